What follows belongs to an exercise in optimizing a design on an open flow for small area; a production flow would make more cautious choices.
At most, simulation tests tie the RTL to the original design; equivalence was not proved.
The runs stand in the order in which they began. Some may have run side by side, so a run need not build on the results above it, and the first need not be the original design.
Not every run is shown, and edits may drop behaviour that the tests do not exercise.
Only the layout flow was run in runs 2, 3, 7, 8, 18 and 21; the RTL was not checked for function there.
No activity file was given, so power comes from the tool's default toggle rates.

## flow/design.v

```verilog
module alu #(
	parameter INT_W =3,
	parameter FRAC_W = 5,
	parameter INST_W = 3,
	parameter DATA_W = INT_W + FRAC_W
)(
	input 				i_clk,
	input 				i_rst_n,
	input				i_valid,
	input signed	[DATA_W-1:0]	i_data_a,
	input signed	[DATA_W-1:0]	i_data_b,
	input		[INST_W-1:0]	i_inst,
	output				o_valid,
	output		[DATA_W-1:0] 	o_data
);
localparam ADD = 3'b000;
localparam SUB = 3'b001;
localparam MULTI = 3'b010;
localparam NAND = 3'b011;
localparam XNOR = 3'b100;
localparam SIGMOID = 3'b101;
localparam R_CIRCULAR_SHIFT = 3'b110;
localparam MIN = 3'b111;
localparam ROUND_DOWN = 1'b0;
localparam ROUND = 1'b1;
reg [DATA_W:0]	o_data_w, o_data_r;
reg	   	o_valid_w, o_valid_r;
assign o_valid = o_valid_r;
assign o_data = o_data_r;
always@(*) begin
	o_data_w = o_data_r;
	if(i_valid) begin
		case(i_inst)
			ADD: 
				o_data_w = arithmetic(i_data_a, i_data_b, ADD);
			SUB: 
				o_data_w = arithmetic(i_data_a, i_data_b, SUB);
			MULTI: 
				o_data_w = multi(i_data_a, i_data_b, ROUND);
			NAND: 
				o_data_w = ~(i_data_a & i_data_b);
			XNOR:
				o_data_w = ~(i_data_a ^ i_data_b);
			SIGMOID: 
				o_data_w = sigmoid(i_data_a);
			R_CIRCULAR_SHIFT: 
				o_data_w = rotate_R(i_data_a, i_data_b);
			MIN: 
				o_data_w = (i_data_a < i_data_b) ? i_data_a : i_data_b;
		endcase
		o_valid_w = 1'b1;
	end
	else
		o_valid_w = 1'b0;
end
always@(posedge i_clk or negedge i_rst_n) begin
	if(!i_rst_n) begin
		o_data_r <= 0;
		o_valid_r <= 0;
	end else begin
		o_data_r <= o_data_w;
		o_valid_r <= o_valid_w;
	end
end
function [DATA_W-1:0] arithmetic;
	input signed [DATA_W-1:0] 	i_data_a, i_data_b;
	input 				minus;
	reg   	     [DATA_W:0]		temp;
	begin
		if (minus)
			temp = i_data_a - i_data_b;
		else
			temp = i_data_a + i_data_b;
		arithmetic = (temp[DATA_W:DATA_W-1] == 2'b00 || temp[DATA_W:DATA_W-1] == 2'b11) ? temp[DATA_W-1:0] : {temp[DATA_W],{(DATA_W-1){!temp[DATA_W]}}};
	end
endfunction
function [DATA_W-1:0] multi;
	input signed [DATA_W-1:0] 	i_data_a, i_data_b;
	input 				round;
	reg				carry;
	reg				ovf;
	reg   	     [DATA_W-1:0]	temp;
	reg   signed [2*DATA_W-1:0] 	result; 
	begin
		result = i_data_a * i_data_b;
		ovf = (|result[2*DATA_W-1:DATA_W+FRAC_W-1]) && !(&result[2*DATA_W-1:DATA_W+FRAC_W-1]);
		if (round) begin
			carry = result[DATA_W*2-1] ? (result[FRAC_W-1] & (|result[FRAC_W-2:0])) : result[FRAC_W-1];
			temp = result[DATA_W+FRAC_W-1:FRAC_W] + carry;
			multi = (!ovf && !(!result[DATA_W*2-1] && temp[DATA_W-1])) ? 
				temp : {result[DATA_W*2-1],{(DATA_W-1){!result[DATA_W*2-1]}}};
		end
		else
			multi = !ovf ? 
				result[DATA_W+FRAC_W-1:FRAC_W]  : {result[DATA_W*2-1],{(DATA_W-1){!result[DATA_W*2-1]}}};
	end
endfunction
function [DATA_W-1:0] sigmoid;
	input signed [DATA_W-1:0]  	i_data_a;
	begin
		if (!i_data_a[DATA_W-1] && i_data_a >= 8'b01000000)
			sigmoid = 8'b00100000;
		else if (i_data_a[DATA_W-1] && (i_data_a[DATA_W-2:0] <= 7'b1000000))
			sigmoid = 8'b00000000;
		else
			sigmoid = multi(8'b00001000 , (i_data_a-8'b11000000), ROUND_DOWN);
	end
endfunction
function [DATA_W-1:0] rotate_R;
	input 	[DATA_W-1:0] 	i_data_a, i_data_b;
	reg 	[2:0] 		shift;
	begin
		shift = i_data_b[2:0];
		rotate_R = ({i_data_a, i_data_a} >> shift);
	end
endfunction
endmodule
```

## flow/config.mk

```make
export PLATFORM = sky130hd
export DESIGN_NAME = alu
export DESIGN_NICKNAME = alu
export VERILOG_FILES = /design/flow/design.v
export SDC_FILE = /design/flow/constraint.sdc
export NUM_CORES = 8
export LEC_CHECK = 0
export CAP_MARGIN = 20
export CORE_MARGIN = 2
export CORE_UTILIZATION = 40
export SLEW_MARGIN = 20
```

## flow/constraint.sdc

```tcl
create_clock -name core_clock -period 7.0 [get_ports {i_clk}]
set_input_delay 1.4000 -clock core_clock [delete_from_list [all_inputs] [get_ports {i_clk}]]
set_output_delay 1.4000 -clock core_clock [all_outputs]
set_load 0.01 [all_outputs]
```

## flow/run.sh

```bash
#!/bin/bash
# synth_recipe.tcl (not shown) runs the flow's synth.tcl, then flattens the netlist and writes it again
# the make line also repeats each setting of config.mk as NAME=value (left out here)
make -C /OpenROAD-flow-scripts/flow DESIGN_CONFIG=/design/flow/config.mk WORK_HOME=/design/flow/orfs CLKGATE_MAP_FILE= SYNTH_SCRIPT=/design/flow/synth_recipe.tcl finish
```

==> results by group, run 1 <==
Die
  – Core ar.: 0.01211 sq mm
  – Top Ports: 31
  – Total die area: 0.01346 sq mm
  – Initial cell density of the core: 0.4145
  – Chip width: between 100 and 150 microns
  – Die Y: 116.0 microns
  – Row count: 40

GRT
  – GRT overflow: 0
  – Vias in the first global route: 5078
  – Global-route wire length before repair: 25450 microns
  – Antenna violations before repair: 0
  – Largest net degree at the start of global routing: 24
  – Global Route Usage Sum: 0.2417

Detailed routing
  – # DRC: 0
  – Antenna Nets Post-Route: 0
  – Number of vias per cell: around 5.5
  – WL final: around 15000 microns
  – Wire per inst: roughly 18 microns
  – Vias: 4808
  – DR pass1 iterations: 5
  – Iter 0 DRT Violations: 333

Yosys
  – Post-Synth Simple-Gate Area: 0.1780
  – Cell taking the most area after synthesis: fa_1
  – Post-synthesis mux area share: 0.08375
  – Mapped Area: around 0.0050 sq mm
  – Mapped Cells: around 620
  – XOR/XNOR share of the synthesized area: 0.04885
  – Syn_area_per_cell: slightly above 8 sq um
  – Main combinational cell family by area after synthesis: adder cells
  – Syn nets: approximately 740
  – Yosys warns: 1
  – Most frequent cell after synthesis: inv_1
  – Number of synthesized flops with an enable pin: 0
  – Post-synthesis async set-or-reset flop share: 1.000
  – Synthesized flop and latch total: 9
  – Netlist cell types: between 70 and 80
  – Area share of the largest cell type after synthesis: 0.2273
  – Top post-synthesis cells by area: fa_1 23%, ha_1 12%, inv_1 8.1%, nor2_1 4.6%, dfrtp_1 4.5%
  – Seq/Total Area, Yosys: 0.04487
  – Post-Synth Adder-Cell Area: 0.3470
  – Post-synthesis compound-gate area fraction: 0.1919
  – Post-synth top cells: 108 x inv_1, 61 x nor2_1, 57 x fa_1
  – Primary FF master, synth: dfrtp_1

Placed design
  – Final GP Congestion: 0.9302
  – Placed cell count: about 870
  – Port-buffer cells: 30
  – DP HPWL: 12880 microns
  – Pre-CTS setup slack: -0.4304 ns
  – Cell Area, Placed: roughly 0.0060 sq mm

Timing
  – Pins over their slew limit: 0
  – Setup ws final: between 0.3 and 0.4 ns
  – WHS: approximately 0.49 ns
  – Post-route clock period utilization: 0.9567
  – Crit path time final: 6.697 ns
  – Final setup fails: 0
  – Max frequency: about 150 MHz
  – RSZ-0062 raised after global routing: no
  – Final Hold Vio Count: 0
  – Clock skew: 0 ns
  – Max_slew headroom: 0.4775
  – Setup TNS: 0 ns
  – Worst-Margin Slew: 0.7813 ns

Setup path
  – WP depth: 27
  – CP max stage cell: fa_1
  – WP buf/inv: 8
  – Critical path destination: o_data_r[6]
  – Crit-path max FO: 5
  – Most frequent cell on the critical path: inv_1
  – Crit-path leading delay family: adder cells
  – Crit end category: register
  – R2R setup slack: ~6.3 ns
  – Worst flop-to-flop path endpoint: o_data_r[6]
  – Worst Reg-to-Reg Cells: 3
  – Critical Path RT: 7.10 ns
  – Crit path launch type: input port
  – R2R Path Start: o_data_r[6]
  – Crit path DAT: roughly 7 ns
  – WS Path Type: in -> reg
  – CP peak stage delay: between 0.5 and 0.6 ns
  – Crit path launch: i_data_b[3]

Power and ir drop
  – Worst vdd ir: roughly 0.00024 V
  – PwrDens: about 340 mW/mm^2
  – Lkg Pwr: between 0.003 and 0.004 uW

Clock tree
  – Root Driver: clkbuf_16
  – Clock Path Buffers: 2
  – CTS tree: yes
  – Sink Count: 9
  – Inserted Clock Buffers: 3
  – Clock latency (worst-skew pair): 0.24 ns
  – Htree depth: 1
  – Clock transition at path regs: 0.04 ns

Job
  – MaxCap Viol Count: 0

Layout
  – Proportion of layout cells with a drive suffix above 1: 0.2000
  – Filler cells: 1206
  – Ant. Diodes: 0
  – Multi-input logic area: 0.004373 sq mm
  – Finished Layout Cells: about 870
  – Sequential cell area: roughly 230 sq um
  – Nets@finish: 833
  – Area delta synth->final: 24.63%
  – Layout Cell Area excl Fill: 0.006256 sq mm

Outcome
  – Outcome: timing/DRC/antenna clean

Min path
  – Worst min path class: reg -> reg
==> final cells by class <==
class / instances / share of cell area
clock buffer: 4 / 0.01260
timing repair buffer: 113 / 0.1528
tap: 168 / 0.03360
multi-input combinational: 469 / 0.6990
inverter: 110 / 0.06600
sequential: 9 / 0.03600
==> power by group <==
part | switching [uW] | internal (uW) | leakage, uW
Combinational | 1040 | 908 | 0.00286
Clock | 24.4 | 76.1 | 0.0000382
Sequential | 10.9 | 72.5 | 0.000108
==> logic make-up after synthesis <==
kind of cell | Yosys count
AND/OR/NAND/NOR | 178
buffers and inverters | 138
AO/OA/AOI/OAI | 129
adder cells (fa/ha/maj) | 105
multiplexers | 29
XOR/XNOR | 28
flip-flops | 9
==> state kept, by name, indices dropped and copies added (netlist names) <==
| signal | cells |
|---|---|
| o_data_r | 8 |
| o_valid_r | 1 |
==> how the worst min path moves through the flow <==
stage	start	end	slack, ns	cells after the start
2_1_floorplan	o_data_r[2]	o_data_r[2]	0.52	2
3_3_place_gp	o_data_r[2]	o_data_r[2]	0.48	2
3_5_place_dp	o_data_r[2]	o_data_r[2]	0.49	2
4_1_cts	o_data_r[2]	o_data_r[2]	0.50	2
5_1_grt	o_data_r[5]	o_data_r[5]	0.53	2
6_report	o_data_r[2]	o_data_r[2]	0.49	2
==> per-stage QoR <==
stage / utilization / power (uW)
CTS: 0.5043 / 2071
global route: 0.5165 / 2353
finish: 0.5165 / 2133
floorplan: - / 1335
detailed placement: 0.4965 / 1930
global placement: 0.4965 / 1894
==> cell usage in the layout (no fill, tap or decap), types with 4 or more instances in the layout <==
| cell type | n |
|---|---|
| inv_1 | 102 |
| buf_4 | 80 |
| fa_1 | 57 |
| nor2_1 | 56 |
| ha_1 | 43 |
| nand2_1 | 29 |
| and2_1 | 26 |
| a21oi_1 | 25 |
| xnor2_1 | 19 |
| o21ai_0 | 18 |
| o211ai_1 | 17 |
| mux2i_1 | 17 |
| nand3_1 | 16 |
| clkdlybuf4s50_1 | 14 |
| dlymetal6s2s_1 | 12 |
| mux4_2 | 10 |
| nand2b_1 | 9 |
| dfrtp_1 | 9 |
| inv_2 | 7 |
| xor2_1 | 7 |
| nor3_1 | 7 |
| o221ai_1 | 7 |
| a21o_1 | 6 |
| nor2_2 | 6 |
| a31oi_1 | 6 |
| a211oi_1 | 5 |
| and3_1 | 4 |
==> layer usage <==
metal / track usage / wire (microns)
met4: 0.06667 / 378
met3: 0.03556 / 795
met5: 0 / 0
met1: 0.3054 / 6619
met2: 0.4308 / 7499
==> worst reg2reg max path, delay by kind of cell (launching register included) <==
kind	cells	cell delay [ns]
AND/OR/NAND/NOR	1	0.09
flip-flops	1	0.37
AO/OA/AOI/OAI	2	0.15
==> what timing repair did <==
| item | in CTS | in global routing |
|---|---|---|
| setup endpoints to repair | 6 | 8 |
| hold buffers | 0 | 0 |
| gates cloned | 0 | 0 |
| pin swaps | 3 | 12 |
| setup buffers | 0 | 4 |
| resized for setup | 9 | 38 |
==> run 2: changes to the inputs <==
==> flow/design.v (replaced) <==
module alu (
	input			i_clk,
	input			i_rst_n,
	input			i_valid,
	input	signed	[7:0]	i_data_a,
	input	signed	[7:0]	i_data_b,
	input		[2:0]	i_inst,
	output			o_valid,
	output		[7:0]	o_data
);
reg		o_valid_r;
reg	[7:0]	o_data_r;
reg	[7:0]	res;
assign o_valid = o_valid_r;
assign o_data  = o_data_r;
wire [7:0] a = i_data_a;
wire [7:0] b = i_data_b;
wire       sub = i_inst[0];
wire [7:0] bx  = b ^ {8{sub}};
wire [8:0] cy;
wire [8:0] s;
assign cy[0] = sub;
genvar gi;
generate for (gi = 0; gi < 8; gi = gi + 1) begin : g_add
	assign s[gi] = a[gi] ^ bx[gi] ^ cy[gi];
	assign cy[gi+1] = (a[gi] & bx[gi]) | (a[gi] & cy[gi]) | (bx[gi] & cy[gi]);
end endgenerate
assign s[8] = a[7] ^ bx[7] ^ cy[8];
wire [7:0] as_res = (s[8] ^ s[7]) ? {s[8], {7{~s[8]}}} : s[7:0];
wire [7:0] min_res = s[8] ? a : b;
	wire pp1 = a[0] & b[0];
	wire pp2 = a[0] & b[1];
	wire pp3 = a[0] & b[2];
	wire pp4 = a[0] & b[3];
	wire pp5 = a[0] & b[4];
	wire pp6 = a[0] & b[5];
	wire pp7 = a[0] & b[6];
	wire pp8 = ~(a[0] & b[7]);
	wire pp9 = a[1] & b[0];
	wire pp10 = a[1] & b[1];
	wire pp11 = a[1] & b[2];
	wire pp12 = a[1] & b[3];
	wire pp13 = a[1] & b[4];
	wire pp14 = a[1] & b[5];
	wire pp15 = a[1] & b[6];
	wire pp16 = ~(a[1] & b[7]);
	wire pp17 = a[2] & b[0];
	wire pp18 = a[2] & b[1];
	wire pp19 = a[2] & b[2];
	wire pp20 = a[2] & b[3];
	wire pp21 = a[2] & b[4];
	wire pp22 = a[2] & b[5];
	wire pp23 = a[2] & b[6];
	wire pp24 = ~(a[2] & b[7]);
	wire pp25 = a[3] & b[0];
	wire pp26 = a[3] & b[1];
	wire pp27 = a[3] & b[2];
	wire pp28 = a[3] & b[3];
	wire pp29 = a[3] & b[4];
	wire pp30 = a[3] & b[5];
	wire pp31 = a[3] & b[6];
	wire pp32 = ~(a[3] & b[7]);
	wire pp33 = a[4] & b[0];
	wire pp34 = a[4] & b[1];
	wire pp35 = a[4] & b[2];
	wire pp36 = a[4] & b[3];
	wire pp37 = a[4] & b[4];
	wire pp38 = a[4] & b[5];
	wire pp39 = a[4] & b[6];
	wire pp40 = ~(a[4] & b[7]);
	wire pp41 = a[5] & b[0];
	wire pp42 = a[5] & b[1];
	wire pp43 = a[5] & b[2];
	wire pp44 = a[5] & b[3];
	wire pp45 = a[5] & b[4];
	wire pp46 = a[5] & b[5];
	wire pp47 = a[5] & b[6];
	wire pp48 = ~(a[5] & b[7]);
	wire pp49 = a[6] & b[0];
	wire pp50 = a[6] & b[1];
	wire pp51 = a[6] & b[2];
	wire pp52 = a[6] & b[3];
	wire pp53 = a[6] & b[4];
	wire pp54 = a[6] & b[5];
	wire pp55 = a[6] & b[6];
	wire pp56 = ~(a[6] & b[7]);
	wire pp57 = ~(a[7] & b[0]);
	wire pp58 = ~(a[7] & b[1]);
	wire pp59 = ~(a[7] & b[2]);
	wire pp60 = ~(a[7] & b[3]);
	wire pp61 = ~(a[7] & b[4]);
	wire pp62 = ~(a[7] & b[5]);
	wire pp63 = ~(a[7] & b[6]);
	wire pp64 = a[7] & b[7];
	wire nx = ~(a[7] ^ b[7]);
	wire ci65 = ~pp1;
	wire hc66 = nx & ci65;
	wire ci67 = ~pp1;
	wire s68 = pp2 ^ pp9 ^ ci67;
	wire c69 = (pp2 & pp9) | (pp2 & ci67) | (pp9 & ci67);
	wire hc70 = hc66 & s68;
	wire ci71 = ~pp1;
	wire s72 = pp10 ^ pp17 ^ pp3;
	wire c73 = (pp10 & pp17) | (pp10 & pp3) | (pp17 & pp3);
	wire s74 = ci71 ^ c69 ^ s72;
	wire c75 = (ci71 & c69) | (ci71 & s72) | (c69 & s72);
	wire hc76 = hc70 & s74;
	wire ci77 = ~pp1;
	wire s78 = pp11 ^ pp18 ^ pp25;
	wire c79 = (pp11 & pp18) | (pp11 & pp25) | (pp18 & pp25);
	wire s80 = pp4 ^ ci77 ^ c73;
	wire c81 = (pp4 & ci77) | (pp4 & c73) | (ci77 & c73);
	wire s82 = s78 ^ c75 ^ s80;
	wire c83 = (s78 & c75) | (s78 & s80) | (c75 & s80);
	wire hc84 = hc76 & s82;
	wire s85 = pp1 ^ pp12 ^ pp19;
	wire c86 = (pp1 & pp12) | (pp1 & pp19) | (pp12 & pp19);
	wire s87 = pp26 ^ pp33 ^ pp5;
	wire c88 = (pp26 & pp33) | (pp26 & pp5) | (pp33 & pp5);
	wire s89 = c79 ^ s85 ^ s87;
	wire c90 = (c79 & s85) | (c79 & s87) | (s85 & s87);
	wire s91 = c81 ^ s89 ^ c83;
	wire c92 = (c81 & s89) | (c81 & c83) | (s89 & c83);
	wire hc93 = hc84 & s91;
	wire s94 = pp13 ^ pp20 ^ pp27;
	wire c95 = (pp13 & pp20) | (pp13 & pp27) | (pp20 & pp27);
	wire s96 = pp34 ^ pp41 ^ pp6;
	wire c97 = (pp34 & pp41) | (pp34 & pp6) | (pp41 & pp6);
	wire s98 = c86 ^ c88 ^ s94;
	wire c99 = (c86 & c88) | (c86 & s94) | (c88 & s94);
	wire s100 = s96 ^ c90 ^ s98;
	wire c101 = (s96 & c90) | (s96 & s98) | (c90 & s98);
	wire s102 = s100 ^ c92 ^ hc93;
	wire c103 = (s100 & c92) | (s100 & hc93) | (c92 & hc93);
	wire s104 = pp14 ^ pp21 ^ pp28;
	wire c105 = (pp14 & pp21) | (pp14 & pp28) | (pp21 & pp28);
	wire s106 = pp35 ^ pp42 ^ pp49;
	wire c107 = (pp35 & pp42) | (pp35 & pp49) | (pp42 & pp49);
	wire s108 = pp7 ^ c95 ^ c97;
	wire c109 = (pp7 & c95) | (pp7 & c97) | (c95 & c97);
	wire s110 = s104 ^ s106 ^ c99;
	wire c111 = (s104 & s106) | (s104 & c99) | (s106 & c99);
	wire s112 = s108 ^ c101 ^ s110;
	wire c113 = (s108 & c101) | (s108 & s110) | (c101 & s110);
	wire s114 = s112 ^ c103;
	wire c115 = s112 & c103;
	wire s116 = pp15 ^ pp22 ^ pp29;
	wire c117 = (pp15 & pp22) | (pp15 & pp29) | (pp22 & pp29);
	wire s118 = pp36 ^ pp43 ^ pp50;
	wire c119 = (pp36 & pp43) | (pp36 & pp50) | (pp43 & pp50);
	wire s120 = pp57 ^ pp8 ^ c105;
	wire c121 = (pp57 & pp8) | (pp57 & c105) | (pp8 & c105);
	wire s122 = c107 ^ s116 ^ s118;
	wire c123 = (c107 & s116) | (c107 & s118) | (s116 & s118);
	wire s124 = c109 ^ s120 ^ s122;
	wire c125 = (c109 & s120) | (c109 & s122) | (s120 & s122);
	wire s126 = c111 ^ s124 ^ c113;
	wire c127 = (c111 & s124) | (c111 & c113) | (s124 & c113);
	wire s128 = s126 ^ c115;
	wire c129 = s126 & c115;
	wire ci130 = ~pp16;
	wire s131 = pp23 ^ pp30 ^ pp37;
	wire c132 = (pp23 & pp30) | (pp23 & pp37) | (pp30 & pp37);
	wire s133 = pp44 ^ pp51 ^ pp58;
	wire c134 = (pp44 & pp51) | (pp44 & pp58) | (pp51 & pp58);
	wire s135 = ci130 ^ c117 ^ c119;
	wire c136 = (ci130 & c117) | (ci130 & c119) | (c117 & c119);
	wire s137 = s131 ^ s133 ^ c121;
	wire c138 = (s131 & s133) | (s131 & c121) | (s133 & c121);
	wire s139 = c123 ^ s135 ^ s137;
	wire c140 = (c123 & s135) | (c123 & s137) | (s135 & s137);
	wire s141 = c125 ^ s139 ^ c127;
	wire c142 = (c125 & s139) | (c125 & c127) | (s139 & c127);
	wire s143 = s141 ^ c129;
	wire c144 = s141 & c129;
	wire s145 = pp16 ^ pp24 ^ pp31;
	wire c146 = (pp16 & pp24) | (pp16 & pp31) | (pp24 & pp31);
	wire s147 = pp38 ^ pp45 ^ pp52;
	wire c148 = (pp38 & pp45) | (pp38 & pp52) | (pp45 & pp52);
	wire s149 = pp59 ^ c132 ^ c134;
	wire c150 = (pp59 & c132) | (pp59 & c134) | (c132 & c134);
	wire s151 = s145 ^ s147 ^ c136;
	wire c152 = (s145 & s147) | (s145 & c136) | (s147 & c136);
	wire s153 = s149 ^ c138 ^ s151;
	wire c154 = (s149 & c138) | (s149 & s151) | (c138 & s151);
	wire s155 = c140 ^ s153 ^ c142;
	wire c156 = (c140 & s153) | (c140 & c142) | (s153 & c142);
	wire s157 = s155 ^ c144;
	wire c158 = s155 & c144;
	wire s159 = pp32 ^ pp39 ^ pp46;
	wire c160 = (pp32 & pp39) | (pp32 & pp46) | (pp39 & pp46);
	wire s161 = pp53 ^ pp60 ^ c146;
	wire c162 = (pp53 & pp60) | (pp53 & c146) | (pp60 & c146);
	wire s163 = c148 ^ s159 ^ c150;
	wire c164 = (c148 & s159) | (c148 & c150) | (s159 & c150);
	wire s165 = s161 ^ c152 ^ s163;
	wire c166 = (s161 & c152) | (s161 & s163) | (c152 & s163);
	wire s167 = c154 ^ s165 ^ c156;
	wire c168 = (c154 & s165) | (c154 & c156) | (s165 & c156);
	wire s169 = c158 ^ s167;
	wire c170 = c158 & s167;
	wire s171 = pp40 ^ pp47 ^ pp54;
	wire c172 = (pp40 & pp47) | (pp40 & pp54) | (pp47 & pp54);
	wire s173 = pp61 ^ c160 ^ s171;
	wire c174 = (pp61 & c160) | (pp61 & s171) | (c160 & s171);
	wire s175 = c162 ^ s173 ^ c164;
	wire c176 = (c162 & s173) | (c162 & c164) | (s173 & c164);
	wire s177 = c166 ^ s175 ^ c168;
	wire c178 = (c166 & s175) | (c166 & c168) | (s175 & c168);
	wire s179 = c170 ^ s177;
	wire c180 = c170 & s177;
	wire s181 = pp48 ^ pp55 ^ pp62;
	wire c182 = (pp48 & pp55) | (pp48 & pp62) | (pp55 & pp62);
	wire s183 = c172 ^ s181 ^ c174;
	wire c184 = (c172 & s181) | (c172 & c174) | (s181 & c174);
	wire s185 = s183 ^ c176 ^ c178;
	wire c186 = (s183 & c176) | (s183 & c178) | (c176 & c178);
	wire s187 = c180 ^ s185;
	wire c188 = c180 & s185;
	wire s189 = pp56 ^ pp63 ^ c182;
	wire c190 = (pp56 & pp63) | (pp56 & c182) | (pp63 & c182);
	wire s191 = s189 ^ c184 ^ c186;
	wire c192 = (s189 & c184) | (s189 & c186) | (c184 & c186);
	wire s193 = c188 ^ s191;
	wire c194 = c188 & s191;
	wire s195 = pp64 ^ c190 ^ c192;
	wire c196 = (pp64 & c190) | (pp64 & c192) | (c190 & c192);
	wire s197 = c194 ^ s195;
	wire c198 = c194 & s195;
	wire ci199 = ~c196;
	wire s200 = ci199 ^ c198;
wire [15:5] pr = {s200, s197, s193, s187, s179, s169, s157, s143, s128, s114, s102};
wire       movf = !((pr[15:12] == 4'b0000) || (pr[15:12] == 4'b1111));
wire [7:0] mul_res = movf ? {pr[15], {7{~pr[15]}}} : pr[12:5];
wire       sg_hi  = ~a[7] & a[6];
wire       sg_mid = ~(a[7] ^ a[6]);
wire [7:0] sig_res = {2'b00, sg_hi, sg_mid & ~a[6], a[5:2] & {4{sg_mid}}};
wire [15:0] rr = {a, a} >> b[2:0];
wire [7:0] ror_res = rr[7:0];
always @(*) begin
	case (i_inst)
		3'd0, 3'd1: res = as_res;
		3'd2: res = mul_res;
		3'd3: res = ~(a & b);
		3'd4: res = ~(a ^ b);
		3'd5: res = sig_res;
		3'd6: res = ror_res;
		default: res = min_res;
	endcase
end
always @(posedge i_clk or negedge i_rst_n) begin
	if (!i_rst_n)
		o_valid_r <= 1'b0;
	else
		o_valid_r <= i_valid;
end
always @(posedge i_clk)
	o_data_r <= res;
endmodule
--- a/flow/config.mk
+++ b/flow/config.mk
@@ -5,6 +5,7 @@
 export SDC_FILE = /design/flow/constraint.sdc
 export NUM_CORES = 8
 export LEC_CHECK = 0
+export ABC_AREA = 1
 export CAP_MARGIN = 20
 export CORE_MARGIN = 2
 export CORE_UTILIZATION = 40
==> results by group, run 2 <==
Timing
  – Pins over their slew limit: 0 (unchanged)
  – RSZ-0062 raised after global routing: yes
  – Max_slew headroom: 0.6244 (+0.1468)
  – WHS: 1.304 ns (+0.8105 ns)
  – Post-route clock period utilization: 1.015 (+0.05813)
  – Setup ws final: -0.1036 ns (-0.4069 ns)
  – Final Hold Vio Count: 0 (unchanged)
  – Max frequency: 140.8 MHz (-5.7%)
  – Final setup fails: 8 (+8)
  – Crit path time final: 7.104 ns (+0.4069 ns)
  – Worst-Margin Slew: 0.5617 ns (-0.2196 ns)

Clock tree
  – Inserted Clock Buffers: 3 (unchanged)
  – Root Driver: clkbuf_8
  – Clock transition at path regs: 0.05 ns (about the same)
  – Sink Count: 9 (unchanged)
  – Hold_buf cts: 0 (unchanged)
  – Clock Path Buffers: 2 (unchanged)
  – CTS tree: yes
  – Htree depth: 1 (unchanged)

Yosys
  – Cell taking the most area after synthesis: fa_1
  – Post-synthesis async set-or-reset flop share: 0.1111 (-0.8889)
  – Seq/Total Area, Yosys: 0.05617 (+0.01130)
  – Mapped Area: 0.003297 sq mm (-34%)
  – Area share of the largest cell type after synthesis: 0.3461 (+0.1188)
  – Most frequent cell after synthesis: nand2_1
  – Top post-synthesis cells by area: fa_1 35%, nand2_1 16%, inv_1 12%, ha_1 8.7%, nand3_1 6.1%
  – Primary FF master, synth: dfxtp_1
  – Yosys warns: 1 (unchanged)
  – Netlist cell types: 25 (-66%)
  – Syn_area_per_cell: 6.812 sq um (-16%)
  – Number of synthesized flops with an enable pin: 0 (unchanged)
  – Mapped Cells: 484 (-21%)
  – Synthesized flop and latch total: 9 (unchanged)
  – Post-synth top cells: 142 x nand2_1, 104 x inv_1, 57 x fa_1
  – Syn nets: 586 (-21%)

GRT
  – Global-route wire length before repair: 16070 microns (-37%)
  – Global Route Usage Sum: 0.2364 (-0.005305)
  – Antenna violations before repair: 0 (unchanged)
  – Vias in the first global route: 3284 (-35%)
  – Largest net degree at the start of global routing: 16 (-33%)
  – GRT overflow: 0 (unchanged)

Die
  – Core ar.: 0.008093 sq mm (-33%)
  – Row count: 33 (-18%)
  – Initial cell density of the core: 0.4074 (-0.007073)
  – Top Ports: 31 (unchanged)
  – Chip width: 94.79 microns (-18%)
  – Die Y: 94.79 microns (-18%)
  – Total die area: 0.008984 sq mm (-33%)

Power and ir drop
  – PwrDens: 196.9 mW/mm^2 (-42%)
  – Worst vdd ir: 0.0001116 V (-54%)
  – Lkg Pwr: 0.002350 uW (-22%)

Layout
  – Most frequent cells in the layout: 123 x nand2_1, 98 x inv_1, 48 x buf_4, 44 x fa_1, 39 x nand3_1
  – Ant. Diodes: 0 (unchanged)
  – Number of flip-flops in the largest register: 8 (unchanged)
  – Finished Layout Cells: 654 (-25%)
  – Most common library cell in the layout ignoring fill and taps: nand2_1
  – Proportion of layout cells with a drive suffix above 1: 0.2332 (+0.03315)
  – Area delta synth->final: 28.31%
  – Nets@finish: 652 (-22%)
  – Top Registers: o_data_r x8, o_valid_r x1
  – Biggest register: o_data_r

Setup path
  – Most frequent cell on the critical path: fa_2
  – WS Path Type: in -> reg
  – Crit path DAT: 7.21 ns (+0.41 ns)
  – Cell Chain, Critical Path: buf_8, buf_8, nand2_4, inv_2, fa_1, fa_2, fa_2, fa_2, fa_2, fa_2, fa_2, fa_2, fa_2, fa_2, fa_2, fa_1, ha_4, inv_4, nand2_2, nand2_2, buf_4, buf_6, a22oi_2, nand4_1
  – CP peak stage delay: 0.57 ns (+0.02 ns)
  – Crit path launch: i_data_a[3]
  – Crit end category: register
  – Critical Path RT: 7.10 ns (about the same)
  – Crit path launch type: input port
  – Crit-path max FO: 5 (unchanged)
  – CP max stage cell: fa_1

Outcome
  – Outcome: failed layout checks
  – Fail Reasons: setup timing

Detailed routing
  – Vias: 3246 (-32%)
  – Antenna Nets Post-Route: 0 (unchanged)
  – Number of vias per cell: 4.963 (-9.9%)
  – Iter 0 DRT Violations: 180 (-46%)
  – WL final: 9936 microns (-35%)
  – DR pass1 iterations: 5 (unchanged)
  – # DRC: 0 (unchanged)
  – Wire per inst: 15.19 microns (-13%)

Job
  – MaxCap Viol Count: 0 (unchanged)

Placed design
  – Final GP Congestion: 0.9354 (+0.56%)
  – DP HPWL: 8440 microns (-34%)
  – Placed cell count: 648 (-25%)
  – Port-buffer cells: 30 (unchanged)

Min path
  – Worst min path class: in -> async
run 2: power breakdown:
part | internal [uW] | switching [uW]
clock network | 39.8 | 22.3
registers | 65.1 | 3.91
logic | 308 | 394
run 2: final timing paths:
| path | end | slack, ns |
|---|---|---|
| min in group core_clock | o_valid_r | 1.60 |
| max | o_data_r[7] | -0.10 |
| max in group asynchronous | o_valid_r | 5.60 |
| min | o_valid_r | 1.30 |
run 2: worst max-delay path: cells and delay by family:
family | cells | cell delay [ns]
AOI/OAI and AO/OA | 1 | 0.13
adders and majority gates | 13 | 4.86
buffers and inverters | 6 | 0.54
and+or+nand+nor | 4 | 0.28
run 2: metrics by stage:
step | util | setup TNS, ns | cell area, sq um | setup slack (ns) | total power [uW]
5_1_grt | 0.5227 | -2.110 | 4230 | -0.3104 | 922.9
6_report | 0.5227 | -0.4555 | 4230 | -0.1036 | 832.9
3_3_place_gp | 0.5026 | -5.671 | 4068 | -0.7171 | 710.1
2_1_floorplan | - | -0.7644 | 3391 | -0.1402 | 524.1
4_1_cts | 0.5159 | -0.7929 | 4175 | -0.1245 | 812.3
3_5_place_dp | 0.5026 | -7.013 | 4068 | -0.9003 | 727.3
run 2: area by class of cell:
cell class | count | area [sq um]
fill | 854 | 3862
multi-input combinational | 341 | 2741
timing repair buffer | 82 | 698.2
inverter | 113 | 429.2
sequential | 9 | 185.2
tap | 105 | 131.4
clock buffer | 4 | 45.04
run 2: cells by family (layout without fill, tap and decap cells):
kind of cell | count (synthesis) | after routing | synth area share
and+or+nand+nor | 221 | 221 | 0.2767
buffers and inverters | 134 | 199 | 0.1598
adders and majority gates | 80 | 80 | 0.4334
AOI/OAI and AO/OA | 31 | 31 | 0.05009
xor gates and xnor gates | 9 | 9 | 0.02391
DFF | 9 | 9 | 0.05616
run 2: timing repair:
action                                  CTS  global route
pin swaps                                10            12
setup buffers                             1             1
gates resized for setup                  71            21
endpoints found under the setup margin    8             8
run 2: routing by layer:
metal  part of all wire  track usage  up-vias
li1                   -            -     1570
met1               0.45       0.3355     1570
met2               0.48       0.3995       94
met3              0.047      0.01516       12
met4              0.016      0.04710        0
met5                  0            0        -
==> run 3: changes to the inputs <==
==> flow/design.v (replaced) <==
module alu (
	input			i_clk,
	input			i_rst_n,
	input			i_valid,
	input	signed	[7:0]	i_data_a,
	input	signed	[7:0]	i_data_b,
	input		[2:0]	i_inst,
	output			o_valid,
	output		[7:0]	o_data
);
reg		o_valid_r;
reg	[7:0]	o_data_r;
reg	[7:0]	res;
assign o_valid = o_valid_r;
assign o_data  = o_data_r;
wire [7:0] a = i_data_a;
wire [7:0] b = i_data_b;
wire       sub = i_inst[0];
wire [8:0] s   = {a[7], a} + ({b[7], b} ^ {9{sub}}) + sub;
wire [7:0] as_res = (s[8] ^ s[7]) ? {s[8], {7{~s[8]}}} : s[7:0];
wire [7:0] min_res = s[8] ? a : b;
wire signed [15:0] prod = $signed(a) * $signed(b);
wire [15:0] pr = prod + 16'd15 + {15'd0, ~(a[7] ^ b[7])};
wire       movf = !((pr[15:12] == 4'b0000) || (pr[15:12] == 4'b1111));
wire [7:0] mul_res = movf ? {pr[15], {7{~pr[15]}}} : pr[12:5];
wire       sg_hi  = ~a[7] & a[6];
wire       sg_mid = ~(a[7] ^ a[6]);
wire [7:0] sig_res = {2'b00, sg_hi, sg_mid & ~a[6], a[5:2] & {4{sg_mid}}};
wire [15:0] rr = {a, a} >> b[2:0];
wire [7:0] ror_res = rr[7:0];
always @(*) begin
	case (i_inst)
		3'd0, 3'd1: res = as_res;
		3'd2: res = mul_res;
		3'd3: res = ~(a & b);
		3'd4: res = ~(a ^ b);
		3'd5: res = sig_res;
		3'd6: res = ror_res;
		default: res = min_res;
	endcase
end
always @(posedge i_clk or negedge i_rst_n) begin
	if (!i_rst_n)
		o_valid_r <= 1'b0;
	else
		o_valid_r <= i_valid;
end
always @(posedge i_clk)
	o_data_r <= res;
endmodule
--- a/flow/config.mk
+++ b/flow/config.mk
@@ -8,5 +8,5 @@
 export ABC_AREA = 1
 export CAP_MARGIN = 20
 export CORE_MARGIN = 2
-export CORE_UTILIZATION = 40
+export CORE_UTILIZATION = 55
 export SLEW_MARGIN = 20
==> results by group, run 3 <==
Die
  – Top Ports: 31 (unchanged)
  – Total die area: 0.009046 sq mm (+0.69%)
  – Row count: 33 (unchanged)
  – Core ar.: 0.008134 sq mm (+0.51%)
  – Die Y: 95.11 microns (+0.34%)
  – Initial cell density of the core: 0.5613 (+0.1539)
  – Chip width: 95.11 microns (+0.34%)

Job
  – MaxCap Viol Count: 0 (unchanged)

Layout
  – Proportion of layout cells with a drive suffix above 1: 0.06483 (-0.1683)
  – Top Registers: o_data_r x8, o_valid_r x1
  – Nets@finish: 852 (+31%)
  – Ant. Diodes: 0 (unchanged)
  – Biggest register: o_data_r
  – Most common library cell in the layout ignoring fill and taps: nand2_1
  – Number of flip-flops in the largest register: 8 (unchanged)
  – Area delta synth->final: 10.47%
  – Layout Cell Area excl Fill: 0.005044 sq mm (+19%)
  – Most frequent cells in the layout: 194 x nand2_1, 174 x inv_1, 58 x fa_1, 46 x ha_1, 42 x nand3_1
  – Filler cells: 809 (-5.3%)

Yosys
  – Mapped Area: 0.004566 sq mm (+38%)
  – Top post-synthesis cells by area: fa_1 25%, nand2_1 16%, inv_1 14%, ha_1 13%, nand3_1 4.6%
  – Seq/Total Area, Yosys: 0.04056 (-0.01561)
  – Area share of the largest cell type after synthesis: 0.2543 (-0.09179)
  – Cell taking the most area after synthesis: fa_1
  – Most frequent cell after synthesis: nand2_1
  – Yosys warns: 1 (unchanged)
  – Post-synth top cells: 194 x nand2_1, 174 x inv_1, 58 x fa_1
  – Syn nets: 824 (+41%)
  – Primary FF master, synth: dfxtp_1
  – Netlist cell types: 40 (+60%)
  – Synthesized flop and latch total: 9 (unchanged)
  – Mapped Cells: 698 (+44%)
  – Number of synthesized flops with an enable pin: 0 (unchanged)
  – Syn_area_per_cell: 6.541 sq um (-4.0%)
  – Post-synthesis async set-or-reset flop share: 0.1111 (unchanged)

Setup path
  – Most frequent cell on the critical path: nand2_1
  – Crit end category: register
  – Crit path launch type: input port
  – WS Path Type: in -> reg
  – Crit-path max FO: 13 (+8)
  – CP peak stage delay: 0.80 ns (+0.23 ns)
  – Crit path DAT: 6.46 ns (-0.75 ns)
  – CP max stage cell: clkdlybuf4s50_1
  – Cell Chain, Critical Path: clkdlybuf4s50_1, nand2_1, fa_1, inv_1, fa_1, inv_1, fa_1, inv_1, fa_1, ha_1, inv_1, nor3_2, nand3_1, nand2_1, inv_1, nand2_1, nand2_1, nand2_1, nand3_1, nand2_1, nand3_1
  – Critical Path RT: 7.10 ns (about the same)

GRT
  – Antenna violations before repair: 0 (unchanged)
  – Global-route wire length before repair: 21050 microns (+31%)
  – Global Route Usage Sum: 0.3002 (+0.06381)
  – GRT overflow: 0 (unchanged)
  – Largest net degree at the start of global routing: 17 (+1)
  – Vias in the first global route: 4379 (+33%)

Detailed routing
  – Number of vias per cell: 5.153 (+3.8%)
  – Antenna Nets Post-Route: 0 (unchanged)
  – Wire per inst: 14.71 microns (-3.1%)
  – Iter 0 DRT Violations: 193 (+7.2%)
  – WL final: 12210 microns (+23%)
  – # DRC: 0 (unchanged)
  – Vias: 4277 (+32%)
  – DR pass1 iterations: 5 (unchanged)

Timing
  – Final setup fails: 0 (-8)
  – Post-route clock period utilization: 0.9087 (-0.1061)
  – RSZ-0062 raised after global routing: no
  – Worst-Margin Slew: 0.7753 ns (+0.2136 ns)
  – Max frequency: 157.2 MHz (+12%)
  – Crit path time final: 6.361 ns (-0.7430 ns)
  – Pins over their slew limit: 0 (unchanged)
  – Final Hold Vio Count: 0 (unchanged)
  – Setup TNS: 0 ns (+0.4555 ns)
  – Max_slew headroom: 0.4784 (-0.1460)
  – Setup ws final: 0.6394 ns (+0.7430 ns)

Clock tree
  – PostCTS Resize Cnt: 0 (-100%)
  – Root Driver: clkbuf_8
  – Hold_buf cts: 0 (unchanged)
  – Clock transition at path regs: 0.04 ns (about the same)
  – Sink Count: 9 (unchanged)
  – Inserted Clock Buffers: 3 (unchanged)
  – CTS tree: yes
  – Clock Path Buffers: 2 (unchanged)
  – Postcts setup bufs: 0 (-1)
  – Htree depth: 1 (unchanged)

Placed design
  – Pre-CTS setup slack: 0.4342 ns (+1.334 ns)
  – Final GP Congestion: 0.9514 (+1.7%)
  – Cell Area, Placed: 0.004999 sq mm (+23%)
  – Port-buffer cells: 30 (unchanged)
  – DP HPWL: 10530 microns (+25%)

Outcome
  – Outcome: timing/DRC/antenna clean

Power and ir drop
  – Lkg Pwr: 0.002903 uW (+24%)
  – PwrDens: 332.3 mW/mm^2 (+69%)
  – Worst vdd ir: 0.0004543 V (+310%)

Min path
  – Worst min path class: in -> async
## run 3: changes by cell type in the layout (fill, tap and decap cells not counted), moves of 6 or more
cell             previous run  this run
a21oi_1                     7        27
buf_4                      48        11
clkdlybuf4s50_1            16        30
fa_1                       44        58
fa_2                       13         0
ha_1                       20        46
inv_1                      98       174
nand2_1                   123       194
o211ai_1                    0         6
xnor2_1                     1        12
## run 3: final timing paths
kind / slack (ns) / startpoint / end
max in group asynchronous: 5.58 / i_rst_n / o_valid_r
setup / recovery: 0.64 / i_data_a[7] / o_data_r[1]
hold / removal: 1.32 / i_rst_n / o_valid_r
min in group core_clock: 1.65 / i_valid / o_valid_r
## run 3: area by class of cell
class                      instances  area, sq um  area share
inverter                         186        698.2      0.1384
timing repair buffer              41        382.9     0.07591
clock buffer                       4        45.04    0.008931
multi-input combinational        485         3601      0.7140
sequential                         9        185.2     0.03672
tap                              105        131.4     0.02605
## run 3: critical path, delay by kind of cell
kind / cells / cell delay, ns
fa+ha+maj: 5 / 2.61
simple gates: 10 / 1.24
buf+inv: 6 / 1.19
## run 3: kinds of logic (layout without fill, tap and decap cells)
logic type,count (synthesis),count (layout),share of synthesized area
mux,1,1,0.002192
compound gates,70,70,0.09427
simple gates,286,286,0.2658
xor+xnor,24,24,0.04604
buf+inv,204,231,0.1707
fa+ha+maj,104,104,0.3804
flops,9,9,0.04056
## run 3: report_power, final
part | total [uW] | leakage [uW] | switching, uW | internal [uW]
registers | 82.4 | 0.0000790 | 9.31 | 73.1
logic | 1530 | 0.00280 | 966 | 567
clock network | 61.4 | 0.0000228 | 21.6 | 39.8
total | 1680 | 0.00290 | 997 | 679
## run 3: layer usage
layer / track usage / vias up / part of all wire
met5: 0 / - / 0
met4: 0.09541 / 0 / 0.026
met3: 0.01581 / 19 / 0.046
met2: 0.5012 / 122 / 0.46
met1: 0.4188 / 1974 / 0.46
li1: - / 2162 / -
## run 3: through the flow
step | hold slack (ns) | power, uW | std cells | utilization
finish | 1.318 | 1676 | 830 | 0.6201
global route | 1.319 | 1917 | 830 | 0.6201
CTS | 1.320 | 1683 | 830 | 0.6201
detailed placement | 1.560 | 1609 | 826 | 0.6145
global placement | 1.549 | 1577 | 826 | 0.6145
floorplan | 1.104 | 1234 | 698 | -
==> run 4: changes to the inputs <==
--- a/flow/design.v
+++ b/flow/design.v
@@ -19,7 +19,7 @@
 wire [8:0] s   = {a[7], a} + ({b[7], b} ^ {9{sub}}) + sub;
 wire [7:0] as_res = (s[8] ^ s[7]) ? {s[8], {7{~s[8]}}} : s[7:0];
 wire [7:0] min_res = s[8] ? a : b;
-wire signed [15:0] prod = $signed(a) * $signed(b);
+wire signed [15:0] prod = i_data_a * i_data_b;
 wire [15:0] pr = prod + 16'd15 + {15'd0, ~(a[7] ^ b[7])};
 wire       movf = !((pr[15:12] == 4'b0000) || (pr[15:12] == 4'b1111));
 wire [7:0] mul_res = movf ? {pr[15], {7{~pr[15]}}} : pr[12:5];
==> results by group, run 4 <==
Job
  – MaxCap Viol Count: 0 (unchanged)

Die
  – Row count: 33 (unchanged)
  – Total die area: 0.009046 sq mm (unchanged)
  – Chip width: 95.11 microns (unchanged)
  – Initial cell density of the core: 0.5613 (unchanged)
  – Top Ports: 31 (unchanged)
  – Core ar.: 0.008134 sq mm (unchanged)
  – Die Y: 95.11 microns (unchanged)

Setup path
  – Crit-path max FO: 13 (unchanged)
  – CP max stage cell: clkdlybuf4s50_1
  – Cell Chain, Critical Path: clkdlybuf4s50_1, nand2_1, fa_1, inv_1, fa_1, inv_1, fa_1, inv_1, fa_1, ha_1, inv_1, nor3_2, nand3_1, nand2_1, inv_1, nand2_1, nand2_1, nand2_1, nand3_1, nand2_1, nand3_1
  – Crit-path leading delay family: adder cells
  – Critical Path RT: 7.10 ns (about the same)
  – Crit path DAT: 6.46 ns (about the same)
  – Crit end category: register
  – Crit path launch: i_data_a[7]
  – WS Path Type: in -> reg
  – WP buf/inv: 6 (unchanged)
  – Most frequent cell on the critical path: nand2_1
  – CP peak stage delay: 0.80 ns (about the same)
  – Crit path launch type: input port

Layout
  – Proportion of layout cells with a drive suffix above 1: 0.06483 (unchanged)
  – Area delta synth->final: 10.47% (unchanged)
  – Biggest register: o_data_r
  – Ant. Diodes: 0 (unchanged)
  – Most common library cell in the layout ignoring fill and taps: nand2_1
  – Number of flip-flops in the largest register: 8 (unchanged)
  – Finished Layout Cells: 830 (unchanged)
  – Top Registers: o_data_r x8, o_valid_r x1
  – Most frequent cells in the layout: 194 x nand2_1, 174 x inv_1, 58 x fa_1, 46 x ha_1, 42 x nand3_1
  – Nets@finish: 852 (unchanged)

Placed design
  – DP HPWL: 10530 microns (unchanged)
  – Final GP Congestion: 0.9514 (unchanged)
  – Placed cell count: 826 (unchanged)
  – Port-buffer cells: 30 (unchanged)

Detailed routing
  – Wire per inst: 14.71 microns (unchanged)
  – # DRC: 0 (unchanged)
  – WL final: 12210 microns (unchanged)
  – Met3 Routed Length: 563 microns (unchanged)
  – Metal2 WL: 5661 microns (unchanged)
  – DR pass1 iterations: 5 (unchanged)
  – Max Used Layer: met4
  – Iter 0 DRT Violations: 193 (unchanged)
  – Antenna Nets Post-Route: 0 (unchanged)
  – Vias: 4277 (unchanged)
  – M1 wire length: 5668 microns (unchanged)
  – Number of vias per cell: 5.153 (unchanged)

Yosys
  – Primary FF master, synth: dfxtp_1
  – Area share of the largest cell type after synthesis: 0.2543 (unchanged)
  – Mapped Area: 0.004566 sq mm (unchanged)
  – Post-synth top cells: 194 x nand2_1, 174 x inv_1, 58 x fa_1
  – Most frequent cell after synthesis: nand2_1
  – Post-synthesis async set-or-reset flop share: 0.1111 (unchanged)
  – Yosys warns: 1 (unchanged)
  – Synthesized flop and latch total: 9 (unchanged)
  – Syn_area_per_cell: 6.541 sq um (unchanged)
  – Netlist cell types: 40 (unchanged)
  – Cell taking the most area after synthesis: fa_1
  – Seq/Total Area, Yosys: 0.04056 (unchanged)
  – Syn nets: 824 (unchanged)
  – Top post-synthesis cells by area: fa_1 25%, nand2_1 16%, inv_1 14%, ha_1 13%, nand3_1 4.6%
  – Number of synthesized flops with an enable pin: 0 (unchanged)
  – Mapped Cells: 698 (unchanged)

Timing
  – Crit path time final: 6.361 ns (unchanged)
  – Max frequency: 157.2 MHz (unchanged)
  – Pins over their slew limit: 0 (unchanged)
  – Worst-Margin Slew: 0.7753 ns (unchanged)
  – RSZ-0062 raised after global routing: no
  – Post-route clock period utilization: 0.9087 (unchanged)
  – Setup TNS: 0 ns (unchanged)
  – Final setup fails: 0 (unchanged)
  – WHS: 1.318 ns (unchanged)
  – Max_slew headroom: 0.4784 (unchanged)
  – Final Hold Vio Count: 0 (unchanged)

Power and ir drop
  – Net Sw Frac: 0.5947 (unchanged)
  – NetSw: 996.7 uW (unchanged)
  – Power share of the sequential group: 0.049 (about the same)
  – Clock power share: 0.037 (about the same)
  – Lkg Pwr: 0.002903 uW (unchanged)
  – Worst vdd ir: 0.0004543 V (unchanged)
  – Combinational Power Share: 0.914 (about the same)
  – Internal: 679.4 uW (unchanged)
  – PwrDens: 332.3 mW/mm^2 (unchanged)

Outcome
  – Outcome: timing/DRC/antenna clean

GRT
  – Largest net degree at the start of global routing: 17 (unchanged)
  – Antenna violations before repair: 0 (unchanged)
  – Global Route Usage Sum: 0.3002 (unchanged)
  – GRT overflow: 0 (unchanged)
  – Global-route wire length before repair: 21050 microns (unchanged)
  – Vias in the first global route: 4379 (unchanged)

Min path
  – Worst min path class: in -> async

Clock tree
  – PostCTS Resize Cnt: 0 (unchanged)
  – Postcts setup bufs: 0 (unchanged)
  – Root Driver: clkbuf_8
  – Inserted Clock Buffers: 3 (unchanged)
  – Clock Path Buffers: 2 (unchanged)
  – Sink Count: 9 (unchanged)
  – Clock transition at path regs: 0.04 ns (about the same)
  – Htree depth: 1 (unchanged)
  – Hold_buf cts: 0 (unchanged)
  – CTS tree: yes
[run 4: final timing paths]
check	to	cells past startpoint
setup / recovery	o_data_r[1]	21
hold / removal	o_valid_r	1
max in group asynchronous	o_valid_r	1
min in group core_clock	o_valid_r	1
[run 4: cell type report]
class | count | area (sq um)
Fill cell | 809 | 3090
Multi-Input combinational cell | 485 | 3601
Timing Repair Buffer | 41 | 382.9
Inverter | 186 | 698.2
Clock buffer | 4 | 45.04
Sequential cell | 9 | 185.2
Tap cell | 105 | 131.4
[run 4: metal layers]
| metal | up-vias | global-route usage |
|---|---|---|
| met5 | - | 0 |
| met4 | 0 | 0.09541 |
| met3 | 19 | 0.01581 |
| met2 | 122 | 0.5012 |
| met1 | 1974 | 0.4188 |
| li1 | 2162 | - |
[run 4: logic make-up after synthesis]
| logic type | after synthesis | synth area share |
|---|---|---|
| AOI/OAI and AO/OA | 70 | 0.09427 |
| xor gates and xnor gates | 24 | 0.04604 |
| adders and majority gates | 104 | 0.3804 |
| buffers and inverters | 204 | 0.1707 |
| DFF | 9 | 0.04056 |
| muxes | 1 | 0.002192 |
| and+or+nand+nor | 286 | 0.2658 |
[run 4: per-stage QoR]
stage	total power, uW	worst slack [ns]	area (sq um)	util
after floorplan	1234	1.484	4566	-
after global placement	1577	0.6022	4999	0.6145
after detailed placement	1609	0.4342	4999	0.6145
after CTS	1683	0.6586	5044	0.6201
after global routing	1917	0.2255	5044	0.6201
final	1676	0.6394	5044	0.6201
[run 4: power groups by stage]
stage          clock network [uW]  registers, uW  logic (uW)
2_1_floorplan                   0           90.3        1140
3_3_place_gp                    0           82.8        1490
3_5_place_dp                    0           83.4        1530
4_1_cts                      62.7           82.4        1540
5_1_grt                      65.6           83.7        1770
6_report                     61.4           82.4        1530
==> run 5: changes to the inputs <==
==> flow/design.v (replaced) <==
module alu (
	input			i_clk,
	input			i_rst_n,
	input			i_valid,
	input	signed	[7:0]	i_data_a,
	input	signed	[7:0]	i_data_b,
	input		[2:0]	i_inst,
	output			o_valid,
	output		[7:0]	o_data
);
reg		o_valid_r;
reg	[7:0]	o_data_r;
reg	[7:0]	res;
reg	[7:0]	oth;
assign o_valid = o_valid_r;
assign o_data  = o_data_r;
wire [7:0] a = i_data_a;
wire [7:0] b = i_data_b;
wire       sub = i_inst[0];
wire [7:0] bx  = b ^ {8{sub}};
wire [8:0] cy;
wire [7:0] s;
assign cy[0] = sub;
genvar gi;
generate for (gi = 0; gi < 8; gi = gi + 1) begin : g_add
	assign s[gi] = a[gi] ^ bx[gi] ^ cy[gi];
	assign cy[gi+1] = (a[gi] & bx[gi]) | (a[gi] & cy[gi]) | (bx[gi] & cy[gi]);
end endgenerate
wire       aovf = cy[8] ^ cy[7];
wire       s8   = s[7] ^ aovf;
wire [7:0] as_res = aovf ? {s8, {7{~s8}}} : s;
wire [7:0] min_res = s8 ? a : b;
	wire pp1 = a[0] & b[0];
	wire pp2 = a[0] & b[1];
	wire pp3 = a[0] & b[2];
	wire pp4 = a[0] & b[3];
	wire pp5 = a[0] & b[4];
	wire pp6 = a[0] & b[5];
	wire pp7 = a[0] & b[6];
	wire pp8 = ~(a[0] & b[7]);
	wire pp9 = a[1] & b[0];
	wire pp10 = a[1] & b[1];
	wire pp11 = a[1] & b[2];
	wire pp12 = a[1] & b[3];
	wire pp13 = a[1] & b[4];
	wire pp14 = a[1] & b[5];
	wire pp15 = a[1] & b[6];
	wire pp16 = ~(a[1] & b[7]);
	wire pp17 = a[2] & b[0];
	wire pp18 = a[2] & b[1];
	wire pp19 = a[2] & b[2];
	wire pp20 = a[2] & b[3];
	wire pp21 = a[2] & b[4];
	wire pp22 = a[2] & b[5];
	wire pp23 = a[2] & b[6];
	wire pp24 = ~(a[2] & b[7]);
	wire pp25 = a[3] & b[0];
	wire pp26 = a[3] & b[1];
	wire pp27 = a[3] & b[2];
	wire pp28 = a[3] & b[3];
	wire pp29 = a[3] & b[4];
	wire pp30 = a[3] & b[5];
	wire pp31 = a[3] & b[6];
	wire pp32 = ~(a[3] & b[7]);
	wire pp33 = a[4] & b[0];
	wire pp34 = a[4] & b[1];
	wire pp35 = a[4] & b[2];
	wire pp36 = a[4] & b[3];
	wire pp37 = a[4] & b[4];
	wire pp38 = a[4] & b[5];
	wire pp39 = a[4] & b[6];
	wire pp40 = ~(a[4] & b[7]);
	wire pp41 = a[5] & b[0];
	wire pp42 = a[5] & b[1];
	wire pp43 = a[5] & b[2];
	wire pp44 = a[5] & b[3];
	wire pp45 = a[5] & b[4];
	wire pp46 = a[5] & b[5];
	wire pp47 = a[5] & b[6];
	wire pp48 = ~(a[5] & b[7]);
	wire pp49 = a[6] & b[0];
	wire pp50 = a[6] & b[1];
	wire pp51 = a[6] & b[2];
	wire pp52 = a[6] & b[3];
	wire pp53 = a[6] & b[4];
	wire pp54 = a[6] & b[5];
	wire pp55 = a[6] & b[6];
	wire pp56 = ~(a[6] & b[7]);
	wire pp57 = ~(a[7] & b[0]);
	wire pp58 = ~(a[7] & b[1]);
	wire pp59 = ~(a[7] & b[2]);
	wire pp60 = ~(a[7] & b[3]);
	wire pp61 = ~(a[7] & b[4]);
	wire pp62 = ~(a[7] & b[5]);
	wire pp63 = ~(a[7] & b[6]);
	wire pp64 = a[7] & b[7];
	wire nx65 = ~(a[7] ^ b[7]);
	wire kc66 = nx65 | pp1;
	wire kc67 = pp2 | pp9;
	wire ks68 = ~(pp2 ^ pp9);
	wire ac69 = kc66 & ks68;
	wire kc70 = pp10 | pp17;
	wire ks71 = ~(pp10 ^ pp17);
	wire fs72 = pp3 ^ kc67 ^ ks71;
	wire fc73 = (pp3 & kc67) | (pp3 & ks71) | (kc67 & ks71);
	wire ac74 = ac69 & fs72;
	wire kc75 = pp11 | pp18;
	wire ks76 = ~(pp11 ^ pp18);
	wire fs77 = pp25 ^ pp4 ^ kc70;
	wire fc78 = (pp25 & pp4) | (pp25 & kc70) | (pp4 & kc70);
	wire fs79 = ks76 ^ fs77 ^ fc73;
	wire fc80 = (ks76 & fs77) | (ks76 & fc73) | (fs77 & fc73);
	wire ac81 = ac74 & fs79;
	wire fs82 = pp12 ^ pp19 ^ pp26;
	wire fc83 = (pp12 & pp19) | (pp12 & pp26) | (pp19 & pp26);
	wire fs84 = pp33 ^ pp5 ^ kc75;
	wire fc85 = (pp33 & pp5) | (pp33 & kc75) | (pp5 & kc75);
	wire fs86 = fs82 ^ fc78 ^ fs84;
	wire fc87 = (fs82 & fc78) | (fs82 & fs84) | (fc78 & fs84);
	wire mc88 = (fc80 & fs86) | (fc80 & ac81) | (fs86 & ac81);
	wire fs89 = pp13 ^ pp20 ^ pp27;
	wire fc90 = (pp13 & pp20) | (pp13 & pp27) | (pp20 & pp27);
	wire fs91 = pp34 ^ pp41 ^ pp6;
	wire fc92 = (pp34 & pp41) | (pp34 & pp6) | (pp41 & pp6);
	wire fs93 = fc83 ^ fs89 ^ fs91;
	wire fc94 = (fc83 & fs89) | (fc83 & fs91) | (fs89 & fs91);
	wire fs95 = fc85 ^ fs93 ^ fc87;
	wire fc96 = (fc85 & fs93) | (fc85 & fc87) | (fs93 & fc87);
	wire fs97 = pp14 ^ pp21 ^ pp28;
	wire fc98 = (pp14 & pp21) | (pp14 & pp28) | (pp21 & pp28);
	wire fs99 = pp35 ^ pp42 ^ pp49;
	wire fc100 = (pp35 & pp42) | (pp35 & pp49) | (pp42 & pp49);
	wire fs101 = pp7 ^ fc90 ^ fc92;
	wire fc102 = (pp7 & fc90) | (pp7 & fc92) | (fc90 & fc92);
	wire fs103 = fs97 ^ fs99 ^ fc94;
	wire fc104 = (fs97 & fs99) | (fs97 & fc94) | (fs99 & fc94);
	wire fs105 = fs101 ^ fs103 ^ fc96;
	wire fc106 = (fs101 & fs103) | (fs101 & fc96) | (fs103 & fc96);
	wire fs107 = pp15 ^ pp22 ^ pp29;
	wire fc108 = (pp15 & pp22) | (pp15 & pp29) | (pp22 & pp29);
	wire fs109 = pp36 ^ pp43 ^ pp50;
	wire fc110 = (pp36 & pp43) | (pp36 & pp50) | (pp43 & pp50);
	wire fs111 = pp57 ^ pp8 ^ fc100;
	wire fc112 = (pp57 & pp8) | (pp57 & fc100) | (pp8 & fc100);
	wire fs113 = fc98 ^ fs107 ^ fs109;
	wire fc114 = (fc98 & fs107) | (fc98 & fs109) | (fs107 & fs109);
	wire fs115 = fc102 ^ fs111 ^ fs113;
	wire fc116 = (fc102 & fs111) | (fc102 & fs113) | (fs111 & fs113);
	wire fs117 = fc104 ^ fs115 ^ fc106;
	wire fc118 = (fc104 & fs115) | (fc104 & fc106) | (fs115 & fc106);
	wire kc119 = pp16 | pp23;
	wire ks120 = ~(pp16 ^ pp23);
	wire fs121 = pp30 ^ pp37 ^ pp44;
	wire fc122 = (pp30 & pp37) | (pp30 & pp44) | (pp37 & pp44);
	wire fs123 = pp51 ^ pp58 ^ ks120;
	wire fc124 = (pp51 & pp58) | (pp51 & ks120) | (pp58 & ks120);
	wire fs125 = fc108 ^ fc110 ^ fs121;
	wire fc126 = (fc108 & fc110) | (fc108 & fs121) | (fc110 & fs121);
	wire fs127 = fs123 ^ fc112 ^ fc114;
	wire fc128 = (fs123 & fc112) | (fs123 & fc114) | (fc112 & fc114);
	wire fs129 = fs125 ^ fs127 ^ fc116;
	wire fc130 = (fs125 & fs127) | (fs125 & fc116) | (fs127 & fc116);
	wire fs131 = pp24 ^ pp31 ^ pp38;
	wire fc132 = (pp24 & pp31) | (pp24 & pp38) | (pp31 & pp38);
	wire fs133 = pp45 ^ pp52 ^ pp59;
	wire fc134 = (pp45 & pp52) | (pp45 & pp59) | (pp52 & pp59);
	wire fs135 = kc119 ^ fc122 ^ fs131;
	wire fc136 = (kc119 & fc122) | (kc119 & fs131) | (fc122 & fs131);
	wire fs137 = fs133 ^ fc124 ^ fc126;
	wire fc138 = (fs133 & fc124) | (fs133 & fc126) | (fc124 & fc126);
	wire fs139 = fs135 ^ fc128 ^ fs137;
	wire fc140 = (fs135 & fc128) | (fs135 & fs137) | (fc128 & fs137);
	wire fs141 = pp32 ^ pp39 ^ pp46;
	wire fc142 = (pp32 & pp39) | (pp32 & pp46) | (pp39 & pp46);
	wire fs143 = pp53 ^ pp60 ^ fc132;
	wire fc144 = (pp53 & pp60) | (pp53 & fc132) | (pp60 & fc132);
	wire fs145 = fc134 ^ fs141 ^ fs143;
	wire fc146 = (fc134 & fs141) | (fc134 & fs143) | (fs141 & fs143);
	wire fs147 = fc136 ^ fs145 ^ fc138;
	wire fc148 = (fc136 & fs145) | (fc136 & fc138) | (fs145 & fc138);
	wire fs149 = pp40 ^ pp47 ^ pp54;
	wire fc150 = (pp40 & pp47) | (pp40 & pp54) | (pp47 & pp54);
	wire fs151 = pp61 ^ fc142 ^ fs149;
	wire fc152 = (pp61 & fc142) | (pp61 & fs149) | (fc142 & fs149);
	wire fs153 = fc144 ^ fs151 ^ fc146;
	wire fc154 = (fc144 & fs151) | (fc144 & fc146) | (fs151 & fc146);
	wire fs155 = pp48 ^ pp55 ^ pp62;
	wire fc156 = (pp48 & pp55) | (pp48 & pp62) | (pp55 & pp62);
	wire fs157 = fc150 ^ fs155 ^ fc152;
	wire fc158 = (fc150 & fs155) | (fc150 & fc152) | (fs155 & fc152);
	wire fs159 = pp56 ^ pp63 ^ fc156;
	wire fc160 = (pp56 & pp63) | (pp56 & fc156) | (pp63 & fc156);
	wire cp161 = fs95 ^ mc88;
	wire cg162 = fs95 & mc88;
	wire cp163 = fs105 ^ 1'b0;
	wire cg164 = fs105 & 1'b0;
	wire cp165 = fs117 ^ 1'b0;
	wire cg166 = fs117 & 1'b0;
	wire cp167 = fs129 ^ fc118;
	wire cg168 = fs129 & fc118;
	wire cp169 = fc130 ^ fs139;
	wire cg170 = fc130 & fs139;
	wire cp171 = fc140 ^ fs147;
	wire cg172 = fc140 & fs147;
	wire cp173 = fs153 ^ fc148;
	wire cg174 = fs153 & fc148;
	wire cp175 = fs157 ^ fc154;
	wire cg176 = fs157 & fc154;
	wire cp177 = fs159 ^ fc158;
	wire cg178 = fs159 & fc158;
	wire cp179 = pp64 ^ fc160;
	wire cg180 = pp64 & fc160;
	wire cp181 = 1'b0 ^ 1'b0;
	wire cg182 = 1'b0 & 1'b0;
	wire ps183 = cp161 ^ 1'b0;
	wire pc184 = cg162 | (cp161 & 1'b0);
	wire ps185 = cp163 ^ pc184;
	wire pc186 = cg164 | (cp163 & pc184);
	wire ps187 = cp165 ^ pc186;
	wire pc188 = cg166 | (cp165 & pc186);
	wire ps189 = cp167 ^ pc188;
	wire pc190 = cg168 | (cp167 & pc188);
	wire ps191 = cp169 ^ pc190;
	wire pc192 = cg170 | (cp169 & pc190);
	wire ps193 = cp171 ^ pc192;
	wire pc194 = cg172 | (cp171 & pc192);
	wire ps195 = cp173 ^ pc194;
	wire pc196 = cg174 | (cp173 & pc194);
	wire ps197 = cp175 ^ pc196;
	wire pc198 = cg176 | (cp175 & pc196);
	wire ps199 = cp177 ^ pc198;
	wire pc200 = cg178 | (cp177 & pc198);
	wire ps201 = cp179 ^ pc200;
	wire pc202 = cg180 | (cp179 & pc200);
	wire ps203 = cp181 ^ pc202;
	wire pc204 = cg182 | (cp181 & pc202);
	wire p15205 = ~ps203;
	wire o1206 = (cp175 ^ 1'b0) | (cp177 ^ (cg176 | (cp175 & 1'b0))) | (cp179 ^ (cg178 | (cp177 & (cg176 | (cp175 & 1'b0))))) | ~(cp181 ^ (cg180 | (cp179 & (cg178 | (cp177 & (cg176 | (cp175 & 1'b0)))))));
	wire o2207 = (cp175 ^ 1'b0) & (cp177 ^ (cg176 | (cp175 & 1'b0))) & (cp179 ^ (cg178 | (cp177 & (cg176 | (cp175 & 1'b0))))) & ~(cp181 ^ (cg180 | (cp179 & (cg178 | (cp177 & (cg176 | (cp175 & 1'b0)))))));
	wire o1208 = (cp175 ^ 1'b1) | (cp177 ^ (cg176 | (cp175 & 1'b1))) | (cp179 ^ (cg178 | (cp177 & (cg176 | (cp175 & 1'b1))))) | ~(cp181 ^ (cg180 | (cp179 & (cg178 | (cp177 & (cg176 | (cp175 & 1'b1)))))));
	wire o2209 = (cp175 ^ 1'b1) & (cp177 ^ (cg176 | (cp175 & 1'b1))) & (cp179 ^ (cg178 | (cp177 & (cg176 | (cp175 & 1'b1))))) & ~(cp181 ^ (cg180 | (cp179 & (cg178 | (cp177 & (cg176 | (cp175 & 1'b1)))))));
	wire movf210 = pc196 ? (o1208 & ~o2209) : (o1206 & ~o2207);
wire [15:5] pr = {p15205, ps201, ps199, ps197, ps195, ps193, ps191, ps189, ps187, ps185, ps183};
wire       msgn = a[7] ^ b[7];
wire       movf = movf210;
wire [7:0] mul_res = movf ? {msgn, {7{~msgn}}} : pr[12:5];
wire       sg_hi  = ~a[7] & a[6];
wire       sg_mid = ~(a[7] ^ a[6]);
wire [7:0] sig_res = {2'b00, sg_hi, sg_mid & ~a[6], a[5:2] & {4{sg_mid}}};
wire [15:0] rr = {a, a} >> b[2:0];
wire [7:0] ror_res = rr[7:0];
always @(*) begin
	case (i_inst)
		3'd0, 3'd1: oth = as_res;
		3'd3: oth = ~(a & b);
		3'd4: oth = ~(a ^ b);
		3'd5: oth = sig_res;
		3'd6: oth = ror_res;
		default: oth = min_res;
	endcase
	res = (i_inst == 3'd2) ? mul_res : oth;
end
always @(posedge i_clk or negedge i_rst_n) begin
	if (!i_rst_n)
		o_valid_r <= 1'b0;
	else
		o_valid_r <= i_valid;
end
always @(posedge i_clk)
	o_data_r <= res;
endmodule
==> flow/flow/run.sh (new file) <==
#!/bin/bash
set -euo pipefail
W=$PWD
export FLOW_WORK=$W
export FLOW_ABC_SCRIPT=$W/flow/area.abc
LIB=$FLOW_HOME/platforms/sky130hd/lib/sky130_fd_sc_hd__tt_025C_1v80.lib

# impl.v must do what design.v does: prove it before laying it out
cat > equiv.ys <<EOY
read_liberty -ignore_miss_func $LIB
read_verilog -sv $W/design.v
rename alu gold
read_verilog -sv $W/flow/impl.v
proc; flatten; opt_clean
rename alu gate
miter -equiv -flatten -make_assert gold gate miter
hierarchy -top miter
flatten; async2sync; opt -fast
sat -verify -prove-asserts -set-init-zero -seq 2 -show-inputs miter
EOY
yosys -l equiv.log -q -s equiv.ys > /dev/null

MK=(make -C "$FLOW_HOME" DESIGN_CONFIG="$W/config.mk" WORK_HOME="$W/orfs"
    CLKGATE_MAP_FILE= SYNTH_SCRIPT="$W/flow/synth.tcl"
    VERILOG_FILES="$W/flow/impl.v" ADDER_MAP_FILE=
    "BUFFER_PORTS_ARGS=-buffer_cell sky130_fd_sc_hd__buf_1")
"${MK[@]}" synth > make_synth.log 2>&1
"${MK[@]}" finish > make_finish.log 2>&1
R=$W/orfs/results/sky130hd/alu/base
: # left out here: write the final layout as DEF
==> flow/flow/area.abc (new file) <==
strash
dch
amap
==> flow/flow/impl.v (new file) <==
// generated by gen/gen.py (impl )
module alu (
	input			i_clk,
	input			i_rst_n,
	input			i_valid,
	input	signed	[7:0]	i_data_a,
	input	signed	[7:0]	i_data_b,
	input		[2:0]	i_inst,
	output			o_valid,
	output		[7:0]	o_data
);
reg		o_valid_r;
reg	[7:0]	o_data_r;
reg	[7:0]	res;
reg	[7:0]	oth;

assign o_valid = o_valid_r;
assign o_data  = o_data_r;

wire [7:0] a = i_data_a;
wire [7:0] b = i_data_b;

// add / sub / compare share one ripple adder; s8 is the true sign
wire       sub = i_inst[0];
wire [7:0] bx  = b ^ {8{sub}};
wire [8:0] cy;
wire [7:0] s;
assign cy[0] = sub;
genvar gi;
generate for (gi = 0; gi < 8; gi = gi + 1) begin : g_add
	assign s[gi] = a[gi] ^ bx[gi] ^ cy[gi];
	assign cy[gi+1] = (a[gi] & bx[gi]) | (a[gi] & cy[gi]) | (bx[gi] & cy[gi]);
end endgenerate
wire       aovf = cy[8] ^ cy[7];
wire       s8   = s[7] ^ aovf;
wire [7:0] as_res = aovf ? {s8, {7{~s8}}} : s;
wire [7:0] min_res = s8 ? a : b;

// multiply: pr = (a*b + 15 + (a*b >= 0)) >> 5, saturated
	wire pp1 = a[0] & b[0];
	wire pp2 = a[0] & b[1];
	wire pp3 = a[0] & b[2];
	wire pp4 = a[0] & b[3];
	wire pp5 = a[0] & b[4];
	wire pp6 = a[0] & b[5];
	wire pp7 = a[0] & b[6];
	wire pp8 = ~(a[0] & b[7]);
	wire pp9 = a[1] & b[0];
	wire pp10 = a[1] & b[1];
	wire pp11 = a[1] & b[2];
	wire pp12 = a[1] & b[3];
	wire pp13 = a[1] & b[4];
	wire pp14 = a[1] & b[5];
	wire pp15 = a[1] & b[6];
	wire pp16 = ~(a[1] & b[7]);
	wire pp17 = a[2] & b[0];
	wire pp18 = a[2] & b[1];
	wire pp19 = a[2] & b[2];
	wire pp20 = a[2] & b[3];
	wire pp21 = a[2] & b[4];
	wire pp22 = a[2] & b[5];
	wire pp23 = a[2] & b[6];
	wire pp24 = ~(a[2] & b[7]);
	wire pp25 = a[3] & b[0];
	wire pp26 = a[3] & b[1];
	wire pp27 = a[3] & b[2];
	wire pp28 = a[3] & b[3];
	wire pp29 = a[3] & b[4];
	wire pp30 = a[3] & b[5];
	wire pp31 = a[3] & b[6];
	wire pp32 = ~(a[3] & b[7]);
	wire pp33 = a[4] & b[0];
	wire pp34 = a[4] & b[1];
	wire pp35 = a[4] & b[2];
	wire pp36 = a[4] & b[3];
	wire pp37 = a[4] & b[4];
	wire pp38 = a[4] & b[5];
	wire pp39 = a[4] & b[6];
	wire pp40 = ~(a[4] & b[7]);
	wire pp41 = a[5] & b[0];
	wire pp42 = a[5] & b[1];
	wire pp43 = a[5] & b[2];
	wire pp44 = a[5] & b[3];
	wire pp45 = a[5] & b[4];
	wire pp46 = a[5] & b[5];
	wire pp47 = a[5] & b[6];
	wire pp48 = ~(a[5] & b[7]);
	wire pp49 = a[6] & b[0];
	wire pp50 = a[6] & b[1];
	wire pp51 = a[6] & b[2];
	wire pp52 = a[6] & b[3];
	wire pp53 = a[6] & b[4];
	wire pp54 = a[6] & b[5];
	wire pp55 = a[6] & b[6];
	wire pp56 = ~(a[6] & b[7]);
	wire pp57 = ~(a[7] & b[0]);
	wire pp58 = ~(a[7] & b[1]);
	wire pp59 = ~(a[7] & b[2]);
	wire pp60 = ~(a[7] & b[3]);
	wire pp61 = ~(a[7] & b[4]);
	wire pp62 = ~(a[7] & b[5]);
	wire pp63 = ~(a[7] & b[6]);
	wire pp64 = a[7] & b[7];
	wire nx65 = ~(a[7] ^ b[7]);
	wire kc66 = nx65 | pp1;
	wire kc67 = pp2 | pp9;
	wire ks68 = ~(pp2 ^ pp9);
	wire ac69 = kc66 & ks68;
	wire kc70 = pp10 | pp17;
	wire ks71 = ~(pp10 ^ pp17);
	wire fs72, fc73;
	sky130_fd_sc_hd__fa_1 u_fs72 (.A(pp3), .B(kc67), .CIN(ks71), .SUM(fs72), .COUT(fc73));
	wire ac74 = ac69 & fs72;
	wire kc75 = pp11 | pp18;
	wire ks76 = ~(pp11 ^ pp18);
	wire fs77, fc78;
	sky130_fd_sc_hd__fa_1 u_fs77 (.A(pp25), .B(pp4), .CIN(kc70), .SUM(fs77), .COUT(fc78));
	wire fs79, fc80;
	sky130_fd_sc_hd__fa_1 u_fs79 (.A(ks76), .B(fs77), .CIN(fc73), .SUM(fs79), .COUT(fc80));
	wire ac81 = ac74 & fs79;
	wire fs82, fc83;
	sky130_fd_sc_hd__fa_1 u_fs82 (.A(pp12), .B(pp19), .CIN(pp26), .SUM(fs82), .COUT(fc83));
	wire fs84, fc85;
	sky130_fd_sc_hd__fa_1 u_fs84 (.A(pp33), .B(pp5), .CIN(kc75), .SUM(fs84), .COUT(fc85));
	wire fs86, fc87;
	sky130_fd_sc_hd__fa_1 u_fs86 (.A(fs82), .B(fc78), .CIN(fs84), .SUM(fs86), .COUT(fc87));
	wire mc88 = (fc80 & fs86) | (fc80 & ac81) | (fs86 & ac81);
	wire fs89, fc90;
	sky130_fd_sc_hd__fa_1 u_fs89 (.A(pp13), .B(pp20), .CIN(pp27), .SUM(fs89), .COUT(fc90));
	wire fs91, fc92;
	sky130_fd_sc_hd__fa_1 u_fs91 (.A(pp34), .B(pp41), .CIN(pp6), .SUM(fs91), .COUT(fc92));
	wire fs93, fc94;
	sky130_fd_sc_hd__fa_1 u_fs93 (.A(fc83), .B(fs89), .CIN(fs91), .SUM(fs93), .COUT(fc94));
	wire fs95, fc96;
	sky130_fd_sc_hd__fa_1 u_fs95 (.A(fc85), .B(fs93), .CIN(fc87), .SUM(fs95), .COUT(fc96));
	wire fs97, fc98;
	sky130_fd_sc_hd__fa_1 u_fs97 (.A(pp14), .B(pp21), .CIN(pp28), .SUM(fs97), .COUT(fc98));
	wire fs99, fc100;
	sky130_fd_sc_hd__fa_1 u_fs99 (.A(pp35), .B(pp42), .CIN(pp49), .SUM(fs99), .COUT(fc100));
	wire fs101, fc102;
	sky130_fd_sc_hd__fa_1 u_fs101 (.A(pp7), .B(fc90), .CIN(fc92), .SUM(fs101), .COUT(fc102));
	wire fs103, fc104;
	sky130_fd_sc_hd__fa_1 u_fs103 (.A(fs97), .B(fs99), .CIN(fc94), .SUM(fs103), .COUT(fc104));
	wire fs105, fc106;
	sky130_fd_sc_hd__fa_1 u_fs105 (.A(fs101), .B(fs103), .CIN(fc96), .SUM(fs105), .COUT(fc106));
	wire fs107, fc108;
	sky130_fd_sc_hd__fa_1 u_fs107 (.A(pp15), .B(pp22), .CIN(pp29), .SUM(fs107), .COUT(fc108));
	wire fs109, fc110;
	sky130_fd_sc_hd__fa_1 u_fs109 (.A(pp36), .B(pp43), .CIN(pp50), .SUM(fs109), .COUT(fc110));
	wire fs111, fc112;
	sky130_fd_sc_hd__fa_1 u_fs111 (.A(pp57), .B(pp8), .CIN(fc100), .SUM(fs111), .COUT(fc112));
	wire fs113, fc114;
	sky130_fd_sc_hd__fa_1 u_fs113 (.A(fc98), .B(fs107), .CIN(fs109), .SUM(fs113), .COUT(fc114));
	wire fs115, fc116;
	sky130_fd_sc_hd__fa_1 u_fs115 (.A(fc102), .B(fs111), .CIN(fs113), .SUM(fs115), .COUT(fc116));
	wire fs117, fc118;
	sky130_fd_sc_hd__fa_1 u_fs117 (.A(fc104), .B(fs115), .CIN(fc106), .SUM(fs117), .COUT(fc118));
	wire kc119 = pp16 | pp23;
	wire ks120 = ~(pp16 ^ pp23);
	wire fs121, fc122;
	sky130_fd_sc_hd__fa_1 u_fs121 (.A(pp30), .B(pp37), .CIN(pp44), .SUM(fs121), .COUT(fc122));
	wire fs123, fc124;
	sky130_fd_sc_hd__fa_1 u_fs123 (.A(pp51), .B(pp58), .CIN(ks120), .SUM(fs123), .COUT(fc124));
	wire fs125, fc126;
	sky130_fd_sc_hd__fa_1 u_fs125 (.A(fc108), .B(fc110), .CIN(fs121), .SUM(fs125), .COUT(fc126));
	wire fs127, fc128;
	sky130_fd_sc_hd__fa_1 u_fs127 (.A(fs123), .B(fc112), .CIN(fc114), .SUM(fs127), .COUT(fc128));
	wire fs129, fc130;
	sky130_fd_sc_hd__fa_1 u_fs129 (.A(fs125), .B(fs127), .CIN(fc116), .SUM(fs129), .COUT(fc130));
	wire fs131, fc132;
	sky130_fd_sc_hd__fa_1 u_fs131 (.A(pp24), .B(pp31), .CIN(pp38), .SUM(fs131), .COUT(fc132));
	wire fs133, fc134;
	sky130_fd_sc_hd__fa_1 u_fs133 (.A(pp45), .B(pp52), .CIN(pp59), .SUM(fs133), .COUT(fc134));
	wire fs135, fc136;
	sky130_fd_sc_hd__fa_1 u_fs135 (.A(kc119), .B(fc122), .CIN(fs131), .SUM(fs135), .COUT(fc136));
	wire fs137, fc138;
	sky130_fd_sc_hd__fa_1 u_fs137 (.A(fs133), .B(fc124), .CIN(fc126), .SUM(fs137), .COUT(fc138));
	wire fs139, fc140;
	sky130_fd_sc_hd__fa_1 u_fs139 (.A(fs135), .B(fc128), .CIN(fs137), .SUM(fs139), .COUT(fc140));
	wire fs141, fc142;
	sky130_fd_sc_hd__fa_1 u_fs141 (.A(pp32), .B(pp39), .CIN(pp46), .SUM(fs141), .COUT(fc142));
	wire fs143, fc144;
	sky130_fd_sc_hd__fa_1 u_fs143 (.A(pp53), .B(pp60), .CIN(fc132), .SUM(fs143), .COUT(fc144));
	wire fs145, fc146;
	sky130_fd_sc_hd__fa_1 u_fs145 (.A(fc134), .B(fs141), .CIN(fs143), .SUM(fs145), .COUT(fc146));
	wire fs147, fc148;
	sky130_fd_sc_hd__fa_1 u_fs147 (.A(fc136), .B(fs145), .CIN(fc138), .SUM(fs147), .COUT(fc148));
	wire fs149, fc150;
	sky130_fd_sc_hd__fa_1 u_fs149 (.A(pp40), .B(pp47), .CIN(pp54), .SUM(fs149), .COUT(fc150));
	wire fs151, fc152;
	sky130_fd_sc_hd__fa_1 u_fs151 (.A(pp61), .B(fc142), .CIN(fs149), .SUM(fs151), .COUT(fc152));
	wire fs153, fc154;
	sky130_fd_sc_hd__fa_1 u_fs153 (.A(fc144), .B(fs151), .CIN(fc146), .SUM(fs153), .COUT(fc154));
	wire fs155, fc156;
	sky130_fd_sc_hd__fa_1 u_fs155 (.A(pp48), .B(pp55), .CIN(pp62), .SUM(fs155), .COUT(fc156));
	wire fs157, fc158;
	sky130_fd_sc_hd__fa_1 u_fs157 (.A(fc150), .B(fs155), .CIN(fc152), .SUM(fs157), .COUT(fc158));
	wire fs159, fc160;
	sky130_fd_sc_hd__fa_1 u_fs159 (.A(pp56), .B(pp63), .CIN(fc156), .SUM(fs159), .COUT(fc160));
	wire cp161 = fs95 ^ mc88;
	wire cg162 = fs95 & mc88;
	wire cp163 = fs105 ^ 1'b0;
	wire cg164 = fs105 & 1'b0;
	wire cp165 = fs117 ^ 1'b0;
	wire cg166 = fs117 & 1'b0;
	wire cp167 = fs129 ^ fc118;
	wire cg168 = fs129 & fc118;
	wire cp169 = fc130 ^ fs139;
	wire cg170 = fc130 & fs139;
	wire cp171 = fc140 ^ fs147;
	wire cg172 = fc140 & fs147;
	wire cp173 = fs153 ^ fc148;
	wire cg174 = fs153 & fc148;
	wire cp175 = fs157 ^ fc154;
	wire cg176 = fs157 & fc154;
	wire cp177 = fs159 ^ fc158;
	wire cg178 = fs159 & fc158;
	wire cp179 = pp64 ^ fc160;
	wire cg180 = pp64 & fc160;
	wire cp181 = 1'b0 ^ 1'b0;
	wire cg182 = 1'b0 & 1'b0;
	wire ps183 = cp161 ^ 1'b0;
	wire pc184 = cg162 | (cp161 & 1'b0);
	wire ps185 = cp163 ^ pc184;
	wire pc186 = cg164 | (cp163 & pc184);
	wire ps187 = cp165 ^ pc186;
	wire pc188 = cg166 | (cp165 & pc186);
	wire ps189 = cp167 ^ pc188;
	wire pc190 = cg168 | (cp167 & pc188);
	wire ps191 = cp169 ^ pc190;
	wire pc192 = cg170 | (cp169 & pc190);
	wire ps193 = cp171 ^ pc192;
	wire pc194 = cg172 | (cp171 & pc192);
	wire ps195 = cp173 ^ pc194;
	wire pc196 = cg174 | (cp173 & pc194);
	wire ps197 = cp175 ^ pc196;
	wire pc198 = cg176 | (cp175 & pc196);
	wire ps199 = cp177 ^ pc198;
	wire pc200 = cg178 | (cp177 & pc198);
	wire ps201 = cp179 ^ pc200;
	wire pc202 = cg180 | (cp179 & pc200);
	wire ps203 = cp181 ^ pc202;
	wire pc204 = cg182 | (cp181 & pc202);
	wire p15205 = ~ps203;
	wire o1206 = (cp175 ^ 1'b0) | (cp177 ^ (cg176 | (cp175 & 1'b0))) | (cp179 ^ (cg178 | (cp177 & (cg176 | (cp175 & 1'b0))))) | ~(cp181 ^ (cg180 | (cp179 & (cg178 | (cp177 & (cg176 | (cp175 & 1'b0)))))));
	wire o2207 = (cp175 ^ 1'b0) & (cp177 ^ (cg176 | (cp175 & 1'b0))) & (cp179 ^ (cg178 | (cp177 & (cg176 | (cp175 & 1'b0))))) & ~(cp181 ^ (cg180 | (cp179 & (cg178 | (cp177 & (cg176 | (cp175 & 1'b0)))))));
	wire o1208 = (cp175 ^ 1'b1) | (cp177 ^ (cg176 | (cp175 & 1'b1))) | (cp179 ^ (cg178 | (cp177 & (cg176 | (cp175 & 1'b1))))) | ~(cp181 ^ (cg180 | (cp179 & (cg178 | (cp177 & (cg176 | (cp175 & 1'b1)))))));
	wire o2209 = (cp175 ^ 1'b1) & (cp177 ^ (cg176 | (cp175 & 1'b1))) & (cp179 ^ (cg178 | (cp177 & (cg176 | (cp175 & 1'b1))))) & ~(cp181 ^ (cg180 | (cp179 & (cg178 | (cp177 & (cg176 | (cp175 & 1'b1)))))));
	wire movf210 = pc196 ? (o1208 & ~o2209) : (o1206 & ~o2207);
wire [15:5] pr = {p15205, ps201, ps199, ps197, ps195, ps193, ps191, ps189, ps187, ps185, ps183};
wire       msgn = a[7] ^ b[7];
wire       movf = movf210;
wire [7:0] mul_res = movf ? {msgn, {7{~msgn}}} : pr[12:5];

// sigmoid
wire       sg_hi  = ~a[7] & a[6];
wire       sg_mid = ~(a[7] ^ a[6]);
wire [7:0] sig_res = {2'b00, sg_hi, sg_mid & ~a[6], a[5:2] & {4{sg_mid}}};

wire [15:0] rr = {a, a} >> b[2:0];
wire [7:0] ror_res = rr[7:0];

always @(*) begin
	case (i_inst)
		3'd0, 3'd1: oth = as_res;
		3'd3: oth = ~(a & b);
		3'd4: oth = ~(a ^ b);
		3'd5: oth = sig_res;
		3'd6: oth = ror_res;
		default: oth = min_res;
	endcase
	res = (i_inst == 3'd2) ? mul_res : oth;
end

always @(posedge i_clk or negedge i_rst_n) begin
	if (!i_rst_n)
		o_valid_r <= 1'b0;
	else
		o_valid_r <= i_valid;
end

always @(posedge i_clk)
	o_data_r <= res;

endmodule
==> flow/flow/synth.tcl (new file) <==
proc abc {args} {
  set i [lsearch -exact $args -script]
  if {$i >= 0 && ![string match "*-fast*" $args]} {
    lset args [expr {$i + 1}] $::env(FLOW_ABC_SCRIPT)
    set j [lsearch -exact $args -D]
    if {$j >= 0} { set args [lreplace $args $j [expr {$j + 1}]] }
  }
  puts "abc (flow wrapper): $args"
  yosys abc {*}$args
}
source $::env(FLOW_WORK)/synth_recipe.tcl
==> flow/standard.sh (new file) <==
#!/bin/bash
# synth_recipe.tcl (not shown) runs the flow's synth.tcl, then flattens the netlist and writes it again
# the make line also repeats each setting of config.mk as NAME=value (left out here)
make -C /OpenROAD-flow-scripts/flow DESIGN_CONFIG=/design/flow/config.mk WORK_HOME=/design/flow/orfs CLKGATE_MAP_FILE= SYNTH_SCRIPT=/design/flow/synth_recipe.tcl "${@:-finish}"
--- a/flow/config.mk
+++ b/flow/config.mk
@@ -5,8 +5,7 @@
 export SDC_FILE = /design/flow/constraint.sdc
 export NUM_CORES = 8
 export LEC_CHECK = 0
-export ABC_AREA = 1
 export CAP_MARGIN = 20
 export CORE_MARGIN = 2
-export CORE_UTILIZATION = 55
+export CORE_UTILIZATION = 40
 export SLEW_MARGIN = 20
removed: flow/run.sh
==> results by group, run 5 <==
Yosys
  – Most frequent cell after synthesis: nor2_1
  – Syn_area_per_cell: 6.919 sq um (+5.8%)
  – Mapped Area: 0.002546 sq mm (-44%)
  – Cell taking the most area after synthesis: fa_1
  – Syn nets: 431 (-48%)
  – Post-synth top cells: 96 x nor2_1, 41 x fa_1, 40 x nand2_1
  – Number of synthesized flops with an enable pin: 0 (unchanged)
  – Seq/Total Area, Yosys: 0.07273 (+0.03217)
  – Primary FF master, synth: dfxtp_1
  – Top post-synthesis cells by area: fa_1 32%, nor2_1 14%, a21oi_1 7.7%, o22ai_1 7.6%, dfxtp_1 6.3%
  – Area share of the largest cell type after synthesis: 0.3224 (+0.06804)
  – Yosys warns: 1 (unchanged)
  – Netlist cell types: 26 (-35%)
  – Synthesized flop and latch total: 9 (unchanged)
  – Post-synthesis async set-or-reset flop share: 0.1111 (unchanged)
  – Mapped Cells: 368 (-47%)

Setup path
  – Critical Path RT: 7.07 ns (-0.03 ns)
  – CP peak stage delay: 0.47 ns (-0.33 ns)
  – Crit end category: register
  – Cell Chain, Critical Path: buf_1, clkinv_1, nor2_1, fa_1, fa_1, fa_1, fa_1, fa_1, o21ai_0, nor2_1, a21oi_1, nor2_1, a21oi_1, nor2_1, a21oi_1, nor2_1, a21oi_1, nand2_1, o22ai_1, clkinv_1, nor2_1, nor2_1, o21ai_0, o21ai_0
  – WS Path Type: in -> reg
  – WP buf/inv: 3 (-3)
  – Most frequent cell on the critical path: nor2_1
  – Crit path launch type: input port
  – CP max stage cell: fa_1
  – Crit-path max FO: 8 (-5)
  – Crit path DAT: 6.54 ns (+0.08 ns)
  – Crit-path leading delay family: adder cells

Detailed routing
  – Wire per inst: 18.73 microns (+27%)
  – Number of vias per cell: 6.239 (+21%)
  – # DRC: 0 (unchanged)
  – Antenna Nets Post-Route: 0 (unchanged)
  – WL final: 9476 microns (-22%)
  – Iter 0 DRT Violations: 343 (+78%)
  – DR pass1 iterations: 6 (+1)
  – Vias: 3157 (-26%)

Timing
  – Setup TNS: 0 ns (unchanged)
  – Final setup fails: 0 (unchanged)
  – Max frequency: 154.4 MHz (-1.8%)
  – Final Hold Vio Count: 0 (unchanged)
  – Worst-Margin Slew: 1.080 ns (+0.3048 ns)
  – Post-route clock period utilization: 0.9252 (+0.01656)
  – Pins over their slew limit: 0 (unchanged)
  – RSZ-0062 raised after global routing: no
  – Max_slew headroom: 0.2744 (-0.2040)
  – WHS: 0.9172 ns (-0.4010 ns)
  – Crit path time final: 6.477 ns (+0.1160 ns)

Layout
  – Area delta synth->final: 17.94%
  – Filler cells: 670 (-17%)
  – Number of flip-flops in the largest register: 8 (unchanged)
  – Nets@finish: 493 (-42%)
  – Proportion of layout cells with a drive suffix above 1: 0.07226 (+0.007433)
  – Most frequent cells in the layout: 96 x nor2_1, 41 x fa_1, 40 x nand2_1, 39 x a21oi_1, 34 x clkinv_1
  – Most common library cell in the layout ignoring fill and taps: nor2_1
  – Ant. Diodes: 0 (unchanged)
  – Top Registers: o_data_r x8, o_valid_r x1
  – Layout Cell Area excl Fill: 0.003003 sq mm (-40%)
  – Finished Layout Cells: 506 (-39%)
  – Biggest register: o_data_r

Outcome
  – Outcome: timing/DRC/antenna clean

GRT
  – Largest net degree at the start of global routing: 16 (-1)
  – Global-route wire length before repair: 15320 microns (-27%)
  – Vias in the first global route: 3039 (-31%)
  – Antenna violations before repair: 0 (unchanged)
  – GRT overflow: 0 (unchanged)
  – Global Route Usage Sum: 0.2762 (-0.02404)

Clock tree
  – Sink Count: 9 (unchanged)
  – Inserted Clock Buffers: 3 (unchanged)
  – Clock Path Buffers: 2 (unchanged)
  – Htree depth: 1 (unchanged)
  – CTS tree: yes
  – Postcts setup bufs: 0 (unchanged)
  – Root Driver: clkbuf_8
  – Clock transition at path regs: 0.05 ns (about the same)

Placed design
  – Port-buffer cells: 30 (unchanged)
  – Cell Area, Placed: 0.002958 sq mm (-41%)
  – Placed cell count: 502 (-39%)
  – DP HPWL: 7806 microns (-26%)
  – Final GP Congestion: 1.029 (+8.1%)

Die
  – Initial cell density of the core: 0.4080 (-0.1533)
  – Core ar.: 0.006241 sq mm (-23%)
  – Chip width: 83.79 microns (-12%)
  – Top Ports: 31 (unchanged)
  – Die Y: 83.79 microns (-12%)
  – Total die area: 0.007020 sq mm (-22%)
  – Row count: 29 (-12%)

Power and ir drop
  – Lkg Pwr: 0.001151 uW (-60%)
  – PwrDens: 223.3 mW/mm^2 (-33%)
  – Worst vdd ir: 0.0001084 V (-76%)

Job
  – MaxCap Viol Count: 0 (unchanged)

Min path
  – Worst min path class: in -> async
[run 5: stage by stage]
step / util / total power, uW / setup slack (ns)
finish: 0.4812 / 670.7 / 0.5234
CTS: 0.4812 / 660.7 / 0.6152
detailed placement: 0.4739 / 596.7 / 0.3592
global route: 0.4812 / 743.2 / 0.08047
floorplan: - / 433.4 / 0.7057
global placement: 0.4739 / 590.3 / 0.4444
[run 5: layout make-up]
type,instances,area [sq um],share of cell area
inverters,35,131.4,0.04375
clock buffers,4,45.04,0.01500
multi-input cells,324,2230,0.7425
flip-flops and latches,9,185.2,0.06167
repair buffers,57,315.3,0.1050
well taps,77,96.34,0.03208
[run 5: final timing paths]
kind / depth (start not counted) / endpoint / from / slack (ns)
worst max-delay path: 24 / o_data_r[7] / i_data_a[0] / 0.52
worst min-delay path: 1 / o_valid_r / i_rst_n / 0.92
max in group asynchronous: 1 / o_valid_r / i_rst_n / 5.99
min in group core_clock: 1 / o_valid_r / i_valid / 1.26
[run 5: logic make-up (layout without fill, tap and decap cells)]
| kind of cell | after synthesis | in the layout | share of synthesized area |
|---|---|---|---|
| compound gates | 129 | 129 | 0.3155 |
| fa+ha+maj | 41 | 41 | 0.3224 |
| buf+inv | 35 | 96 | 0.05160 |
| flops | 9 | 9 | 0.07272 |
| simple gates | 154 | 154 | 0.2378 |
[run 5: power by group]
group	total, uW	internal, uW	switching, uW
logic	538	206	332
clock network	62.4	39.9	22.5
registers	70.7	65.4	5.28
[run 5: timing repair]
| action | CTS | global route |
|---|---|---|
| hold buffers | 0 | 0 |
| resized for setup | 0 | 1 |
| endpoints found under the setup margin | 0 | 4 |
[run 5: per-layer routing]
layer  vias to the layer above  GRT usage  share of wire
met5                         -          0              0
met4                         0    0.09238          0.032
met3                        34    0.05440          0.096
met2                       179     0.4480           0.46
met1                      1490     0.3698           0.41
li1                       1454          -              -
==> run 6: changes to the inputs <==
--- a/flow/config.mk
+++ b/flow/config.mk
@@ -8,4 +8,6 @@
 export CAP_MARGIN = 20
 export CORE_MARGIN = 2
 export CORE_UTILIZATION = 40
+export CTS_BUF_LIST = sky130_fd_sc_hd__clkbuf_2
+export GPL_TIMING_DRIVEN = 0
 export SLEW_MARGIN = 20
==> results by group, run 6 <==
Yosys
  – Yosys warns: 1 (unchanged)
  – Mapped Cells: 368 (unchanged)
  – Syn nets: 431 (unchanged)
  – Post-synthesis async set-or-reset flop share: 0.1111 (unchanged)
  – Synthesized flop and latch total: 9 (unchanged)
  – Netlist cell types: 26 (unchanged)
  – Top post-synthesis cells by area: fa_1 32%, nor2_1 14%, a21oi_1 7.7%, o22ai_1 7.6%, dfxtp_1 6.3%
  – Syn_area_per_cell: 6.919 sq um (unchanged)
  – Cell taking the most area after synthesis: fa_1
  – Post-synth top cells: 96 x nor2_1, 41 x fa_1, 40 x nand2_1
  – Most frequent cell after synthesis: nor2_1
  – Mapped Area: 0.002546 sq mm (unchanged)
  – Area share of the largest cell type after synthesis: 0.3224 (unchanged)
  – Number of synthesized flops with an enable pin: 0 (unchanged)
  – Seq/Total Area, Yosys: 0.07273 (unchanged)
  – Primary FF master, synth: dfxtp_1

GRT
  – Antenna violations before repair: 0 (unchanged)
  – Vias in the first global route: 2796 (-8.0%)
  – GRT overflow: 0 (unchanged)
  – Largest net degree at the start of global routing: 17 (+1)
  – Global-route wire length before repair: 14190 microns (-7.4%)
  – Global Route Usage Sum: 0.2529 (-0.02329)

Timing
  – Final setup fails: 0 (unchanged)
  – Max frequency: 151.3 MHz (-2.0%)
  – Final Hold Vio Count: 0 (unchanged)
  – Max_slew headroom: 0.4692 (+0.1948)
  – Post-route clock period utilization: 0.9445 (+0.01926)
  – WHS: 0.8999 ns (-0.01724 ns)
  – Worst-Margin Slew: 0.7962 ns (-0.2839 ns)
  – Pins over their slew limit: 0 (unchanged)
  – Setup TNS: 0 ns (unchanged)
  – Crit path time final: 6.611 ns (+0.1348 ns)

Detailed routing
  – # DRC: 0 (unchanged)
  – Wire per inst: 17.76 microns (-5.2%)
  – WL final: 8526 microns (-10%)
  – Iter 0 DRT Violations: 261 (-24%)
  – Number of vias per cell: 6.085 (-2.5%)
  – Vias: 2921 (-7.5%)
  – DR pass1 iterations: 5 (-1)
  – Antenna Nets Post-Route: 0 (unchanged)

Power and ir drop
  – PwrDens: 224.3 mW/mm^2 (+0.45%)
  – Lkg Pwr: 0.001059 uW (-8.0%)
  – Clock power share: 0.050 (-0.043)
  – Worst vdd ir: 0.0001900 V (+75%)
  – Power share of the sequential group: 0.106 (about the same)
  – Net Sw Frac: 0.5786 (+0.04237)
  – Combinational Power Share: 0.844 (+0.042)
  – Internal: 270.3 uW (-13%)
  – NetSw: 371.1 uW (+3.2%)

Die
  – Top Ports: 31 (unchanged)
  – Total die area: 0.007020 sq mm (unchanged)
  – Die Y: 83.79 microns (unchanged)
  – Initial cell density of the core: 0.4080 (unchanged)
  – Core ar.: 0.006241 sq mm (unchanged)
  – Chip width: 83.79 microns (unchanged)
  – Row count: 29 (unchanged)

Job
  – MaxCap Viol Count: 0 (unchanged)

Setup path
  – Most frequent cell on the critical path: nor2_1
  – Crit path launch type: input port
  – Crit-path max FO: 16 (+8)
  – WP buf/inv: 3 (unchanged)
  – Crit-path leading delay family: adder cells
  – CP peak stage delay: 0.47 ns (about the same)
  – Crit end category: register
  – WS Path Type: in -> reg
  – CP max stage cell: fa_1
  – Cell Chain, Critical Path: buf_1, inv_4, nor2_1, fa_1, fa_1, fa_1, fa_1, fa_1, o21ai_0, nor2_1, a21oi_1, nor2_1, a21oi_1, nor2_1, a21oi_1, nor2_1, a21oi_2, nand2_1, o22ai_4, clkinv_1, nor2_2, nor2_1, o21ai_0, o21ai_0
  – Crit path DAT: 6.71 ns (+0.17 ns)
  – Critical Path RT: 7.10 ns (+0.03 ns)

Clock tree
  – CTS tree: yes
  – Root Driver: clkbuf_2
  – Clock transition at path regs: 0.09 ns (+0.04 ns)
  – Htree depth: 1 (unchanged)
  – Postcts setup bufs: 0 (unchanged)
  – Clock Path Buffers: 2 (unchanged)
  – Hold_buf cts: 0 (unchanged)
  – Inserted Clock Buffers: 3 (unchanged)
  – Sink Count: 9 (unchanged)
  – PostCTS Resize Cnt: 12 (+12)

Layout
  – Number of flip-flops in the largest register: 8 (unchanged)
  – Nets@finish: 467 (-5.3%)
  – Filler cells: 678 (+1.2%)
  – Proportion of layout cells with a drive suffix above 1: 0.07692 (+0.004662)
  – Biggest register: o_data_r
  – Ant. Diodes: 0 (unchanged)
  – Area delta synth->final: 12.28%
  – Most frequent cells in the layout: 93 x nor2_1, 41 x fa_1, 40 x nand2_1, 36 x a21oi_1, 30 x o22ai_1
  – Top Registers: o_data_r x8, o_valid_r x1
  – Utilization after layout: 0.4581 (-0.02306)
  – Most common library cell in the layout ignoring fill and taps: nor2_1

Placed design
  – DP HPWL: 6732 microns (-14%)
  – Final GP Congestion: 0.9451 (-8.1%)
  – Port-buffer cells: 30 (unchanged)

Outcome
  – Outcome: timing/DRC/antenna clean

Min path
  – Worst min path class: in -> async
[run 6: cell type report]
type,count,area (sq um),area share
Clock buffer,4,20.02,0.007002
Inverter,35,162.7,0.05689
Multi-Input combinational cell,324,2270,0.7939
Sequential cell,9,185.2,0.06477
Tap cell,77,96.34,0.03370
Timing Repair Buffer,31,125.1,0.04376
[run 6: metal layers]
| metal | vias up | GRT usage | wire [microns] |
|---|---|---|---|
| met5 | - | 0 | 0 |
| met4 | 0 | 0.03666 | 63 |
| met3 | 8 | 0.03462 | 647 |
| met2 | 131 | 0.4131 | 4039 |
| met1 | 1381 | 0.3666 | 3774 |
| li1 | 1401 | - | - |
[run 6: worst max path at each step]
stage,cells after the start,endpoint,from
floorplan,23,o_data_r[7],i_data_b[0]
global placement,24,o_data_r[7],i_data_b[2]
finish,24,o_data_r[7],i_data_b[0]
CTS,24,o_data_r[7],i_data_b[0]
global route,24,o_data_r[7],i_data_b[0]
detailed placement,24,o_data_r[7],i_data_b[2]
[run 6: kinds of logic after synthesis]
| kind of cell | synth area share |
|---|---|
| simple gates | 0.2378 |
| flops | 0.07272 |
| compound gates | 0.3155 |
| fa+ha+maj | 0.3224 |
| buf+inv | 0.05160 |
[run 6: power by group through the flow]
stage                     clock (uW)  combinational, uW  sequential, uW
after CTS                       35.0                523            68.0
final                           32.3                541            67.9
after floorplan                    0                356            76.9
after detailed placement           0                514            69.2
after global placement             0                502            68.7
after global routing            38.7                614            68.6
[run 6: through the flow]
step | instance area, sq um | total power [uW] | cells | setup slack, ns
5_1_grt | 2859 | 721.5 | 480 | -0.02989
3_5_place_dp | 2755 | 583.1 | 475 | -1.042
4_1_cts | 2798 | 626.1 | 479 | 0.02552
3_3_place_gp | 2755 | 570.9 | 475 | -0.9525
2_1_floorplan | 2546 | 433.4 | 368 | 0.7057
6_report | 2859 | 641.4 | 480 | 0.3886
==> run 7: changes to the inputs <==
--- a/flow/design.v
+++ b/flow/design.v
@@ -11,7 +11,6 @@
 reg		o_valid_r;
 reg	[7:0]	o_data_r;
 reg	[7:0]	res;
-reg	[7:0]	oth;
 assign o_valid = o_valid_r;
 assign o_data  = o_data_r;
 wire [7:0] a = i_data_a;
@@ -28,8 +27,6 @@
 end endgenerate
 wire       aovf = cy[8] ^ cy[7];
 wire       s8   = s[7] ^ aovf;
-wire [7:0] as_res = aovf ? {s8, {7{~s8}}} : s;
-wire [7:0] min_res = s8 ? a : b;
 	wire pp1 = a[0] & b[0];
 	wire pp2 = a[0] & b[1];
 	wire pp3 = a[0] & b[2];
@@ -243,12 +240,15 @@
 wire [15:5] pr = {p15205, ps201, ps199, ps197, ps195, ps193, ps191, ps189, ps187, ps185, ps183};
 wire       msgn = a[7] ^ b[7];
 wire       movf = movf210;
-wire [7:0] mul_res = movf ? {msgn, {7{~msgn}}} : pr[12:5];
 wire       sg_hi  = ~a[7] & a[6];
 wire       sg_mid = ~(a[7] ^ a[6]);
 wire [7:0] sig_res = {2'b00, sg_hi, sg_mid & ~a[6], a[5:2] & {4{sg_mid}}};
 wire [15:0] rr = {a, a} >> b[2:0];
 wire [7:0] ror_res = rr[7:0];
+wire [7:0] as_res = aovf ? {s8, {7{~s8}}} : s;
+wire [7:0] min_res = s8 ? a : b;
+wire [7:0] mul_res = movf ? {msgn, {7{~msgn}}} : pr[12:5];
+reg  [7:0] oth;
 always @(*) begin
 	case (i_inst)
 		3'd0, 3'd1: oth = as_res;
==> flow/flow/area.abc (replaced) <==
strash
balance; rewrite; refactor; balance; rewrite; rewrite -z; balance; refactor -z; rewrite -z; balance
balance; rewrite; refactor; balance; rewrite; rewrite -z; balance; refactor -z; rewrite -z; balance
dch -f
amap
--- a/flow/flow/impl.v
+++ b/flow/flow/impl.v
@@ -12,7 +12,6 @@
 reg		o_valid_r;
 reg	[7:0]	o_data_r;
 reg	[7:0]	res;
-reg	[7:0]	oth;
 
 assign o_valid = o_valid_r;
 assign o_data  = o_data_r;
@@ -33,9 +32,6 @@
 end endgenerate
 wire       aovf = cy[8] ^ cy[7];
 wire       s8   = s[7] ^ aovf;
-wire [7:0] as_res = aovf ? {s8, {7{~s8}}} : s;
-wire [7:0] min_res = s8 ? a : b;
-
 // multiply: pr = (a*b + 15 + (a*b >= 0)) >> 5, saturated
 	wire pp1 = a[0] & b[0];
 	wire pp2 = a[0] & b[1];
@@ -250,7 +246,6 @@
 wire [15:5] pr = {p15205, ps201, ps199, ps197, ps195, ps193, ps191, ps189, ps187, ps185, ps183};
 wire       msgn = a[7] ^ b[7];
 wire       movf = movf210;
-wire [7:0] mul_res = movf ? {msgn, {7{~msgn}}} : pr[12:5];
 
 // sigmoid
 wire       sg_hi  = ~a[7] & a[6];
@@ -260,6 +255,10 @@
 wire [15:0] rr = {a, a} >> b[2:0];
 wire [7:0] ror_res = rr[7:0];
 
+wire [7:0] as_res = aovf ? {s8, {7{~s8}}} : s;
+wire [7:0] min_res = s8 ? a : b;
+wire [7:0] mul_res = movf ? {msgn, {7{~msgn}}} : pr[12:5];
+reg  [7:0] oth;
 always @(*) begin
 	case (i_inst)
 		3'd0, 3'd1: oth = as_res;
@@ -271,7 +270,6 @@
 	endcase
 	res = (i_inst == 3'd2) ? mul_res : oth;
 end
-
 always @(posedge i_clk or negedge i_rst_n) begin
 	if (!i_rst_n)
 		o_valid_r <= 1'b0;
--- a/flow/config.mk
+++ b/flow/config.mk
@@ -8,6 +8,8 @@
 export CAP_MARGIN = 20
 export CORE_MARGIN = 2
 export CORE_UTILIZATION = 40
-export CTS_BUF_LIST = sky130_fd_sc_hd__clkbuf_2
+export CTS_BUF_LIST = sky130_fd_sc_hd__clkbuf_4
+export CTS_CLUSTER_DIAMETER = 200
+export CTS_CLUSTER_SIZE = 20
 export GPL_TIMING_DRIVEN = 0
 export SLEW_MARGIN = 20
==> results by group, run 7 <==
Die
  – Die Y: 83.81 microns (about the same)
  – Row count: 29 (unchanged)
  – Total die area: 0.007023 sq mm (about the same)
  – Chip width: 83.81 microns (about the same)
  – Initial cell density of the core: 0.4082 (about the same)
  – Top Ports: 31 (unchanged)
  – Core ar.: 0.006241 sq mm (unchanged)

Setup path
  – Critical Path RT: 7.15 ns (+0.05 ns)
  – Crit-path max FO: 10 (-6)
  – WP buf/inv: 2 (-1)
  – CP max stage cell: fa_1
  – Crit path launch: i_data_a[2]
  – Critical path destination: o_data_r[2]
  – Most frequent cell on the critical path: fa_1
  – Crit path DAT: 6.79 ns (+0.08 ns)
  – Cell Chain, Critical Path: buf_1, clkinv_2, nor2_2, fa_1, fa_1, fa_1, fa_1, fa_1, o22ai_1, or2_0, o21ai_0, nand2_1, o21ai_0, nand2_1, o21ai_0, nand2_1, o21ai_0, or3_1, nand2_2, o21ai_4, a31oi_1, a31oi_1
  – Crit-path leading delay family: adder cells
  – Crit end category: register
  – CP peak stage delay: 0.48 ns (about the same)
  – Crit path launch type: input port
  – WS Path Type: in -> reg
  – WP depth: 22 (-8.3%)

Layout
  – Ant. Diodes: 0 (unchanged)
  – Nets@finish: 444 (-4.9%)
  – Most frequent cells in the layout: 69 x nor2_1, 41 x fa_1, 38 x nand2_1, 30 x clkinv_1, 27 x buf_1
  – Sequential cell area: 185.2 sq um (unchanged)
  – Most common library cell in the layout ignoring fill and taps: nor2_1
  – Multi-input logic area: 0.002241 sq mm (-1.3%)
  – Top Registers: o_data_r x8, o_valid_r x1
  – Utilization after layout: 0.4537 (-0.004410)
  – Number of flip-flops in the largest register: 8 (unchanged)
  – Filler cells: 663 (-2.2%)
  – Biggest register: o_data_r
  – Area delta synth->final: 11.15%
  – Proportion of layout cells with a drive suffix above 1: 0.05000 (-0.02692)
  – Finished Layout Cells: 457 (-4.8%)

Yosys
  – Mapped Area: 0.002547 sq mm (about the same)
  – Syn nets: 409 (-5.1%)
  – Post-synth top cells: 70 x nor2_1, 41 x fa_1, 39 x nand2_1
  – Number of synthesized flops with an enable pin: 0 (unchanged)
  – Mapped Cells: 346 (-6.0%)
  – Primary FF master, synth: dfxtp_1
  – Area share of the largest cell type after synthesis: 0.3222 (about the same)
  – Synthesized flop and latch total: 9 (unchanged)
  – Most frequent cell after synthesis: nor2_1
  – Cell taking the most area after synthesis: fa_1
  – Seq/Total Area, Yosys: 0.07269 (about the same)
  – Top post-synthesis cells by area: fa_1 32%, nor2_1 10%, dfxtp_1 6.3%, nand2_1 5.7%, clkinv_1 5.6%
  – Netlist cell types: 30 (+15%)
  – Post-synthesis async set-or-reset flop share: 0.1111 (unchanged)
  – Yosys warns: 1 (unchanged)
  – Syn_area_per_cell: 7.363 sq um (+6.4%)

Timing
  – Final Hold Vio Count: 0 (unchanged)
  – Final setup fails: 0 (unchanged)
  – Crit path time final: 6.642 ns (+0.03048 ns)
  – Pins over their slew limit: 0 (unchanged)
  – Max frequency: 150.6 MHz (-0.46%)
  – Max_slew headroom: 0.3131 (-0.1561)
  – Post-route clock period utilization: 0.9488 (+0.004355)
  – Worst-Margin Slew: 1.022 ns (+0.2263 ns)

Detailed routing
  – DR pass1 iterations: 5 (unchanged)
  – Antenna Nets Post-Route: 0 (unchanged)
  – Iter 0 DRT Violations: 278 (+6.5%)
  – Wire per inst: 18.15 microns (+2.2%)
  – Number of vias per cell: 6.219 (+2.2%)
  – # DRC: 0 (unchanged)
  – WL final: 8295 microns (-2.7%)
  – Vias: 2842 (-2.7%)

Clock tree
  – CTS tree: yes
  – Postcts setup bufs: 0 (unchanged)
  – Inserted Clock Buffers: 3 (unchanged)
  – Clock Path Buffers: 2 (unchanged)
  – Htree depth: 1 (unchanged)
  – Sink Count: 9 (unchanged)
  – Root Driver: clkbuf_4
  – Clock transition at path regs: 0.06 ns (-0.03 ns)

Outcome
  – Outcome: timing/DRC/antenna clean

Power and ir drop
  – Total Power: 539.1 uW (-16%)
  – PwrDens: 190.4 mW/mm^2 (-15%)
  – Worst vdd ir: 0.0001633 V (-14%)
  – Lkg Pwr: 0.001015 uW (-4.1%)

Placed design
  – Placed cell count: 453 (-4.6%)
  – DP HPWL: 6456 microns (-4.1%)
  – Port-buffer cells: 30 (unchanged)
  – Final GP Congestion: 0.9133 (-3.4%)

Min path
  – Worst min path class: in -> async

GRT
  – Largest net degree at the start of global routing: 17 (unchanged)
  – GRT overflow: 0 (unchanged)
  – Vias in the first global route: 2706 (-3.2%)
  – Global-route wire length before repair: 13660 microns (-3.7%)
  – Antenna violations before repair: 0 (unchanged)
  – Global Route Usage Sum: 0.2454 (-0.007456)

Job
  – MaxCap Viol Count: 0 (unchanged)
run 7: power breakdown:
| group | leakage [uW] | internal (uW) | switching (uW) |
|---|---|---|---|
| Clock | 0.0000184 | 26.0 | 20.1 |
| Sequential | 0.0000791 | 62.7 | 2.49 |
| Combinational | 0.000917 | 161 | 267 |
| Total | 0.00101 | 250 | 289 |
run 7: layout make-up:
type / count / area share
inverter: 38 / 0.05745
sequential: 9 / 0.06540
timing repair buffer: 30 / 0.04110
clock buffer: 4 / 0.01061
multi-input combinational: 299 / 0.7914
tap: 77 / 0.03403
run 7: worst min path at each step:
stage               startpoint   endpoint  slack [ns]
finish                 i_rst_n  o_valid_r        0.88
global route           i_rst_n  o_valid_r        0.86
CTS                    i_rst_n  o_valid_r        0.87
detailed placement     i_rst_n  o_valid_r        1.16
global placement       i_rst_n  o_valid_r        1.16
floorplan              i_rst_n  o_valid_r        1.10
run 7: cells by family (layout without fill, tap and decap cells):
group,count (synthesis),after routing,share of synthesized area
compound gates,121,121,0.3237
fa+ha+maj,41,41,0.3222
buf+inv,38,72,0.05599
simple gates,137,137,0.2254
flops,9,9,0.07269
run 7: metal layers:
layer  vias up  GRT usage  share of wire
met5         -          0              0
met4         0    0.06745          0.035
met3        26    0.02473          0.071
met2       135     0.4015           0.48
met1      1347     0.3471           0.42
li1       1334          -              -
run 7: repair_timing:
item	in CTS	in global routing
hold buffers	0	0
setup endpoints to repair	8	8
resized for setup	7	10
run 7: metrics by stage:
stage	hold WS [ns]	cell area [sq um]	setup TNS (ns)	worst slack [ns]
2_1_floorplan	1.104	2547	0	0.9077
3_3_place_gp	1.163	2756	-9.284	-1.178
3_5_place_dp	1.164	2756	-9.818	-1.264
4_1_cts	0.8716	2796	0	0.03343
5_1_grt	0.8634	2831	-0.0001434	-0.0001434
6_report	0.8800	2831	0	0.3581
==> run 8: changes to the inputs <==
--- a/flow/config.mk
+++ b/flow/config.mk
@@ -7,9 +7,10 @@
 export LEC_CHECK = 0
 export CAP_MARGIN = 20
 export CORE_MARGIN = 2
-export CORE_UTILIZATION = 40
+export CORE_UTILIZATION = 60
 export CTS_BUF_LIST = sky130_fd_sc_hd__clkbuf_4
 export CTS_CLUSTER_DIAMETER = 200
 export CTS_CLUSTER_SIZE = 20
 export GPL_TIMING_DRIVEN = 0
+export PLACE_DENSITY = 0.8
 export SLEW_MARGIN = 20
==> results by group, run 8 <==
Outcome
  – Outcome: timing/DRC/antenna clean

Layout
  – Top Registers: o_data_r x8, o_valid_r x1
  – Multi-input logic area: 0.002233 sq mm (-0.34%)
  – Area delta synth->final: 13.06%
  – Ant. Diodes: 0 (unchanged)
  – Sequential cell area: 185.2 sq um (unchanged)
  – Proportion of layout cells with a drive suffix above 1: 0.07692 (+0.02692)
  – Number of flip-flops in the largest register: 8 (unchanged)
  – Nets@finish: 454 (+2.3%)
  – Most common library cell in the layout ignoring fill and taps: nor2_1
  – Finished Layout Cells: 440 (-3.7%)
  – Filler cells: 356 (-46%)
  – Most frequent cells in the layout: 70 x nor2_1, 41 x fa_1, 38 x nand2_1, 27 x clkinv_1, 27 x buf_1
  – Biggest register: o_data_r

Placed design
  – Pre-CTS setup slack: -0.9083 ns (+0.3560 ns)
  – Port-buffer cells: 30 (unchanged)
  – Final GP Congestion: 1.013 (+11%)
  – Placed cell count: 426 (-6.0%)
  – DP HPWL: 6120 microns (-5.2%)

Yosys
  – Mapped Area: 0.002547 sq mm (unchanged)
  – Number of synthesized flops with an enable pin: 0 (unchanged)
  – Syn_area_per_cell: 7.363 sq um (unchanged)
  – Syn nets: 409 (unchanged)
  – Mapped Cells: 346 (unchanged)
  – Post-synthesis async set-or-reset flop share: 0.1111 (unchanged)
  – Post-synth top cells: 70 x nor2_1, 41 x fa_1, 39 x nand2_1
  – Area share of the largest cell type after synthesis: 0.3222 (unchanged)
  – Yosys warns: 1 (unchanged)
  – Synthesized flop and latch total: 9 (unchanged)
  – Top post-synthesis cells by area: fa_1 32%, nor2_1 10%, dfxtp_1 6.3%, nand2_1 5.7%, clkinv_1 5.6%
  – Netlist cell types: 30 (unchanged)
  – Most frequent cell after synthesis: nor2_1
  – Cell taking the most area after synthesis: fa_1
  – Primary FF master, synth: dfxtp_1
  – Seq/Total Area, Yosys: 0.07269 (unchanged)

GRT
  – GRT overflow: 0 (unchanged)
  – Vias in the first global route: 2837 (+4.8%)
  – Antenna violations before repair: 0 (unchanged)
  – Met3 Use GR: 0.06140 (+0.03668)
  – GR peak layer: met2
  – Global Route Usage Sum: 0.3435 (+0.09806)
  – Global-route wire length before repair: 13410 microns (-1.9%)
  – GRT met1 Usage: 0.4782 (+0.1311)
  – Global Route met2 Usage: 0.5385 (+0.1370)
  – Largest net degree at the start of global routing: 17 (unchanged)

Die
  – Initial cell density of the core: 0.6278 (+0.2196)
  – Row count: 23 (-21%)
  – Core ar.: 0.004058 sq mm (-35%)
  – Die Y: 69.16 microns (-17%)
  – Top Ports: 31 (unchanged)
  – Chip width: 69.16 microns (-17%)
  – Total die area: 0.004783 sq mm (-32%)

Power and ir drop
  – Total Power: 553.1 uW (+2.6%)
  – Worst vdd ir: 0.0002176 V (+33%)
  – PwrDens: 192.0 mW/mm^2 (+0.86%)
  – Lkg Pwr: 0.001054 uW (+3.9%)

Setup path
  – Crit path DAT: 6.91 ns (+0.12 ns)
  – Crit end category: register
  – Crit path launch type: input port
  – Critical Path RT: 7.13 ns (-0.02 ns)
  – Critical path destination: o_data_r[5]
  – Crit path launch: i_data_a[2]
  – Crit-path max FO: 8 (-2)
  – WS Path Type: in -> reg

Clock tree
  – Root Driver: clkbuf_4
  – Sink Count: 9 (unchanged)
  – Htree depth: 1 (unchanged)
  – Inserted Clock Buffers: 3 (unchanged)
  – Clock transition at path regs: 0.06 ns (about the same)
  – CTS tree: yes
  – Clock Path Buffers: 2 (unchanged)
  – Hold_buf cts: 0 (unchanged)

Min path
  – Worst min path class: in -> async

Detailed routing
  – # DRC: 0 (unchanged)
  – Vias: 2994 (+5.3%)
  – Number of vias per cell: 6.805 (+9.4%)
  – Wire per inst: 18.47 microns (+1.7%)
  – DR pass1 iterations: 6 (+1)
  – Iter 0 DRT Violations: 547 (+97%)
  – WL final: 8126 microns (-2.0%)
  – Antenna Nets Post-Route: 0 (unchanged)

Timing
  – WHS: 0.8910 ns (+0.01092 ns)
  – Pins over their slew limit: 0 (unchanged)
  – Worst-Margin Slew: 1.067 ns (+0.04414 ns)
  – Post-route clock period utilization: 0.9683 (+0.01945)
  – Crit path time final: 6.778 ns (+0.1361 ns)
  – Max frequency: 147.5 MHz (-2.0%)
  – Final setup fails: 0 (unchanged)
  – Setup ws final: 0.2220 ns (-0.1361 ns)
  – Max_slew headroom: 0.2814 (-0.03170)
  – Final Hold Vio Count: 0 (unchanged)
  – Setup TNS: 0 ns (unchanged)

Job
  – MaxCap Viol Count: 0 (unchanged)
## run 8: critical path, cell delays in order
cell        delay, ns
buf_1            0.36
clkinvlp_4       0.24
nor2_1           0.29
fa_1             0.50
fa_1             0.44
fa_1             0.40
fa_1             0.42
fa_1             0.43
o22ai_1          0.19
or2_0            0.17
o21ai_0          0.14
nand2_1          0.11
o21ai_0          0.11
nand2_1          0.09
o21ai_0          0.12
nand2_1          0.09
o21ai_0          0.13
or3_1            0.44
nand2_2          0.25
o21ai_4          0.15
a31oi_1          0.32
a31oi_1          0.10
## run 8: power by group
part	internal [uW]	total (uW)	switching [uW]	leakage (uW)
Clock	25.8	43.6	17.7	0.0000184
Sequential	62.7	64.9	2.19	0.0000791
Combinational	168	445	277	0.000957
## run 8: kinds of logic after synthesis
logic type                 after synthesis  synth area share
and+or+nand+nor                        137            0.2254
adders and majority gates               41            0.3222
AOI/OAI and AO/OA                      121            0.3237
DFF                                      9           0.07269
buffers and inverters                   38           0.05599
## run 8: what timing repair did
item	in CTS	in global routing
setup endpoints to repair	8	8
buffers inserted	0	10
resized for setup	6	12
gates cloned	0	0
## run 8: worst min-delay path by stage
| stage | from | end | slack [ns] |
|---|---|---|---|
| 6_report | i_rst_n | o_valid_r | 0.89 |
| 5_1_grt | i_rst_n | o_valid_r | 0.89 |
| 4_1_cts | i_rst_n | o_valid_r | 0.88 |
| 3_5_place_dp | i_rst_n | o_valid_r | 1.16 |
| 3_3_place_gp | i_rst_n | o_valid_r | 1.16 |
| 2_1_floorplan | i_rst_n | o_valid_r | 1.10 |
## run 8: cell type report
type	count	area share
Sequential cell	9	0.06429
Clock buffer	4	0.01043
Timing Repair Buffer	40	0.06646
Multi-Input combinational cell	299	0.7754
Inverter	38	0.06169
Tap cell	50	0.02172
## run 8: metal layers
metal	vias up	part of all wire	wire length, microns
met3	33	0.11	876
met2	216	0.47	3782
met1	1405	0.39	3189
li1	1340	-	-
met5	-	0	0
met4	0	0.034	278
## run 8: through the flow
step,utilization,instance area [sq um]
3_5_place_dp,0.6710,2723
4_1_cts,0.6824,2769
6_report,0.7098,2880
3_3_place_gp,0.6710,2723
2_1_floorplan,-,2547
5_1_grt,0.7098,2880
==> run 9: changes to the inputs <==
--- a/flow/design.v
+++ b/flow/design.v
@@ -27,87 +27,87 @@
 end endgenerate
 wire       aovf = cy[8] ^ cy[7];
 wire       s8   = s[7] ^ aovf;
-	wire pp1 = a[0] & b[0];
-	wire pp2 = a[0] & b[1];
-	wire pp3 = a[0] & b[2];
-	wire pp4 = a[0] & b[3];
-	wire pp5 = a[0] & b[4];
-	wire pp6 = a[0] & b[5];
-	wire pp7 = a[0] & b[6];
-	wire pp8 = ~(a[0] & b[7]);
-	wire pp9 = a[1] & b[0];
-	wire pp10 = a[1] & b[1];
-	wire pp11 = a[1] & b[2];
-	wire pp12 = a[1] & b[3];
-	wire pp13 = a[1] & b[4];
-	wire pp14 = a[1] & b[5];
-	wire pp15 = a[1] & b[6];
-	wire pp16 = ~(a[1] & b[7]);
-	wire pp17 = a[2] & b[0];
-	wire pp18 = a[2] & b[1];
-	wire pp19 = a[2] & b[2];
-	wire pp20 = a[2] & b[3];
-	wire pp21 = a[2] & b[4];
-	wire pp22 = a[2] & b[5];
-	wire pp23 = a[2] & b[6];
-	wire pp24 = ~(a[2] & b[7]);
-	wire pp25 = a[3] & b[0];
-	wire pp26 = a[3] & b[1];
-	wire pp27 = a[3] & b[2];
-	wire pp28 = a[3] & b[3];
-	wire pp29 = a[3] & b[4];
-	wire pp30 = a[3] & b[5];
-	wire pp31 = a[3] & b[6];
-	wire pp32 = ~(a[3] & b[7]);
-	wire pp33 = a[4] & b[0];
-	wire pp34 = a[4] & b[1];
-	wire pp35 = a[4] & b[2];
-	wire pp36 = a[4] & b[3];
-	wire pp37 = a[4] & b[4];
-	wire pp38 = a[4] & b[5];
-	wire pp39 = a[4] & b[6];
-	wire pp40 = ~(a[4] & b[7]);
-	wire pp41 = a[5] & b[0];
-	wire pp42 = a[5] & b[1];
-	wire pp43 = a[5] & b[2];
-	wire pp44 = a[5] & b[3];
-	wire pp45 = a[5] & b[4];
-	wire pp46 = a[5] & b[5];
-	wire pp47 = a[5] & b[6];
-	wire pp48 = ~(a[5] & b[7]);
-	wire pp49 = a[6] & b[0];
-	wire pp50 = a[6] & b[1];
-	wire pp51 = a[6] & b[2];
-	wire pp52 = a[6] & b[3];
-	wire pp53 = a[6] & b[4];
-	wire pp54 = a[6] & b[5];
-	wire pp55 = a[6] & b[6];
-	wire pp56 = ~(a[6] & b[7]);
-	wire pp57 = ~(a[7] & b[0]);
-	wire pp58 = ~(a[7] & b[1]);
-	wire pp59 = ~(a[7] & b[2]);
-	wire pp60 = ~(a[7] & b[3]);
-	wire pp61 = ~(a[7] & b[4]);
-	wire pp62 = ~(a[7] & b[5]);
-	wire pp63 = ~(a[7] & b[6]);
-	wire pp64 = a[7] & b[7];
-	wire nx65 = ~(a[7] ^ b[7]);
-	wire kc66 = nx65 | pp1;
-	wire kc67 = pp2 | pp9;
-	wire ks68 = ~(pp2 ^ pp9);
-	wire ac69 = kc66 & ks68;
-	wire kc70 = pp10 | pp17;
-	wire ks71 = ~(pp10 ^ pp17);
+	wire pp1 = ~(a[0] & b[0]);
+	wire pp2 = ~(a[0] & b[1]);
+	wire pp3 = ~(a[0] & b[2]);
+	wire pp4 = ~(a[0] & b[3]);
+	wire pp5 = ~(a[0] & b[4]);
+	wire pp6 = ~(a[0] & b[5]);
+	wire pp7 = ~(a[0] & b[6]);
+	wire pp8 = a[0] & b[7];
+	wire pp9 = ~(a[1] & b[0]);
+	wire pp10 = ~(a[1] & b[1]);
+	wire pp11 = ~(a[1] & b[2]);
+	wire pp12 = ~(a[1] & b[3]);
+	wire pp13 = ~(a[1] & b[4]);
+	wire pp14 = ~(a[1] & b[5]);
+	wire pp15 = ~(a[1] & b[6]);
+	wire pp16 = a[1] & b[7];
+	wire pp17 = ~(a[2] & b[0]);
+	wire pp18 = ~(a[2] & b[1]);
+	wire pp19 = ~(a[2] & b[2]);
+	wire pp20 = ~(a[2] & b[3]);
+	wire pp21 = ~(a[2] & b[4]);
+	wire pp22 = ~(a[2] & b[5]);
+	wire pp23 = ~(a[2] & b[6]);
+	wire pp24 = a[2] & b[7];
+	wire pp25 = ~(a[3] & b[0]);
+	wire pp26 = ~(a[3] & b[1]);
+	wire pp27 = ~(a[3] & b[2]);
+	wire pp28 = ~(a[3] & b[3]);
+	wire pp29 = ~(a[3] & b[4]);
+	wire pp30 = ~(a[3] & b[5]);
+	wire pp31 = ~(a[3] & b[6]);
+	wire pp32 = a[3] & b[7];
+	wire pp33 = ~(a[4] & b[0]);
+	wire pp34 = ~(a[4] & b[1]);
+	wire pp35 = ~(a[4] & b[2]);
+	wire pp36 = ~(a[4] & b[3]);
+	wire pp37 = ~(a[4] & b[4]);
+	wire pp38 = ~(a[4] & b[5]);
+	wire pp39 = ~(a[4] & b[6]);
+	wire pp40 = a[4] & b[7];
+	wire pp41 = ~(a[5] & b[0]);
+	wire pp42 = ~(a[5] & b[1]);
+	wire pp43 = ~(a[5] & b[2]);
+	wire pp44 = ~(a[5] & b[3]);
+	wire pp45 = ~(a[5] & b[4]);
+	wire pp46 = ~(a[5] & b[5]);
+	wire pp47 = ~(a[5] & b[6]);
+	wire pp48 = a[5] & b[7];
+	wire pp49 = ~(a[6] & b[0]);
+	wire pp50 = ~(a[6] & b[1]);
+	wire pp51 = ~(a[6] & b[2]);
+	wire pp52 = ~(a[6] & b[3]);
+	wire pp53 = ~(a[6] & b[4]);
+	wire pp54 = ~(a[6] & b[5]);
+	wire pp55 = ~(a[6] & b[6]);
+	wire pp56 = a[6] & b[7];
+	wire pp57 = a[7] & b[0];
+	wire pp58 = a[7] & b[1];
+	wire pp59 = a[7] & b[2];
+	wire pp60 = a[7] & b[3];
+	wire pp61 = a[7] & b[4];
+	wire pp62 = a[7] & b[5];
+	wire pp63 = a[7] & b[6];
+	wire pp64 = ~(a[7] & b[7]);
+	wire nx65 = a[7] ^ b[7];
+	wire kc66 = nx65 & pp1;
+	wire kc67 = pp2 & pp9;
+	wire ks68 = pp2 ^ pp9;
+	wire ac69 = kc66 | ks68;
+	wire kc70 = pp10 & pp17;
+	wire ks71 = pp10 ^ pp17;
 	wire fs72 = pp3 ^ kc67 ^ ks71;
 	wire fc73 = (pp3 & kc67) | (pp3 & ks71) | (kc67 & ks71);
-	wire ac74 = ac69 & fs72;
-	wire kc75 = pp11 | pp18;
-	wire ks76 = ~(pp11 ^ pp18);
+	wire ac74 = ac69 | fs72;
+	wire kc75 = pp11 & pp18;
+	wire ks76 = pp11 ^ pp18;
 	wire fs77 = pp25 ^ pp4 ^ kc70;
 	wire fc78 = (pp25 & pp4) | (pp25 & kc70) | (pp4 & kc70);
 	wire fs79 = ks76 ^ fs77 ^ fc73;
 	wire fc80 = (ks76 & fs77) | (ks76 & fc73) | (fs77 & fc73);
-	wire ac81 = ac74 & fs79;
+	wire ac81 = ac74 | fs79;
 	wire fs82 = pp12 ^ pp19 ^ pp26;
 	wire fc83 = (pp12 & pp19) | (pp12 & pp26) | (pp19 & pp26);
 	wire fs84 = pp33 ^ pp5 ^ kc75;
@@ -145,8 +145,8 @@
 	wire fc116 = (fc102 & fs111) | (fc102 & fs113) | (fs111 & fs113);
 	wire fs117 = fc104 ^ fs115 ^ fc106;
 	wire fc118 = (fc104 & fs115) | (fc104 & fc106) | (fs115 & fc106);
-	wire kc119 = pp16 | pp23;
-	wire ks120 = ~(pp16 ^ pp23);
+	wire kc119 = pp16 & pp23;
+	wire ks120 = pp16 ^ pp23;
 	wire fs121 = pp30 ^ pp37 ^ pp44;
 	wire fc122 = (pp30 & pp37) | (pp30 & pp44) | (pp37 & pp44);
 	wire fs123 = pp51 ^ pp58 ^ ks120;
@@ -187,26 +187,26 @@
 	wire fc158 = (fc150 & fs155) | (fc150 & fc152) | (fs155 & fc152);
 	wire fs159 = pp56 ^ pp63 ^ fc156;
 	wire fc160 = (pp56 & pp63) | (pp56 & fc156) | (pp63 & fc156);
-	wire cp161 = fs95 ^ mc88;
-	wire cg162 = fs95 & mc88;
-	wire cp163 = fs105 ^ 1'b0;
-	wire cg164 = fs105 & 1'b0;
-	wire cp165 = fs117 ^ 1'b0;
-	wire cg166 = fs117 & 1'b0;
-	wire cp167 = fs129 ^ fc118;
-	wire cg168 = fs129 & fc118;
-	wire cp169 = fc130 ^ fs139;
-	wire cg170 = fc130 & fs139;
-	wire cp171 = fc140 ^ fs147;
-	wire cg172 = fc140 & fs147;
-	wire cp173 = fs153 ^ fc148;
-	wire cg174 = fs153 & fc148;
-	wire cp175 = fs157 ^ fc154;
-	wire cg176 = fs157 & fc154;
-	wire cp177 = fs159 ^ fc158;
-	wire cg178 = fs159 & fc158;
-	wire cp179 = pp64 ^ fc160;
-	wire cg180 = pp64 & fc160;
+	wire cp161 = ~fs95 ^ ~mc88;
+	wire cg162 = ~fs95 & ~mc88;
+	wire cp163 = ~fs105 ^ 1'b0;
+	wire cg164 = ~fs105 & 1'b0;
+	wire cp165 = ~fs117 ^ 1'b0;
+	wire cg166 = ~fs117 & 1'b0;
+	wire cp167 = ~fs129 ^ ~fc118;
+	wire cg168 = ~fs129 & ~fc118;
+	wire cp169 = ~fc130 ^ ~fs139;
+	wire cg170 = ~fc130 & ~fs139;
+	wire cp171 = ~fc140 ^ ~fs147;
+	wire cg172 = ~fc140 & ~fs147;
+	wire cp173 = ~fs153 ^ ~fc148;
+	wire cg174 = ~fs153 & ~fc148;
+	wire cp175 = ~fs157 ^ ~fc154;
+	wire cg176 = ~fs157 & ~fc154;
+	wire cp177 = ~fs159 ^ ~fc158;
+	wire cg178 = ~fs159 & ~fc158;
+	wire cp179 = ~pp64 ^ ~fc160;
+	wire cg180 = ~pp64 & ~fc160;
 	wire cp181 = 1'b0 ^ 1'b0;
 	wire cg182 = 1'b0 & 1'b0;
 	wire ps183 = cp161 ^ 1'b0;
@@ -245,21 +245,27 @@
 wire [7:0] sig_res = {2'b00, sg_hi, sg_mid & ~a[6], a[5:2] & {4{sg_mid}}};
 wire [15:0] rr = {a, a} >> b[2:0];
 wire [7:0] ror_res = rr[7:0];
-wire [7:0] as_res = aovf ? {s8, {7{~s8}}} : s;
-wire [7:0] min_res = s8 ? a : b;
-wire [7:0] mul_res = movf ? {msgn, {7{~msgn}}} : pr[12:5];
-reg  [7:0] oth;
-always @(*) begin
-	case (i_inst)
-		3'd0, 3'd1: oth = as_res;
-		3'd3: oth = ~(a & b);
-		3'd4: oth = ~(a ^ b);
-		3'd5: oth = sig_res;
-		3'd6: oth = ror_res;
-		default: oth = min_res;
-	endcase
-	res = (i_inst == 3'd2) ? mul_res : oth;
-end
+wire       is_as  = (i_inst[2:1] == 2'b00);
+wire       is_mul = (i_inst == 3'd2);
+wire       sat    = (is_as & aovf) | (is_mul & movf);
+wire       sgn    = is_mul ? msgn : s8;
+wire       ok_as  = is_as & ~aovf;
+wire       ok_mul = is_mul & ~movf;
+wire       e_nand = (i_inst == 3'd3);
+wire       e_xnor = (i_inst == 3'd4);
+wire       e_sig  = (i_inst == 3'd5);
+wire       e_rlo  = (i_inst == 3'd6) & ~b[2];
+wire       e_rhi  = (i_inst == 3'd6) & b[2];
+wire       e_mina = (i_inst == 3'd7) & s8;
+wire       e_minb = (i_inst == 3'd7) & ~s8;
+wire [15:0] r2 = {a, a} >> b[1:0];
+wire [7:0] rq = r2[7:0];
+wire [7:0] rqh = {rq[3:0], rq[7:4]};
+wire [7:0] satv = {sgn, {7{~sgn}}};
+always @(*)
+	res = ({8{sat}} & satv) | ({8{ok_as}} & s) | ({8{ok_mul}} & pr[12:5])
+	    | ({8{e_nand}} & ~(a & b)) | ({8{e_xnor}} & ~(a ^ b)) | ({8{e_sig}} & sig_res)
+	    | ({8{e_rlo}} & rq) | ({8{e_rhi}} & rqh) | ({8{e_mina}} & a) | ({8{e_minb}} & b);
 always @(posedge i_clk or negedge i_rst_n) begin
 	if (!i_rst_n)
 		o_valid_r <= 1'b0;
==> flow/flow/area.abc (replaced) <==
strash
balance; rewrite; refactor; balance; rewrite; rewrite -z; balance; refactor -z; rewrite -z; balance
&get -n
&deepsyn -T 60
&put
balance; rewrite; refactor; balance; rewrite; rewrite -z; balance; refactor -z; rewrite -z; balance
dch -f
amap
topo
mfs3 -ae -H 6 -R 4
mfs3 -ae -H 6 -R 4 -r
--- a/flow/flow/impl.v
+++ b/flow/flow/impl.v
@@ -1,4 +1,4 @@
-// generated by gen/gen.py (impl )
+// generated by gen/gen.py (impl ops=aoi2 pol=1)
 module alu (
 	input			i_clk,
 	input			i_rst_n,
@@ -33,87 +33,87 @@
 wire       aovf = cy[8] ^ cy[7];
 wire       s8   = s[7] ^ aovf;
 // multiply: pr = (a*b + 15 + (a*b >= 0)) >> 5, saturated
-	wire pp1 = a[0] & b[0];
-	wire pp2 = a[0] & b[1];
-	wire pp3 = a[0] & b[2];
-	wire pp4 = a[0] & b[3];
-	wire pp5 = a[0] & b[4];
-	wire pp6 = a[0] & b[5];
-	wire pp7 = a[0] & b[6];
-	wire pp8 = ~(a[0] & b[7]);
-	wire pp9 = a[1] & b[0];
-	wire pp10 = a[1] & b[1];
-	wire pp11 = a[1] & b[2];
-	wire pp12 = a[1] & b[3];
-	wire pp13 = a[1] & b[4];
-	wire pp14 = a[1] & b[5];
-	wire pp15 = a[1] & b[6];
-	wire pp16 = ~(a[1] & b[7]);
-	wire pp17 = a[2] & b[0];
-	wire pp18 = a[2] & b[1];
-	wire pp19 = a[2] & b[2];
-	wire pp20 = a[2] & b[3];
-	wire pp21 = a[2] & b[4];
-	wire pp22 = a[2] & b[5];
-	wire pp23 = a[2] & b[6];
-	wire pp24 = ~(a[2] & b[7]);
-	wire pp25 = a[3] & b[0];
-	wire pp26 = a[3] & b[1];
-	wire pp27 = a[3] & b[2];
-	wire pp28 = a[3] & b[3];
-	wire pp29 = a[3] & b[4];
-	wire pp30 = a[3] & b[5];
-	wire pp31 = a[3] & b[6];
-	wire pp32 = ~(a[3] & b[7]);
-	wire pp33 = a[4] & b[0];
-	wire pp34 = a[4] & b[1];
-	wire pp35 = a[4] & b[2];
-	wire pp36 = a[4] & b[3];
-	wire pp37 = a[4] & b[4];
-	wire pp38 = a[4] & b[5];
-	wire pp39 = a[4] & b[6];
-	wire pp40 = ~(a[4] & b[7]);
-	wire pp41 = a[5] & b[0];
-	wire pp42 = a[5] & b[1];
-	wire pp43 = a[5] & b[2];
-	wire pp44 = a[5] & b[3];
-	wire pp45 = a[5] & b[4];
-	wire pp46 = a[5] & b[5];
-	wire pp47 = a[5] & b[6];
-	wire pp48 = ~(a[5] & b[7]);
-	wire pp49 = a[6] & b[0];
-	wire pp50 = a[6] & b[1];
-	wire pp51 = a[6] & b[2];
-	wire pp52 = a[6] & b[3];
-	wire pp53 = a[6] & b[4];
-	wire pp54 = a[6] & b[5];
-	wire pp55 = a[6] & b[6];
-	wire pp56 = ~(a[6] & b[7]);
-	wire pp57 = ~(a[7] & b[0]);
-	wire pp58 = ~(a[7] & b[1]);
-	wire pp59 = ~(a[7] & b[2]);
-	wire pp60 = ~(a[7] & b[3]);
-	wire pp61 = ~(a[7] & b[4]);
-	wire pp62 = ~(a[7] & b[5]);
-	wire pp63 = ~(a[7] & b[6]);
-	wire pp64 = a[7] & b[7];
-	wire nx65 = ~(a[7] ^ b[7]);
-	wire kc66 = nx65 | pp1;
-	wire kc67 = pp2 | pp9;
-	wire ks68 = ~(pp2 ^ pp9);
-	wire ac69 = kc66 & ks68;
-	wire kc70 = pp10 | pp17;
-	wire ks71 = ~(pp10 ^ pp17);
+	wire pp1 = ~(a[0] & b[0]);
+	wire pp2 = ~(a[0] & b[1]);
+	wire pp3 = ~(a[0] & b[2]);
+	wire pp4 = ~(a[0] & b[3]);
+	wire pp5 = ~(a[0] & b[4]);
+	wire pp6 = ~(a[0] & b[5]);
+	wire pp7 = ~(a[0] & b[6]);
+	wire pp8 = a[0] & b[7];
+	wire pp9 = ~(a[1] & b[0]);
+	wire pp10 = ~(a[1] & b[1]);
+	wire pp11 = ~(a[1] & b[2]);
+	wire pp12 = ~(a[1] & b[3]);
+	wire pp13 = ~(a[1] & b[4]);
+	wire pp14 = ~(a[1] & b[5]);
+	wire pp15 = ~(a[1] & b[6]);
+	wire pp16 = a[1] & b[7];
+	wire pp17 = ~(a[2] & b[0]);
+	wire pp18 = ~(a[2] & b[1]);
+	wire pp19 = ~(a[2] & b[2]);
+	wire pp20 = ~(a[2] & b[3]);
+	wire pp21 = ~(a[2] & b[4]);
+	wire pp22 = ~(a[2] & b[5]);
+	wire pp23 = ~(a[2] & b[6]);
+	wire pp24 = a[2] & b[7];
+	wire pp25 = ~(a[3] & b[0]);
+	wire pp26 = ~(a[3] & b[1]);
+	wire pp27 = ~(a[3] & b[2]);
+	wire pp28 = ~(a[3] & b[3]);
+	wire pp29 = ~(a[3] & b[4]);
+	wire pp30 = ~(a[3] & b[5]);
+	wire pp31 = ~(a[3] & b[6]);
+	wire pp32 = a[3] & b[7];
+	wire pp33 = ~(a[4] & b[0]);
+	wire pp34 = ~(a[4] & b[1]);
+	wire pp35 = ~(a[4] & b[2]);
+	wire pp36 = ~(a[4] & b[3]);
+	wire pp37 = ~(a[4] & b[4]);
+	wire pp38 = ~(a[4] & b[5]);
+	wire pp39 = ~(a[4] & b[6]);
+	wire pp40 = a[4] & b[7];
+	wire pp41 = ~(a[5] & b[0]);
+	wire pp42 = ~(a[5] & b[1]);
+	wire pp43 = ~(a[5] & b[2]);
+	wire pp44 = ~(a[5] & b[3]);
+	wire pp45 = ~(a[5] & b[4]);
+	wire pp46 = ~(a[5] & b[5]);
+	wire pp47 = ~(a[5] & b[6]);
+	wire pp48 = a[5] & b[7];
+	wire pp49 = ~(a[6] & b[0]);
+	wire pp50 = ~(a[6] & b[1]);
+	wire pp51 = ~(a[6] & b[2]);
+	wire pp52 = ~(a[6] & b[3]);
+	wire pp53 = ~(a[6] & b[4]);
+	wire pp54 = ~(a[6] & b[5]);
+	wire pp55 = ~(a[6] & b[6]);
+	wire pp56 = a[6] & b[7];
+	wire pp57 = a[7] & b[0];
+	wire pp58 = a[7] & b[1];
+	wire pp59 = a[7] & b[2];
+	wire pp60 = a[7] & b[3];
+	wire pp61 = a[7] & b[4];
+	wire pp62 = a[7] & b[5];
+	wire pp63 = a[7] & b[6];
+	wire pp64 = ~(a[7] & b[7]);
+	wire nx65 = a[7] ^ b[7];
+	wire kc66 = nx65 & pp1;
+	wire kc67 = pp2 & pp9;
+	wire ks68 = pp2 ^ pp9;
+	wire ac69 = kc66 | ks68;
+	wire kc70 = pp10 & pp17;
+	wire ks71 = pp10 ^ pp17;
 	wire fs72, fc73;
 	sky130_fd_sc_hd__fa_1 u_fs72 (.A(pp3), .B(kc67), .CIN(ks71), .SUM(fs72), .COUT(fc73));
-	wire ac74 = ac69 & fs72;
-	wire kc75 = pp11 | pp18;
-	wire ks76 = ~(pp11 ^ pp18);
+	wire ac74 = ac69 | fs72;
+	wire kc75 = pp11 & pp18;
+	wire ks76 = pp11 ^ pp18;
 	wire fs77, fc78;
 	sky130_fd_sc_hd__fa_1 u_fs77 (.A(pp25), .B(pp4), .CIN(kc70), .SUM(fs77), .COUT(fc78));
 	wire fs79, fc80;
 	sky130_fd_sc_hd__fa_1 u_fs79 (.A(ks76), .B(fs77), .CIN(fc73), .SUM(fs79), .COUT(fc80));
-	wire ac81 = ac74 & fs79;
+	wire ac81 = ac74 | fs79;
 	wire fs82, fc83;
 	sky130_fd_sc_hd__fa_1 u_fs82 (.A(pp12), .B(pp19), .CIN(pp26), .SUM(fs82), .COUT(fc83));
 	wire fs84, fc85;
@@ -151,8 +151,8 @@
 	sky130_fd_sc_hd__fa_1 u_fs115 (.A(fc102), .B(fs111), .CIN(fs113), .SUM(fs115), .COUT(fc116));
 	wire fs117, fc118;
 	sky130_fd_sc_hd__fa_1 u_fs117 (.A(fc104), .B(fs115), .CIN(fc106), .SUM(fs117), .COUT(fc118));
-	wire kc119 = pp16 | pp23;
-	wire ks120 = ~(pp16 ^ pp23);
+	wire kc119 = pp16 & pp23;
+	wire ks120 = pp16 ^ pp23;
 	wire fs121, fc122;
 	sky130_fd_sc_hd__fa_1 u_fs121 (.A(pp30), .B(pp37), .CIN(pp44), .SUM(fs121), .COUT(fc122));
 	wire fs123, fc124;
@@ -193,26 +193,26 @@
 	sky130_fd_sc_hd__fa_1 u_fs157 (.A(fc150), .B(fs155), .CIN(fc152), .SUM(fs157), .COUT(fc158));
 	wire fs159, fc160;
 	sky130_fd_sc_hd__fa_1 u_fs159 (.A(pp56), .B(pp63), .CIN(fc156), .SUM(fs159), .COUT(fc160));
-	wire cp161 = fs95 ^ mc88;
-	wire cg162 = fs95 & mc88;
-	wire cp163 = fs105 ^ 1'b0;
-	wire cg164 = fs105 & 1'b0;
-	wire cp165 = fs117 ^ 1'b0;
-	wire cg166 = fs117 & 1'b0;
-	wire cp167 = fs129 ^ fc118;
-	wire cg168 = fs129 & fc118;
-	wire cp169 = fc130 ^ fs139;
-	wire cg170 = fc130 & fs139;
-	wire cp171 = fc140 ^ fs147;
-	wire cg172 = fc140 & fs147;
-	wire cp173 = fs153 ^ fc148;
-	wire cg174 = fs153 & fc148;
-	wire cp175 = fs157 ^ fc154;
-	wire cg176 = fs157 & fc154;
-	wire cp177 = fs159 ^ fc158;
-	wire cg178 = fs159 & fc158;
-	wire cp179 = pp64 ^ fc160;
-	wire cg180 = pp64 & fc160;
+	wire cp161 = ~fs95 ^ ~mc88;
+	wire cg162 = ~fs95 & ~mc88;
+	wire cp163 = ~fs105 ^ 1'b0;
+	wire cg164 = ~fs105 & 1'b0;
+	wire cp165 = ~fs117 ^ 1'b0;
+	wire cg166 = ~fs117 & 1'b0;
+	wire cp167 = ~fs129 ^ ~fc118;
+	wire cg168 = ~fs129 & ~fc118;
+	wire cp169 = ~fc130 ^ ~fs139;
+	wire cg170 = ~fc130 & ~fs139;
+	wire cp171 = ~fc140 ^ ~fs147;
+	wire cg172 = ~fc140 & ~fs147;
+	wire cp173 = ~fs153 ^ ~fc148;
+	wire cg174 = ~fs153 & ~fc148;
+	wire cp175 = ~fs157 ^ ~fc154;
+	wire cg176 = ~fs157 & ~fc154;
+	wire cp177 = ~fs159 ^ ~fc158;
+	wire cg178 = ~fs159 & ~fc158;
+	wire cp179 = ~pp64 ^ ~fc160;
+	wire cg180 = ~pp64 & ~fc160;
 	wire cp181 = 1'b0 ^ 1'b0;
 	wire cg182 = 1'b0 & 1'b0;
 	wire ps183 = cp161 ^ 1'b0;
@@ -255,21 +255,28 @@
 wire [15:0] rr = {a, a} >> b[2:0];
 wire [7:0] ror_res = rr[7:0];
 
-wire [7:0] as_res = aovf ? {s8, {7{~s8}}} : s;
-wire [7:0] min_res = s8 ? a : b;
-wire [7:0] mul_res = movf ? {msgn, {7{~msgn}}} : pr[12:5];
-reg  [7:0] oth;
-always @(*) begin
-	case (i_inst)
-		3'd0, 3'd1: oth = as_res;
-		3'd3: oth = ~(a & b);
-		3'd4: oth = ~(a ^ b);
-		3'd5: oth = sig_res;
-		3'd6: oth = ror_res;
-		default: oth = min_res;
-	endcase
-	res = (i_inst == 3'd2) ? mul_res : oth;
-end
+// one AND-OR plane: each result bit is an OR of gated terms
+wire       is_as  = (i_inst[2:1] == 2'b00);
+wire       is_mul = (i_inst == 3'd2);
+wire       sat    = (is_as & aovf) | (is_mul & movf);
+wire       sgn    = is_mul ? msgn : s8;
+wire       ok_as  = is_as & ~aovf;
+wire       ok_mul = is_mul & ~movf;
+wire       e_nand = (i_inst == 3'd3);
+wire       e_xnor = (i_inst == 3'd4);
+wire       e_sig  = (i_inst == 3'd5);
+wire       e_rlo  = (i_inst == 3'd6) & ~b[2];
+wire       e_rhi  = (i_inst == 3'd6) & b[2];
+wire       e_mina = (i_inst == 3'd7) & s8;
+wire       e_minb = (i_inst == 3'd7) & ~s8;
+wire [15:0] r2 = {a, a} >> b[1:0];
+wire [7:0] rq = r2[7:0];
+wire [7:0] rqh = {rq[3:0], rq[7:4]};
+wire [7:0] satv = {sgn, {7{~sgn}}};
+always @(*)
+	res = ({8{sat}} & satv) | ({8{ok_as}} & s) | ({8{ok_mul}} & pr[12:5])
+	    | ({8{e_nand}} & ~(a & b)) | ({8{e_xnor}} & ~(a ^ b)) | ({8{e_sig}} & sig_res)
+	    | ({8{e_rlo}} & rq) | ({8{e_rhi}} & rqh) | ({8{e_mina}} & a) | ({8{e_minb}} & b);
 always @(posedge i_clk or negedge i_rst_n) begin
 	if (!i_rst_n)
 		o_valid_r <= 1'b0;
==> flow/config.mk (replaced) <==
export PLATFORM = sky130hd
export DESIGN_NAME = alu
export DESIGN_NICKNAME = alu
export VERILOG_FILES = /design/flow/design.v
export SDC_FILE = /design/flow/constraint.sdc
export NUM_CORES = 8
export LEC_CHECK = 0
export CAP_MARGIN = 20
export CORE_MARGIN = 2
export CORE_UTILIZATION = 40
export CTS_BUF_LIST = sky130_fd_sc_hd__clkbuf_2
export GPL_TIMING_DRIVEN = 0
export SLEW_MARGIN = 20
==> results by group, run 9 <==
Setup path
  – Critical Path RT: 7.15 ns (+0.02 ns)
  – Crit path DAT: 6.74 ns (-0.17 ns)
  – Crit end category: register
  – WS Path Type: in -> reg
  – Crit-path max FO: 9 (+1)
  – Crit path launch type: input port

Timing
  – Final setup fails: 0 (unchanged)
  – Pins over their slew limit: 0 (unchanged)
  – Setup TNS: 0 ns (unchanged)
  – RSZ-0062 raised after global routing: no
  – Max frequency: 151.6 MHz (+2.7%)
  – WHS: 0.8596 ns (-0.03132 ns)
  – Worst-Margin Slew: 1.042 ns (-0.02486 ns)
  – Max_slew headroom: 0.3002 (+0.01874)
  – Setup ws final: 0.4023 ns (+0.1804 ns)
  – Final Hold Vio Count: 0 (unchanged)
  – Post-route clock period utilization: 0.9425 (-0.02577)
  – Crit path time final: 6.598 ns (-0.1804 ns)

Layout
  – Number of flip-flops in the largest register: 8 (unchanged)
  – Nets@finish: 427 (-5.9%)
  – Biggest register: o_data_r
  – Most common library cell in the layout ignoring fill and taps: nand2_1
  – Layout Cell Area excl Fill: 0.002626 sq mm (-8.8%)
  – Most frequent cells in the layout: 64 x nand2_1, 47 x nor2_1, 42 x o21ai_0, 41 x fa_1, 33 x o22ai_1
  – Top Registers: o_data_r x8, o_valid_r x1
  – Ant. Diodes: 0 (unchanged)
  – Area delta synth->final: 11.71%
  – Filler cells: 594 (+67%)
  – Proportion of layout cells with a drive suffix above 1: 0.05785 (-0.01907)

Power and ir drop
  – Lkg Pwr: 0.0008991 uW (-15%)
  – PwrDens: 182.6 mW/mm^2 (-4.9%)
  – Worst vdd ir: 0.0001024 V (-53%)

GRT
  – Largest net degree at the start of global routing: 18 (+1)
  – Antenna violations before repair: 0 (unchanged)
  – Global Route Usage Sum: 0.2518 (-0.09163)
  – Vias in the first global route: 2544 (-10%)
  – Global-route wire length before repair: 12570 microns (-6.2%)
  – GRT overflow: 0 (unchanged)

Yosys
  – Mapped Area: 0.002351 sq mm (-7.7%)
  – Area share of the largest cell type after synthesis: 0.3491 (+0.02692)
  – Post-synth top cells: 64 x nand2_1, 49 x nor2_1, 42 x o21ai_0
  – Syn_area_per_cell: 7.190 sq um (-2.3%)
  – Post-synthesis async set-or-reset flop share: 0.1111 (unchanged)
  – Top post-synthesis cells by area: fa_1 35%, nand2_1 10%, o21ai_0 8.9%, o22ai_1 8.8%, nor2_1 7.8%
  – Syn nets: 390 (-4.6%)
  – Netlist cell types: 26 (-13%)
  – Number of synthesized flops with an enable pin: 0 (unchanged)
  – Cell taking the most area after synthesis: fa_1
  – Most frequent cell after synthesis: nand2_1
  – Primary FF master, synth: dfxtp_1
  – Seq/Total Area, Yosys: 0.07877 (+0.006074)
  – Synthesized flop and latch total: 9 (unchanged)
  – Yosys warns: 1 (unchanged)
  – Mapped Cells: 327 (-5.5%)

Clock tree
  – Sink Count: 9 (unchanged)
  – Root Driver: clkbuf_2
  – Clock Path Buffers: 2 (unchanged)
  – Hold_buf cts: 0 (unchanged)
  – CTS tree: yes
  – Htree depth: 1 (unchanged)
  – Clock transition at path regs: 0.12 ns (+0.06 ns)
  – Inserted Clock Buffers: 3 (unchanged)

Placed design
  – Final GP Congestion: 0.9479 (-6.4%)
  – Port-buffer cells: 30 (unchanged)
  – Pre-CTS setup slack: -1.022 ns (-0.1139 ns)
  – Cell Area, Placed: 0.002554 sq mm (-6.2%)
  – DP HPWL: 5959 microns (-2.6%)

Detailed routing
  – Vias: 2574 (-14%)
  – Wire per inst: 17.21 microns (-6.8%)
  – DR pass1 iterations: 4 (-2)
  – Iter 0 DRT Violations: 330 (-40%)
  – # DRC: 0 (unchanged)
  – Antenna Nets Post-Route: 0 (unchanged)
  – Number of vias per cell: 5.917 (-13%)
  – WL final: 7487 microns (-7.9%)

Die
  – Core ar.: 0.005608 sq mm (+38%)
  – Initial cell density of the core: 0.4192 (-0.2086)
  – Chip width: 80.67 microns (+17%)
  – Top Ports: 31 (unchanged)
  – Total die area: 0.006507 sq mm (+36%)
  – Row count: 27 (+17%)
  – Die Y: 80.67 microns (+17%)

Min path
  – Worst min path class: in -> async

Job
  – MaxCap Viol Count: 0 (unchanged)

Outcome
  – Outcome: timing/DRC/antenna clean
[run 9: final cells by class]
| cell class | count | area [sq um] | share of cell area |
|---|---|---|---|
| flip-flops and latches | 9 | 185.2 | 0.07051 |
| inverters | 29 | 123.9 | 0.04717 |
| repair buffers | 32 | 141.4 | 0.05384 |
| multi-input cells | 289 | 2066 | 0.7866 |
| clock buffers | 4 | 20.02 | 0.007623 |
| well taps | 72 | 90.09 | 0.03430 |
[run 9: worst max-delay path, cell delays in order]
cell,delay [ns]
buf_2,0.23
clkinvlp_4,0.21
nor2_1,0.17
nor2_1,0.09
fa_1,0.46
fa_1,0.39
fa_1,0.38
fa_1,0.38
fa_1,0.47
nor2_1,0.17
clkinv_1,0.11
nor2_1,0.15
o21bai_1,0.17
nand2_1,0.09
o21ai_0,0.11
nand2_1,0.10
o21ai_0,0.13
nand2_1,0.10
o21ai_0,0.11
nand2_1,0.11
clkinv_1,0.07
a32oi_1,0.06
or2_4,0.31
nand2_1,0.14
nor2_2,0.10
or4_1,0.52
[run 9: power by group]
| group | switching (uW) | internal, uW | total (uW) |
|---|---|---|---|
| Sequential | 2.75 | 63.4 | 66.1 |
| Clock | 24.1 | 15.2 | 39.2 |
| Combinational | 230 | 144 | 374 |
[run 9: repair_timing]
item                                    in CTS  in global routing
setup buffers                                0                  2
endpoints found under the setup margin       8                  8
resized for setup                            7                 13
[run 9: per-layer routing]
metal  vias to the layer above  track usage  share of wire
met3                        15      0.05955          0.076
li1                       1254            -              -
met5                         -            0              0
met1                      1204       0.3477           0.44
met4                         0      0.06441          0.022
met2                       101       0.3967           0.46
[run 9: path summary, 6_finish.rpt]
kind,slack (ns),from,end,cells after the start
max in group asynchronous,6.05,i_rst_n,o_valid_r,1
min in group core_clock,1.22,i_valid,o_valid_r,1
worst min-delay path,0.86,i_rst_n,o_valid_r,1
worst max-delay path,0.40,i_data_b[2],o_data_r[3],26
[run 9: stage by stage]
step	power, uW	utilization	instances
2_1_floorplan	341.7	-	327
3_3_place_gp	429.8	0.4554	429
3_5_place_dp	438.5	0.4554	429
4_1_cts	481.7	0.4603	433
5_1_grt	545.9	0.4683	435
6_report	479.6	0.4683	435
[run 9: cells by family (layout without fill, tap and decap cells)]
group	count (synthesis)	after routing	share of synthesized area
AND/OR/NAND/NOR	133	133	0.2315
AO/OA/AOI/OAI	115	115	0.2943
adder cells (fa/ha/maj)	41	41	0.3491
buffers and inverters	29	65	0.04630
flip-flops	9	9	0.07876
==> run 10: changes to the inputs <==
--- a/flow/flow/run.sh
+++ b/flow/flow/run.sh
@@ -2,7 +2,7 @@
 set -euo pipefail
 W=$PWD
 export FLOW_WORK=$W
-export FLOW_ABC_SCRIPT=$W/flow/area.abc
+export FLOW_ABC_SCRIPTS="$W/flow/abc/a1.abc $W/flow/abc/a2.abc $W/flow/abc/a3.abc $W/flow/abc/a4.abc"
 LIB=$FLOW_HOME/platforms/sky130hd/lib/sky130_fd_sc_hd__tt_025C_1v80.lib
 
 # impl.v must do what design.v does: prove it before laying it out
@@ -23,7 +23,8 @@
 MK=(make -C "$FLOW_HOME" DESIGN_CONFIG="$W/config.mk" WORK_HOME="$W/orfs"
     CLKGATE_MAP_FILE= SYNTH_SCRIPT="$W/flow/synth.tcl"
     VERILOG_FILES="$W/flow/impl.v" ADDER_MAP_FILE=
-    "BUFFER_PORTS_ARGS=-buffer_cell sky130_fd_sc_hd__buf_1")
+    "BUFFER_PORTS_ARGS=-buffer_cell sky130_fd_sc_hd__buf_1"
+    "CTS_ARGS=-sink_clustering_enable -repair_clock_nets -dont_use_dummy_load -buf_list sky130_fd_sc_hd__clkbuf_2 -root_buf sky130_fd_sc_hd__clkbuf_4")
 "${MK[@]}" synth > make_synth.log 2>&1
 "${MK[@]}" finish > make_finish.log 2>&1
 R=$W/orfs/results/sky130hd/alu/base
==> flow/flow/abc/a1.abc (new file) <==
strash
balance; rewrite; refactor; balance; rewrite; rewrite -z; balance; refactor -z; rewrite -z; balance
&get -n
&deepsyn -T 60
&put
balance; rewrite; refactor; balance; rewrite; rewrite -z; balance; refactor -z; rewrite -z; balance
dch -f
amap
topo
mfs3 -ae -H 6 -R 4
mfs3 -ae -H 6 -R 4 -r
==> flow/flow/abc/a2.abc (new file) <==
strash
balance -l; resub -K 6 -l; rewrite -l; resub -K 6 -N 2 -l; refactor -l; resub -K 8 -l; balance -l; resub -K 8 -N 2 -l; rewrite -l; resub -K 10 -l; rewrite -z -l; resub -K 10 -N 2 -l; balance -l; resub -K 12 -l; refactor -z -l; resub -K 12 -N 2 -l; rewrite -z -l; balance -l
balance -l; resub -K 6 -l; rewrite -l; resub -K 6 -N 2 -l; refactor -l; resub -K 8 -l; balance -l; resub -K 8 -N 2 -l; rewrite -l; resub -K 10 -l; rewrite -z -l; resub -K 10 -N 2 -l; balance -l; resub -K 12 -l; refactor -z -l; resub -K 12 -N 2 -l; rewrite -z -l; balance -l
dch -f
amap
topo
mfs3 -ae -H 6 -R 4
mfs3 -ae -H 6 -R 4 -r
==> flow/flow/abc/a3.abc (new file) <==
strash
balance; rewrite; refactor; balance; rewrite; rewrite -z; balance; refactor -z; rewrite -z; balance
balance; rewrite; refactor; balance; rewrite; rewrite -z; balance; refactor -z; rewrite -z; balance
dch -f
amap
topo
mfs3 -ae -H 6 -R 4
mfs3 -ae -H 6 -R 4 -r
==> flow/flow/abc/a4.abc (new file) <==
strash
balance; rewrite; refactor; balance; rewrite; rewrite -z; balance; refactor -z; rewrite -z; balance
&get -n
&deepsyn -T 60
&put
balance; rewrite; refactor; balance; rewrite; rewrite -z; balance; refactor -z; rewrite -z; balance
dch -f
amap
==> flow/flow/synth.tcl (replaced) <==
proc abc {args} {
  set i [lsearch -exact $args -script]
  if {$i < 0 || [string match "*-fast*" $args]} {
    yosys abc {*}$args
    return
  }
  set j [lsearch -exact $args -D]
  if {$j >= 0} { set args [lreplace $args $j [expr {$j + 1}]] }
  set lib [lindex $::env(LIB_FILES) 0]
  yosys design -save flow_pre_abc
  set best ""
  foreach script $::env(FLOW_ABC_SCRIPTS) {
    yosys design -load flow_pre_abc
    lset args [expr {$i + 1}] $script
    puts "abc (flow wrapper): $script"
    yosys abc {*}$args
    set st [tee -q -s result.string stat -liberty $lib]
    if {![regexp {Chip area for module [^:]*: ([0-9.]+)} $st -> area]} { error "no area after abc" }
    puts "abc (flow wrapper): $script gives cell area $area"
    if {$best eq "" || $area < $best} {
      set best $area
      yosys design -save flow_best_abc
    }
  }
  yosys design -load flow_best_abc
  puts "abc (flow wrapper): kept cell area $best"
}
source $::env(FLOW_WORK)/synth_recipe.tcl
removed: flow/flow/area.abc
==> results by group, run 10 <==
Outcome
  – Outcome: timing/DRC/antenna clean

Yosys
  – Post-Synth Adder-Cell Area: 0.3491 (unchanged)
  – Syn nets: 390 (unchanged)
  – Post-synthesis compound-gate area fraction: 0.2943 (unchanged)
  – Mapped Cells: 327 (unchanged)
  – Post-synthesis async set-or-reset flop share: 0.1111 (unchanged)
  – Post-Synth Simple-Gate Area: 0.2315 (unchanged)
  – Most frequent cell after synthesis: nand2_1
  – Post-synthesis mux area share: 0 (unchanged)
  – Seq/Total Area, Yosys: 0.07877 (unchanged)
  – Yosys warns: 1 (unchanged)
  – XOR/XNOR share of the synthesized area: 0 (unchanged)
  – Main combinational cell family by area after synthesis: adder cells
  – Number of synthesized flops with an enable pin: 0 (unchanged)
  – Primary FF master, synth: dfxtp_1
  – Syn_area_per_cell: 7.190 sq um (unchanged)
  – Area share of the largest cell type after synthesis: 0.3491 (unchanged)
  – Synthesized flop and latch total: 9 (unchanged)
  – Top post-synthesis cells by area: fa_1 35%, nand2_1 10%, o21ai_0 8.9%, o22ai_1 8.8%, nor2_1 7.8%
  – Mapped Area: 0.002351 sq mm (unchanged)
  – Cell taking the most area after synthesis: fa_1
  – Post-synth top cells: 64 x nand2_1, 49 x nor2_1, 42 x o21ai_0
  – Netlist cell types: 26 (unchanged)

Layout
  – Number of flip-flops in the largest register: 8 (unchanged)
  – Most common library cell in the layout ignoring fill and taps: nand2_1
  – Finished Layout Cells: 434 (-0.23%)
  – Proportion of layout cells with a drive suffix above 1: 0.05525 (-0.002603)
  – Area delta synth->final: 11.81% (about the same)
  – Top Registers: o_data_r x8, o_valid_r x1
  – Nets@finish: 427 (unchanged)
  – Biggest register: o_data_r
  – Most frequent cells in the layout: 64 x nand2_1, 47 x nor2_1, 42 x o21ai_0, 41 x fa_1, 33 x o22ai_1
  – Ant. Diodes: 0 (unchanged)

Placed design
  – Final GP Congestion: 0.9479 (unchanged)
  – DP HPWL: 5959 microns (unchanged)
  – Placed cell count: 429 (unchanged)
  – Port-buffer cells: 30 (unchanged)

Die
  – Top Ports: 31 (unchanged)
  – Row count: 27 (unchanged)
  – Initial cell density of the core: 0.4192 (unchanged)
  – Core ar.: 0.005608 sq mm (unchanged)
  – Chip width: 80.67 microns (unchanged)
  – Total die area: 0.006507 sq mm (unchanged)
  – Die Y: 80.67 microns (unchanged)

Detailed routing
  – Wire per inst: 17.36 microns (+0.85%)
  – Iter 0 DRT Violations: 321 (-2.7%)
  – Antenna Nets Post-Route: 0 (unchanged)
  – Number of vias per cell: 5.968 (+0.85%)
  – # DRC: 0 (unchanged)
  – DR pass1 iterations: 5 (+1)
  – WL final: 7533 microns (+0.61%)
  – Vias: 2590 (+0.62%)

Clock tree
  – Sink Count: 9 (unchanged)
  – Inserted Clock Buffers: 3 (unchanged)
  – Hold_buf cts: 0 (unchanged)
  – Clock Path Buffers: 2 (unchanged)
  – Htree depth: 1 (unchanged)
  – Clock transition at path regs: 0.08 ns (-0.04 ns)
  – CTS tree: yes
  – Root Driver: clkbuf_4

Power and ir drop
  – Combinational Power Share: 0.775 (-0.005)
  – Internal: 227.8 uW (+2.2%)
  – PwrDens: 184.0 mW/mm^2 (+0.77%)
  – Lkg Pwr: 0.0008963 uW (-0.31%)
  – Total Power: 483.8 uW (+0.87%)
  – Clock power share: 0.088 (+0.006)
  – NetSw: 256.0 uW (-0.28%)
  – Power share of the sequential group: 0.137 (about the same)
  – Worst vdd ir: 0.0001024 V (about the same)
  – Net Sw Frac: 0.5291 (-0.006086)

GRT
  – Vias in the first global route: 2538 (-0.24%)
  – Global Route Usage Sum: 0.2516 (about the same)
  – Global-route wire length before repair: 12540 microns (-0.21%)
  – Antenna violations before repair: 0 (unchanged)
  – GRT overflow: 0 (unchanged)
  – Largest net degree at the start of global routing: 18 (unchanged)

Timing
  – Pins over their slew limit: 0 (unchanged)
  – Crit path time final: 6.617 ns (+0.01898 ns)
  – RSZ-0062 raised after global routing: no
  – Worst-Margin Slew: 1.008 ns (-0.03325 ns)
  – Post-route clock period utilization: 0.9452 (+0.002711)
  – Final Hold Vio Count: 0 (unchanged)
  – Max frequency: 151.1 MHz (-0.29%)
  – Final setup fails: 0 (unchanged)
  – WHS: 0.8682 ns (+0.008575 ns)
  – Max_slew headroom: 0.3225 (+0.02234)

Setup path
  – Crit-path max FO: 9 (unchanged)
  – Crit path launch type: input port
  – Critical Path RT: 7.13 ns (-0.02 ns)
  – Crit path DAT: 6.75 ns (about the same)
  – Crit end category: register
  – WS Path Type: in -> reg

Min path
  – Worst min path class: in -> async

Job
  – MaxCap Viol Count: 0 (unchanged)
-- run 10: logic make-up after synthesis --
logic type / Yosys count
flops: 9
buf+inv: 29
fa+ha+maj: 41
compound gates: 115
simple gates: 133
-- run 10: cell type report --
class | count | area, sq um
Tap cell | 72 | 90.09
Multi-Input combinational cell | 289 | 2066
Sequential cell | 9 | 185.2
Clock buffer | 3 | 22.52
Timing Repair Buffer | 32 | 141.4
Inverter | 29 | 123.9
Fill cell | 591 | 2979
-- run 10: timing repair --
item,in CTS,in global routing
endpoints found under the setup margin,8,8
pin swaps,0,0
buffers inserted,0,2
resized for setup,7,13
-- run 10: power groups by stage --
| stage | clock (uW) | sequential, uW | combinational [uW] |
|---|---|---|---|
| 2_1_floorplan | 0 | 74.2 | 267 |
| 3_3_place_gp | 0 | 67.1 | 363 |
| 3_5_place_dp | 0 | 67.2 | 371 |
| 4_1_cts | 44.3 | 66.1 | 375 |
| 5_1_grt | 48.3 | 67.3 | 434 |
| 6_report | 42.8 | 66.2 | 375 |
-- run 10: per-stage QoR --
stage / area (sq um) / worst slack (ns) / TNS [ns] / util
after floorplan: 2351 / 0.7767 / 0 / -
after global placement: 2554 / -0.9452 / -7.220 / 0.4554
after detailed placement: 2554 / -1.022 / -7.775 / 0.4554
after CTS: 2584 / 0.02245 / 0 / 0.4607
after global routing: 2629 / 0.001625 / 0 / 0.4688
final: 2629 / 0.3833 / 0 / 0.4688
-- run 10: layer usage --
metal,part of all wire,global-route usage,vias up
li1,-,-,1254
met1,0.45,0.3477,1218
met2,0.46,0.3950,102
met3,0.070,0.05955,16
met4,0.023,0.06610,0
met5,0,0,-
-- run 10: how the worst max path moves through the flow --
stage | endpoint | startpoint | depth (start not counted) | slack (ns)
after floorplan | o_data_r[2] | i_data_b[1] | 25 | 0.78
after global placement | o_data_r[0] | i_data_b[1] | 26 | -0.95
after detailed placement | o_data_r[5] | i_data_b[1] | 26 | -1.02
after CTS | o_data_r[3] | i_data_b[1] | 26 | 0.02
after global routing | o_data_r[3] | i_data_b[2] | 26 | 0.002
final | o_data_r[3] | i_data_b[2] | 26 | 0.38
-- run 10: worst max-delay path: stages --
cell        delay [ns]
buf_2             0.23
clkinvlp_4        0.22
nor2_1            0.17
nor2_1            0.09
fa_1              0.46
fa_1              0.39
fa_1              0.38
fa_1              0.38
fa_1              0.47
nor2_1            0.17
clkinv_1          0.11
nor2_1            0.15
o21bai_1          0.17
nand2_1           0.09
o21ai_0           0.11
nand2_1           0.10
o21ai_0           0.13
nand2_1           0.10
o21ai_0           0.11
nand2_1           0.11
clkinv_1          0.07
a32oi_1           0.05
or2_4             0.31
nand2_1           0.14
nor2_2            0.10
or4_1             0.52
==> run 11: changes to the inputs <==
--- a/flow/flow/run.sh
+++ b/flow/flow/run.sh
@@ -23,7 +23,7 @@
 MK=(make -C "$FLOW_HOME" DESIGN_CONFIG="$W/config.mk" WORK_HOME="$W/orfs"
     CLKGATE_MAP_FILE= SYNTH_SCRIPT="$W/flow/synth.tcl"
     VERILOG_FILES="$W/flow/impl.v" ADDER_MAP_FILE=
-    "BUFFER_PORTS_ARGS=-buffer_cell sky130_fd_sc_hd__buf_1"
+    "BUFFER_PORTS_ARGS=-buffer_cell sky130_fd_sc_hd__buf_1" SKIP_CTS_REPAIR_TIMING=1
     "CTS_ARGS=-sink_clustering_enable -repair_clock_nets -dont_use_dummy_load -buf_list sky130_fd_sc_hd__clkbuf_2 -root_buf sky130_fd_sc_hd__clkbuf_4")
 "${MK[@]}" synth > make_synth.log 2>&1
 "${MK[@]}" finish > make_finish.log 2>&1
==> results by group, run 11 <==
GRT
  – Vias in the first global route: 2534 (-0.16%)
  – Largest net degree at the start of global routing: 18 (unchanged)
  – Global Route Usage Sum: 0.2516 (unchanged)
  – Global-route wire length before repair: 12540 microns (about the same)
  – Antenna violations before repair: 0 (unchanged)
  – GRT overflow: 0 (unchanged)

Detailed routing
  – Number of vias per cell: 6.009 (+0.69%)
  – Iter 0 DRT Violations: 312 (-2.8%)
  – WL final: 7588 microns (+0.73%)
  – DR pass1 iterations: 5 (unchanged)
  – Antenna Nets Post-Route: 0 (unchanged)
  – Wire per inst: 17.36 microns (about the same)
  – Vias: 2626 (+1.4%)
  – # DRC: 0 (unchanged)

Die
  – Top Ports: 31 (unchanged)
  – Initial cell density of the core: 0.4192 (unchanged)
  – Core ar.: 0.005608 sq mm (unchanged)
  – Row count: 27 (unchanged)
  – Total die area: 0.006507 sq mm (unchanged)
  – Die Y: 80.67 microns (unchanged)
  – Chip width: 80.67 microns (unchanged)

Yosys
  – Syn nets: 390 (unchanged)
  – Mapped Area: 0.002351 sq mm (unchanged)
  – Seq/Total Area, Yosys: 0.07877 (unchanged)
  – Syn_area_per_cell: 7.190 sq um (unchanged)
  – Synthesized flop and latch total: 9 (unchanged)
  – Primary FF master, synth: dfxtp_1
  – Post-synth top cells: 64 x nand2_1, 49 x nor2_1, 42 x o21ai_0
  – Cell taking the most area after synthesis: fa_1
  – Yosys warns: 1 (unchanged)
  – Post-synthesis async set-or-reset flop share: 0.1111 (unchanged)
  – Mapped Cells: 327 (unchanged)
  – Number of synthesized flops with an enable pin: 0 (unchanged)
  – Most frequent cell after synthesis: nand2_1
  – Netlist cell types: 26 (unchanged)
  – Area share of the largest cell type after synthesis: 0.3491 (unchanged)
  – Top post-synthesis cells by area: fa_1 35%, nand2_1 10%, o21ai_0 8.9%, o22ai_1 8.8%, nor2_1 7.8%

Clock tree
  – Htree depth: 1 (unchanged)
  – Sink Count: 9 (unchanged)
  – Clock Path Buffers: 2 (unchanged)
  – CTS tree: yes
  – Clock transition at path regs: 0.08 ns (about the same)
  – Root Driver: clkbuf_4
  – Inserted Clock Buffers: 3 (unchanged)

Timing
  – Max frequency: 150.8 MHz (-0.25%)
  – Pins over their slew limit: 0 (unchanged)
  – Max_slew headroom: 0.2906 (-0.03197)
  – Crit path time final: 6.633 ns (+0.01670 ns)
  – Final setup fails: 0 (unchanged)
  – Post-route clock period utilization: 0.9476 (+0.002386)
  – Worst-Margin Slew: 1.056 ns (+0.04759 ns)
  – Setup TNS: 0 ns (unchanged)
  – RSZ-0062 raised after global routing: no
  – Final Hold Vio Count: 0 (unchanged)

Setup path
  – CP peak stage delay: 0.53 ns (about the same)
  – Crit-path max FO: 9 (unchanged)
  – Crit-path leading delay family: adder cells
  – CP max stage cell: or4_1
  – Critical Path RT: 7.13 ns (about the same)
  – WP buf/inv: 4 (unchanged)
  – Crit path launch: i_data_b[2]
  – WS Path Type: in -> reg
  – Crit path DAT: 6.77 ns (+0.02 ns)
  – Crit path launch type: input port
  – Crit end category: register

Layout
  – Most common library cell in the layout ignoring fill and taps: nand2_1
  – Multi-input logic area: 0.002066 sq mm (unchanged)
  – Biggest register: o_data_r
  – Layout Cell Area excl Fill: 0.002651 sq mm (+0.86%)
  – Top Registers: o_data_r x8, o_valid_r x1
  – Filler cells: 589 (-0.34%)
  – Proportion of layout cells with a drive suffix above 1: 0.06301 (+0.007765)
  – Sequential cell area: 185.2 sq um (unchanged)
  – Most frequent cells in the layout: 64 x nand2_1, 47 x nor2_1, 42 x o21ai_0, 41 x fa_1, 33 x o22ai_1
  – Ant. Diodes: 0 (unchanged)
  – Nets@finish: 430 (+0.70%)
  – Area delta synth->final: 12.77%
  – Number of flip-flops in the largest register: 8 (unchanged)

Power and ir drop
  – PwrDens: 183.2 mW/mm^2 (-0.42%)
  – Lkg Pwr: 0.0009072 uW (+1.2%)
  – Worst vdd ir: 0.0001024 V (about the same)

Outcome
  – Outcome: timing/DRC/antenna clean

Min path
  – Worst min path class: in -> async

Job
  – MaxCap Viol Count: 0 (unchanged)

Placed design
  – DP HPWL: 5959 microns (unchanged)
  – Cell Area, Placed: 0.002554 sq mm (unchanged)
  – Port-buffer cells: 30 (unchanged)
  – Final GP Congestion: 0.9479 (unchanged)
## run 11: cell counts after synthesis
Identical to the previous run, type by type.
## run 11: final cells by class
cell class / instances / share of cell area
multi-input cells: 289 / 0.7791
flip-flops and latches: 9 / 0.06984
repair buffers: 35 / 0.06182
inverters: 29 / 0.04672
well taps: 72 / 0.03398
clock buffers: 3 / 0.008495
## run 11: worst max-delay path by stage
| stage | endpoint | depth (start not counted) | slack, ns |
|---|---|---|---|
| after global routing | o_data_r[3] | 24 | 0.008 |
| after global placement | o_data_r[0] | 26 | -0.95 |
| after floorplan | o_data_r[2] | 25 | 0.78 |
| after CTS | o_data_r[5] | 26 | -0.77 |
| after detailed placement | o_data_r[5] | 26 | -1.02 |
| final | o_data_r[3] | 26 | 0.37 |
## run 11: report_power, final
part / switching (uW) / total, uW / internal, uW
Clock: 23.3 / 43.3 / 19.9
Sequential: 2.78 / 66.2 / 63.4
Combinational: 231 / 376 / 145
## run 11: routing by layer
layer	part of all wire	wire, microns	up-vias	global-route usage
met5	0	0	-	0
met4	0.019	143	0	0.06780
met3	0.077	584	18	0.05955
met2	0.47	3542	118	0.3942
met1	0.44	3317	1235	0.3477
li1	-	-	1255	-
## run 11: logic make-up after synthesis
| kind of cell | after synthesis | synth area share |
|---|---|---|
| compound gates | 115 | 0.2943 |
| fa+ha+maj | 41 | 0.3491 |
| flops | 9 | 0.07876 |
| buf+inv | 29 | 0.04630 |
| simple gates | 133 | 0.2315 |
## run 11: per-stage QoR
stage	utilization	setup WS [ns]	hold WS [ns]	std cells	power, uW
3_3_place_gp	0.4554	-0.9452	1.162	429	429.8
5_1_grt	0.4728	0.008276	0.8603	437	550.5
2_1_floorplan	-	0.7767	1.104	327	341.7
6_report	0.4728	0.3666	0.8674	437	485.8
3_5_place_dp	0.4554	-1.022	1.165	429	438.5
4_1_cts	0.4594	-0.7715	0.8688	432	484.7
==> run 12: changes to the inputs <==
--- a/flow/design.v
+++ b/flow/design.v
@@ -232,10 +232,10 @@
 	wire ps203 = cp181 ^ pc202;
 	wire pc204 = cg182 | (cp181 & pc202);
 	wire p15205 = ~ps203;
-	wire o1206 = (cp175 ^ 1'b0) | (cp177 ^ (cg176 | (cp175 & 1'b0))) | (cp179 ^ (cg178 | (cp177 & (cg176 | (cp175 & 1'b0))))) | ~(cp181 ^ (cg180 | (cp179 & (cg178 | (cp177 & (cg176 | (cp175 & 1'b0)))))));
-	wire o2207 = (cp175 ^ 1'b0) & (cp177 ^ (cg176 | (cp175 & 1'b0))) & (cp179 ^ (cg178 | (cp177 & (cg176 | (cp175 & 1'b0))))) & ~(cp181 ^ (cg180 | (cp179 & (cg178 | (cp177 & (cg176 | (cp175 & 1'b0)))))));
-	wire o1208 = (cp175 ^ 1'b1) | (cp177 ^ (cg176 | (cp175 & 1'b1))) | (cp179 ^ (cg178 | (cp177 & (cg176 | (cp175 & 1'b1))))) | ~(cp181 ^ (cg180 | (cp179 & (cg178 | (cp177 & (cg176 | (cp175 & 1'b1)))))));
-	wire o2209 = (cp175 ^ 1'b1) & (cp177 ^ (cg176 | (cp175 & 1'b1))) & (cp179 ^ (cg178 | (cp177 & (cg176 | (cp175 & 1'b1))))) & ~(cp181 ^ (cg180 | (cp179 & (cg178 | (cp177 & (cg176 | (cp175 & 1'b1)))))));
+	wire o1206 = (cp175 ^ 1'b0) | (cp177 ^ (cg176 | (cp175 & 1'b0))) | (cp179 ^ (cg178 | (cp177 & (cg176 | (cp175 & 1'b0)))));
+	wire o2207 = (cp175 ^ 1'b0) & (cp177 ^ (cg176 | (cp175 & 1'b0))) & (cp179 ^ (cg178 | (cp177 & (cg176 | (cp175 & 1'b0)))));
+	wire o1208 = (cp175 ^ 1'b1) | (cp177 ^ (cg176 | (cp175 & 1'b1))) | (cp179 ^ (cg178 | (cp177 & (cg176 | (cp175 & 1'b1)))));
+	wire o2209 = (cp175 ^ 1'b1) & (cp177 ^ (cg176 | (cp175 & 1'b1))) & (cp179 ^ (cg178 | (cp177 & (cg176 | (cp175 & 1'b1)))));
 	wire movf210 = pc196 ? (o1208 & ~o2209) : (o1206 & ~o2207);
 wire [15:5] pr = {p15205, ps201, ps199, ps197, ps195, ps193, ps191, ps189, ps187, ps185, ps183};
 wire       msgn = a[7] ^ b[7];
--- a/flow/flow/run.sh
+++ b/flow/flow/run.sh
@@ -2,7 +2,7 @@
 set -euo pipefail
 W=$PWD
 export FLOW_WORK=$W
-export FLOW_ABC_SCRIPTS="$W/flow/abc/a1.abc $W/flow/abc/a2.abc $W/flow/abc/a3.abc $W/flow/abc/a4.abc"
+export FLOW_ABC_SCRIPTS="$W/flow/abc/a1.abc $W/flow/abc/a2.abc $W/flow/abc/a3.abc $W/flow/abc/a4.abc $W/flow/abc/a5.abc"
 LIB=$FLOW_HOME/platforms/sky130hd/lib/sky130_fd_sc_hd__tt_025C_1v80.lib
 
 # impl.v must do what design.v does: prove it before laying it out
@@ -23,9 +23,14 @@
 MK=(make -C "$FLOW_HOME" DESIGN_CONFIG="$W/config.mk" WORK_HOME="$W/orfs"
     CLKGATE_MAP_FILE= SYNTH_SCRIPT="$W/flow/synth.tcl"
     VERILOG_FILES="$W/flow/impl.v" ADDER_MAP_FILE=
-    "BUFFER_PORTS_ARGS=-buffer_cell sky130_fd_sc_hd__buf_1" SKIP_CTS_REPAIR_TIMING=1
+    "BUFFER_PORTS_ARGS=-buffer_cell sky130_fd_sc_hd__buf_1"
     "CTS_ARGS=-sink_clustering_enable -repair_clock_nets -dont_use_dummy_load -buf_list sky130_fd_sc_hd__clkbuf_2 -root_buf sky130_fd_sc_hd__clkbuf_4")
-"${MK[@]}" synth > make_synth.log 2>&1
+if ! "${MK[@]}" synth > make_synth.log 2>&1; then
+  # an ABC script can abort on some inputs: retry with the scripts that do not use &deepsyn
+  rm -rf "$W/orfs/results" "$W/orfs/logs" "$W/orfs/reports" "$W/orfs/objects"
+  export FLOW_ABC_SCRIPTS="$W/flow/abc/a2.abc $W/flow/abc/a3.abc"
+  "${MK[@]}" synth > make_synth_retry.log 2>&1
+fi
 "${MK[@]}" finish > make_finish.log 2>&1
 R=$W/orfs/results/sky130hd/alu/base
 : # left out here: write the final layout as DEF
==> flow/flow/abc/a5.abc (new file) <==
strash
balance; rewrite; refactor; balance; rewrite; rewrite -z; balance; refactor -z; rewrite -z; balance
&get -n
&deepsyn -T 60
&put
balance; rewrite; refactor; balance; rewrite; rewrite -z; balance; refactor -z; rewrite -z; balance
dch -f
amap -F 4 -A 10
topo
mfs3 -ae -H 6 -R 4
mfs3 -ae -H 6 -R 4 -r
--- a/flow/flow/impl.v
+++ b/flow/flow/impl.v
@@ -1,4 +1,4 @@
-// generated by gen/gen.py (impl ops=aoi2 pol=1)
+// generated by gen/gen.py (impl ops=aoi2 pol=1 top3=1)
 module alu (
 	input			i_clk,
 	input			i_rst_n,
@@ -238,10 +238,10 @@
 	wire ps203 = cp181 ^ pc202;
 	wire pc204 = cg182 | (cp181 & pc202);
 	wire p15205 = ~ps203;
-	wire o1206 = (cp175 ^ 1'b0) | (cp177 ^ (cg176 | (cp175 & 1'b0))) | (cp179 ^ (cg178 | (cp177 & (cg176 | (cp175 & 1'b0))))) | ~(cp181 ^ (cg180 | (cp179 & (cg178 | (cp177 & (cg176 | (cp175 & 1'b0)))))));
-	wire o2207 = (cp175 ^ 1'b0) & (cp177 ^ (cg176 | (cp175 & 1'b0))) & (cp179 ^ (cg178 | (cp177 & (cg176 | (cp175 & 1'b0))))) & ~(cp181 ^ (cg180 | (cp179 & (cg178 | (cp177 & (cg176 | (cp175 & 1'b0)))))));
-	wire o1208 = (cp175 ^ 1'b1) | (cp177 ^ (cg176 | (cp175 & 1'b1))) | (cp179 ^ (cg178 | (cp177 & (cg176 | (cp175 & 1'b1))))) | ~(cp181 ^ (cg180 | (cp179 & (cg178 | (cp177 & (cg176 | (cp175 & 1'b1)))))));
-	wire o2209 = (cp175 ^ 1'b1) & (cp177 ^ (cg176 | (cp175 & 1'b1))) & (cp179 ^ (cg178 | (cp177 & (cg176 | (cp175 & 1'b1))))) & ~(cp181 ^ (cg180 | (cp179 & (cg178 | (cp177 & (cg176 | (cp175 & 1'b1)))))));
+	wire o1206 = (cp175 ^ 1'b0) | (cp177 ^ (cg176 | (cp175 & 1'b0))) | (cp179 ^ (cg178 | (cp177 & (cg176 | (cp175 & 1'b0)))));
+	wire o2207 = (cp175 ^ 1'b0) & (cp177 ^ (cg176 | (cp175 & 1'b0))) & (cp179 ^ (cg178 | (cp177 & (cg176 | (cp175 & 1'b0)))));
+	wire o1208 = (cp175 ^ 1'b1) | (cp177 ^ (cg176 | (cp175 & 1'b1))) | (cp179 ^ (cg178 | (cp177 & (cg176 | (cp175 & 1'b1)))));
+	wire o2209 = (cp175 ^ 1'b1) & (cp177 ^ (cg176 | (cp175 & 1'b1))) & (cp179 ^ (cg178 | (cp177 & (cg176 | (cp175 & 1'b1)))));
 	wire movf210 = pc196 ? (o1208 & ~o2209) : (o1206 & ~o2207);
 wire [15:5] pr = {p15205, ps201, ps199, ps197, ps195, ps193, ps191, ps189, ps187, ps185, ps183};
 wire       msgn = a[7] ^ b[7];
--- a/flow/flow/synth.tcl
+++ b/flow/flow/synth.tcl
@@ -13,7 +13,10 @@
     yosys design -load flow_pre_abc
     lset args [expr {$i + 1}] $script
     puts "abc (flow wrapper): $script"
-    yosys abc {*}$args
+    if {[catch {yosys abc {*}$args} err]} {
+      puts "abc (flow wrapper): $script failed: $err"
+      continue
+    }
     set st [tee -q -s result.string stat -liberty $lib]
     if {![regexp {Chip area for module [^:]*: ([0-9.]+)} $st -> area]} { error "no area after abc" }
     puts "abc (flow wrapper): $script gives cell area $area"
@@ -22,6 +25,7 @@
       yosys design -save flow_best_abc
     }
   }
+  if {$best eq ""} { error "every ABC script failed" }
   yosys design -load flow_best_abc
   puts "abc (flow wrapper): kept cell area $best"
 }
==> results by group, run 12 <==
Detailed routing
  – WL final: 7818 microns (+3.0%)
  – Antenna Nets Post-Route: 0 (unchanged)
  – # DRC: 0 (unchanged)
  – DR pass1 iterations: 5 (unchanged)
  – Number of vias per cell: 6.275 (+4.4%)
  – Wire per inst: 18.35 microns (+5.7%)
  – Iter 0 DRT Violations: 292 (-6.4%)
  – Vias: 2673 (+1.8%)

Timing
  – Final Hold Vio Count: 0 (unchanged)
  – Max frequency: 149.4 MHz (-0.90%)
  – Crit path time final: 6.694 ns (+0.06033 ns)
  – Worst-Margin Slew: 0.8505 ns (-0.2055 ns)
  – Post-route clock period utilization: 0.9562 (+0.008618)
  – Pins over their slew limit: 0 (unchanged)
  – Setup ws final: 0.3063 ns (-0.06033 ns)
  – Max_slew headroom: 0.4286 (+0.1381)
  – WHS: 0.8841 ns (+0.01670 ns)
  – Final setup fails: 0 (unchanged)

Clock tree
  – Inserted Clock Buffers: 3 (unchanged)
  – Root Driver: clkbuf_4
  – Postcts setup bufs: 0
  – Htree depth: 1 (unchanged)
  – CTS tree: yes
  – Clock transition at path regs: 0.06 ns (-0.02 ns)
  – Clock Path Buffers: 2 (unchanged)
  – Sink Count: 9 (unchanged)

Layout
  – Nets@finish: 419 (-2.6%)
  – Most common library cell in the layout ignoring fill and taps: nand2_1
  – Top Registers: o_data_r x8, o_valid_r x1
  – Biggest register: o_data_r
  – Most frequent cells in the layout: 56 x nand2_1, 46 x nor2_1, 41 x fa_1, 34 x o22ai_1, 30 x o21ai_0
  – Finished Layout Cells: 426 (-2.5%)
  – Multi-input logic area: 0.002072 sq mm (+0.30%)
  – Area delta synth->final: 10.92%
  – Layout Cell Area excl Fill: 0.002619 sq mm (-1.2%)
  – Sequential cell area: 185.2 sq um (unchanged)
  – Ant. Diodes: 0 (unchanged)
  – Proportion of layout cells with a drive suffix above 1: 0.04237 (-0.02064)
  – Number of flip-flops in the largest register: 8 (unchanged)
  – Filler cells: 603 (+2.4%)

Setup path
  – Most frequent cell on the critical path: fa_1
  – Crit end category: register
  – WS Path Type: in -> reg
  – Crit path DAT: 6.82 ns (+0.05 ns)
  – Critical Path RT: 7.13 ns (about the same)
  – Crit-path leading delay family: adder cells
  – WP buf/inv: 1 (-3)
  – CP max stage cell: fa_1
  – Crit path launch type: input port
  – CP peak stage delay: 0.57 ns (+0.04 ns)
  – Crit-path max FO: 9 (unchanged)
  – Cell Chain, Critical Path: buf_1, nand2_1, fa_1, fa_1, fa_1, fa_1, fa_1, nor2_1, a21o_1, nand2_1, o21ai_0, nand2_1, o21ai_0, nand2_1, o21ai_0, nor2_1, nor3_2, a31oi_2, a32oi_1, nor2b_2, a2111oi_0, o31ai_1

Die
  – Top Ports: 31 (unchanged)
  – Initial cell density of the core: 0.4210 (+0.001785)
  – Core ar.: 0.005608 sq mm (unchanged)
  – Row count: 27 (unchanged)
  – Chip width: 80.83 microns (+0.20%)
  – Total die area: 0.006533 sq mm (+0.40%)
  – Die Y: 80.83 microns (+0.20%)

Yosys
  – Primary FF master, synth: dfxtp_1
  – Syn_area_per_cell: 7.355 sq um (+2.3%)
  – Synthesized flop and latch total: 9 (unchanged)
  – Top post-synthesis cells by area: fa_1 35%, o22ai_1 9.0%, nand2_1 8.9%, nor2_1 7.5%, dfxtp_1 6.8%
  – Most frequent cell after synthesis: nand2_1
  – Yosys warns: 1 (unchanged)
  – Post-synth top cells: 56 x nand2_1, 47 x nor2_1, 41 x fa_1
  – Cell taking the most area after synthesis: fa_1
  – Number of synthesized flops with an enable pin: 0 (unchanged)
  – Seq/Total Area, Yosys: 0.07843 (-0.0003339)
  – Syn nets: 384 (-1.5%)
  – Area share of the largest cell type after synthesis: 0.3476 (-0.001480)
  – Mapped Area: 0.002361 sq mm (+0.43%)
  – Mapped Cells: 321 (-1.8%)
  – Netlist cell types: 31 (+19%)
  – Post-synthesis async set-or-reset flop share: 0.1111 (unchanged)

Power and ir drop
  – Lkg Pwr: 0.0008740 uW (-3.7%)
  – PwrDens: 193.3 mW/mm^2 (+5.5%)
  – Worst vdd ir: 0.0001362 V (+33%)

Placed design
  – DP HPWL: 6229 microns (+4.5%)
  – Cell Area, Placed: 0.002564 sq mm (+0.39%)
  – Port-buffer cells: 30 (unchanged)
  – Placed cell count: 423 (-1.4%)
  – Pre-CTS setup slack: -0.8406 ns (+0.1816 ns)
  – Final GP Congestion: 1.021 (+7.7%)

Outcome
  – Outcome: timing/DRC/antenna clean

GRT
  – Global-route wire length before repair: 12740 microns (+1.6%)
  – Largest net degree at the start of global routing: 16 (-2)
  – Antenna violations before repair: 0 (unchanged)
  – Global Route Usage Sum: 0.2562 (+0.004642)
  – Vias in the first global route: 2498 (-1.4%)
  – GRT overflow: 0 (unchanged)

Min path
  – Worst min path class: in -> async

Job
  – MaxCap Viol Count: 0 (unchanged)
==> run 12: timing repair <==
item	4_1_cts	5_1_grt
endpoints found under the setup margin	8	7
hold buffers	0	0
gates cloned	0	0
gates resized for setup	6	7
==> run 12: final cells by class <==
type                    count  share of cell area
clock buffers               3            0.008600
inverters                  32             0.04969
multi-input cells         280              0.7912
flip-flops and latches      9             0.07071
well taps                  72             0.03440
repair buffers             30             0.04539
==> run 12: final timing paths <==
check | slack, ns | start | cells after the start | end
worst max-delay path | 0.31 | i_data_a[5] | 22 | o_data_r[0]
worst min-delay path | 0.88 | i_rst_n | 1 | o_valid_r
max in group asynchronous | 6.02 | i_rst_n | 1 | o_valid_r
min in group core_clock | 1.23 | i_valid | 1 | o_valid_r
==> run 12: kinds of logic (layout without fill, tap and decap cells) <==
| family | count (synthesis) | in the layout | synth area share |
|---|---|---|---|
| AO/OA/AOI/OAI | 115 | 115 | 0.3068 |
| buffers and inverters | 32 | 65 | 0.05088 |
| AND/OR/NAND/NOR | 124 | 124 | 0.2162 |
| flip-flops | 9 | 9 | 0.07843 |
| adder cells (fa/ha/maj) | 41 | 41 | 0.3476 |
==> run 12: power by group <==
group | internal (uW) | switching [uW] | total (uW)
registers | 64.5 | 2.91 | 67.4
clock network | 19.7 | 17.4 | 37.1
logic | 147 | 254 | 402
==> run 12: stage by stage <==
| step | total power, uW | util | setup TNS, ns |
|---|---|---|---|
| 2_1_floorplan | 349.1 | - | 0 |
| 3_3_place_gp | 453.4 | 0.4572 | -6.281 |
| 3_5_place_dp | 462.5 | 0.4572 | -5.962 |
| 4_1_cts | 504.8 | 0.4634 | 0 |
| 5_1_grt | 568.4 | 0.4670 | -0.01091 |
| 6_report | 506.1 | 0.4670 | 0 |
==> run 12: routing by layer <==
metal  wire [microns]  GRT usage  vias up
met3              743    0.03667       15
met2             3714     0.4149      170
li1                 -          -     1252
met4              151    0.04915        0
met5                0          0        -
met1             3208     0.3678     1236
==> run 13: changes to the inputs <==
--- a/flow/config.mk
+++ b/flow/config.mk
@@ -8,6 +8,6 @@
 export CAP_MARGIN = 20
 export CORE_MARGIN = 2
 export CORE_UTILIZATION = 40
-export CTS_BUF_LIST = sky130_fd_sc_hd__clkbuf_2
 export GPL_TIMING_DRIVEN = 0
+export PLACE_DENSITY = 0.75
 export SLEW_MARGIN = 20
==> results by group, run 13 <==
Layout
  – Proportion of layout cells with a drive suffix above 1: 0.06723 (+0.02485)
  – Utilization after layout: 0.4768 (+0.009817)
  – Sequential cell area: 185.2 sq um (unchanged)
  – Filler cells: 580 (-3.8%)
  – Multi-input logic area: 0.002103 sq mm (+1.5%)
  – Most common library cell in the layout ignoring fill and taps: nand2_1
  – Top Registers: o_data_r x8, o_valid_r x1
  – Biggest register: o_data_r
  – Nets@finish: 422 (+0.72%)
  – Most frequent cells in the layout: 56 x nand2_1, 45 x nor2_1, 41 x fa_1, 34 x o22ai_1, 30 x o21ai_0
  – Ant. Diodes: 0 (unchanged)
  – Area delta synth->final: 13.25%
  – Number of flip-flops in the largest register: 8 (unchanged)

Setup path
  – Crit-path leading delay family: adder cells
  – WP depth: 23 (+4.5%)
  – WS Path Type: in -> reg
  – Most frequent cell on the critical path: fa_1
  – Crit path DAT: 6.98 ns (+0.16 ns)
  – Crit end category: register
  – CP max stage cell: fa_1
  – Cell Chain, Critical Path: buf_2, clkinvlp_4, nor2_2, nor2_1, fa_1, fa_1, fa_1, fa_1, fa_1, nor2_4, a21o_1, nand2_1, o21ai_0, nand2_1, o21ai_0, nand2_1, o21ai_0, nor2_1, nor3_2, a31oi_2, a32oi_2, nor2b_2, or4_1
  – Critical Path RT: 7.13 ns (about the same)
  – CP peak stage delay: 0.54 ns (-0.03 ns)
  – Crit path launch type: input port
  – Critical path destination: o_data_r[3]
  – Crit-path max FO: 9 (unchanged)
  – Crit path launch: i_data_a[1]
  – WP buf/inv: 2 (+1)

Clock tree
  – Clock transition at path regs: 0.06 ns (about the same)
  – Clock Path Buffers: 2 (unchanged)
  – Inserted Clock Buffers: 3 (unchanged)
  – Sink Count: 9 (unchanged)
  – Root Driver: clkbuf_4
  – CTS tree: yes
  – Htree depth: 1 (unchanged)

Placed design
  – Final GP Congestion: 1.049 (+2.8%)
  – Port-buffer cells: 30 (unchanged)
  – DP HPWL: 6109 microns (-1.9%)

Power and ir drop
  – Worst vdd ir: 0.0001114 V (-18%)
  – Total Power: 541.6 uW (+7.0%)
  – Lkg Pwr: 0.0008964 uW (+2.6%)
  – PwrDens: 202.6 mW/mm^2 (+4.8%)

Die
  – Chip width: 80.83 microns (unchanged)
  – Core ar.: 0.005608 sq mm (unchanged)
  – Die Y: 80.83 microns (unchanged)
  – Top Ports: 31 (unchanged)
  – Total die area: 0.006533 sq mm (unchanged)
  – Initial cell density of the core: 0.4210 (unchanged)
  – Row count: 27 (unchanged)

GRT
  – Antenna violations before repair: 0 (unchanged)
  – Largest net degree at the start of global routing: 16 (unchanged)
  – Vias in the first global route: 2567 (+2.8%)
  – Global Route Usage Sum: 0.2526 (-0.003601)
  – Global-route wire length before repair: 12810 microns (+0.54%)
  – GRT overflow: 0 (unchanged)

Yosys
  – XOR/XNOR share of the synthesized area: 0 (unchanged)
  – Post-synthesis mux area share: 0 (unchanged)
  – Post-synthesis async set-or-reset flop share: 0.1111 (unchanged)
  – Netlist cell types: 31 (unchanged)
  – Top post-synthesis cells by area: fa_1 35%, o22ai_1 9.0%, nand2_1 8.9%, nor2_1 7.5%, dfxtp_1 6.8%
  – Mapped Cells: 321 (unchanged)
  – Post-synth top cells: 56 x nand2_1, 47 x nor2_1, 41 x fa_1
  – Syn_area_per_cell: 7.355 sq um (unchanged)
  – Primary FF master, synth: dfxtp_1
  – Area share of the largest cell type after synthesis: 0.3476 (unchanged)
  – Seq/Total Area, Yosys: 0.07843 (unchanged)
  – Post-synthesis compound-gate area fraction: 0.3068 (unchanged)
  – Post-Synth Adder-Cell Area: 0.3476 (unchanged)
  – Synthesized flop and latch total: 9 (unchanged)
  – Yosys warns: 1 (unchanged)
  – Main combinational cell family by area after synthesis: adder cells
  – Cell taking the most area after synthesis: fa_1
  – Syn nets: 384 (unchanged)
  – Most frequent cell after synthesis: nand2_1
  – Number of synthesized flops with an enable pin: 0 (unchanged)
  – Mapped Area: 0.002361 sq mm (unchanged)
  – Post-Synth Simple-Gate Area: 0.2162 (unchanged)

Detailed routing
  – Wire per inst: 18.31 microns (-0.22%)
  – Iter 0 DRT Violations: 392 (+34%)
  – Vias: 2797 (+4.6%)
  – DR pass1 iterations: 5 (unchanged)
  – Antenna Nets Post-Route: 0 (unchanged)
  – # DRC: 0 (unchanged)
  – Number of vias per cell: 6.520 (+3.9%)
  – WL final: 7856 microns (+0.49%)

Timing
  – Final setup fails: 0 (unchanged)
  – RSZ-0062 raised after global routing: yes
  – Post-route clock period utilization: 0.9783 (+0.02205)
  – Pins over their slew limit: 0 (unchanged)
  – Max frequency: 146.0 MHz (-2.3%)
  – Final Hold Vio Count: 0 (unchanged)
  – Worst-Margin Slew: 0.9061 ns (+0.05553 ns)
  – Max_slew headroom: 0.3913 (-0.03730)
  – Crit path time final: 6.848 ns (+0.1543 ns)
  – Setup TNS: 0 ns (unchanged)

Outcome
  – Outcome: timing/DRC/antenna clean

Min path
  – Worst min path class: in -> async

Job
  – MaxCap Viol Count: 0 (unchanged)
## run 13: cell counts after synthesis
Identical to the previous run, type by type.
## run 13: cell families (layout without fill, tap and decap cells)
logic type,after synthesis,after routing
buffers and inverters,32,68
AO/OA/AOI/OAI,115,115
adder cells (fa/ha/maj),41,41
flip-flops,9,9
AND/OR/NAND/NOR,124,124
## run 13: how the worst min path moves through the flow
| stage | end | start | cells after the start | slack (ns) |
|---|---|---|---|---|
| after floorplan | o_valid_r | i_rst_n | 0 | 1.10 |
| after global placement | o_valid_r | i_rst_n | 1 | 1.16 |
| after detailed placement | o_valid_r | i_rst_n | 1 | 1.16 |
| after CTS | o_valid_r | i_rst_n | 1 | 0.89 |
| after global routing | o_valid_r | i_rst_n | 1 | 0.87 |
| final | o_valid_r | i_rst_n | 1 | 0.89 |
## run 13: metal layers
metal	track usage	share of wire	routed length (microns)	vias to the layer above
met5	0	0	0	-
met4	0.09492	0.052	412	0
met3	0.03444	0.10	814	40
met2	0.3992	0.46	3584	221
met1	0.3522	0.39	3045	1290
li1	-	-	-	1246
## run 13: where the power goes
group	leakage, uW	total [uW]	internal [uW]	switching (uW)
Sequential	0.0000790	67.3	64.5	2.78
Combinational	0.000804	438	157	282
Clock	0.0000138	36.0	19.7	16.4
## run 13: stage by stage
stage	instance area, sq um	setup slack (ns)	hold slack, ns	std cells
6_report	2674	0.1520	0.8890	429
5_1_grt	2674	-0.04687	0.8658	429
4_1_cts	2606	0.01222	0.8879	426
3_5_place_dp	2564	-1.042	1.165	423
3_3_place_gp	2564	-0.8444	1.164	423
2_1_floorplan	2361	0.9086	1.104	321
## run 13: timing repair
action / CTS / global route
gates resized for setup: 10 / 11
hold buffers: 0 / 0
setup endpoints to repair: 8 / 7
pin swaps: 0 / 0
setup buffers: 0 / 3
## run 13: cell type report
class | count | area share
Tap cell | 72 | 0.03369
Sequential cell | 9 | 0.06926
Clock buffer | 3 | 0.008423
Multi-Input combinational cell | 280 | 0.7866
Timing Repair Buffer | 33 | 0.05288
Inverter | 32 | 0.04913
==> run 14: changes to the inputs <==
--- a/flow/config.mk
+++ b/flow/config.mk
@@ -9,5 +9,5 @@
 export CORE_MARGIN = 2
 export CORE_UTILIZATION = 40
 export GPL_TIMING_DRIVEN = 0
-export PLACE_DENSITY = 0.75
+export PLACE_DENSITY = 0.9
 export SLEW_MARGIN = 20
==> results by group, run 14 <==
Outcome
  – Outcome: timing/DRC/antenna clean

Detailed routing
  – Vias: 2776 (-0.75%)
  – DR pass1 iterations: 6 (+1)
  – Wire per inst: 19.02 microns (+3.8%)
  – Antenna Nets Post-Route: 0 (unchanged)
  – # DRC: 0 (unchanged)
  – Number of vias per cell: 6.471 (-0.75%)
  – Iter 0 DRT Violations: 380 (-3.1%)
  – WL final: 8158 microns (+3.8%)

Die
  – Core ar.: 0.005608 sq mm (unchanged)
  – Chip width: 80.83 microns (unchanged)
  – Top Ports: 31 (unchanged)
  – Die Y: 80.83 microns (unchanged)
  – Initial cell density of the core: 0.4210 (unchanged)
  – Total die area: 0.006533 sq mm (unchanged)
  – Row count: 27 (unchanged)

Setup path
  – Crit-path max FO: 9 (unchanged)
  – Critical Path RT: 7.15 ns (+0.02 ns)
  – Crit end category: register
  – Crit path launch type: input port
  – WS Path Type: in -> reg
  – Crit path DAT: 6.83 ns (-0.15 ns)

GRT
  – Global Route Usage Sum: 0.2613 (+0.008653)
  – Antenna violations before repair: 0 (unchanged)
  – GRT overflow: 0 (unchanged)
  – Vias in the first global route: 2731 (+6.4%)
  – Largest net degree at the start of global routing: 16 (unchanged)
  – Global-route wire length before repair: 13040 microns (+1.8%)

Placed design
  – Final GP Congestion: 0.9899 (-5.7%)
  – Port-buffer cells: 30 (unchanged)
  – Placed cell count: 423 (unchanged)
  – DP HPWL: 6275 microns (+2.7%)
  – Cell Area, Placed: 0.002564 sq mm (unchanged)
  – Pre-CTS setup slack: -1.018 ns (+0.02351 ns)

Power and ir drop
  – Lkg Pwr: 0.0008911 uW (-0.60%)
  – Power share of the sequential group: 0.129 (+0.005)
  – Worst vdd ir: 0.0001457 V (+31%)
  – Internal: 237.0 uW (-1.6%)
  – Combinational Power Share: 0.794 (-0.015)
  – Net Sw Frac: 0.5532 (-0.002110)
  – Clock power share: 0.078 (+0.011)
  – NetSw: 293.5 uW (-2.4%)
  – PwrDens: 199.5 mW/mm^2 (-1.5%)

Min path
  – Worst min path class: in -> async

Clock tree
  – Hold_buf cts: 0 (unchanged)
  – Htree depth: 1 (unchanged)
  – Root Driver: clkbuf_4
  – CTS tree: yes
  – Clock transition at path regs: 0.07 ns (about the same)
  – Inserted Clock Buffers: 3 (unchanged)
  – Sink Count: 9 (unchanged)
  – Clock Path Buffers: 2 (unchanged)

Timing
  – Worst-Margin Slew: 0.9507 ns (+0.04465 ns)
  – Max frequency: 149.9 MHz (+2.7%)
  – Setup ws final: 0.3289 ns (+0.1769 ns)
  – Final setup fails: 0 (unchanged)
  – Post-route clock period utilization: 0.9530 (-0.02527)
  – Setup TNS: 0 ns (unchanged)
  – Crit path time final: 6.671 ns (-0.1769 ns)
  – Max_slew headroom: 0.3613 (-0.03000)
  – Final Hold Vio Count: 0 (unchanged)
  – Pins over their slew limit: 0 (unchanged)

Layout
  – Number of flip-flops in the largest register: 8 (unchanged)
  – Most common library cell in the layout ignoring fill and taps: nand2_1
  – Layout Cell Area excl Fill: 0.002659 sq mm (-0.56%)
  – Top Registers: o_data_r x8, o_valid_r x1
  – Proportion of layout cells with a drive suffix above 1: 0.05602 (-0.01120)
  – Sequential cell area: 185.2 sq um (unchanged)
  – Most frequent cells in the layout: 56 x nand2_1, 45 x nor2_1, 41 x fa_1, 34 x o22ai_1, 30 x o21ai_0
  – Ant. Diodes: 0 (unchanged)
  – Biggest register: o_data_r
  – Area delta synth->final: 12.61%
  – Multi-input logic area: 0.002091 sq mm (-0.59%)
  – Filler cells: 604 (+4.1%)
  – Nets@finish: 422 (unchanged)
  – Finished Layout Cells: 429 (unchanged)

Yosys
  – Seq/Total Area, Yosys: 0.07843 (unchanged)
  – Post-synth top cells: 56 x nand2_1, 47 x nor2_1, 41 x fa_1
  – Syn_area_per_cell: 7.355 sq um (unchanged)
  – Cell taking the most area after synthesis: fa_1
  – Netlist cell types: 31 (unchanged)
  – Most frequent cell after synthesis: nand2_1
  – Synthesized flop and latch total: 9 (unchanged)
  – Number of synthesized flops with an enable pin: 0 (unchanged)
  – Yosys warns: 1 (unchanged)
  – Area share of the largest cell type after synthesis: 0.3476 (unchanged)
  – Primary FF master, synth: dfxtp_1
  – Post-synthesis async set-or-reset flop share: 0.1111 (unchanged)
  – Syn nets: 384 (unchanged)
  – Mapped Area: 0.002361 sq mm (unchanged)
  – Mapped Cells: 321 (unchanged)
  – Top post-synthesis cells by area: fa_1 35%, o22ai_1 9.0%, nand2_1 8.9%, nor2_1 7.5%, dfxtp_1 6.8%

Job
  – MaxCap Viol Count: 0 (unchanged)
==> run 14: critical path, cell delays in order <==
cell and delay [ns]:
buf_2 0.22, clkinvlp_4 0.21, nor2_2 0.24, nor2_1 0.11
fa_1 0.39, fa_1 0.42, fa_1 0.39, fa_1 0.39
fa_1 0.49, nor2_2 0.19, a21o_1 0.15, nand2_1 0.06
o21ai_0 0.10, nand2_1 0.09, o21ai_0 0.12, nand2_1 0.09
o21ai_0 0.13, nor2_1 0.15, nor3_2 0.39, a31oi_4 0.15
a32oi_2 0.31, nor2b_2 0.15, or4_1 0.49
==> run 14: area by class of cell <==
class                      instances  area share
timing repair buffer              33     0.05271
clock buffer                       3    0.008471
multi-input combinational        280      0.7864
sequential                         9     0.06965
tap                               72     0.03388
inverter                          32     0.04894
==> run 14: kinds of logic after synthesis <==
logic type	Yosys count	share of synthesized area
simple gates	124	0.2162
compound gates	115	0.3068
flops	9	0.07843
buf+inv	32	0.05088
fa+ha+maj	41	0.3476
==> run 14: power by group through the flow <==
stage / combinational, uW / clock [uW] / sequential [uW]
3_3_place_gp: 379 / 0 / 67.9
4_1_cts: 400 / 39.9 / 68.3
5_1_grt: 473 / 43.6 / 69.4
3_5_place_dp: 394 / 0 / 69.4
2_1_floorplan: 273 / 0 / 75.9
6_report: 421 / 41.2 / 68.4
==> run 14: layer usage <==
metal	wire, microns	GRT usage	vias to the layer above
met4	266	0.09661	0
met1	3232	0.3396	1319
met5	0	0	-
li1	-	-	1247
met3	866	0.05556	30
met2	3792	0.4281	180
==> run 14: metrics by stage <==
step | hold slack (ns) | util | total power (uW)
after floorplan | 1.104 | - | 349.1
after global placement | 1.166 | 0.4572 | 446.7
after detailed placement | 1.165 | 0.4572 | 463.5
after CTS | 0.8845 | 0.4634 | 507.8
after global routing | 0.8754 | 0.4741 | 585.9
final | 0.8784 | 0.4741 | 530.5
==> run 14: worst paths after layout <==
check	start	end	cells after the start
max	i_data_a[1]	o_data_r[3]	23
min	i_rst_n	o_valid_r	1
max in group asynchronous	i_rst_n	o_valid_r	1
min in group core_clock	i_valid	o_valid_r	1
==> run 14: repair_timing <==
action | 4_1_cts | 5_1_grt
gates resized for setup | 6 | 10
buffers inserted | 0 | 3
endpoints found under the setup margin | 8 | 7
pin swaps | 0 | 0
cloned | 0 | 0
==> run 15: changes to the inputs <==
--- a/flow/config.mk
+++ b/flow/config.mk
@@ -7,7 +7,6 @@
 export LEC_CHECK = 0
 export CAP_MARGIN = 20
 export CORE_MARGIN = 2
-export CORE_UTILIZATION = 40
+export CORE_UTILIZATION = 30
 export GPL_TIMING_DRIVEN = 0
-export PLACE_DENSITY = 0.9
 export SLEW_MARGIN = 20
==> results by group, run 15 <==
Outcome
  – Outcome: timing/DRC/antenna clean

Layout
  – Sequential cell area: 185.2 sq um (unchanged)
  – Number of flip-flops in the largest register: 8 (unchanged)
  – Proportion of layout cells with a drive suffix above 1: 0.08540 (+0.02938)
  – Biggest register: o_data_r
  – Most frequent cells in the layout: 56 x nand2_1, 45 x nor2_1, 41 x fa_1, 34 x o22ai_1, 30 x o21ai_0
  – Ant. Diodes: 0 (unchanged)
  – Filler cells: 851 (+41%)
  – Area delta synth->final: 16.43%
  – Multi-input logic area: 0.002088 sq mm (-0.12%)
  – Top Registers: o_data_r x8, o_valid_r x1
  – Nets@finish: 428 (+1.4%)
  – Utilization after layout: 0.3576 (-0.1165)
  – Most common library cell in the layout ignoring fill and taps: nand2_1
  – Finished Layout Cells: 465 (+8.4%)

Timing
  – Worst-Margin Slew: 0.9447 ns (-0.005984 ns)
  – Setup TNS: 0 ns (unchanged)
  – Final setup fails: 0 (unchanged)
  – Post-route clock period utilization: 0.9477 (-0.005332)
  – Setup ws final: 0.3662 ns (+0.03733 ns)
  – WHS: 0.8939 ns (+0.01549 ns)
  – Max_slew headroom: 0.3653 (+0.004020)
  – Final Hold Vio Count: 0 (unchanged)
  – Pins over their slew limit: 0 (unchanged)
  – Crit path time final: 6.634 ns (-0.03733 ns)
  – RSZ-0062 raised after global routing: no
  – Max frequency: 150.7 MHz (+0.56%)

GRT
  – Antenna violations before repair: 0 (unchanged)
  – GR peak layer: met2
  – Met3 Use GR: 0.02441 (-0.03115)
  – Largest net degree at the start of global routing: 16 (unchanged)
  – Global-route wire length before repair: 13460 microns (+3.2%)
  – Vias in the first global route: 2639 (-3.4%)
  – Global Route met2 Usage: 0.3096 (-0.1185)
  – GRT met1 Usage: 0.2921 (-0.04752)
  – Global Route Usage Sum: 0.1974 (-0.06388)
  – GRT overflow: 0 (unchanged)

Setup path
  – Cell Chain, Critical Path: buf_1, nand2_1, fa_1, fa_1, fa_1, fa_1, fa_1, nor2_1, a21oi_1, a21o_1, nand2_1, o21ai_0, nand2_1, o21ai_0, nand2_1, o21ai_0, nor2_1, nor3_2, a31oi_2, a32oi_2, nor2b_2, nor4_1, o31ai_1
  – Critical Path RT: 7.15 ns (about the same)
  – WP buf/inv: 1 (-1)
  – WS Path Type: in -> reg
  – Crit end category: register
  – Crit path launch type: input port
  – Most frequent cell on the critical path: fa_1
  – Crit-path max FO: 9 (unchanged)
  – Crit-path leading delay family: adder cells
  – CP max stage cell: fa_1
  – Crit path DAT: 6.78 ns (-0.05 ns)
  – CP peak stage delay: 0.57 ns (+0.08 ns)

Clock tree
  – Inserted Clock Buffers: 3 (unchanged)
  – Clock transition at path regs: 0.06 ns (about the same)
  – Root Driver: clkbuf_4
  – Htree depth: 1 (unchanged)
  – Clock Path Buffers: 2 (unchanged)
  – Sink Count: 9 (unchanged)
  – CTS tree: yes
  – Hold_buf cts: 0 (unchanged)

Power and ir drop
  – Lkg Pwr: 0.0009286 uW (+4.2%)
  – NetSw: 274.5 uW (-6.5%)
  – Combinational Power Share: 0.798 (+0.004)
  – Internal: 235.1 uW (-0.82%)
  – Worst vdd ir: 0.00008184 V (-44%)
  – Net Sw Frac: 0.5387 (-0.01454)
  – Clock power share: 0.071 (-0.007)
  – Power share of the sequential group: 0.132 (+0.003)
  – PwrDens: 185.4 mW/mm^2 (-7.1%)

Die
  – Initial cell density of the core: 0.3071 (-0.1139)
  – Die Y: 92.72 microns (+15%)
  – Chip width: 92.72 microns (+15%)
  – Top Ports: 31 (unchanged)
  – Total die area: 0.008596 sq mm (+32%)
  – Core ar.: 0.007687 sq mm (+37%)
  – Row count: 32 (+19%)

Detailed routing
  – DR pass1 iterations: 5 (-1)
  – Number of vias per cell: 5.796 (-10%)
  – Iter 0 DRT Violations: 340 (-11%)
  – # DRC: 0 (unchanged)
  – WL final: 8177 microns (+0.23%)
  – Vias: 2695 (-2.9%)
  – Wire per inst: 17.58 microns (-7.5%)
  – Antenna Nets Post-Route: 0 (unchanged)

Yosys
  – Mapped Cells: 321 (unchanged)
  – Post-synthesis async set-or-reset flop share: 0.1111 (unchanged)
  – Top post-synthesis cells by area: fa_1 35%, o22ai_1 9.0%, nand2_1 8.9%, nor2_1 7.5%, dfxtp_1 6.8%
  – Syn nets: 384 (unchanged)
  – Most frequent cell after synthesis: nand2_1
  – Synthesized flop and latch total: 9 (unchanged)
  – Syn_area_per_cell: 7.355 sq um (unchanged)
  – Netlist cell types: 31 (unchanged)
  – Number of synthesized flops with an enable pin: 0 (unchanged)
  – Yosys warns: 1 (unchanged)
  – Area share of the largest cell type after synthesis: 0.3476 (unchanged)
  – Seq/Total Area, Yosys: 0.07843 (unchanged)
  – Primary FF master, synth: dfxtp_1
  – Post-synth top cells: 56 x nand2_1, 47 x nor2_1, 41 x fa_1
  – Cell taking the most area after synthesis: fa_1
  – Mapped Area: 0.002361 sq mm (unchanged)

Placed design
  – Placed cell count: 453 (+7.1%)
  – Pre-CTS setup slack: -1.093 ns (-0.07470 ns)
  – Final GP Congestion: 0.9322 (-5.8%)
  – DP HPWL: 6353 microns (+1.2%)
  – Port-buffer cells: 30 (unchanged)

Job
  – MaxCap Viol Count: 0 (unchanged)

Min path
  – Worst min path class: in -> async
## run 15: what timing repair did
action / in CTS / in global routing
setup buffers: 0 / 9
pin swaps: 0 / 1
gates resized for setup: 7 / 15
setup endpoints to repair: 8 / 7
## run 15: metrics by stage
stage	cell area, sq um	total power (uW)
3_5_place_dp	2601	457.8
3_3_place_gp	2601	453.0
6_report	2749	509.6
4_1_cts	2639	501.0
5_1_grt	2749	578.6
2_1_floorplan	2361	349.1
## run 15: worst max-delay path by stage
stage	start	end	slack (ns)	cells past startpoint
after CTS	i_data_b[1]	o_data_r[3]	0.05	23
after detailed placement	i_data_b[1]	o_data_r[0]	-1.09	25
final	i_data_a[5]	o_data_r[4]	0.37	23
after global placement	i_data_b[1]	o_data_r[0]	-1.11	25
after floorplan	i_data_b[1]	o_data_r[2]	0.91	22
after global routing	i_data_a[1]	o_data_r[4]	0.04	25
## run 15: layout make-up
| type | count | share of cell area |
|---|---|---|
| Multi-Input combinational cell | 280 | 0.7597 |
| Sequential cell | 9 | 0.06736 |
| Clock buffer | 3 | 0.008193 |
| Timing Repair Buffer | 39 | 0.06964 |
| Tap cell | 102 | 0.04643 |
| Inverter | 32 | 0.04870 |
## run 15: cells by family after synthesis
logic type                 Yosys count  synth area share
buffers and inverters               32           0.05088
adders and majority gates           41            0.3476
and+or+nand+nor                    124            0.2162
AOI/OAI and AO/OA                  115            0.3068
DFF                                  9           0.07843
## run 15: routing by layer
layer	vias to the layer above	wire length, microns
li1	1262	-
met1	1271	3783
met2	144	3656
met3	18	561
met4	0	176
met5	-	0
## run 15: power by group through the flow
stage	Clock [uW]	Sequential [uW]	Combinational [uW]
4_1_cts	37.9	67.3	396
6_report	36.0	67.1	406
3_5_place_dp	0	68.4	389
5_1_grt	41.2	68.5	469
3_3_place_gp	0	68.2	385
2_1_floorplan	0	75.9	273
==> run 16: changes to the inputs <==
--- a/flow/config.mk
+++ b/flow/config.mk
@@ -7,6 +7,6 @@
 export LEC_CHECK = 0
 export CAP_MARGIN = 20
 export CORE_MARGIN = 2
-export CORE_UTILIZATION = 30
+export CORE_UTILIZATION = 55
 export GPL_TIMING_DRIVEN = 0
 export SLEW_MARGIN = 20
==> results by group, run 16 <==
Outcome
  – Outcome: timing/DRC/antenna clean

Die
  – Total die area: 0.004833 sq mm (-44%)
  – Core ar.: 0.004058 sq mm (-47%)
  – Top Ports: 31 (unchanged)
  – Row count: 23 (-28%)
  – Initial cell density of the core: 0.5819 (+0.2747)
  – Die Y: 69.52 microns (-25%)
  – Chip width: 69.52 microns (-25%)

Setup path
  – Critical Path RT: 7.17 ns (+0.02 ns)
  – Crit path DAT: 6.85 ns (+0.07 ns)
  – Crit-path max FO: 9 (unchanged)
  – WS Path Type: in -> reg
  – Crit end category: register
  – Crit path launch type: input port

Clock tree
  – Inserted Clock Buffers: 3 (unchanged)
  – CTS tree: yes
  – Clock transition at path regs: 0.06 ns (about the same)
  – Postcts setup bufs: 0 (unchanged)
  – Root Driver: clkbuf_4
  – Htree depth: 1 (unchanged)
  – Sink Count: 9 (unchanged)
  – Clock Path Buffers: 2 (unchanged)
  – Hold_buf cts: 0 (unchanged)

Timing
  – Final setup fails: 0 (unchanged)
  – Worst-Margin Slew: 0.8715 ns (-0.07327 ns)
  – Post-route clock period utilization: 0.9533 (+0.005635)
  – Max_slew headroom: 0.4146 (+0.04922)
  – RSZ-0062 raised after global routing: no
  – Setup TNS: 0 ns (unchanged)
  – Crit path time final: 6.673 ns (+0.03944 ns)
  – Setup ws final: 0.3268 ns (-0.03945 ns)
  – Final Hold Vio Count: 0 (unchanged)
  – Pins over their slew limit: 0 (unchanged)
  – Max frequency: 149.9 MHz (-0.59%)
  – WHS: 0.8893 ns (-0.004533 ns)

GRT
  – Vias in the first global route: 2649 (+0.38%)
  – Global Route Usage Sum: 0.3412 (+0.1438)
  – Largest net degree at the start of global routing: 16 (unchanged)
  – Antenna violations before repair: 0 (unchanged)
  – Global-route wire length before repair: 12940 microns (-3.9%)
  – GRT overflow: 0 (unchanged)

Power and ir drop
  – Worst vdd ir: 0.0001531 V (+87%)
  – Lkg Pwr: 0.0008884 uW (-4.3%)
  – PwrDens: 197.1 mW/mm^2 (+6.3%)
  – Total Power: 512.1 uW (+0.49%)

Layout
  – Proportion of layout cells with a drive suffix above 1: 0.05367 (-0.03173)
  – Number of flip-flops in the largest register: 8 (unchanged)
  – Most common library cell in the layout ignoring fill and taps: nand2_1
  – Sequential cell area: 185.2 sq um (unchanged)
  – Nets@finish: 419 (-2.1%)
  – Area delta synth->final: 10.07%
  – Multi-input logic area: 0.002077 sq mm (-0.54%)
  – Biggest register: o_data_r
  – Ant. Diodes: 0 (unchanged)
  – Most frequent cells in the layout: 56 x nand2_1, 45 x nor2_1, 41 x fa_1, 34 x o22ai_1, 30 x o21ai_0
  – Utilization after layout: 0.6405 (+0.2829)
  – Top Registers: o_data_r x8, o_valid_r x1
  – Filler cells: 379 (-55%)

Yosys
  – Primary FF master, synth: dfxtp_1
  – Netlist cell types: 31 (unchanged)
  – Mapped Cells: 321 (unchanged)
  – Mapped Area: 0.002361 sq mm (unchanged)
  – Cell taking the most area after synthesis: fa_1
  – Seq/Total Area, Yosys: 0.07843 (unchanged)
  – Syn nets: 384 (unchanged)
  – Post-synth top cells: 56 x nand2_1, 47 x nor2_1, 41 x fa_1
  – Top post-synthesis cells by area: fa_1 35%, o22ai_1 9.0%, nand2_1 8.9%, nor2_1 7.5%, dfxtp_1 6.8%
  – Post-synthesis async set-or-reset flop share: 0.1111 (unchanged)
  – Synthesized flop and latch total: 9 (unchanged)
  – Number of synthesized flops with an enable pin: 0 (unchanged)
  – Most frequent cell after synthesis: nand2_1
  – Yosys warns: 1 (unchanged)
  – Syn_area_per_cell: 7.355 sq um (unchanged)
  – Area share of the largest cell type after synthesis: 0.3476 (unchanged)

Detailed routing
  – Iter 0 DRT Violations: 436 (+28%)
  – WL final: 7890 microns (-3.5%)
  – DR pass1 iterations: 5 (unchanged)
  – Wire per inst: 19.53 microns (+11%)
  – Vias: 2729 (+1.3%)
  – Number of vias per cell: 6.755 (+17%)
  – # DRC: 0 (unchanged)
  – Antenna Nets Post-Route: 0 (unchanged)

Job
  – MaxCap Viol Count: 0 (unchanged)

Placed design
  – Final GP Congestion: 0.9964 (+6.9%)
  – Pre-CTS setup slack: -0.8863 ns (+0.2066 ns)
  – DP HPWL: 6117 microns (-3.7%)
  – Port-buffer cells: 30 (unchanged)

Min path
  – Worst min path class: in -> async
==> run 16: cell counts after synthesis <==
No cell type changed its count.
==> run 16: final cells by class <==
type	instances	area share
multi-input combinational	280	0.7992
sequential	9	0.07126
inverter	32	0.05007
timing repair buffer	30	0.04670
tap	50	0.02407
clock buffer	3	0.008666
==> run 16: kinds of logic (layout without fill, tap and decap cells) <==
family / count (synthesis) / after routing / synth area share
AND/OR/NAND/NOR: 124 / 124 / 0.2162
AO/OA/AOI/OAI: 115 / 115 / 0.3068
adder cells (fa/ha/maj): 41 / 41 / 0.3476
buffers and inverters: 32 / 65 / 0.05088
flip-flops: 9 / 9 / 0.07843
==> run 16: stage by stage <==
step                cells  instance area [sq um]
finish                404                   2599
global route          404                   2599
CTS                   404                   2575
detailed placement    401                   2536
global placement      401                   2536
floorplan             321                   2361
==> run 16: what timing repair did <==
action                     4_1_cts  5_1_grt
setup endpoints to repair        8        7
gates cloned                     0        0
gates resized for setup          8       10
==> run 16: how the worst max path moves through the flow <==
stage / startpoint / to / slack, ns / cells past startpoint
2_1_floorplan: i_data_b[1] / o_data_r[2] / 0.91 / 22
3_3_place_gp: i_data_b[1] / o_data_r[0] / -0.85 / 25
3_5_place_dp: i_data_b[1] / o_data_r[0] / -0.89 / 25
4_1_cts: i_data_a[2] / o_data_r[3] / 0.004 / 23
5_1_grt: i_data_a[2] / o_data_r[0] / 0.009 / 25
6_report: i_data_a[5] / o_data_r[0] / 0.33 / 23
==> run 16: worst max-delay path, cell delays in order <==
cell and delay, ns:
buf_1 0.37, nand2_1 0.20, fa_1 0.58, fa_1 0.44, fa_1 0.43, fa_1 0.40, fa_1 0.40, nor2_1 0.16
a21oi_1 0.09, a21o_1 0.19, nand2_1 0.06, o21ai_0 0.11, nand2_1 0.09, o21ai_0 0.11, nand2_1 0.09, o21ai_0 0.11
nor2_1 0.21, nor3_2 0.10, a31oi_2 0.43, a32oi_1 0.14, nor2b_1 0.51, a2111oi_0 0.13, o31ai_1 0.10
==> run 16: per-layer routing <==
layer  part of all wire  wire [microns]  global-route usage  vias up
li1                   -               -                   -     1253
met1               0.38            3013              0.4547     1257
met2               0.47            3725              0.5545      185
met3               0.11             866             0.07267       34
met4              0.036             285              0.1133        0
met5                  0               0                   0        -
==> run 16: report_power, final <==
part | internal, uW | switching (uW)
combinational | 149 | 256
sequential | 64.4 | 2.80
clock | 19.9 | 19.8
total | 234 | 278
==> run 17: changes to the inputs <==
==> flow/design.v (replaced) <==
module alu (
	input			i_clk,
	input			i_rst_n,
	input			i_valid,
	input	signed	[7:0]	i_data_a,
	input	signed	[7:0]	i_data_b,
	input		[2:0]	i_inst,
	output			o_valid,
	output		[7:0]	o_data
);
reg		o_valid_r;
reg	[7:0]	o_data_r;
reg	[7:0]	res;
assign o_valid = o_valid_r;
assign o_data  = o_data_r;
wire [7:0] a = i_data_a;
wire [7:0] b = i_data_b;
wire       sub = i_inst[0];
wire [7:0] bx  = b ^ {8{sub}};
wire [8:0] cy;
wire [7:0] s;
assign cy[0] = sub;
genvar gi;
generate for (gi = 0; gi < 8; gi = gi + 1) begin : g_add
	assign s[gi] = a[gi] ^ bx[gi] ^ cy[gi];
	assign cy[gi+1] = (a[gi] & bx[gi]) | (a[gi] & cy[gi]) | (bx[gi] & cy[gi]);
end endgenerate
wire       aovf = cy[8] ^ cy[7];
wire       s8   = s[7] ^ aovf;
	wire bo1 = b[0] ^ 1'b0;
	wire bt2 = (b[1] & ~b[0] & ~1'b0) | (~b[1] & b[0] & 1'b0);
	wire bz3 = bo1 | bt2;
	wire bp4 = (((bo1 & a[0]) | (bt2 & 1'b0)) ^ b[1]);
	wire bp5 = (((bo1 & a[1]) | (bt2 & a[0])) ^ b[1]);
	wire bp6 = (((bo1 & a[2]) | (bt2 & a[1])) ^ b[1]);
	wire bp7 = (((bo1 & a[3]) | (bt2 & a[2])) ^ b[1]);
	wire bp8 = (((bo1 & a[4]) | (bt2 & a[3])) ^ b[1]);
	wire bp9 = (((bo1 & a[5]) | (bt2 & a[4])) ^ b[1]);
	wire bp10 = (((bo1 & a[6]) | (bt2 & a[5])) ^ b[1]);
	wire bp11 = (((bo1 & a[7]) | (bt2 & a[6])) ^ b[1]);
	wire bp12 = ~(((bo1 & a[7]) | (bt2 & a[7])) ^ b[1]);
	wire bn13 = b[1];
	wire bo14 = b[2] ^ b[1];
	wire bt15 = (b[3] & ~b[2] & ~b[1]) | (~b[3] & b[2] & b[1]);
	wire bz16 = bo14 | bt15;
	wire bp17 = (((bo14 & a[0]) | (bt15 & 1'b0)) ^ b[3]);
	wire bp18 = (((bo14 & a[1]) | (bt15 & a[0])) ^ b[3]);
	wire bp19 = (((bo14 & a[2]) | (bt15 & a[1])) ^ b[3]);
	wire bp20 = (((bo14 & a[3]) | (bt15 & a[2])) ^ b[3]);
	wire bp21 = (((bo14 & a[4]) | (bt15 & a[3])) ^ b[3]);
	wire bp22 = (((bo14 & a[5]) | (bt15 & a[4])) ^ b[3]);
	wire bp23 = (((bo14 & a[6]) | (bt15 & a[5])) ^ b[3]);
	wire bp24 = (((bo14 & a[7]) | (bt15 & a[6])) ^ b[3]);
	wire bp25 = ~(((bo14 & a[7]) | (bt15 & a[7])) ^ b[3]);
	wire bn26 = b[3];
	wire bo27 = b[4] ^ b[3];
	wire bt28 = (b[5] & ~b[4] & ~b[3]) | (~b[5] & b[4] & b[3]);
	wire bz29 = bo27 | bt28;
	wire bp30 = (((bo27 & a[0]) | (bt28 & 1'b0)) ^ b[5]);
	wire bp31 = (((bo27 & a[1]) | (bt28 & a[0])) ^ b[5]);
	wire bp32 = (((bo27 & a[2]) | (bt28 & a[1])) ^ b[5]);
	wire bp33 = (((bo27 & a[3]) | (bt28 & a[2])) ^ b[5]);
	wire bp34 = (((bo27 & a[4]) | (bt28 & a[3])) ^ b[5]);
	wire bp35 = (((bo27 & a[5]) | (bt28 & a[4])) ^ b[5]);
	wire bp36 = (((bo27 & a[6]) | (bt28 & a[5])) ^ b[5]);
	wire bp37 = (((bo27 & a[7]) | (bt28 & a[6])) ^ b[5]);
	wire bp38 = ~(((bo27 & a[7]) | (bt28 & a[7])) ^ b[5]);
	wire bn39 = b[5];
	wire bo40 = b[6] ^ b[5];
	wire bt41 = (b[7] & ~b[6] & ~b[5]) | (~b[7] & b[6] & b[5]);
	wire bz42 = bo40 | bt41;
	wire bp43 = (((bo40 & a[0]) | (bt41 & 1'b0)) ^ b[7]);
	wire bp44 = (((bo40 & a[1]) | (bt41 & a[0])) ^ b[7]);
	wire bp45 = (((bo40 & a[2]) | (bt41 & a[1])) ^ b[7]);
	wire bp46 = (((bo40 & a[3]) | (bt41 & a[2])) ^ b[7]);
	wire bp47 = (((bo40 & a[4]) | (bt41 & a[3])) ^ b[7]);
	wire bp48 = (((bo40 & a[5]) | (bt41 & a[4])) ^ b[7]);
	wire bp49 = (((bo40 & a[6]) | (bt41 & a[5])) ^ b[7]);
	wire bp50 = (((bo40 & a[7]) | (bt41 & a[6])) ^ b[7]);
	wire bp51 = ~(((bo40 & a[7]) | (bt41 & a[7])) ^ b[7]);
	wire bn52 = b[7];
	wire nx53 = ~(a[7] ^ b[7]);
	wire kc54 = bn13 | nx53;
	wire ks55 = ~(bn13 ^ nx53);
	wire ac56 = ks55 & bp4;
	wire kc57 = kc54 | bp5;
	wire ks58 = ~(kc54 ^ bp5);
	wire ac59 = ac56 & ks58;
	wire kc60 = bn26 | bp17;
	wire ks61 = ~(bn26 ^ bp17);
	wire fs62 = bp6 ^ kc57 ^ ks61;
	wire fc63 = (bp6 & kc57) | (bp6 & ks61) | (kc57 & ks61);
	wire ac64 = ac59 & fs62;
	wire kc65 = bp18 | bp7;
	wire ks66 = ~(bp18 ^ bp7);
	wire fs67 = kc60 ^ ks66 ^ fc63;
	wire fc68 = (kc60 & ks66) | (kc60 & fc63) | (ks66 & fc63);
	wire ac69 = ac64 & fs67;
	wire fs70 = bn39 ^ bp19 ^ bp30;
	wire fc71 = (bn39 & bp19) | (bn39 & bp30) | (bp19 & bp30);
	wire fs72 = bp8 ^ kc65 ^ fs70;
	wire fc73 = (bp8 & kc65) | (bp8 & fs70) | (kc65 & fs70);
	wire mc74 = (fs72 & fc68) | (fs72 & ac69) | (fc68 & ac69);
	wire fs75 = bp20 ^ bp31 ^ bp9;
	wire fc76 = (bp20 & bp31) | (bp20 & bp9) | (bp31 & bp9);
	wire fs77 = fc71 ^ fs75 ^ fc73;
	wire fc78 = (fc71 & fs75) | (fc71 & fc73) | (fs75 & fc73);
	wire fs79 = bn52 ^ bp10 ^ bp21;
	wire fc80 = (bn52 & bp10) | (bn52 & bp21) | (bp10 & bp21);
	wire fs81 = bp32 ^ bp43 ^ fc76;
	wire fc82 = (bp32 & bp43) | (bp32 & fc76) | (bp43 & fc76);
	wire fs83 = fs79 ^ fs81 ^ fc78;
	wire fc84 = (fs79 & fs81) | (fs79 & fc78) | (fs81 & fc78);
	wire fs85 = bp11 ^ bp22 ^ bp33;
	wire fc86 = (bp11 & bp22) | (bp11 & bp33) | (bp22 & bp33);
	wire fs87 = bp44 ^ fc80 ^ fs85;
	wire fc88 = (bp44 & fc80) | (bp44 & fs85) | (fc80 & fs85);
	wire fs89 = fc82 ^ fs87 ^ fc84;
	wire fc90 = (fc82 & fs87) | (fc82 & fc84) | (fs87 & fc84);
	wire kc91 = bp12 | bp23;
	wire ks92 = ~(bp12 ^ bp23);
	wire fs93 = bp34 ^ bp45 ^ ks92;
	wire fc94 = (bp34 & bp45) | (bp34 & ks92) | (bp45 & ks92);
	wire fs95 = fc86 ^ fs93 ^ fc88;
	wire fc96 = (fc86 & fs93) | (fc86 & fc88) | (fs93 & fc88);
	wire kc97 = bp24 | bp35;
	wire ks98 = ~(bp24 ^ bp35);
	wire fs99 = bp46 ^ kc91 ^ ks98;
	wire fc100 = (bp46 & kc91) | (bp46 & ks98) | (kc91 & ks98);
	wire fs101 = fc94 ^ fs99 ^ fc96;
	wire fc102 = (fc94 & fs99) | (fc94 & fc96) | (fs99 & fc96);
	wire fs103 = bp25 ^ bp36 ^ bp47;
	wire fc104 = (bp25 & bp36) | (bp25 & bp47) | (bp36 & bp47);
	wire fs105 = kc97 ^ fs103 ^ fc100;
	wire fc106 = (kc97 & fs103) | (kc97 & fc100) | (fs103 & fc100);
	wire kc107 = bp37 | bp48;
	wire ks108 = ~(bp37 ^ bp48);
	wire fs109 = ks108 ^ fc104 ^ fc106;
	wire fc110 = (ks108 & fc104) | (ks108 & fc106) | (fc104 & fc106);
	wire fs111 = bp38 ^ bp49 ^ kc107;
	wire fc112 = (bp38 & bp49) | (bp38 & kc107) | (bp49 & kc107);
	wire hs113 = bp50 ^ fc112;
	wire hc114 = bp50 & fc112;
	wire cp115 = fs77 ^ mc74;
	wire cg116 = fs77 & mc74;
	wire cp117 = fs83 ^ 1'b0;
	wire cg118 = fs83 & 1'b0;
	wire cp119 = fs89 ^ 1'b0;
	wire cg120 = fs89 & 1'b0;
	wire cp121 = fs95 ^ fc90;
	wire cg122 = fs95 & fc90;
	wire cp123 = fs101 ^ 1'b0;
	wire cg124 = fs101 & 1'b0;
	wire cp125 = fs105 ^ fc102;
	wire cg126 = fs105 & fc102;
	wire cp127 = fs109 ^ 1'b0;
	wire cg128 = fs109 & 1'b0;
	wire cp129 = fs111 ^ fc110;
	wire cg130 = fs111 & fc110;
	wire cp131 = hs113 ^ 1'b1;
	wire cg132 = hs113 & 1'b1;
	wire cp133 = bp51 ^ hc114;
	wire cg134 = bp51 & hc114;
	wire cp135 = 1'b1 ^ 1'b0;
	wire cg136 = 1'b1 & 1'b0;
	wire ps137 = cp115 ^ 1'b0;
	wire pc138 = cg116 | (cp115 & 1'b0);
	wire ps139 = cp117 ^ pc138;
	wire pc140 = cg118 | (cp117 & pc138);
	wire ps141 = cp119 ^ pc140;
	wire pc142 = cg120 | (cp119 & pc140);
	wire ps143 = cp121 ^ pc142;
	wire pc144 = cg122 | (cp121 & pc142);
	wire ps145 = cp123 ^ pc144;
	wire pc146 = cg124 | (cp123 & pc144);
	wire ps147 = cp125 ^ pc146;
	wire pc148 = cg126 | (cp125 & pc146);
	wire ps149 = cp127 ^ pc148;
	wire pc150 = cg128 | (cp127 & pc148);
	wire ps151 = cp129 ^ pc150;
	wire pc152 = cg130 | (cp129 & pc150);
	wire ps153 = cp131 ^ pc152;
	wire pc154 = cg132 | (cp131 & pc152);
	wire ps155 = cp133 ^ pc154;
	wire pc156 = cg134 | (cp133 & pc154);
	wire ps157 = cp135 ^ pc156;
	wire pc158 = cg136 | (cp135 & pc156);
	wire o1159 = (cp129 ^ 1'b0) | (cp131 ^ (cg130 | (cp129 & 1'b0))) | (cp133 ^ (cg132 | (cp131 & (cg130 | (cp129 & 1'b0)))));
	wire o2160 = (cp129 ^ 1'b0) & (cp131 ^ (cg130 | (cp129 & 1'b0))) & (cp133 ^ (cg132 | (cp131 & (cg130 | (cp129 & 1'b0)))));
	wire o1161 = (cp129 ^ 1'b1) | (cp131 ^ (cg130 | (cp129 & 1'b1))) | (cp133 ^ (cg132 | (cp131 & (cg130 | (cp129 & 1'b1)))));
	wire o2162 = (cp129 ^ 1'b1) & (cp131 ^ (cg130 | (cp129 & 1'b1))) & (cp133 ^ (cg132 | (cp131 & (cg130 | (cp129 & 1'b1)))));
	wire movf163 = pc150 ? (o1161 & ~o2162) : (o1159 & ~o2160);
wire [15:5] pr = {ps157, ps155, ps153, ps151, ps149, ps147, ps145, ps143, ps141, ps139, ps137};
wire       msgn = a[7] ^ b[7];
wire       movf = movf163;
wire       sg_hi  = ~a[7] & a[6];
wire       sg_mid = ~(a[7] ^ a[6]);
wire [7:0] sig_res = {2'b00, sg_hi, sg_mid & ~a[6], a[5:2] & {4{sg_mid}}};
wire [15:0] rr = {a, a} >> b[2:0];
wire [7:0] ror_res = rr[7:0];
wire       is_as  = (i_inst[2:1] == 2'b00);
wire       is_mul = (i_inst == 3'd2);
wire       sat    = (is_as & aovf) | (is_mul & movf);
wire       sgn    = is_mul ? msgn : s8;
wire       ok_as  = is_as & ~aovf;
wire       ok_mul = is_mul & ~movf;
wire       e_nand = (i_inst == 3'd3);
wire       e_xnor = (i_inst == 3'd4);
wire       e_sig  = (i_inst == 3'd5);
wire       e_rlo  = (i_inst == 3'd6) & ~b[2];
wire       e_rhi  = (i_inst == 3'd6) & b[2];
wire       e_mina = (i_inst == 3'd7) & s8;
wire       e_minb = (i_inst == 3'd7) & ~s8;
wire [15:0] r2 = {a, a} >> b[1:0];
wire [7:0] rq = r2[7:0];
wire [7:0] rqh = {rq[3:0], rq[7:4]};
wire [7:0] satv = {sgn, {7{~sgn}}};
always @(*)
	res = ({8{sat}} & satv) | ({8{ok_as}} & s) | ({8{ok_mul}} & pr[12:5])
	    | ({8{e_nand}} & ~(a & b)) | ({8{e_xnor}} & ~(a ^ b)) | ({8{e_sig}} & sig_res)
	    | ({8{e_rlo}} & rq) | ({8{e_rhi}} & rqh) | ({8{e_mina}} & a) | ({8{e_minb}} & b);
always @(posedge i_clk or negedge i_rst_n) begin
	if (!i_rst_n)
		o_valid_r <= 1'b0;
	else
		o_valid_r <= i_valid;
end
always @(posedge i_clk)
	o_data_r <= res;
endmodule
==> flow/flow/impl.v (replaced) <==
// generated by gen/gen.py (impl ops=aoi2 pol=0 top3=1 booth=1)
module alu (
	input			i_clk,
	input			i_rst_n,
	input			i_valid,
	input	signed	[7:0]	i_data_a,
	input	signed	[7:0]	i_data_b,
	input		[2:0]	i_inst,
	output			o_valid,
	output		[7:0]	o_data
);
reg		o_valid_r;
reg	[7:0]	o_data_r;
reg	[7:0]	res;

assign o_valid = o_valid_r;
assign o_data  = o_data_r;

wire [7:0] a = i_data_a;
wire [7:0] b = i_data_b;

// add / sub / compare share one ripple adder; s8 is the true sign
wire       sub = i_inst[0];
wire [7:0] bx  = b ^ {8{sub}};
wire [8:0] cy;
wire [7:0] s;
assign cy[0] = sub;
genvar gi;
generate for (gi = 0; gi < 8; gi = gi + 1) begin : g_add
	assign s[gi] = a[gi] ^ bx[gi] ^ cy[gi];
	assign cy[gi+1] = (a[gi] & bx[gi]) | (a[gi] & cy[gi]) | (bx[gi] & cy[gi]);
end endgenerate
wire       aovf = cy[8] ^ cy[7];
wire       s8   = s[7] ^ aovf;
// multiply: pr = (a*b + 15 + (a*b >= 0)) >> 5, saturated
	wire bo1 = b[0] ^ 1'b0;
	wire bt2 = (b[1] & ~b[0] & ~1'b0) | (~b[1] & b[0] & 1'b0);
	wire bz3 = bo1 | bt2;
	wire bp4 = (((bo1 & a[0]) | (bt2 & 1'b0)) ^ b[1]);
	wire bp5 = (((bo1 & a[1]) | (bt2 & a[0])) ^ b[1]);
	wire bp6 = (((bo1 & a[2]) | (bt2 & a[1])) ^ b[1]);
	wire bp7 = (((bo1 & a[3]) | (bt2 & a[2])) ^ b[1]);
	wire bp8 = (((bo1 & a[4]) | (bt2 & a[3])) ^ b[1]);
	wire bp9 = (((bo1 & a[5]) | (bt2 & a[4])) ^ b[1]);
	wire bp10 = (((bo1 & a[6]) | (bt2 & a[5])) ^ b[1]);
	wire bp11 = (((bo1 & a[7]) | (bt2 & a[6])) ^ b[1]);
	wire bp12 = ~(((bo1 & a[7]) | (bt2 & a[7])) ^ b[1]);
	wire bn13 = b[1];
	wire bo14 = b[2] ^ b[1];
	wire bt15 = (b[3] & ~b[2] & ~b[1]) | (~b[3] & b[2] & b[1]);
	wire bz16 = bo14 | bt15;
	wire bp17 = (((bo14 & a[0]) | (bt15 & 1'b0)) ^ b[3]);
	wire bp18 = (((bo14 & a[1]) | (bt15 & a[0])) ^ b[3]);
	wire bp19 = (((bo14 & a[2]) | (bt15 & a[1])) ^ b[3]);
	wire bp20 = (((bo14 & a[3]) | (bt15 & a[2])) ^ b[3]);
	wire bp21 = (((bo14 & a[4]) | (bt15 & a[3])) ^ b[3]);
	wire bp22 = (((bo14 & a[5]) | (bt15 & a[4])) ^ b[3]);
	wire bp23 = (((bo14 & a[6]) | (bt15 & a[5])) ^ b[3]);
	wire bp24 = (((bo14 & a[7]) | (bt15 & a[6])) ^ b[3]);
	wire bp25 = ~(((bo14 & a[7]) | (bt15 & a[7])) ^ b[3]);
	wire bn26 = b[3];
	wire bo27 = b[4] ^ b[3];
	wire bt28 = (b[5] & ~b[4] & ~b[3]) | (~b[5] & b[4] & b[3]);
	wire bz29 = bo27 | bt28;
	wire bp30 = (((bo27 & a[0]) | (bt28 & 1'b0)) ^ b[5]);
	wire bp31 = (((bo27 & a[1]) | (bt28 & a[0])) ^ b[5]);
	wire bp32 = (((bo27 & a[2]) | (bt28 & a[1])) ^ b[5]);
	wire bp33 = (((bo27 & a[3]) | (bt28 & a[2])) ^ b[5]);
	wire bp34 = (((bo27 & a[4]) | (bt28 & a[3])) ^ b[5]);
	wire bp35 = (((bo27 & a[5]) | (bt28 & a[4])) ^ b[5]);
	wire bp36 = (((bo27 & a[6]) | (bt28 & a[5])) ^ b[5]);
	wire bp37 = (((bo27 & a[7]) | (bt28 & a[6])) ^ b[5]);
	wire bp38 = ~(((bo27 & a[7]) | (bt28 & a[7])) ^ b[5]);
	wire bn39 = b[5];
	wire bo40 = b[6] ^ b[5];
	wire bt41 = (b[7] & ~b[6] & ~b[5]) | (~b[7] & b[6] & b[5]);
	wire bz42 = bo40 | bt41;
	wire bp43 = (((bo40 & a[0]) | (bt41 & 1'b0)) ^ b[7]);
	wire bp44 = (((bo40 & a[1]) | (bt41 & a[0])) ^ b[7]);
	wire bp45 = (((bo40 & a[2]) | (bt41 & a[1])) ^ b[7]);
	wire bp46 = (((bo40 & a[3]) | (bt41 & a[2])) ^ b[7]);
	wire bp47 = (((bo40 & a[4]) | (bt41 & a[3])) ^ b[7]);
	wire bp48 = (((bo40 & a[5]) | (bt41 & a[4])) ^ b[7]);
	wire bp49 = (((bo40 & a[6]) | (bt41 & a[5])) ^ b[7]);
	wire bp50 = (((bo40 & a[7]) | (bt41 & a[6])) ^ b[7]);
	wire bp51 = ~(((bo40 & a[7]) | (bt41 & a[7])) ^ b[7]);
	wire bn52 = b[7];
	wire nx53 = ~(a[7] ^ b[7]);
	wire kc54 = bn13 | nx53;
	wire ks55 = ~(bn13 ^ nx53);
	wire ac56 = ks55 & bp4;
	wire kc57 = kc54 | bp5;
	wire ks58 = ~(kc54 ^ bp5);
	wire ac59 = ac56 & ks58;
	wire kc60 = bn26 | bp17;
	wire ks61 = ~(bn26 ^ bp17);
	wire fs62, fc63;
	sky130_fd_sc_hd__fa_1 u_fs62 (.A(bp6), .B(kc57), .CIN(ks61), .SUM(fs62), .COUT(fc63));
	wire ac64 = ac59 & fs62;
	wire kc65 = bp18 | bp7;
	wire ks66 = ~(bp18 ^ bp7);
	wire fs67, fc68;
	sky130_fd_sc_hd__fa_1 u_fs67 (.A(kc60), .B(ks66), .CIN(fc63), .SUM(fs67), .COUT(fc68));
	wire ac69 = ac64 & fs67;
	wire fs70, fc71;
	sky130_fd_sc_hd__fa_1 u_fs70 (.A(bn39), .B(bp19), .CIN(bp30), .SUM(fs70), .COUT(fc71));
	wire fs72, fc73;
	sky130_fd_sc_hd__fa_1 u_fs72 (.A(bp8), .B(kc65), .CIN(fs70), .SUM(fs72), .COUT(fc73));
	wire mc74 = (fs72 & fc68) | (fs72 & ac69) | (fc68 & ac69);
	wire fs75, fc76;
	sky130_fd_sc_hd__fa_1 u_fs75 (.A(bp20), .B(bp31), .CIN(bp9), .SUM(fs75), .COUT(fc76));
	wire fs77, fc78;
	sky130_fd_sc_hd__fa_1 u_fs77 (.A(fc71), .B(fs75), .CIN(fc73), .SUM(fs77), .COUT(fc78));
	wire fs79, fc80;
	sky130_fd_sc_hd__fa_1 u_fs79 (.A(bn52), .B(bp10), .CIN(bp21), .SUM(fs79), .COUT(fc80));
	wire fs81, fc82;
	sky130_fd_sc_hd__fa_1 u_fs81 (.A(bp32), .B(bp43), .CIN(fc76), .SUM(fs81), .COUT(fc82));
	wire fs83, fc84;
	sky130_fd_sc_hd__fa_1 u_fs83 (.A(fs79), .B(fs81), .CIN(fc78), .SUM(fs83), .COUT(fc84));
	wire fs85, fc86;
	sky130_fd_sc_hd__fa_1 u_fs85 (.A(bp11), .B(bp22), .CIN(bp33), .SUM(fs85), .COUT(fc86));
	wire fs87, fc88;
	sky130_fd_sc_hd__fa_1 u_fs87 (.A(bp44), .B(fc80), .CIN(fs85), .SUM(fs87), .COUT(fc88));
	wire fs89, fc90;
	sky130_fd_sc_hd__fa_1 u_fs89 (.A(fc82), .B(fs87), .CIN(fc84), .SUM(fs89), .COUT(fc90));
	wire kc91 = bp12 | bp23;
	wire ks92 = ~(bp12 ^ bp23);
	wire fs93, fc94;
	sky130_fd_sc_hd__fa_1 u_fs93 (.A(bp34), .B(bp45), .CIN(ks92), .SUM(fs93), .COUT(fc94));
	wire fs95, fc96;
	sky130_fd_sc_hd__fa_1 u_fs95 (.A(fc86), .B(fs93), .CIN(fc88), .SUM(fs95), .COUT(fc96));
	wire kc97 = bp24 | bp35;
	wire ks98 = ~(bp24 ^ bp35);
	wire fs99, fc100;
	sky130_fd_sc_hd__fa_1 u_fs99 (.A(bp46), .B(kc91), .CIN(ks98), .SUM(fs99), .COUT(fc100));
	wire fs101, fc102;
	sky130_fd_sc_hd__fa_1 u_fs101 (.A(fc94), .B(fs99), .CIN(fc96), .SUM(fs101), .COUT(fc102));
	wire fs103, fc104;
	sky130_fd_sc_hd__fa_1 u_fs103 (.A(bp25), .B(bp36), .CIN(bp47), .SUM(fs103), .COUT(fc104));
	wire fs105, fc106;
	sky130_fd_sc_hd__fa_1 u_fs105 (.A(kc97), .B(fs103), .CIN(fc100), .SUM(fs105), .COUT(fc106));
	wire kc107 = bp37 | bp48;
	wire ks108 = ~(bp37 ^ bp48);
	wire fs109, fc110;
	sky130_fd_sc_hd__fa_1 u_fs109 (.A(ks108), .B(fc104), .CIN(fc106), .SUM(fs109), .COUT(fc110));
	wire fs111, fc112;
	sky130_fd_sc_hd__fa_1 u_fs111 (.A(bp38), .B(bp49), .CIN(kc107), .SUM(fs111), .COUT(fc112));
	wire hs113, hc114;
	sky130_fd_sc_hd__ha_1 u_hs113 (.A(bp50), .B(fc112), .SUM(hs113), .COUT(hc114));
	wire cp115 = fs77 ^ mc74;
	wire cg116 = fs77 & mc74;
	wire cp117 = fs83 ^ 1'b0;
	wire cg118 = fs83 & 1'b0;
	wire cp119 = fs89 ^ 1'b0;
	wire cg120 = fs89 & 1'b0;
	wire cp121 = fs95 ^ fc90;
	wire cg122 = fs95 & fc90;
	wire cp123 = fs101 ^ 1'b0;
	wire cg124 = fs101 & 1'b0;
	wire cp125 = fs105 ^ fc102;
	wire cg126 = fs105 & fc102;
	wire cp127 = fs109 ^ 1'b0;
	wire cg128 = fs109 & 1'b0;
	wire cp129 = fs111 ^ fc110;
	wire cg130 = fs111 & fc110;
	wire cp131 = hs113 ^ 1'b1;
	wire cg132 = hs113 & 1'b1;
	wire cp133 = bp51 ^ hc114;
	wire cg134 = bp51 & hc114;
	wire cp135 = 1'b1 ^ 1'b0;
	wire cg136 = 1'b1 & 1'b0;
	wire ps137 = cp115 ^ 1'b0;
	wire pc138 = cg116 | (cp115 & 1'b0);
	wire ps139 = cp117 ^ pc138;
	wire pc140 = cg118 | (cp117 & pc138);
	wire ps141 = cp119 ^ pc140;
	wire pc142 = cg120 | (cp119 & pc140);
	wire ps143 = cp121 ^ pc142;
	wire pc144 = cg122 | (cp121 & pc142);
	wire ps145 = cp123 ^ pc144;
	wire pc146 = cg124 | (cp123 & pc144);
	wire ps147 = cp125 ^ pc146;
	wire pc148 = cg126 | (cp125 & pc146);
	wire ps149 = cp127 ^ pc148;
	wire pc150 = cg128 | (cp127 & pc148);
	wire ps151 = cp129 ^ pc150;
	wire pc152 = cg130 | (cp129 & pc150);
	wire ps153 = cp131 ^ pc152;
	wire pc154 = cg132 | (cp131 & pc152);
	wire ps155 = cp133 ^ pc154;
	wire pc156 = cg134 | (cp133 & pc154);
	wire ps157 = cp135 ^ pc156;
	wire pc158 = cg136 | (cp135 & pc156);
	wire o1159 = (cp129 ^ 1'b0) | (cp131 ^ (cg130 | (cp129 & 1'b0))) | (cp133 ^ (cg132 | (cp131 & (cg130 | (cp129 & 1'b0)))));
	wire o2160 = (cp129 ^ 1'b0) & (cp131 ^ (cg130 | (cp129 & 1'b0))) & (cp133 ^ (cg132 | (cp131 & (cg130 | (cp129 & 1'b0)))));
	wire o1161 = (cp129 ^ 1'b1) | (cp131 ^ (cg130 | (cp129 & 1'b1))) | (cp133 ^ (cg132 | (cp131 & (cg130 | (cp129 & 1'b1)))));
	wire o2162 = (cp129 ^ 1'b1) & (cp131 ^ (cg130 | (cp129 & 1'b1))) & (cp133 ^ (cg132 | (cp131 & (cg130 | (cp129 & 1'b1)))));
	wire movf163 = pc150 ? (o1161 & ~o2162) : (o1159 & ~o2160);
wire [15:5] pr = {ps157, ps155, ps153, ps151, ps149, ps147, ps145, ps143, ps141, ps139, ps137};
wire       msgn = a[7] ^ b[7];
wire       movf = movf163;

// sigmoid
wire       sg_hi  = ~a[7] & a[6];
wire       sg_mid = ~(a[7] ^ a[6]);
wire [7:0] sig_res = {2'b00, sg_hi, sg_mid & ~a[6], a[5:2] & {4{sg_mid}}};

wire [15:0] rr = {a, a} >> b[2:0];
wire [7:0] ror_res = rr[7:0];

// one AND-OR plane: each result bit is an OR of gated terms
wire       is_as  = (i_inst[2:1] == 2'b00);
wire       is_mul = (i_inst == 3'd2);
wire       sat    = (is_as & aovf) | (is_mul & movf);
wire       sgn    = is_mul ? msgn : s8;
wire       ok_as  = is_as & ~aovf;
wire       ok_mul = is_mul & ~movf;
wire       e_nand = (i_inst == 3'd3);
wire       e_xnor = (i_inst == 3'd4);
wire       e_sig  = (i_inst == 3'd5);
wire       e_rlo  = (i_inst == 3'd6) & ~b[2];
wire       e_rhi  = (i_inst == 3'd6) & b[2];
wire       e_mina = (i_inst == 3'd7) & s8;
wire       e_minb = (i_inst == 3'd7) & ~s8;
wire [15:0] r2 = {a, a} >> b[1:0];
wire [7:0] rq = r2[7:0];
wire [7:0] rqh = {rq[3:0], rq[7:4]};
wire [7:0] satv = {sgn, {7{~sgn}}};
always @(*)
	res = ({8{sat}} & satv) | ({8{ok_as}} & s) | ({8{ok_mul}} & pr[12:5])
	    | ({8{e_nand}} & ~(a & b)) | ({8{e_xnor}} & ~(a ^ b)) | ({8{e_sig}} & sig_res)
	    | ({8{e_rlo}} & rq) | ({8{e_rhi}} & rqh) | ({8{e_mina}} & a) | ({8{e_minb}} & b);
always @(posedge i_clk or negedge i_rst_n) begin
	if (!i_rst_n)
		o_valid_r <= 1'b0;
	else
		o_valid_r <= i_valid;
end

always @(posedge i_clk)
	o_data_r <= res;

endmodule
--- a/flow/config.mk
+++ b/flow/config.mk
@@ -7,6 +7,6 @@
 export LEC_CHECK = 0
 export CAP_MARGIN = 20
 export CORE_MARGIN = 2
-export CORE_UTILIZATION = 55
+export CORE_UTILIZATION = 40
 export GPL_TIMING_DRIVEN = 0
 export SLEW_MARGIN = 20
==> results by group, run 17 <==
Placed design
  – Port-buffer cells: 30 (unchanged)
  – DP HPWL: 5694 microns (-6.9%)
  – Final GP Congestion: 0.9501 (-4.6%)
  – Cell Area, Placed: 0.002421 sq mm (-4.5%)

Die
  – Total die area: 0.006158 sq mm (+27%)
  – Row count: 27 (+17%)
  – Die Y: 78.47 microns (+13%)
  – Chip width: 78.47 microns (+13%)
  – Top Ports: 31 (unchanged)
  – Core ar.: 0.005439 sq mm (+34%)
  – Initial cell density of the core: 0.4079 (-0.1740)

Yosys
  – Primary FF master, synth: dfxtp_1
  – Most frequent cell after synthesis: o22ai_1
  – Synthesized flop and latch total: 9 (unchanged)
  – Area share of the largest cell type after synthesis: 0.1805 (-0.1672)
  – Mapped Area: 0.002218 sq mm (-6.0%)
  – Number of synthesized flops with an enable pin: 0 (unchanged)
  – Netlist cell types: 33 (+6.5%)
  – Yosys warns: 1 (unchanged)
  – Post-synthesis async set-or-reset flop share: 0.1111 (unchanged)
  – Post-synth top cells: 61 x o22ai_1, 56 x o21ai_0, 51 x nor2_1
  – Mapped Cells: 342 (+6.5%)
  – Syn_area_per_cell: 6.486 sq um (-12%)
  – Seq/Total Area, Yosys: 0.08347 (+0.005043)
  – Syn nets: 385 (+0.26%)
  – Top post-synthesis cells by area: fa_1 18%, o22ai_1 17%, o21ai_0 13%, nor2_1 8.6%, dfxtp_1 7.2%
  – Cell taking the most area after synthesis: fa_1

Job
  – MaxCap Viol Count: 0 (unchanged)

Layout
  – Biggest register: o_data_r
  – Top Registers: o_data_r x8, o_valid_r x1
  – Nets@finish: 425 (+1.4%)
  – Utilization after layout: 0.4764 (-0.1640)
  – Most common library cell in the layout ignoring fill and taps: o22ai_1
  – Area delta synth->final: 16.81%
  – Filler cells: 585 (+54%)
  – Most frequent cells in the layout: 58 x o22ai_1, 54 x o21ai_0, 50 x nor2_1, 40 x nand2_1, 25 x buf_1
  – Proportion of layout cells with a drive suffix above 1: 0.07105 (+0.01738)
  – Number of flip-flops in the largest register: 8 (unchanged)
  – Ant. Diodes: 0 (unchanged)
  – Layout Cell Area excl Fill: 0.002591 sq mm (-0.29%)

Outcome
  – Outcome: timing/DRC/antenna clean

Clock tree
  – Root Driver: clkbuf_4
  – Clock Path Buffers: 2 (unchanged)
  – CTS tree: yes
  – Sink Count: 9 (unchanged)
  – Hold_buf cts: 0 (unchanged)
  – Clock transition at path regs: 0.07 ns (about the same)
  – Htree depth: 1 (unchanged)
  – Inserted Clock Buffers: 3 (unchanged)

Min path
  – Worst min path class: in -> async

Timing
  – Final Hold Vio Count: 0 (unchanged)
  – Post-route clock period utilization: 0.9259 (-0.02744)
  – Pins over their slew limit: 0 (unchanged)
  – RSZ-0062 raised after global routing: no
  – Setup TNS: 0 ns (unchanged)
  – Max_slew headroom: 0.4933 (+0.07879)
  – Worst-Margin Slew: 0.7565 ns (-0.1150 ns)
  – WHS: 0.8640 ns (-0.02530 ns)
  – Crit path time final: 6.481 ns (-0.1921 ns)
  – Max frequency: 154.3 MHz (+3.0%)
  – Final setup fails: 0 (unchanged)

GRT
  – Largest net degree at the start of global routing: 24 (+8)
  – GRT overflow: 0 (unchanged)
  – Vias in the first global route: 2520 (-4.9%)
  – Global Route Usage Sum: 0.2521 (-0.08911)
  – Antenna violations before repair: 0 (unchanged)
  – Global-route wire length before repair: 12350 microns (-4.5%)

Power and ir drop
  – Lkg Pwr: 0.0008328 uW (-6.3%)
  – Worst vdd ir: 0.00008671 V (-43%)
  – PwrDens: 175.7 mW/mm^2 (-11%)
  – Total Power: 455.2 uW (-11%)

Setup path
  – WS Path Type: in -> reg
  – Crit-path max FO: 20 (+11)
  – Critical Path RT: 7.15 ns (-0.02 ns)
  – Crit path DAT: 6.63 ns (-0.22 ns)
  – Crit path launch type: input port
  – Crit end category: register

Detailed routing
  – # DRC: 0 (unchanged)
  – Antenna Nets Post-Route: 0 (unchanged)
  – DR pass1 iterations: 5 (unchanged)
  – Vias: 2822 (+3.4%)
  – Wire per inst: 16.58 microns (-15%)
  – Number of vias per cell: 6.243 (-7.6%)
  – WL final: 7492 microns (-5.0%)
  – Iter 0 DRT Violations: 287 (-34%)
-- run 17: cell types whose count changed after synthesis, moves of 7 or more --
cell and change:
o21ai_0 +26, a21oi_1 +7, nand2_1 -16, o22ai_1 +27
fa_1 -21, clkinv_1 -8
-- run 17: where the power goes --
group          total [uW]  leakage (uW)  internal (uW)  switching, uW
clock                41.4     0.0000138           20.0           21.5
combinational         347      0.000740            128            219
sequential           66.4     0.0000791           63.7           2.70
total                 455      0.000833            212            244
-- run 17: final cells by class --
| class | count | area, sq um | share of cell area |
|---|---|---|---|
| multi-input cells | 309 | 2022 | 0.7803 |
| well taps | 72 | 90.09 | 0.03477 |
| inverters | 24 | 105.1 | 0.04056 |
| repair buffers | 35 | 166.4 | 0.06422 |
| flip-flops and latches | 9 | 185.2 | 0.07146 |
| clock buffers | 3 | 22.52 | 0.008691 |
-- run 17: final timing paths --
| kind | from | to | slack [ns] | cells past startpoint |
|---|---|---|---|---|
| min in group core_clock | i_valid | o_valid_r | 1.22 | 1 |
| max in group asynchronous | i_rst_n | o_valid_r | 6.04 | 1 |
| worst min-delay path | i_rst_n | o_valid_r | 0.86 | 1 |
| worst max-delay path | i_data_b[3] | o_data_r[2] | 0.52 | 22 |
-- run 17: per-stage QoR --
stage,cells,setup slack [ns]
finish,452,0.5188
global route,452,0.1014
CTS,447,0.09485
detailed placement,444,-1.543
global placement,444,-1.478
floorplan,342,0.4447
-- run 17: kinds of logic after synthesis --
group	synth area share
AO/OA/AOI/OAI	0.4591
AND/OR/NAND/NOR	0.2307
adder cells (fa/ha/maj)	0.1861
flip-flops	0.08347
buffers and inverters	0.04061
-- run 17: repair_timing --
action,in CTS,in global routing
endpoints found under the hold margin,0,0
pin swaps,0,2
buffers inserted,0,5
resized for setup,21,14
endpoints found under the setup margin,8,7
-- run 17: layer usage --
metal | global-route usage | wire length, microns | vias to the layer above
li1 | - | - | 1414
met1 | 0.3402 | 3451 | 1288
met2 | 0.4336 | 3481 | 109
met3 | 0.01264 | 418 | 11
met4 | 0.07895 | 140 | 0
met5 | 0 | 0 | -
-- run 17: critical path, cell delays in order --
cell and delay [ns]:
buf_4 0.24, clkinv_2 0.26, a32oi_4 0.35, o22ai_1 0.14, a21oi_1 0.22, fa_1 0.46, fa_1 0.38, fa_1 0.39
fa_1 0.38, fa_1 0.38, nand2_1 0.08, o21ai_0 0.14, o21ai_1 0.24, nand2_1 0.14, o21ai_1 0.20, nand2_1 0.12
nand2_1 0.09, a32oi_1 0.10, or2_4 0.31, nand2_1 0.12, nor2b_2 0.09, or4_1 0.40
==> run 18: changes to the inputs <==
--- a/flow/design.v
+++ b/flow/design.v
@@ -80,91 +80,91 @@
 	wire bp51 = ~(((bo40 & a[7]) | (bt41 & a[7])) ^ b[7]);
 	wire bn52 = b[7];
 	wire nx53 = ~(a[7] ^ b[7]);
-	wire kc54 = bn13 | nx53;
-	wire ks55 = ~(bn13 ^ nx53);
-	wire ac56 = ks55 & bp4;
-	wire kc57 = kc54 | bp5;
-	wire ks58 = ~(kc54 ^ bp5);
-	wire ac59 = ac56 & ks58;
-	wire kc60 = bn26 | bp17;
-	wire ks61 = ~(bn26 ^ bp17);
-	wire fs62 = bp6 ^ kc57 ^ ks61;
-	wire fc63 = (bp6 & kc57) | (bp6 & ks61) | (kc57 & ks61);
-	wire ac64 = ac59 & fs62;
-	wire kc65 = bp18 | bp7;
-	wire ks66 = ~(bp18 ^ bp7);
-	wire fs67 = kc60 ^ ks66 ^ fc63;
-	wire fc68 = (kc60 & ks66) | (kc60 & fc63) | (ks66 & fc63);
-	wire ac69 = ac64 & fs67;
-	wire fs70 = bn39 ^ bp19 ^ bp30;
-	wire fc71 = (bn39 & bp19) | (bn39 & bp30) | (bp19 & bp30);
-	wire fs72 = bp8 ^ kc65 ^ fs70;
-	wire fc73 = (bp8 & kc65) | (bp8 & fs70) | (kc65 & fs70);
-	wire mc74 = (fs72 & fc68) | (fs72 & ac69) | (fc68 & ac69);
-	wire fs75 = bp20 ^ bp31 ^ bp9;
-	wire fc76 = (bp20 & bp31) | (bp20 & bp9) | (bp31 & bp9);
-	wire fs77 = fc71 ^ fs75 ^ fc73;
-	wire fc78 = (fc71 & fs75) | (fc71 & fc73) | (fs75 & fc73);
-	wire fs79 = bn52 ^ bp10 ^ bp21;
-	wire fc80 = (bn52 & bp10) | (bn52 & bp21) | (bp10 & bp21);
-	wire fs81 = bp32 ^ bp43 ^ fc76;
-	wire fc82 = (bp32 & bp43) | (bp32 & fc76) | (bp43 & fc76);
-	wire fs83 = fs79 ^ fs81 ^ fc78;
-	wire fc84 = (fs79 & fs81) | (fs79 & fc78) | (fs81 & fc78);
-	wire fs85 = bp11 ^ bp22 ^ bp33;
-	wire fc86 = (bp11 & bp22) | (bp11 & bp33) | (bp22 & bp33);
-	wire fs87 = bp44 ^ fc80 ^ fs85;
-	wire fc88 = (bp44 & fc80) | (bp44 & fs85) | (fc80 & fs85);
-	wire fs89 = fc82 ^ fs87 ^ fc84;
-	wire fc90 = (fc82 & fs87) | (fc82 & fc84) | (fs87 & fc84);
-	wire kc91 = bp12 | bp23;
-	wire ks92 = ~(bp12 ^ bp23);
-	wire fs93 = bp34 ^ bp45 ^ ks92;
-	wire fc94 = (bp34 & bp45) | (bp34 & ks92) | (bp45 & ks92);
-	wire fs95 = fc86 ^ fs93 ^ fc88;
-	wire fc96 = (fc86 & fs93) | (fc86 & fc88) | (fs93 & fc88);
-	wire kc97 = bp24 | bp35;
-	wire ks98 = ~(bp24 ^ bp35);
-	wire fs99 = bp46 ^ kc91 ^ ks98;
-	wire fc100 = (bp46 & kc91) | (bp46 & ks98) | (kc91 & ks98);
-	wire fs101 = fc94 ^ fs99 ^ fc96;
-	wire fc102 = (fc94 & fs99) | (fc94 & fc96) | (fs99 & fc96);
-	wire fs103 = bp25 ^ bp36 ^ bp47;
-	wire fc104 = (bp25 & bp36) | (bp25 & bp47) | (bp36 & bp47);
-	wire fs105 = kc97 ^ fs103 ^ fc100;
-	wire fc106 = (kc97 & fs103) | (kc97 & fc100) | (fs103 & fc100);
-	wire kc107 = bp37 | bp48;
-	wire ks108 = ~(bp37 ^ bp48);
-	wire fs109 = ks108 ^ fc104 ^ fc106;
-	wire fc110 = (ks108 & fc104) | (ks108 & fc106) | (fc104 & fc106);
-	wire fs111 = bp38 ^ bp49 ^ kc107;
-	wire fc112 = (bp38 & bp49) | (bp38 & kc107) | (bp49 & kc107);
-	wire hs113 = bp50 ^ fc112;
-	wire hc114 = bp50 & fc112;
-	wire cp115 = fs77 ^ mc74;
-	wire cg116 = fs77 & mc74;
-	wire cp117 = fs83 ^ 1'b0;
-	wire cg118 = fs83 & 1'b0;
-	wire cp119 = fs89 ^ 1'b0;
-	wire cg120 = fs89 & 1'b0;
-	wire cp121 = fs95 ^ fc90;
-	wire cg122 = fs95 & fc90;
-	wire cp123 = fs101 ^ 1'b0;
-	wire cg124 = fs101 & 1'b0;
-	wire cp125 = fs105 ^ fc102;
-	wire cg126 = fs105 & fc102;
-	wire cp127 = fs109 ^ 1'b0;
-	wire cg128 = fs109 & 1'b0;
-	wire cp129 = fs111 ^ fc110;
-	wire cg130 = fs111 & fc110;
-	wire cp131 = hs113 ^ 1'b1;
-	wire cg132 = hs113 & 1'b1;
-	wire cp133 = bp51 ^ hc114;
-	wire cg134 = bp51 & hc114;
-	wire cp135 = 1'b1 ^ 1'b0;
-	wire cg136 = 1'b1 & 1'b0;
-	wire ps137 = cp115 ^ 1'b0;
-	wire pc138 = cg116 | (cp115 & 1'b0);
+	wire hs54 = bn52 ^ bp10;
+	wire hc55 = bn52 & bp10;
+	wire hs56 = bp11 ^ bp22;
+	wire hc57 = bp11 & bp22;
+	wire ks58 = ~(bp12 ^ bp23);
+	wire kc59 = bp12 | bp23;
+	wire ki60 = ~bp24;
+	wire ki61 = ~bn13;
+	wire ki62 = ~bn26;
+	wire ki63 = ~bp18;
+	wire fs64 = bn39 ^ bp19 ^ bp30;
+	wire fc65 = (bn39 & bp19) | (bn39 & bp30) | (bp19 & bp30);
+	wire hs66 = bp20 ^ bp31;
+	wire hc67 = bp20 & bp31;
+	wire fs68 = bp21 ^ bp32 ^ bp43;
+	wire fc69 = (bp21 & bp32) | (bp21 & bp43) | (bp32 & bp43);
+	wire fs70 = bp33 ^ bp44 ^ hc55;
+	wire fc71 = (bp33 & bp44) | (bp33 & hc55) | (bp44 & hc55);
+	wire fs72 = bp34 ^ bp45 ^ hc57;
+	wire fc73 = (bp34 & bp45) | (bp34 & hc57) | (bp45 & hc57);
+	wire fs74 = bp35 ^ bp46 ^ ki60;
+	wire fc75 = (bp35 & bp46) | (bp35 & ki60) | (bp46 & ki60);
+	wire fs76 = bp24 ^ bp25 ^ bp36;
+	wire fc77 = (bp24 & bp25) | (bp24 & bp36) | (bp25 & bp36);
+	wire ki78 = ~bp37;
+	wire hs79 = nx53 ^ ki61;
+	wire hc80 = nx53 & ki61;
+	wire ks81 = ~(bn13 ^ bp5);
+	wire kc82 = bn13 | bp5;
+	wire fs83 = ki62 ^ bp17 ^ bp6;
+	wire fc84 = (ki62 & bp17) | (ki62 & bp6) | (bp17 & bp6);
+	wire fs85 = bn26 ^ bp7 ^ ki63;
+	wire fc86 = (bn26 & bp7) | (bn26 & ki63) | (bp7 & ki63);
+	wire fs87 = bp18 ^ bp8 ^ fs64;
+	wire fc88 = (bp18 & bp8) | (bp18 & fs64) | (bp8 & fs64);
+	wire fs89 = bp9 ^ hs66 ^ fc65;
+	wire fc90 = (bp9 & hs66) | (bp9 & fc65) | (hs66 & fc65);
+	wire fs91 = hc67 ^ hs54 ^ fs68;
+	wire fc92 = (hc67 & hs54) | (hc67 & fs68) | (hs54 & fs68);
+	wire fs93 = hs56 ^ fc69 ^ fs70;
+	wire fc94 = (hs56 & fc69) | (hs56 & fs70) | (fc69 & fs70);
+	wire fs95 = ks58 ^ fc71 ^ fs72;
+	wire fc96 = (ks58 & fc71) | (ks58 & fs72) | (fc71 & fs72);
+	wire fs97 = kc59 ^ fs74 ^ fc73;
+	wire fc98 = (kc59 & fs74) | (kc59 & fc73) | (fs74 & fc73);
+	wire fs99 = bp47 ^ fs76 ^ fc75;
+	wire fc100 = (bp47 & fs76) | (bp47 & fc75) | (fs76 & fc75);
+	wire fs101 = bp48 ^ ki78 ^ fc77;
+	wire fc102 = (bp48 & ki78) | (bp48 & fc77) | (ki78 & fc77);
+	wire fs103 = bp37 ^ bp38 ^ bp49;
+	wire fc104 = (bp37 & bp38) | (bp37 & bp49) | (bp38 & bp49);
+	wire ki105 = ~bp50;
+	wire lcy106 = (hs79 & bp4) | ((hs79 | bp4) & 1'b0);
+	wire lcy107 = (hc80 & ks81) | ((hc80 | ks81) & lcy106);
+	wire lcy108 = (kc82 & fs83) | ((kc82 | fs83) & lcy107);
+	wire lcy109 = (fc84 & fs85) | ((fc84 | fs85) & lcy108);
+	wire lcy110 = (fc86 & fs87) | ((fc86 | fs87) & lcy109);
+	wire cp111 = fs89 ^ fc88;
+	wire cg112 = fs89 & fc88;
+	wire cp113 = fc90 ^ fs91;
+	wire cg114 = fc90 & fs91;
+	wire cp115 = fc92 ^ fs93;
+	wire cg116 = fc92 & fs93;
+	wire cp117 = fc94 ^ fs95;
+	wire cg118 = fc94 & fs95;
+	wire cp119 = fc96 ^ fs97;
+	wire cg120 = fc96 & fs97;
+	wire cp121 = fs99 ^ fc98;
+	wire cg122 = fs99 & fc98;
+	wire cp123 = fs101 ^ fc100;
+	wire cg124 = fs101 & fc100;
+	wire cp125 = fs103 ^ fc102;
+	wire cg126 = fs103 & fc102;
+	wire cp127 = ki105 ^ fc104;
+	wire cg128 = ki105 & fc104;
+	wire cp129 = bp50 ^ bp51;
+	wire cg130 = bp50 & bp51;
+	wire cp131 = 1'b1 ^ 1'b0;
+	wire cg132 = 1'b1 & 1'b0;
+	wire ps133 = cp111 ^ lcy110;
+	wire pc134 = cg112 | (cp111 & lcy110);
+	wire ps135 = cp113 ^ pc134;
+	wire pc136 = cg114 | (cp113 & pc134);
+	wire ps137 = cp115 ^ pc136;
+	wire pc138 = cg116 | (cp115 & pc136);
 	wire ps139 = cp117 ^ pc138;
 	wire pc140 = cg118 | (cp117 & pc138);
 	wire ps141 = cp119 ^ pc140;
@@ -181,18 +181,14 @@
 	wire pc152 = cg130 | (cp129 & pc150);
 	wire ps153 = cp131 ^ pc152;
 	wire pc154 = cg132 | (cp131 & pc152);
-	wire ps155 = cp133 ^ pc154;
-	wire pc156 = cg134 | (cp133 & pc154);
-	wire ps157 = cp135 ^ pc156;
-	wire pc158 = cg136 | (cp135 & pc156);
-	wire o1159 = (cp129 ^ 1'b0) | (cp131 ^ (cg130 | (cp129 & 1'b0))) | (cp133 ^ (cg132 | (cp131 & (cg130 | (cp129 & 1'b0)))));
-	wire o2160 = (cp129 ^ 1'b0) & (cp131 ^ (cg130 | (cp129 & 1'b0))) & (cp133 ^ (cg132 | (cp131 & (cg130 | (cp129 & 1'b0)))));
-	wire o1161 = (cp129 ^ 1'b1) | (cp131 ^ (cg130 | (cp129 & 1'b1))) | (cp133 ^ (cg132 | (cp131 & (cg130 | (cp129 & 1'b1)))));
-	wire o2162 = (cp129 ^ 1'b1) & (cp131 ^ (cg130 | (cp129 & 1'b1))) & (cp133 ^ (cg132 | (cp131 & (cg130 | (cp129 & 1'b1)))));
-	wire movf163 = pc150 ? (o1161 & ~o2162) : (o1159 & ~o2160);
-wire [15:5] pr = {ps157, ps155, ps153, ps151, ps149, ps147, ps145, ps143, ps141, ps139, ps137};
+	wire o1155 = (cp125 ^ 1'b0) | (cp127 ^ (cg126 | (cp125 & 1'b0))) | (cp129 ^ (cg128 | (cp127 & (cg126 | (cp125 & 1'b0)))));
+	wire o2156 = (cp125 ^ 1'b0) & (cp127 ^ (cg126 | (cp125 & 1'b0))) & (cp129 ^ (cg128 | (cp127 & (cg126 | (cp125 & 1'b0)))));
+	wire o1157 = (cp125 ^ 1'b1) | (cp127 ^ (cg126 | (cp125 & 1'b1))) | (cp129 ^ (cg128 | (cp127 & (cg126 | (cp125 & 1'b1)))));
+	wire o2158 = (cp125 ^ 1'b1) & (cp127 ^ (cg126 | (cp125 & 1'b1))) & (cp129 ^ (cg128 | (cp127 & (cg126 | (cp125 & 1'b1)))));
+	wire movf159 = pc146 ? (o1157 & ~o2158) : (o1155 & ~o2156);
+wire [15:5] pr = {ps153, ps151, ps149, ps147, ps145, ps143, ps141, ps139, ps137, ps135, ps133};
 wire       msgn = a[7] ^ b[7];
-wire       movf = movf163;
+wire       movf = movf159;
 wire       sg_hi  = ~a[7] & a[6];
 wire       sg_mid = ~(a[7] ^ a[6]);
 wire [7:0] sig_res = {2'b00, sg_hi, sg_mid & ~a[6], a[5:2] & {4{sg_mid}}};
--- a/flow/flow/impl.v
+++ b/flow/flow/impl.v
@@ -1,4 +1,4 @@
-// generated by gen/gen.py (impl ops=aoi2 pol=0 top3=1 booth=1)
+// generated by gen/gen.py (impl ops=aoi2 pol=0 top3=1 booth=1 sched=dadda)
 module alu (
 	input			i_clk,
 	input			i_rst_n,
@@ -86,91 +86,91 @@
 	wire bp51 = ~(((bo40 & a[7]) | (bt41 & a[7])) ^ b[7]);
 	wire bn52 = b[7];
 	wire nx53 = ~(a[7] ^ b[7]);
-	wire kc54 = bn13 | nx53;
-	wire ks55 = ~(bn13 ^ nx53);
-	wire ac56 = ks55 & bp4;
-	wire kc57 = kc54 | bp5;
-	wire ks58 = ~(kc54 ^ bp5);
-	wire ac59 = ac56 & ks58;
-	wire kc60 = bn26 | bp17;
-	wire ks61 = ~(bn26 ^ bp17);
-	wire fs62, fc63;
-	sky130_fd_sc_hd__fa_1 u_fs62 (.A(bp6), .B(kc57), .CIN(ks61), .SUM(fs62), .COUT(fc63));
-	wire ac64 = ac59 & fs62;
-	wire kc65 = bp18 | bp7;
-	wire ks66 = ~(bp18 ^ bp7);
-	wire fs67, fc68;
-	sky130_fd_sc_hd__fa_1 u_fs67 (.A(kc60), .B(ks66), .CIN(fc63), .SUM(fs67), .COUT(fc68));
-	wire ac69 = ac64 & fs67;
+	wire hs54, hc55;
+	sky130_fd_sc_hd__ha_1 u_hs54 (.A(bn52), .B(bp10), .SUM(hs54), .COUT(hc55));
+	wire hs56, hc57;
+	sky130_fd_sc_hd__ha_1 u_hs56 (.A(bp11), .B(bp22), .SUM(hs56), .COUT(hc57));
+	wire ks58 = ~(bp12 ^ bp23);
+	wire kc59 = bp12 | bp23;
+	wire ki60 = ~bp24;
+	wire ki61 = ~bn13;
+	wire ki62 = ~bn26;
+	wire ki63 = ~bp18;
+	wire fs64, fc65;
+	sky130_fd_sc_hd__fa_1 u_fs64 (.A(bn39), .B(bp19), .CIN(bp30), .SUM(fs64), .COUT(fc65));
+	wire hs66, hc67;
+	sky130_fd_sc_hd__ha_1 u_hs66 (.A(bp20), .B(bp31), .SUM(hs66), .COUT(hc67));
+	wire fs68, fc69;
+	sky130_fd_sc_hd__fa_1 u_fs68 (.A(bp21), .B(bp32), .CIN(bp43), .SUM(fs68), .COUT(fc69));
 	wire fs70, fc71;
-	sky130_fd_sc_hd__fa_1 u_fs70 (.A(bn39), .B(bp19), .CIN(bp30), .SUM(fs70), .COUT(fc71));
+	sky130_fd_sc_hd__fa_1 u_fs70 (.A(bp33), .B(bp44), .CIN(hc55), .SUM(fs70), .COUT(fc71));
 	wire fs72, fc73;
-	sky130_fd_sc_hd__fa_1 u_fs72 (.A(bp8), .B(kc65), .CIN(fs70), .SUM(fs72), .COUT(fc73));
-	wire mc74 = (fs72 & fc68) | (fs72 & ac69) | (fc68 & ac69);
-	wire fs75, fc76;
-	sky130_fd_sc_hd__fa_1 u_fs75 (.A(bp20), .B(bp31), .CIN(bp9), .SUM(fs75), .COUT(fc76));
-	wire fs77, fc78;
-	sky130_fd_sc_hd__fa_1 u_fs77 (.A(fc71), .B(fs75), .CIN(fc73), .SUM(fs77), .COUT(fc78));
-	wire fs79, fc80;
-	sky130_fd_sc_hd__fa_1 u_fs79 (.A(bn52), .B(bp10), .CIN(bp21), .SUM(fs79), .COUT(fc80));
-	wire fs81, fc82;
-	sky130_fd_sc_hd__fa_1 u_fs81 (.A(bp32), .B(bp43), .CIN(fc76), .SUM(fs81), .COUT(fc82));
+	sky130_fd_sc_hd__fa_1 u_fs72 (.A(bp34), .B(bp45), .CIN(hc57), .SUM(fs72), .COUT(fc73));
+	wire fs74, fc75;
+	sky130_fd_sc_hd__fa_1 u_fs74 (.A(bp35), .B(bp46), .CIN(ki60), .SUM(fs74), .COUT(fc75));
+	wire fs76, fc77;
+	sky130_fd_sc_hd__fa_1 u_fs76 (.A(bp24), .B(bp25), .CIN(bp36), .SUM(fs76), .COUT(fc77));
+	wire ki78 = ~bp37;
+	wire hs79, hc80;
+	sky130_fd_sc_hd__ha_1 u_hs79 (.A(nx53), .B(ki61), .SUM(hs79), .COUT(hc80));
+	wire ks81 = ~(bn13 ^ bp5);
+	wire kc82 = bn13 | bp5;
 	wire fs83, fc84;
-	sky130_fd_sc_hd__fa_1 u_fs83 (.A(fs79), .B(fs81), .CIN(fc78), .SUM(fs83), .COUT(fc84));
+	sky130_fd_sc_hd__fa_1 u_fs83 (.A(ki62), .B(bp17), .CIN(bp6), .SUM(fs83), .COUT(fc84));
 	wire fs85, fc86;
-	sky130_fd_sc_hd__fa_1 u_fs85 (.A(bp11), .B(bp22), .CIN(bp33), .SUM(fs85), .COUT(fc86));
+	sky130_fd_sc_hd__fa_1 u_fs85 (.A(bn26), .B(bp7), .CIN(ki63), .SUM(fs85), .COUT(fc86));
 	wire fs87, fc88;
-	sky130_fd_sc_hd__fa_1 u_fs87 (.A(bp44), .B(fc80), .CIN(fs85), .SUM(fs87), .COUT(fc88));
+	sky130_fd_sc_hd__fa_1 u_fs87 (.A(bp18), .B(bp8), .CIN(fs64), .SUM(fs87), .COUT(fc88));
 	wire fs89, fc90;
-	sky130_fd_sc_hd__fa_1 u_fs89 (.A(fc82), .B(fs87), .CIN(fc84), .SUM(fs89), .COUT(fc90));
-	wire kc91 = bp12 | bp23;
-	wire ks92 = ~(bp12 ^ bp23);
+	sky130_fd_sc_hd__fa_1 u_fs89 (.A(bp9), .B(hs66), .CIN(fc65), .SUM(fs89), .COUT(fc90));
+	wire fs91, fc92;
+	sky130_fd_sc_hd__fa_1 u_fs91 (.A(hc67), .B(hs54), .CIN(fs68), .SUM(fs91), .COUT(fc92));
 	wire fs93, fc94;
-	sky130_fd_sc_hd__fa_1 u_fs93 (.A(bp34), .B(bp45), .CIN(ks92), .SUM(fs93), .COUT(fc94));
+	sky130_fd_sc_hd__fa_1 u_fs93 (.A(hs56), .B(fc69), .CIN(fs70), .SUM(fs93), .COUT(fc94));
 	wire fs95, fc96;
-	sky130_fd_sc_hd__fa_1 u_fs95 (.A(fc86), .B(fs93), .CIN(fc88), .SUM(fs95), .COUT(fc96));
-	wire kc97 = bp24 | bp35;
-	wire ks98 = ~(bp24 ^ bp35);
+	sky130_fd_sc_hd__fa_1 u_fs95 (.A(ks58), .B(fc71), .CIN(fs72), .SUM(fs95), .COUT(fc96));
+	wire fs97, fc98;
+	sky130_fd_sc_hd__fa_1 u_fs97 (.A(kc59), .B(fs74), .CIN(fc73), .SUM(fs97), .COUT(fc98));
 	wire fs99, fc100;
-	sky130_fd_sc_hd__fa_1 u_fs99 (.A(bp46), .B(kc91), .CIN(ks98), .SUM(fs99), .COUT(fc100));
+	sky130_fd_sc_hd__fa_1 u_fs99 (.A(bp47), .B(fs76), .CIN(fc75), .SUM(fs99), .COUT(fc100));
 	wire fs101, fc102;
-	sky130_fd_sc_hd__fa_1 u_fs101 (.A(fc94), .B(fs99), .CIN(fc96), .SUM(fs101), .COUT(fc102));
+	sky130_fd_sc_hd__fa_1 u_fs101 (.A(bp48), .B(ki78), .CIN(fc77), .SUM(fs101), .COUT(fc102));
 	wire fs103, fc104;
-	sky130_fd_sc_hd__fa_1 u_fs103 (.A(bp25), .B(bp36), .CIN(bp47), .SUM(fs103), .COUT(fc104));
-	wire fs105, fc106;
-	sky130_fd_sc_hd__fa_1 u_fs105 (.A(kc97), .B(fs103), .CIN(fc100), .SUM(fs105), .COUT(fc106));
-	wire kc107 = bp37 | bp48;
-	wire ks108 = ~(bp37 ^ bp48);
-	wire fs109, fc110;
-	sky130_fd_sc_hd__fa_1 u_fs109 (.A(ks108), .B(fc104), .CIN(fc106), .SUM(fs109), .COUT(fc110));
-	wire fs111, fc112;
-	sky130_fd_sc_hd__fa_1 u_fs111 (.A(bp38), .B(bp49), .CIN(kc107), .SUM(fs111), .COUT(fc112));
-	wire hs113, hc114;
-	sky130_fd_sc_hd__ha_1 u_hs113 (.A(bp50), .B(fc112), .SUM(hs113), .COUT(hc114));
-	wire cp115 = fs77 ^ mc74;
-	wire cg116 = fs77 & mc74;
-	wire cp117 = fs83 ^ 1'b0;
-	wire cg118 = fs83 & 1'b0;
-	wire cp119 = fs89 ^ 1'b0;
-	wire cg120 = fs89 & 1'b0;
-	wire cp121 = fs95 ^ fc90;
-	wire cg122 = fs95 & fc90;
-	wire cp123 = fs101 ^ 1'b0;
-	wire cg124 = fs101 & 1'b0;
-	wire cp125 = fs105 ^ fc102;
-	wire cg126 = fs105 & fc102;
-	wire cp127 = fs109 ^ 1'b0;
-	wire cg128 = fs109 & 1'b0;
-	wire cp129 = fs111 ^ fc110;
-	wire cg130 = fs111 & fc110;
-	wire cp131 = hs113 ^ 1'b1;
-	wire cg132 = hs113 & 1'b1;
-	wire cp133 = bp51 ^ hc114;
-	wire cg134 = bp51 & hc114;
-	wire cp135 = 1'b1 ^ 1'b0;
-	wire cg136 = 1'b1 & 1'b0;
-	wire ps137 = cp115 ^ 1'b0;
-	wire pc138 = cg116 | (cp115 & 1'b0);
+	sky130_fd_sc_hd__fa_1 u_fs103 (.A(bp37), .B(bp38), .CIN(bp49), .SUM(fs103), .COUT(fc104));
+	wire ki105 = ~bp50;
+	wire lcy106 = (hs79 & bp4) | ((hs79 | bp4) & 1'b0);
+	wire lcy107 = (hc80 & ks81) | ((hc80 | ks81) & lcy106);
+	wire lcy108 = (kc82 & fs83) | ((kc82 | fs83) & lcy107);
+	wire lcy109 = (fc84 & fs85) | ((fc84 | fs85) & lcy108);
+	wire lcy110 = (fc86 & fs87) | ((fc86 | fs87) & lcy109);
+	wire cp111 = fs89 ^ fc88;
+	wire cg112 = fs89 & fc88;
+	wire cp113 = fc90 ^ fs91;
+	wire cg114 = fc90 & fs91;
+	wire cp115 = fc92 ^ fs93;
+	wire cg116 = fc92 & fs93;
+	wire cp117 = fc94 ^ fs95;
+	wire cg118 = fc94 & fs95;
+	wire cp119 = fc96 ^ fs97;
+	wire cg120 = fc96 & fs97;
+	wire cp121 = fs99 ^ fc98;
+	wire cg122 = fs99 & fc98;
+	wire cp123 = fs101 ^ fc100;
+	wire cg124 = fs101 & fc100;
+	wire cp125 = fs103 ^ fc102;
+	wire cg126 = fs103 & fc102;
+	wire cp127 = ki105 ^ fc104;
+	wire cg128 = ki105 & fc104;
+	wire cp129 = bp50 ^ bp51;
+	wire cg130 = bp50 & bp51;
+	wire cp131 = 1'b1 ^ 1'b0;
+	wire cg132 = 1'b1 & 1'b0;
+	wire ps133 = cp111 ^ lcy110;
+	wire pc134 = cg112 | (cp111 & lcy110);
+	wire ps135 = cp113 ^ pc134;
+	wire pc136 = cg114 | (cp113 & pc134);
+	wire ps137 = cp115 ^ pc136;
+	wire pc138 = cg116 | (cp115 & pc136);
 	wire ps139 = cp117 ^ pc138;
 	wire pc140 = cg118 | (cp117 & pc138);
 	wire ps141 = cp119 ^ pc140;
@@ -187,18 +187,14 @@
 	wire pc152 = cg130 | (cp129 & pc150);
 	wire ps153 = cp131 ^ pc152;
 	wire pc154 = cg132 | (cp131 & pc152);
-	wire ps155 = cp133 ^ pc154;
-	wire pc156 = cg134 | (cp133 & pc154);
-	wire ps157 = cp135 ^ pc156;
-	wire pc158 = cg136 | (cp135 & pc156);
-	wire o1159 = (cp129 ^ 1'b0) | (cp131 ^ (cg130 | (cp129 & 1'b0))) | (cp133 ^ (cg132 | (cp131 & (cg130 | (cp129 & 1'b0)))));
-	wire o2160 = (cp129 ^ 1'b0) & (cp131 ^ (cg130 | (cp129 & 1'b0))) & (cp133 ^ (cg132 | (cp131 & (cg130 | (cp129 & 1'b0)))));
-	wire o1161 = (cp129 ^ 1'b1) | (cp131 ^ (cg130 | (cp129 & 1'b1))) | (cp133 ^ (cg132 | (cp131 & (cg130 | (cp129 & 1'b1)))));
-	wire o2162 = (cp129 ^ 1'b1) & (cp131 ^ (cg130 | (cp129 & 1'b1))) & (cp133 ^ (cg132 | (cp131 & (cg130 | (cp129 & 1'b1)))));
-	wire movf163 = pc150 ? (o1161 & ~o2162) : (o1159 & ~o2160);
-wire [15:5] pr = {ps157, ps155, ps153, ps151, ps149, ps147, ps145, ps143, ps141, ps139, ps137};
+	wire o1155 = (cp125 ^ 1'b0) | (cp127 ^ (cg126 | (cp125 & 1'b0))) | (cp129 ^ (cg128 | (cp127 & (cg126 | (cp125 & 1'b0)))));
+	wire o2156 = (cp125 ^ 1'b0) & (cp127 ^ (cg126 | (cp125 & 1'b0))) & (cp129 ^ (cg128 | (cp127 & (cg126 | (cp125 & 1'b0)))));
+	wire o1157 = (cp125 ^ 1'b1) | (cp127 ^ (cg126 | (cp125 & 1'b1))) | (cp129 ^ (cg128 | (cp127 & (cg126 | (cp125 & 1'b1)))));
+	wire o2158 = (cp125 ^ 1'b1) & (cp127 ^ (cg126 | (cp125 & 1'b1))) & (cp129 ^ (cg128 | (cp127 & (cg126 | (cp125 & 1'b1)))));
+	wire movf159 = pc146 ? (o1157 & ~o2158) : (o1155 & ~o2156);
+wire [15:5] pr = {ps153, ps151, ps149, ps147, ps145, ps143, ps141, ps139, ps137, ps135, ps133};
 wire       msgn = a[7] ^ b[7];
-wire       movf = movf163;
+wire       movf = movf159;
 
 // sigmoid
 wire       sg_hi  = ~a[7] & a[6];
==> results by group, run 18 <==
Clock tree
  – Postcts setup bufs: 0 (unchanged)
  – Hold_buf cts: 0 (unchanged)
  – Clock transition at path regs: 0.07 ns (about the same)
  – Root Driver: clkbuf_4
  – Htree depth: 1 (unchanged)
  – Sink Count: 9 (unchanged)
  – Inserted Clock Buffers: 3 (unchanged)
  – PostCTS Resize Cnt: 16 (-24%)
  – Clock Path Buffers: 2 (unchanged)
  – CTS tree: yes

Layout
  – Top Registers: o_data_r x8, o_valid_r x1
  – Area delta synth->final: 14.22%
  – Most common library cell in the layout ignoring fill and taps: o22ai_1
  – Proportion of layout cells with a drive suffix above 1: 0.05808 (-0.01297)
  – Sequential cell area: 185.2 sq um (unchanged)
  – Multi-input logic area: 0.002039 sq mm (+0.87%)
  – Most frequent cells in the layout: 57 x o22ai_1, 50 x nor2_1, 49 x o21ai_0, 38 x a21oi_1, 37 x clkinv_1
  – Number of flip-flops in the largest register: 8 (unchanged)
  – Finished Layout Cells: 468 (+3.5%)
  – Layout Cell Area excl Fill: 0.002634 sq mm (+1.6%)
  – Filler cells: 614 (+5.0%)
  – Nets@finish: 441 (+3.8%)
  – Ant. Diodes: 0 (unchanged)
  – Biggest register: o_data_r

GRT
  – Antenna violations before repair: 0 (unchanged)
  – GRT overflow: 0 (unchanged)
  – Vias in the first global route: 2727 (+8.2%)
  – Largest net degree at the start of global routing: 24 (unchanged)
  – Global-route wire length before repair: 13940 microns (+13%)
  – Global Route Usage Sum: 0.2760 (+0.02391)

Timing
  – Pins over their slew limit: 0 (unchanged)
  – Max frequency: 155.1 MHz (+0.52%)
  – Crit path time final: 6.448 ns (-0.03350 ns)
  – Worst-Margin Slew: 0.8076 ns (+0.05118 ns)
  – Post-route clock period utilization: 0.9211 (-0.004785)
  – Max_slew headroom: 0.4477 (-0.04569)
  – RSZ-0062 raised after global routing: no
  – Final Hold Vio Count: 0 (unchanged)
  – Final setup fails: 0 (unchanged)

Power and ir drop
  – Lkg Pwr: 0.0008466 uW (+1.7%)
  – PwrDens: 196.2 mW/mm^2 (+12%)
  – Worst vdd ir: 0.0001992 V (+130%)

Setup path
  – WS Path Type: in -> reg
  – Critical Path RT: 7.14 ns (about the same)
  – CP peak stage delay: 0.47 ns (about the same)
  – Most frequent cell on the critical path: nand2_1
  – Crit-path max FO: 23 (+15%)
  – CP max stage cell: fa_1
  – Crit path launch type: input port
  – Crit end category: register
  – Crit path DAT: 6.58 ns (-0.05 ns)

Yosys
  – Mapped Cells: 363 (+6.1%)
  – Post-Synth Simple-Gate Area: 0.1742 (-0.05651)
  – Seq/Total Area, Yosys: 0.08030 (-0.003170)
  – Syn nets: 406 (+5.5%)
  – Area share of the largest cell type after synthesis: 0.1682 (-0.01228)
  – Mapped Area: 0.002306 sq mm (+3.9%)
  – Post-synthesis mux area share: 0 (unchanged)
  – Number of synthesized flops with an enable pin: 0 (unchanged)
  – Cell taking the most area after synthesis: o22ai_1
  – Post-synth top cells: 62 x o22ai_1, 51 x nor2_1, 50 x o21ai_0
  – Most frequent cell after synthesis: o22ai_1
  – Yosys warns: 1 (unchanged)
  – Post-synthesis async set-or-reset flop share: 0.1111 (unchanged)
  – Netlist cell types: 25 (-24%)
  – Post-Synth Adder-Cell Area: 0.1693 (-0.01684)
  – Post-synthesis compound-gate area fraction: 0.5079 (+0.04876)
  – Syn_area_per_cell: 6.353 sq um (-2.1%)
  – XOR/XNOR share of the synthesized area: 0 (unchanged)
  – Main combinational cell family by area after synthesis: compound AO/OA/AOI/OAI gates
  – Top post-synthesis cells by area: o22ai_1 17%, fa_1 15%, o21ai_0 11%, nor2_1 8.3%, a21oi_1 8.2%
  – Primary FF master, synth: dfxtp_1
  – Synthesized flop and latch total: 9 (unchanged)

Die
  – Initial cell density of the core: 0.4162 (+0.008347)
  – Top Ports: 31 (unchanged)
  – Total die area: 0.006388 sq mm (+3.7%)
  – Chip width: 79.93 microns (+1.9%)
  – Row count: 27 (unchanged)
  – Core ar.: 0.005540 sq mm (+1.9%)
  – Die Y: 79.93 microns (+1.9%)

Detailed routing
  – Wire per inst: 17.38 microns (+4.8%)
  – Antenna Nets Post-Route: 0 (unchanged)
  – DR pass1 iterations: 6 (+1)
  – Number of vias per cell: 6.329 (+1.4%)
  – WL final: 8132 microns (+8.5%)
  – Iter 0 DRT Violations: 286 (-0.35%)
  – Vias: 2962 (+5.0%)
  – # DRC: 0 (unchanged)

Placed design
  – Port-buffer cells: 30 (unchanged)
  – Cell Area, Placed: 0.002509 sq mm (+3.6%)
  – Placed cell count: 465 (+4.7%)
  – Final GP Congestion: 0.9652 (+1.6%)
  – DP HPWL: 6050 microns (+6.2%)

Min path
  – Worst min path class: in -> async

Job
  – MaxCap Viol Count: 0 (unchanged)

Outcome
  – Outcome: timing/DRC/antenna clean
run 18: changes by cell type after synthesis, moves of 8 or more:
cell,before,now
clkinv_1,24,42
a21oi_1,24,38
nand2_1,40,28
nor3_1,7,15
run 18: critical path, delay by kind of cell:
kind	cells	cell delay [ns]
simple gates	11	1.16
compound gates	15	2.62
buf+inv	2	0.45
fa+ha+maj	2	0.93
run 18: area by class of cell:
cell class,count,share of cell area
inverter,42,0.06461
timing repair buffer,30,0.04798
clock buffer,3,0.008551
sequential,9,0.07031
tap,72,0.03420
multi-input combinational,312,0.7743
run 18: per-stage QoR:
step	utilization	total power, uW	worst slack (ns)	hold slack, ns	TNS (ns)
after floorplan	-	352.3	0.8575	1.104	0
after global placement	0.4528	445.0	-1.876	1.162	-14.18
after detailed placement	0.4528	451.2	-1.579	1.165	-11.75
after CTS	0.4675	504.1	0.1062	0.8742	0
after global routing	0.4754	589.7	0.006351	0.8615	0
final	0.4754	516.8	0.5523	0.8785	0
run 18: power by group:
group	switching, uW	internal (uW)	total [uW]
clock	23.2	19.9	43.1
combinational	263	143	406
sequential	2.86	65.2	68.0
total	289	228	517
run 18: cells by family (layout without fill, tap and decap cells):
| group | count (synthesis) | count (layout) |
|---|---|---|
| AOI/OAI and AO/OA | 192 | 192 |
| and+or+nand+nor | 99 | 99 |
| buffers and inverters | 42 | 75 |
| adders and majority gates | 21 | 21 |
| DFF | 9 | 9 |
run 18: worst paths after layout:
check	startpoint	endpoint	cells past startpoint	slack (ns)
max	i_data_b[1]	o_data_r[0]	30	0.55
min	i_rst_n	o_valid_r	1	0.88
max in group asynchronous	i_rst_n	o_valid_r	1	6.03
min in group core_clock	i_valid	o_valid_r	1	1.23
run 18: metal layers:
metal | GRT usage | share of wire | wire, microns | vias up
li1 | - | - | - | 1482
met4 | 0.02712 | 0.012 | 95 | 0
met3 | 0.04977 | 0.076 | 620 | 12
met5 | 0 | 0 | 0 | -
met1 | 0.3956 | 0.45 | 3631 | 1338
met2 | 0.4467 | 0.47 | 3784 | 130
==> run 19: changes to the inputs <==
==> flow/design.v: back to that of run 17 <==
--- a/flow/flow/run.sh
+++ b/flow/flow/run.sh
@@ -23,7 +23,7 @@
 MK=(make -C "$FLOW_HOME" DESIGN_CONFIG="$W/config.mk" WORK_HOME="$W/orfs"
     CLKGATE_MAP_FILE= SYNTH_SCRIPT="$W/flow/synth.tcl"
     VERILOG_FILES="$W/flow/impl.v" ADDER_MAP_FILE=
-    "BUFFER_PORTS_ARGS=-buffer_cell sky130_fd_sc_hd__buf_1"
+    "BUFFER_PORTS_ARGS=-buffer_cell sky130_fd_sc_hd__buf_1" SKIP_INCREMENTAL_REPAIR=1
     "CTS_ARGS=-sink_clustering_enable -repair_clock_nets -dont_use_dummy_load -buf_list sky130_fd_sc_hd__clkbuf_2 -root_buf sky130_fd_sc_hd__clkbuf_4")
 if ! "${MK[@]}" synth > make_synth.log 2>&1; then
   # an ABC script can abort on some inputs: retry with the scripts that do not use &deepsyn
==> flow/flow/impl.v: back to that of run 17 <==
--- a/flow/config.mk
+++ b/flow/config.mk
@@ -9,4 +9,5 @@
 export CORE_MARGIN = 2
 export CORE_UTILIZATION = 40
 export GPL_TIMING_DRIVEN = 0
+export SETUP_SLACK_MARGIN = 0.2
 export SLEW_MARGIN = 20
==> results by group, run 19 <==
Outcome
  – Outcome: timing/DRC/antenna clean

Power and ir drop
  – PwrDens: 176.9 mW/mm^2 (-9.8%)
  – Worst vdd ir: 0.00008430 V (-58%)
  – Lkg Pwr: 0.0008129 uW (-4.0%)

Setup path
  – WS Path Type: in -> reg
  – Crit-path max FO: 20 (-13%)
  – Crit path DAT: 6.87 ns (+0.29 ns)
  – Crit end category: register
  – Critical Path RT: 7.14 ns (about the same)
  – Crit path launch type: input port

Yosys
  – Cell taking the most area after synthesis: fa_1
  – Top post-synthesis cells by area: fa_1 18%, o22ai_1 17%, o21ai_0 13%, nor2_1 8.6%, dfxtp_1 7.2%
  – Mapped Area: 0.002218 sq mm (-3.8%)
  – Post-synthesis async set-or-reset flop share: 0.1111 (unchanged)
  – Primary FF master, synth: dfxtp_1
  – Netlist cell types: 33 (+32%)
  – Synthesized flop and latch total: 9 (unchanged)
  – Seq/Total Area, Yosys: 0.08347 (+0.003170)
  – Mapped Cells: 342 (-5.8%)
  – Post-synth top cells: 61 x o22ai_1, 56 x o21ai_0, 51 x nor2_1
  – Syn nets: 385 (-5.2%)
  – Most frequent cell after synthesis: o22ai_1
  – Yosys warns: 1 (unchanged)
  – Number of synthesized flops with an enable pin: 0 (unchanged)
  – Area share of the largest cell type after synthesis: 0.1805 (+0.01228)
  – Syn_area_per_cell: 6.486 sq um (+2.1%)

Clock tree
  – Clock transition at path regs: 0.07 ns (about the same)
  – Sink Count: 9 (unchanged)
  – Htree depth: 1 (unchanged)
  – Hold_buf cts: 0 (unchanged)
  – PostCTS Resize Cnt: 28 (+12)
  – CTS tree: yes
  – Inserted Clock Buffers: 3 (unchanged)
  – Root Driver: clkbuf_4
  – Clock Path Buffers: 2 (unchanged)
  – Postcts setup bufs: 1 (+1)

Min path
  – Worst min path class: in -> async

Detailed routing
  – Number of vias per cell: 6.290 (-0.61%)
  – DR pass1 iterations: 5 (-1)
  – # DRC: 0 (unchanged)
  – Antenna Nets Post-Route: 0 (unchanged)
  – Vias: 2818 (-4.9%)
  – Iter 0 DRT Violations: 261 (-8.7%)
  – Wire per inst: 16.85 microns (-3.0%)
  – WL final: 7548 microns (-7.2%)

Timing
  – Post-route clock period utilization: 0.9616 (+0.04047)
  – Final Hold Vio Count: 0 (unchanged)
  – Worst-Margin Slew: 0.7635 ns (-0.04413 ns)
  – Setup ws final: 0.2691 ns (-0.2833 ns)
  – Final setup fails: 0 (unchanged)
  – Pins over their slew limit: 0 (unchanged)
  – Crit path time final: 6.731 ns (+0.2833 ns)
  – WHS: 0.8653 ns (-0.01321 ns)
  – Max_slew headroom: 0.4886 (+0.04096)
  – Max frequency: 148.6 MHz (-4.2%)

GRT
  – Global-route wire length before repair: 12500 microns (-10%)
  – Antenna violations before repair: 0 (unchanged)
  – Largest net degree at the start of global routing: 24 (unchanged)
  – GRT overflow: 0 (unchanged)
  – Vias in the first global route: 2566 (-5.9%)
  – Global Route Usage Sum: 0.2547 (-0.02124)

Layout
  – Nets@finish: 421 (-4.5%)
  – Proportion of layout cells with a drive suffix above 1: 0.05053 (-0.007549)
  – Layout Cell Area excl Fill: 0.002546 sq mm (-3.3%)
  – Area delta synth->final: 14.78%
  – Top Registers: o_data_r x8, o_valid_r x1
  – Most common library cell in the layout ignoring fill and taps: o22ai_1
  – Biggest register: o_data_r
  – Number of flip-flops in the largest register: 8 (unchanged)
  – Utilization after layout: 0.4681 (-0.007245)
  – Ant. Diodes: 0 (unchanged)
  – Most frequent cells in the layout: 59 x o22ai_1, 55 x o21ai_0, 50 x nor2_1, 40 x nand2_1, 25 x buf_1

Placed design
  – Pre-CTS setup slack: -1.543 ns (+0.03552 ns)
  – Port-buffer cells: 30 (unchanged)
  – Cell Area, Placed: 0.002421 sq mm (-3.5%)
  – Final GP Congestion: 0.9501 (-1.6%)
  – DP HPWL: 5694 microns (-5.9%)

Die
  – Initial cell density of the core: 0.4079 (-0.008347)
  – Die Y: 78.47 microns (-1.8%)
  – Total die area: 0.006158 sq mm (-3.6%)
  – Chip width: 78.47 microns (-1.8%)
  – Top Ports: 31 (unchanged)
  – Core ar.: 0.005439 sq mm (-1.8%)
  – Row count: 27 (unchanged)

Job
  – MaxCap Viol Count: 0 (unchanged)
[run 19: cell types whose count changed in the layout (fill, tap and decap cells not counted), moves of 4 or more]
cell	change
nand2_1	+12
o221ai_1	-7
a21oi_1	-14
o31ai_1	-7
clkinv_2	+4
nor3_1	-7
a22oi_1	-7
or2_0	+5
clkinv_1	-18
o21ai_0	+6
o22ai_2	-4
[run 19: worst max-delay path, cell delays in order]
cell      delay (ns)
buf_4           0.24
clkinv_2        0.26
a32oi_4         0.35
o22ai_1         0.14
a21oi_1         0.22
fa_1            0.45
fa_1            0.38
fa_1            0.38
fa_1            0.38
fa_1            0.38
nand2_1         0.08
o21ai_0         0.14
o21ai_1         0.24
nand2_1         0.14
o21ai_0         0.26
nand2_1         0.14
nand2_1         0.09
a32oi_1         0.09
or2_1           0.38
nand2_1         0.15
nor2b_1         0.13
or4_1           0.42
[run 19: kinds of logic (layout without fill, tap and decap cells)]
group                    after synthesis  in the layout  share of synthesized area
flip-flops                             9              9                    0.08347
AO/OA/AOI/OAI                        169            169                     0.4591
buffers and inverters                 24             58                    0.04061
AND/OR/NAND/NOR                      119            119                     0.2307
adder cells (fa/ha/maj)               21             21                     0.1861
[run 19: worst paths after layout]
path                        startpoint     endpoint  slack [ns]  depth (start not counted)
worst max-delay path       i_data_b[3]  o_data_r[2]        0.27                         22
worst min-delay path           i_rst_n    o_valid_r        0.87                          1
max in group asynchronous      i_rst_n    o_valid_r        6.04                          1
min in group core_clock        i_valid    o_valid_r        1.23                          1
[run 19: metal layers]
| metal | up-vias | track usage | share of wire |
|---|---|---|---|
| met5 | - | 0 | 0 |
| met4 | 0 | 0.08772 | 0.013 |
| met2 | 121 | 0.4388 | 0.47 |
| met3 | 9 | 0.01494 | 0.055 |
| met1 | 1278 | 0.3388 | 0.46 |
| li1 | 1410 | - | - |
[run 19: final cells by class]
| type | count | area (sq um) |
|---|---|---|
| clock buffers | 3 | 22.52 |
| well taps | 72 | 90.09 |
| fillers | 595 | 2893 |
| repair buffers | 31 | 137.6 |
| inverters | 24 | 100.1 |
| multi-input cells | 309 | 2011 |
| flip-flops and latches | 9 | 185.2 |
[run 19: through the flow]
step / power, uW / cells / setup TNS (ns)
5_1_grt: 505.7 / 448 / -1.407
2_1_floorplan: 306.1 / 342 / 0
3_5_place_dp: 401.3 / 444 / -11.79
3_3_place_gp: 396.1 / 444 / -11.29
4_1_cts: 449.6 / 448 / 0
6_report: 450.5 / 448 / 0
[run 19: power by group]
part / leakage [uW] / total, uW / switching, uW / internal [uW]
registers: 0.0000791 / 66.4 / 2.70 / 63.7
clock network: 0.0000138 / 41.3 / 21.4 / 19.9
logic: 0.000720 / 343 / 218 / 125
==> run 20: changes to the inputs <==
--- a/flow/design.v
+++ b/flow/design.v
@@ -82,95 +82,95 @@
 	wire nx53 = ~(a[7] ^ b[7]);
 	wire kc54 = bn13 | nx53;
 	wire ks55 = ~(bn13 ^ nx53);
-	wire ac56 = ks55 & bp4;
-	wire kc57 = kc54 | bp5;
-	wire ks58 = ~(kc54 ^ bp5);
-	wire ac59 = ac56 & ks58;
-	wire kc60 = bn26 | bp17;
-	wire ks61 = ~(bn26 ^ bp17);
-	wire fs62 = bp6 ^ kc57 ^ ks61;
-	wire fc63 = (bp6 & kc57) | (bp6 & ks61) | (kc57 & ks61);
-	wire ac64 = ac59 & fs62;
-	wire kc65 = bp18 | bp7;
-	wire ks66 = ~(bp18 ^ bp7);
-	wire fs67 = kc60 ^ ks66 ^ fc63;
-	wire fc68 = (kc60 & ks66) | (kc60 & fc63) | (ks66 & fc63);
-	wire ac69 = ac64 & fs67;
-	wire fs70 = bn39 ^ bp19 ^ bp30;
-	wire fc71 = (bn39 & bp19) | (bn39 & bp30) | (bp19 & bp30);
-	wire fs72 = bp8 ^ kc65 ^ fs70;
-	wire fc73 = (bp8 & kc65) | (bp8 & fs70) | (kc65 & fs70);
-	wire mc74 = (fs72 & fc68) | (fs72 & ac69) | (fc68 & ac69);
-	wire fs75 = bp20 ^ bp31 ^ bp9;
-	wire fc76 = (bp20 & bp31) | (bp20 & bp9) | (bp31 & bp9);
-	wire fs77 = fc71 ^ fs75 ^ fc73;
-	wire fc78 = (fc71 & fs75) | (fc71 & fc73) | (fs75 & fc73);
-	wire fs79 = bn52 ^ bp10 ^ bp21;
-	wire fc80 = (bn52 & bp10) | (bn52 & bp21) | (bp10 & bp21);
-	wire fs81 = bp32 ^ bp43 ^ fc76;
-	wire fc82 = (bp32 & bp43) | (bp32 & fc76) | (bp43 & fc76);
-	wire fs83 = fs79 ^ fs81 ^ fc78;
-	wire fc84 = (fs79 & fs81) | (fs79 & fc78) | (fs81 & fc78);
-	wire fs85 = bp11 ^ bp22 ^ bp33;
-	wire fc86 = (bp11 & bp22) | (bp11 & bp33) | (bp22 & bp33);
-	wire fs87 = bp44 ^ fc80 ^ fs85;
-	wire fc88 = (bp44 & fc80) | (bp44 & fs85) | (fc80 & fs85);
-	wire fs89 = fc82 ^ fs87 ^ fc84;
-	wire fc90 = (fc82 & fs87) | (fc82 & fc84) | (fs87 & fc84);
-	wire kc91 = bp12 | bp23;
-	wire ks92 = ~(bp12 ^ bp23);
-	wire fs93 = bp34 ^ bp45 ^ ks92;
-	wire fc94 = (bp34 & bp45) | (bp34 & ks92) | (bp45 & ks92);
-	wire fs95 = fc86 ^ fs93 ^ fc88;
-	wire fc96 = (fc86 & fs93) | (fc86 & fc88) | (fs93 & fc88);
-	wire kc97 = bp24 | bp35;
-	wire ks98 = ~(bp24 ^ bp35);
-	wire fs99 = bp46 ^ kc91 ^ ks98;
-	wire fc100 = (bp46 & kc91) | (bp46 & ks98) | (kc91 & ks98);
-	wire fs101 = fc94 ^ fs99 ^ fc96;
-	wire fc102 = (fc94 & fs99) | (fc94 & fc96) | (fs99 & fc96);
-	wire fs103 = bp25 ^ bp36 ^ bp47;
-	wire fc104 = (bp25 & bp36) | (bp25 & bp47) | (bp36 & bp47);
-	wire fs105 = kc97 ^ fs103 ^ fc100;
-	wire fc106 = (kc97 & fs103) | (kc97 & fc100) | (fs103 & fc100);
-	wire kc107 = bp37 | bp48;
-	wire ks108 = ~(bp37 ^ bp48);
-	wire fs109 = ks108 ^ fc104 ^ fc106;
-	wire fc110 = (ks108 & fc104) | (ks108 & fc106) | (fc104 & fc106);
-	wire fs111 = bp38 ^ bp49 ^ kc107;
-	wire fc112 = (bp38 & bp49) | (bp38 & kc107) | (bp49 & kc107);
-	wire hs113 = bp50 ^ fc112;
-	wire hc114 = bp50 & fc112;
-	wire cp115 = fs77 ^ mc74;
-	wire cg116 = fs77 & mc74;
-	wire cp117 = fs83 ^ 1'b0;
-	wire cg118 = fs83 & 1'b0;
-	wire cp119 = fs89 ^ 1'b0;
-	wire cg120 = fs89 & 1'b0;
-	wire cp121 = fs95 ^ fc90;
-	wire cg122 = fs95 & fc90;
-	wire cp123 = fs101 ^ 1'b0;
-	wire cg124 = fs101 & 1'b0;
-	wire cp125 = fs105 ^ fc102;
-	wire cg126 = fs105 & fc102;
-	wire cp127 = fs109 ^ 1'b0;
-	wire cg128 = fs109 & 1'b0;
-	wire cp129 = fs111 ^ fc110;
-	wire cg130 = fs111 & fc110;
-	wire cp131 = hs113 ^ 1'b1;
-	wire cg132 = hs113 & 1'b1;
-	wire cp133 = bp51 ^ hc114;
-	wire cg134 = bp51 & hc114;
-	wire cp135 = 1'b1 ^ 1'b0;
-	wire cg136 = 1'b1 & 1'b0;
-	wire ps137 = cp115 ^ 1'b0;
-	wire pc138 = cg116 | (cp115 & 1'b0);
-	wire ps139 = cp117 ^ pc138;
-	wire pc140 = cg118 | (cp117 & pc138);
-	wire ps141 = cp119 ^ pc140;
-	wire pc142 = cg120 | (cp119 & pc140);
-	wire ps143 = cp121 ^ pc142;
-	wire pc144 = cg122 | (cp121 & pc142);
+	wire hs56 = kc54 ^ bp5;
+	wire hc57 = kc54 & bp5;
+	wire kc58 = bn26 | bp17;
+	wire ks59 = ~(bn26 ^ bp17);
+	wire fs60 = bp6 ^ hc57 ^ ks59;
+	wire fc61 = (bp6 & hc57) | (bp6 & ks59) | (hc57 & ks59);
+	wire kc62 = bp18 | bp7;
+	wire ks63 = ~(bp18 ^ bp7);
+	wire fs64 = kc58 ^ ks63 ^ fc61;
+	wire fc65 = (kc58 & ks63) | (kc58 & fc61) | (ks63 & fc61);
+	wire fs66 = bn39 ^ bp19 ^ bp30;
+	wire fc67 = (bn39 & bp19) | (bn39 & bp30) | (bp19 & bp30);
+	wire fs68 = bp8 ^ kc62 ^ fs66;
+	wire fc69 = (bp8 & kc62) | (bp8 & fs66) | (kc62 & fs66);
+	wire lg70 = ks55 & bp4;
+	wire lp71 = ks55 | bp4;
+	wire lg72 = hs56 & 1'b1;
+	wire lp73 = hs56 | 1'b1;
+	wire lg74 = fs60 & 1'b0;
+	wire lp75 = fs60 | 1'b0;
+	wire lg76 = fs64 & 1'b0;
+	wire lp77 = fs64 | 1'b0;
+	wire lg78 = fs68 & fc65;
+	wire lp79 = fs68 | fc65;
+	wire lcy80 = (lg70 & lp73 & lp75 & lp77 & lp79) | (lg72 & lp75 & lp77 & lp79) | (lg74 & lp77 & lp79) | (lg76 & lp79) | (lg78);
+	wire fs81 = bp20 ^ bp31 ^ bp9;
+	wire fc82 = (bp20 & bp31) | (bp20 & bp9) | (bp31 & bp9);
+	wire fs83 = fc67 ^ fs81 ^ fc69;
+	wire fc84 = (fc67 & fs81) | (fc67 & fc69) | (fs81 & fc69);
+	wire fs85 = bn52 ^ bp10 ^ bp21;
+	wire fc86 = (bn52 & bp10) | (bn52 & bp21) | (bp10 & bp21);
+	wire fs87 = bp32 ^ bp43 ^ fc82;
+	wire fc88 = (bp32 & bp43) | (bp32 & fc82) | (bp43 & fc82);
+	wire fs89 = fs85 ^ fs87 ^ fc84;
+	wire fc90 = (fs85 & fs87) | (fs85 & fc84) | (fs87 & fc84);
+	wire fs91 = bp11 ^ bp22 ^ bp33;
+	wire fc92 = (bp11 & bp22) | (bp11 & bp33) | (bp22 & bp33);
+	wire fs93 = bp44 ^ fc86 ^ fs91;
+	wire fc94 = (bp44 & fc86) | (bp44 & fs91) | (fc86 & fs91);
+	wire fs95 = fc88 ^ fs93 ^ fc90;
+	wire fc96 = (fc88 & fs93) | (fc88 & fc90) | (fs93 & fc90);
+	wire kc97 = bp12 | bp23;
+	wire ks98 = ~(bp12 ^ bp23);
+	wire fs99 = bp34 ^ bp45 ^ ks98;
+	wire fc100 = (bp34 & bp45) | (bp34 & ks98) | (bp45 & ks98);
+	wire fs101 = fc92 ^ fs99 ^ fc94;
+	wire fc102 = (fc92 & fs99) | (fc92 & fc94) | (fs99 & fc94);
+	wire kc103 = bp24 | bp35;
+	wire ks104 = ~(bp24 ^ bp35);
+	wire fs105 = bp46 ^ kc97 ^ ks104;
+	wire fc106 = (bp46 & kc97) | (bp46 & ks104) | (kc97 & ks104);
+	wire fs107 = fc100 ^ fs105 ^ fc102;
+	wire fc108 = (fc100 & fs105) | (fc100 & fc102) | (fs105 & fc102);
+	wire fs109 = bp25 ^ bp36 ^ bp47;
+	wire fc110 = (bp25 & bp36) | (bp25 & bp47) | (bp36 & bp47);
+	wire fs111 = kc103 ^ fs109 ^ fc106;
+	wire fc112 = (kc103 & fs109) | (kc103 & fc106) | (fs109 & fc106);
+	wire kc113 = bp37 | bp48;
+	wire ks114 = ~(bp37 ^ bp48);
+	wire fs115 = ks114 ^ fc110 ^ fc112;
+	wire fc116 = (ks114 & fc110) | (ks114 & fc112) | (fc110 & fc112);
+	wire fs117 = bp38 ^ bp49 ^ kc113;
+	wire fc118 = (bp38 & bp49) | (bp38 & kc113) | (bp49 & kc113);
+	wire hs119 = bp50 ^ fc118;
+	wire hc120 = bp50 & fc118;
+	wire cp121 = fs83 ^ 1'b0;
+	wire cg122 = fs83 & 1'b0;
+	wire cp123 = fs89 ^ 1'b0;
+	wire cg124 = fs89 & 1'b0;
+	wire cp125 = fs95 ^ 1'b0;
+	wire cg126 = fs95 & 1'b0;
+	wire cp127 = fs101 ^ fc96;
+	wire cg128 = fs101 & fc96;
+	wire cp129 = fs107 ^ 1'b0;
+	wire cg130 = fs107 & 1'b0;
+	wire cp131 = fs111 ^ fc108;
+	wire cg132 = fs111 & fc108;
+	wire cp133 = fs115 ^ 1'b0;
+	wire cg134 = fs115 & 1'b0;
+	wire cp135 = fs117 ^ fc116;
+	wire cg136 = fs117 & fc116;
+	wire cp137 = hs119 ^ 1'b1;
+	wire cg138 = hs119 & 1'b1;
+	wire cp139 = bp51 ^ hc120;
+	wire cg140 = bp51 & hc120;
+	wire cp141 = 1'b1 ^ 1'b0;
+	wire cg142 = 1'b1 & 1'b0;
+	wire ps143 = cp121 ^ lcy80;
+	wire pc144 = cg122 | (cp121 & lcy80);
 	wire ps145 = cp123 ^ pc144;
 	wire pc146 = cg124 | (cp123 & pc144);
 	wire ps147 = cp125 ^ pc146;
@@ -185,14 +185,20 @@
 	wire pc156 = cg134 | (cp133 & pc154);
 	wire ps157 = cp135 ^ pc156;
 	wire pc158 = cg136 | (cp135 & pc156);
-	wire o1159 = (cp129 ^ 1'b0) | (cp131 ^ (cg130 | (cp129 & 1'b0))) | (cp133 ^ (cg132 | (cp131 & (cg130 | (cp129 & 1'b0)))));
-	wire o2160 = (cp129 ^ 1'b0) & (cp131 ^ (cg130 | (cp129 & 1'b0))) & (cp133 ^ (cg132 | (cp131 & (cg130 | (cp129 & 1'b0)))));
-	wire o1161 = (cp129 ^ 1'b1) | (cp131 ^ (cg130 | (cp129 & 1'b1))) | (cp133 ^ (cg132 | (cp131 & (cg130 | (cp129 & 1'b1)))));
-	wire o2162 = (cp129 ^ 1'b1) & (cp131 ^ (cg130 | (cp129 & 1'b1))) & (cp133 ^ (cg132 | (cp131 & (cg130 | (cp129 & 1'b1)))));
-	wire movf163 = pc150 ? (o1161 & ~o2162) : (o1159 & ~o2160);
-wire [15:5] pr = {ps157, ps155, ps153, ps151, ps149, ps147, ps145, ps143, ps141, ps139, ps137};
+	wire ps159 = cp137 ^ pc158;
+	wire pc160 = cg138 | (cp137 & pc158);
+	wire ps161 = cp139 ^ pc160;
+	wire pc162 = cg140 | (cp139 & pc160);
+	wire ps163 = cp141 ^ pc162;
+	wire pc164 = cg142 | (cp141 & pc162);
+	wire o1165 = (cp135 ^ 1'b0) | (cp137 ^ (cg136 | (cp135 & 1'b0))) | (cp139 ^ (cg138 | (cp137 & (cg136 | (cp135 & 1'b0)))));
+	wire o2166 = (cp135 ^ 1'b0) & (cp137 ^ (cg136 | (cp135 & 1'b0))) & (cp139 ^ (cg138 | (cp137 & (cg136 | (cp135 & 1'b0)))));
+	wire o1167 = (cp135 ^ 1'b1) | (cp137 ^ (cg136 | (cp135 & 1'b1))) | (cp139 ^ (cg138 | (cp137 & (cg136 | (cp135 & 1'b1)))));
+	wire o2168 = (cp135 ^ 1'b1) & (cp137 ^ (cg136 | (cp135 & 1'b1))) & (cp139 ^ (cg138 | (cp137 & (cg136 | (cp135 & 1'b1)))));
+	wire movf169 = pc156 ? (o1167 & ~o2168) : (o1165 & ~o2166);
+wire [15:5] pr = {ps163, ps161, ps159, ps157, ps155, ps153, ps151, ps149, ps147, ps145, ps143};
 wire       msgn = a[7] ^ b[7];
-wire       movf = movf163;
+wire       movf = movf169;
 wire       sg_hi  = ~a[7] & a[6];
 wire       sg_mid = ~(a[7] ^ a[6]);
 wire [7:0] sig_res = {2'b00, sg_hi, sg_mid & ~a[6], a[5:2] & {4{sg_mid}}};
--- a/flow/flow/impl.v
+++ b/flow/flow/impl.v
@@ -1,4 +1,4 @@
-// generated by gen/gen.py (impl ops=aoi2 pol=0 top3=1 booth=1)
+// generated by gen/gen.py (impl ops=aoi2 pol=0 top3=1 booth=1 sched=hyb)
 module alu (
 	input			i_clk,
 	input			i_rst_n,
@@ -88,95 +88,95 @@
 	wire nx53 = ~(a[7] ^ b[7]);
 	wire kc54 = bn13 | nx53;
 	wire ks55 = ~(bn13 ^ nx53);
-	wire ac56 = ks55 & bp4;
-	wire kc57 = kc54 | bp5;
-	wire ks58 = ~(kc54 ^ bp5);
-	wire ac59 = ac56 & ks58;
-	wire kc60 = bn26 | bp17;
-	wire ks61 = ~(bn26 ^ bp17);
-	wire fs62, fc63;
-	sky130_fd_sc_hd__fa_1 u_fs62 (.A(bp6), .B(kc57), .CIN(ks61), .SUM(fs62), .COUT(fc63));
-	wire ac64 = ac59 & fs62;
-	wire kc65 = bp18 | bp7;
-	wire ks66 = ~(bp18 ^ bp7);
-	wire fs67, fc68;
-	sky130_fd_sc_hd__fa_1 u_fs67 (.A(kc60), .B(ks66), .CIN(fc63), .SUM(fs67), .COUT(fc68));
-	wire ac69 = ac64 & fs67;
-	wire fs70, fc71;
-	sky130_fd_sc_hd__fa_1 u_fs70 (.A(bn39), .B(bp19), .CIN(bp30), .SUM(fs70), .COUT(fc71));
-	wire fs72, fc73;
-	sky130_fd_sc_hd__fa_1 u_fs72 (.A(bp8), .B(kc65), .CIN(fs70), .SUM(fs72), .COUT(fc73));
-	wire mc74 = (fs72 & fc68) | (fs72 & ac69) | (fc68 & ac69);
-	wire fs75, fc76;
-	sky130_fd_sc_hd__fa_1 u_fs75 (.A(bp20), .B(bp31), .CIN(bp9), .SUM(fs75), .COUT(fc76));
-	wire fs77, fc78;
-	sky130_fd_sc_hd__fa_1 u_fs77 (.A(fc71), .B(fs75), .CIN(fc73), .SUM(fs77), .COUT(fc78));
-	wire fs79, fc80;
-	sky130_fd_sc_hd__fa_1 u_fs79 (.A(bn52), .B(bp10), .CIN(bp21), .SUM(fs79), .COUT(fc80));
+	wire hs56, hc57;
+	sky130_fd_sc_hd__ha_1 u_hs56 (.A(kc54), .B(bp5), .SUM(hs56), .COUT(hc57));
+	wire kc58 = bn26 | bp17;
+	wire ks59 = ~(bn26 ^ bp17);
+	wire fs60, fc61;
+	sky130_fd_sc_hd__fa_1 u_fs60 (.A(bp6), .B(hc57), .CIN(ks59), .SUM(fs60), .COUT(fc61));
+	wire kc62 = bp18 | bp7;
+	wire ks63 = ~(bp18 ^ bp7);
+	wire fs64, fc65;
+	sky130_fd_sc_hd__fa_1 u_fs64 (.A(kc58), .B(ks63), .CIN(fc61), .SUM(fs64), .COUT(fc65));
+	wire fs66, fc67;
+	sky130_fd_sc_hd__fa_1 u_fs66 (.A(bn39), .B(bp19), .CIN(bp30), .SUM(fs66), .COUT(fc67));
+	wire fs68, fc69;
+	sky130_fd_sc_hd__fa_1 u_fs68 (.A(bp8), .B(kc62), .CIN(fs66), .SUM(fs68), .COUT(fc69));
+	wire lg70 = ks55 & bp4;
+	wire lp71 = ks55 | bp4;
+	wire lg72 = hs56 & 1'b1;
+	wire lp73 = hs56 | 1'b1;
+	wire lg74 = fs60 & 1'b0;
+	wire lp75 = fs60 | 1'b0;
+	wire lg76 = fs64 & 1'b0;
+	wire lp77 = fs64 | 1'b0;
+	wire lg78 = fs68 & fc65;
+	wire lp79 = fs68 | fc65;
+	wire lcy80 = (lg70 & lp73 & lp75 & lp77 & lp79) | (lg72 & lp75 & lp77 & lp79) | (lg74 & lp77 & lp79) | (lg76 & lp79) | (lg78);
 	wire fs81, fc82;
-	sky130_fd_sc_hd__fa_1 u_fs81 (.A(bp32), .B(bp43), .CIN(fc76), .SUM(fs81), .COUT(fc82));
+	sky130_fd_sc_hd__fa_1 u_fs81 (.A(bp20), .B(bp31), .CIN(bp9), .SUM(fs81), .COUT(fc82));
 	wire fs83, fc84;
-	sky130_fd_sc_hd__fa_1 u_fs83 (.A(fs79), .B(fs81), .CIN(fc78), .SUM(fs83), .COUT(fc84));
+	sky130_fd_sc_hd__fa_1 u_fs83 (.A(fc67), .B(fs81), .CIN(fc69), .SUM(fs83), .COUT(fc84));
 	wire fs85, fc86;
-	sky130_fd_sc_hd__fa_1 u_fs85 (.A(bp11), .B(bp22), .CIN(bp33), .SUM(fs85), .COUT(fc86));
+	sky130_fd_sc_hd__fa_1 u_fs85 (.A(bn52), .B(bp10), .CIN(bp21), .SUM(fs85), .COUT(fc86));
 	wire fs87, fc88;
-	sky130_fd_sc_hd__fa_1 u_fs87 (.A(bp44), .B(fc80), .CIN(fs85), .SUM(fs87), .COUT(fc88));
+	sky130_fd_sc_hd__fa_1 u_fs87 (.A(bp32), .B(bp43), .CIN(fc82), .SUM(fs87), .COUT(fc88));
 	wire fs89, fc90;
-	sky130_fd_sc_hd__fa_1 u_fs89 (.A(fc82), .B(fs87), .CIN(fc84), .SUM(fs89), .COUT(fc90));
-	wire kc91 = bp12 | bp23;
-	wire ks92 = ~(bp12 ^ bp23);
+	sky130_fd_sc_hd__fa_1 u_fs89 (.A(fs85), .B(fs87), .CIN(fc84), .SUM(fs89), .COUT(fc90));
+	wire fs91, fc92;
+	sky130_fd_sc_hd__fa_1 u_fs91 (.A(bp11), .B(bp22), .CIN(bp33), .SUM(fs91), .COUT(fc92));
 	wire fs93, fc94;
-	sky130_fd_sc_hd__fa_1 u_fs93 (.A(bp34), .B(bp45), .CIN(ks92), .SUM(fs93), .COUT(fc94));
+	sky130_fd_sc_hd__fa_1 u_fs93 (.A(bp44), .B(fc86), .CIN(fs91), .SUM(fs93), .COUT(fc94));
 	wire fs95, fc96;
-	sky130_fd_sc_hd__fa_1 u_fs95 (.A(fc86), .B(fs93), .CIN(fc88), .SUM(fs95), .COUT(fc96));
-	wire kc97 = bp24 | bp35;
-	wire ks98 = ~(bp24 ^ bp35);
+	sky130_fd_sc_hd__fa_1 u_fs95 (.A(fc88), .B(fs93), .CIN(fc90), .SUM(fs95), .COUT(fc96));
+	wire kc97 = bp12 | bp23;
+	wire ks98 = ~(bp12 ^ bp23);
 	wire fs99, fc100;
-	sky130_fd_sc_hd__fa_1 u_fs99 (.A(bp46), .B(kc91), .CIN(ks98), .SUM(fs99), .COUT(fc100));
+	sky130_fd_sc_hd__fa_1 u_fs99 (.A(bp34), .B(bp45), .CIN(ks98), .SUM(fs99), .COUT(fc100));
 	wire fs101, fc102;
-	sky130_fd_sc_hd__fa_1 u_fs101 (.A(fc94), .B(fs99), .CIN(fc96), .SUM(fs101), .COUT(fc102));
-	wire fs103, fc104;
-	sky130_fd_sc_hd__fa_1 u_fs103 (.A(bp25), .B(bp36), .CIN(bp47), .SUM(fs103), .COUT(fc104));
+	sky130_fd_sc_hd__fa_1 u_fs101 (.A(fc92), .B(fs99), .CIN(fc94), .SUM(fs101), .COUT(fc102));
+	wire kc103 = bp24 | bp35;
+	wire ks104 = ~(bp24 ^ bp35);
 	wire fs105, fc106;
-	sky130_fd_sc_hd__fa_1 u_fs105 (.A(kc97), .B(fs103), .CIN(fc100), .SUM(fs105), .COUT(fc106));
-	wire kc107 = bp37 | bp48;
-	wire ks108 = ~(bp37 ^ bp48);
+	sky130_fd_sc_hd__fa_1 u_fs105 (.A(bp46), .B(kc97), .CIN(ks104), .SUM(fs105), .COUT(fc106));
+	wire fs107, fc108;
+	sky130_fd_sc_hd__fa_1 u_fs107 (.A(fc100), .B(fs105), .CIN(fc102), .SUM(fs107), .COUT(fc108));
 	wire fs109, fc110;
-	sky130_fd_sc_hd__fa_1 u_fs109 (.A(ks108), .B(fc104), .CIN(fc106), .SUM(fs109), .COUT(fc110));
+	sky130_fd_sc_hd__fa_1 u_fs109 (.A(bp25), .B(bp36), .CIN(bp47), .SUM(fs109), .COUT(fc110));
 	wire fs111, fc112;
-	sky130_fd_sc_hd__fa_1 u_fs111 (.A(bp38), .B(bp49), .CIN(kc107), .SUM(fs111), .COUT(fc112));
-	wire hs113, hc114;
-	sky130_fd_sc_hd__ha_1 u_hs113 (.A(bp50), .B(fc112), .SUM(hs113), .COUT(hc114));
-	wire cp115 = fs77 ^ mc74;
-	wire cg116 = fs77 & mc74;
-	wire cp117 = fs83 ^ 1'b0;
-	wire cg118 = fs83 & 1'b0;
-	wire cp119 = fs89 ^ 1'b0;
-	wire cg120 = fs89 & 1'b0;
-	wire cp121 = fs95 ^ fc90;
-	wire cg122 = fs95 & fc90;
-	wire cp123 = fs101 ^ 1'b0;
-	wire cg124 = fs101 & 1'b0;
-	wire cp125 = fs105 ^ fc102;
-	wire cg126 = fs105 & fc102;
-	wire cp127 = fs109 ^ 1'b0;
-	wire cg128 = fs109 & 1'b0;
-	wire cp129 = fs111 ^ fc110;
-	wire cg130 = fs111 & fc110;
-	wire cp131 = hs113 ^ 1'b1;
-	wire cg132 = hs113 & 1'b1;
-	wire cp133 = bp51 ^ hc114;
-	wire cg134 = bp51 & hc114;
-	wire cp135 = 1'b1 ^ 1'b0;
-	wire cg136 = 1'b1 & 1'b0;
-	wire ps137 = cp115 ^ 1'b0;
-	wire pc138 = cg116 | (cp115 & 1'b0);
-	wire ps139 = cp117 ^ pc138;
-	wire pc140 = cg118 | (cp117 & pc138);
-	wire ps141 = cp119 ^ pc140;
-	wire pc142 = cg120 | (cp119 & pc140);
-	wire ps143 = cp121 ^ pc142;
-	wire pc144 = cg122 | (cp121 & pc142);
+	sky130_fd_sc_hd__fa_1 u_fs111 (.A(kc103), .B(fs109), .CIN(fc106), .SUM(fs111), .COUT(fc112));
+	wire kc113 = bp37 | bp48;
+	wire ks114 = ~(bp37 ^ bp48);
+	wire fs115, fc116;
+	sky130_fd_sc_hd__fa_1 u_fs115 (.A(ks114), .B(fc110), .CIN(fc112), .SUM(fs115), .COUT(fc116));
+	wire fs117, fc118;
+	sky130_fd_sc_hd__fa_1 u_fs117 (.A(bp38), .B(bp49), .CIN(kc113), .SUM(fs117), .COUT(fc118));
+	wire hs119, hc120;
+	sky130_fd_sc_hd__ha_1 u_hs119 (.A(bp50), .B(fc118), .SUM(hs119), .COUT(hc120));
+	wire cp121 = fs83 ^ 1'b0;
+	wire cg122 = fs83 & 1'b0;
+	wire cp123 = fs89 ^ 1'b0;
+	wire cg124 = fs89 & 1'b0;
+	wire cp125 = fs95 ^ 1'b0;
+	wire cg126 = fs95 & 1'b0;
+	wire cp127 = fs101 ^ fc96;
+	wire cg128 = fs101 & fc96;
+	wire cp129 = fs107 ^ 1'b0;
+	wire cg130 = fs107 & 1'b0;
+	wire cp131 = fs111 ^ fc108;
+	wire cg132 = fs111 & fc108;
+	wire cp133 = fs115 ^ 1'b0;
+	wire cg134 = fs115 & 1'b0;
+	wire cp135 = fs117 ^ fc116;
+	wire cg136 = fs117 & fc116;
+	wire cp137 = hs119 ^ 1'b1;
+	wire cg138 = hs119 & 1'b1;
+	wire cp139 = bp51 ^ hc120;
+	wire cg140 = bp51 & hc120;
+	wire cp141 = 1'b1 ^ 1'b0;
+	wire cg142 = 1'b1 & 1'b0;
+	wire ps143 = cp121 ^ lcy80;
+	wire pc144 = cg122 | (cp121 & lcy80);
 	wire ps145 = cp123 ^ pc144;
 	wire pc146 = cg124 | (cp123 & pc144);
 	wire ps147 = cp125 ^ pc146;
@@ -191,14 +191,20 @@
 	wire pc156 = cg134 | (cp133 & pc154);
 	wire ps157 = cp135 ^ pc156;
 	wire pc158 = cg136 | (cp135 & pc156);
-	wire o1159 = (cp129 ^ 1'b0) | (cp131 ^ (cg130 | (cp129 & 1'b0))) | (cp133 ^ (cg132 | (cp131 & (cg130 | (cp129 & 1'b0)))));
-	wire o2160 = (cp129 ^ 1'b0) & (cp131 ^ (cg130 | (cp129 & 1'b0))) & (cp133 ^ (cg132 | (cp131 & (cg130 | (cp129 & 1'b0)))));
-	wire o1161 = (cp129 ^ 1'b1) | (cp131 ^ (cg130 | (cp129 & 1'b1))) | (cp133 ^ (cg132 | (cp131 & (cg130 | (cp129 & 1'b1)))));
-	wire o2162 = (cp129 ^ 1'b1) & (cp131 ^ (cg130 | (cp129 & 1'b1))) & (cp133 ^ (cg132 | (cp131 & (cg130 | (cp129 & 1'b1)))));
-	wire movf163 = pc150 ? (o1161 & ~o2162) : (o1159 & ~o2160);
-wire [15:5] pr = {ps157, ps155, ps153, ps151, ps149, ps147, ps145, ps143, ps141, ps139, ps137};
+	wire ps159 = cp137 ^ pc158;
+	wire pc160 = cg138 | (cp137 & pc158);
+	wire ps161 = cp139 ^ pc160;
+	wire pc162 = cg140 | (cp139 & pc160);
+	wire ps163 = cp141 ^ pc162;
+	wire pc164 = cg142 | (cp141 & pc162);
+	wire o1165 = (cp135 ^ 1'b0) | (cp137 ^ (cg136 | (cp135 & 1'b0))) | (cp139 ^ (cg138 | (cp137 & (cg136 | (cp135 & 1'b0)))));
+	wire o2166 = (cp135 ^ 1'b0) & (cp137 ^ (cg136 | (cp135 & 1'b0))) & (cp139 ^ (cg138 | (cp137 & (cg136 | (cp135 & 1'b0)))));
+	wire o1167 = (cp135 ^ 1'b1) | (cp137 ^ (cg136 | (cp135 & 1'b1))) | (cp139 ^ (cg138 | (cp137 & (cg136 | (cp135 & 1'b1)))));
+	wire o2168 = (cp135 ^ 1'b1) & (cp137 ^ (cg136 | (cp135 & 1'b1))) & (cp139 ^ (cg138 | (cp137 & (cg136 | (cp135 & 1'b1)))));
+	wire movf169 = pc156 ? (o1167 & ~o2168) : (o1165 & ~o2166);
+wire [15:5] pr = {ps163, ps161, ps159, ps157, ps155, ps153, ps151, ps149, ps147, ps145, ps143};
 wire       msgn = a[7] ^ b[7];
-wire       movf = movf163;
+wire       movf = movf169;
 
 // sigmoid
 wire       sg_hi  = ~a[7] & a[6];
==> results by group, run 20 <==
Outcome
  – Outcome: timing/DRC/antenna clean

Setup path
  – CP max stage cell: fa_1
  – Crit-path max FO: 18 (-10%)
  – WS Path Type: in -> reg
  – WP depth: 22 (unchanged)
  – Crit end category: register
  – CP peak stage delay: 0.52 ns (+0.07 ns)
  – Crit path launch type: input port
  – Crit-path leading delay family: adder cells
  – Most frequent cell on the critical path: fa_1
  – WP buf/inv: 2 (unchanged)
  – Critical Path RT: 7.13 ns (about the same)
  – Crit path DAT: 6.97 ns (+0.10 ns)
  – Cell Chain, Critical Path: buf_2, clkinv_4, nor2_1, a32oi_4, o22ai_1, nor2_1, a21oi_1, fa_1, fa_1, fa_1, fa_1, fa_1, nand2_1, o21ai_0, nand2_1, o21ai_0, nand2_1, o21ai_0, nand2_1, nand3_1, nor2_1, or4_1

Yosys
  – Syn_area_per_cell: 6.504 sq um (+0.27%)
  – Syn nets: 387 (+0.52%)
  – Mapped Cells: 343 (+0.29%)
  – Seq/Total Area, Yosys: 0.08301 (-0.0004682)
  – Cell taking the most area after synthesis: fa_1
  – Netlist cell types: 30 (-9.1%)
  – Area share of the largest cell type after synthesis: 0.1795 (-0.001012)
  – Post-synthesis async set-or-reset flop share: 0.1111 (unchanged)
  – Primary FF master, synth: dfxtp_1
  – Most frequent cell after synthesis: o22ai_1
  – Synthesized flop and latch total: 9 (unchanged)
  – Post-synth top cells: 59 x o22ai_1, 50 x nor2_1, 50 x o21ai_0
  – Mapped Area: 0.002231 sq mm (+0.56%)
  – Number of synthesized flops with an enable pin: 0 (unchanged)
  – Yosys warns: 1 (unchanged)
  – Top post-synthesis cells by area: fa_1 18%, o22ai_1 17%, o21ai_0 11%, nor2_1 8.4%, dfxtp_1 7.2%

Layout
  – Top Registers: o_data_r x8, o_valid_r x1
  – Nets@finish: 422 (+0.24%)
  – Most common library cell in the layout ignoring fill and taps: o22ai_1
  – Area delta synth->final: 12.96%
  – Finished Layout Cells: 448 (unchanged)
  – Ant. Diodes: 0 (unchanged)
  – Biggest register: o_data_r
  – Most frequent cells in the layout: 57 x o22ai_1, 50 x nor2_1, 50 x o21ai_0, 38 x nand2_1, 30 x a21oi_1
  – Number of flip-flops in the largest register: 8 (unchanged)
  – Proportion of layout cells with a drive suffix above 1: 0.03457 (-0.01596)

Timing
  – Crit path time final: 6.837 ns (+0.1060 ns)
  – Final Hold Vio Count: 0 (unchanged)
  – Worst-Margin Slew: 0.8563 ns (+0.09278 ns)
  – Post-route clock period utilization: 0.9767 (+0.01514)
  – WHS: 0.8855 ns (+0.02021 ns)
  – Setup ws final: 0.1631 ns (-0.1060 ns)
  – Max_slew headroom: 0.4291 (-0.05948)
  – Final setup fails: 0 (unchanged)
  – Pins over their slew limit: 0 (unchanged)
  – Max frequency: 146.3 MHz (-1.6%)

Clock tree
  – Postcts setup bufs: 0 (-1)
  – Sink Count: 9 (unchanged)
  – Htree depth: 1 (unchanged)
  – CTS tree: yes
  – Clock Path Buffers: 2 (unchanged)
  – Hold_buf cts: 0 (unchanged)
  – Inserted Clock Buffers: 3 (unchanged)
  – PostCTS Resize Cnt: 17 (-39%)
  – Clock transition at path regs: 0.06 ns (about the same)
  – Root Driver: clkbuf_4

Die
  – Core ar.: 0.005439 sq mm (unchanged)
  – Row count: 27 (unchanged)
  – Total die area: 0.006191 sq mm (+0.54%)
  – Die Y: 78.68 microns (+0.27%)
  – Initial cell density of the core: 0.4102 (+0.002300)
  – Top Ports: 31 (unchanged)
  – Chip width: 78.68 microns (+0.27%)

Detailed routing
  – WL final: 7501 microns (-0.62%)
  – Wire per inst: 16.74 microns (-0.62%)
  – Antenna Nets Post-Route: 0 (unchanged)
  – DR pass1 iterations: 7 (+2)
  – Number of vias per cell: 6.295 (about the same)
  – Vias: 2820 (+0.071%)
  – # DRC: 0 (unchanged)
  – Iter 0 DRT Violations: 377 (+44%)

Placed design
  – Port-buffer cells: 30 (unchanged)
  – Placed cell count: 445 (+0.23%)
  – DP HPWL: 5696 microns (about the same)
  – Pre-CTS setup slack: -1.041 ns (+0.5020 ns)
  – Final GP Congestion: 0.9653 (+1.6%)

GRT
  – Global Route Usage Sum: 0.2502 (-0.004493)
  – Vias in the first global route: 2563 (-0.12%)
  – Antenna violations before repair: 0 (unchanged)
  – Global-route wire length before repair: 12520 microns (+0.17%)
  – GRT overflow: 0 (unchanged)
  – Largest net degree at the start of global routing: 22 (-8.3%)

Min path
  – Worst min path class: in -> async

Power and ir drop
  – Worst vdd ir: 0.00007467 V (-11%)
  – Lkg Pwr: 0.0008105 uW (-0.30%)
  – PwrDens: 172.6 mW/mm^2 (-2.5%)

Job
  – MaxCap Viol Count: 0 (unchanged)
## run 20: cell count changes in the layout (fill, tap and decap cells not counted), moves of 3 or more
| cell | before | now |
|---|---|---|
| a21oi_1 | 24 | 30 |
| o21ai_0 | 55 | 50 |
| nor3b_1 | 0 | 4 |
| buf_4 | 3 | 0 |
| or4_1 | 3 | 6 |
## run 20: cells by family after synthesis
| group | Yosys count | synth area share |
|---|---|---|
| DFF | 9 | 0.08300 |
| AOI/OAI and AO/OA | 166 | 0.4431 |
| adders and majority gates | 22 | 0.1907 |
| buffers and inverters | 24 | 0.04038 |
| and+or+nand+nor | 122 | 0.2429 |
## run 20: layout make-up
| type | count | area (sq um) |
|---|---|---|
| multi-input cells | 310 | 2002 |
| well taps | 72 | 90.09 |
| flip-flops and latches | 9 | 185.2 |
| inverters | 24 | 97.59 |
| repair buffers | 30 | 122.6 |
| clock buffers | 3 | 22.52 |
| fillers | 597 | 2919 |
## run 20: power by group
| group | internal, uW | leakage, uW | switching [uW] |
|---|---|---|---|
| combinational | 124 | 0.000718 | 208 |
| sequential | 62.6 | 0.0000791 | 2.47 |
| clock | 19.8 | 0.0000138 | 18.0 |
| total | 206 | 0.000810 | 229 |
## run 20: worst paths after layout
kind | end | start | slack, ns
worst max-delay path | o_data_r[1] | i_data_b[1] | 0.16
worst min-delay path | o_valid_r | i_rst_n | 0.89
max in group asynchronous | o_valid_r | i_rst_n | 6.02
min in group core_clock | o_valid_r | i_valid | 1.23
## run 20: metrics by stage
step	TNS, ns	instance area (sq um)	utilization	total power, uW
after global placement	-7.373	2434	0.4474	384.5
after global routing	-1.622	2520	0.4633	480.7
after floorplan	0	2231	-	306.0
after CTS	0	2520	0.4633	430.4
after detailed placement	-7.786	2434	0.4474	387.8
final	0	2520	0.4633	434.8
## run 20: per-layer routing
metal  part of all wire  track usage  vias to the layer above
met5                  0            0                        -
met2               0.46       0.4120                      109
met4              0.025      0.09649                        0
met1               0.46       0.3423                     1295
li1                   -            -                     1398
met3              0.055      0.01609                       18
==> run 21: changes to the inputs <==
--- a/flow/design.v
+++ b/flow/design.v
@@ -90,8 +90,8 @@
 	wire fc61 = (bp6 & hc57) | (bp6 & ks59) | (hc57 & ks59);
 	wire kc62 = bp18 | bp7;
 	wire ks63 = ~(bp18 ^ bp7);
-	wire fs64 = kc58 ^ ks63 ^ fc61;
-	wire fc65 = (kc58 & ks63) | (kc58 & fc61) | (ks63 & fc61);
+	wire hs64 = kc58 ^ ks63;
+	wire hc65 = kc58 & ks63;
 	wire fs66 = bn39 ^ bp19 ^ bp30;
 	wire fc67 = (bn39 & bp19) | (bn39 & bp30) | (bp19 & bp30);
 	wire fs68 = bp8 ^ kc62 ^ fs66;
@@ -102,27 +102,27 @@
 	wire lp73 = hs56 | 1'b1;
 	wire lg74 = fs60 & 1'b0;
 	wire lp75 = fs60 | 1'b0;
-	wire lg76 = fs64 & 1'b0;
-	wire lp77 = fs64 | 1'b0;
-	wire lg78 = fs68 & fc65;
-	wire lp79 = fs68 | fc65;
+	wire lg76 = hs64 & fc61;
+	wire lp77 = hs64 | fc61;
+	wire lg78 = hc65 & fs68;
+	wire lp79 = hc65 | fs68;
 	wire lcy80 = (lg70 & lp73 & lp75 & lp77 & lp79) | (lg72 & lp75 & lp77 & lp79) | (lg74 & lp77 & lp79) | (lg76 & lp79) | (lg78);
 	wire fs81 = bp20 ^ bp31 ^ bp9;
 	wire fc82 = (bp20 & bp31) | (bp20 & bp9) | (bp31 & bp9);
-	wire fs83 = fc67 ^ fs81 ^ fc69;
-	wire fc84 = (fc67 & fs81) | (fc67 & fc69) | (fs81 & fc69);
+	wire hs83 = fc67 ^ fs81;
+	wire hc84 = fc67 & fs81;
 	wire fs85 = bn52 ^ bp10 ^ bp21;
 	wire fc86 = (bn52 & bp10) | (bn52 & bp21) | (bp10 & bp21);
 	wire fs87 = bp32 ^ bp43 ^ fc82;
 	wire fc88 = (bp32 & bp43) | (bp32 & fc82) | (bp43 & fc82);
-	wire fs89 = fs85 ^ fs87 ^ fc84;
-	wire fc90 = (fs85 & fs87) | (fs85 & fc84) | (fs87 & fc84);
+	wire fs89 = fs85 ^ hc84 ^ fs87;
+	wire fc90 = (fs85 & hc84) | (fs85 & fs87) | (hc84 & fs87);
 	wire fs91 = bp11 ^ bp22 ^ bp33;
 	wire fc92 = (bp11 & bp22) | (bp11 & bp33) | (bp22 & bp33);
 	wire fs93 = bp44 ^ fc86 ^ fs91;
 	wire fc94 = (bp44 & fc86) | (bp44 & fs91) | (fc86 & fs91);
-	wire fs95 = fc88 ^ fs93 ^ fc90;
-	wire fc96 = (fc88 & fs93) | (fc88 & fc90) | (fs93 & fc90);
+	wire hs95 = fc88 ^ fs93;
+	wire hc96 = fc88 & fs93;
 	wire kc97 = bp12 | bp23;
 	wire ks98 = ~(bp12 ^ bp23);
 	wire fs99 = bp34 ^ bp45 ^ ks98;
@@ -133,36 +133,36 @@
 	wire ks104 = ~(bp24 ^ bp35);
 	wire fs105 = bp46 ^ kc97 ^ ks104;
 	wire fc106 = (bp46 & kc97) | (bp46 & ks104) | (kc97 & ks104);
-	wire fs107 = fc100 ^ fs105 ^ fc102;
-	wire fc108 = (fc100 & fs105) | (fc100 & fc102) | (fs105 & fc102);
+	wire hs107 = fc100 ^ fs105;
+	wire hc108 = fc100 & fs105;
 	wire fs109 = bp25 ^ bp36 ^ bp47;
 	wire fc110 = (bp25 & bp36) | (bp25 & bp47) | (bp36 & bp47);
 	wire fs111 = kc103 ^ fs109 ^ fc106;
 	wire fc112 = (kc103 & fs109) | (kc103 & fc106) | (fs109 & fc106);
 	wire kc113 = bp37 | bp48;
 	wire ks114 = ~(bp37 ^ bp48);
-	wire fs115 = ks114 ^ fc110 ^ fc112;
-	wire fc116 = (ks114 & fc110) | (ks114 & fc112) | (fc110 & fc112);
+	wire hs115 = ks114 ^ fc110;
+	wire hc116 = ks114 & fc110;
 	wire fs117 = bp38 ^ bp49 ^ kc113;
 	wire fc118 = (bp38 & bp49) | (bp38 & kc113) | (bp49 & kc113);
 	wire hs119 = bp50 ^ fc118;
 	wire hc120 = bp50 & fc118;
-	wire cp121 = fs83 ^ 1'b0;
-	wire cg122 = fs83 & 1'b0;
+	wire cp121 = hs83 ^ fc69;
+	wire cg122 = hs83 & fc69;
 	wire cp123 = fs89 ^ 1'b0;
 	wire cg124 = fs89 & 1'b0;
-	wire cp125 = fs95 ^ 1'b0;
-	wire cg126 = fs95 & 1'b0;
-	wire cp127 = fs101 ^ fc96;
-	wire cg128 = fs101 & fc96;
-	wire cp129 = fs107 ^ 1'b0;
-	wire cg130 = fs107 & 1'b0;
-	wire cp131 = fs111 ^ fc108;
-	wire cg132 = fs111 & fc108;
-	wire cp133 = fs115 ^ 1'b0;
-	wire cg134 = fs115 & 1'b0;
-	wire cp135 = fs117 ^ fc116;
-	wire cg136 = fs117 & fc116;
+	wire cp125 = hs95 ^ fc90;
+	wire cg126 = hs95 & fc90;
+	wire cp127 = hc96 ^ fs101;
+	wire cg128 = hc96 & fs101;
+	wire cp129 = hs107 ^ fc102;
+	wire cg130 = hs107 & fc102;
+	wire cp131 = hc108 ^ fs111;
+	wire cg132 = hc108 & fs111;
+	wire cp133 = hs115 ^ fc112;
+	wire cg134 = hs115 & fc112;
+	wire cp135 = hc116 ^ fs117;
+	wire cg136 = hc116 & fs117;
 	wire cp137 = hs119 ^ 1'b1;
 	wire cg138 = hs119 & 1'b1;
 	wire cp139 = bp51 ^ hc120;
--- a/flow/flow/impl.v
+++ b/flow/flow/impl.v
@@ -1,4 +1,4 @@
-// generated by gen/gen.py (impl ops=aoi2 pol=0 top3=1 booth=1 sched=hyb)
+// generated by gen/gen.py (impl ops=aoi2 pol=0 top3=1 booth=1 sched=hyb hadelta=0.2)
 module alu (
 	input			i_clk,
 	input			i_rst_n,
@@ -96,8 +96,8 @@
 	sky130_fd_sc_hd__fa_1 u_fs60 (.A(bp6), .B(hc57), .CIN(ks59), .SUM(fs60), .COUT(fc61));
 	wire kc62 = bp18 | bp7;
 	wire ks63 = ~(bp18 ^ bp7);
-	wire fs64, fc65;
-	sky130_fd_sc_hd__fa_1 u_fs64 (.A(kc58), .B(ks63), .CIN(fc61), .SUM(fs64), .COUT(fc65));
+	wire hs64, hc65;
+	sky130_fd_sc_hd__ha_1 u_hs64 (.A(kc58), .B(ks63), .SUM(hs64), .COUT(hc65));
 	wire fs66, fc67;
 	sky130_fd_sc_hd__fa_1 u_fs66 (.A(bn39), .B(bp19), .CIN(bp30), .SUM(fs66), .COUT(fc67));
 	wire fs68, fc69;
@@ -108,27 +108,27 @@
 	wire lp73 = hs56 | 1'b1;
 	wire lg74 = fs60 & 1'b0;
 	wire lp75 = fs60 | 1'b0;
-	wire lg76 = fs64 & 1'b0;
-	wire lp77 = fs64 | 1'b0;
-	wire lg78 = fs68 & fc65;
-	wire lp79 = fs68 | fc65;
+	wire lg76 = hs64 & fc61;
+	wire lp77 = hs64 | fc61;
+	wire lg78 = hc65 & fs68;
+	wire lp79 = hc65 | fs68;
 	wire lcy80 = (lg70 & lp73 & lp75 & lp77 & lp79) | (lg72 & lp75 & lp77 & lp79) | (lg74 & lp77 & lp79) | (lg76 & lp79) | (lg78);
 	wire fs81, fc82;
 	sky130_fd_sc_hd__fa_1 u_fs81 (.A(bp20), .B(bp31), .CIN(bp9), .SUM(fs81), .COUT(fc82));
-	wire fs83, fc84;
-	sky130_fd_sc_hd__fa_1 u_fs83 (.A(fc67), .B(fs81), .CIN(fc69), .SUM(fs83), .COUT(fc84));
+	wire hs83, hc84;
+	sky130_fd_sc_hd__ha_1 u_hs83 (.A(fc67), .B(fs81), .SUM(hs83), .COUT(hc84));
 	wire fs85, fc86;
 	sky130_fd_sc_hd__fa_1 u_fs85 (.A(bn52), .B(bp10), .CIN(bp21), .SUM(fs85), .COUT(fc86));
 	wire fs87, fc88;
 	sky130_fd_sc_hd__fa_1 u_fs87 (.A(bp32), .B(bp43), .CIN(fc82), .SUM(fs87), .COUT(fc88));
 	wire fs89, fc90;
-	sky130_fd_sc_hd__fa_1 u_fs89 (.A(fs85), .B(fs87), .CIN(fc84), .SUM(fs89), .COUT(fc90));
+	sky130_fd_sc_hd__fa_1 u_fs89 (.A(fs85), .B(hc84), .CIN(fs87), .SUM(fs89), .COUT(fc90));
 	wire fs91, fc92;
 	sky130_fd_sc_hd__fa_1 u_fs91 (.A(bp11), .B(bp22), .CIN(bp33), .SUM(fs91), .COUT(fc92));
 	wire fs93, fc94;
 	sky130_fd_sc_hd__fa_1 u_fs93 (.A(bp44), .B(fc86), .CIN(fs91), .SUM(fs93), .COUT(fc94));
-	wire fs95, fc96;
-	sky130_fd_sc_hd__fa_1 u_fs95 (.A(fc88), .B(fs93), .CIN(fc90), .SUM(fs95), .COUT(fc96));
+	wire hs95, hc96;
+	sky130_fd_sc_hd__ha_1 u_hs95 (.A(fc88), .B(fs93), .SUM(hs95), .COUT(hc96));
 	wire kc97 = bp12 | bp23;
 	wire ks98 = ~(bp12 ^ bp23);
 	wire fs99, fc100;
@@ -139,36 +139,36 @@
 	wire ks104 = ~(bp24 ^ bp35);
 	wire fs105, fc106;
 	sky130_fd_sc_hd__fa_1 u_fs105 (.A(bp46), .B(kc97), .CIN(ks104), .SUM(fs105), .COUT(fc106));
-	wire fs107, fc108;
-	sky130_fd_sc_hd__fa_1 u_fs107 (.A(fc100), .B(fs105), .CIN(fc102), .SUM(fs107), .COUT(fc108));
+	wire hs107, hc108;
+	sky130_fd_sc_hd__ha_1 u_hs107 (.A(fc100), .B(fs105), .SUM(hs107), .COUT(hc108));
 	wire fs109, fc110;
 	sky130_fd_sc_hd__fa_1 u_fs109 (.A(bp25), .B(bp36), .CIN(bp47), .SUM(fs109), .COUT(fc110));
 	wire fs111, fc112;
 	sky130_fd_sc_hd__fa_1 u_fs111 (.A(kc103), .B(fs109), .CIN(fc106), .SUM(fs111), .COUT(fc112));
 	wire kc113 = bp37 | bp48;
 	wire ks114 = ~(bp37 ^ bp48);
-	wire fs115, fc116;
-	sky130_fd_sc_hd__fa_1 u_fs115 (.A(ks114), .B(fc110), .CIN(fc112), .SUM(fs115), .COUT(fc116));
+	wire hs115, hc116;
+	sky130_fd_sc_hd__ha_1 u_hs115 (.A(ks114), .B(fc110), .SUM(hs115), .COUT(hc116));
 	wire fs117, fc118;
 	sky130_fd_sc_hd__fa_1 u_fs117 (.A(bp38), .B(bp49), .CIN(kc113), .SUM(fs117), .COUT(fc118));
 	wire hs119, hc120;
 	sky130_fd_sc_hd__ha_1 u_hs119 (.A(bp50), .B(fc118), .SUM(hs119), .COUT(hc120));
-	wire cp121 = fs83 ^ 1'b0;
-	wire cg122 = fs83 & 1'b0;
+	wire cp121 = hs83 ^ fc69;
+	wire cg122 = hs83 & fc69;
 	wire cp123 = fs89 ^ 1'b0;
 	wire cg124 = fs89 & 1'b0;
-	wire cp125 = fs95 ^ 1'b0;
-	wire cg126 = fs95 & 1'b0;
-	wire cp127 = fs101 ^ fc96;
-	wire cg128 = fs101 & fc96;
-	wire cp129 = fs107 ^ 1'b0;
-	wire cg130 = fs107 & 1'b0;
-	wire cp131 = fs111 ^ fc108;
-	wire cg132 = fs111 & fc108;
-	wire cp133 = fs115 ^ 1'b0;
-	wire cg134 = fs115 & 1'b0;
-	wire cp135 = fs117 ^ fc116;
-	wire cg136 = fs117 & fc116;
+	wire cp125 = hs95 ^ fc90;
+	wire cg126 = hs95 & fc90;
+	wire cp127 = hc96 ^ fs101;
+	wire cg128 = hc96 & fs101;
+	wire cp129 = hs107 ^ fc102;
+	wire cg130 = hs107 & fc102;
+	wire cp131 = hc108 ^ fs111;
+	wire cg132 = hc108 & fs111;
+	wire cp133 = hs115 ^ fc112;
+	wire cg134 = hs115 & fc112;
+	wire cp135 = hc116 ^ fs117;
+	wire cg136 = hc116 & fs117;
 	wire cp137 = hs119 ^ 1'b1;
 	wire cg138 = hs119 & 1'b1;
 	wire cp139 = bp51 ^ hc120;
--- a/flow/config.mk
+++ b/flow/config.mk
@@ -9,5 +9,5 @@
 export CORE_MARGIN = 2
 export CORE_UTILIZATION = 40
 export GPL_TIMING_DRIVEN = 0
-export SETUP_SLACK_MARGIN = 0.2
+export SETUP_SLACK_MARGIN = 0.35
 export SLEW_MARGIN = 20
==> results by group, run 21 <==
Setup path
  – Crit path launch type: input port
  – WS Path Type: in -> reg
  – Crit end category: register
  – Crit-path max FO: 12 (-6)
  – Crit path DAT: 6.88 ns (-0.09 ns)
  – Critical Path RT: 7.17 ns (+0.04 ns)

Clock tree
  – PostCTS Resize Cnt: 28 (+11)
  – Hold_buf cts: 0 (unchanged)
  – Clock Path Buffers: 2 (unchanged)
  – Sink Count: 9 (unchanged)
  – Htree depth: 1 (unchanged)
  – CTS tree: yes
  – Clock transition at path regs: 0.06 ns (about the same)
  – Root Driver: clkbuf_4
  – Inserted Clock Buffers: 3 (unchanged)
  – Postcts setup bufs: 0 (unchanged)

Yosys
  – Mapped Cells: 361 (+5.2%)
  – Mapped Area: 0.002288 sq mm (+2.6%)
  – Netlist cell types: 32 (+6.7%)
  – Number of synthesized flops with an enable pin: 0 (unchanged)
  – Yosys warns: 1 (unchanged)
  – Area share of the largest cell type after synthesis: 0.1668 (-0.01272)
  – Seq/Total Area, Yosys: 0.08092 (-0.002088)
  – Post-synth top cells: 64 x nor2_1, 61 x o22ai_1, 44 x o21ai_0
  – Primary FF master, synth: dfxtp_1
  – Top post-synthesis cells by area: o22ai_1 17%, fa_1 13%, nor2_1 10%, o21ai_0 9.6%, a21oi_1 8.3%
  – Syn_area_per_cell: 6.339 sq um (-2.5%)
  – Post-synthesis async set-or-reset flop share: 0.1111 (unchanged)
  – Synthesized flop and latch total: 9 (unchanged)
  – Syn nets: 405 (+4.7%)
  – Cell taking the most area after synthesis: o22ai_1
  – Most frequent cell after synthesis: nor2_1

Outcome
  – Outcome: timing/DRC/antenna clean

Timing
  – Worst-Margin Slew: 0.6751 ns (-0.1812 ns)
  – Final Hold Vio Count: 0 (unchanged)
  – Max_slew headroom: 0.5483 (+0.1191)
  – Setup ws final: 0.2935 ns (+0.1304 ns)
  – Max frequency: 149.1 MHz (+1.9%)
  – Post-route clock period utilization: 0.9581 (-0.01863)
  – Pins over their slew limit: 0 (unchanged)
  – Final setup fails: 0 (unchanged)
  – Crit path time final: 6.707 ns (-0.1304 ns)

Job
  – MaxCap Viol Count: 0 (unchanged)

Detailed routing
  – Metal2 WL: 3489 microns (+1.8%)
  – # DRC: 0 (unchanged)
  – Antenna Nets Post-Route: 0 (unchanged)
  – Met3 Routed Length: 691 microns (+67%)
  – Wire per inst: 17.23 microns (+2.9%)
  – Vias: 2915 (+3.4%)
  – Number of vias per cell: 6.255 (-0.62%)
  – WL final: 8029 microns (+7.0%)
  – Iter 0 DRT Violations: 334 (-11%)
  – Max Used Layer: met4
  – DR pass1 iterations: 5 (-2)
  – M1 wire length: 3603 microns (+3.8%)

Die
  – Die Y: 79.64 microns (+1.2%)
  – Chip width: 79.64 microns (+1.2%)
  – Initial cell density of the core: 0.4156 (+0.005419)
  – Total die area: 0.006343 sq mm (+2.5%)
  – Core ar.: 0.005507 sq mm (+1.2%)
  – Top Ports: 31 (unchanged)
  – Row count: 27 (unchanged)

Layout
  – Ant. Diodes: 0 (unchanged)
  – Nets@finish: 440 (+4.3%)
  – Top Registers: o_data_r x8, o_valid_r x1
  – Proportion of layout cells with a drive suffix above 1: 0.05584 (+0.02126)
  – Layout Cell Area excl Fill: 0.002596 sq mm (+3.0%)
  – Finished Layout Cells: 466 (+4.0%)
  – Area delta synth->final: 13.45%
  – Most common library cell in the layout ignoring fill and taps: nor2_1
  – Biggest register: o_data_r
  – Most frequent cells in the layout: 63 x nor2_1, 56 x o22ai_1, 44 x o21ai_0, 38 x a21oi_1, 31 x nand2_1
  – Number of flip-flops in the largest register: 8 (unchanged)

GRT
  – Global Route Usage Sum: 0.2655 (+0.01522)
  – GRT overflow: 0 (unchanged)
  – Global-route wire length before repair: 13300 microns (+6.2%)
  – Antenna violations before repair: 0 (unchanged)
  – Vias in the first global route: 2678 (+4.5%)
  – Largest net degree at the start of global routing: 23 (+4.5%)

Placed design
  – DP HPWL: 6042 microns (+6.1%)
  – Port-buffer cells: 30 (unchanged)
  – Pre-CTS setup slack: -1.284 ns (-0.2426 ns)
  – Placed cell count: 463 (+4.0%)
  – Cell Area, Placed: 0.002491 sq mm (+2.4%)
  – Final GP Congestion: 0.9976 (+3.3%)

Power and ir drop
  – Worst vdd ir: 0.00008933 V (+20%)
  – Lkg Pwr: 0.0008844 uW (+9.1%)
  – PwrDens: 189.0 mW/mm^2 (+9.5%)

Min path
  – Worst min path class: in -> async
## run 21: per-layer routing
metal / vias to the layer above / GRT usage
li1: 1466 / -
met1: 1293 / 0.3854
met2: 128 / 0.4084
met3: 28 / 0.03846
met4: 0 / 0.07069
met5: - / 0
## run 21: worst max-delay path by stage
stage,startpoint,slack [ns],depth (start not counted),end
floorplan,i_data_b[1],0.85,24,o_data_r[3]
global placement,i_data_b[1],-1.24,28,o_data_r[4]
detailed placement,i_data_b[1],-1.28,28,o_data_r[4]
global route,i_data_b[0],-0.29,27,o_data_r[4]
finish,i_data_a[7],0.29,28,o_data_r[4]
CTS,i_data_a[7],0.37,28,o_data_r[4]
## run 21: kinds of logic (layout without fill, tap and decap cells)
| kind of cell | after synthesis | in the layout | share of synthesized area |
|---|---|---|---|
| flops | 9 | 9 | 0.08092 |
| simple gates | 123 | 123 | 0.2307 |
| compound gates | 178 | 178 | 0.4713 |
| fa+ha+maj | 22 | 22 | 0.1695 |
| buf+inv | 29 | 62 | 0.04757 |
## run 21: cell type report
class,count,area (sq um)
Clock buffer,3,22.52
Fill cell,614,2910
Inverter,29,121.4
Multi-Input combinational cell,323,2053
Sequential cell,9,185.2
Tap cell,72,90.09
Timing Repair Buffer,30,123.9
## run 21: power breakdown
part           internal, uW  switching [uW]
Combinational           142             242
Sequential             65.0            3.07
Clock                  19.8            18.1
Total                   227             263
## run 21: critical path: stages
cell and delay, ns:
buf_1 0.37, clkinv_2 0.31, o22ai_1 0.45, clkinv_1 0.28, nand2_1 0.16, ha_1 0.18
fa_1 0.41, o21a_1 0.11, a222oi_1 0.21, o21bai_1 0.20, o22ai_1 0.12, nand2_1 0.11
nor2_1 0.06, a21oi_1 0.17, nor2_1 0.08, a21oi_1 0.21, nor2_1 0.08, a21oi_1 0.17
nor2_1 0.07, a21oi_1 0.24, o22ai_1 0.16, nor2_1 0.17, o32ai_1 0.11, nand2b_2 0.25
nand3_1 0.15, nor2_2 0.28, clkinv_1 0.21, o2111ai_1 0.13
## run 21: stage by stage
stage / total power (uW) / TNS, ns / hold WS, ns / utilization
after floorplan: 341.9 / 0 / 1.104 / -
after global placement: 436.2 / -8.709 / 1.163 / 0.4524
after detailed placement: 443.3 / -8.821 / 1.164 / 0.4524
after CTS: 491.4 / 0 / 0.8793 / 0.4715
after global routing: 551.3 / -1.517 / 0.8711 / 0.4715
final: 490.7 / 0 / 0.8830 / 0.4715
==> run 22: changes to the inputs <==
==> flow/design.v: back to that of run 20 <==
==> flow/flow/impl.v: back to that of run 20 <==
==> results by group, run 22 <==
Die
  – Core ar.: 0.005439 sq mm (-1.2%)
  – Top Ports: 31 (unchanged)
  – Row count: 27 (unchanged)
  – Chip width: 78.68 microns (-1.2%)
  – Initial cell density of the core: 0.4102 (-0.005419)
  – Total die area: 0.006191 sq mm (-2.4%)
  – Die Y: 78.68 microns (-1.2%)

Power and ir drop
  – Lkg Pwr: 0.0008146 uW (-7.9%)
  – PwrDens: 171.4 mW/mm^2 (-9.3%)
  – NetSw: 228.4 uW (-13%)
  – Internal: 206.9 uW (-8.9%)
  – Power share of the sequential group: 0.149 (+0.010)
  – Combinational Power Share: 0.765 (-0.019)
  – Worst vdd ir: 0.00007452 V (-17%)
  – Net Sw Frac: 0.5247 (-0.01221)
  – Clock power share: 0.086 (+0.009)

Yosys
  – Most frequent cell after synthesis: o22ai_1
  – Post-synth top cells: 59 x o22ai_1, 50 x nor2_1, 50 x o21ai_0
  – Cell taking the most area after synthesis: fa_1
  – Syn_area_per_cell: 6.504 sq um (+2.6%)
  – Number of synthesized flops with an enable pin: 0 (unchanged)
  – Seq/Total Area, Yosys: 0.08301 (+0.002088)
  – Primary FF master, synth: dfxtp_1
  – Netlist cell types: 30 (-6.3%)
  – Mapped Area: 0.002231 sq mm (-2.5%)
  – Synthesized flop and latch total: 9 (unchanged)
  – Mapped Cells: 343 (-5.0%)
  – Yosys warns: 1 (unchanged)
  – Syn nets: 387 (-4.4%)
  – Area share of the largest cell type after synthesis: 0.1795 (+0.01272)
  – Post-synthesis async set-or-reset flop share: 0.1111 (unchanged)
  – Top post-synthesis cells by area: fa_1 18%, o22ai_1 17%, o21ai_0 11%, nor2_1 8.4%, dfxtp_1 7.2%

Outcome
  – Outcome: timing/DRC/antenna clean

Placed design
  – DP HPWL: 5696 microns (-5.7%)
  – Final GP Congestion: 0.9653 (-3.2%)
  – Port-buffer cells: 30 (unchanged)
  – Placed cell count: 445 (-3.9%)
  – Cell Area, Placed: 0.002434 sq mm (-2.3%)

Min path
  – Worst min path class: in -> async

Detailed routing
  – Iter 0 DRT Violations: 452 (+35%)
  – DR pass1 iterations: 5 (unchanged)
  – Wire per inst: 16.60 microns (-3.6%)
  – Vias: 2859 (-1.9%)
  – # DRC: 0 (unchanged)
  – Antenna Nets Post-Route: 0 (unchanged)
  – WL final: 7438 microns (-7.4%)
  – Number of vias per cell: 6.382 (+2.0%)

Clock tree
  – Inserted Clock Buffers: 3 (unchanged)
  – Htree depth: 1 (unchanged)
  – CTS tree: yes
  – Sink Count: 9 (unchanged)
  – Root Driver: clkbuf_4
  – PostCTS Resize Cnt: 22 (-21%)
  – Clock Path Buffers: 2 (unchanged)
  – Clock transition at path regs: 0.06 ns (about the same)
  – Postcts setup bufs: 0 (unchanged)
  – Hold_buf cts: 0 (unchanged)

GRT
  – Vias in the first global route: 2566 (-4.2%)
  – Antenna violations before repair: 0 (unchanged)
  – GRT overflow: 0 (unchanged)
  – Global-route wire length before repair: 12520 microns (-5.9%)
  – Global Route Usage Sum: 0.2502 (-0.01522)
  – Largest net degree at the start of global routing: 22 (-4.3%)

Layout
  – Layout Cell Area excl Fill: 0.002540 sq mm (-2.2%)
  – Utilization after layout: 0.4670 (-0.004495)
  – Proportion of layout cells with a drive suffix above 1: 0.03989 (-0.01594)
  – Area delta synth->final: 13.85%
  – Most frequent cells in the layout: 57 x o22ai_1, 50 x nor2_1, 50 x o21ai_0, 37 x nand2_1, 30 x a21oi_1
  – Number of flip-flops in the largest register: 8 (unchanged)
  – Finished Layout Cells: 448 (-3.9%)
  – Nets@finish: 422 (-4.1%)
  – Ant. Diodes: 0 (unchanged)
  – Top Registers: o_data_r x8, o_valid_r x1
  – Most common library cell in the layout ignoring fill and taps: o22ai_1
  – Biggest register: o_data_r

Timing
  – Final Hold Vio Count: 0 (unchanged)
  – Crit path time final: 6.684 ns (-0.02241 ns)
  – Post-route clock period utilization: 0.9549 (-0.003202)
  – WHS: 0.8875 ns (+0.004499 ns)
  – Final setup fails: 0 (unchanged)
  – Max_slew headroom: 0.4221 (-0.1261)
  – Worst-Margin Slew: 0.8668 ns (+0.1917 ns)
  – Setup TNS: 0 ns (unchanged)
  – Max frequency: 149.6 MHz (+0.34%)
  – Pins over their slew limit: 0 (unchanged)

Setup path
  – Critical Path RT: 7.13 ns (-0.04 ns)
  – Crit path DAT: 6.82 ns (-0.06 ns)
  – Crit-path max FO: 9 (-3)
  – WS Path Type: in -> reg
  – Crit path launch type: input port
  – Crit end category: register

Job
  – MaxCap Viol Count: 0 (unchanged)
==> run 22: cell count changes after synthesis, moves of 5 or more <==
| cell | change |
|---|---|
| nor2_1 | -14 |
| a21oi_1 | -8 |
| nand2_1 | +7 |
| o21ai_0 | +6 |
| clkinv_1 | -5 |
| fa_1 | +5 |
| ha_1 | -5 |
==> run 22: final timing paths <==
path | from | endpoint | slack, ns | cells past startpoint
max in group asynchronous | i_rst_n | o_valid_r | 6.02 | 1
worst max-delay path | i_data_b[2] | o_data_r[5] | 0.32 | 22
min in group core_clock | i_valid | o_valid_r | 1.23 | 1
worst min-delay path | i_rst_n | o_valid_r | 0.89 | 1
==> run 22: area by class of cell <==
type	count	area (sq um)
clock buffer	3	22.52
fill	591	2899
inverter	24	98.84
multi-input combinational	310	2016
sequential	9	185.2
tap	72	90.09
timing repair buffer	30	127.6
==> run 22: cells by family after synthesis <==
family	share of synthesized area
buffers and inverters	0.04038
and+or+nand+nor	0.2429
DFF	0.08300
AOI/OAI and AO/OA	0.4431
adders and majority gates	0.1907
==> run 22: layer usage <==
metal,GRT usage,vias to the layer above,wire (microns)
met5,0,-,0
met2,0.4120,143,3346
met1,0.3423,1289,3392
met3,0.01609,24,463
met4,0.09649,0,236
li1,-,1403,-
==> run 22: power groups by stage <==
stage          Clock [uW]  Sequential (uW)  Combinational, uW
2_1_floorplan           0             72.5                234
3_3_place_gp            0             66.2                318
3_5_place_dp            0             66.3                322
4_1_cts              38.1             65.2                329
5_1_grt              39.6             66.1                377
6_report             37.3             65.1                333
==> run 22: per-stage QoR <==
step / power [uW] / setup slack [ns]
after floorplan: 306.0 / 0.6747
after global placement: 384.5 / -0.9768
after detailed placement: 387.8 / -1.041
after CTS: 432.5 / 0.3612
after global routing: 482.7 / -0.06941
final: 435.3 / 0.3159
==> run 22: worst max-delay path, cell delays in order <==
cell and delay [ns]:
buf_1 0.26, clkinv_2 0.21, nor2_1 0.27, a32oi_4 0.13
o22ai_1 0.19, nor2_1 0.06, a21oi_1 0.19, fa_1 0.46
fa_1 0.39, fa_1 0.39, fa_1 0.40, fa_1 0.52
nand2_1 0.10, o21ai_0 0.24, nand2_1 0.13, o21ai_0 0.27
nand2_1 0.14, o21ai_0 0.23, nand2_2 0.17, nand3_1 0.14
nor2_1 0.12, or4_1 0.43
==> run 23: changes to the inputs <==
--- a/flow/flow/run.sh
+++ b/flow/flow/run.sh
@@ -2,7 +2,7 @@
 set -euo pipefail
 W=$PWD
 export FLOW_WORK=$W
-export FLOW_ABC_SCRIPTS="$W/flow/abc/a1.abc $W/flow/abc/a2.abc $W/flow/abc/a3.abc $W/flow/abc/a4.abc $W/flow/abc/a5.abc"
+export FLOW_ABC_SCRIPTS="$W/flow/abc/a1.abc $W/flow/abc/a2.abc $W/flow/abc/a3.abc $W/flow/abc/a4.abc $W/flow/abc/a5.abc $W/flow/abc/a6.abc"
 LIB=$FLOW_HOME/platforms/sky130hd/lib/sky130_fd_sc_hd__tt_025C_1v80.lib
 
 # impl.v must do what design.v does: prove it before laying it out
==> flow/flow/abc/a6.abc (new file) <==
strash
balance; rewrite; refactor; balance; rewrite; rewrite -z; balance; refactor -z; rewrite -z; balance
&get -n
&deepsyn -T 60
&put
balance; rewrite; refactor; balance; rewrite; rewrite -z; balance; refactor -z; rewrite -z; balance
dch -f
amap -m
topo
mfs3 -ae -H 6 -R 4
mfs3 -ae -H 6 -R 4 -r
==> results by group, run 23 <==
Outcome
  – Outcome: timing/DRC/antenna clean

Yosys
  – Post-synthesis async set-or-reset flop share: 0.1111 (unchanged)
  – Cell taking the most area after synthesis: o22ai_1
  – Synthesized flop and latch total: 9 (unchanged)
  – Most frequent cell after synthesis: o22ai_1
  – Primary FF master, synth: dfxtp_1
  – Mapped Cells: 343 (unchanged)
  – Yosys warns: 1 (unchanged)
  – Syn nets: 387 (unchanged)
  – Mapped Area: 0.002212 sq mm (-0.84%)
  – Area share of the largest cell type after synthesis: 0.1895 (+0.01001)
  – Netlist cell types: 27 (-10%)
  – Seq/Total Area, Yosys: 0.08371 (+0.0007042)
  – Top post-synthesis cells by area: o22ai_1 19%, fa_1 18%, o21ai_0 11%, nor2_1 9.0%, dfxtp_1 7.2%
  – Post-synth top cells: 67 x o22ai_1, 53 x nor2_1, 48 x o21ai_0
  – Syn_area_per_cell: 6.449 sq um (-0.84%)
  – Number of synthesized flops with an enable pin: 0 (unchanged)

Layout
  – Most common library cell in the layout ignoring fill and taps: o22ai_1
  – Most frequent cells in the layout: 63 x o22ai_1, 52 x nor2_1, 48 x o21ai_0, 37 x nand2_1, 28 x a21oi_1
  – Multi-input logic area: 0.001986 sq mm (-1.5%)
  – Finished Layout Cells: 448 (unchanged)
  – Ant. Diodes: 0 (unchanged)
  – Area delta synth->final: 13.69%
  – Utilization after layout: 0.4624 (-0.004601)
  – Nets@finish: 422 (unchanged)
  – Top Registers: o_data_r x8, o_valid_r x1
  – Number of flip-flops in the largest register: 8 (unchanged)
  – Proportion of layout cells with a drive suffix above 1: 0.04521 (+0.005319)
  – Sequential cell area: 185.2 sq um (unchanged)
  – Filler cells: 590 (-0.17%)
  – Biggest register: o_data_r

Min path
  – Worst min path class: in -> async

Detailed routing
  – Antenna Nets Post-Route: 0 (unchanged)
  – # DRC: 0 (unchanged)
  – Wire per inst: 17.20 microns (+3.6%)
  – Iter 0 DRT Violations: 283 (-37%)
  – DR pass1 iterations: 5 (unchanged)
  – Number of vias per cell: 6.408 (+0.42%)
  – WL final: 7706 microns (+3.6%)
  – Vias: 2871 (+0.42%)

Die
  – Row count: 27 (unchanged)
  – Chip width: 78.37 microns (-0.40%)
  – Initial cell density of the core: 0.4067 (-0.003451)
  – Die Y: 78.37 microns (-0.40%)
  – Total die area: 0.006141 sq mm (-0.80%)
  – Core ar.: 0.005439 sq mm (unchanged)
  – Top Ports: 31 (unchanged)

Setup path
  – Crit-path max FO: 9 (unchanged)
  – Crit path DAT: 6.72 ns (-0.10 ns)
  – Crit path launch type: input port
  – Critical Path RT: 7.12 ns (about the same)
  – WS Path Type: in -> reg
  – Crit end category: register

Clock tree
  – PostCTS Resize Cnt: 24 (+9.1%)
  – Htree depth: 1 (unchanged)
  – Postcts setup bufs: 0 (unchanged)
  – Clock transition at path regs: 0.06 ns (about the same)
  – Clock Path Buffers: 2 (unchanged)
  – Hold_buf cts: 0 (unchanged)
  – Sink Count: 9 (unchanged)
  – Root Driver: clkbuf_4
  – CTS tree: yes
  – Inserted Clock Buffers: 3 (unchanged)

GRT
  – Global-route wire length before repair: 12980 microns (+3.7%)
  – Global Route Usage Sum: 0.2627 (+0.01246)
  – Vias in the first global route: 2672 (+4.1%)
  – Largest net degree at the start of global routing: 24 (+9.1%)
  – GRT overflow: 0 (unchanged)
  – Antenna violations before repair: 0 (unchanged)

Placed design
  – DP HPWL: 5729 microns (+0.58%)
  – Final GP Congestion: 0.9184 (-4.9%)
  – Placed cell count: 445 (unchanged)
  – Pre-CTS setup slack: -1.237 ns (-0.1956 ns)
  – Port-buffer cells: 30 (unchanged)

Timing
  – Setup ws final: 0.3952 ns (+0.07925 ns)
  – Pins over their slew limit: 0 (unchanged)
  – Max_slew headroom: 0.3948 (-0.02737)
  – Final setup fails: 0 (unchanged)
  – Crit path time final: 6.605 ns (-0.07926 ns)
  – Max frequency: 151.4 MHz (+1.2%)
  – Post-route clock period utilization: 0.9435 (-0.01132)
  – Worst-Margin Slew: 0.9079 ns (+0.04105 ns)
  – Final Hold Vio Count: 0 (unchanged)

Power and ir drop
  – Worst vdd ir: 0.00008034 V (+7.8%)
  – Total Power: 432.5 uW (-0.64%)
  – Lkg Pwr: 0.0008208 uW (+0.76%)
  – PwrDens: 172.0 mW/mm^2 (+0.34%)

Job
  – MaxCap Viol Count: 0 (unchanged)
==> run 23: changes by cell type in the layout (fill, tap and decap cells not counted), moves of 2 or more <==
cell     before  now
a21oi_1      30   28
a32oi_4       2    0
nor2_1       50   52
o21ai_0      50   48
o22ai_1      57   63
o22ai_4       1    3
o32ai_1       3    0
or2_0         6    3
==> run 23: logic make-up after synthesis <==
group	synth area share
buffers and inverters	0.04242
flip-flops	0.08371
AND/OR/NAND/NOR	0.2438
AO/OA/AOI/OAI	0.4378
adder cells (fa/ha/maj)	0.1923
==> run 23: how the worst max path moves through the flow <==
stage,end,from,slack (ns)
detailed placement,o_data_r[2],i_data_b[1],-1.24
global route,o_data_r[3],i_data_b[4],-0.15
finish,o_data_r[2],i_data_b[4],0.40
CTS,o_data_r[2],i_data_b[1],0.41
floorplan,o_data_r[1],i_data_b[1],0.62
global placement,o_data_r[2],i_data_b[1],-1.22
==> run 23: report_power, final <==
part	switching [uW]	total (uW)	internal [uW]
Sequential	2.37	64.9	62.5
Combinational	208	332	124
Clock	16.2	35.8	19.7
==> run 23: worst max-delay path, stage by stage <==
cell and delay (ns):
buf_1 0.27, clkinv_1 0.26, o22ai_4 0.35, nor2_1 0.09
o21ai_0 0.22, fa_1 0.47, fa_1 0.39, fa_1 0.39
fa_1 0.39, fa_1 0.50, nand2_1 0.09, o21ai_0 0.26
nand2_1 0.15, o21ai_0 0.27, nand2_1 0.13, o22ai_1 0.18
nand2_2 0.17, nand3_1 0.14, nor2_1 0.14, or4_1 0.44
==> run 23: through the flow <==
step | TNS [ns] | hold slack [ns] | area [sq um]
6_report | 0 | 0.8937 | 2515
4_1_cts | 0 | 0.8894 | 2515
3_3_place_gp | -9.237 | 1.163 | 2415
3_5_place_dp | -9.446 | 1.165 | 2415
2_1_floorplan | 0 | 1.104 | 2212
5_1_grt | -0.9267 | 0.8876 | 2515
==> run 23: area by class of cell <==
type | instances | area share
clock buffers | 3 | 0.008955
inverters | 25 | 0.04080
multi-input cells | 309 | 0.7896
flip-flops and latches | 9 | 0.07363
well taps | 72 | 0.03582
repair buffers | 30 | 0.05124
==> run 23: layer usage <==
layer / part of all wire / track usage
met3: 0.074 / 0.01034
met2: 0.46 / 0.4414
met4: 0.037 / 0.1246
met5: 0 / 0
met1: 0.42 / 0.3480
==> run 24: changes to the inputs <==
--- a/flow/config.mk
+++ b/flow/config.mk
@@ -9,5 +9,5 @@
 export CORE_MARGIN = 2
 export CORE_UTILIZATION = 40
 export GPL_TIMING_DRIVEN = 0
-export SETUP_SLACK_MARGIN = 0.35
+export SETUP_SLACK_MARGIN = 0.25
 export SLEW_MARGIN = 20
==> results by group, run 24 <==
Yosys
  – Area share of the largest cell type after synthesis: 0.1895 (unchanged)
  – Post-Synth Adder-Cell Area: 0.1923 (unchanged)
  – Yosys warns: 1 (unchanged)
  – Mapped Area: 0.002212 sq mm (unchanged)
  – Post-synthesis mux area share: 0 (unchanged)
  – Post-synth top cells: 67 x o22ai_1, 53 x nor2_1, 48 x o21ai_0
  – Synthesized flop and latch total: 9 (unchanged)
  – Seq/Total Area, Yosys: 0.08371 (unchanged)
  – XOR/XNOR share of the synthesized area: 0 (unchanged)
  – Primary FF master, synth: dfxtp_1
  – Mapped Cells: 343 (unchanged)
  – Post-synthesis compound-gate area fraction: 0.4378 (unchanged)
  – Top post-synthesis cells by area: o22ai_1 19%, fa_1 18%, o21ai_0 11%, nor2_1 9.0%, dfxtp_1 7.2%
  – Cell taking the most area after synthesis: o22ai_1
  – Syn nets: 387 (unchanged)
  – Post-Synth Simple-Gate Area: 0.2438 (unchanged)
  – Main combinational cell family by area after synthesis: compound AO/OA/AOI/OAI gates
  – Most frequent cell after synthesis: o22ai_1
  – Number of synthesized flops with an enable pin: 0 (unchanged)
  – Netlist cell types: 27 (unchanged)
  – Post-synthesis async set-or-reset flop share: 0.1111 (unchanged)
  – Syn_area_per_cell: 6.449 sq um (unchanged)

Clock tree
  – Hold_buf cts: 0 (unchanged)
  – Postcts setup bufs: 0 (unchanged)
  – CTS tree: yes
  – Clock Path Buffers: 2 (unchanged)
  – PostCTS Resize Cnt: 22 (-8.3%)
  – Inserted Clock Buffers: 3 (unchanged)
  – Root Driver: clkbuf_4
  – Htree depth: 1 (unchanged)
  – Clock transition at path regs: 0.06 ns (about the same)
  – Sink Count: 9 (unchanged)

Power and ir drop
  – Combinational Power Share: 0.765 (-0.002)
  – PwrDens: 172.3 mW/mm^2 (+0.19%)
  – Net Sw Frac: 0.5242 (about the same)
  – Internal: 205.9 uW (about the same)
  – Power share of the sequential group: 0.150 (about the same)
  – Clock power share: 0.085 (+0.002)
  – Lkg Pwr: 0.0008172 uW (-0.43%)
  – Worst vdd ir: 0.00007967 V (-0.83%)
  – NetSw: 226.8 uW (+0.11%)

Setup path
  – Crit path DAT: 6.85 ns (+0.13 ns)
  – WS Path Type: in -> reg
  – Crit-path max FO: 9 (unchanged)
  – Crit end category: register
  – Critical Path RT: 7.13 ns (about the same)
  – Crit path launch type: input port

GRT
  – GRT overflow: 0 (unchanged)
  – Global Route Usage Sum: 0.2627 (unchanged)
  – Global-route wire length before repair: 12990 microns (about the same)
  – Antenna violations before repair: 0 (unchanged)
  – Largest net degree at the start of global routing: 24 (unchanged)
  – Vias in the first global route: 2681 (+0.34%)

Layout
  – Proportion of layout cells with a drive suffix above 1: 0.03989 (-0.005319)
  – Nets@finish: 422 (unchanged)
  – Area delta synth->final: 13.52%
  – Most frequent cells in the layout: 63 x o22ai_1, 52 x nor2_1, 48 x o21ai_0, 38 x nand2_1, 28 x a21oi_1
  – Ant. Diodes: 0 (unchanged)
  – Top Registers: o_data_r x8, o_valid_r x1
  – Number of flip-flops in the largest register: 8 (unchanged)
  – Most common library cell in the layout ignoring fill and taps: o22ai_1
  – Finished Layout Cells: 448 (unchanged)
  – Biggest register: o_data_r

Timing
  – Final setup fails: 0 (unchanged)
  – WHS: 0.8852 ns (-0.008554 ns)
  – Worst-Margin Slew: 0.9158 ns (+0.007962 ns)
  – Final Hold Vio Count: 0 (unchanged)
  – Setup TNS: 0 ns (unchanged)
  – Max_slew headroom: 0.3894 (-0.005308)
  – Pins over their slew limit: 0 (unchanged)
  – Crit path time final: 6.725 ns (+0.1202 ns)
  – Post-route clock period utilization: 0.9607 (+0.01717)
  – Max frequency: 148.7 MHz (-1.8%)
  – Setup ws final: 0.2750 ns (-0.1202 ns)

Die
  – Row count: 27 (unchanged)
  – Die Y: 78.37 microns (unchanged)
  – Total die area: 0.006141 sq mm (unchanged)
  – Core ar.: 0.005439 sq mm (unchanged)
  – Top Ports: 31 (unchanged)
  – Initial cell density of the core: 0.4067 (unchanged)
  – Chip width: 78.37 microns (unchanged)

Detailed routing
  – Vias: 2846 (-0.87%)
  – Antenna Nets Post-Route: 0 (unchanged)
  – Number of vias per cell: 6.353 (-0.87%)
  – Wire per inst: 17.21 microns (about the same)
  – DR pass1 iterations: 5 (unchanged)
  – # DRC: 0 (unchanged)
  – Iter 0 DRT Violations: 270 (-4.6%)
  – WL final: 7711 microns (about the same)

Placed design
  – Final GP Congestion: 0.9184 (unchanged)
  – DP HPWL: 5729 microns (unchanged)
  – Placed cell count: 445 (unchanged)
  – Pre-CTS setup slack: -1.237 ns (unchanged)
  – Port-buffer cells: 30 (unchanged)

Outcome
  – Outcome: timing/DRC/antenna clean

Min path
  – Worst min path class: in -> async

Job
  – MaxCap Viol Count: 0 (unchanged)
[run 24: cell types whose count changed in the layout (fill, tap and decap cells not counted)]
cell | previous run | this run
buf_1 | 26 | 27
nand2_1 | 37 | 38
nand2_2 | 1 | 0
buf_2 | 1 | 0
[run 24: logic make-up (layout without fill, tap and decap cells)]
| group | Yosys count | after routing |
|---|---|---|
| adder cells (fa/ha/maj) | 22 | 22 |
| flip-flops | 9 | 9 |
| AO/OA/AOI/OAI | 164 | 164 |
| AND/OR/NAND/NOR | 123 | 123 |
| buffers and inverters | 25 | 58 |
[run 24: per-layer routing]
| metal | share of wire | vias up | global-route usage | wire length, microns |
|---|---|---|---|---|
| met5 | 0 | - | 0 | 0 |
| li1 | - | 1399 | - | - |
| met3 | 0.071 | 28 | 0.01034 | 548 |
| met2 | 0.46 | 151 | 0.4422 | 3583 |
| met1 | 0.43 | 1268 | 0.3473 | 3290 |
| met4 | 0.037 | 0 | 0.1246 | 288 |
[run 24: stage by stage]
step             util  power, uW  cell area, sq um
2_1_floorplan       -      306.1              2212
3_3_place_gp   0.4440      382.7              2415
3_5_place_dp   0.4440      386.8              2415
4_1_cts        0.4617      428.6              2511
5_1_grt        0.4617      488.5              2511
6_report       0.4617      432.7              2511
[run 24: power by group through the flow]
stage               clock network (uW)  logic, uW  registers, uW
floorplan                            0        234           72.4
global placement                     0        317           66.0
detailed placement                   0        321           66.0
CTS                               36.4        327           65.0
global route                      38.3        384           65.8
finish                            36.8        331           64.9
[run 24: path summary, 6_finish.rpt]
check | start | endpoint | slack [ns] | cells after the start
setup / recovery | i_data_b[2] | o_data_r[2] | 0.27 | 22
hold / removal | i_rst_n | o_valid_r | 0.89 | 1
max in group asynchronous | i_rst_n | o_valid_r | 6.02 | 1
min in group core_clock | i_valid | o_valid_r | 1.24 | 1
[run 24: worst max-delay path, cell delays in order]
cell	delay [ns]
buf_1	0.30
clkinv_2	0.21
nor2_2	0.21
o22ai_4	0.13
o22ai_1	0.17
nor2_1	0.06
a21oi_1	0.18
fa_1	0.47
fa_1	0.39
fa_1	0.39
fa_1	0.39
fa_1	0.50
nand2_1	0.09
o21ai_0	0.26
nand2_1	0.15
o21ai_0	0.28
nand2_1	0.14
o22ai_1	0.15
nand2_1	0.23
nand3_1	0.18
nor2_1	0.13
or4_1	0.43
[run 24: final cells by class]
class,count,area [sq um]
multi-input combinational,309,1983
timing repair buffer,30,127.6
inverter,25,102.6
sequential,9,185.2
tap,72,90.09
fill,589,2928
clock buffer,3,22.52
==> run 25: changes to the inputs <==
--- a/flow/flow/run.sh
+++ b/flow/flow/run.sh
@@ -23,7 +23,7 @@
 MK=(make -C "$FLOW_HOME" DESIGN_CONFIG="$W/config.mk" WORK_HOME="$W/orfs"
     CLKGATE_MAP_FILE= SYNTH_SCRIPT="$W/flow/synth.tcl"
     VERILOG_FILES="$W/flow/impl.v" ADDER_MAP_FILE=
-    "BUFFER_PORTS_ARGS=-buffer_cell sky130_fd_sc_hd__buf_1" SKIP_INCREMENTAL_REPAIR=1
+    "BUFFER_PORTS_ARGS=-buffer_cell sky130_fd_sc_hd__buf_1" SKIP_INCREMENTAL_REPAIR=1 SETUP_MOVE_SEQUENCE=unbuffer,swap,buffer,split,sizeup,clone
     "CTS_ARGS=-sink_clustering_enable -repair_clock_nets -dont_use_dummy_load -buf_list sky130_fd_sc_hd__clkbuf_2 -root_buf sky130_fd_sc_hd__clkbuf_4")
 if ! "${MK[@]}" synth > make_synth.log 2>&1; then
   # an ABC script can abort on some inputs: retry with the scripts that do not use &deepsyn
--- a/flow/config.mk
+++ b/flow/config.mk
@@ -9,5 +9,5 @@
 export CORE_MARGIN = 2
 export CORE_UTILIZATION = 40
 export GPL_TIMING_DRIVEN = 0
-export SETUP_SLACK_MARGIN = 0.25
+export SETUP_SLACK_MARGIN = 0.35
 export SLEW_MARGIN = 20
==> results by group, run 25 <==
Yosys
  – Number of synthesized flops with an enable pin: 0 (unchanged)
  – Post-synthesis async set-or-reset flop share: 0.1111 (unchanged)
  – Primary FF master, synth: dfxtp_1
  – Syn_area_per_cell: 6.449 sq um (unchanged)
  – Synthesized flop and latch total: 9 (unchanged)
  – Syn nets: 387 (unchanged)
  – Most frequent cell after synthesis: o22ai_1
  – Cell taking the most area after synthesis: o22ai_1
  – Seq/Total Area, Yosys: 0.08371 (unchanged)
  – Mapped Cells: 343 (unchanged)
  – Area share of the largest cell type after synthesis: 0.1895 (unchanged)
  – Mapped Area: 0.002212 sq mm (unchanged)
  – Top post-synthesis cells by area: o22ai_1 19%, fa_1 18%, o21ai_0 11%, nor2_1 9.0%, dfxtp_1 7.2%
  – Netlist cell types: 27 (unchanged)
  – Post-synth top cells: 67 x o22ai_1, 53 x nor2_1, 48 x o21ai_0
  – Yosys warns: 1 (unchanged)

Clock tree
  – Clock Path Buffers: 2 (unchanged)
  – Postcts setup bufs: 15 (+15)
  – Clock transition at path regs: 0.06 ns (about the same)
  – PostCTS Resize Cnt: 0 (-100%)
  – Htree depth: 1 (unchanged)
  – Sink Count: 9 (unchanged)
  – CTS tree: yes
  – Root Driver: clkbuf_4
  – Hold_buf cts: 0 (unchanged)
  – Inserted Clock Buffers: 3 (unchanged)

GRT
  – Global-route wire length before repair: 13460 microns (+3.6%)
  – Global Route Usage Sum: 0.2748 (+0.01215)
  – Antenna violations before repair: 0 (unchanged)
  – Vias in the first global route: 2762 (+3.0%)
  – GRT overflow: 0 (unchanged)
  – Largest net degree at the start of global routing: 21 (-13%)

Layout
  – Nets@finish: 437 (+3.6%)
  – Filler cells: 597 (+1.4%)
  – Biggest register: o_data_r
  – Layout Cell Area excl Fill: 0.002562 sq mm (+2.0%)
  – Area delta synth->final: 15.84%
  – Most common library cell in the layout ignoring fill and taps: o22ai_1
  – Number of flip-flops in the largest register: 8 (unchanged)
  – Most frequent cells in the layout: 67 x o22ai_1, 53 x nor2_1, 48 x o21ai_0, 38 x nand2_1, 30 x buf_1
  – Sequential cell area: 185.2 sq um (unchanged)
  – Multi-input logic area: 0.001933 sq mm (-2.5%)
  – Finished Layout Cells: 463 (+3.3%)
  – Top Registers: o_data_r x8, o_valid_r x1
  – Proportion of layout cells with a drive suffix above 1: 0.04604 (+0.006142)
  – Utilization after layout: 0.4711 (+0.009432)
  – Ant. Diodes: 0 (unchanged)

Min path
  – Worst min path class: in -> async

Timing
  – Max_slew headroom: 0.3970 (+0.007523)
  – Post-route clock period utilization: 0.9415 (-0.01922)
  – Setup ws final: 0.4095 ns (+0.1346 ns)
  – Pins over their slew limit: 0 (unchanged)
  – Final Hold Vio Count: 0 (unchanged)
  – Max frequency: 151.7 MHz (+2.0%)
  – Worst-Margin Slew: 0.9045 ns (-0.01128 ns)
  – Crit path time final: 6.590 ns (-0.1346 ns)
  – Final setup fails: 0 (unchanged)

Power and ir drop
  – Lkg Pwr: 0.0008641 uW (+5.7%)
  – PwrDens: 171.3 mW/mm^2 (-0.62%)
  – Total Power: 438.8 uW (+1.4%)
  – Worst vdd ir: 0.00007898 V (-0.87%)

Detailed routing
  – Metal2 WL: 3655 microns (+2.0%)
  – Number of vias per cell: 6.328 (-0.38%)
  – Iter 0 DRT Violations: 333 (+23%)
  – Vias: 2930 (+3.0%)
  – Antenna Nets Post-Route: 0 (unchanged)
  – WL final: 8102 microns (+5.1%)
  – Wire per inst: 17.50 microns (+1.7%)
  – DR pass1 iterations: 6 (+1)
  – Max Used Layer: met4
  – M1 wire length: 3453 microns (+5.0%)
  – Met3 Routed Length: 584 microns (+6.6%)
  – # DRC: 0 (unchanged)

Setup path
  – WS Path Type: in -> reg
  – Critical Path RT: 7.13 ns (about the same)
  – Crit path launch type: input port
  – Crit path DAT: 6.72 ns (-0.13 ns)
  – Crit end category: register
  – Crit-path max FO: 7 (-2)

Placed design
  – Cell Area, Placed: 0.002415 sq mm (unchanged)
  – Placed cell count: 445 (unchanged)
  – Port-buffer cells: 30 (unchanged)
  – Final GP Congestion: 0.9184 (unchanged)
  – Pre-CTS setup slack: -1.237 ns (unchanged)
  – DP HPWL: 5729 microns (unchanged)

Outcome
  – Outcome: timing/DRC/antenna clean

Die
  – Core ar.: 0.005439 sq mm (unchanged)
  – Die Y: 78.37 microns (unchanged)
  – Total die area: 0.006141 sq mm (unchanged)
  – Initial cell density of the core: 0.4067 (unchanged)
  – Row count: 27 (unchanged)
  – Chip width: 78.37 microns (unchanged)
  – Top Ports: 31 (unchanged)

Job
  – MaxCap Viol Count: 0 (unchanged)
==> run 25: final timing paths <==
check                      slack (ns)          end   startpoint  cells past startpoint
max                              0.41  o_data_r[2]  i_data_b[2]                     23
min                              0.89    o_valid_r      i_rst_n                      1
max in group asynchronous        6.02    o_valid_r      i_rst_n                      1
min in group core_clock          1.24    o_valid_r      i_valid                      1
==> run 25: logic make-up (layout without fill, tap and decap cells) <==
logic type                 count (synthesis)  after routing  share of synthesized area
DFF                                        9              9                    0.08371
AOI/OAI and AO/OA                        164            164                     0.4378
adders and majority gates                 22             22                     0.1923
buffers and inverters                     25             73                    0.04242
and+or+nand+nor                          123            123                     0.2438
==> run 25: report_power, final <==
part / internal [uW] / leakage [uW] / total [uW] / switching, uW
sequential: 62.5 / 0.0000791 / 64.9 / 2.37
combinational: 128 / 0.000771 / 337 / 209
clock: 19.7 / 0.0000138 / 36.8 / 17.1
==> run 25: worst max-delay path: stages <==
cell	delay (ns)
buf_1	0.22
clkinv_1	0.22
nor2_1	0.18
o22ai_1	0.09
buf_4	0.15
o22ai_1	0.14
nor2_1	0.06
a21oi_1	0.18
fa_1	0.46
fa_1	0.39
fa_1	0.40
fa_1	0.40
fa_1	0.50
nand2_1	0.09
o21ai_0	0.26
nand2_1	0.15
o21ai_0	0.27
nand2_1	0.14
o22ai_1	0.16
nand2_1	0.14
nand3_1	0.13
nor2_1	0.14
or4_1	0.44
==> run 25: cell type report <==
cell class / instances / area share
multi-input cells: 309 / 0.7544
repair buffers: 45 / 0.09277
flip-flops and latches: 9 / 0.07227
inverters: 25 / 0.03662
well taps: 72 / 0.03516
clock buffers: 3 / 0.008789
==> run 25: metrics by stage <==
step                      setup TNS (ns)  hold slack (ns)
after floorplan                        0            1.104
after global placement            -9.237            1.163
after detailed placement          -9.446            1.165
after CTS                              0           0.8894
after global routing             -0.7108           0.8876
final                                  0           0.8855
==> run 25: layer usage <==
metal | vias up | global-route usage
met5 | - | 0
met2 | 164 | 0.4500
met1 | 1301 | 0.3616
li1 | 1428 | -
met4 | 0 | 0.1491
met3 | 37 | 0.01839

-- port drivers added, routing unchanged --
The results above use ideal ports. As a check the final layouts listed here were re-extracted and re-timed, cells and wires unchanged.
Step 1, drivers: a clkbuf_16 drives i_clk and a buf_2 each remaining input, both assumed.
Step 2, shift: input delay + t, output delay - t, t = (earliest + latest rising clock arrival at the registers) / 2. This alone moves slack from input paths to output paths.
Three values: ideal, step 1, step 2; two values: the first two.
run	t (ns)	setup slack, ns	worst hold slack (ns)	slew at the worst register clock pin (ns)	worst data-port slew with drivers (ns)
run 1	0.262	0.303 / 0.313 / 0.051	0.494 / 0.494 / 0.494	0.04 / 0.04	0.04
run 2	0.254	-0.104 / -0.124 / -0.377	1.304 / 1.317 / 1.571	0.05 / 0.05	0.05
run 3	0.257	0.639 / 0.642 / 0.385	1.318 / 1.317 / 1.574	0.05 / 0.05	0.04
run 4	0.257	0.639 / 0.642 / 0.385	1.318 / 1.317 / 1.574	0.05 / 0.05	0.04
run 5	0.260	0.523 / 0.526 / 0.266	0.917 / 0.916 / 1.176	0.05 / 0.05	0.03
run 6	0.254	0.389 / 0.380 / 0.127	0.900 / 0.907 / 1.161	0.09 / 0.09	0.04
run 7	0.293	0.358 / 0.361 / 0.068	0.880 / 0.879 / 1.173	0.06 / 0.06	0.04
run 8	0.279	0.222 / 0.220 / -0.059	0.891 / 0.897 / 1.176	0.06 / 0.06	0.03
run 9	0.294	0.402 / 0.406 / 0.111	0.860 / 0.858 / 1.152	0.12 / 0.12	0.03
run 10	0.298	0.383 / 0.388 / 0.090	0.868 / 0.865 / 1.163	0.08 / 0.08	0.03
run 11	0.300	0.367 / 0.371 / 0.071	0.867 / 0.863 / 1.163	0.08 / 0.08	0.03
run 12	0.280	0.306 / 0.301 / 0.020	0.884 / 0.888 / 1.169	0.06 / 0.06	0.03
run 13	0.275	0.152 / 0.147 / -0.128	0.889 / 0.893 / 1.168	0.06 / 0.06	0.04
run 14	0.297	0.329 / 0.328 / 0.031	0.878 / 0.881 / 1.178	0.07 / 0.07	0.04
run 15	0.269	0.366 / 0.355 / 0.086	0.894 / 0.900 / 1.169	0.06 / 0.06	0.03
run 16	0.283	0.327 / 0.322 / 0.038	0.889 / 0.891 / 1.174	0.07 / 0.07	0.03
run 17	0.300	0.519 / 0.516 / 0.216	0.864 / 0.869 / 1.169	0.07 / 0.07	0.03
run 18	0.294	0.552 / 0.556 / 0.262	0.878 / 0.880 / 1.174	0.08 / 0.08	0.03
run 19	0.294	0.269 / 0.265 / -0.029	0.865 / 0.873 / 1.167	0.07 / 0.07	0.03
run 20	0.279	0.163 / 0.162 / -0.117	0.885 / 0.891 / 1.170	0.06 / 0.06	0.03
run 21	0.287	0.293 / 0.297 / 0.010	0.883 / 0.885 / 1.172	0.06 / 0.06	0.03
run 22	0.278	0.316 / 0.312 / 0.034	0.887 / 0.893 / 1.171	0.06 / 0.06	0.03
run 23	0.273	0.395 / 0.392 / 0.119	0.894 / 0.896 / 1.169	0.06 / 0.06	0.04
run 24	0.280	0.275 / 0.269 / -0.011	0.885 / 0.887 / 1.167	0.06 / 0.06	0.03
run 25	0.281	0.410 / 0.404 / 0.123	0.886 / 0.888 / 1.169	0.06 / 0.06	0.03
With both steps, setup timing fails in 5 of these runs, where it was met with ideal ports. For run 17, which loses most, drivers alone change the setup slack by -0.003 ns; drivers and shift together by -0.303 ns.
